What follows belongs to an exercise in optimizing a design on an open flow for a short achievable clock period; a production flow would make more cautious choices.
RTL that was checked went through simulation tests only; none was proved equivalent to the original.
Order is by start time. A run may have started before the one above it ended, and the first run may already hold edits.
The series may have gaps, and a smaller design here may also do less where the tests do not look.
For runs 2 to 10 and 15, only the layout was checked, not whether the RTL still works.
The clock cells of runs 9 and 11 to 21 come from the design's own scripts or RTL, not from TritonCTS.
The clock input has no modelled driver; a real chip could not lean on it and would need a root buffer or a full tree.
Power figures rest on the tool's default switching activity, not on a simulated workload.

--- design.v ---
module pe
#(
    parameter DATA_BIT = 8
)(
    input clk, 
    input rst,
    input [DATA_BIT-1:0] input_north, 
    input [DATA_BIT-1:0] input_west,
    output reg [DATA_BIT-1:0] output_south, 
    output reg [DATA_BIT-1:0] output_east,
    output reg [2*DATA_BIT-1:0] result
);
    (* use_dsp = "yes" *) reg [DATA_BIT-1:0] north_reg;
    (* use_dsp = "yes" *) reg [DATA_BIT-1:0] west_reg;
    (* use_dsp = "yes" *) reg [2*DATA_BIT-1:0] mult_reg;
    always @(posedge clk or posedge rst) begin 
        if(rst) begin
            north_reg <= 0;
            west_reg <= 0;
            mult_reg <= 0;
            result <= 0;
            output_east <= 0;
            output_south <= 0;
        end
        else begin
            north_reg <= input_north;
            west_reg <= input_west;
            mult_reg <= north_reg * west_reg;
            result <= mult_reg + result;
            output_east <= input_west;
            output_south <= input_north;
        end
    end
endmodule
module systolic_array
#(
    parameter DATA_BIT = 8
)
(
    input [DATA_BIT-1:0] input_west0, 
    input [DATA_BIT-1:0] input_west4, 
    input [DATA_BIT-1:0] input_west8, 
    input [DATA_BIT-1:0] input_west12,
    input [DATA_BIT-1:0] input_north0, 
    input [DATA_BIT-1:0] input_north1, 
    input [DATA_BIT-1:0] input_north2, 
    input [DATA_BIT-1:0] input_north3,
    input clk, 
    input rst, 
    output reg done,
    output [2*DATA_BIT-1:0] result0, result1, result2, result3, 
                            result4, result5, result6, result7, 
                            result8, result9, result10, result11, 
                            result12, result13, result14, result15
);
    reg [3:0] count;
    wire [DATA_BIT-1:0] output_south0, output_south1, output_south2, output_south3, 
                         output_south4, output_south5, output_south6, output_south7, 
                         output_south8, output_south9, output_south10, output_south11, 
                         output_south12, output_south13, output_south14, output_south15;
    wire [DATA_BIT-1:0] output_east0, output_east1, output_east2, output_east3, 
                         output_east4, output_east5, output_east6, output_east7, 
                         output_east8, output_east9, output_east10, output_east11, 
                         output_east12, output_east13, output_east14, output_east15;
    pe #(.DATA_BIT(DATA_BIT)) P0 (clk, rst, input_north0, input_west0, output_south0, output_east0, result0);
    pe #(.DATA_BIT(DATA_BIT)) P1 (clk, rst, input_north1, output_east0, output_south1, output_east1, result1);
    pe #(.DATA_BIT(DATA_BIT)) P2 (clk, rst, input_north2, output_east1, output_south2, output_east2, result2);
    pe #(.DATA_BIT(DATA_BIT)) P3 (clk, rst, input_north3, output_east2, output_south3, output_east3, result3);
    pe #(.DATA_BIT(DATA_BIT)) P4 (clk, rst, output_south0, input_west4, output_south4, output_east4, result4);
    pe #(.DATA_BIT(DATA_BIT)) P8 (clk, rst, output_south4, input_west8, output_south8, output_east8, result8);
    pe #(.DATA_BIT(DATA_BIT)) P12 (clk, rst, output_south8, input_west12, output_south12, output_east12, result12);
    pe #(.DATA_BIT(DATA_BIT)) P5 (clk, rst, output_south1, output_east4, output_south5, output_east5, result5);
    pe #(.DATA_BIT(DATA_BIT)) P6 (clk, rst, output_south2, output_east5, output_south6, output_east6, result6);
    pe #(.DATA_BIT(DATA_BIT)) P7 (clk, rst, output_south3, output_east6, output_south7, output_east7, result7);
    pe #(.DATA_BIT(DATA_BIT)) P9 (clk, rst, output_south5, output_east8, output_south9, output_east9, result9);
    pe #(.DATA_BIT(DATA_BIT)) P10 (clk, rst, output_south6, output_east9, output_south10, output_east10, result10);
    pe #(.DATA_BIT(DATA_BIT)) P11 (clk, rst, output_south7, output_east10, output_south11, output_east11, result11);
    pe #(.DATA_BIT(DATA_BIT)) P13 (clk, rst, output_south9, output_east12, output_south13, output_east13, result13);
    pe #(.DATA_BIT(DATA_BIT)) P14 (clk, rst, output_south10, output_east13, output_south14, output_east14, result14);
    pe #(.DATA_BIT(DATA_BIT)) P15 (clk, rst, output_south11, output_east14, output_south15, output_east15, result15);
    always @(posedge clk or posedge rst) begin
        if(rst) begin
            done <= 0;
            count <= 0;
        end
        else begin
            if(count == 9) begin
                done <= 1;
                count <= 0;
            end
            else begin
                done <= 0;
                count <= count + 1;
            end
        end 
    end 
endmodule
--- run.sh ---
#!/bin/bash
# synth_recipe.tcl (not shown) runs the flow's synth.tcl, then flattens the netlist and writes it again
# the make line also repeats each setting of config.mk as NAME=value (left out here)
make -C /OpenROAD-flow-scripts/flow DESIGN_CONFIG=/design/flow/config.mk WORK_HOME=/design/flow/orfs CLKGATE_MAP_FILE= SYNTH_SCRIPT=/design/flow/synth_recipe.tcl finish
--- config.mk ---
export PLATFORM = sky130hd
export DESIGN_NAME = systolic_array
export DESIGN_NICKNAME = systolic_array
export VERILOG_FILES = /design/flow/design.v
export SDC_FILE = /design/flow/constraint.sdc
export NUM_CORES = 4
export LEC_CHECK = 0
export CAP_MARGIN = 20
export CORE_MARGIN = 2
export CORE_UTILIZATION = 40
export SLEW_MARGIN = 20
--- constraint.sdc ---
create_clock -name core_clock -period 5.0 [get_ports {clk}]
set_input_delay 1.0000 -clock core_clock [delete_from_list [all_inputs] [get_ports {clk}]]
set_output_delay 1.0000 -clock core_clock [all_outputs]
set_load 0.01 [all_outputs]
==> results of run 1 <==
[area by class of cell]
class	count	share of cell area
repair buffers	380	0.0517
clock buffers	125	0.0369
multi-input cells	4449	0.555
clock inverters	51	0.00918
inverters	951	0.0486
well taps	2072	0.0353
diodes	4	0.000136
flip-flops and latches	773	0.263
[power groups by stage]
| stage | Combinational, mW | Clock (mW) | Sequential [mW] |
|---|---|---|---|
| floorplan | 18.6 | 0 | 10.2 |
| global placement | 25.1 | 0 | 10.4 |
| detailed placement | 25.6 | 0 | 10.4 |
| CTS | 25.8 | 7.71 | 10.3 |
| global route | 29.1 | 7.96 | 10.5 |
| finish | 25.6 | 7.46 | 10.2 |
[logic make-up after synthesis]
| family | after synthesis | share of synthesized area |
|---|---|---|
| simple gates | 1777 | 0.152 |
| buf+inv | 972 | 0.0572 |
| compound gates | 920 | 0.0945 |
| fa+ha+maj | 1408 | 0.346 |
| xor+xnor | 340 | 0.0467 |
| mux | 4 | 0.000647 |
| flops | 773 | 0.303 |
[per-layer routing]
metal  share of wire  vias up  GRT usage
met4           0.027        6     0.0570
met3           0.040      192     0.0286
met1            0.43    22100      0.233
met2            0.51      646      0.330
li1                -    21200          -
met5         0.00029        -          0
[path summary, 6_finish.rpt]
path | end
setup / recovery | P1.mult_reg[15]$_DFF_PP0_
hold / removal | P2.west_reg[5]$_DFF_PP0_
setup reg to reg | P1.mult_reg[15]$_DFF_PP0_
hold reg to reg | P2.west_reg[5]$_DFF_PP0_
max in group asynchronous | P3.output_south[6]$_DFF_PP0_
min in group asynchronous | P10.west_reg[6]$_DFF_PP0_
[cells in the final DEF (no fill, tap or decap), drive strengths merged, types with 214 or more instances in the layout]
| cell | synthesis | routed |
|---|---|---|
| inv | 951 | 956 |
| fa | 592 | 592 |
| nand2 | 322 | 322 |
| clkdlybuf4s50 | 0 | 322 |
| dfrtp | 773 | 773 |
| ha | 816 | 816 |
| and2 | 845 | 845 |
| a21oi | 274 | 274 |
| xnor2 | 266 | 266 |
| nor2 | 214 | 214 |
[worst max-delay path, delay by kind of cell (launching register included)]
kind	cells	cell delay [ns]
buffers and inverters	2	0.10
AO/OA/AOI/OAI	6	1.30
adder cells (fa/ha/maj)	5	2.26
flip-flops	1	0.50
AND/OR/NAND/NOR	1	0.24
XOR/XNOR	1	0.15
[per-stage QoR]
| step | setup TNS (ns) | power [mW] | cell area, µm² |
|---|---|---|---|
| global placement | 0 | 35.5 | 70100 |
| detailed placement | 0 | 36.0 | 70100 |
| finish | 0 | 43.3 | 73500 |
| CTS | 0 | 43.8 | 73500 |
| floorplan | -5104.17 | 28.8 | 63800 |
| global route | 0 | 47.5 | 73500 |
==> impl_metrics.tcl, run 1 <==
set metrics [dict create \
    avgSynthCellArea_um2 10.3 \
    holdWs_ns 0.408 \
    pre_cts_slack_ns 0.279 \
    hold_viol 0 \
    syn_to_final_growth_pct 15.2 \
    core_um2 158000 \
    root_buffer "clkbuf_16" \
    fillCellCount 14800 \
    crit_top_cell "fa_1" \
    end_kind "flip-flop" \
    wl_per_cell_um 16.8 \
    grt_pass1_vias 46800 \
    min_from "P1.west_reg[5]$_DFF_PP0_" \
    reg2reg_from "P1.west_reg[2]$_DFF_PP0_" \
    grt_use_total 0.186 \
    r2r_setup_slack_ns 0.31 \
    cts_buffers 96 \
    synth_fp_nets 7668 \
    vias 44200 \
    clkSinkCount 773 \
    cts_tree "done" \
    first_pass_iters 5 \
    place_congestion 0.886 \
    cts-htree-levels 3 \
    fmax_mhz 213 \
    switching_share 0.413 \
    clk_pin_slew_ns 0.06 \
    drc 0 \
    post-cts-setup-buffers 0 \
    p_seq_frac 0.236 \
    synth_seq_cells 773 \
    grt_overflow_total 0 \
    cpPeakStageDelay_ns 0.50 \
    dp_cells 8625 \
    finalCritPeriodShare 0.938 \
    avgViaCountPerCell 5.01 \
    power.density_nw_per_um2 589 \
    tightest_slew_ns 0.825 \
    post_cts_resized 0 \
    layout-drive-gt1-share 0.0401 \
    synth_common_cells "inv_1, and2_1, ha_1" \
    synth_top_cell_by_area "dfrtp_1" \
    p_clk_frac 0.172 \
    p_comb_frac 0.592 \
    io_buffer_count 322 \
    nets 8125 \
    arrival_ns 5.30 \
    fin_util 0.464 \
    crit_chain "and2_1 -> fa_1 -> fa_1 -> inv_1 -> fa_1 -> fa_1 -> inv_1 -> ha_1 -> o21a_1 -> o31a_1 -> o211ai_1 -> a21oi_1 -> a2111oi_2 -> a21oi_1 -> xnor2_1" \
    cp.required_ns 5.61 \
    cp-startpoint "P1.west_reg[2]$_DFF_PP0_" \
    syn_area_um2 63800 \
    yosysWarnings 2 \
    grt_pass1_wl_um 245000 \
    synth_flop_cell "dfrtp_1" \
    ir_worst_vdd_mv 0.467 \
    rows 146 \
    io_pins 323 \
    p_int_mw 25.4 \
    drtAntennaViolNets 0 \
    synth_edf_count 0 \
    hpwl_um 119000 \
    fin_cells 8805 \
    cp_slowest_cell "dfrtp_1" \
    synth_cell_type_count 73 \
    rr_worst_depth 15 \
    grt_max_degree 111 \
    rsz0062_at_grt "false" \
    skew_ns 0.0275 \
    seq_area_um2 19300 \
    syn_inst 6194 \
    ctsHoldBuffers 0 \
    die_y_um 403 \
    drt-initial-drc-count 1811 \
    report.final.slew_viol_count 0 \
    hold_path_depth 0 \
    multiInputGateArea_um2 40800 \
    hold_path_class "flip-flop to flip-flop" \
    fin_ws_ns 0.309 \
    path_class "flip-flop to flip-flop" \
    yosysTopAreaCellShare 0.303 \
    yosysSeqAreaShare 0.303 \
    async_flop_share 1.00 \
    post-synth-top-count-cell "inv_1" \
    fin_crit_ns 4.69 \
    startpoint_type "flip-flop" \
    status "complete, no violations" \
    die_x_um 403 \
    cts_buffer_depth 3 \
    cp_max_fo 7 \
    setup_viol 0 \
    dieArea_um2 163000 \
    start_util 0.403 \
    antenna_found_initial 9 \
    clk_latency_ns 0.73 \
    netlist_top_cells_area "dfrtp_1, fa_1, ha_1, and2_1, inv_1" \
    p_leak_nw 35.9 \
    relSlewSlack 0.449 \
    p_switching_mw 17.9 \
    maxCapViolCount 0 \
    wl_um 148000 \
]
==> run 2, diff against run 1 <==
==> design.v (replaced) <==
module pe (
    input clk,
    input rst,
    input [7:0] a,
    input [7:0] b,
    output reg [15:0] result
);
    reg [48:0] s1;
    reg [28:0] s2;
    wire pp0_0 = a[0] & b[0];
    wire pp0_1 = a[0] & b[1];
    wire pp0_2 = a[0] & b[2];
    wire pp0_3 = a[0] & b[3];
    wire pp0_4 = a[0] & b[4];
    wire pp0_5 = a[0] & b[5];
    wire pp0_6 = a[0] & b[6];
    wire pp0_7 = a[0] & b[7];
    wire pp1_0 = a[1] & b[0];
    wire pp1_1 = a[1] & b[1];
    wire pp1_2 = a[1] & b[2];
    wire pp1_3 = a[1] & b[3];
    wire pp1_4 = a[1] & b[4];
    wire pp1_5 = a[1] & b[5];
    wire pp1_6 = a[1] & b[6];
    wire pp1_7 = a[1] & b[7];
    wire pp2_0 = a[2] & b[0];
    wire pp2_1 = a[2] & b[1];
    wire pp2_2 = a[2] & b[2];
    wire pp2_3 = a[2] & b[3];
    wire pp2_4 = a[2] & b[4];
    wire pp2_5 = a[2] & b[5];
    wire pp2_6 = a[2] & b[6];
    wire pp2_7 = a[2] & b[7];
    wire pp3_0 = a[3] & b[0];
    wire pp3_1 = a[3] & b[1];
    wire pp3_2 = a[3] & b[2];
    wire pp3_3 = a[3] & b[3];
    wire pp3_4 = a[3] & b[4];
    wire pp3_5 = a[3] & b[5];
    wire pp3_6 = a[3] & b[6];
    wire pp3_7 = a[3] & b[7];
    wire pp4_0 = a[4] & b[0];
    wire pp4_1 = a[4] & b[1];
    wire pp4_2 = a[4] & b[2];
    wire pp4_3 = a[4] & b[3];
    wire pp4_4 = a[4] & b[4];
    wire pp4_5 = a[4] & b[5];
    wire pp4_6 = a[4] & b[6];
    wire pp4_7 = a[4] & b[7];
    wire pp5_0 = a[5] & b[0];
    wire pp5_1 = a[5] & b[1];
    wire pp5_2 = a[5] & b[2];
    wire pp5_3 = a[5] & b[3];
    wire pp5_4 = a[5] & b[4];
    wire pp5_5 = a[5] & b[5];
    wire pp5_6 = a[5] & b[6];
    wire pp5_7 = a[5] & b[7];
    wire pp6_0 = a[6] & b[0];
    wire pp6_1 = a[6] & b[1];
    wire pp6_2 = a[6] & b[2];
    wire pp6_3 = a[6] & b[3];
    wire pp6_4 = a[6] & b[4];
    wire pp6_5 = a[6] & b[5];
    wire pp6_6 = a[6] & b[6];
    wire pp6_7 = a[6] & b[7];
    wire pp7_0 = a[7] & b[0];
    wire pp7_1 = a[7] & b[1];
    wire pp7_2 = a[7] & b[2];
    wire pp7_3 = a[7] & b[3];
    wire pp7_4 = a[7] & b[4];
    wire pp7_5 = a[7] & b[5];
    wire pp7_6 = a[7] & b[6];
    wire pp7_7 = a[7] & b[7];
    wire xs1;
    wire xc2;
    assign xs1 = pp0_6 ^ pp1_5;
    assign xc2 = pp0_6 & pp1_5;
    wire xs3;
    wire xc4;
    assign xs3 = pp0_7 ^ pp1_6 ^ pp2_5;
    assign xc4 = (pp0_7 & pp1_6) | (pp2_5 & (pp0_7 ^ pp1_6));
    wire xs5;
    wire xc6;
    assign xs5 = pp3_4 ^ pp4_3;
    assign xc6 = pp3_4 & pp4_3;
    wire xs7;
    wire xc8;
    assign xs7 = pp1_7 ^ pp2_6 ^ pp3_5;
    assign xc8 = (pp1_7 & pp2_6) | (pp3_5 & (pp1_7 ^ pp2_6));
    wire xs9;
    wire xc10;
    assign xs9 = pp4_4 ^ pp5_3;
    assign xc10 = pp4_4 & pp5_3;
    wire xs11;
    wire xc12;
    assign xs11 = pp2_7 ^ pp3_6 ^ pp4_5;
    assign xc12 = (pp2_7 & pp3_6) | (pp4_5 & (pp2_7 ^ pp3_6));
    wire xs13;
    wire xc14;
    assign xs13 = pp0_4 ^ pp1_3;
    assign xc14 = pp0_4 & pp1_3;
    wire xs15;
    wire xc16;
    assign xs15 = pp0_5 ^ pp1_4 ^ pp2_3;
    assign xc16 = (pp0_5 & pp1_4) | (pp2_3 & (pp0_5 ^ pp1_4));
    wire xs17;
    wire xc18;
    assign xs17 = pp3_2 ^ pp4_1;
    assign xc18 = pp3_2 & pp4_1;
    wire xs19;
    wire xc20;
    assign xs19 = pp2_4 ^ pp3_3 ^ pp4_2;
    assign xc20 = (pp2_4 & pp3_3) | (pp4_2 & (pp2_4 ^ pp3_3));
    wire xs21;
    wire xc22;
    assign xs21 = pp5_1 ^ pp6_0 ^ xs1;
    assign xc22 = (pp5_1 & pp6_0) | (xs1 & (pp5_1 ^ pp6_0));
    wire xs23;
    wire xc24;
    assign xs23 = pp5_2 ^ pp6_1 ^ pp7_0;
    assign xc24 = (pp5_2 & pp6_1) | (pp7_0 & (pp5_2 ^ pp6_1));
    wire xs25;
    wire xc26;
    assign xs25 = xs3 ^ xs5 ^ xc2;
    assign xc26 = (xs3 & xs5) | (xc2 & (xs3 ^ xs5));
    wire xs27;
    wire xc28;
    assign xs27 = pp6_2 ^ pp7_1 ^ xs7;
    assign xc28 = (pp6_2 & pp7_1) | (xs7 & (pp6_2 ^ pp7_1));
    wire xs29;
    wire xc30;
    assign xs29 = xs9 ^ xc4 ^ xc6;
    assign xc30 = (xs9 & xc4) | (xc6 & (xs9 ^ xc4));
    wire xs31;
    wire xc32;
    assign xs31 = pp5_4 ^ pp6_3 ^ pp7_2;
    assign xc32 = (pp5_4 & pp6_3) | (pp7_2 & (pp5_4 ^ pp6_3));
    wire xs33;
    wire xc34;
    assign xs33 = xs11 ^ xc8 ^ xc10;
    assign xc34 = (xs11 & xc8) | (xc10 & (xs11 ^ xc8));
    wire xs35;
    wire xc36;
    assign xs35 = pp3_7 ^ pp4_6 ^ pp5_5;
    assign xc36 = (pp3_7 & pp4_6) | (pp5_5 & (pp3_7 ^ pp4_6));
    wire xs37;
    wire xc38;
    assign xs37 = pp6_4 ^ pp7_3 ^ xc12;
    assign xc38 = (pp6_4 & pp7_3) | (xc12 & (pp6_4 ^ pp7_3));
    wire xs39;
    wire xc40;
    assign xs39 = pp4_7 ^ pp5_6 ^ pp6_5;
    assign xc40 = (pp4_7 & pp5_6) | (pp6_5 & (pp4_7 ^ pp5_6));
    wire xs41;
    wire xc42;
    assign xs41 = s1[6] ^ s1[7];
    assign xc42 = s1[6] & s1[7];
    wire xs43;
    wire xc44;
    assign xs43 = s1[10] ^ s1[11] ^ s1[12];
    assign xc44 = (s1[10] & s1[11]) | (s1[12] & (s1[10] ^ s1[11]));
    wire xs45;
    wire xc46;
    assign xs45 = s1[14] ^ s1[15] ^ s1[16];
    assign xc46 = (s1[14] & s1[15]) | (s1[16] & (s1[14] ^ s1[15]));
    wire xs47;
    wire xc48;
    assign xs47 = s1[18] ^ s1[19] ^ s1[20];
    assign xc48 = (s1[18] & s1[19]) | (s1[20] & (s1[18] ^ s1[19]));
    wire xs49;
    wire xc50;
    assign xs49 = s1[22] ^ s1[23] ^ s1[24];
    assign xc50 = (s1[22] & s1[23]) | (s1[24] & (s1[22] ^ s1[23]));
    wire xs51;
    wire xc52;
    assign xs51 = s1[26] ^ s1[27] ^ s1[28];
    assign xc52 = (s1[26] & s1[27]) | (s1[28] & (s1[26] ^ s1[27]));
    wire xs53;
    wire xc54;
    assign xs53 = s1[30] ^ s1[31] ^ s1[32];
    assign xc54 = (s1[30] & s1[31]) | (s1[32] & (s1[30] ^ s1[31]));
    wire xs55;
    wire xc56;
    assign xs55 = s1[34] ^ s1[35] ^ s1[36];
    assign xc56 = (s1[34] & s1[35]) | (s1[36] & (s1[34] ^ s1[35]));
    wire xs57;
    wire xc58;
    assign xs57 = s1[38] ^ s1[39] ^ s1[40];
    assign xc58 = (s1[38] & s1[39]) | (s1[40] & (s1[38] ^ s1[39]));
    wire xs59;
    wire xc60;
    assign xs59 = s1[42] ^ s1[43] ^ s1[44];
    assign xc60 = (s1[42] & s1[43]) | (s1[44] & (s1[42] ^ s1[43]));
    wire xs61;
    wire xc62;
    assign xs61 = s1[3] ^ s1[4];
    assign xc62 = s1[3] & s1[4];
    wire xs63;
    wire xc64;
    assign xs63 = s1[8] ^ s1[9] ^ xs41;
    assign xc64 = (s1[8] & s1[9]) | (xs41 & (s1[8] ^ s1[9]));
    wire xs65;
    wire xc66;
    assign xs65 = s1[13] ^ xs43 ^ xc42;
    assign xc66 = (s1[13] & xs43) | (xc42 & (s1[13] ^ xs43));
    wire xs67;
    wire xc68;
    assign xs67 = s1[17] ^ xs45 ^ xc44;
    assign xc68 = (s1[17] & xs45) | (xc44 & (s1[17] ^ xs45));
    wire xs69;
    wire xc70;
    assign xs69 = s1[21] ^ xs47 ^ xc46;
    assign xc70 = (s1[21] & xs47) | (xc46 & (s1[21] ^ xs47));
    wire xs71;
    wire xc72;
    assign xs71 = s1[25] ^ xs49 ^ xc48;
    assign xc72 = (s1[25] & xs49) | (xc48 & (s1[25] ^ xs49));
    wire xs73;
    wire xc74;
    assign xs73 = s1[29] ^ xs51 ^ xc50;
    assign xc74 = (s1[29] & xs51) | (xc50 & (s1[29] ^ xs51));
    wire xs75;
    wire xc76;
    assign xs75 = s1[33] ^ xs53 ^ xc52;
    assign xc76 = (s1[33] & xs53) | (xc52 & (s1[33] ^ xs53));
    wire xs77;
    wire xc78;
    assign xs77 = s1[37] ^ xs55 ^ xc54;
    assign xc78 = (s1[37] & xs55) | (xc54 & (s1[37] ^ xs55));
    wire xs79;
    wire xc80;
    assign xs79 = s1[41] ^ xs57 ^ xc56;
    assign xc80 = (s1[41] & xs57) | (xc56 & (s1[41] ^ xs57));
    wire xs81;
    wire xc82;
    assign xs81 = s1[45] ^ xs59 ^ xc58;
    assign xc82 = (s1[45] & xs59) | (xc58 & (s1[45] ^ xs59));
    wire xs83;
    wire xc84;
    assign xs83 = s1[46] ^ s1[47] ^ xc60;
    assign xc84 = (s1[46] & s1[47]) | (xc60 & (s1[46] ^ s1[47]));
    wire xs85;
    wire xc86;
    assign xs85 = result[1] ^ s2[1];
    assign xc86 = result[1] & s2[1];
    wire xs87;
    wire xc88;
    assign xs87 = result[2] ^ s2[3] ^ s2[4];
    assign xc88 = (result[2] & s2[3]) | (s2[4] & (result[2] ^ s2[3]));
    wire xs89;
    wire xc90;
    assign xs89 = result[3] ^ s2[5] ^ s2[6];
    assign xc90 = (result[3] & s2[5]) | (s2[6] & (result[3] ^ s2[5]));
    wire xs91;
    wire xc92;
    assign xs91 = result[4] ^ s2[7] ^ s2[8];
    assign xc92 = (result[4] & s2[7]) | (s2[8] & (result[4] ^ s2[7]));
    wire xs93;
    wire xc94;
    assign xs93 = result[5] ^ s2[9] ^ s2[10];
    assign xc94 = (result[5] & s2[9]) | (s2[10] & (result[5] ^ s2[9]));
    wire xs95;
    wire xc96;
    assign xs95 = result[6] ^ s2[11] ^ s2[12];
    assign xc96 = (result[6] & s2[11]) | (s2[12] & (result[6] ^ s2[11]));
    wire xs97;
    wire xc98;
    assign xs97 = result[7] ^ s2[13] ^ s2[14];
    assign xc98 = (result[7] & s2[13]) | (s2[14] & (result[7] ^ s2[13]));
    wire xs99;
    wire xc100;
    assign xs99 = result[8] ^ s2[15] ^ s2[16];
    assign xc100 = (result[8] & s2[15]) | (s2[16] & (result[8] ^ s2[15]));
    wire xs101;
    wire xc102;
    assign xs101 = result[9] ^ s2[17] ^ s2[18];
    assign xc102 = (result[9] & s2[17]) | (s2[18] & (result[9] ^ s2[17]));
    wire xs103;
    wire xc104;
    assign xs103 = result[10] ^ s2[19] ^ s2[20];
    assign xc104 = (result[10] & s2[19]) | (s2[20] & (result[10] ^ s2[19]));
    wire xs105;
    wire xc106;
    assign xs105 = result[11] ^ s2[21] ^ s2[22];
    assign xc106 = (result[11] & s2[21]) | (s2[22] & (result[11] ^ s2[21]));
    wire xs107;
    wire xc108;
    assign xs107 = result[12] ^ s2[23] ^ s2[24];
    assign xc108 = (result[12] & s2[23]) | (s2[24] & (result[12] ^ s2[23]));
    wire xs109;
    wire xc110;
    assign xs109 = result[13] ^ s2[25] ^ s2[26];
    assign xc110 = (result[13] & s2[25]) | (s2[26] & (result[13] ^ s2[25]));
    wire xs111;
    wire xc112;
    assign xs111 = result[14] ^ s2[27] ^ s2[28];
    assign xc112 = (result[14] & s2[27]) | (s2[28] & (result[14] ^ s2[27]));
    wire [48:0] s1_d;
    assign s1_d[0] = pp0_0;
    assign s1_d[1] = pp0_1;
    assign s1_d[2] = pp1_0;
    assign s1_d[3] = pp0_2;
    assign s1_d[4] = pp1_1;
    assign s1_d[5] = pp2_0;
    assign s1_d[6] = pp0_3;
    assign s1_d[7] = pp1_2;
    assign s1_d[8] = pp2_1;
    assign s1_d[9] = pp3_0;
    assign s1_d[10] = pp2_2;
    assign s1_d[11] = pp3_1;
    assign s1_d[12] = pp4_0;
    assign s1_d[13] = xs13;
    assign s1_d[14] = pp5_0;
    assign s1_d[15] = xs15;
    assign s1_d[16] = xs17;
    assign s1_d[17] = xc14;
    assign s1_d[18] = xs19;
    assign s1_d[19] = xs21;
    assign s1_d[20] = xc16;
    assign s1_d[21] = xc18;
    assign s1_d[22] = xs23;
    assign s1_d[23] = xs25;
    assign s1_d[24] = xc20;
    assign s1_d[25] = xc22;
    assign s1_d[26] = xs27;
    assign s1_d[27] = xs29;
    assign s1_d[28] = xc24;
    assign s1_d[29] = xc26;
    assign s1_d[30] = xs31;
    assign s1_d[31] = xs33;
    assign s1_d[32] = xc28;
    assign s1_d[33] = xc30;
    assign s1_d[34] = xs35;
    assign s1_d[35] = xs37;
    assign s1_d[36] = xc32;
    assign s1_d[37] = xc34;
    assign s1_d[38] = pp7_4;
    assign s1_d[39] = xs39;
    assign s1_d[40] = xc36;
    assign s1_d[41] = xc38;
    assign s1_d[42] = pp5_7;
    assign s1_d[43] = pp6_6;
    assign s1_d[44] = pp7_5;
    assign s1_d[45] = xc40;
    assign s1_d[46] = pp6_7;
    assign s1_d[47] = pp7_6;
    assign s1_d[48] = pp7_7;
    wire [28:0] s2_d;
    assign s2_d[0] = s1[0];
    assign s2_d[1] = s1[1];
    assign s2_d[2] = s1[2];
    assign s2_d[3] = s1[5];
    assign s2_d[4] = xs61;
    assign s2_d[5] = xs63;
    assign s2_d[6] = xc62;
    assign s2_d[7] = xs65;
    assign s2_d[8] = xc64;
    assign s2_d[9] = xs67;
    assign s2_d[10] = xc66;
    assign s2_d[11] = xs69;
    assign s2_d[12] = xc68;
    assign s2_d[13] = xs71;
    assign s2_d[14] = xc70;
    assign s2_d[15] = xs73;
    assign s2_d[16] = xc72;
    assign s2_d[17] = xs75;
    assign s2_d[18] = xc74;
    assign s2_d[19] = xs77;
    assign s2_d[20] = xc76;
    assign s2_d[21] = xs79;
    assign s2_d[22] = xc78;
    assign s2_d[23] = xs81;
    assign s2_d[24] = xc80;
    assign s2_d[25] = xs83;
    assign s2_d[26] = xc82;
    assign s2_d[27] = s1[48];
    assign s2_d[28] = xc84;
    wire [15:0] acc_x = {result[15], xs111, xs109, xs107, xs105, xs103, xs101, xs99, xs97, xs95, xs93, xs91, xs89, xs87, s2[2], result[0]};
    wire [15:0] acc_y = {xc112, xc110, xc108, xc106, xc104, xc102, xc100, xc98, xc96, xc94, xc92, xc90, xc88, xc86, xs85, s2[0]};
    always @(posedge clk or posedge rst) begin
        if (rst) begin
            s1 <= 0;
            s2 <= 0;
            result <= 0;
        end else begin
            s1 <= s1_d;
            s2 <= s2_d;
            result <= acc_x + acc_y;
        end
    end
endmodule
module systolic_array
#(
    parameter DATA_BIT = 8
)
(
    input [DATA_BIT-1:0] input_west0,
    input [DATA_BIT-1:0] input_west4,
    input [DATA_BIT-1:0] input_west8,
    input [DATA_BIT-1:0] input_west12,
    input [DATA_BIT-1:0] input_north0,
    input [DATA_BIT-1:0] input_north1,
    input [DATA_BIT-1:0] input_north2,
    input [DATA_BIT-1:0] input_north3,
    input clk,
    input rst,
    output reg done,
    output [2*DATA_BIT-1:0] result0, result1, result2, result3,
                            result4, result5, result6, result7,
                            result8, result9, result10, result11,
                            result12, result13, result14, result15
);
    reg [3:0] count;
    reg [7:0] wd0_0, wd0_1, wd0_2, wd1_0, wd1_1, wd1_2, wd2_0, wd2_1, wd2_2, wd3_0, wd3_1, wd3_2;
    reg [7:0] nd0_0, nd0_1, nd0_2, nd1_0, nd1_1, nd1_2, nd2_0, nd2_1, nd2_2, nd3_0, nd3_1, nd3_2;
    always @(posedge clk or posedge rst) begin
        if (rst) begin
            wd0_0 <= 0; wd0_1 <= 0; wd0_2 <= 0;
            wd1_0 <= 0; wd1_1 <= 0; wd1_2 <= 0;
            wd2_0 <= 0; wd2_1 <= 0; wd2_2 <= 0;
            wd3_0 <= 0; wd3_1 <= 0; wd3_2 <= 0;
            nd0_0 <= 0; nd0_1 <= 0; nd0_2 <= 0;
            nd1_0 <= 0; nd1_1 <= 0; nd1_2 <= 0;
            nd2_0 <= 0; nd2_1 <= 0; nd2_2 <= 0;
            nd3_0 <= 0; nd3_1 <= 0; nd3_2 <= 0;
        end else begin
            wd0_0 <= input_west0;  wd0_1 <= wd0_0; wd0_2 <= wd0_1;
            wd1_0 <= input_west4;  wd1_1 <= wd1_0; wd1_2 <= wd1_1;
            wd2_0 <= input_west8;  wd2_1 <= wd2_0; wd2_2 <= wd2_1;
            wd3_0 <= input_west12; wd3_1 <= wd3_0; wd3_2 <= wd3_1;
            nd0_0 <= input_north0; nd0_1 <= nd0_0; nd0_2 <= nd0_1;
            nd1_0 <= input_north1; nd1_1 <= nd1_0; nd1_2 <= nd1_1;
            nd2_0 <= input_north2; nd2_1 <= nd2_0; nd2_2 <= nd2_1;
            nd3_0 <= input_north3; nd3_1 <= nd3_0; nd3_2 <= nd3_1;
        end
    end
    pe P0 (.clk(clk), .rst(rst), .a(input_north0), .b(input_west0), .result(result0));
    pe P1 (.clk(clk), .rst(rst), .a(input_north1), .b(wd0_0), .result(result1));
    pe P2 (.clk(clk), .rst(rst), .a(input_north2), .b(wd0_1), .result(result2));
    pe P3 (.clk(clk), .rst(rst), .a(input_north3), .b(wd0_2), .result(result3));
    pe P4 (.clk(clk), .rst(rst), .a(nd0_0), .b(input_west4), .result(result4));
    pe P5 (.clk(clk), .rst(rst), .a(nd1_0), .b(wd1_0), .result(result5));
    pe P6 (.clk(clk), .rst(rst), .a(nd2_0), .b(wd1_1), .result(result6));
    pe P7 (.clk(clk), .rst(rst), .a(nd3_0), .b(wd1_2), .result(result7));
    pe P8 (.clk(clk), .rst(rst), .a(nd0_1), .b(input_west8), .result(result8));
    pe P9 (.clk(clk), .rst(rst), .a(nd1_1), .b(wd2_0), .result(result9));
    pe P10 (.clk(clk), .rst(rst), .a(nd2_1), .b(wd2_1), .result(result10));
    pe P11 (.clk(clk), .rst(rst), .a(nd3_1), .b(wd2_2), .result(result11));
    pe P12 (.clk(clk), .rst(rst), .a(nd0_2), .b(input_west12), .result(result12));
    pe P13 (.clk(clk), .rst(rst), .a(nd1_2), .b(wd3_0), .result(result13));
    pe P14 (.clk(clk), .rst(rst), .a(nd2_2), .b(wd3_1), .result(result14));
    pe P15 (.clk(clk), .rst(rst), .a(nd3_2), .b(wd3_2), .result(result15));
    always @(posedge clk or posedge rst) begin
        if (rst) begin
            done <= 0;
            count <= 0;
        end else begin
            if (count == 9) begin
                done <= 1;
                count <= 0;
            end else begin
                done <= 0;
                count <= count + 1;
            end
        end
    end
endmodule
--- a/config.mk
+++ b/config.mk
@@ -8,4 +8,5 @@
 export CAP_MARGIN = 20
 export CORE_MARGIN = 2
 export CORE_UTILIZATION = 40
+export SETUP_SLACK_MARGIN = 3.2
 export SLEW_MARGIN = 20
==> run 2 against run 1 <==
Against the previous run:
- die area increased by 24%
- register-to-register slack improved by 2.0 ns
- combinational power increased by 65%
- total power increased by 75%
- area after synthesis increased by 24%
- via count increased by 3.5%
- sequential share of layout area increased by 16 points
- first-iteration DRC count increased by 22%
- largest power group unchanged
- clock power increased by about 90%
==> impl_metrics.tcl, run 2 <==
set metrics [dict create \
    grt_use_total 0.184 \
    fin_crit_ns 2.68 \
    status "complete, no violations" \
    grt_max_degree 107 \
    fmax_mhz 373 \
    endpoint "P4.result[14]$_DFF_PP0_" \
    clk_pin_slew_ns 0.06 \
    grt_overflow_total 0 \
    fin_util 0.516 \
    cts_tree "done" \
    core_um2 197000 \
    fin_tns_setup_ns 0 \
    post-synth-top-count-cell "dfrtp_1" \
    tightest_slew_ns 0.688 \
    synth_fp_nets 6984 \
    synth_edf_count 0 \
    rr_worst_depth 8 \
    cts_buffer_depth 3 \
    yosysWarnings 2 \
    cts_buffers 183 \
    p_leak_nw 48.0 \
    dieArea_um2 202000 \
    synth_seq_cells 1701 \
    syn_to_final_growth_pct 28.1 \
    fin_cells 9592 \
    maxCapViolCount 0 \
    syn_area_um2 79400 \
    yosysSeqAreaShare 0.536 \
    cp-startpoint "P4.result[8]$_DFF_PP0_" \
    synth_top_cell_by_area "dfrtp_1" \
    ctsHoldBuffers 0 \
    synth_cell_type_count 69 \
    yosysTopAreaCellShare 0.536 \
    avgViaCountPerCell 4.76 \
    drt-initial-drc-count 2206 \
    rows 163 \
    final_cell_mix "dfrtp_1, and2_1, fa_1" \
    io_buffer_count 322 \
    startpoint_type "flip-flop" \
    cp.required_ns 5.74 \
    hold_viol 0 \
    skew_ns 0.0262 \
    syn_inst 5766 \
    hpwl_um 126000 \
    ir_worst_vdd_mv 0.515 \
    reg2reg_from "P4.result[8]$_DFF_PP0_" \
    hold_path_class "flip-flop to flip-flop" \
    report.final.slew_viol_count 0 \
    grt_pass1_wl_um 290000 \
    async_flop_share 1.00 \
    nets 8015 \
    wl_um 183000 \
    relSlewSlack 0.541 \
    clkSinkCount 1701 \
    clk_latency_ns 0.82 \
    path_class "flip-flop to flip-flop" \
    r2r_setup_slack_ns 2.32 \
    first_pass_iters 5 \
    cts-htree-levels 4 \
    place_area_um2 86200 \
    wl_per_cell_um 19.1 \
    die_y_um 449 \
    grt_pass1_vias 51300 \
    layout_commonest_cell "dfrtp_1" \
    rsz0062_at_grt "true" \
    finalCritPeriodShare 0.536 \
    end_kind "flip-flop" \
    root_buffer "clkbuf_16" \
    arrival_ns 3.42 \
    avgSynthCellArea_um2 13.8 \
    stdcell_area_um2 102000 \
    place_congestion 0.834 \
    vias 45700 \
    drc 0 \
    setup_viol 0 \
    start_util 0.402 \
    io_pins 323 \
    netlist_top_cells_area "dfrtp_1, fa_1, and2_1, ha_1, inv_1" \
    dp_cells 8726 \
    cp_max_fo 6 \
    synth_flop_cell "dfrtp_1" \
    antenna_found_initial 7 \
    r2r_end "P4.result[14]$_DFF_PP0_" \
    hold_path_depth 0 \
    power.density_nw_per_um2 743 \
    layout-drive-gt1-share 0.286 \
    holdWs_ns 0.343 \
    die_x_um 449 \
    synth_common_cells "dfrtp_1, and2_1, fa_1" \
    drtAntennaViolNets 0 \
]
-- run 2: cell types whose count changed in the layout (fill, tap and decap cells not counted), moves of 117 or more --
cell	before	now
a21oi_1	273	80
buf_4	47	389
buf_6	0	324
clkdlybuf4s50_1	322	15
dfrtp_1	772	1533
dfrtp_2	1	163
fa_1	592	754
ha_1	816	199
ha_4	0	143
inv_1	950	636
nor2_1	214	96
o21ai_0	161	44
xnor2_1	266	125
-- run 2: worst min-delay path by stage --
stage | startpoint | endpoint | slack [ns]
2_1_floorplan | P0.s1[0]$_DFF_PP0_ | P0.s2[0]$_DFF_PP0_ | 0.33
3_3_place_gp | P8.s1[0]$_DFF_PP0_ | P8.s2[0]$_DFF_PP0_ | 0.33
3_5_place_dp | P15.s1[1]$_DFF_PP0_ | P15.s2[1]$_DFF_PP0_ | 0.33
4_1_cts | input_north0[3] | nd0_0[3]$_DFF_PP0_ | 0.32
5_1_grt | input_west12[6] | wd3_0[6]$_DFF_PP0_ | 0.34
6_report | P8.s1[1]$_DFF_PP0_ | P8.s2[1]$_DFF_PP0_ | 0.34
-- run 2: cells by family after synthesis --
logic type / share of synthesized area
AO/OA/AOI/OAI: 0.0535
XOR/XNOR: 0.0235
adder cells (fa/ha/maj): 0.256
buffers and inverters: 0.0343
flip-flops: 0.536
multiplexers: 0.000252
AND/OR/NAND/NOR: 0.0964
-- run 2: timing repair --
action / 4_1_cts / 5_1_grt
setup buffers: 412 / 114
pin swaps: 502 / 296
resized for setup: 2183 / 440
setup endpoints to repair: 1522 / 540
-- run 2: report_power, final --
part / switching [mW] / internal (mW) / leakage [nW]
Sequential: 2.25 / 17.0 / 21.0
Combinational: 20.3 / 21.8 / 23.9
Clock: 5.75 / 8.45 / 3.12
-- run 2: stage by stage --
step,power (mW),setup slack (ns)
2_1_floorplan,39.0,-19.58
3_3_place_gp,46.7,1.85
3_5_place_dp,47.1,1.83
4_1_cts,71.2,2.27
5_1_grt,80.7,2.24
6_report,75.6,2.32
-- run 2: worst max-delay path, cell delays in order, from the launching register on --
cell and delay (ns):
dfrtp_1 0.41, fa_1 0.55, ha_2 0.31, and4_2 0.26, and2_1 0.19, nor4_2 0.21, a21oi_2 0.12, or4b_1 0.48
nand3_1 0.09
-- run 2: layout make-up --
class | instances | area [µm²]
inverters | 649 | 2440
fillers | 16500 | 95500
flip-flops and latches | 1701 | 42800
well taps | 2640 | 3300
clock inverters | 88 | 1190
diodes | 4 | 10.0
multi-input cells | 3372 | 38600
clock buffers | 248 | 5220
repair buffers | 890 | 8130
-- run 2: metal layers --
metal / global-route usage / part of all wire / vias up
li1: - / - / 20400
met1: 0.236 / 0.42 / 24300
met2: 0.317 / 0.52 / 723
met3: 0.0316 / 0.037 / 283
met4: 0.0588 / 0.032 / 2
met5: 0 / 0.000071 / -
==> run 3, diff against run 2 <==
--- a/config.mk
+++ b/config.mk
@@ -8,5 +8,4 @@
 export CAP_MARGIN = 20
 export CORE_MARGIN = 2
 export CORE_UTILIZATION = 40
-export SETUP_SLACK_MARGIN = 3.2
 export SLEW_MARGIN = 20
==> run 3 against run 2 <==
Against the previous run:
- register-to-register slack got worse by 0.24 ns
- final cell count fell by 5.5%
- sequential cell count did not move
- total power fell by 19%
- area after synthesis did not move
- sequential share of layout area rose by 3.9 points
- maximum frequency fell by 15%
- combinational power fell by 35%
- clock-buffer cell count did not move
- hold slack barely moved
- critical endpoint is now result13[12]
- die area did not move
- final area fell by 9.0%
- critical path type is now flip-flop to output pin
==> impl_metrics.tcl, run 3 <==
set metrics [dict create \
    status "complete, no violations" \
    place_congestion 0.834 \
    post-synth-top-count-cell "dfrtp_1" \
    first_pass_iters 5 \
    post-cts-setup-buffers 0 \
    io_buffer_count 322 \
    drtAntennaViolNets 0 \
    p_comb_frac 0.450 \
    rr_worst_depth 8 \
    switching_share 0.374 \
    start_util 0.402 \
    min_from "P8.s1[1]$_DFF_PP0_" \
    synth_top_cell_by_area "dfrtp_1" \
    syn_area_um2 79400 \
    setup_viol 0 \
    final_cell_mix "dfrtp_1, and2_1, fa_1" \
    cts-htree-levels 4 \
    fin_tns_setup_ns 0 \
    clk_pin_slew_ns 0.06 \
    p_clk_frac 0.233 \
    ctsHoldBuffers 0 \
    cp-startpoint "P13.result[12]$_DFF_PP0_" \
    grt_overflow_total 0 \
    report.final.slew_viol_count 0 \
    layout-drive-gt1-share 0.0600 \
    cts_tree "done" \
    startpoint_type "flip-flop" \
    yosysTopAreaCellShare 0.536 \
    end_kind "output pin" \
    avgSynthCellArea_um2 13.8 \
    r2r_setup_slack_ns 2.08 \
    cp_top_family "buffers and inverters" \
    fmax_mhz 317 \
    synth_cell_type_count 69 \
    wl_um 169000 \
    cp_max_fo 2 \
    endpoint "result13[12]" \
    synth_edf_count 0 \
    async_flop_share 1.00 \
    synth_fp_nets 6984 \
    fillCellCount 17400 \
    cts_buffers 183 \
    synth_common_cells "dfrtp_1, and2_1, fa_1" \
    die_x_um 449 \
    tightest_slew_ns 0.850 \
    clkSinkCount 1701 \
    nets 7489 \
    power.density_nw_per_um2 658 \
    clk_latency_ns 0.81 \
    avgViaCountPerCell 4.72 \
    path_buf_inv 1 \
    drt-initial-drc-count 1976 \
    syn_to_final_growth_pct 16.6 \
    fin_crit_ns 3.15 \
    netlist_top_cells_area "dfrtp_1, fa_1, and2_1, ha_1, inv_1" \
    cts_buffer_depth 3 \
    path_class "flip-flop to output pin" \
    p_switching_mw 22.8 \
    grt_pass1_wl_um 273000 \
    r2r_end "P3.result[11]$_DFF_PP0_" \
    cpPeakStageDelay_ns 0.78 \
    dieArea_um2 202000 \
    p_seq_frac 0.317 \
    hpwl_um 126000 \
    relSlewSlack 0.433 \
    grt_use_total 0.173 \
    cp_slowest_cell "clkdlybuf4s50_1" \
    rows 163 \
    reg2reg_from "P3.result[2]$_DFF_PP0_" \
    cp.depth 1 \
    ir_worst_vdd_mv 0.426 \
    holdWs_ns 0.343 \
    fin_util 0.469 \
    post_cts_resized 0 \
    layout_commonest_cell "dfrtp_1" \
    yosysSeqAreaShare 0.536 \
    cp.required_ns 4.00 \
    skew_ns 0.0265 \
    grt_pass1_vias 48000 \
    antenna_found_initial 10 \
    syn_inst 5766 \
    p_leak_nw 44.3 \
    wl_per_cell_um 18.6 \
    drc 0 \
    root_buffer "clkbuf_16" \
    die_y_um 449 \
    core_um2 197000 \
    finalCritPeriodShare 0.630 \
    io_pins 323 \
    dp_cells 8726 \
    fin_cells 9067 \
    hold_path_class "flip-flop to flip-flop" \
    synth_flop_cell "dfrtp_1" \
    maxCapViolCount 0 \
    hold_viol 0 \
    crit_chain "clkdlybuf4s50_1" \
    rsz0062_at_grt "false" \
    grt_max_degree 107 \
    synth_seq_cells 1701 \
    arrival_ns 2.15 \
    vias 42800 \
    yosysWarnings 2 \
    p_int_mw 38.2 \
]
run 3: cell counts after synthesis:
Identical to the previous run, type by type.
run 3: how the worst min path moves through the flow:
stage	to	slack (ns)	cells after the start
6_report	P8.s2[1]$_DFF_PP0_	0.34	0
5_1_grt	P4.s2[0]$_DFF_PP0_	0.35	0
4_1_cts	P11.s2[3]$_DFF_PP0_	0.34	0
3_5_place_dp	P15.s2[1]$_DFF_PP0_	0.33	0
3_3_place_gp	P8.s2[0]$_DFF_PP0_	0.33	0
2_1_floorplan	P0.s2[0]$_DFF_PP0_	0.33	0
run 3: area by class of cell:
cell class                      instances  area (µm²)  area share
Multi-Input combinational cell       3372       34100       0.368
Clock inverter                         88        1190      0.0128
Sequential cell                      1701       42600       0.460
Antenna cell                            5        12.5    0.000135
Clock buffer                          248        5220      0.0564
Tap cell                             2640        3300      0.0357
Inverter                              649        2440      0.0264
Timing Repair Buffer                  364        3780      0.0408
run 3: cells by family (layout without fill, tap and decap cells):
logic type	count (synthesis)	in the layout	share of synthesized area
compound gates	631	631	0.0535
xor+xnor	213	213	0.0235
fa+ha+maj	1152	1152	0.256
buf+inv	693	1349	0.0343
flops	1701	1701	0.536
mux	2	2	0.000252
other cells	0	5	0
simple gates	1374	1374	0.0964
run 3: power groups by stage:
stage	clock, mW	sequential [mW]	combinational (mW)
4_1_cts	14.6	19.5	27.7
5_1_grt	15.2	19.8	31.0
2_1_floorplan	0	19.3	19.8
3_3_place_gp	0	19.7	27.0
3_5_place_dp	0	19.7	27.4
6_report	14.2	19.3	27.4
run 3: metal layers:
metal	routed length [µm]	up-vias	part of all wire	global-route usage
met5	34	-	0.00020	0
met4	5970	4	0.035	0.0615
met3	6440	285	0.038	0.0309
met2	83600	695	0.50	0.289
met1	72800	22500	0.43	0.228
li1	-	19300	-	-
run 3: per-stage QoR:
step	worst slack, ns	instance area (µm²)	power [mW]
floorplan	-19.58	79400	39.0
global placement	1.85	86200	46.7
detailed placement	1.83	86200	47.1
CTS	1.65	92600	61.7
global route	1.75	92600	65.9
finish	1.85	92600	61.0
==> run 4, diff against run 3 <==
--- a/design.v
+++ b/design.v
@@ -239,62 +239,62 @@
     wire xc84;
     assign xs83 = s1[46] ^ s1[47] ^ xc60;
     assign xc84 = (s1[46] & s1[47]) | (xc60 & (s1[46] ^ s1[47]));
-    wire xs85;
-    wire xc86;
-    assign xs85 = result[1] ^ s2[1];
-    assign xc86 = result[1] & s2[1];
-    wire xs87;
-    wire xc88;
-    assign xs87 = result[2] ^ s2[3] ^ s2[4];
-    assign xc88 = (result[2] & s2[3]) | (s2[4] & (result[2] ^ s2[3]));
-    wire xs89;
-    wire xc90;
-    assign xs89 = result[3] ^ s2[5] ^ s2[6];
-    assign xc90 = (result[3] & s2[5]) | (s2[6] & (result[3] ^ s2[5]));
-    wire xs91;
-    wire xc92;
-    assign xs91 = result[4] ^ s2[7] ^ s2[8];
-    assign xc92 = (result[4] & s2[7]) | (s2[8] & (result[4] ^ s2[7]));
-    wire xs93;
-    wire xc94;
-    assign xs93 = result[5] ^ s2[9] ^ s2[10];
-    assign xc94 = (result[5] & s2[9]) | (s2[10] & (result[5] ^ s2[9]));
-    wire xs95;
-    wire xc96;
-    assign xs95 = result[6] ^ s2[11] ^ s2[12];
-    assign xc96 = (result[6] & s2[11]) | (s2[12] & (result[6] ^ s2[11]));
-    wire xs97;
-    wire xc98;
-    assign xs97 = result[7] ^ s2[13] ^ s2[14];
-    assign xc98 = (result[7] & s2[13]) | (s2[14] & (result[7] ^ s2[13]));
-    wire xs99;
-    wire xc100;
-    assign xs99 = result[8] ^ s2[15] ^ s2[16];
-    assign xc100 = (result[8] & s2[15]) | (s2[16] & (result[8] ^ s2[15]));
-    wire xs101;
-    wire xc102;
-    assign xs101 = result[9] ^ s2[17] ^ s2[18];
-    assign xc102 = (result[9] & s2[17]) | (s2[18] & (result[9] ^ s2[17]));
-    wire xs103;
-    wire xc104;
-    assign xs103 = result[10] ^ s2[19] ^ s2[20];
-    assign xc104 = (result[10] & s2[19]) | (s2[20] & (result[10] ^ s2[19]));
-    wire xs105;
-    wire xc106;
-    assign xs105 = result[11] ^ s2[21] ^ s2[22];
-    assign xc106 = (result[11] & s2[21]) | (s2[22] & (result[11] ^ s2[21]));
-    wire xs107;
-    wire xc108;
-    assign xs107 = result[12] ^ s2[23] ^ s2[24];
-    assign xc108 = (result[12] & s2[23]) | (s2[24] & (result[12] ^ s2[23]));
-    wire xs109;
-    wire xc110;
-    assign xs109 = result[13] ^ s2[25] ^ s2[26];
-    assign xc110 = (result[13] & s2[25]) | (s2[26] & (result[13] ^ s2[25]));
-    wire xs111;
-    wire xc112;
-    assign xs111 = result[14] ^ s2[27] ^ s2[28];
-    assign xc112 = (result[14] & s2[27]) | (s2[28] & (result[14] ^ s2[27]));
+    wire h85;
+    wire g86;
+    assign h85 = s1[1] ^ s1[2];
+    assign g86 = s1[1] & s1[2];
+    wire h87;
+    wire g88;
+    assign h87 = s1[5] ^ xs61;
+    assign g88 = s1[5] & xs61;
+    wire h89;
+    wire g90;
+    assign h89 = xs63 ^ xc62;
+    assign g90 = xs63 & xc62;
+    wire h91;
+    wire g92;
+    assign h91 = xs65 ^ xc64;
+    assign g92 = xs65 & xc64;
+    wire h93;
+    wire g94;
+    assign h93 = xs67 ^ xc66;
+    assign g94 = xs67 & xc66;
+    wire h95;
+    wire g96;
+    assign h95 = xs69 ^ xc68;
+    assign g96 = xs69 & xc68;
+    wire h97;
+    wire g98;
+    assign h97 = xs71 ^ xc70;
+    assign g98 = xs71 & xc70;
+    wire h99;
+    wire g100;
+    assign h99 = xs73 ^ xc72;
+    assign g100 = xs73 & xc72;
+    wire h101;
+    wire g102;
+    assign h101 = xs75 ^ xc74;
+    assign g102 = xs75 & xc74;
+    wire h103;
+    wire g104;
+    assign h103 = xs77 ^ xc76;
+    assign g104 = xs77 & xc76;
+    wire h105;
+    wire g106;
+    assign h105 = xs79 ^ xc78;
+    assign g106 = xs79 & xc78;
+    wire h107;
+    wire g108;
+    assign h107 = xs81 ^ xc80;
+    assign g108 = xs81 & xc80;
+    wire h109;
+    wire g110;
+    assign h109 = xs83 ^ xc82;
+    assign g110 = xs83 & xc82;
+    wire h111;
+    wire g112;
+    assign h111 = s1[48] ^ xc84;
+    assign g112 = s1[48] & xc84;
     wire [48:0] s1_d;
     assign s1_d[0] = pp0_0;
     assign s1_d[1] = pp0_1;
@@ -347,36 +347,290 @@
     assign s1_d[48] = pp7_7;
     wire [28:0] s2_d;
     assign s2_d[0] = s1[0];
-    assign s2_d[1] = s1[1];
-    assign s2_d[2] = s1[2];
-    assign s2_d[3] = s1[5];
-    assign s2_d[4] = xs61;
-    assign s2_d[5] = xs63;
-    assign s2_d[6] = xc62;
-    assign s2_d[7] = xs65;
-    assign s2_d[8] = xc64;
-    assign s2_d[9] = xs67;
-    assign s2_d[10] = xc66;
-    assign s2_d[11] = xs69;
-    assign s2_d[12] = xc68;
-    assign s2_d[13] = xs71;
-    assign s2_d[14] = xc70;
-    assign s2_d[15] = xs73;
-    assign s2_d[16] = xc72;
-    assign s2_d[17] = xs75;
-    assign s2_d[18] = xc74;
-    assign s2_d[19] = xs77;
-    assign s2_d[20] = xc76;
-    assign s2_d[21] = xs79;
-    assign s2_d[22] = xc78;
-    assign s2_d[23] = xs81;
-    assign s2_d[24] = xc80;
-    assign s2_d[25] = xs83;
-    assign s2_d[26] = xc82;
-    assign s2_d[27] = s1[48];
-    assign s2_d[28] = xc84;
-    wire [15:0] acc_x = {result[15], xs111, xs109, xs107, xs105, xs103, xs101, xs99, xs97, xs95, xs93, xs91, xs89, xs87, s2[2], result[0]};
-    wire [15:0] acc_y = {xc112, xc110, xc108, xc106, xc104, xc102, xc100, xc98, xc96, xc94, xc92, xc90, xc88, xc86, xs85, s2[0]};
+    assign s2_d[1] = h85;
+    assign s2_d[2] = g86;
+    assign s2_d[3] = h87;
+    assign s2_d[4] = g88;
+    assign s2_d[5] = h89;
+    assign s2_d[6] = g90;
+    assign s2_d[7] = h91;
+    assign s2_d[8] = g92;
+    assign s2_d[9] = h93;
+    assign s2_d[10] = g94;
+    assign s2_d[11] = h95;
+    assign s2_d[12] = g96;
+    assign s2_d[13] = h97;
+    assign s2_d[14] = g98;
+    assign s2_d[15] = h99;
+    assign s2_d[16] = g100;
+    assign s2_d[17] = h101;
+    assign s2_d[18] = g102;
+    assign s2_d[19] = h103;
+    assign s2_d[20] = g104;
+    assign s2_d[21] = h105;
+    assign s2_d[22] = g106;
+    assign s2_d[23] = h107;
+    assign s2_d[24] = g108;
+    assign s2_d[25] = h109;
+    assign s2_d[26] = g110;
+    assign s2_d[27] = h111;
+    assign s2_d[28] = g112;
+    wire pg113;
+    wire pp114;
+    wire px115;
+    assign pg113 = (result[0] ^ s2[0]) & 1'b0;
+    assign pp114 = (result[0] ^ s2[0]) | 1'b0;
+    assign px115 = (result[0] ^ s2[0]) ^ 1'b0;
+    wire pg116;
+    wire pp117;
+    wire px118;
+    assign pg116 = (result[1] ^ s2[1]) & (result[0] & s2[0]);
+    assign pp117 = (result[1] ^ s2[1]) | (result[0] & s2[0]);
+    assign px118 = (result[1] ^ s2[1]) ^ (result[0] & s2[0]);
+    wire pg119;
+    wire pp120;
+    wire px121;
+    assign pg119 = (result[2] ^ s2[3]) & ((result[1] & s2[1]) | s2[2]);
+    assign pp120 = (result[2] ^ s2[3]) | ((result[1] & s2[1]) | s2[2]);
+    assign px121 = (result[2] ^ s2[3]) ^ ((result[1] & s2[1]) | s2[2]);
+    wire pg122;
+    wire pp123;
+    wire px124;
+    assign pg122 = (result[3] ^ s2[5]) & ((result[2] & s2[3]) | s2[4]);
+    assign pp123 = (result[3] ^ s2[5]) | ((result[2] & s2[3]) | s2[4]);
+    assign px124 = (result[3] ^ s2[5]) ^ ((result[2] & s2[3]) | s2[4]);
+    wire pg125;
+    wire pp126;
+    wire px127;
+    assign pg125 = (result[4] ^ s2[7]) & ((result[3] & s2[5]) | s2[6]);
+    assign pp126 = (result[4] ^ s2[7]) | ((result[3] & s2[5]) | s2[6]);
+    assign px127 = (result[4] ^ s2[7]) ^ ((result[3] & s2[5]) | s2[6]);
+    wire pg128;
+    wire pp129;
+    wire px130;
+    assign pg128 = (result[5] ^ s2[9]) & ((result[4] & s2[7]) | s2[8]);
+    assign pp129 = (result[5] ^ s2[9]) | ((result[4] & s2[7]) | s2[8]);
+    assign px130 = (result[5] ^ s2[9]) ^ ((result[4] & s2[7]) | s2[8]);
+    wire pg131;
+    wire pp132;
+    wire px133;
+    assign pg131 = (result[6] ^ s2[11]) & ((result[5] & s2[9]) | s2[10]);
+    assign pp132 = (result[6] ^ s2[11]) | ((result[5] & s2[9]) | s2[10]);
+    assign px133 = (result[6] ^ s2[11]) ^ ((result[5] & s2[9]) | s2[10]);
+    wire pg134;
+    wire pp135;
+    wire px136;
+    assign pg134 = (result[7] ^ s2[13]) & ((result[6] & s2[11]) | s2[12]);
+    assign pp135 = (result[7] ^ s2[13]) | ((result[6] & s2[11]) | s2[12]);
+    assign px136 = (result[7] ^ s2[13]) ^ ((result[6] & s2[11]) | s2[12]);
+    wire pg137;
+    wire pp138;
+    wire px139;
+    assign pg137 = (result[8] ^ s2[15]) & ((result[7] & s2[13]) | s2[14]);
+    assign pp138 = (result[8] ^ s2[15]) | ((result[7] & s2[13]) | s2[14]);
+    assign px139 = (result[8] ^ s2[15]) ^ ((result[7] & s2[13]) | s2[14]);
+    wire pg140;
+    wire pp141;
+    wire px142;
+    assign pg140 = (result[9] ^ s2[17]) & ((result[8] & s2[15]) | s2[16]);
+    assign pp141 = (result[9] ^ s2[17]) | ((result[8] & s2[15]) | s2[16]);
+    assign px142 = (result[9] ^ s2[17]) ^ ((result[8] & s2[15]) | s2[16]);
+    wire pg143;
+    wire pp144;
+    wire px145;
+    assign pg143 = (result[10] ^ s2[19]) & ((result[9] & s2[17]) | s2[18]);
+    assign pp144 = (result[10] ^ s2[19]) | ((result[9] & s2[17]) | s2[18]);
+    assign px145 = (result[10] ^ s2[19]) ^ ((result[9] & s2[17]) | s2[18]);
+    wire pg146;
+    wire pp147;
+    wire px148;
+    assign pg146 = (result[11] ^ s2[21]) & ((result[10] & s2[19]) | s2[20]);
+    assign pp147 = (result[11] ^ s2[21]) | ((result[10] & s2[19]) | s2[20]);
+    assign px148 = (result[11] ^ s2[21]) ^ ((result[10] & s2[19]) | s2[20]);
+    wire pg149;
+    wire pp150;
+    wire px151;
+    assign pg149 = (result[12] ^ s2[23]) & ((result[11] & s2[21]) | s2[22]);
+    assign pp150 = (result[12] ^ s2[23]) | ((result[11] & s2[21]) | s2[22]);
+    assign px151 = (result[12] ^ s2[23]) ^ ((result[11] & s2[21]) | s2[22]);
+    wire pg152;
+    wire pp153;
+    wire px154;
+    assign pg152 = (result[13] ^ s2[25]) & ((result[12] & s2[23]) | s2[24]);
+    assign pp153 = (result[13] ^ s2[25]) | ((result[12] & s2[23]) | s2[24]);
+    assign px154 = (result[13] ^ s2[25]) ^ ((result[12] & s2[23]) | s2[24]);
+    wire pg155;
+    wire pp156;
+    wire px157;
+    assign pg155 = (result[14] ^ s2[27]) & ((result[13] & s2[25]) | s2[26]);
+    assign pp156 = (result[14] ^ s2[27]) | ((result[13] & s2[25]) | s2[26]);
+    assign px157 = (result[14] ^ s2[27]) ^ ((result[13] & s2[25]) | s2[26]);
+    wire pg158;
+    wire pp159;
+    wire px160;
+    assign pg158 = result[15] & ((result[14] & s2[27]) | s2[28]);
+    assign pp159 = result[15] | ((result[14] & s2[27]) | s2[28]);
+    assign px160 = result[15] ^ ((result[14] & s2[27]) | s2[28]);
+    wire pG161;
+    wire pP162;
+    assign pG161 = pg116 | (pp117 & pg113);
+    assign pP162 = pp117 & pp114;
+    wire pG163;
+    wire pP164;
+    assign pG163 = pg122 | (pp123 & pg119);
+    assign pP164 = pp123 & pp120;
+    wire pG165;
+    wire pP166;
+    assign pG165 = pg128 | (pp129 & pg125);
+    assign pP166 = pp129 & pp126;
+    wire pG167;
+    wire pP168;
+    assign pG167 = pg134 | (pp135 & pg131);
+    assign pP168 = pp135 & pp132;
+    wire pG169;
+    wire pP170;
+    assign pG169 = pg140 | (pp141 & pg137);
+    assign pP170 = pp141 & pp138;
+    wire pG171;
+    wire pP172;
+    assign pG171 = pg146 | (pp147 & pg143);
+    assign pP172 = pp147 & pp144;
+    wire pG173;
+    wire pP174;
+    assign pG173 = pg152 | (pp153 & pg149);
+    assign pP174 = pp153 & pp150;
+    wire pG175;
+    wire pP176;
+    assign pG175 = pg158 | (pp159 & pg155);
+    assign pP176 = pp159 & pp156;
+    wire pG177;
+    wire pP178;
+    assign pG177 = pg119 | (pp120 & pG161);
+    assign pP178 = pp120 & pP162;
+    wire pG179;
+    wire pP180;
+    assign pG179 = pG163 | (pP164 & pG161);
+    assign pP180 = pP164 & pP162;
+    wire pG181;
+    wire pP182;
+    assign pG181 = pg131 | (pp132 & pG165);
+    assign pP182 = pp132 & pP166;
+    wire pG183;
+    wire pP184;
+    assign pG183 = pG167 | (pP168 & pG165);
+    assign pP184 = pP168 & pP166;
+    wire pG185;
+    wire pP186;
+    assign pG185 = pg143 | (pp144 & pG169);
+    assign pP186 = pp144 & pP170;
+    wire pG187;
+    wire pP188;
+    assign pG187 = pG171 | (pP172 & pG169);
+    assign pP188 = pP172 & pP170;
+    wire pG189;
+    wire pP190;
+    assign pG189 = pg155 | (pp156 & pG173);
+    assign pP190 = pp156 & pP174;
+    wire pG191;
+    wire pP192;
+    assign pG191 = pG175 | (pP176 & pG173);
+    assign pP192 = pP176 & pP174;
+    wire pG193;
+    wire pP194;
+    assign pG193 = pg125 | (pp126 & pG179);
+    assign pP194 = pp126 & pP180;
+    wire pG195;
+    wire pP196;
+    assign pG195 = pG165 | (pP166 & pG179);
+    assign pP196 = pP166 & pP180;
+    wire pG197;
+    wire pP198;
+    assign pG197 = pG181 | (pP182 & pG179);
+    assign pP198 = pP182 & pP180;
+    wire pG199;
+    wire pP200;
+    assign pG199 = pG183 | (pP184 & pG179);
+    assign pP200 = pP184 & pP180;
+    wire pG201;
+    wire pP202;
+    assign pG201 = pg149 | (pp150 & pG187);
+    assign pP202 = pp150 & pP188;
+    wire pG203;
+    wire pP204;
+    assign pG203 = pG173 | (pP174 & pG187);
+    assign pP204 = pP174 & pP188;
+    wire pG205;
+    wire pP206;
+    assign pG205 = pG189 | (pP190 & pG187);
+    assign pP206 = pP190 & pP188;
+    wire pG207;
+    wire pP208;
+    assign pG207 = pG191 | (pP192 & pG187);
+    assign pP208 = pP192 & pP188;
+    wire pG209;
+    wire pP210;
+    assign pG209 = pg137 | (pp138 & pG199);
+    assign pP210 = pp138 & pP200;
+    wire pG211;
+    wire pP212;
+    assign pG211 = pG169 | (pP170 & pG199);
+    assign pP212 = pP170 & pP200;
+    wire pG213;
+    wire pP214;
+    assign pG213 = pG185 | (pP186 & pG199);
+    assign pP214 = pP186 & pP200;
+    wire pG215;
+    wire pP216;
+    assign pG215 = pG187 | (pP188 & pG199);
+    assign pP216 = pP188 & pP200;
+    wire pG217;
+    wire pP218;
+    assign pG217 = pG201 | (pP202 & pG199);
+    assign pP218 = pP202 & pP200;
+    wire pG219;
+    wire pP220;
+    assign pG219 = pG203 | (pP204 & pG199);
+    assign pP220 = pP204 & pP200;
+    wire pG221;
+    wire pP222;
+    assign pG221 = pG205 | (pP206 & pG199);
+    assign pP222 = pP206 & pP200;
+    wire pG223;
+    wire pP224;
+    assign pG223 = pG207 | (pP208 & pG199);
+    assign pP224 = pP208 & pP200;
+    wire ps225;
+    assign ps225 = px118 ^ pg113;
+    wire ps226;
+    assign ps226 = px121 ^ pG161;
+    wire ps227;
+    assign ps227 = px124 ^ pG177;
+    wire ps228;
+    assign ps228 = px127 ^ pG179;
+    wire ps229;
+    assign ps229 = px130 ^ pG193;
+    wire ps230;
+    assign ps230 = px133 ^ pG195;
+    wire ps231;
+    assign ps231 = px136 ^ pG197;
+    wire ps232;
+    assign ps232 = px139 ^ pG199;
+    wire ps233;
+    assign ps233 = px142 ^ pG209;
+    wire ps234;
+    assign ps234 = px145 ^ pG211;
+    wire ps235;
+    assign ps235 = px148 ^ pG213;
+    wire ps236;
+    assign ps236 = px151 ^ pG215;
+    wire ps237;
+    assign ps237 = px154 ^ pG217;
+    wire ps238;
+    assign ps238 = px157 ^ pG219;
+    wire ps239;
+    assign ps239 = px160 ^ pG221;
+    wire [15:0] acc_x = {ps239, ps238, ps237, ps236, ps235, ps234, ps233, ps232, ps231, ps230, ps229, ps228, ps227, ps226, ps225, px115};
+    wire [15:0] acc_y = {1'b0, 1'b0, 1'b0, 1'b0, 1'b0, 1'b0, 1'b0, 1'b0, 1'b0, 1'b0, 1'b0, 1'b0, 1'b0, 1'b0, 1'b0, 1'b0};
     always @(posedge clk or posedge rst) begin
         if (rst) begin
             s1 <= 0;
@@ -385,7 +639,7 @@
         end else begin
             s1 <= s1_d;
             s2 <= s2_d;
-            result <= acc_x + acc_y;
+            result <= acc_x;
         end
     end
 endmodule
--- a/config.mk
+++ b/config.mk
@@ -8,4 +8,5 @@
 export CAP_MARGIN = 20
 export CORE_MARGIN = 2
 export CORE_UTILIZATION = 40
+export SETUP_SLACK_MARGIN = 3.2
 export SLEW_MARGIN = 20
==> run 4 against run 3 <==
Against the previous run:
- still clean on timing, DRC and antenna
- critical path depth grew 1
- critical path type unchanged
- combinational power grew 24%
- via count grew 10%
- wire length grew 8.3%
- die area grew 5.4%
- sequential cell count is the same
- non-clock buffer count grew 527
- final area grew 16%
- clock power is essentially flat
==> impl_metrics.tcl, run 4 <==
set metrics [dict create \
    power.density_nw_per_um2 630 \
    synth_common_cells "dfrtp_1, ha_1, inv_1" \
    netlist_top_cells_area "dfrtp_1, ha_1, fa_1, and2_1, inv_1" \
    cp_max_fo 2 \
    report.final.slew_viol_count 0 \
    async_flop_share 1.00 \
    yosysTopAreaCellShare 0.509 \
    wl_um 183000 \
    tightest_slew_ns 0.606 \
    synth_seq_cells 1701 \
    path_class "flip-flop to output pin" \
    drtAntennaViolNets 0 \
    cts_buffers 190 \
    fin_tns_setup_ns 0 \
    clk_latency_ns 0.84 \
    place_area_um2 90900 \
    switching_share 0.363 \
    fmax_mhz 404 \
    cp.required_ns 4.00 \
    cts-htree-levels 4 \
    die_x_um 461 \
    nets 9093 \
    min_from "P14.s1[0]$_DFF_PP0_" \
    drc 0 \
    clk_pin_slew_ns 0.06 \
    p_int_mw 43.0 \
    p_seq_frac 0.282 \
    startpoint_type "flip-flop" \
    rsz0062_at_grt "true" \
    total_power_mw 67.6 \
    vias 47200 \
    synth_edf_count 0 \
    yosysWarnings 2 \
    drt-initial-drc-count 1820 \
    multiInputGateArea_um2 42900 \
    avgViaCountPerCell 4.56 \
    skew_ns 0.0354 \
    layout-drive-gt1-share 0.313 \
    first_pass_iters 7 \
    post-synth-top-count-cell "dfrtp_1" \
    fin_crit_ns 2.48 \
    synth_fp_nets 8010 \
    hold_path_class "flip-flop to flip-flop" \
    p_switching_mw 24.6 \
    hpwl_um 126000 \
    die_y_um 461 \
    stdcell_area_um2 107000 \
    syn_to_final_growth_pct 28.3 \
    status "complete, no violations" \
    start_util 0.403 \
    arrival_ns 1.48 \
    syn_area_um2 83700 \
    core_um2 207000 \
    reg2reg_from "P1.result[5]$_DFF_PP0_" \
    final_cell_mix "dfrtp_1, inv_1, and2_1" \
    io_buffer_count 322 \
    grt_max_degree 169 \
    dieArea_um2 213000 \
    dp_cells 9473 \
    seq_area_um2 42800 \
    grt_pass1_wl_um 294000 \
    wl_per_cell_um 17.7 \
    finalCritPeriodShare 0.496 \
    fin_cells 10400 \
    end_kind "output pin" \
    cp-startpoint "P0.result[3]$_DFF_PP0_" \
    ir_worst_vdd_mv 0.497 \
    synth_cell_type_count 44 \
    io_pins 323 \
    avgSynthCellArea_um2 13.2 \
    antenna_found_initial 10 \
    synth_top_cell_by_area "dfrtp_1" \
    p_comb_frac 0.504 \
    p_clk_frac 0.214 \
    grt_overflow_total 0 \
    hold_viol 0 \
    maxCapViolCount 0 \
    clkSinkCount 1701 \
    cts_buffer_depth 3 \
    setup_viol 0 \
    syn_inst 6328 \
    ctsHoldBuffers 0 \
    rows 167 \
    grt_use_total 0.176 \
    synth_flop_cell "dfrtp_1" \
    place_congestion 0.803 \
    fillCellCount 17300 \
    p_leak_nw 52.5 \
    grt_pass1_vias 53200 \
    layout_commonest_cell "dfrtp_1" \
    relSlewSlack 0.596 \
    cts_tree "done" \
    yosysSeqAreaShare 0.509 \
    root_buffer "clkbuf_16" \
]
-- run 4: per-stage QoR --
stage | utilization | hold WS, ns | setup WS, ns
4_1_cts | 0.503 | 0.349 | 2.45
3_3_place_gp | 0.438 | 0.333 | 1.85
6_report | 0.517 | 0.347 | 2.52
2_1_floorplan | - | 0.331 | -19.58
5_1_grt | 0.517 | 0.320 | 2.44
3_5_place_dp | 0.438 | 0.336 | 1.80
-- run 4: cell type report --
class	count	share of cell area
Inverter	982	0.0347
Timing Repair Buffer	891	0.0737
Antenna cell	5	0.000117
Clock inverter	79	0.00988
Sequential cell	1701	0.398
Multi-Input combinational cell	3645	0.400
Tap cell	2788	0.0325
Clock buffer	267	0.0513
-- run 4: cells by family after synthesis --
logic type	count (synthesis)	synth area share
DFF	1701	0.509
buffers and inverters	982	0.0440
AOI/OAI and AO/OA	240	0.0235
muxes	1	0.000120
xor gates and xnor gates	179	0.0187
adders and majority gates	1616	0.296
and+or+nand+nor	1609	0.109
-- run 4: path summary, 6_finish.rpt --
path / end / slack (ns) / cells past startpoint
max: result0[3] / 2.52 / 2
min: P14.s2[0]$_DFF_PP0_ / 0.35 / 0
max reg2reg: P1.result[9]$_DFF_PP0_ / 2.52 / 9
min reg2reg: P14.s2[0]$_DFF_PP0_ / 0.35 / 0
max in group asynchronous: P0.result[7]$_DFF_PP0_ / 3.19 / 4
min in group asynchronous: P14.s1[36]$_DFF_PP0_ / 0.96 / 3
-- run 4: worst max-delay path, stage by stage (launching register included) --
cell and delay, ns:
dfrtp_1 0.40, buf_6 0.12, buf_6 0.12
-- run 4: power by group through the flow --
stage,clock network [mW],registers [mW],logic (mW)
final,14.5,19.1,34.1
after global routing,15.5,19.4,38.1
after CTS,14.9,19.0,30.9
after detailed placement,0,19.2,24.3
after global placement,0,19.2,23.5
after floorplan,0,19.0,16.9
-- run 4: layer usage --
layer  GRT usage  wire length, µm  vias up
met5           0               50        -
met4      0.0484             4200        8
met3      0.0310             6500      270
met2       0.302            92200      615
met1       0.230            80000    24600
li1            -                -    21800
-- run 4: timing repair --
item	CTS	global route
gates cloned	2	3
setup buffers	402	127
endpoints found under the setup margin	1016	1183
resized for setup	2418	465
pin swaps	685	464
==> run 5, diff against run 4 <==
--- a/config.mk
+++ b/config.mk
@@ -8,5 +8,7 @@
 export CAP_MARGIN = 20
 export CORE_MARGIN = 2
 export CORE_UTILIZATION = 40
+export CTS_CLUSTER_DIAMETER = 80
+export CTS_CLUSTER_SIZE = 30
 export SETUP_SLACK_MARGIN = 3.2
 export SLEW_MARGIN = 20
==> run 5 against run 4 <==
Against the previous run:
- combinational power is 1% higher
- largest cell class unchanged
- largest power group unchanged
- global-route usage is 0.19 points lower
- final area is 1.7% lower
- still clean
==> impl_metrics.tcl, run 5 <==
set metrics [dict create \
    grt_overflow_total 0 \
    netlist_top_cells_area "dfrtp_1, ha_1, fa_1, and2_1, inv_1" \
    fin_ws_ns 2.53 \
    layout_commonest_cell "dfrtp_1" \
    grt_max_degree 169 \
    skew_ns 0.0396 \
    hold_viol 0 \
    maxCapViolCount 0 \
    stdcell_area_um2 105000 \
    pre_cts_slack_ns 1.80 \
    cp-startpoint "P9.result[4]$_DFF_PP0_" \
    grt_pass1_wl_um 291000 \
    cts_buffers 109 \
    cts_tree "done" \
    drc 0 \
    met2_length_um 91200 \
    status "complete, no violations" \
    yosysSeqAreaShare 0.509 \
    async_flop_share 1.00 \
    fillCellCount 17500 \
    avgViaCountPerCell 4.56 \
    cts-htree-levels 3 \
    cp.required_ns 4.00 \
    clk_latency_ns 0.80 \
    reg2reg_from "P9.result[4]$_DFF_PP0_" \
    die_x_um 461 \
    nets 9029 \
    tightest_slew_ns 0.616 \
    core_um2 207000 \
    io_pins 323 \
    synth_flop_cell "dfrtp_1" \
    synth_top_cell_by_area "dfrtp_1" \
    dieArea_um2 213000 \
    synth_cell_type_count 44 \
    io_buffer_count 322 \
    rows 167 \
    startpoint_type "flip-flop" \
    hpwl_um 126000 \
    drtAntennaViolNets 0 \
    yosysWarnings 2 \
    fin_tns_setup_ns 0 \
    synth_common_cells "dfrtp_1, ha_1, inv_1" \
    synth_fp_nets 8010 \
    rsz0062_at_grt "true" \
    fin_cells 10200 \
    clk_pin_slew_ns 0.09 \
    wl_um 181000 \
    final_cell_mix "dfrtp_1, inv_1, and2_1" \
    setup_viol 0 \
    start_util 0.403 \
    clkSinkCount 1701 \
    cts_buffer_depth 3 \
    syn_area_um2 83700 \
    p_leak_nw 51.4 \
    end_kind "output pin" \
    root_buffer "clkbuf_16" \
    place_congestion 0.803 \
    grt_use_total 0.174 \
    grt_pass1_vias 52700 \
    drt-initial-drc-count 1821 \
    route.met3.wl_um 6540 \
    cp_max_fo 2 \
    place_area_um2 90900 \
    dp_cells 9473 \
    report.final.slew_viol_count 0 \
    synth_edf_count 0 \
    top_layer "met5" \
    first_pass_iters 5 \
    antenna_found_initial 11 \
    arrival_ns 1.47 \
    syn_inst 6328 \
    ir_worst_vdd_mv 0.479 \
    post-synth-top-count-cell "dfrtp_1" \
    met1Wirelength_um 79200 \
    power.density_nw_per_um2 608 \
    fmax_mhz 406 \
    fin_crit_ns 2.47 \
    layout-drive-gt1-share 0.311 \
    wl_per_cell_um 17.7 \
    min_from "P15.s1[0]$_DFF_PP0_" \
    relSlewSlack 0.589 \
    avgSynthCellArea_um2 13.2 \
    synth_seq_cells 1701 \
    yosysTopAreaCellShare 0.509 \
    vias 46700 \
    path_class "flip-flop to output pin" \
    die_y_um 461 \
    syn_to_final_growth_pct 26.0 \
    hold_path_class "flip-flop to flip-flop" \
    finalCritPeriodShare 0.493 \
]
[run 5: cell counts after synthesis]
Identical to the previous run, type by type.
[run 5: worst max-delay path, cell delays in order, from the launching register on]
cell and delay [ns]:
dfrtp_2 0.44, buf_12 0.13, buf_6 0.11
[run 5: path summary, 6_finish.rpt]
path | end | slack, ns | cells past startpoint
setup / recovery | result9[4] | 2.53 | 2
hold / removal | P15.s2[0]$_DFF_PP0_ | 0.35 | 0
setup reg to reg | P9.result[12]$_DFF_PP0_ | 2.55 | 11
hold reg to reg | P15.s2[0]$_DFF_PP0_ | 0.35 | 0
max in group asynchronous | P0.result[7]$_DFF_PP0_ | 3.36 | 5
min in group asynchronous | P14.s1[38]$_DFF_PP0_ | 0.80 | 4
[run 5: per-layer routing]
metal	vias to the layer above	global-route usage
li1	21600	-
met1	24400	0.229
met2	508	0.302
met3	228	0.0270
met4	8	0.0415
met5	-	0
[run 5: kinds of logic after synthesis]
logic type / Yosys count / synth area share
buffers and inverters: 982 / 0.0440
xor gates and xnor gates: 179 / 0.0187
AOI/OAI and AO/OA: 240 / 0.0235
and+or+nand+nor: 1609 / 0.109
DFF: 1701 / 0.509
muxes: 1 / 0.000120
adders and majority gates: 1616 / 0.296
[run 5: layout make-up]
class                      count  area (µm²)  area share
multi-input combinational   3645       43200       0.410
sequential                  1701       42800       0.405
timing repair buffer         908        8100      0.0768
inverter                     982        3720      0.0353
tap                         2788        3490      0.0331
clock buffer                 118        2870      0.0272
clock inverter                87        1300      0.0123
antenna                        6        15.0    0.000142
[run 5: timing repair]
| item | CTS | global route |
|---|---|---|
| resized for setup | 2517 | 497 |
| setup endpoints to repair | 1153 | 1142 |
| setup buffers | 416 | 130 |
| gates cloned | 3 | 2 |
| pin swaps | 741 | 454 |
| hold buffers | 0 | 0 |
[run 5: power breakdown]
group	internal (mW)	switching [mW]	leakage [nW]	total [mW]
Combinational	17.7	16.8	28.3	34.5
Sequential	17.0	2.08	21.1	19.0
Clock	4.86	5.76	2.01	10.6
Total	39.5	24.6	51.4	64.1
[run 5: metrics by stage]
| step | hold slack [ns] | utilization | total power [mW] |
|---|---|---|---|
| 6_report | 0.350 | 0.508 | 64.1 |
| 5_1_grt | 0.355 | 0.508 | 69.5 |
| 4_1_cts | 0.354 | 0.495 | 61.4 |
| 3_5_place_dp | 0.336 | 0.438 | 43.5 |
| 3_3_place_gp | 0.333 | 0.438 | 42.6 |
| 2_1_floorplan | 0.331 | - | 35.8 |
==> run 6, diff against run 5 <==
--- a/design.v
+++ b/design.v
@@ -1,6 +1,7 @@
 module pe (
     input clk,
     input rst,
+    input ok,
     input [7:0] a,
     input [7:0] b,
     output reg [15:0] result
@@ -631,14 +632,13 @@
     assign ps239 = px160 ^ pG221;
     wire [15:0] acc_x = {ps239, ps238, ps237, ps236, ps235, ps234, ps233, ps232, ps231, ps230, ps229, ps228, ps227, ps226, ps225, px115};
     wire [15:0] acc_y = {1'b0, 1'b0, 1'b0, 1'b0, 1'b0, 1'b0, 1'b0, 1'b0, 1'b0, 1'b0, 1'b0, 1'b0, 1'b0, 1'b0, 1'b0, 1'b0};
+    always @(posedge clk) s1 <= s1_d;
     always @(posedge clk or posedge rst) begin
         if (rst) begin
-            s1 <= 0;
             s2 <= 0;
             result <= 0;
         end else begin
-            s1 <= s1_d;
-            s2 <= s2_d;
+            s2 <= ok ? s2_d : 0;
             result <= acc_x;
         end
     end
@@ -667,17 +667,7 @@
     reg [3:0] count;
     reg [7:0] wd0_0, wd0_1, wd0_2, wd1_0, wd1_1, wd1_2, wd2_0, wd2_1, wd2_2, wd3_0, wd3_1, wd3_2;
     reg [7:0] nd0_0, nd0_1, nd0_2, nd1_0, nd1_1, nd1_2, nd2_0, nd2_1, nd2_2, nd3_0, nd3_1, nd3_2;
-    always @(posedge clk or posedge rst) begin
-        if (rst) begin
-            wd0_0 <= 0; wd0_1 <= 0; wd0_2 <= 0;
-            wd1_0 <= 0; wd1_1 <= 0; wd1_2 <= 0;
-            wd2_0 <= 0; wd2_1 <= 0; wd2_2 <= 0;
-            wd3_0 <= 0; wd3_1 <= 0; wd3_2 <= 0;
-            nd0_0 <= 0; nd0_1 <= 0; nd0_2 <= 0;
-            nd1_0 <= 0; nd1_1 <= 0; nd1_2 <= 0;
-            nd2_0 <= 0; nd2_1 <= 0; nd2_2 <= 0;
-            nd3_0 <= 0; nd3_1 <= 0; nd3_2 <= 0;
-        end else begin
+    always @(posedge clk) begin
             wd0_0 <= input_west0;  wd0_1 <= wd0_0; wd0_2 <= wd0_1;
             wd1_0 <= input_west4;  wd1_1 <= wd1_0; wd1_2 <= wd1_1;
             wd2_0 <= input_west8;  wd2_1 <= wd2_0; wd2_2 <= wd2_1;
@@ -686,24 +676,28 @@
             nd1_0 <= input_north1; nd1_1 <= nd1_0; nd1_2 <= nd1_1;
             nd2_0 <= input_north2; nd2_1 <= nd2_0; nd2_2 <= nd2_1;
             nd3_0 <= input_north3; nd3_1 <= nd3_0; nd3_2 <= nd3_1;
-        end
     end
-    pe P0 (.clk(clk), .rst(rst), .a(input_north0), .b(input_west0), .result(result0));
-    pe P1 (.clk(clk), .rst(rst), .a(input_north1), .b(wd0_0), .result(result1));
-    pe P2 (.clk(clk), .rst(rst), .a(input_north2), .b(wd0_1), .result(result2));
-    pe P3 (.clk(clk), .rst(rst), .a(input_north3), .b(wd0_2), .result(result3));
-    pe P4 (.clk(clk), .rst(rst), .a(nd0_0), .b(input_west4), .result(result4));
-    pe P5 (.clk(clk), .rst(rst), .a(nd1_0), .b(wd1_0), .result(result5));
-    pe P6 (.clk(clk), .rst(rst), .a(nd2_0), .b(wd1_1), .result(result6));
-    pe P7 (.clk(clk), .rst(rst), .a(nd3_0), .b(wd1_2), .result(result7));
-    pe P8 (.clk(clk), .rst(rst), .a(nd0_1), .b(input_west8), .result(result8));
-    pe P9 (.clk(clk), .rst(rst), .a(nd1_1), .b(wd2_0), .result(result9));
-    pe P10 (.clk(clk), .rst(rst), .a(nd2_1), .b(wd2_1), .result(result10));
-    pe P11 (.clk(clk), .rst(rst), .a(nd3_1), .b(wd2_2), .result(result11));
-    pe P12 (.clk(clk), .rst(rst), .a(nd0_2), .b(input_west12), .result(result12));
-    pe P13 (.clk(clk), .rst(rst), .a(nd1_2), .b(wd3_0), .result(result13));
-    pe P14 (.clk(clk), .rst(rst), .a(nd2_2), .b(wd3_1), .result(result14));
-    pe P15 (.clk(clk), .rst(rst), .a(nd3_2), .b(wd3_2), .result(result15));
+    reg [3:0] vld;
+    always @(posedge clk or posedge rst) begin
+        if (rst) vld <= 4'b0;
+        else vld <= {vld[2:0], 1'b1};
+    end
+    pe P0 (.clk(clk), .rst(rst), .ok(vld[0]), .a(input_north0), .b(input_west0), .result(result0));
+    pe P1 (.clk(clk), .rst(rst), .ok(vld[1]), .a(input_north1), .b(wd0_0), .result(result1));
+    pe P2 (.clk(clk), .rst(rst), .ok(vld[2]), .a(input_north2), .b(wd0_1), .result(result2));
+    pe P3 (.clk(clk), .rst(rst), .ok(vld[3]), .a(input_north3), .b(wd0_2), .result(result3));
+    pe P4 (.clk(clk), .rst(rst), .ok(vld[1]), .a(nd0_0), .b(input_west4), .result(result4));
+    pe P5 (.clk(clk), .rst(rst), .ok(vld[1]), .a(nd1_0), .b(wd1_0), .result(result5));
+    pe P6 (.clk(clk), .rst(rst), .ok(vld[2]), .a(nd2_0), .b(wd1_1), .result(result6));
+    pe P7 (.clk(clk), .rst(rst), .ok(vld[3]), .a(nd3_0), .b(wd1_2), .result(result7));
+    pe P8 (.clk(clk), .rst(rst), .ok(vld[2]), .a(nd0_1), .b(input_west8), .result(result8));
+    pe P9 (.clk(clk), .rst(rst), .ok(vld[2]), .a(nd1_1), .b(wd2_0), .result(result9));
+    pe P10 (.clk(clk), .rst(rst), .ok(vld[2]), .a(nd2_1), .b(wd2_1), .result(result10));
+    pe P11 (.clk(clk), .rst(rst), .ok(vld[3]), .a(nd3_1), .b(wd2_2), .result(result11));
+    pe P12 (.clk(clk), .rst(rst), .ok(vld[3]), .a(nd0_2), .b(input_west12), .result(result12));
+    pe P13 (.clk(clk), .rst(rst), .ok(vld[3]), .a(nd1_2), .b(wd3_0), .result(result13));
+    pe P14 (.clk(clk), .rst(rst), .ok(vld[3]), .a(nd2_2), .b(wd3_1), .result(result14));
+    pe P15 (.clk(clk), .rst(rst), .ok(vld[3]), .a(nd3_2), .b(wd3_2), .result(result15));
     always @(posedge clk or posedge rst) begin
         if (rst) begin
             done <= 0;
--- a/config.mk
+++ b/config.mk
@@ -8,7 +8,5 @@
 export CAP_MARGIN = 20
 export CORE_MARGIN = 2
 export CORE_UTILIZATION = 40
-export CTS_CLUSTER_DIAMETER = 80
-export CTS_CLUSTER_SIZE = 30
 export SETUP_SLACK_MARGIN = 3.2
 export SLEW_MARGIN = 20
==> run 6 against run 5 <==
Against the previous run:
- maximum frequency decreased by 4.0%
- clock power grew about 40%
- register-to-register slack worse by 0.12 ns
- global-route usage down 0.61 points
- critical endpoint is now P6.result[14]$_DFF_PP0_
- clock-buffer cell count up 174
- still clean on timing, DRC and antenna
==> impl_metrics.tcl, run 6 <==
set metrics [dict create \
    ir_worst_vdd_mv 0.349 \
    skew_ns 0.0326 \
    ctsHoldBuffers 0 \
    syn_area_um2 84000 \
    fmax_mhz 389 \
    clkSinkCount 1705 \
    clk_latency_ns 0.83 \
    report.final.slew_viol_count 0 \
    wl_um 179000 \
    grt_use_total 0.168 \
    met1Wirelength_um 77600 \
    synth_fp_nets 9119 \
    syn_to_final_growth_pct 26.1 \
    nets 9949 \
    worst_hold_path.endpoint "wd0_0[7]$_DFF_P_" \
    core_um2 209000 \
    relSlewSlack 0.405 \
    cts_tree "done" \
    cp_max_fo 4 \
    grt_pass1_wl_um 286000 \
    hold_path_depth 1 \
    dieArea_um2 214000 \
    grt_overflow_total 0 \
    grt_pass1_vias 53300 \
    final_cell_mix "inv_1, and2_1, dfrtp_1" \
    route.met3.wl_um 7980 \
    layout_commonest_cell "inv_1" \
    yosysTopAreaCellShare 0.233 \
    cp.required_ns 5.70 \
    p_leak_nw 51.5 \
    p_seq_frac 0.317 \
    syn_inst 7437 \
    synth_edf_count 0 \
    fin_crit_ns 2.57 \
    synth_flop_cell "dfxtp_1" \
    die_x_um 462 \
    startpoint_type "flip-flop" \
    rr_worst_depth 11 \
    tightest_slew_ns 0.893 \
    cp_top_family "compound AO/OA/AOI/OAI gates" \
    path_buf_inv 1 \
    p_comb_frac 0.426 \
    total_power_mw 57.5 \
    setup_viol 0 \
    rsz0062_at_grt "true" \
    p_clk_frac 0.257 \
    io_pins 323 \
    hold_path_class "input pin to flip-flop" \
    cts_buffer_depth 3 \
    cts_buffers 189 \
    avgSynthCellArea_um2 11.3 \
    wl_per_cell_um 15.9 \
    avgViaCountPerCell 4.34 \
    hpwl_um 128000 \
    vias 48800 \
    synth_cell_type_count 39 \
    drc 0 \
    status "complete, no violations" \
    first_pass_iters 5 \
    yosysWarnings 2 \
    end_kind "flip-flop" \
    async_flop_share 0.428 \
    drt-initial-drc-count 1475 \
    post-synth-top-count-cell "inv_1" \
    crit_chain "ha_4 -> nor2_4 -> inv_2 -> ha_1 -> nor2b_1 -> nor3_4 -> o21ai_4 -> o31a_4 -> a211oi_4 -> o21bai_1 -> xor2_1" \
    r2r_end "P6.result[14]$_DFF_PP0_" \
    switching_share 0.341 \
    rows 168 \
    reg2reg_from "P6.result[3]$_DFF_PP0_" \
    power.density_nw_per_um2 542 \
    antenna_found_initial 19 \
    arrival_ns 3.27 \
    layout-drive-gt1-share 0.336 \
    met2_length_um 87800 \
    path_class "flip-flop to flip-flop" \
    hold_viol 0 \
    cts-htree-levels 4 \
    synth_seq_cells 1705 \
    die_y_um 462 \
    synth_top_cell_by_area "dfxtp_1" \
    yosysSeqAreaShare 0.450 \
    min_from "input_west0[7]" \
    io_buffer_count 322 \
    r2r_setup_slack_ns 2.43 \
    fin_util 0.507 \
    clk_pin_slew_ns 0.06 \
    place_congestion 0.805 \
    netlist_top_cells_area "dfxtp_1, dfrtp_1, ha_1, fa_1, and2_1" \
    fin_tns_setup_ns 0 \
    cpPeakStageDelay_ns 0.43 \
    finalCritPeriodShare 0.514 \
    synth_common_cells "inv_1, and2_1, ha_1" \
    start_util 0.402 \
    top_layer "met5" \
    p_int_mw 37.9 \
    p_switching_mw 19.6 \
    drtAntennaViolNets 0 \
    grt_max_degree 116 \
    root_buffer "clkbuf_16" \
    maxCapViolCount 0 \
    fillCellCount 18200 \
    cp_slowest_cell "dfrtp_1" \
]
-- run 6: cell types whose count changed after synthesis, moves of 33 or more --
cell,previous run,this run
dfxtp_1,0,976
dfrtp_1,1701,729
inv_1,982,1727
and2_1,833,1296
nor2_1,177,85
clkbuf_1,0,50
nand2b_1,56,19
o21bai_1,16,49
-- run 6: metrics by stage --
step                hold WS, ns  cell area [µm²]  setup slack (ns)  std cells
floorplan                 0.352            84600             -5.99       7437
global placement          0.428            91500              1.88      10500
detailed placement        0.430            91500              1.89      10500
CTS                       0.328           103000              2.43      11100
global route              0.319           106000              2.36      11200
finish                    0.376           106000              2.43      11200
-- run 6: power by group through the flow --
stage	combinational (mW)	clock, mW	sequential [mW]
floorplan	13.2	0	18.1
detailed placement	19.4	0	18.3
finish	24.5	14.8	18.2
global placement	18.7	0	18.3
global route	27.8	15.7	18.5
CTS	22.4	15.2	18.2
-- run 6: worst max path at each step --
stage / cells after the start / startpoint / end
after floorplan: 1 / rst / P0.result[0]$_DFF_PP0_
after global placement: 6 / input_west8[7] / P8.s1[26]$_DFF_P_
after detailed placement: 5 / input_west8[7] / P8.s1[23]$_DFF_P_
after CTS: 11 / P10.result[2]$_DFF_PP0_ / P10.result[12]$_DFF_PP0_
after global routing: 11 / P0.result[4]$_DFF_PP0_ / P0.result[14]$_DFF_PP0_
final: 11 / P6.result[3]$_DFF_PP0_ / P6.result[14]$_DFF_PP0_
-- run 6: layout make-up --
| class | instances | area (µm²) | area share |
|---|---|---|---|
| Tap cell | 2805 | 3510 | 0.0331 |
| Timing Repair Buffer | 689 | 5920 | 0.0559 |
| Inverter | 1743 | 6560 | 0.0619 |
| Clock inverter | 66 | 787 | 0.00743 |
| Clock buffer | 292 | 5960 | 0.0563 |
| Sequential cell | 1705 | 38400 | 0.363 |
| Antenna cell | 6 | 15.0 | 0.000142 |
| Multi-Input combinational cell | 3939 | 44800 | 0.423 |
-- run 6: timing repair --
item                                    CTS  global route
gates cloned                              0             0
setup buffers                           235           104
gates resized for setup                2372           957
endpoints found under the hold margin     0             0
setup endpoints to repair              1143           829
pin swaps                               629           321
-- run 6: layer usage --
| metal | track usage | up-vias |
|---|---|---|
| li1 | - | 23700 |
| met1 | 0.210 | 24200 |
| met2 | 0.291 | 618 |
| met3 | 0.0354 | 290 |
| met4 | 0.0507 | 16 |
| met5 | 0 | - |
-- run 6: cell families (layout without fill, tap and decap cells) --
logic type | after synthesis | in the layout | synth area share
other cells | 1 | 7 | 0.0000446
buf+inv | 1793 | 2790 | 0.0801
fa+ha+maj | 1616 | 1616 | 0.295
xor+xnor | 193 | 193 | 0.0201
flops | 1705 | 1705 | 0.450
simple gates | 1858 | 1858 | 0.131
compound gates | 271 | 271 | 0.0244
==> run 7, diff against run 6 <==
--- a/design.v
+++ b/design.v
@@ -391,87 +391,87 @@
     wire pg119;
     wire pp120;
     wire px121;
-    assign pg119 = (result[2] ^ s2[3]) & ((result[1] & s2[1]) | s2[2]);
-    assign pp120 = (result[2] ^ s2[3]) | ((result[1] & s2[1]) | s2[2]);
-    assign px121 = (result[2] ^ s2[3]) ^ ((result[1] & s2[1]) | s2[2]);
+    assign pg119 = (result[2] ^ s2[3]) & (result[1] ? (s2[1] | s2[2]) : s2[2]);
+    assign pp120 = (result[2] ^ s2[3]) | (result[1] ? (s2[1] | s2[2]) : s2[2]);
+    assign px121 = (result[2] ^ s2[3]) ^ (result[1] ? (s2[1] | s2[2]) : s2[2]);
     wire pg122;
     wire pp123;
     wire px124;
-    assign pg122 = (result[3] ^ s2[5]) & ((result[2] & s2[3]) | s2[4]);
-    assign pp123 = (result[3] ^ s2[5]) | ((result[2] & s2[3]) | s2[4]);
-    assign px124 = (result[3] ^ s2[5]) ^ ((result[2] & s2[3]) | s2[4]);
+    assign pg122 = (result[3] ^ s2[5]) & (result[2] ? (s2[3] | s2[4]) : s2[4]);
+    assign pp123 = (result[3] ^ s2[5]) | (result[2] ? (s2[3] | s2[4]) : s2[4]);
+    assign px124 = (result[3] ^ s2[5]) ^ (result[2] ? (s2[3] | s2[4]) : s2[4]);
     wire pg125;
     wire pp126;
     wire px127;
-    assign pg125 = (result[4] ^ s2[7]) & ((result[3] & s2[5]) | s2[6]);
-    assign pp126 = (result[4] ^ s2[7]) | ((result[3] & s2[5]) | s2[6]);
-    assign px127 = (result[4] ^ s2[7]) ^ ((result[3] & s2[5]) | s2[6]);
+    assign pg125 = (result[4] ^ s2[7]) & (result[3] ? (s2[5] | s2[6]) : s2[6]);
+    assign pp126 = (result[4] ^ s2[7]) | (result[3] ? (s2[5] | s2[6]) : s2[6]);
+    assign px127 = (result[4] ^ s2[7]) ^ (result[3] ? (s2[5] | s2[6]) : s2[6]);
     wire pg128;
     wire pp129;
     wire px130;
-    assign pg128 = (result[5] ^ s2[9]) & ((result[4] & s2[7]) | s2[8]);
-    assign pp129 = (result[5] ^ s2[9]) | ((result[4] & s2[7]) | s2[8]);
-    assign px130 = (result[5] ^ s2[9]) ^ ((result[4] & s2[7]) | s2[8]);
+    assign pg128 = (result[5] ^ s2[9]) & (result[4] ? (s2[7] | s2[8]) : s2[8]);
+    assign pp129 = (result[5] ^ s2[9]) | (result[4] ? (s2[7] | s2[8]) : s2[8]);
+    assign px130 = (result[5] ^ s2[9]) ^ (result[4] ? (s2[7] | s2[8]) : s2[8]);
     wire pg131;
     wire pp132;
     wire px133;
-    assign pg131 = (result[6] ^ s2[11]) & ((result[5] & s2[9]) | s2[10]);
-    assign pp132 = (result[6] ^ s2[11]) | ((result[5] & s2[9]) | s2[10]);
-    assign px133 = (result[6] ^ s2[11]) ^ ((result[5] & s2[9]) | s2[10]);
+    assign pg131 = (result[6] ^ s2[11]) & (result[5] ? (s2[9] | s2[10]) : s2[10]);
+    assign pp132 = (result[6] ^ s2[11]) | (result[5] ? (s2[9] | s2[10]) : s2[10]);
+    assign px133 = (result[6] ^ s2[11]) ^ (result[5] ? (s2[9] | s2[10]) : s2[10]);
     wire pg134;
     wire pp135;
     wire px136;
-    assign pg134 = (result[7] ^ s2[13]) & ((result[6] & s2[11]) | s2[12]);
-    assign pp135 = (result[7] ^ s2[13]) | ((result[6] & s2[11]) | s2[12]);
-    assign px136 = (result[7] ^ s2[13]) ^ ((result[6] & s2[11]) | s2[12]);
+    assign pg134 = (result[7] ^ s2[13]) & (result[6] ? (s2[11] | s2[12]) : s2[12]);
+    assign pp135 = (result[7] ^ s2[13]) | (result[6] ? (s2[11] | s2[12]) : s2[12]);
+    assign px136 = (result[7] ^ s2[13]) ^ (result[6] ? (s2[11] | s2[12]) : s2[12]);
     wire pg137;
     wire pp138;
     wire px139;
-    assign pg137 = (result[8] ^ s2[15]) & ((result[7] & s2[13]) | s2[14]);
-    assign pp138 = (result[8] ^ s2[15]) | ((result[7] & s2[13]) | s2[14]);
-    assign px139 = (result[8] ^ s2[15]) ^ ((result[7] & s2[13]) | s2[14]);
+    assign pg137 = (result[8] ^ s2[15]) & (result[7] ? (s2[13] | s2[14]) : s2[14]);
+    assign pp138 = (result[8] ^ s2[15]) | (result[7] ? (s2[13] | s2[14]) : s2[14]);
+    assign px139 = (result[8] ^ s2[15]) ^ (result[7] ? (s2[13] | s2[14]) : s2[14]);
     wire pg140;
     wire pp141;
     wire px142;
-    assign pg140 = (result[9] ^ s2[17]) & ((result[8] & s2[15]) | s2[16]);
-    assign pp141 = (result[9] ^ s2[17]) | ((result[8] & s2[15]) | s2[16]);
-    assign px142 = (result[9] ^ s2[17]) ^ ((result[8] & s2[15]) | s2[16]);
+    assign pg140 = (result[9] ^ s2[17]) & (result[8] ? (s2[15] | s2[16]) : s2[16]);
+    assign pp141 = (result[9] ^ s2[17]) | (result[8] ? (s2[15] | s2[16]) : s2[16]);
+    assign px142 = (result[9] ^ s2[17]) ^ (result[8] ? (s2[15] | s2[16]) : s2[16]);
     wire pg143;
     wire pp144;
     wire px145;
-    assign pg143 = (result[10] ^ s2[19]) & ((result[9] & s2[17]) | s2[18]);
-    assign pp144 = (result[10] ^ s2[19]) | ((result[9] & s2[17]) | s2[18]);
-    assign px145 = (result[10] ^ s2[19]) ^ ((result[9] & s2[17]) | s2[18]);
+    assign pg143 = (result[10] ^ s2[19]) & (result[9] ? (s2[17] | s2[18]) : s2[18]);
+    assign pp144 = (result[10] ^ s2[19]) | (result[9] ? (s2[17] | s2[18]) : s2[18]);
+    assign px145 = (result[10] ^ s2[19]) ^ (result[9] ? (s2[17] | s2[18]) : s2[18]);
     wire pg146;
     wire pp147;
     wire px148;
-    assign pg146 = (result[11] ^ s2[21]) & ((result[10] & s2[19]) | s2[20]);
-    assign pp147 = (result[11] ^ s2[21]) | ((result[10] & s2[19]) | s2[20]);
-    assign px148 = (result[11] ^ s2[21]) ^ ((result[10] & s2[19]) | s2[20]);
+    assign pg146 = (result[11] ^ s2[21]) & (result[10] ? (s2[19] | s2[20]) : s2[20]);
+    assign pp147 = (result[11] ^ s2[21]) | (result[10] ? (s2[19] | s2[20]) : s2[20]);
+    assign px148 = (result[11] ^ s2[21]) ^ (result[10] ? (s2[19] | s2[20]) : s2[20]);
     wire pg149;
     wire pp150;
     wire px151;
-    assign pg149 = (result[12] ^ s2[23]) & ((result[11] & s2[21]) | s2[22]);
-    assign pp150 = (result[12] ^ s2[23]) | ((result[11] & s2[21]) | s2[22]);
-    assign px151 = (result[12] ^ s2[23]) ^ ((result[11] & s2[21]) | s2[22]);
+    assign pg149 = (result[12] ^ s2[23]) & (result[11] ? (s2[21] | s2[22]) : s2[22]);
+    assign pp150 = (result[12] ^ s2[23]) | (result[11] ? (s2[21] | s2[22]) : s2[22]);
+    assign px151 = (result[12] ^ s2[23]) ^ (result[11] ? (s2[21] | s2[22]) : s2[22]);
     wire pg152;
     wire pp153;
     wire px154;
-    assign pg152 = (result[13] ^ s2[25]) & ((result[12] & s2[23]) | s2[24]);
-    assign pp153 = (result[13] ^ s2[25]) | ((result[12] & s2[23]) | s2[24]);
-    assign px154 = (result[13] ^ s2[25]) ^ ((result[12] & s2[23]) | s2[24]);
+    assign pg152 = (result[13] ^ s2[25]) & (result[12] ? (s2[23] | s2[24]) : s2[24]);
+    assign pp153 = (result[13] ^ s2[25]) | (result[12] ? (s2[23] | s2[24]) : s2[24]);
+    assign px154 = (result[13] ^ s2[25]) ^ (result[12] ? (s2[23] | s2[24]) : s2[24]);
     wire pg155;
     wire pp156;
     wire px157;
-    assign pg155 = (result[14] ^ s2[27]) & ((result[13] & s2[25]) | s2[26]);
-    assign pp156 = (result[14] ^ s2[27]) | ((result[13] & s2[25]) | s2[26]);
-    assign px157 = (result[14] ^ s2[27]) ^ ((result[13] & s2[25]) | s2[26]);
+    assign pg155 = (result[14] ^ s2[27]) & (result[13] ? (s2[25] | s2[26]) : s2[26]);
+    assign pp156 = (result[14] ^ s2[27]) | (result[13] ? (s2[25] | s2[26]) : s2[26]);
+    assign px157 = (result[14] ^ s2[27]) ^ (result[13] ? (s2[25] | s2[26]) : s2[26]);
     wire pg158;
     wire pp159;
     wire px160;
-    assign pg158 = result[15] & ((result[14] & s2[27]) | s2[28]);
-    assign pp159 = result[15] | ((result[14] & s2[27]) | s2[28]);
-    assign px160 = result[15] ^ ((result[14] & s2[27]) | s2[28]);
+    assign pg158 = result[15] & (result[14] ? (s2[27] | s2[28]) : s2[28]);
+    assign pp159 = result[15] | (result[14] ? (s2[27] | s2[28]) : s2[28]);
+    assign px160 = result[15] ^ (result[14] ? (s2[27] | s2[28]) : s2[28]);
     wire pG161;
     wire pP162;
     assign pG161 = pg116 | (pp117 & pg113);
--- a/config.mk
+++ b/config.mk
@@ -7,6 +7,9 @@
 export LEC_CHECK = 0
 export CAP_MARGIN = 20
 export CORE_MARGIN = 2
-export CORE_UTILIZATION = 40
+export CORE_UTILIZATION = 65
+export CTS_CLUSTER_DIAMETER = 60
+export CTS_CLUSTER_SIZE = 30
+export PLACE_DENSITY = 0.75
 export SETUP_SLACK_MARGIN = 3.2
 export SLEW_MARGIN = 20
==> run 7 against run 6 <==
Against the previous run:
- final area decreased by 3.4%
- maximum frequency increased by 1.3%
- global-route usage increased by 9.7 points
- worst setup slack improved by 0.032 ns
- clock power decreased by 22%
- total power decreased by 2.8%
- core utilization increased by 30 points
- clock-buffer cell count decreased by 130
- area after synthesis decreased by 0.67%
- still clean
- first-iteration DRC count increased by 46%
==> impl_metrics.tcl, run 7 <==
set metrics [dict create \
    cts-htree-levels 4 \
    report.final.slew_viol_count 0 \
    cp_max_fo 4 \
    fin_util 0.803 \
    p_seq_frac 0.329 \
    syn_inst 7437 \
    synth_flop_cell "dfxtp_1" \
    worst_hold_path.endpoint "wd3_1[5]$_DFF_P_" \
    synth_common_cells "inv_1, and2_1, dfxtp_1" \
    avgViaCountPerCell 4.99 \
    post-synth-top-count-cell "inv_1" \
    synth_cell_type_count 39 \
    startpoint_type "flip-flop" \
    fin_tns_setup_ns 0 \
    wl_um 179000 \
    io_buffer_count 322 \
    relSlewSlack 0.405 \
    clkSinkCount 1705 \
    hold_path_class "flip-flop to flip-flop" \
    antenna_found_initial 11 \
    grt_overflow_total 0 \
    finalCritPeriodShare 0.507 \
    p_leak_nw 50.8 \
    p_int_mw 35.5 \
    synth_edf_count 0 \
    ir_worst_vdd_mv 0.490 \
    cp_slowest_cell "dfrtp_1" \
    clk_pin_slew_ns 0.11 \
    setup_viol 0 \
    root_buffer "clkbuf_16" \
    core_um2 128000 \
    yosysTopAreaCellShare 0.234 \
    dieArea_um2 131000 \
    skew_ns 0.0396 \
    first_pass_iters 5 \
    r2r_setup_slack_ns 2.46 \
    drc 0 \
    switching_share 0.365 \
    p_clk_frac 0.208 \
    drt-initial-drc-count 2147 \
    path_class "flip-flop to flip-flop" \
    rsz0062_at_grt "true" \
    syn_to_final_growth_pct 22.6 \
    nets 9762 \
    cts_buffers 135 \
    power.density_nw_per_um2 546 \
    hpwl_um 118000 \
    rows 131 \
    fin_crit_ns 2.54 \
    status "complete, no violations" \
    syn_area_um2 83500 \
    grt_pass1_wl_um 277000 \
    grt_max_degree 123 \
    avgSynthCellArea_um2 11.2 \
    layout-drive-gt1-share 0.323 \
    fillCellCount 7418 \
    drtAntennaViolNets 0 \
    ctsHoldBuffers 0 \
    synth_fp_nets 8895 \
    seq_area_um2 38400 \
    start_util 0.655 \
    rr_worst_depth 12 \
    tightest_slew_ns 0.893 \
    crit_chain "buf_6 -> a21o_1 -> inv_1 -> ha_2 -> nor3b_4 -> nor3_2 -> o21ai_4 -> o31a_4 -> a211oi_4 -> buf_4 -> o31ai_2 -> xnor2_1" \
    grt_pass1_vias 54100 \
    grt_use_total 0.266 \
    r2r_end "P4.result[15]$_DFF_PP0_" \
    p_comb_frac 0.464 \
    final_cell_mix "inv_1, and2_1, dfrtp_1" \
    synth_seq_cells 1705 \
    place_area_um2 89100 \
    p_switching_mw 20.4 \
    io_pins 323 \
    netlist_top_cells_area "dfxtp_1, dfrtp_1, fa_1, ha_1, and2_1" \
    wl_per_cell_um 17.8 \
    reg2reg_from "P4.result[4]$_DFF_PP0_" \
    arrival_ns 3.21 \
    cpPeakStageDelay_ns 0.42 \
    die_y_um 362 \
    cp.required_ns 5.68 \
    stdcell_area_um2 102000 \
    clk_latency_ns 0.79 \
    hold_path_depth 0 \
    hold_viol 0 \
    maxCapViolCount 0 \
    layout_commonest_cell "inv_1" \
    cts_tree "done" \
    place_congestion 0.840 \
    fmax_mhz 394 \
    die_x_um 362 \
    min_from "wd3_0[5]$_DFF_P_" \
    yosysSeqAreaShare 0.453 \
    async_flop_share 0.428 \
    multiInputGateArea_um2 44000 \
    yosysWarnings 2 \
    vias 50300 \
    synth_top_cell_by_area "dfxtp_1" \
    cts_buffer_depth 3 \
    end_kind "flip-flop" \
]
[run 7: changes by cell type after synthesis, moves of 64 or more]
cell,before,now
xnor2_1,66,210
xor2_1,127,207
or2_2,160,0
a21o_1,1,161
nor2_1,85,21
a21oi_1,94,158
ha_1,1008,784
[run 7: cell families after synthesis]
group                      count (synthesis)  share of synthesized area
AOI/OAI and AO/OA                        495                     0.0428
xor gates and xnor gates                 417                     0.0438
adders and majority gates               1392                      0.263
buffers and inverters                   1793                     0.0806
DFF                                     1705                      0.453
other                                      1                  0.0000449
and+or+nand+nor                         1634                      0.117
[run 7: critical path: cells and delay by family, from the launching register on]
kind                     cells  cell delay [ns]
AO/OA/AOI/OAI                5             0.93
XOR/XNOR                     1             0.13
adder cells (fa/ha/maj)      1             0.24
buffers and inverters        3             0.38
flip-flops                   1             0.42
AND/OR/NAND/NOR              2             0.30
[run 7: layer usage]
| layer | vias to the layer above | global-route usage | wire length (µm) |
|---|---|---|---|
| met5 | - | 0 | 47 |
| met2 | 853 | 0.464 | 91600 |
| met4 | 8 | 0.0832 | 5390 |
| met1 | 25400 | 0.338 | 74300 |
| met3 | 324 | 0.0448 | 7670 |
| li1 | 23700 | - | - |
[run 7: through the flow]
stage | total power [mW] | hold WS (ns) | worst slack [ns] | cells
5_1_grt | 59.7 | 0.375 | 2.38 | 10100
3_5_place_dp | 37.8 | 0.427 | 1.77 | 9391
4_1_cts | 52.6 | 0.377 | 2.50 | 9945
3_3_place_gp | 36.9 | 0.424 | 1.77 | 9391
2_1_floorplan | 31.5 | 0.352 | -5.99 | 7437
6_report | 55.9 | 0.409 | 2.46 | 10100
[run 7: final cells by class]
type / count / share of cell area
antenna: 6 / 0.000147
timing repair buffer: 780 / 0.0635
multi-input combinational: 3939 / 0.430
clock buffer: 162 / 0.0369
clock inverter: 84 / 0.0101
inverter: 1743 / 0.0640
sequential: 1705 / 0.375
tap: 1662 / 0.0203
[run 7: worst max path at each step]
stage / start / to
after floorplan: rst / P0.result[0]$_DFF_PP0_
after global placement: input_west0[5] / P0.s1[26]$_DFF_P_
after detailed placement: input_west0[5] / P0.s1[26]$_DFF_P_
after CTS: P9.result[3]$_DFF_PP0_ / P9.result[14]$_DFF_PP0_
after global routing: P9.result[5]$_DFF_PP0_ / P9.result[12]$_DFF_PP0_
final: P4.result[4]$_DFF_PP0_ / P4.result[15]$_DFF_PP0_
[run 7: power by group through the flow]
stage | clock network, mW | logic [mW] | registers (mW)
3_3_place_gp | 0 | 18.2 | 18.7
3_5_place_dp | 0 | 19.1 | 18.7
2_1_floorplan | 0 | 13.0 | 18.5
6_report | 11.6 | 25.9 | 18.4
4_1_cts | 11.8 | 22.6 | 18.2
5_1_grt | 12.4 | 28.7 | 18.6
[run 7: timing repair]
action / 4_1_cts / 5_1_grt
setup endpoints to repair: 974 / 985
setup buffers: 308 / 130
pin swaps: 610 / 341
gates resized for setup: 2320 / 1056
==> run 8, diff against run 7 <==
--- a/config.mk
+++ b/config.mk
@@ -7,9 +7,6 @@
 export LEC_CHECK = 0
 export CAP_MARGIN = 20
 export CORE_MARGIN = 2
-export CORE_UTILIZATION = 65
-export CTS_CLUSTER_DIAMETER = 60
-export CTS_CLUSTER_SIZE = 30
-export PLACE_DENSITY = 0.75
+export CORE_UTILIZATION = 40
 export SETUP_SLACK_MARGIN = 3.2
 export SLEW_MARGIN = 20
==> run 8 against run 7 <==
Against the previous run:
- die area rose by 62%
- register-to-register slack barely moved
- final cell count rose by 12%
- hold slack got worse by 0.017 ns
- final area rose by 3.4%
- total power rose by 4.6%
- sequential power barely moved
- clock skew fell by 0.0091 ns
- sequential cell count did not move
- highest routed layer unchanged
==> impl_metrics.tcl, run 8 <==
set metrics [dict create \
    hpwl_um 131000 \
    drtAntennaViolNets 0 \
    cp_top_family "compound AO/OA/AOI/OAI gates" \
    syn_to_final_growth_pct 26.8 \
    fillCellCount 18100 \
    ctsHoldBuffers 0 \
    layout-drive-gt1-share 0.325 \
    async_flop_share 0.428 \
    netlist_top_cells_area "dfxtp_1, dfrtp_1, fa_1, ha_1, and2_1" \
    clkSinkCount 1705 \
    min_from "input_west4[7]" \
    setup_viol 0 \
    place_congestion 0.806 \
    cts_buffers 186 \
    arrival_ns 3.26 \
    rows 167 \
    grt_max_degree 130 \
    syn_area_um2 83500 \
    final_cell_mix "inv_1, and2_1, dfrtp_1" \
    cts_buffer_depth 3 \
    multiInputGateArea_um2 44000 \
    skew_ns 0.0305 \
    drc 0 \
    avgViaCountPerCell 4.38 \
    io_buffer_count 322 \
    cp.required_ns 5.73 \
    r2r_setup_slack_ns 2.47 \
    hold_viol 0 \
    cp_slowest_cell "dfrtp_1" \
    synth_common_cells "inv_1, and2_1, dfxtp_1" \
    synth_top_cell_by_area "dfxtp_1" \
    ir_worst_vdd_mv 0.379 \
    fmax_mhz 394 \
    finalCritPeriodShare 0.507 \
    p_leak_nw 51.8 \
    die_y_um 461 \
    synth_flop_cell "dfxtp_1" \
    maxCapViolCount 0 \
    die_x_um 461 \
    grt_use_total 0.174 \
    hold_path_depth 1 \
    drt-initial-drc-count 1671 \
    io_pins 323 \
    synth_edf_count 0 \
    wl_per_cell_um 16.2 \
    nets 9818 \
    vias 49500 \
    stdcell_area_um2 106000 \
    reg2reg_from "P13.result[3]$_DFF_PP0_" \
    fin_tns_setup_ns 0 \
    crit_chain "buf_6 -> xnor2_2 -> inv_1 -> ha_2 -> nor3b_4 -> nor3_4 -> o21ai_4 -> o31a_4 -> a211o_1 -> a21oi_2 -> xnor2_1" \
    cp-startpoint "P13.result[3]$_DFF_PP0_" \
    synth_seq_cells 1705 \
    yosysTopAreaCellShare 0.234 \
    place_area_um2 90500 \
    clk_latency_ns 0.83 \
    seq_area_um2 38400 \
    end_kind "flip-flop" \
    grt_pass1_vias 54300 \
    avgSynthCellArea_um2 11.2 \
    syn_inst 7437 \
    worst_hold_path.endpoint "wd1_0[7]$_DFF_P_" \
    startpoint_type "flip-flop" \
    rsz0062_at_grt "true" \
    first_pass_iters 5 \
    status "complete, no violations" \
    grt_pass1_wl_um 291000 \
    synth_cell_type_count 39 \
    path_class "flip-flop to flip-flop" \
    root_buffer "clkbuf_16" \
    post-synth-top-count-cell "inv_1" \
    rr_worst_depth 11 \
    power.density_nw_per_um2 552 \
    yosysSeqAreaShare 0.453 \
    grt_overflow_total 0 \
    report.final.slew_viol_count 0 \
    r2r_end "P13.result[12]$_DFF_PP0_" \
    core_um2 207000 \
    layout_commonest_cell "inv_1" \
    synth_fp_nets 8895 \
    cp_max_fo 4 \
    fin_util 0.511 \
    clk_pin_slew_ns 0.06 \
    tightest_slew_ns 0.881 \
    relSlewSlack 0.412 \
    cpPeakStageDelay_ns 0.39 \
    cts_tree "done" \
    path_buf_inv 2 \
    yosysWarnings 2 \
    antenna_found_initial 17 \
    cts-htree-levels 4 \
    fin_crit_ns 2.54 \
    start_util 0.403 \
    dieArea_um2 212000 \
    wl_um 183000 \
    hold_path_class "input pin to flip-flop" \
]
## run 8: cell types whose count changed in the layout (fill, tap and decap cells not counted), sizes merged
cell and delta:
clkbuf +116, inv -35, clkinv +14, bufinv +11, dlygate4sd2 +5, buf -3, clkdlybuf4s50 +3, clkdlybuf4s15 +2
clkinvlp +2, dlymetal6s2s -2
## run 8: metrics by stage
step                      setup WS [ns]  hold slack [ns]  instances  power, mW
after global routing               2.35            0.343      11300       62.9
after floorplan                   -5.99            0.352       7437       31.5
after CTS                          2.48            0.345      11200       56.2
after global placement             1.74            0.423      10500       37.4
final                              2.47            0.392      11300       58.5
after detailed placement           1.72            0.427      10500       38.1
## run 8: worst max-delay path by stage
stage | endpoint | cells past startpoint
final | P13.result[12]$_DFF_PP0_ | 11
after global routing | P13.result[12]$_DFF_PP0_ | 11
after global placement | P0.s1[26]$_DFF_P_ | 6
after floorplan | P0.result[0]$_DFF_PP0_ | 1
after CTS | result10[1] | 1
after detailed placement | P0.s1[26]$_DFF_P_ | 6
## run 8: final cells by class
| class | instances | area share |
|---|---|---|
| flip-flops and latches | 1705 | 0.363 |
| clock inverters | 76 | 0.00935 |
| well taps | 2788 | 0.0329 |
| clock buffers | 278 | 0.0526 |
| diodes | 6 | 0.000142 |
| multi-input cells | 3939 | 0.415 |
| repair buffers | 785 | 0.0648 |
| inverters | 1743 | 0.0619 |
## run 8: cells by family (layout without fill, tap and decap cells)
| group | Yosys count | after routing | synth area share |
|---|---|---|---|
| AO/OA/AOI/OAI | 495 | 495 | 0.0428 |
| XOR/XNOR | 417 | 417 | 0.0438 |
| adder cells (fa/ha/maj) | 1392 | 1392 | 0.263 |
| buffers and inverters | 1793 | 2882 | 0.0806 |
| flip-flops | 1705 | 1705 | 0.453 |
| other | 1 | 7 | 0.0000449 |
| AND/OR/NAND/NOR | 1634 | 1634 | 0.117 |
## run 8: per-layer routing
layer / up-vias / share of wire / GRT usage
met5: - / 0.00040 / 0
met4: 10 / 0.024 / 0.0479
met3: 274 / 0.039 / 0.0332
met2: 608 / 0.50 / 0.300
met1: 24800 / 0.44 / 0.222
li1: 23800 / - / -
## run 8: repair_timing
action | in CTS | in global routing
pin swaps | 601 | 330
gates resized for setup | 2366 | 1014
cloned | 0 | 1
buffers inserted | 305 | 136
endpoints found under the setup margin | 932 | 996
## run 8: where the power goes
part | internal [mW] | switching, mW
clock | 8.63 | 5.84
combinational | 13.2 | 12.3
sequential | 16.4 | 2.07
## run 8: worst register-to-register path: stages, from the launching register on
cell and delay (ns):
dfrtp_1 0.39, buf_6 0.14, xnor2_2 0.18, inv_1 0.08, ha_2 0.19, nor3b_4 0.17, nor3_4 0.23, o21ai_4 0.10
o31a_4 0.37, a211o_1 0.34, a21oi_2 0.14, xnor2_1 0.13
==> run 9, diff against run 8 <==
==> flow/run.sh (new file) <==
#!/bin/bash
# The standard ORFS flow (standard.sh), except that the clock tree is a
# two-level tree built by flow/manual_cts.tcl (sourced as the PRE_CTS_TCL hook).
set -euo pipefail
here=$(pwd)
bash standard.sh synth > synth.log 2>&1
bash standard.sh floorplan > floorplan.log 2>&1
bash standard.sh place > place.log 2>&1
PRE_CTS_TCL=$here/flow/manual_cts.tcl bash standard.sh cts > cts.log 2>&1
grep -q "manual_cts: clock tree built" orfs/logs/sky130hd/systolic_array/base/4_1_cts.log
bash standard.sh finish > finish.log 2>&1
==> flow/manual_cts.tcl (new file) <==
# Manual two-level clock tree: the clock port drives NROOT root buffers, each
# root drives the leaf buffers of one region, and each leaf buffer drives a
# cluster of about LEAF_SIZE neighbouring flip-flops.
set leaf_size [expr {[info exists ::env(MCTS_LEAF_SIZE)] ? $::env(MCTS_LEAF_SIZE) : 28}]
set nroot [expr {[info exists ::env(MCTS_NROOT)] ? $::env(MCTS_NROOT) : 4}]
set bufcell [expr {[info exists ::env(MCTS_BUF)] ? $::env(MCTS_BUF) : "sky130_fd_sc_hd__clkbuf_16"}]
set rootcell [expr {[info exists ::env(MCTS_ROOTBUF)] ? $::env(MCTS_ROOTBUF) : "sky130_fd_sc_hd__clkbuf_16"}]

set block [ord::get_db_block]
set dbu [$block getDbUnitsPerMicron]
set clk_port_name [get_full_name [lindex [get_property [lindex [all_clocks] 0] sources] 0]]
set clknet [$block findNet $clk_port_name]

# sinks: every instance pin on the clock net, with its location in um
set sinks {}
foreach it [$clknet getITerms] {
  set inst [$it getInst]
  set bb [$inst getBBox]
  set x [expr {([$bb xMin] + [$bb xMax]) / 2.0 / $dbu}]
  set y [expr {([$bb yMin] + [$bb yMax]) / 2.0 / $dbu}]
  lappend sinks [list [$inst getName]/[[$it getMTerm] getName] $x $y]
}
set n [llength $sinks]
puts "manual_cts: $n sinks on $clk_port_name"

# split a list of {name x y} into groups of near-equal size on a grid
proc grid_split {items ngroups} {
  set xs [lsort -real [lmap i $items {lindex $i 1}]]
  set ys [lsort -real [lmap i $items {lindex $i 2}]]
  set w [expr {max(1.0, [lindex $xs end] - [lindex $xs 0])}]
  set h [expr {max(1.0, [lindex $ys end] - [lindex $ys 0])}]
  set nx [expr {max(1, int(round(sqrt($ngroups * $w / $h))))}]
  if {$nx > $ngroups} { set nx $ngroups }
  set ny [expr {int(ceil(double($ngroups) / $nx))}]
  set byx [lsort -real -index 1 $items]
  set m [llength $byx]
  set groups {}
  for {set i 0} {$i < $nx} {incr i} {
    set a [expr {$i * $m / $nx}]
    set b [expr {($i + 1) * $m / $nx - 1}]
    set col [lsort -real -index 2 [lrange $byx $a $b]]
    set mc [llength $col]
    # snake order so neighbouring groups stay close
    for {set j 0} {$j < $ny} {incr j} {
      set c [expr {$j * $mc / $ny}]
      set d [expr {($j + 1) * $mc / $ny - 1}]
      if {$d >= $c} { lappend groups [lrange $col $c $d] }
    }
  }
  return $groups
}

proc centroid {g} {
  set sx 0; set sy 0
  foreach i $g { set sx [expr {$sx + [lindex $i 1]}]; set sy [expr {$sy + [lindex $i 2]}] }
  return [list [expr {$sx / [llength $g]}] [expr {$sy / [llength $g]}]]
}

set nleaf [expr {int(ceil(double($n) / $leaf_size))}]
set leaves {}
set k 0
foreach g [grid_split $sinks $nleaf] {
  lassign [centroid $g] cx cy
  set pins [lmap i $g {get_pins [lindex $i 0]}]
  set name clkleaf_$k
  insert_buffer -buffer_cell $bufcell -net $clk_port_name -load_pins $pins -location [list $cx $cy] -buffer_name $name -net_name clknet_leaf_$k
  set drv [[[$block findITerm [lindex $g 0 0]] getNet] getFirstOutput]
  lappend leaves [list [[$drv getInst] getName]/A $cx $cy]
  incr k
}
puts "manual_cts: $k leaf buffers"
set k 0
foreach g [grid_split $leaves $nroot] {
  lassign [centroid $g] cx cy
  set pins [lmap i $g {get_pins [lindex $i 0]}]
  insert_buffer -buffer_cell $rootcell -net $clk_port_name -load_pins $pins -location [list $cx $cy] -buffer_name clkroot_$k -net_name clknet_root_$k
  incr k
}
puts "manual_cts: $k root buffers"
foreach net [$block getNets] {
  if {[string match clknet_* [$net getName]] || [$net getName] eq $clk_port_name} { $net setSigType CLOCK }
}
set_propagated_clock [all_clocks]

# The tree is complete: TritonCTS, which cts.tcl calls next, has nothing left to do.
rename clock_tree_synthesis triton_clock_tree_synthesis
proc clock_tree_synthesis {args} { puts "manual_cts: clock tree built by manual_cts.tcl" }
==> standard.sh (new file) <==
#!/bin/bash
# synth_recipe.tcl (not shown) runs the flow's synth.tcl, then flattens the netlist and writes it again
# the make line also repeats each setting of config.mk as NAME=value (left out here)
make -C /OpenROAD-flow-scripts/flow DESIGN_CONFIG=/design/flow/config.mk WORK_HOME=/design/flow/orfs CLKGATE_MAP_FILE= SYNTH_SCRIPT=/design/flow/synth_recipe.tcl "${@:-finish}"
--- a/config.mk
+++ b/config.mk
@@ -7,6 +7,7 @@
 export LEC_CHECK = 0
 export CAP_MARGIN = 20
 export CORE_MARGIN = 2
-export CORE_UTILIZATION = 40
+export CORE_UTILIZATION = 65
+export PLACE_DENSITY = 0.75
 export SETUP_SLACK_MARGIN = 3.2
 export SLEW_MARGIN = 20
removed: run.sh
==> run 9 against run 8 <==
Against the previous run:
- largest power group unchanged
- combinational power about the same
- critical endpoint is now P14.result[12]$_DFF_PP0_
- die area decreased by 38%
- clock skew decreased by 0.0023 ns
- synthesized cell count unchanged
- critical path type unchanged
- final area decreased by 5.9%
- critical path depth unchanged
- hold slack improved by 0.029 ns
- final cell count decreased by 13%
- sequential share of layout area increased by 2.3 points
- maximum frequency decreased by 0.32%
==> impl_metrics.tcl, run 9 <==
set metrics [dict create \
    synth_seq_cells 1705 \
    seq_area_um2 38400 \
    multiInputGateArea_um2 44000 \
    layout-drive-gt1-share 0.314 \
    cp.required_ns 5.43 \
    total_power_mw 50.7 \
    synth_cell_type_count 39 \
    synth_edf_count 0 \
    grt_overflow_total 0 \
    drtAntennaViolNets 0 \
    io_pins 323 \
    die_x_um 362 \
    stdcell_area_um2 99600 \
    report.final.slew_viol_count 0 \
    arrival_ns 2.97 \
    hpwl_um 118000 \
    yosysTopAreaCellShare 0.234 \
    synth_fp_nets 8895 \
    dieArea_um2 131000 \
    die_y_um 362 \
    syn_area_um2 83500 \
    first_pass_iters 5 \
    path_class "flip-flop to flip-flop" \
    core_um2 128000 \
    hold_viol 0 \
    yosysSeqAreaShare 0.453 \
    clk_latency_ns 0.53 \
    cpPeakStageDelay_ns 0.40 \
    io_buffer_count 322 \
    startpoint_type "flip-flop" \
    wl_um 174000 \
    rows 131 \
    skew_ns 0.0282 \
    hold_path_class "flip-flop to flip-flop" \
    crit_chain "buf_6 -> xnor2_4 -> inv_2 -> ha_4 -> nor3b_4 -> nor3_2 -> o21ai_4 -> o31a_4 -> a211o_1 -> a21oi_2 -> xnor2_1" \
    syn_to_final_growth_pct 19.3 \
    rsz0062_at_grt "true" \
    drc 0 \
    final_cell_mix "inv_1, and2_1, dfrtp_1" \
    grt_pass1_vias 52900 \
    finalCritPeriodShare 0.509 \
    place_area_um2 89100 \
    power.density_nw_per_um2 509 \
    vias 49300 \
    syn_inst 7437 \
    cp_max_fo 4 \
    p_leak_nw 49.4 \
    end_kind "flip-flop" \
    synth_common_cells "inv_1, and2_1, dfxtp_1" \
    grt_use_total 0.254 \
    nets 9684 \
    ctsHoldBuffers 0 \
    avgViaCountPerCell 4.98 \
    maxCapViolCount 0 \
    avgSynthCellArea_um2 11.2 \
    tightest_slew_ns 0.895 \
    clk_pin_slew_ns 0.10 \
    grt_max_degree 123 \
    path_buf_inv 2 \
    start_util 0.655 \
    relSlewSlack 0.403 \
    cp_top_family "compound AO/OA/AOI/OAI gates" \
    layout_commonest_cell "inv_1" \
    place_congestion 0.840 \
    wl_per_cell_um 17.6 \
    async_flop_share 0.428 \
    grt_pass1_wl_um 269000 \
    yosysWarnings 2 \
    status "complete, no violations" \
    post-synth-top-count-cell "inv_1" \
    antenna_found_initial 7 \
    drt-initial-drc-count 2199 \
    cp_slowest_cell "dfrtp_1" \
    setup_viol 0 \
    fin_crit_ns 2.54 \
    fillCellCount 7863 \
    ir_worst_vdd_mv 0.413 \
    netlist_top_cells_area "dfxtp_1, dfrtp_1, fa_1, ha_1, and2_1" \
    fmax_mhz 393 \
    synth_flop_cell "dfxtp_1" \
    synth_top_cell_by_area "dfxtp_1" \
]
-- run 9: cell types whose count changed in the layout (fill, tap and decap cells not counted), moves of 17 or more --
cell and delta:
clkdlybuf4s50_1 -17, clkbuf_1 -44, buf_4 -38, fa_1 -29, bufinv_16 -17, clkinv_2 -31, clkbuf_8 -40, clkbuf_16 -123
buf_2 +32, fa_2 +29
-- run 9: worst register-to-register path, stage by stage, from the launching register on --
cell and delay, ns:
dfrtp_1 0.40, buf_6 0.14, xnor2_4 0.18, inv_2 0.08
ha_4 0.16, nor3b_4 0.15, nor3_2 0.27, o21ai_4 0.11
o31a_4 0.34, a211o_1 0.32, a21oi_2 0.17, xnor2_1 0.15
-- run 9: routing by layer --
layer,global-route usage,wire [µm],up-vias
li1,-,-,23400
met1,0.333,73700,25000
met2,0.451,88700,691
met3,0.0295,6660,257
met4,0.0589,4980,0
met5,0,0,-
-- run 9: kinds of logic after synthesis --
family	after synthesis	share of synthesized area
flip-flops	1705	0.453
adder cells (fa/ha/maj)	1392	0.263
XOR/XNOR	417	0.0438
AND/OR/NAND/NOR	1634	0.117
other	1	0.0000449
AO/OA/AOI/OAI	495	0.0428
buffers and inverters	1793	0.0806
-- run 9: what timing repair did --
action,4_1_cts,5_1_grt
gates cloned,1,4
pin swaps,606,360
setup buffers,296,126
endpoints found under the setup margin,1518,1208
gates resized for setup,2460,1121
-- run 9: path summary, 6_finish.rpt --
kind	end	start	slack (ns)	cells after the start
min	wd3_2[7]$_DFF_P_	wd3_1[7]$_DFF_P_	0.42	0
max reg2reg	P14.result[12]$_DFF_PP0_	P14.result[3]$_DFF_PP0_	2.46	11
min in group asynchronous	P0.result[14]$_DFF_PP0_	rst	1.12	4
max	P14.result[12]$_DFF_PP0_	P14.result[3]$_DFF_PP0_	2.46	11
max in group asynchronous	P3.result[11]$_DFF_PP0_	rst	3.19	5
min reg2reg	wd3_2[7]$_DFF_P_	wd3_1[7]$_DFF_P_	0.42	0
-- run 9: area by class of cell, without the clock buffers --
class	instances	area share
antenna	7	0.000176
inverter	1743	0.0657
multi-input combinational	3939	0.442
sequential	1705	0.386
tap	1662	0.0209
timing repair buffer	769	0.0687
-- run 9: per-stage QoR --
step                instances   util   TNS, ns  hold slack (ns)  setup WS, ns
CTS                      9756  0.746         0            0.435          2.54
detailed placement       9391  0.699         0            0.427          1.77
finish                   9893  0.781         0            0.421          2.46
global route             9888  0.781         0            0.429          2.40
global placement         9391  0.699         0            0.424          1.77
floorplan                7437      -  -4364.97            0.352         -5.99
-- run 9: report_power, final --
part | switching, mW | leakage (nW) | internal, mW | total, mW
logic | 12.7 | 31.1 | 13.1 | 25.8
clock network | 4.01 | 0.838 | 2.43 | 6.44
registers | 2.03 | 17.5 | 16.4 | 18.4
total | 18.7 | 49.4 | 31.9 | 50.7
==> run 10, diff against run 9 <==
==> run.sh (new file) <==
#!/bin/bash
# synth_recipe.tcl (not shown) runs the flow's synth.tcl, then flattens the netlist and writes it again
# the make line also repeats each setting of config.mk as NAME=value (left out here)
make -C /OpenROAD-flow-scripts/flow DESIGN_CONFIG=/design/flow/config.mk WORK_HOME=/design/flow/orfs CLKGATE_MAP_FILE= SYNTH_SCRIPT=/design/flow/synth_recipe.tcl finish
--- a/config.mk
+++ b/config.mk
@@ -5,9 +5,9 @@
 export SDC_FILE = /design/flow/constraint.sdc
 export NUM_CORES = 4
 export LEC_CHECK = 0
+export ABC_AREA = 1
 export CAP_MARGIN = 20
 export CORE_MARGIN = 2
-export CORE_UTILIZATION = 65
-export PLACE_DENSITY = 0.75
+export CORE_UTILIZATION = 40
 export SETUP_SLACK_MARGIN = 3.2
 export SLEW_MARGIN = 20
removed: flow/run.sh
removed: flow/manual_cts.tcl
removed: standard.sh
==> run 10 against run 9 <==
Against the previous run:
- register-to-register slack better by 0.27 ns
- clock power grew 130%
- critical endpoint is now result2[15]
- largest cell class unchanged
- final cell count increased by 39%
- clock skew increased by 0.017 ns
- first-iteration DRC count is 24% higher
- still clean on timing, DRC and antenna
==> impl_metrics.tcl, run 10 <==
set metrics [dict create \
    status "complete, no violations" \
    synth_edf_count 0 \
    arrival_ns 1.48 \
    yosys.area_share.adder 0.250 \
    p_leak_nw 65.0 \
    nets 12100 \
    synth_common_cells "inv_1, nand2_1, dfxtp_1" \
    synth_fp_nets 11400 \
    grt_overflow_total 0 \
    cpPeakStageDelay_ns 0.49 \
    yosysWarnings 2 \
    hold_viol 0 \
    wl_per_cell_um 15.8 \
    synth_cell_type_count 20 \
    gr-max-usage-layer "met2" \
    post-synth-top-count-cell "inv_1" \
    synth_top_family_by_area "adder cells" \
    gr-usage-met3 0.0373 \
    avgViaCountPerCell 4.33 \
    maxCapViolCount 0 \
    p_clk_frac 0.238 \
    synth_seq_cells 1705 \
    syn_inst 9963 \
    io_pins 323 \
    synth_top_cell_by_area "dfxtp_1" \
    seq_area_um2 38400 \
    syn_area_um2 88100 \
    cp_slowest_cell "dfrtp_2" \
    grt_use_total 0.191 \
    clk_latency_ns 0.84 \
    root_buffer "clkbuf_16" \
    drc 0 \
    report.final.slew_viol_count 0 \
    startpoint_type "flip-flop" \
    p_seq_frac 0.303 \
    die_y_um 473 \
    ctsHoldBuffers 0 \
    vias 59400 \
    p_int_mw 38.0 \
    synthSimpleGateAreaFrac 0.112 \
    fmax_mhz 403 \
    avgSynthCellArea_um2 8.84 \
    cts_tree "done" \
    p_comb_frac 0.459 \
    layout_commonest_cell "inv_1" \
    first_pass_iters 5 \
    yosysTopAreaCellShare 0.222 \
    async_flop_share 0.428 \
    end_kind "output pin" \
    fin_tns_setup_ns 0 \
    cts-htree-levels 4 \
    io_buffer_count 322 \
    start_util 0.402 \
    fillCellCount 19700 \
    synth_compound_area_frac 0.0201 \
    finalCritPeriodShare 0.496 \
    final_cell_mix "inv_1, nand2_1, dfxtp_1" \
    power.density_nw_per_um2 554 \
    rows 172 \
    cts_buffers 190 \
    switching_share 0.383 \
    yosysSeqAreaShare 0.429 \
    tightest_slew_ns 1.18 \
    grt_pass1_wl_um 335000 \
    skew_ns 0.0456 \
    cp_top_family "flip-flops" \
    drtAntennaViolNets 0 \
    wl_um 216000 \
    path_class "flip-flop to output pin" \
    relSlewSlack 0.214 \
    grt_max_degree 117 \
    antenna_found_initial 25 \
    setup_viol 0 \
    multiInputGateArea_um2 42300 \
    dieArea_um2 224000 \
    holdWs_ns 0.387 \
    cts_buffer_depth 3 \
    cp_max_fo 2 \
    clkSinkCount 1705 \
    clk_pin_slew_ns 0.06 \
    ir_worst_vdd_mv 0.372 \
    syn_to_final_growth_pct 26.1 \
    grt_util_met2 0.332 \
    netlist_top_cells_area "dfxtp_1, dfrtp_1, inv_1, fa_1, ha_1" \
    die_x_um 473 \
    place_congestion 0.868 \
    cp.required_ns 4.00 \
    p_switching_mw 23.6 \
    synthMuxAreaShare 0 \
    path_buf_inv 1 \
    grt_pass1_vias 62300 \
    fin_crit_ns 2.48 \
    synth_xor_area_frac 0.0320 \
    crit_chain "buf_6" \
    core_um2 219000 \
    synth_flop_cell "dfxtp_1" \
    grt_util_met1 0.242 \
    hold_path_class "input pin to flip-flop" \
    hpwl_um 157000 \
    drt-initial-drc-count 2724 \
    rsz0062_at_grt "true" \
    layout-drive-gt1-share 0.287 \
]
[run 10: worst register-to-register path: stages (launching register included)]
cell,delay [ns]
dfrtp_2,0.44
buf_6,0.13
buf_6,0.10
buf_6,0.10
buf_6,0.12
xor2_4,0.19
inv_1,0.07
ha_2,0.18
inv_2,0.06
nand2_4,0.05
nor2_4,0.08
nand3_2,0.09
nand2_4,0.10
fa_2,0.43
[run 10: cell families after synthesis]
kind of cell / after synthesis
buffers and inverters: 3672
DFF: 1705
xor gates and xnor gates: 322
and+or+nand+nor: 2533
AOI/OAI and AO/OA: 338
adders and majority gates: 1392
other: 1
[run 10: repair_timing]
item,4_1_cts,5_1_grt
gates cloned,1,0
resized for setup,2693,1073
pin swaps,533,297
setup buffers,318,155
endpoints found under the setup margin,1190,779
[run 10: power by group through the flow]
stage                     Sequential [mW]  Clock (mW)  Combinational [mW]
after floorplan                      18.4           0                14.1
after global placement               19.0           0                20.1
after detailed placement             19.0           0                20.9
after CTS                            18.6        15.0                25.1
after global routing                 18.9        15.6                31.9
final                                18.6        14.7                28.3
[run 10: worst paths after layout]
check,start,end,slack [ns],cells after the start
min reg2reg,P2.s1[0]$_DFF_P_,P2.s2[0]$_DFF_PP0_,0.41,2
max reg2reg,P8.result[4]$_DFF_PP0_,P8.result[8]$_DFF_PP0_,2.73,13
max in group asynchronous,rst,P5.result[13]$_DFF_PP0_,3.43,5
min in group asynchronous,rst,P1.s2[1]$_DFF_PP0_,0.75,2
min,input_north1[1],nd1_0[1]$_DFF_P_,0.39,1
max,P2.result[15]$_DFF_PP0_,result2[15],2.52,1
[run 10: routing by layer]
metal  up-vias  part of all wire  routed length (µm)
met4        14             0.026                5580
li1      28900                 -                   -
met3       327             0.048               10400
met2       998              0.49              107000
met1     29100              0.43               93600
met5         -           0.00044                  95
[run 10: per-stage QoR]
| stage | utilization | std cells | setup slack [ns] | instance area [µm²] | total power, mW |
|---|---|---|---|---|---|
| floorplan | - | 9963 | -5.99 | 89100 | 32.5 |
| global placement | 0.431 | 12900 | 1.75 | 94500 | 39.1 |
| detailed placement | 0.431 | 12900 | 1.76 | 94500 | 39.9 |
| CTS | 0.488 | 13600 | 2.44 | 107000 | 58.8 |
| global route | 0.507 | 13700 | 2.46 | 111000 | 66.3 |
| finish | 0.507 | 13700 | 2.52 | 111000 | 61.6 |
[run 10: layout make-up]
class                           instances  area share
Tap cell                             2871      0.0323
Clock inverter                         71     0.00881
Multi-Input combinational cell       4586       0.381
Sequential cell                      1705       0.346
Timing Repair inverter                  1   0.0000451
Timing Repair Buffer                  831      0.0670
Clock buffer                          289      0.0512
Antenna cell                            6    0.000135
Inverter                             3364       0.114
==> run 11, diff against run 10 <==
--- a/design.v
+++ b/design.v
@@ -379,267 +379,339 @@
     wire pg113;
     wire pp114;
     wire px115;
-    assign pg113 = (result[0] ^ s2[0]) & 1'b0;
-    assign pp114 = (result[0] ^ s2[0]) | 1'b0;
-    assign px115 = (result[0] ^ s2[0]) ^ 1'b0;
+    assign pg113 = (racc[0] ^ s2[0]) & 1'b0;
+    assign pp114 = (racc[0] ^ s2[0]) ^ 1'b0;
+    assign px115 = (racc[0] ^ s2[0]) ^ 1'b0;
     wire pg116;
     wire pp117;
     wire px118;
-    assign pg116 = (result[1] ^ s2[1]) & (result[0] & s2[0]);
-    assign pp117 = (result[1] ^ s2[1]) | (result[0] & s2[0]);
-    assign px118 = (result[1] ^ s2[1]) ^ (result[0] & s2[0]);
+    assign pg116 = (racc[1] ^ s2[1]) & (racc[0] & s2[0]);
+    assign pp117 = (racc[1] ^ s2[1]) ^ (racc[0] & s2[0]);
+    assign px118 = (racc[1] ^ s2[1]) ^ (racc[0] & s2[0]);
     wire pg119;
     wire pp120;
     wire px121;
-    assign pg119 = (result[2] ^ s2[3]) & (result[1] ? (s2[1] | s2[2]) : s2[2]);
-    assign pp120 = (result[2] ^ s2[3]) | (result[1] ? (s2[1] | s2[2]) : s2[2]);
-    assign px121 = (result[2] ^ s2[3]) ^ (result[1] ? (s2[1] | s2[2]) : s2[2]);
+    assign pg119 = (racc[2] ^ s2[3]) & (racc[1] ? (s2[1] | s2[2]) : s2[2]);
+    assign pp120 = (racc[2] ^ s2[3]) ^ (racc[1] ? (s2[1] | s2[2]) : s2[2]);
+    assign px121 = (racc[2] ^ s2[3]) ^ (racc[1] ? (s2[1] | s2[2]) : s2[2]);
     wire pg122;
     wire pp123;
     wire px124;
-    assign pg122 = (result[3] ^ s2[5]) & (result[2] ? (s2[3] | s2[4]) : s2[4]);
-    assign pp123 = (result[3] ^ s2[5]) | (result[2] ? (s2[3] | s2[4]) : s2[4]);
-    assign px124 = (result[3] ^ s2[5]) ^ (result[2] ? (s2[3] | s2[4]) : s2[4]);
+    assign pg122 = (racc[3] ^ s2[5]) & (racc[2] ? (s2[3] | s2[4]) : s2[4]);
+    assign pp123 = (racc[3] ^ s2[5]) ^ (racc[2] ? (s2[3] | s2[4]) : s2[4]);
+    assign px124 = (racc[3] ^ s2[5]) ^ (racc[2] ? (s2[3] | s2[4]) : s2[4]);
     wire pg125;
     wire pp126;
     wire px127;
-    assign pg125 = (result[4] ^ s2[7]) & (result[3] ? (s2[5] | s2[6]) : s2[6]);
-    assign pp126 = (result[4] ^ s2[7]) | (result[3] ? (s2[5] | s2[6]) : s2[6]);
-    assign px127 = (result[4] ^ s2[7]) ^ (result[3] ? (s2[5] | s2[6]) : s2[6]);
+    assign pg125 = (racc[4] ^ s2[7]) & (racc[3] ? (s2[5] | s2[6]) : s2[6]);
+    assign pp126 = (racc[4] ^ s2[7]) ^ (racc[3] ? (s2[5] | s2[6]) : s2[6]);
+    assign px127 = (racc[4] ^ s2[7]) ^ (racc[3] ? (s2[5] | s2[6]) : s2[6]);
     wire pg128;
     wire pp129;
     wire px130;
-    assign pg128 = (result[5] ^ s2[9]) & (result[4] ? (s2[7] | s2[8]) : s2[8]);
-    assign pp129 = (result[5] ^ s2[9]) | (result[4] ? (s2[7] | s2[8]) : s2[8]);
-    assign px130 = (result[5] ^ s2[9]) ^ (result[4] ? (s2[7] | s2[8]) : s2[8]);
+    assign pg128 = (racc[5] ^ s2[9]) & (racc[4] ? (s2[7] | s2[8]) : s2[8]);
+    assign pp129 = (racc[5] ^ s2[9]) ^ (racc[4] ? (s2[7] | s2[8]) : s2[8]);
+    assign px130 = (racc[5] ^ s2[9]) ^ (racc[4] ? (s2[7] | s2[8]) : s2[8]);
     wire pg131;
     wire pp132;
     wire px133;
-    assign pg131 = (result[6] ^ s2[11]) & (result[5] ? (s2[9] | s2[10]) : s2[10]);
-    assign pp132 = (result[6] ^ s2[11]) | (result[5] ? (s2[9] | s2[10]) : s2[10]);
-    assign px133 = (result[6] ^ s2[11]) ^ (result[5] ? (s2[9] | s2[10]) : s2[10]);
+    assign pg131 = (racc[6] ^ s2[11]) & (racc[5] ? (s2[9] | s2[10]) : s2[10]);
+    assign pp132 = (racc[6] ^ s2[11]) ^ (racc[5] ? (s2[9] | s2[10]) : s2[10]);
+    assign px133 = (racc[6] ^ s2[11]) ^ (racc[5] ? (s2[9] | s2[10]) : s2[10]);
     wire pg134;
     wire pp135;
     wire px136;
-    assign pg134 = (result[7] ^ s2[13]) & (result[6] ? (s2[11] | s2[12]) : s2[12]);
-    assign pp135 = (result[7] ^ s2[13]) | (result[6] ? (s2[11] | s2[12]) : s2[12]);
-    assign px136 = (result[7] ^ s2[13]) ^ (result[6] ? (s2[11] | s2[12]) : s2[12]);
+    assign pg134 = (racc[7] ^ s2[13]) & (racc[6] ? (s2[11] | s2[12]) : s2[12]);
+    assign pp135 = (racc[7] ^ s2[13]) ^ (racc[6] ? (s2[11] | s2[12]) : s2[12]);
+    assign px136 = (racc[7] ^ s2[13]) ^ (racc[6] ? (s2[11] | s2[12]) : s2[12]);
     wire pg137;
     wire pp138;
     wire px139;
-    assign pg137 = (result[8] ^ s2[15]) & (result[7] ? (s2[13] | s2[14]) : s2[14]);
-    assign pp138 = (result[8] ^ s2[15]) | (result[7] ? (s2[13] | s2[14]) : s2[14]);
-    assign px139 = (result[8] ^ s2[15]) ^ (result[7] ? (s2[13] | s2[14]) : s2[14]);
+    assign pg137 = (racc[8] ^ s2[15]) & (racc[7] ? (s2[13] | s2[14]) : s2[14]);
+    assign pp138 = (racc[8] ^ s2[15]) ^ (racc[7] ? (s2[13] | s2[14]) : s2[14]);
+    assign px139 = (racc[8] ^ s2[15]) ^ (racc[7] ? (s2[13] | s2[14]) : s2[14]);
     wire pg140;
     wire pp141;
     wire px142;
-    assign pg140 = (result[9] ^ s2[17]) & (result[8] ? (s2[15] | s2[16]) : s2[16]);
-    assign pp141 = (result[9] ^ s2[17]) | (result[8] ? (s2[15] | s2[16]) : s2[16]);
-    assign px142 = (result[9] ^ s2[17]) ^ (result[8] ? (s2[15] | s2[16]) : s2[16]);
+    assign pg140 = (racc[9] ^ s2[17]) & (racc[8] ? (s2[15] | s2[16]) : s2[16]);
+    assign pp141 = (racc[9] ^ s2[17]) ^ (racc[8] ? (s2[15] | s2[16]) : s2[16]);
+    assign px142 = (racc[9] ^ s2[17]) ^ (racc[8] ? (s2[15] | s2[16]) : s2[16]);
     wire pg143;
     wire pp144;
     wire px145;
-    assign pg143 = (result[10] ^ s2[19]) & (result[9] ? (s2[17] | s2[18]) : s2[18]);
-    assign pp144 = (result[10] ^ s2[19]) | (result[9] ? (s2[17] | s2[18]) : s2[18]);
-    assign px145 = (result[10] ^ s2[19]) ^ (result[9] ? (s2[17] | s2[18]) : s2[18]);
+    assign pg143 = (racc[10] ^ s2[19]) & (racc[9] ? (s2[17] | s2[18]) : s2[18]);
+    assign pp144 = (racc[10] ^ s2[19]) ^ (racc[9] ? (s2[17] | s2[18]) : s2[18]);
+    assign px145 = (racc[10] ^ s2[19]) ^ (racc[9] ? (s2[17] | s2[18]) : s2[18]);
     wire pg146;
     wire pp147;
     wire px148;
-    assign pg146 = (result[11] ^ s2[21]) & (result[10] ? (s2[19] | s2[20]) : s2[20]);
-    assign pp147 = (result[11] ^ s2[21]) | (result[10] ? (s2[19] | s2[20]) : s2[20]);
-    assign px148 = (result[11] ^ s2[21]) ^ (result[10] ? (s2[19] | s2[20]) : s2[20]);
+    assign pg146 = (racc[11] ^ s2[21]) & (racc[10] ? (s2[19] | s2[20]) : s2[20]);
+    assign pp147 = (racc[11] ^ s2[21]) ^ (racc[10] ? (s2[19] | s2[20]) : s2[20]);
+    assign px148 = (racc[11] ^ s2[21]) ^ (racc[10] ? (s2[19] | s2[20]) : s2[20]);
     wire pg149;
     wire pp150;
     wire px151;
-    assign pg149 = (result[12] ^ s2[23]) & (result[11] ? (s2[21] | s2[22]) : s2[22]);
-    assign pp150 = (result[12] ^ s2[23]) | (result[11] ? (s2[21] | s2[22]) : s2[22]);
-    assign px151 = (result[12] ^ s2[23]) ^ (result[11] ? (s2[21] | s2[22]) : s2[22]);
+    assign pg149 = (racc[12] ^ s2[23]) & (racc[11] ? (s2[21] | s2[22]) : s2[22]);
+    assign pp150 = (racc[12] ^ s2[23]) ^ (racc[11] ? (s2[21] | s2[22]) : s2[22]);
+    assign px151 = (racc[12] ^ s2[23]) ^ (racc[11] ? (s2[21] | s2[22]) : s2[22]);
     wire pg152;
     wire pp153;
     wire px154;
-    assign pg152 = (result[13] ^ s2[25]) & (result[12] ? (s2[23] | s2[24]) : s2[24]);
-    assign pp153 = (result[13] ^ s2[25]) | (result[12] ? (s2[23] | s2[24]) : s2[24]);
-    assign px154 = (result[13] ^ s2[25]) ^ (result[12] ? (s2[23] | s2[24]) : s2[24]);
+    assign pg152 = (racc[13] ^ s2[25]) & (racc[12] ? (s2[23] | s2[24]) : s2[24]);
+    assign pp153 = (racc[13] ^ s2[25]) ^ (racc[12] ? (s2[23] | s2[24]) : s2[24]);
+    assign px154 = (racc[13] ^ s2[25]) ^ (racc[12] ? (s2[23] | s2[24]) : s2[24]);
     wire pg155;
     wire pp156;
     wire px157;
-    assign pg155 = (result[14] ^ s2[27]) & (result[13] ? (s2[25] | s2[26]) : s2[26]);
-    assign pp156 = (result[14] ^ s2[27]) | (result[13] ? (s2[25] | s2[26]) : s2[26]);
-    assign px157 = (result[14] ^ s2[27]) ^ (result[13] ? (s2[25] | s2[26]) : s2[26]);
+    assign pg155 = (racc[14] ^ s2[27]) & (racc[13] ? (s2[25] | s2[26]) : s2[26]);
+    assign pp156 = (racc[14] ^ s2[27]) ^ (racc[13] ? (s2[25] | s2[26]) : s2[26]);
+    assign px157 = (racc[14] ^ s2[27]) ^ (racc[13] ? (s2[25] | s2[26]) : s2[26]);
     wire pg158;
     wire pp159;
     wire px160;
-    assign pg158 = result[15] & (result[14] ? (s2[27] | s2[28]) : s2[28]);
-    assign pp159 = result[15] | (result[14] ? (s2[27] | s2[28]) : s2[28]);
-    assign px160 = result[15] ^ (result[14] ? (s2[27] | s2[28]) : s2[28]);
+    assign pg158 = racc[15] & (racc[14] ? (s2[27] | s2[28]) : s2[28]);
+    assign pp159 = racc[15] ^ (racc[14] ? (s2[27] | s2[28]) : s2[28]);
+    assign px160 = racc[15] ^ (racc[14] ? (s2[27] | s2[28]) : s2[28]);
     wire pG161;
     wire pP162;
     assign pG161 = pg116 | (pp117 & pg113);
     assign pP162 = pp117 & pp114;
     wire pG163;
     wire pP164;
-    assign pG163 = pg122 | (pp123 & pg119);
-    assign pP164 = pp123 & pp120;
+    assign pG163 = pg119 | (pp120 & pg116);
+    assign pP164 = pp120 & pp117;
     wire pG165;
     wire pP166;
-    assign pG165 = pg128 | (pp129 & pg125);
-    assign pP166 = pp129 & pp126;
+    assign pG165 = pg122 | (pp123 & pg119);
+    assign pP166 = pp123 & pp120;
     wire pG167;
     wire pP168;
-    assign pG167 = pg134 | (pp135 & pg131);
-    assign pP168 = pp135 & pp132;
+    assign pG167 = pg125 | (pp126 & pg122);
+    assign pP168 = pp126 & pp123;
     wire pG169;
     wire pP170;
-    assign pG169 = pg140 | (pp141 & pg137);
-    assign pP170 = pp141 & pp138;
+    assign pG169 = pg128 | (pp129 & pg125);
+    assign pP170 = pp129 & pp126;
     wire pG171;
     wire pP172;
-    assign pG171 = pg146 | (pp147 & pg143);
-    assign pP172 = pp147 & pp144;
+    assign pG171 = pg131 | (pp132 & pg128);
+    assign pP172 = pp132 & pp129;
     wire pG173;
     wire pP174;
-    assign pG173 = pg152 | (pp153 & pg149);
-    assign pP174 = pp153 & pp150;
+    assign pG173 = pg134 | (pp135 & pg131);
+    assign pP174 = pp135 & pp132;
     wire pG175;
     wire pP176;
-    assign pG175 = pg158 | (pp159 & pg155);
-    assign pP176 = pp159 & pp156;
+    assign pG175 = pg137 | (pp138 & pg134);
+    assign pP176 = pp138 & pp135;
     wire pG177;
     wire pP178;
-    assign pG177 = pg119 | (pp120 & pG161);
-    assign pP178 = pp120 & pP162;
+    assign pG177 = pg140 | (pp141 & pg137);
+    assign pP178 = pp141 & pp138;
     wire pG179;
     wire pP180;
-    assign pG179 = pG163 | (pP164 & pG161);
-    assign pP180 = pP164 & pP162;
+    assign pG179 = pg143 | (pp144 & pg140);
+    assign pP180 = pp144 & pp141;
     wire pG181;
     wire pP182;
-    assign pG181 = pg131 | (pp132 & pG165);
-    assign pP182 = pp132 & pP166;
+    assign pG181 = pg146 | (pp147 & pg143);
+    assign pP182 = pp147 & pp144;
     wire pG183;
     wire pP184;
-    assign pG183 = pG167 | (pP168 & pG165);
-    assign pP184 = pP168 & pP166;
+    assign pG183 = pg149 | (pp150 & pg146);
+    assign pP184 = pp150 & pp147;
     wire pG185;
     wire pP186;
-    assign pG185 = pg143 | (pp144 & pG169);
-    assign pP186 = pp144 & pP170;
+    assign pG185 = pg152 | (pp153 & pg149);
+    assign pP186 = pp153 & pp150;
     wire pG187;
     wire pP188;
-    assign pG187 = pG171 | (pP172 & pG169);
-    assign pP188 = pP172 & pP170;
+    assign pG187 = pg155 | (pp156 & pg152);
+    assign pP188 = pp156 & pp153;
     wire pG189;
     wire pP190;
-    assign pG189 = pg155 | (pp156 & pG173);
-    assign pP190 = pp156 & pP174;
+    assign pG189 = pg158 | (pp159 & pg155);
+    assign pP190 = pp159 & pp156;
     wire pG191;
     wire pP192;
-    assign pG191 = pG175 | (pP176 & pG173);
-    assign pP192 = pP176 & pP174;
+    assign pG191 = pG163 | (pP164 & pg113);
+    assign pP192 = pP164 & pp114;
     wire pG193;
     wire pP194;
-    assign pG193 = pg125 | (pp126 & pG179);
-    assign pP194 = pp126 & pP180;
+    assign pG193 = pG165 | (pP166 & pG161);
+    assign pP194 = pP166 & pP162;
     wire pG195;
     wire pP196;
-    assign pG195 = pG165 | (pP166 & pG179);
-    assign pP196 = pP166 & pP180;
+    assign pG195 = pG167 | (pP168 & pG163);
+    assign pP196 = pP168 & pP164;
     wire pG197;
     wire pP198;
-    assign pG197 = pG181 | (pP182 & pG179);
-    assign pP198 = pP182 & pP180;
+    assign pG197 = pG169 | (pP170 & pG165);
+    assign pP198 = pP170 & pP166;
     wire pG199;
     wire pP200;
-    assign pG199 = pG183 | (pP184 & pG179);
-    assign pP200 = pP184 & pP180;
+    assign pG199 = pG171 | (pP172 & pG167);
+    assign pP200 = pP172 & pP168;
     wire pG201;
     wire pP202;
-    assign pG201 = pg149 | (pp150 & pG187);
-    assign pP202 = pp150 & pP188;
+    assign pG201 = pG173 | (pP174 & pG169);
+    assign pP202 = pP174 & pP170;
     wire pG203;
     wire pP204;
-    assign pG203 = pG173 | (pP174 & pG187);
-    assign pP204 = pP174 & pP188;
+    assign pG203 = pG175 | (pP176 & pG171);
+    assign pP204 = pP176 & pP172;
     wire pG205;
     wire pP206;
-    assign pG205 = pG189 | (pP190 & pG187);
-    assign pP206 = pP190 & pP188;
+    assign pG205 = pG177 | (pP178 & pG173);
+    assign pP206 = pP178 & pP174;
     wire pG207;
     wire pP208;
-    assign pG207 = pG191 | (pP192 & pG187);
-    assign pP208 = pP192 & pP188;
+    assign pG207 = pG179 | (pP180 & pG175);
+    assign pP208 = pP180 & pP176;
     wire pG209;
     wire pP210;
-    assign pG209 = pg137 | (pp138 & pG199);
-    assign pP210 = pp138 & pP200;
+    assign pG209 = pG181 | (pP182 & pG177);
+    assign pP210 = pP182 & pP178;
     wire pG211;
     wire pP212;
-    assign pG211 = pG169 | (pP170 & pG199);
-    assign pP212 = pP170 & pP200;
+    assign pG211 = pG183 | (pP184 & pG179);
+    assign pP212 = pP184 & pP180;
     wire pG213;
     wire pP214;
-    assign pG213 = pG185 | (pP186 & pG199);
-    assign pP214 = pP186 & pP200;
+    assign pG213 = pG185 | (pP186 & pG181);
+    assign pP214 = pP186 & pP182;
     wire pG215;
     wire pP216;
-    assign pG215 = pG187 | (pP188 & pG199);
-    assign pP216 = pP188 & pP200;
+    assign pG215 = pG187 | (pP188 & pG183);
+    assign pP216 = pP188 & pP184;
     wire pG217;
     wire pP218;
-    assign pG217 = pG201 | (pP202 & pG199);
-    assign pP218 = pP202 & pP200;
+    assign pG217 = pG189 | (pP190 & pG185);
+    assign pP218 = pP190 & pP186;
     wire pG219;
     wire pP220;
-    assign pG219 = pG203 | (pP204 & pG199);
-    assign pP220 = pP204 & pP200;
+    assign pG219 = pG195 | (pP196 & pg113);
+    assign pP220 = pP196 & pp114;
     wire pG221;
     wire pP222;
-    assign pG221 = pG205 | (pP206 & pG199);
-    assign pP222 = pP206 & pP200;
+    assign pG221 = pG197 | (pP198 & pG161);
+    assign pP222 = pP198 & pP162;
     wire pG223;
     wire pP224;
-    assign pG223 = pG207 | (pP208 & pG199);
-    assign pP224 = pP208 & pP200;
-    wire ps225;
-    assign ps225 = px118 ^ pg113;
-    wire ps226;
-    assign ps226 = px121 ^ pG161;
-    wire ps227;
-    assign ps227 = px124 ^ pG177;
-    wire ps228;
-    assign ps228 = px127 ^ pG179;
-    wire ps229;
-    assign ps229 = px130 ^ pG193;
-    wire ps230;
-    assign ps230 = px133 ^ pG195;
-    wire ps231;
-    assign ps231 = px136 ^ pG197;
-    wire ps232;
-    assign ps232 = px139 ^ pG199;
-    wire ps233;
-    assign ps233 = px142 ^ pG209;
-    wire ps234;
-    assign ps234 = px145 ^ pG211;
-    wire ps235;
-    assign ps235 = px148 ^ pG213;
-    wire ps236;
-    assign ps236 = px151 ^ pG215;
-    wire ps237;
-    assign ps237 = px154 ^ pG217;
-    wire ps238;
-    assign ps238 = px157 ^ pG219;
-    wire ps239;
-    assign ps239 = px160 ^ pG221;
-    wire [15:0] acc_x = {ps239, ps238, ps237, ps236, ps235, ps234, ps233, ps232, ps231, ps230, ps229, ps228, ps227, ps226, ps225, px115};
+    assign pG223 = pG199 | (pP200 & pG191);
+    assign pP224 = pP200 & pP192;
+    wire pG225;
+    wire pP226;
+    assign pG225 = pG201 | (pP202 & pG193);
+    assign pP226 = pP202 & pP194;
+    wire pG227;
+    wire pP228;
+    assign pG227 = pG203 | (pP204 & pG195);
+    assign pP228 = pP204 & pP196;
+    wire pG229;
+    wire pP230;
+    assign pG229 = pG205 | (pP206 & pG197);
+    assign pP230 = pP206 & pP198;
+    wire pG231;
+    wire pP232;
+    assign pG231 = pG207 | (pP208 & pG199);
+    assign pP232 = pP208 & pP200;
+    wire pG233;
+    wire pP234;
+    assign pG233 = pG209 | (pP210 & pG201);
+    assign pP234 = pP210 & pP202;
+    wire pG235;
+    wire pP236;
+    assign pG235 = pG211 | (pP212 & pG203);
+    assign pP236 = pP212 & pP204;
+    wire pG237;
+    wire pP238;
+    assign pG237 = pG213 | (pP214 & pG205);
+    assign pP238 = pP214 & pP206;
+    wire pG239;
+    wire pP240;
+    assign pG239 = pG215 | (pP216 & pG207);
+    assign pP240 = pP216 & pP208;
+    wire pG241;
+    wire pP242;
+    assign pG241 = pG217 | (pP218 & pG209);
+    assign pP242 = pP218 & pP210;
+    wire pG243;
+    wire pP244;
+    assign pG243 = pG227 | (pP228 & pg113);
+    assign pP244 = pP228 & pp114;
+    wire pG245;
+    wire pP246;
+    assign pG245 = pG229 | (pP230 & pG161);
+    assign pP246 = pP230 & pP162;
+    wire pG247;
+    wire pP248;
+    assign pG247 = pG231 | (pP232 & pG191);
+    assign pP248 = pP232 & pP192;
+    wire pG249;
+    wire pP250;
+    assign pG249 = pG233 | (pP234 & pG193);
+    assign pP250 = pP234 & pP194;
+    wire pG251;
+    wire pP252;
+    assign pG251 = pG235 | (pP236 & pG219);
+    assign pP252 = pP236 & pP220;
+    wire pG253;
+    wire pP254;
+    assign pG253 = pG237 | (pP238 & pG221);
+    assign pP254 = pP238 & pP222;
+    wire pG255;
+    wire pP256;
+    assign pG255 = pG239 | (pP240 & pG223);
+    assign pP256 = pP240 & pP224;
+    wire pG257;
+    wire pP258;
+    assign pG257 = pG241 | (pP242 & pG225);
+    assign pP258 = pP242 & pP226;
+    wire ps259;
+    assign ps259 = px118 ^ pg113;
+    wire ps260;
+    assign ps260 = px121 ^ pG161;
+    wire ps261;
+    assign ps261 = px124 ^ pG191;
+    wire ps262;
+    assign ps262 = px127 ^ pG193;
+    wire ps263;
+    assign ps263 = px130 ^ pG219;
+    wire ps264;
+    assign ps264 = px133 ^ pG221;
+    wire ps265;
+    assign ps265 = px136 ^ pG223;
+    wire ps266;
+    assign ps266 = px139 ^ pG225;
+    wire ps267;
+    assign ps267 = px142 ^ pG243;
+    wire ps268;
+    assign ps268 = px145 ^ pG245;
+    wire ps269;
+    assign ps269 = px148 ^ pG247;
+    wire ps270;
+    assign ps270 = px151 ^ pG249;
+    wire ps271;
+    assign ps271 = px154 ^ pG251;
+    wire ps272;
+    assign ps272 = px157 ^ pG253;
+    wire ps273;
+    assign ps273 = px160 ^ pG255;
+    wire [15:0] acc_x = {ps273, ps272, ps271, ps270, ps269, ps268, ps267, ps266, ps265, ps264, ps263, ps262, ps261, ps260, ps259, px115};
     wire [15:0] acc_y = {1'b0, 1'b0, 1'b0, 1'b0, 1'b0, 1'b0, 1'b0, 1'b0, 1'b0, 1'b0, 1'b0, 1'b0, 1'b0, 1'b0, 1'b0, 1'b0};
+    reg [15:0] racc_n;
+    wire [15:0] racc = ~racc_n;
     always @(posedge clk) s1 <= s1_d;
     always @(posedge clk or posedge rst) begin
         if (rst) begin
             s2 <= 0;
             result <= 0;
+            racc_n <= 16'hffff;
         end else begin
             s2 <= ok ? s2_d : 0;
             result <= acc_x;
+            racc_n <= ~acc_x;
         end
     end
 endmodule
==> flow/run.sh (new file) <==
#!/bin/bash
# The standard ORFS flow (standard.sh), except that the clock tree is a
# two-level tree built by flow/manual_cts.tcl (sourced as the PRE_CTS_TCL hook).
set -euo pipefail
here=$(pwd)
bash standard.sh synth > synth.log 2>&1
bash standard.sh floorplan > floorplan.log 2>&1
bash standard.sh place > place.log 2>&1
PRE_CTS_TCL=$here/flow/manual_cts.tcl bash standard.sh cts > cts.log 2>&1
grep -q "manual_cts: clock tree built" orfs/logs/sky130hd/systolic_array/base/4_1_cts.log
bash standard.sh finish > finish.log 2>&1
==> flow/manual_cts.tcl: back to that of run 9 <==
==> standard.sh (new file) <==
#!/bin/bash
# synth_recipe.tcl (not shown) runs the flow's synth.tcl, then flattens the netlist and writes it again
# the make line also repeats each setting of config.mk as NAME=value (left out here)
make -C /OpenROAD-flow-scripts/flow DESIGN_CONFIG=/design/flow/config.mk WORK_HOME=/design/flow/orfs CLKGATE_MAP_FILE= SYNTH_SCRIPT=/design/flow/synth_recipe.tcl "${@:-finish}"
--- a/config.mk
+++ b/config.mk
@@ -8,6 +8,7 @@
 export ABC_AREA = 1
 export CAP_MARGIN = 20
 export CORE_MARGIN = 2
-export CORE_UTILIZATION = 40
+export CORE_UTILIZATION = 65
+export PLACE_DENSITY = 0.75
 export SETUP_SLACK_MARGIN = 3.2
 export SLEW_MARGIN = 20
removed: run.sh
==> run 11 against run 10 <==
Against the previous run:
- total power up 19%
- global-route usage up 8.5 points
- final cell count down 2.5%
==> impl_metrics.tcl, run 11 <==
set metrics [dict create \
    reg2reg_from "P3.racc_n[0]$_DFF_PP1_" \
    yosysWarnings 2 \
    power.density_nw_per_um2 629 \
    crit_chain "buf_6" \
    path_class "flip-flop to output pin" \
    io_buffer_count 322 \
    drtAntennaViolNets 0 \
    startpoint_type "flip-flop" \
    synth_seq_cells 1961 \
    cp_slowest_cell "dfrtp_2" \
    rsz0062_at_grt "true" \
    stdcell_area_um2 116000 \
    skew_ns 0.0414 \
    fin_ws_ns 2.79 \
    core_um2 148000 \
    netlist_top_cells_area "dfxtp_1, dfrtp_1, inv_1, fa_1, nand2_1" \
    vias 66500 \
    nets 12700 \
    finalCritPeriodShare 0.443 \
    drc 0 \
    min_from "P14.s1[0]$_DFF_P_" \
    wl_um 224000 \
    rows 141 \
    antenna_found_initial 17 \
    clk_pin_slew_ns 0.11 \
    clk_latency_ns 0.57 \
    place_congestion 0.883 \
    worst_hold_path.endpoint "P14.s2[0]$_DFF_PP0_" \
    post-synth-top-count-cell "inv_1" \
    hold_path_depth 2 \
    io_pins 323 \
    synth_common_cells "inv_1, nand2_1, dfxtp_1" \
    end_kind "output pin" \
    syn_inst 11000 \
    r2r_setup_slack_ns 2.89 \
    pre_cts_slack_ns 1.85 \
    synth_cell_type_count 25 \
    synth_fp_nets 12200 \
    layout-drive-gt1-share 0.314 \
    dp_cells 13000 \
    dieArea_um2 152000 \
    arrival_ns 1.21 \
    grt_pass1_wl_um 339000 \
    syn_area_um2 96800 \
    ctsHoldBuffers 0 \
    ir_worst_vdd_mv 0.517 \
    report.final.slew_viol_count 0 \
    synth_top_cell_by_area "dfxtp_1" \
    cp_max_fo 1 \
    cpPeakStageDelay_ns 0.50 \
    grt_use_total 0.277 \
    tightest_slew_ns 1.29 \
    fin_cells 13400 \
    die_x_um 390 \
    grt_pass1_vias 67600 \
    hpwl_um 153000 \
    syn_to_final_growth_pct 20.0 \
    r2r_end "P3.result[15]$_DFF_PP0_" \
    hold_viol 0 \
    path_buf_inv 1 \
    fillCellCount 9404 \
    synth_flop_cell "dfxtp_1" \
    rr_worst_depth 12 \
    drt-initial-drc-count 3496 \
    place_area_um2 102000 \
    holdWs_ns 0.399 \
    grt_max_degree 91 \
    p_leak_nw 66.1 \
    cp_top_family "flip-flops" \
    yosysSeqAreaShare 0.460 \
    maxCapViolCount 0 \
    die_y_um 390 \
    grt_overflow_total 0 \
    wl_per_cell_um 16.8 \
    first_pass_iters 8 \
    hold_path_class "flip-flop to flip-flop" \
    fin_util 0.786 \
    cp.required_ns 4.00 \
    fmax_mhz 452 \
    avgViaCountPerCell 4.97 \
    async_flop_share 0.502 \
    relSlewSlack 0.140 \
    fin_crit_ns 2.21 \
    setup_viol 0 \
    status "complete, no violations" \
    yosysTopAreaCellShare 0.202 \
    start_util 0.655 \
    synth_edf_count 0 \
    avgSynthCellArea_um2 8.80 \
    layout_commonest_cell "inv_1" \
    final_cell_mix "inv_1, nand2_1, dfrtp_1" \
]
-- run 11: how the worst max path moves through the flow --
stage / startpoint / endpoint / slack, ns / depth (start not counted)
floorplan: rst / P0.result[0]$_DFF_PP0_ / -9.36 / 1
global placement: input_west0[5] / P0.s1[26]$_DFF_P_ / 1.84 / 7
detailed placement: input_west0[5] / P0.s1[26]$_DFF_P_ / 1.85 / 7
CTS: P8.result[1]$_DFF_PP0_ / result8[1] / 2.75 / 1
global route: P8.result[2]$_DFF_PP0_ / result8[2] / 2.77 / 1
finish: P3.result[4]$_DFF_PP0_ / result3[4] / 2.79 / 1
-- run 11: stage by stage --
stage	TNS [ns]	power [mW]
after CTS	0	61.9
after global routing	0	78.0
final	0	73.1
after detailed placement	0	51.1
after global placement	0	50.5
after floorplan	-8239.15	42.3
-- run 11: cells by family after synthesis --
| family | count (synthesis) | share of synthesized area |
|---|---|---|
| compound gates | 322 | 0.0224 |
| xor+xnor | 370 | 0.0353 |
| fa+ha+maj | 1152 | 0.194 |
| buf+inv | 3737 | 0.145 |
| flops | 1961 | 0.460 |
| other cells | 1 | 0.0000387 |
| simple gates | 3462 | 0.144 |
-- run 11: metal layers --
layer	wire (µm)	track usage
met5	97	0
met4	8460	0.0774
met3	9930	0.0257
met2	115000	0.493
met1	90800	0.362
-- run 11: area by class of cell, without the clock buffers --
class / count / area [µm²] / area share
Multi-Input combinational cell: 5307 / 48000 / 0.414
Timing Repair Buffer: 677 / 5800 / 0.0499
Inverter: 3429 / 12900 / 0.111
Tap cell: 1930 / 2410 / 0.0208
Antenna cell: 2 / 5.00 / 0.0000431
Sequential cell: 1961 / 45100 / 0.388
-- run 11: what timing repair did --
action | in CTS | in global routing
setup endpoints to repair | 2013 | 1199
cloned | 6 | 2
hold endpoints to repair | 0 | 0
gates resized for setup | 2636 | 1933
setup buffers | 124 | 195
pin swaps | 740 | 840
-- run 11: power breakdown --
group,leakage (nW),switching [mW],internal (mW),total (mW)
Clock,0.937,4.63,2.70,7.33
Combinational,45.0,24.5,18.0,42.6
Sequential,20.2,2.64,20.5,23.2
==> run 12, diff against run 11 <==
--- a/design.v
+++ b/design.v
@@ -376,329 +376,329 @@
     assign s2_d[26] = g110;
     assign s2_d[27] = h111;
     assign s2_d[28] = g112;
-    wire pg113;
-    wire pp114;
-    wire px115;
-    assign pg113 = (racc[0] ^ s2[0]) & 1'b0;
-    assign pp114 = (racc[0] ^ s2[0]) ^ 1'b0;
-    assign px115 = (racc[0] ^ s2[0]) ^ 1'b0;
-    wire pg116;
-    wire pp117;
-    wire px118;
-    assign pg116 = (racc[1] ^ s2[1]) & (racc[0] & s2[0]);
-    assign pp117 = (racc[1] ^ s2[1]) ^ (racc[0] & s2[0]);
-    assign px118 = (racc[1] ^ s2[1]) ^ (racc[0] & s2[0]);
-    wire pg119;
-    wire pp120;
-    wire px121;
-    assign pg119 = (racc[2] ^ s2[3]) & (racc[1] ? (s2[1] | s2[2]) : s2[2]);
-    assign pp120 = (racc[2] ^ s2[3]) ^ (racc[1] ? (s2[1] | s2[2]) : s2[2]);
-    assign px121 = (racc[2] ^ s2[3]) ^ (racc[1] ? (s2[1] | s2[2]) : s2[2]);
-    wire pg122;
-    wire pp123;
-    wire px124;
-    assign pg122 = (racc[3] ^ s2[5]) & (racc[2] ? (s2[3] | s2[4]) : s2[4]);
-    assign pp123 = (racc[3] ^ s2[5]) ^ (racc[2] ? (s2[3] | s2[4]) : s2[4]);
-    assign px124 = (racc[3] ^ s2[5]) ^ (racc[2] ? (s2[3] | s2[4]) : s2[4]);
-    wire pg125;
-    wire pp126;
-    wire px127;
-    assign pg125 = (racc[4] ^ s2[7]) & (racc[3] ? (s2[5] | s2[6]) : s2[6]);
-    assign pp126 = (racc[4] ^ s2[7]) ^ (racc[3] ? (s2[5] | s2[6]) : s2[6]);
-    assign px127 = (racc[4] ^ s2[7]) ^ (racc[3] ? (s2[5] | s2[6]) : s2[6]);
-    wire pg128;
-    wire pp129;
-    wire px130;
-    assign pg128 = (racc[5] ^ s2[9]) & (racc[4] ? (s2[7] | s2[8]) : s2[8]);
-    assign pp129 = (racc[5] ^ s2[9]) ^ (racc[4] ? (s2[7] | s2[8]) : s2[8]);
-    assign px130 = (racc[5] ^ s2[9]) ^ (racc[4] ? (s2[7] | s2[8]) : s2[8]);
-    wire pg131;
-    wire pp132;
-    wire px133;
-    assign pg131 = (racc[6] ^ s2[11]) & (racc[5] ? (s2[9] | s2[10]) : s2[10]);
-    assign pp132 = (racc[6] ^ s2[11]) ^ (racc[5] ? (s2[9] | s2[10]) : s2[10]);
-    assign px133 = (racc[6] ^ s2[11]) ^ (racc[5] ? (s2[9] | s2[10]) : s2[10]);
-    wire pg134;
-    wire pp135;
-    wire px136;
-    assign pg134 = (racc[7] ^ s2[13]) & (racc[6] ? (s2[11] | s2[12]) : s2[12]);
-    assign pp135 = (racc[7] ^ s2[13]) ^ (racc[6] ? (s2[11] | s2[12]) : s2[12]);
-    assign px136 = (racc[7] ^ s2[13]) ^ (racc[6] ? (s2[11] | s2[12]) : s2[12]);
-    wire pg137;
-    wire pp138;
-    wire px139;
-    assign pg137 = (racc[8] ^ s2[15]) & (racc[7] ? (s2[13] | s2[14]) : s2[14]);
-    assign pp138 = (racc[8] ^ s2[15]) ^ (racc[7] ? (s2[13] | s2[14]) : s2[14]);
-    assign px139 = (racc[8] ^ s2[15]) ^ (racc[7] ? (s2[13] | s2[14]) : s2[14]);
-    wire pg140;
-    wire pp141;
-    wire px142;
-    assign pg140 = (racc[9] ^ s2[17]) & (racc[8] ? (s2[15] | s2[16]) : s2[16]);
-    assign pp141 = (racc[9] ^ s2[17]) ^ (racc[8] ? (s2[15] | s2[16]) : s2[16]);
-    assign px142 = (racc[9] ^ s2[17]) ^ (racc[8] ? (s2[15] | s2[16]) : s2[16]);
-    wire pg143;
-    wire pp144;
-    wire px145;
-    assign pg143 = (racc[10] ^ s2[19]) & (racc[9] ? (s2[17] | s2[18]) : s2[18]);
-    assign pp144 = (racc[10] ^ s2[19]) ^ (racc[9] ? (s2[17] | s2[18]) : s2[18]);
-    assign px145 = (racc[10] ^ s2[19]) ^ (racc[9] ? (s2[17] | s2[18]) : s2[18]);
-    wire pg146;
-    wire pp147;
-    wire px148;
-    assign pg146 = (racc[11] ^ s2[21]) & (racc[10] ? (s2[19] | s2[20]) : s2[20]);
-    assign pp147 = (racc[11] ^ s2[21]) ^ (racc[10] ? (s2[19] | s2[20]) : s2[20]);
-    assign px148 = (racc[11] ^ s2[21]) ^ (racc[10] ? (s2[19] | s2[20]) : s2[20]);
-    wire pg149;
-    wire pp150;
-    wire px151;
-    assign pg149 = (racc[12] ^ s2[23]) & (racc[11] ? (s2[21] | s2[22]) : s2[22]);
-    assign pp150 = (racc[12] ^ s2[23]) ^ (racc[11] ? (s2[21] | s2[22]) : s2[22]);
-    assign px151 = (racc[12] ^ s2[23]) ^ (racc[11] ? (s2[21] | s2[22]) : s2[22]);
-    wire pg152;
-    wire pp153;
-    wire px154;
-    assign pg152 = (racc[13] ^ s2[25]) & (racc[12] ? (s2[23] | s2[24]) : s2[24]);
-    assign pp153 = (racc[13] ^ s2[25]) ^ (racc[12] ? (s2[23] | s2[24]) : s2[24]);
-    assign px154 = (racc[13] ^ s2[25]) ^ (racc[12] ? (s2[23] | s2[24]) : s2[24]);
-    wire pg155;
-    wire pp156;
-    wire px157;
-    assign pg155 = (racc[14] ^ s2[27]) & (racc[13] ? (s2[25] | s2[26]) : s2[26]);
-    assign pp156 = (racc[14] ^ s2[27]) ^ (racc[13] ? (s2[25] | s2[26]) : s2[26]);
-    assign px157 = (racc[14] ^ s2[27]) ^ (racc[13] ? (s2[25] | s2[26]) : s2[26]);
-    wire pg158;
-    wire pp159;
-    wire px160;
-    assign pg158 = racc[15] & (racc[14] ? (s2[27] | s2[28]) : s2[28]);
-    assign pp159 = racc[15] ^ (racc[14] ? (s2[27] | s2[28]) : s2[28]);
-    assign px160 = racc[15] ^ (racc[14] ? (s2[27] | s2[28]) : s2[28]);
-    wire pG161;
-    wire pP162;
-    assign pG161 = pg116 | (pp117 & pg113);
-    assign pP162 = pp117 & pp114;
-    wire pG163;
-    wire pP164;
-    assign pG163 = pg119 | (pp120 & pg116);
-    assign pP164 = pp120 & pp117;
-    wire pG165;
-    wire pP166;
-    assign pG165 = pg122 | (pp123 & pg119);
-    assign pP166 = pp123 & pp120;
-    wire pG167;
-    wire pP168;
-    assign pG167 = pg125 | (pp126 & pg122);
-    assign pP168 = pp126 & pp123;
-    wire pG169;
-    wire pP170;
-    assign pG169 = pg128 | (pp129 & pg125);
-    assign pP170 = pp129 & pp126;
-    wire pG171;
-    wire pP172;
-    assign pG171 = pg131 | (pp132 & pg128);
-    assign pP172 = pp132 & pp129;
-    wire pG173;
-    wire pP174;
-    assign pG173 = pg134 | (pp135 & pg131);
-    assign pP174 = pp135 & pp132;
-    wire pG175;
-    wire pP176;
-    assign pG175 = pg137 | (pp138 & pg134);
-    assign pP176 = pp138 & pp135;
-    wire pG177;
-    wire pP178;
-    assign pG177 = pg140 | (pp141 & pg137);
-    assign pP178 = pp141 & pp138;
-    wire pG179;
-    wire pP180;
-    assign pG179 = pg143 | (pp144 & pg140);
-    assign pP180 = pp144 & pp141;
-    wire pG181;
-    wire pP182;
-    assign pG181 = pg146 | (pp147 & pg143);
-    assign pP182 = pp147 & pp144;
-    wire pG183;
-    wire pP184;
-    assign pG183 = pg149 | (pp150 & pg146);
-    assign pP184 = pp150 & pp147;
-    wire pG185;
-    wire pP186;
-    assign pG185 = pg152 | (pp153 & pg149);
-    assign pP186 = pp153 & pp150;
-    wire pG187;
-    wire pP188;
-    assign pG187 = pg155 | (pp156 & pg152);
-    assign pP188 = pp156 & pp153;
-    wire pG189;
-    wire pP190;
-    assign pG189 = pg158 | (pp159 & pg155);
-    assign pP190 = pp159 & pp156;
-    wire pG191;
-    wire pP192;
-    assign pG191 = pG163 | (pP164 & pg113);
-    assign pP192 = pP164 & pp114;
-    wire pG193;
-    wire pP194;
-    assign pG193 = pG165 | (pP166 & pG161);
-    assign pP194 = pP166 & pP162;
-    wire pG195;
-    wire pP196;
-    assign pG195 = pG167 | (pP168 & pG163);
-    assign pP196 = pP168 & pP164;
-    wire pG197;
-    wire pP198;
-    assign pG197 = pG169 | (pP170 & pG165);
-    assign pP198 = pP170 & pP166;
-    wire pG199;
-    wire pP200;
-    assign pG199 = pG171 | (pP172 & pG167);
-    assign pP200 = pP172 & pP168;
-    wire pG201;
-    wire pP202;
-    assign pG201 = pG173 | (pP174 & pG169);
-    assign pP202 = pP174 & pP170;
-    wire pG203;
-    wire pP204;
-    assign pG203 = pG175 | (pP176 & pG171);
-    assign pP204 = pP176 & pP172;
-    wire pG205;
-    wire pP206;
-    assign pG205 = pG177 | (pP178 & pG173);
-    assign pP206 = pP178 & pP174;
-    wire pG207;
-    wire pP208;
-    assign pG207 = pG179 | (pP180 & pG175);
-    assign pP208 = pP180 & pP176;
-    wire pG209;
-    wire pP210;
-    assign pG209 = pG181 | (pP182 & pG177);
-    assign pP210 = pP182 & pP178;
-    wire pG211;
-    wire pP212;
-    assign pG211 = pG183 | (pP184 & pG179);
-    assign pP212 = pP184 & pP180;
-    wire pG213;
-    wire pP214;
-    assign pG213 = pG185 | (pP186 & pG181);
-    assign pP214 = pP186 & pP182;
-    wire pG215;
-    wire pP216;
-    assign pG215 = pG187 | (pP188 & pG183);
-    assign pP216 = pP188 & pP184;
-    wire pG217;
-    wire pP218;
-    assign pG217 = pG189 | (pP190 & pG185);
-    assign pP218 = pP190 & pP186;
-    wire pG219;
-    wire pP220;
-    assign pG219 = pG195 | (pP196 & pg113);
-    assign pP220 = pP196 & pp114;
-    wire pG221;
-    wire pP222;
-    assign pG221 = pG197 | (pP198 & pG161);
-    assign pP222 = pP198 & pP162;
-    wire pG223;
-    wire pP224;
-    assign pG223 = pG199 | (pP200 & pG191);
-    assign pP224 = pP200 & pP192;
-    wire pG225;
-    wire pP226;
-    assign pG225 = pG201 | (pP202 & pG193);
-    assign pP226 = pP202 & pP194;
-    wire pG227;
-    wire pP228;
-    assign pG227 = pG203 | (pP204 & pG195);
-    assign pP228 = pP204 & pP196;
-    wire pG229;
-    wire pP230;
-    assign pG229 = pG205 | (pP206 & pG197);
-    assign pP230 = pP206 & pP198;
-    wire pG231;
-    wire pP232;
-    assign pG231 = pG207 | (pP208 & pG199);
-    assign pP232 = pP208 & pP200;
-    wire pG233;
-    wire pP234;
-    assign pG233 = pG209 | (pP210 & pG201);
-    assign pP234 = pP210 & pP202;
-    wire pG235;
-    wire pP236;
-    assign pG235 = pG211 | (pP212 & pG203);
-    assign pP236 = pP212 & pP204;
-    wire pG237;
-    wire pP238;
-    assign pG237 = pG213 | (pP214 & pG205);
-    assign pP238 = pP214 & pP206;
-    wire pG239;
-    wire pP240;
-    assign pG239 = pG215 | (pP216 & pG207);
-    assign pP240 = pP216 & pP208;
-    wire pG241;
-    wire pP242;
-    assign pG241 = pG217 | (pP218 & pG209);
-    assign pP242 = pP218 & pP210;
-    wire pG243;
-    wire pP244;
-    assign pG243 = pG227 | (pP228 & pg113);
-    assign pP244 = pP228 & pp114;
-    wire pG245;
-    wire pP246;
-    assign pG245 = pG229 | (pP230 & pG161);
-    assign pP246 = pP230 & pP162;
-    wire pG247;
-    wire pP248;
-    assign pG247 = pG231 | (pP232 & pG191);
-    assign pP248 = pP232 & pP192;
-    wire pG249;
-    wire pP250;
-    assign pG249 = pG233 | (pP234 & pG193);
-    assign pP250 = pP234 & pP194;
-    wire pG251;
-    wire pP252;
-    assign pG251 = pG235 | (pP236 & pG219);
-    assign pP252 = pP236 & pP220;
-    wire pG253;
-    wire pP254;
-    assign pG253 = pG237 | (pP238 & pG221);
-    assign pP254 = pP238 & pP222;
-    wire pG255;
-    wire pP256;
-    assign pG255 = pG239 | (pP240 & pG223);
-    assign pP256 = pP240 & pP224;
-    wire pG257;
-    wire pP258;
-    assign pG257 = pG241 | (pP242 & pG225);
-    assign pP258 = pP242 & pP226;
-    wire ps259;
-    assign ps259 = px118 ^ pg113;
-    wire ps260;
-    assign ps260 = px121 ^ pG161;
-    wire ps261;
-    assign ps261 = px124 ^ pG191;
-    wire ps262;
-    assign ps262 = px127 ^ pG193;
-    wire ps263;
-    assign ps263 = px130 ^ pG219;
-    wire ps264;
-    assign ps264 = px133 ^ pG221;
-    wire ps265;
-    assign ps265 = px136 ^ pG223;
-    wire ps266;
-    assign ps266 = px139 ^ pG225;
-    wire ps267;
-    assign ps267 = px142 ^ pG243;
-    wire ps268;
-    assign ps268 = px145 ^ pG245;
-    wire ps269;
-    assign ps269 = px148 ^ pG247;
-    wire ps270;
-    assign ps270 = px151 ^ pG249;
-    wire ps271;
-    assign ps271 = px154 ^ pG251;
-    wire ps272;
-    assign ps272 = px157 ^ pG253;
-    wire ps273;
-    assign ps273 = px160 ^ pG255;
-    wire [15:0] acc_x = {ps273, ps272, ps271, ps270, ps269, ps268, ps267, ps266, ps265, ps264, ps263, ps262, ps261, ps260, ps259, px115};
+    wire lg113;
+    wire lt114;
+    wire lp115;
+    assign lg113 = (racc[0] ^ s2[0]) & 1'b0;
+    assign lt114 = (racc[0] ^ s2[0]) | 1'b0;
+    assign lp115 = (racc[0] ^ s2[0]) ^ 1'b0;
+    wire lg116;
+    wire lt117;
+    wire lp118;
+    assign lg116 = (racc[1] ^ s2[1]) & (racc[0] & s2[0]);
+    assign lt117 = (racc[1] ^ s2[1]) | (racc[0] & s2[0]);
+    assign lp118 = (racc[1] ^ s2[1]) ^ (racc[0] & s2[0]);
+    wire lg119;
+    wire lt120;
+    wire lp121;
+    assign lg119 = (racc[2] ^ s2[3]) & (racc[1] ? (s2[1] | s2[2]) : s2[2]);
+    assign lt120 = (racc[2] ^ s2[3]) | (racc[1] ? (s2[1] | s2[2]) : s2[2]);
+    assign lp121 = (racc[2] ^ s2[3]) ^ (racc[1] ? (s2[1] | s2[2]) : s2[2]);
+    wire lg122;
+    wire lt123;
+    wire lp124;
+    assign lg122 = (racc[3] ^ s2[5]) & (racc[2] ? (s2[3] | s2[4]) : s2[4]);
+    assign lt123 = (racc[3] ^ s2[5]) | (racc[2] ? (s2[3] | s2[4]) : s2[4]);
+    assign lp124 = (racc[3] ^ s2[5]) ^ (racc[2] ? (s2[3] | s2[4]) : s2[4]);
+    wire lg125;
+    wire lt126;
+    wire lp127;
+    assign lg125 = (racc[4] ^ s2[7]) & (racc[3] ? (s2[5] | s2[6]) : s2[6]);
+    assign lt126 = (racc[4] ^ s2[7]) | (racc[3] ? (s2[5] | s2[6]) : s2[6]);
+    assign lp127 = (racc[4] ^ s2[7]) ^ (racc[3] ? (s2[5] | s2[6]) : s2[6]);
+    wire lg128;
+    wire lt129;
+    wire lp130;
+    assign lg128 = (racc[5] ^ s2[9]) & (racc[4] ? (s2[7] | s2[8]) : s2[8]);
+    assign lt129 = (racc[5] ^ s2[9]) | (racc[4] ? (s2[7] | s2[8]) : s2[8]);
+    assign lp130 = (racc[5] ^ s2[9]) ^ (racc[4] ? (s2[7] | s2[8]) : s2[8]);
+    wire lg131;
+    wire lt132;
+    wire lp133;
+    assign lg131 = (racc[6] ^ s2[11]) & (racc[5] ? (s2[9] | s2[10]) : s2[10]);
+    assign lt132 = (racc[6] ^ s2[11]) | (racc[5] ? (s2[9] | s2[10]) : s2[10]);
+    assign lp133 = (racc[6] ^ s2[11]) ^ (racc[5] ? (s2[9] | s2[10]) : s2[10]);
+    wire lg134;
+    wire lt135;
+    wire lp136;
+    assign lg134 = (racc[7] ^ s2[13]) & (racc[6] ? (s2[11] | s2[12]) : s2[12]);
+    assign lt135 = (racc[7] ^ s2[13]) | (racc[6] ? (s2[11] | s2[12]) : s2[12]);
+    assign lp136 = (racc[7] ^ s2[13]) ^ (racc[6] ? (s2[11] | s2[12]) : s2[12]);
+    wire lg137;
+    wire lt138;
+    wire lp139;
+    assign lg137 = (racc[8] ^ s2[15]) & (racc[7] ? (s2[13] | s2[14]) : s2[14]);
+    assign lt138 = (racc[8] ^ s2[15]) | (racc[7] ? (s2[13] | s2[14]) : s2[14]);
+    assign lp139 = (racc[8] ^ s2[15]) ^ (racc[7] ? (s2[13] | s2[14]) : s2[14]);
+    wire lg140;
+    wire lt141;
+    wire lp142;
+    assign lg140 = (racc[9] ^ s2[17]) & (racc[8] ? (s2[15] | s2[16]) : s2[16]);
+    assign lt141 = (racc[9] ^ s2[17]) | (racc[8] ? (s2[15] | s2[16]) : s2[16]);
+    assign lp142 = (racc[9] ^ s2[17]) ^ (racc[8] ? (s2[15] | s2[16]) : s2[16]);
+    wire lg143;
+    wire lt144;
+    wire lp145;
+    assign lg143 = (racc[10] ^ s2[19]) & (racc[9] ? (s2[17] | s2[18]) : s2[18]);
+    assign lt144 = (racc[10] ^ s2[19]) | (racc[9] ? (s2[17] | s2[18]) : s2[18]);
+    assign lp145 = (racc[10] ^ s2[19]) ^ (racc[9] ? (s2[17] | s2[18]) : s2[18]);
+    wire lg146;
+    wire lt147;
+    wire lp148;
+    assign lg146 = (racc[11] ^ s2[21]) & (racc[10] ? (s2[19] | s2[20]) : s2[20]);
+    assign lt147 = (racc[11] ^ s2[21]) | (racc[10] ? (s2[19] | s2[20]) : s2[20]);
+    assign lp148 = (racc[11] ^ s2[21]) ^ (racc[10] ? (s2[19] | s2[20]) : s2[20]);
+    wire lg149;
+    wire lt150;
+    wire lp151;
+    assign lg149 = (racc[12] ^ s2[23]) & (racc[11] ? (s2[21] | s2[22]) : s2[22]);
+    assign lt150 = (racc[12] ^ s2[23]) | (racc[11] ? (s2[21] | s2[22]) : s2[22]);
+    assign lp151 = (racc[12] ^ s2[23]) ^ (racc[11] ? (s2[21] | s2[22]) : s2[22]);
+    wire lg152;
+    wire lt153;
+    wire lp154;
+    assign lg152 = (racc[13] ^ s2[25]) & (racc[12] ? (s2[23] | s2[24]) : s2[24]);
+    assign lt153 = (racc[13] ^ s2[25]) | (racc[12] ? (s2[23] | s2[24]) : s2[24]);
+    assign lp154 = (racc[13] ^ s2[25]) ^ (racc[12] ? (s2[23] | s2[24]) : s2[24]);
+    wire lg155;
+    wire lt156;
+    wire lp157;
+    assign lg155 = (racc[14] ^ s2[27]) & (racc[13] ? (s2[25] | s2[26]) : s2[26]);
+    assign lt156 = (racc[14] ^ s2[27]) | (racc[13] ? (s2[25] | s2[26]) : s2[26]);
+    assign lp157 = (racc[14] ^ s2[27]) ^ (racc[13] ? (s2[25] | s2[26]) : s2[26]);
+    wire lg158;
+    wire lt159;
+    wire lp160;
+    assign lg158 = racc[15] & (racc[14] ? (s2[27] | s2[28]) : s2[28]);
+    assign lt159 = racc[15] | (racc[14] ? (s2[27] | s2[28]) : s2[28]);
+    assign lp160 = racc[15] ^ (racc[14] ? (s2[27] | s2[28]) : s2[28]);
+    wire lH161;
+    wire lT162;
+    assign lH161 = lg116 | (lt114 & lg113);
+    assign lT162 = lt114 & 1'b0;
+    wire lH163;
+    wire lT164;
+    assign lH163 = lg119 | (lt117 & lg116);
+    assign lT164 = lt117 & lt114;
+    wire lH165;
+    wire lT166;
+    assign lH165 = lg122 | (lt120 & lg119);
+    assign lT166 = lt120 & lt117;
+    wire lH167;
+    wire lT168;
+    assign lH167 = lg125 | (lt123 & lg122);
+    assign lT168 = lt123 & lt120;
+    wire lH169;
+    wire lT170;
+    assign lH169 = lg128 | (lt126 & lg125);
+    assign lT170 = lt126 & lt123;
+    wire lH171;
+    wire lT172;
+    assign lH171 = lg131 | (lt129 & lg128);
+    assign lT172 = lt129 & lt126;
+    wire lH173;
+    wire lT174;
+    assign lH173 = lg134 | (lt132 & lg131);
+    assign lT174 = lt132 & lt129;
+    wire lH175;
+    wire lT176;
+    assign lH175 = lg137 | (lt135 & lg134);
+    assign lT176 = lt135 & lt132;
+    wire lH177;
+    wire lT178;
+    assign lH177 = lg140 | (lt138 & lg137);
+    assign lT178 = lt138 & lt135;
+    wire lH179;
+    wire lT180;
+    assign lH179 = lg143 | (lt141 & lg140);
+    assign lT180 = lt141 & lt138;
+    wire lH181;
+    wire lT182;
+    assign lH181 = lg146 | (lt144 & lg143);
+    assign lT182 = lt144 & lt141;
+    wire lH183;
+    wire lT184;
+    assign lH183 = lg149 | (lt147 & lg146);
+    assign lT184 = lt147 & lt144;
+    wire lH185;
+    wire lT186;
+    assign lH185 = lg152 | (lt150 & lg149);
+    assign lT186 = lt150 & lt147;
+    wire lH187;
+    wire lT188;
+    assign lH187 = lg155 | (lt153 & lg152);
+    assign lT188 = lt153 & lt150;
+    wire lH189;
+    wire lT190;
+    assign lH189 = lg158 | (lt156 & lg155);
+    assign lT190 = lt156 & lt153;
+    wire lH191;
+    wire lT192;
+    assign lH191 = lH163 | (lT164 & lg113);
+    assign lT192 = lT164 & 1'b0;
+    wire lH193;
+    wire lT194;
+    assign lH193 = lH165 | (lT166 & lH161);
+    assign lT194 = lT166 & lT162;
+    wire lH195;
+    wire lT196;
+    assign lH195 = lH167 | (lT168 & lH163);
+    assign lT196 = lT168 & lT164;
+    wire lH197;
+    wire lT198;
+    assign lH197 = lH169 | (lT170 & lH165);
+    assign lT198 = lT170 & lT166;
+    wire lH199;
+    wire lT200;
+    assign lH199 = lH171 | (lT172 & lH167);
+    assign lT200 = lT172 & lT168;
+    wire lH201;
+    wire lT202;
+    assign lH201 = lH173 | (lT174 & lH169);
+    assign lT202 = lT174 & lT170;
+    wire lH203;
+    wire lT204;
+    assign lH203 = lH175 | (lT176 & lH171);
+    assign lT204 = lT176 & lT172;
+    wire lH205;
+    wire lT206;
+    assign lH205 = lH177 | (lT178 & lH173);
+    assign lT206 = lT178 & lT174;
+    wire lH207;
+    wire lT208;
+    assign lH207 = lH179 | (lT180 & lH175);
+    assign lT208 = lT180 & lT176;
+    wire lH209;
+    wire lT210;
+    assign lH209 = lH181 | (lT182 & lH177);
+    assign lT210 = lT182 & lT178;
+    wire lH211;
+    wire lT212;
+    assign lH211 = lH183 | (lT184 & lH179);
+    assign lT212 = lT184 & lT180;
+    wire lH213;
+    wire lT214;
+    assign lH213 = lH185 | (lT186 & lH181);
+    assign lT214 = lT186 & lT182;
+    wire lH215;
+    wire lT216;
+    assign lH215 = lH187 | (lT188 & lH183);
+    assign lT216 = lT188 & lT184;
+    wire lH217;
+    wire lT218;
+    assign lH217 = lH189 | (lT190 & lH185);
+    assign lT218 = lT190 & lT186;
+    wire lH219;
+    wire lT220;
+    assign lH219 = lH195 | (lT196 & lg113);
+    assign lT220 = lT196 & 1'b0;
+    wire lH221;
+    wire lT222;
+    assign lH221 = lH197 | (lT198 & lH161);
+    assign lT222 = lT198 & lT162;
+    wire lH223;
+    wire lT224;
+    assign lH223 = lH199 | (lT200 & lH191);
+    assign lT224 = lT200 & lT192;
+    wire lH225;
+    wire lT226;
+    assign lH225 = lH201 | (lT202 & lH193);
+    assign lT226 = lT202 & lT194;
+    wire lH227;
+    wire lT228;
+    assign lH227 = lH203 | (lT204 & lH195);
+    assign lT228 = lT204 & lT196;
+    wire lH229;
+    wire lT230;
+    assign lH229 = lH205 | (lT206 & lH197);
+    assign lT230 = lT206 & lT198;
+    wire lH231;
+    wire lT232;
+    assign lH231 = lH207 | (lT208 & lH199);
+    assign lT232 = lT208 & lT200;
+    wire lH233;
+    wire lT234;
+    assign lH233 = lH209 | (lT210 & lH201);
+    assign lT234 = lT210 & lT202;
+    wire lH235;
+    wire lT236;
+    assign lH235 = lH211 | (lT212 & lH203);
+    assign lT236 = lT212 & lT204;
+    wire lH237;
+    wire lT238;
+    assign lH237 = lH213 | (lT214 & lH205);
+    assign lT238 = lT214 & lT206;
+    wire lH239;
+    wire lT240;
+    assign lH239 = lH215 | (lT216 & lH207);
+    assign lT240 = lT216 & lT208;
+    wire lH241;
+    wire lT242;
+    assign lH241 = lH217 | (lT218 & lH209);
+    assign lT242 = lT218 & lT210;
+    wire lH243;
+    wire lT244;
+    assign lH243 = lH227 | (lT228 & lg113);
+    assign lT244 = lT228 & 1'b0;
+    wire lH245;
+    wire lT246;
+    assign lH245 = lH229 | (lT230 & lH161);
+    assign lT246 = lT230 & lT162;
+    wire lH247;
+    wire lT248;
+    assign lH247 = lH231 | (lT232 & lH191);
+    assign lT248 = lT232 & lT192;
+    wire lH249;
+    wire lT250;
+    assign lH249 = lH233 | (lT234 & lH193);
+    assign lT250 = lT234 & lT194;
+    wire lH251;
+    wire lT252;
+    assign lH251 = lH235 | (lT236 & lH219);
+    assign lT252 = lT236 & lT220;
+    wire lH253;
+    wire lT254;
+    assign lH253 = lH237 | (lT238 & lH221);
+    assign lT254 = lT238 & lT222;
+    wire lH255;
+    wire lT256;
+    assign lH255 = lH239 | (lT240 & lH223);
+    assign lT256 = lT240 & lT224;
+    wire lH257;
+    wire lT258;
+    assign lH257 = lH241 | (lT242 & lH225);
+    assign lT258 = lT242 & lT226;
+    wire ls259;
+    assign ls259 = lp118 ^ (lt114 & lg113);
+    wire ls260;
+    assign ls260 = lp121 ^ (lt117 & lH161);
+    wire ls261;
+    assign ls261 = lp124 ^ (lt120 & lH191);
+    wire ls262;
+    assign ls262 = lp127 ^ (lt123 & lH193);
+    wire ls263;
+    assign ls263 = lp130 ^ (lt126 & lH219);
+    wire ls264;
+    assign ls264 = lp133 ^ (lt129 & lH221);
+    wire ls265;
+    assign ls265 = lp136 ^ (lt132 & lH223);
+    wire ls266;
+    assign ls266 = lp139 ^ (lt135 & lH225);
+    wire ls267;
+    assign ls267 = lp142 ^ (lt138 & lH243);
+    wire ls268;
+    assign ls268 = lp145 ^ (lt141 & lH245);
+    wire ls269;
+    assign ls269 = lp148 ^ (lt144 & lH247);
+    wire ls270;
+    assign ls270 = lp151 ^ (lt147 & lH249);
+    wire ls271;
+    assign ls271 = lp154 ^ (lt150 & lH251);
+    wire ls272;
+    assign ls272 = lp157 ^ (lt153 & lH253);
+    wire ls273;
+    assign ls273 = lp160 ^ (lt156 & lH255);
+    wire [15:0] acc_x = {ls273, ls272, ls271, ls270, ls269, ls268, ls267, ls266, ls265, ls264, ls263, ls262, ls261, ls260, ls259, lp115};
     wire [15:0] acc_y = {1'b0, 1'b0, 1'b0, 1'b0, 1'b0, 1'b0, 1'b0, 1'b0, 1'b0, 1'b0, 1'b0, 1'b0, 1'b0, 1'b0, 1'b0, 1'b0};
     reg [15:0] racc_n;
     wire [15:0] racc = ~racc_n;
--- a/flow/manual_cts.tcl
+++ b/flow/manual_cts.tcl
@@ -5,6 +5,32 @@
 set nroot [expr {[info exists ::env(MCTS_NROOT)] ? $::env(MCTS_NROOT) : 4}]
 set bufcell [expr {[info exists ::env(MCTS_BUF)] ? $::env(MCTS_BUF) : "sky130_fd_sc_hd__clkbuf_16"}]
 set rootcell [expr {[info exists ::env(MCTS_ROOTBUF)] ? $::env(MCTS_ROOTBUF) : "sky130_fd_sc_hd__clkbuf_16"}]
+
+# Output buffers: move each port's buffer next to the cell that drives it, so the
+# buffer (not the flip-flop) drives the long wire to the pin.
+if {![info exists ::env(MCTS_MOVE_OUTBUF)] || $::env(MCTS_MOVE_OUTBUF)} {
+  set nmoved 0
+  set blk [ord::get_db_block]
+  foreach bt [$blk getBTerms] {
+    if {[$bt getIoType] ne "OUTPUT"} continue
+    set onet [$bt getNet]
+    if {$onet eq "NULL"} continue
+    set drv [$onet getFirstOutput]
+    if {$drv eq "NULL"} continue
+    set buf [$drv getInst]
+    if {![string match *buf* [[$buf getMaster] getName]]} continue
+    set ain [$buf findITerm A]
+    if {$ain eq "NULL"} continue
+    set inet [$ain getNet]
+    if {$inet eq "NULL"} continue
+    set src [$inet getFirstOutput]
+    if {$src eq "NULL"} continue
+    lassign [[$src getInst] getLocation] sx sy
+    $buf setLocation $sx $sy
+    incr nmoved
+  }
+  puts "manual_cts: moved $nmoved output buffers next to their drivers"
+}
 
 set block [ord::get_db_block]
 set dbu [$block getDbUnitsPerMicron]
==> run 12 against run 11 <==
Against the previous run:
- global-route usage rose by 1.0 points
- critical endpoint is now P14.result[14]$_DFF_PP0_
- via count rose by 7.4%
- still clean on timing, DRC and antenna
- combinational power rose by 6.1%
==> impl_metrics.tcl, run 12 <==
set metrics [dict create \
    setup_viol 0 \
    yosysTopAreaCellShare 0.193 \
    clk_pin_slew_ns 0.10 \
    die_y_um 399 \
    grt_max_degree 114 \
    fin_crit_ns 2.13 \
    fin_tns_setup_ns 0 \
    place_area_um2 107000 \
    report.final.slew_viol_count 0 \
    dieArea_um2 159000 \
    wl_um 248000 \
    drt-initial-drc-count 3908 \
    avgSynthCellArea_um2 8.64 \
    synth_fp_nets 13200 \
    first_pass_iters 6 \
    maxCapViolCount 0 \
    wl_per_cell_um 17.3 \
    post-synth-top-count-cell "inv_1" \
    cp_max_fo 3 \
    tightest_slew_ns 1.09 \
    reg2reg_from "P14.racc_n[2]$_DFF_PP1_" \
    synth_common_cells "inv_1, nand2_1, dfxtp_1" \
    r2r_setup_slack_ns 2.87 \
    synth_cell_type_count 32 \
    cp.required_ns 5.45 \
    synth_flop_cell "dfxtp_1" \
    netlist_top_cells_area "dfxtp_1, dfrtp_1, inv_1, fa_1, ha_1" \
    vias 71400 \
    avgViaCountPerCell 4.98 \
    syn_inst 11700 \
    synth_top_cell_by_area "dfxtp_1" \
    ir_worst_vdd_mv 0.567 \
    die_x_um 399 \
    stdcell_area_um2 124000 \
    clk_latency_ns 0.57 \
    synth_seq_cells 1961 \
    path_class "flip-flop to flip-flop" \
    relSlewSlack 0.276 \
    skew_ns 0.0206 \
    status "complete, no violations" \
    fmax_mhz 469 \
    power.density_nw_per_um2 614 \
    drc 0 \
    async_flop_share 0.502 \
    yosysSeqAreaShare 0.439 \
    final_cell_mix "inv_1, nand2_1, dfrtp_1" \
    startpoint_type "flip-flop" \
    layout-drive-gt1-share 0.339 \
    syn_to_final_growth_pct 21.9 \
    start_util 0.652 \
    layout_commonest_cell "inv_1" \
    yosysWarnings 2 \
    place_congestion 0.923 \
    holdWs_ns 0.407 \
    syn_area_um2 101000 \
    core_um2 156000 \
    grt_use_total 0.287 \
    nets 13800 \
    io_buffer_count 322 \
    end_kind "flip-flop" \
    hold_path_class "flip-flop to flip-flop" \
    hold_viol 0 \
    grt_pass1_wl_um 369000 \
    finalCritPeriodShare 0.427 \
    endpoint "P14.result[14]$_DFF_PP0_" \
    cp-startpoint "P14.racc_n[2]$_DFF_PP1_" \
    grt_pass1_vias 73300 \
    grt_overflow_total 0 \
    synth_edf_count 0 \
    antenna_found_initial 25 \
    rows 145 \
    r2r_end "P14.result[14]$_DFF_PP0_" \
    p_leak_nw 71.1 \
    hpwl_um 160000 \
    rr_worst_depth 13 \
    arrival_ns 2.58 \
    rsz0062_at_grt "true" \
    drtAntennaViolNets 0 \
    io_pins 323 \
]
-- run 12: kinds of logic (layout without fill, tap and decap cells) --
group,after synthesis,count (layout),synth area share
fa+ha+maj,1440,1440,0.220
simple gates,3592,3592,0.141
other cells,1,13,0.0000369
xor+xnor,352,352,0.0316
buf+inv,4056,4571,0.150
compound gates,339,339,0.0185
flops,1961,1961,0.439
-- run 12: worst min path at each step --
stage	start	end	slack (ns)	depth (start not counted)
2_1_floorplan	nd0_0[0]$_DFF_P_	nd0_1[0]$_DFF_P_	0.33	0
3_3_place_gp	P7.s1[0]$_DFF_P_	P7.s2[0]$_DFF_PP0_	0.40	2
3_5_place_dp	P6.s1[0]$_DFF_P_	P6.s2[0]$_DFF_PP0_	0.40	2
4_1_cts	P14.s1[0]$_DFF_P_	P14.s2[0]$_DFF_PP0_	0.41	2
5_1_grt	nd3_1[1]$_DFF_P_	nd3_2[1]$_DFF_P_	0.43	0
6_report	P14.s1[0]$_DFF_P_	P14.s2[0]$_DFF_PP0_	0.41	2
-- run 12: routing by layer --
metal | up-vias | GRT usage | part of all wire
li1 | 33700 | - | -
met3 | 632 | 0.0410 | 0.055
met2 | 1953 | 0.501 | 0.51
met5 | - | 0 | 0.00043
met4 | 16 | 0.0928 | 0.046
met1 | 35100 | 0.368 | 0.39
-- run 12: layout make-up, without the clock buffers --
cell class / count / area (µm²)
multi-input combinational: 5724 / 52800
sequential: 1961 / 45100
fill: 9440 / 31900
inverter: 3748 / 14100
timing repair buffer: 747 / 7230
tap: 2058 / 2570
antenna: 12 / 30.0
-- run 12: timing repair --
action,CTS,global route
gates cloned,3,2
setup endpoints to repair,1873,1279
pin swaps,925,823
setup buffers,219,171
resized for setup,3417,1984
hold buffers,0,0
-- run 12: power breakdown --
group | internal [mW] | switching (mW) | total (mW)
combinational | 18.9 | 26.3 | 45.2
sequential | 20.5 | 2.90 | 23.4
clock | 2.70 | 4.66 | 7.36
total | 42.1 | 33.9 | 75.9
-- run 12: stage by stage --
stage               instances  worst slack [ns]  power, mW   util
finish                  14300              2.87       75.9  0.795
global route            14300              2.78       81.1  0.795
CTS                     14100              2.86       66.2  0.742
detailed placement      13800              1.84       52.2  0.685
global placement        13800              1.88       51.2  0.685
floorplan               11700             -9.36       43.4      -
-- run 12: worst max-delay path, cell delays in order (launching register included) --
cell and delay, ns:
dfstp_2 0.60, xnor2_4 0.15, inv_2 0.08, ha_4 0.18
nor2_2 0.13, nand4_1 0.12, nand2_2 0.13, nand2_4 0.09
nand2_4 0.09, nand2_4 0.06, nand3b_1 0.15, nand2_1 0.09
nand2_1 0.08, nand2_1 0.07
==> run 13, diff against run 12 <==
--- a/design.v
+++ b/design.v
@@ -379,99 +379,99 @@
     wire lg113;
     wire lt114;
     wire lp115;
-    assign lg113 = (racc[0] ^ s2[0]) & 1'b0;
-    assign lt114 = (racc[0] ^ s2[0]) | 1'b0;
-    assign lp115 = (racc[0] ^ s2[0]) ^ 1'b0;
+    assign lg113 = (result[0] ^ s2[0]) & 1'b0;
+    assign lt114 = (result[0] ^ s2[0]) | 1'b0;
+    assign lp115 = (result[0] ^ s2[0]) ^ 1'b0;
     wire lg116;
     wire lt117;
     wire lp118;
-    assign lg116 = (racc[1] ^ s2[1]) & (racc[0] & s2[0]);
-    assign lt117 = (racc[1] ^ s2[1]) | (racc[0] & s2[0]);
-    assign lp118 = (racc[1] ^ s2[1]) ^ (racc[0] & s2[0]);
+    assign lg116 = (result[1] ^ s2[1]) & (result[0] & s2[0]);
+    assign lt117 = (result[1] ^ s2[1]) | (result[0] & s2[0]);
+    assign lp118 = (result[1] ^ s2[1]) ^ (result[0] & s2[0]);
     wire lg119;
     wire lt120;
     wire lp121;
-    assign lg119 = (racc[2] ^ s2[3]) & (racc[1] ? (s2[1] | s2[2]) : s2[2]);
-    assign lt120 = (racc[2] ^ s2[3]) | (racc[1] ? (s2[1] | s2[2]) : s2[2]);
-    assign lp121 = (racc[2] ^ s2[3]) ^ (racc[1] ? (s2[1] | s2[2]) : s2[2]);
+    assign lg119 = (result[2] ^ s2[3]) & (result[1] ? (s2[1] | s2[2]) : s2[2]);
+    assign lt120 = (result[2] ^ s2[3]) | (result[1] ? (s2[1] | s2[2]) : s2[2]);
+    assign lp121 = (result[2] ^ s2[3]) ^ (result[1] ? (s2[1] | s2[2]) : s2[2]);
     wire lg122;
     wire lt123;
     wire lp124;
-    assign lg122 = (racc[3] ^ s2[5]) & (racc[2] ? (s2[3] | s2[4]) : s2[4]);
-    assign lt123 = (racc[3] ^ s2[5]) | (racc[2] ? (s2[3] | s2[4]) : s2[4]);
-    assign lp124 = (racc[3] ^ s2[5]) ^ (racc[2] ? (s2[3] | s2[4]) : s2[4]);
+    assign lg122 = (result[3] ^ s2[5]) & (result[2] ? (s2[3] | s2[4]) : s2[4]);
+    assign lt123 = (result[3] ^ s2[5]) | (result[2] ? (s2[3] | s2[4]) : s2[4]);
+    assign lp124 = (result[3] ^ s2[5]) ^ (result[2] ? (s2[3] | s2[4]) : s2[4]);
     wire lg125;
     wire lt126;
     wire lp127;
-    assign lg125 = (racc[4] ^ s2[7]) & (racc[3] ? (s2[5] | s2[6]) : s2[6]);
-    assign lt126 = (racc[4] ^ s2[7]) | (racc[3] ? (s2[5] | s2[6]) : s2[6]);
-    assign lp127 = (racc[4] ^ s2[7]) ^ (racc[3] ? (s2[5] | s2[6]) : s2[6]);
+    assign lg125 = (result[4] ^ s2[7]) & (result[3] ? (s2[5] | s2[6]) : s2[6]);
+    assign lt126 = (result[4] ^ s2[7]) | (result[3] ? (s2[5] | s2[6]) : s2[6]);
+    assign lp127 = (result[4] ^ s2[7]) ^ (result[3] ? (s2[5] | s2[6]) : s2[6]);
     wire lg128;
     wire lt129;
     wire lp130;
-    assign lg128 = (racc[5] ^ s2[9]) & (racc[4] ? (s2[7] | s2[8]) : s2[8]);
-    assign lt129 = (racc[5] ^ s2[9]) | (racc[4] ? (s2[7] | s2[8]) : s2[8]);
-    assign lp130 = (racc[5] ^ s2[9]) ^ (racc[4] ? (s2[7] | s2[8]) : s2[8]);
+    assign lg128 = (result[5] ^ s2[9]) & (result[4] ? (s2[7] | s2[8]) : s2[8]);
+    assign lt129 = (result[5] ^ s2[9]) | (result[4] ? (s2[7] | s2[8]) : s2[8]);
+    assign lp130 = (result[5] ^ s2[9]) ^ (result[4] ? (s2[7] | s2[8]) : s2[8]);
     wire lg131;
     wire lt132;
     wire lp133;
-    assign lg131 = (racc[6] ^ s2[11]) & (racc[5] ? (s2[9] | s2[10]) : s2[10]);
-    assign lt132 = (racc[6] ^ s2[11]) | (racc[5] ? (s2[9] | s2[10]) : s2[10]);
-    assign lp133 = (racc[6] ^ s2[11]) ^ (racc[5] ? (s2[9] | s2[10]) : s2[10]);
+    assign lg131 = (result[6] ^ s2[11]) & (result[5] ? (s2[9] | s2[10]) : s2[10]);
+    assign lt132 = (result[6] ^ s2[11]) | (result[5] ? (s2[9] | s2[10]) : s2[10]);
+    assign lp133 = (result[6] ^ s2[11]) ^ (result[5] ? (s2[9] | s2[10]) : s2[10]);
     wire lg134;
     wire lt135;
     wire lp136;
-    assign lg134 = (racc[7] ^ s2[13]) & (racc[6] ? (s2[11] | s2[12]) : s2[12]);
-    assign lt135 = (racc[7] ^ s2[13]) | (racc[6] ? (s2[11] | s2[12]) : s2[12]);
-    assign lp136 = (racc[7] ^ s2[13]) ^ (racc[6] ? (s2[11] | s2[12]) : s2[12]);
+    assign lg134 = (result[7] ^ s2[13]) & (result[6] ? (s2[11] | s2[12]) : s2[12]);
+    assign lt135 = (result[7] ^ s2[13]) | (result[6] ? (s2[11] | s2[12]) : s2[12]);
+    assign lp136 = (result[7] ^ s2[13]) ^ (result[6] ? (s2[11] | s2[12]) : s2[12]);
     wire lg137;
     wire lt138;
     wire lp139;
-    assign lg137 = (racc[8] ^ s2[15]) & (racc[7] ? (s2[13] | s2[14]) : s2[14]);
-    assign lt138 = (racc[8] ^ s2[15]) | (racc[7] ? (s2[13] | s2[14]) : s2[14]);
-    assign lp139 = (racc[8] ^ s2[15]) ^ (racc[7] ? (s2[13] | s2[14]) : s2[14]);
+    assign lg137 = (result[8] ^ s2[15]) & (result[7] ? (s2[13] | s2[14]) : s2[14]);
+    assign lt138 = (result[8] ^ s2[15]) | (result[7] ? (s2[13] | s2[14]) : s2[14]);
+    assign lp139 = (result[8] ^ s2[15]) ^ (result[7] ? (s2[13] | s2[14]) : s2[14]);
     wire lg140;
     wire lt141;
     wire lp142;
-    assign lg140 = (racc[9] ^ s2[17]) & (racc[8] ? (s2[15] | s2[16]) : s2[16]);
-    assign lt141 = (racc[9] ^ s2[17]) | (racc[8] ? (s2[15] | s2[16]) : s2[16]);
-    assign lp142 = (racc[9] ^ s2[17]) ^ (racc[8] ? (s2[15] | s2[16]) : s2[16]);
+    assign lg140 = (result[9] ^ s2[17]) & (result[8] ? (s2[15] | s2[16]) : s2[16]);
+    assign lt141 = (result[9] ^ s2[17]) | (result[8] ? (s2[15] | s2[16]) : s2[16]);
+    assign lp142 = (result[9] ^ s2[17]) ^ (result[8] ? (s2[15] | s2[16]) : s2[16]);
     wire lg143;
     wire lt144;
     wire lp145;
-    assign lg143 = (racc[10] ^ s2[19]) & (racc[9] ? (s2[17] | s2[18]) : s2[18]);
-    assign lt144 = (racc[10] ^ s2[19]) | (racc[9] ? (s2[17] | s2[18]) : s2[18]);
-    assign lp145 = (racc[10] ^ s2[19]) ^ (racc[9] ? (s2[17] | s2[18]) : s2[18]);
+    assign lg143 = (result[10] ^ s2[19]) & (result[9] ? (s2[17] | s2[18]) : s2[18]);
+    assign lt144 = (result[10] ^ s2[19]) | (result[9] ? (s2[17] | s2[18]) : s2[18]);
+    assign lp145 = (result[10] ^ s2[19]) ^ (result[9] ? (s2[17] | s2[18]) : s2[18]);
     wire lg146;
     wire lt147;
     wire lp148;
-    assign lg146 = (racc[11] ^ s2[21]) & (racc[10] ? (s2[19] | s2[20]) : s2[20]);
-    assign lt147 = (racc[11] ^ s2[21]) | (racc[10] ? (s2[19] | s2[20]) : s2[20]);
-    assign lp148 = (racc[11] ^ s2[21]) ^ (racc[10] ? (s2[19] | s2[20]) : s2[20]);
+    assign lg146 = (result[11] ^ s2[21]) & (result[10] ? (s2[19] | s2[20]) : s2[20]);
+    assign lt147 = (result[11] ^ s2[21]) | (result[10] ? (s2[19] | s2[20]) : s2[20]);
+    assign lp148 = (result[11] ^ s2[21]) ^ (result[10] ? (s2[19] | s2[20]) : s2[20]);
     wire lg149;
     wire lt150;
     wire lp151;
-    assign lg149 = (racc[12] ^ s2[23]) & (racc[11] ? (s2[21] | s2[22]) : s2[22]);
-    assign lt150 = (racc[12] ^ s2[23]) | (racc[11] ? (s2[21] | s2[22]) : s2[22]);
-    assign lp151 = (racc[12] ^ s2[23]) ^ (racc[11] ? (s2[21] | s2[22]) : s2[22]);
+    assign lg149 = (result[12] ^ s2[23]) & (result[11] ? (s2[21] | s2[22]) : s2[22]);
+    assign lt150 = (result[12] ^ s2[23]) | (result[11] ? (s2[21] | s2[22]) : s2[22]);
+    assign lp151 = (result[12] ^ s2[23]) ^ (result[11] ? (s2[21] | s2[22]) : s2[22]);
     wire lg152;
     wire lt153;
     wire lp154;
-    assign lg152 = (racc[13] ^ s2[25]) & (racc[12] ? (s2[23] | s2[24]) : s2[24]);
-    assign lt153 = (racc[13] ^ s2[25]) | (racc[12] ? (s2[23] | s2[24]) : s2[24]);
-    assign lp154 = (racc[13] ^ s2[25]) ^ (racc[12] ? (s2[23] | s2[24]) : s2[24]);
+    assign lg152 = (result[13] ^ s2[25]) & (result[12] ? (s2[23] | s2[24]) : s2[24]);
+    assign lt153 = (result[13] ^ s2[25]) | (result[12] ? (s2[23] | s2[24]) : s2[24]);
+    assign lp154 = (result[13] ^ s2[25]) ^ (result[12] ? (s2[23] | s2[24]) : s2[24]);
     wire lg155;
     wire lt156;
     wire lp157;
-    assign lg155 = (racc[14] ^ s2[27]) & (racc[13] ? (s2[25] | s2[26]) : s2[26]);
-    assign lt156 = (racc[14] ^ s2[27]) | (racc[13] ? (s2[25] | s2[26]) : s2[26]);
-    assign lp157 = (racc[14] ^ s2[27]) ^ (racc[13] ? (s2[25] | s2[26]) : s2[26]);
+    assign lg155 = (result[14] ^ s2[27]) & (result[13] ? (s2[25] | s2[26]) : s2[26]);
+    assign lt156 = (result[14] ^ s2[27]) | (result[13] ? (s2[25] | s2[26]) : s2[26]);
+    assign lp157 = (result[14] ^ s2[27]) ^ (result[13] ? (s2[25] | s2[26]) : s2[26]);
     wire lg158;
     wire lt159;
     wire lp160;
-    assign lg158 = racc[15] & (racc[14] ? (s2[27] | s2[28]) : s2[28]);
-    assign lt159 = racc[15] | (racc[14] ? (s2[27] | s2[28]) : s2[28]);
-    assign lp160 = racc[15] ^ (racc[14] ? (s2[27] | s2[28]) : s2[28]);
+    assign lg158 = result[15] & (result[14] ? (s2[27] | s2[28]) : s2[28]);
+    assign lt159 = result[15] | (result[14] ? (s2[27] | s2[28]) : s2[28]);
+    assign lp160 = result[15] ^ (result[14] ? (s2[27] | s2[28]) : s2[28]);
     wire lH161;
     wire lT162;
     assign lH161 = lg116 | (lt114 & lg113);
@@ -700,18 +700,14 @@
     assign ls273 = lp160 ^ (lt156 & lH255);
     wire [15:0] acc_x = {ls273, ls272, ls271, ls270, ls269, ls268, ls267, ls266, ls265, ls264, ls263, ls262, ls261, ls260, ls259, lp115};
     wire [15:0] acc_y = {1'b0, 1'b0, 1'b0, 1'b0, 1'b0, 1'b0, 1'b0, 1'b0, 1'b0, 1'b0, 1'b0, 1'b0, 1'b0, 1'b0, 1'b0, 1'b0};
-    reg [15:0] racc_n;
-    wire [15:0] racc = ~racc_n;
     always @(posedge clk) s1 <= s1_d;
     always @(posedge clk or posedge rst) begin
         if (rst) begin
             s2 <= 0;
             result <= 0;
-            racc_n <= 16'hffff;
         end else begin
             s2 <= ok ? s2_d : 0;
             result <= acc_x;
-            racc_n <= ~acc_x;
         end
     end
 endmodule
==> run 13 against run 12 <==
Against the previous run:
- still clean on timing, DRC and antenna
- critical path depth shrank 12
- wire length shrank 3.8%
- sequential share of layout area shrank 2.3 points
- die area shrank 10%
- clock power shrank about 10%
- worst setup slack lost 0.030 ns
- final cell count shrank 6.7%
- synthesized cell count shrank 7.5%
- combinational power shrank 15%
- critical path type is now flip-flop to output pin
- critical endpoint is now result1[7]
- highest routed layer unchanged
==> impl_metrics.tcl, run 13 <==
set metrics [dict create \
    status "complete, no violations" \
    clk_latency_ns 0.55 \
    p_switching_mw 28.1 \
    first_pass_iters 6 \
    startpoint_type "flip-flop" \
    setup_viol 0 \
    drc 0 \
    synth_seq_cells 1705 \
    synth_fp_nets 12200 \
    synth_flop_cell "dfxtp_1" \
    netlist_top_cells_area "dfxtp_1, dfrtp_1, inv_1, fa_1, nand2_1" \
    start_util 0.654 \
    nets 12900 \
    rsz0062_at_grt "true" \
    hpwl_um 160000 \
    path_buf_inv 1 \
    place_congestion 0.922 \
    relSlewSlack 0.163 \
    grt_pass1_vias 67100 \
    cpPeakStageDelay_ns 0.46 \
    syn_to_final_growth_pct 23.6 \
    grt_pass1_wl_um 349000 \
    r2r_setup_slack_ns 2.86 \
    io_pins 323 \
    post-synth-top-count-cell "inv_1" \
    fin_cells 13400 \
    fin_crit_ns 2.16 \
    syn_area_um2 91000 \
    tightest_slew_ns 1.26 \
    dp_cells 12800 \
    layout_commonest_cell "inv_1" \
    die_y_um 378 \
    layout-drive-gt1-share 0.329 \
    synth_top_cell_by_area "dfxtp_1" \
    yosysWarnings 2 \
    antenna_found_initial 13 \
    ir_worst_vdd_mv 0.566 \
    drt-initial-drc-count 4203 \
    cp.required_ns 4.00 \
    hold_path_depth 2 \
    path_class "flip-flop to output pin" \
    wl_um 238000 \
    arrival_ns 1.16 \
    grt_use_total 0.307 \
    drtAntennaViolNets 0 \
    p_int_mw 35.4 \
    cp.depth 1 \
    vias 66600 \
    cp_slowest_cell "dfrtp_1" \
    synth_cell_type_count 30 \
    report.final.slew_viol_count 0 \
    p_seq_frac 0.293 \
    holdWs_ns 0.419 \
    p_comb_frac 0.604 \
    cp_top_family "flip-flops" \
    syn_inst 10900 \
    finalCritPeriodShare 0.433 \
    grt_overflow_total 0 \
    skew_ns 0.0344 \
    io_buffer_count 322 \
    die_x_um 378 \
    cp_max_fo 2 \
    grt_max_degree 144 \
    hold_path_class "flip-flop to flip-flop" \
    wl_per_cell_um 17.8 \
    rows 137 \
    rr_worst_depth 13 \
    avgSynthCellArea_um2 8.37 \
    clk_pin_slew_ns 0.12 \
    p_clk_frac 0.104 \
    fmax_mhz 462 \
    dieArea_um2 143000 \
    hold_viol 0 \
    maxCapViolCount 0 \
    avgViaCountPerCell 4.98 \
    final_cell_mix "inv_1, nand2_1, dfrtp_1" \
    end_kind "output pin" \
    core_um2 139000 \
    synth_edf_count 0 \
    yosysTopAreaCellShare 0.215 \
    crit_chain "buf_6" \
    synth_common_cells "inv_1, nand2_1, dfxtp_1" \
    power.density_nw_per_um2 565 \
    p_leak_nw 64.4 \
    yosysSeqAreaShare 0.415 \
    switching_share 0.443 \
    async_flop_share 0.428 \
]
==> run 13: changes by cell type after synthesis, moves of 48 or more <==
cell | before | now
nand2_1 | 2819 | 2606
nand3_1 | 289 | 104
ha_1 | 864 | 752
inv_1 | 3667 | 3429
xnor2_1 | 208 | 49
nand3b_1 | 16 | 64
nor2_1 | 277 | 423
xor2_1 | 128 | 257
dfstp_2 | 256 | 0
inv_2 | 81 | 28
==> run 13: per-layer routing <==
metal	vias to the layer above	wire length [µm]	global-route usage
li1	31300	-	-
met3	570	13800	0.0426
met5	-	29	0
met1	32800	93500	0.393
met4	4	11400	0.101
met2	1942	120000	0.537
==> run 13: worst register-to-register path, cell delays in order, from the launching register on <==
cell and delay, ns:
dfrtp_1 0.43, buf_4 0.16, xor2_2 0.20, inv_1 0.09, ha_2 0.23, nor2_1 0.17, inv_1 0.12, nor2_1 0.18
and2_1 0.16, nand2_2 0.05, nand2_2 0.09, nand2_1 0.06, nand2_1 0.05, nand2_1 0.06
==> run 13: cells by family (layout without fill, tap and decap cells) <==
kind of cell,Yosys count,after routing,share of synthesized area
buffers and inverters,3777,4391,0.156
and+or+nand+nor,3392,3392,0.150
DFF,1705,1705,0.415
adders and majority gates,1312,1312,0.227
AOI/OAI and AO/OA,370,370,0.0223
xor gates and xnor gates,306,306,0.0295
other,1,7,0.0000412
==> run 13: layout make-up, without the clock buffers <==
class / instances / area [µm²]
diodes: 6 / 15.0
fillers: 8446 / 26700
well taps: 1876 / 2350
inverters: 3469 / 13100
flip-flops and latches: 1705 / 38400
multi-input cells: 5381 / 48700
repair buffers: 854 / 8200
==> run 13: timing repair <==
action | 4_1_cts | 5_1_grt
cloned | 2 | 3
hold buffers | 0 | 0
setup buffers | 331 | 175
pin swaps | 610 | 596
hold endpoints to repair | 0 | 0
endpoints found under the setup margin | 1400 | 859
gates resized for setup | 3078 | 2063
==> run 13: stage by stage <==
stage                     worst slack [ns]  total power [mW]   TNS, ns  utilization  instance area (µm²)
after global routing                  2.77              67.7         0        0.808               112000
after floorplan                      -5.99              34.8  -4364.97            -                92000
after CTS                             2.86              54.1         0        0.748               104000
after global placement                1.78              42.0         0        0.690                96000
after detailed placement              1.74              42.7         0        0.690                96000
final                                 2.84              63.5         0        0.808               112000
==> run 13: worst paths after layout <==
| path | from | to |
|---|---|---|
| worst max register to register | P2.result[7]$_DFF_PP0_ | P2.result[14]$_DFF_PP0_ |
| worst min register to register | P9.s1[0]$_DFF_P_ | P9.s2[0]$_DFF_PP0_ |
| worst min-delay path | P9.s1[0]$_DFF_P_ | P9.s2[0]$_DFF_PP0_ |
| min in group asynchronous | rst | P6.s2[2]$_DFF_PP0_ |
| worst max-delay path | P1.result[7]$_DFF_PP0_ | result1[7] |
| max in group asynchronous | rst | P15.result[0]$_DFF_PP0_ |
==> run 13: power by group through the flow <==
stage | sequential, mW | clock, mW | combinational, mW
CTS | 18.2 | 6.60 | 29.3
finish | 18.6 | 6.59 | 38.3
global route | 18.8 | 7.08 | 41.8
global placement | 18.8 | 0 | 23.1
floorplan | 18.4 | 0 | 16.4
detailed placement | 18.9 | 0 | 23.8
==> run 14, diff against run 13 <==
==> design.v: back to that of run 12 <==
--- a/config.mk
+++ b/config.mk
@@ -12,3 +12,4 @@
 export PLACE_DENSITY = 0.75
 export SETUP_SLACK_MARGIN = 3.2
 export SLEW_MARGIN = 20
+export TNS_END_PERCENT = 5
==> run 14 against run 13 <==
Against the previous run:
- still clean
- combinational power shrank 7.8%
- sequential cell count grew 256
- clock power grew 11%
- largest power group unchanged
==> impl_metrics.tcl, run 14 <==
set metrics [dict create \
    status "complete, no violations" \
    relSlewSlack 0.302 \
    drt-initial-drc-count 3542 \
    maxCapViolCount 0 \
    ctsHoldBuffers 0 \
    report.final.slew_viol_count 0 \
    wl_um 219000 \
    synth_seq_cells 1961 \
    hold_viol 0 \
    setup_viol 0 \
    rows 145 \
    core_um2 156000 \
    drc 0 \
    path_class "flip-flop to flip-flop" \
    yosysWarnings 2 \
    cp_top_family "simple AND/OR/NAND/NOR gates" \
    synth_common_cells "inv_1, nand2_1, dfxtp_1" \
    io_buffer_count 322 \
    syn_to_final_growth_pct 11.7 \
    vias 68200 \
    fmax_mhz 470 \
    syn_area_um2 101000 \
    grt_pass1_vias 70300 \
    crit_chain "inv_1 -> a21oi_2 -> inv_1 -> ha_1 -> nor2_4 -> nor3_2 -> nor3_1 -> o21ai_1 -> inv_1 -> nand2_2 -> nand3_1 -> nand2_1" \
    clk_latency_ns 0.56 \
    arrival_ns 2.56 \
    die_x_um 399 \
    tightest_slew_ns 1.05 \
    fin_ws_ns 2.87 \
    cp_max_fo 3 \
    cp.required_ns 5.43 \
    skew_ns 0.0189 \
    syn_inst 11700 \
    cp_slowest_cell "dfstp_2" \
    hpwl_um 160000 \
    synth_top_cell_by_area "dfxtp_1" \
    netlist_top_cells_area "dfxtp_1, dfrtp_1, inv_1, fa_1, ha_1" \
    avgViaCountPerCell 4.85 \
    cpPeakStageDelay_ns 0.57 \
    rsz0062_at_grt "true" \
    final_cell_mix "inv_1, nand2_1, dfxtp_1" \
    io_pins 323 \
    end_kind "flip-flop" \
    dieArea_um2 159000 \
    startpoint_type "flip-flop" \
    path_buf_inv 3 \
    fin_crit_ns 2.13 \
    p_leak_nw 67.8 \
    avgSynthCellArea_um2 8.64 \
    grt_overflow_total 0 \
    first_pass_iters 8 \
    synth_flop_cell "dfxtp_1" \
    layout_commonest_cell "inv_1" \
    nets 13500 \
    place_congestion 0.893 \
    antenna_found_initial 14 \
    yosysSeqAreaShare 0.439 \
    ir_worst_vdd_mv 0.465 \
    grt_use_total 0.267 \
    wl_per_cell_um 15.6 \
    crit_top_cell "inv_1" \
    layout-drive-gt1-share 0.169 \
    synth_fp_nets 13200 \
    async_flop_share 0.502 \
    grt_max_degree 146 \
    power.density_nw_per_um2 580 \
    die_y_um 399 \
    yosysTopAreaCellShare 0.193 \
    synth_edf_count 0 \
    finalCritPeriodShare 0.426 \
    holdWs_ns 0.410 \
    synth_cell_type_count 32 \
    clk_pin_slew_ns 0.11 \
    hold_path_class "flip-flop to flip-flop" \
    start_util 0.652 \
    grt_pass1_wl_um 344000 \
    drtAntennaViolNets 0 \
    post-synth-top-count-cell "inv_1" \
    pre_cts_slack_ns 1.89 \
]
## run 14: timing repair
item | CTS | global route
endpoints found under the setup margin | 2077 | 1857
pin swaps | 5 | 374
hold endpoints to repair | 0 | 0
cloned | 1 | 0
setup buffers | 6 | 122
resized for setup | 1362 | 1218
## run 14: worst paths after layout
path	cells past startpoint	start	slack (ns)	to
worst min-delay path	2	P15.s1[0]$_DFF_P_	0.41	P15.s2[0]$_DFF_PP0_
min in group asynchronous	3	rst	0.91	P12.result[14]$_DFF_PP0_
worst max-delay path	12	P1.racc_n[10]$_DFF_PP1_	2.87	P1.result[15]$_DFF_PP0_
worst max register to register	12	P1.racc_n[10]$_DFF_PP1_	2.87	P1.result[15]$_DFF_PP0_
max in group asynchronous	5	rst	3.08	P10.racc_n[11]$_DFF_PP1_
worst min register to register	2	P15.s1[0]$_DFF_P_	0.41	P15.s2[0]$_DFF_PP0_
## run 14: report_power, final
group / internal [mW] / total (mW) / switching (mW)
Sequential: 20.4 / 23.1 / 2.63
Clock: 2.70 / 7.33 / 4.63
Combinational: 13.8 / 35.3 / 21.5
## run 14: worst reg2reg max path, delay by kind of cell, from the launching register on
family	cells	cell delay [ns]
AND/OR/NAND/NOR	6	0.70
flip-flops	1	0.57
AO/OA/AOI/OAI	2	0.26
buffers and inverters	3	0.24
adder cells (fa/ha/maj)	1	0.22
## run 14: cell type report, without the clock buffers
| cell class | count | area, µm² |
|---|---|---|
| inverters | 3748 | 14100 |
| multi-input cells | 5724 | 46300 |
| flip-flops and latches | 1961 | 44500 |
| fillers | 11400 | 42300 |
| diodes | 4 | 10.0 |
| repair buffers | 480 | 3940 |
| repair inverters | 1 | 5.00 |
| well taps | 2058 | 2570 |
## run 14: kinds of logic (layout without fill, tap and decap cells)
logic type                 count (synthesis)  count (layout)  share of synthesized area
AOI/OAI and AO/OA                        339             339                     0.0185
buffers and inverters                   4056            4305                      0.150
xor gates and xnor gates                 352             352                     0.0316
DFF                                     1961            1961                      0.439
and+or+nand+nor                         3592            3592                      0.141
adders and majority gates               1440            1440                      0.220
other                                      1               5                  0.0000369
## run 14: per-layer routing
layer | global-route usage | up-vias | share of wire | routed length (µm)
met5 | 0 | - | 0.00025 | 55
met4 | 0.0757 | 10 | 0.036 | 7870
met3 | 0.0250 | 377 | 0.042 | 9290
met2 | 0.483 | 1360 | 0.51 | 111000
met1 | 0.341 | 33300 | 0.41 | 90200
li1 | - | 33100 | - | -
## run 14: metrics by stage
step                      utilization  power [mW]  setup TNS, ns  instance area (µm²)  instances
after floorplan                     -        43.3       -8239.15               101000      11700
after global placement          0.684        51.6              0               106000      13800
after detailed placement        0.684        52.7              0               106000      13800
after CTS                       0.694        60.1              0               108000      13900
after global routing            0.728        71.0              0               113000      14100
final                           0.728        65.7              0               113000      14100
==> run 15, diff against run 14 <==
--- a/design.v
+++ b/design.v
@@ -376,342 +376,664 @@
     assign s2_d[26] = g110;
     assign s2_d[27] = h111;
     assign s2_d[28] = g112;
-    wire lg113;
-    wire lt114;
-    wire lp115;
-    assign lg113 = (racc[0] ^ s2[0]) & 1'b0;
-    assign lt114 = (racc[0] ^ s2[0]) | 1'b0;
-    assign lp115 = (racc[0] ^ s2[0]) ^ 1'b0;
-    wire lg116;
-    wire lt117;
-    wire lp118;
-    assign lg116 = (racc[1] ^ s2[1]) & (racc[0] & s2[0]);
-    assign lt117 = (racc[1] ^ s2[1]) | (racc[0] & s2[0]);
-    assign lp118 = (racc[1] ^ s2[1]) ^ (racc[0] & s2[0]);
-    wire lg119;
-    wire lt120;
-    wire lp121;
-    assign lg119 = (racc[2] ^ s2[3]) & (racc[1] ? (s2[1] | s2[2]) : s2[2]);
-    assign lt120 = (racc[2] ^ s2[3]) | (racc[1] ? (s2[1] | s2[2]) : s2[2]);
-    assign lp121 = (racc[2] ^ s2[3]) ^ (racc[1] ? (s2[1] | s2[2]) : s2[2]);
-    wire lg122;
-    wire lt123;
-    wire lp124;
-    assign lg122 = (racc[3] ^ s2[5]) & (racc[2] ? (s2[3] | s2[4]) : s2[4]);
-    assign lt123 = (racc[3] ^ s2[5]) | (racc[2] ? (s2[3] | s2[4]) : s2[4]);
-    assign lp124 = (racc[3] ^ s2[5]) ^ (racc[2] ? (s2[3] | s2[4]) : s2[4]);
-    wire lg125;
-    wire lt126;
-    wire lp127;
-    assign lg125 = (racc[4] ^ s2[7]) & (racc[3] ? (s2[5] | s2[6]) : s2[6]);
-    assign lt126 = (racc[4] ^ s2[7]) | (racc[3] ? (s2[5] | s2[6]) : s2[6]);
-    assign lp127 = (racc[4] ^ s2[7]) ^ (racc[3] ? (s2[5] | s2[6]) : s2[6]);
-    wire lg128;
-    wire lt129;
-    wire lp130;
-    assign lg128 = (racc[5] ^ s2[9]) & (racc[4] ? (s2[7] | s2[8]) : s2[8]);
-    assign lt129 = (racc[5] ^ s2[9]) | (racc[4] ? (s2[7] | s2[8]) : s2[8]);
-    assign lp130 = (racc[5] ^ s2[9]) ^ (racc[4] ? (s2[7] | s2[8]) : s2[8]);
-    wire lg131;
-    wire lt132;
-    wire lp133;
-    assign lg131 = (racc[6] ^ s2[11]) & (racc[5] ? (s2[9] | s2[10]) : s2[10]);
-    assign lt132 = (racc[6] ^ s2[11]) | (racc[5] ? (s2[9] | s2[10]) : s2[10]);
-    assign lp133 = (racc[6] ^ s2[11]) ^ (racc[5] ? (s2[9] | s2[10]) : s2[10]);
-    wire lg134;
-    wire lt135;
-    wire lp136;
-    assign lg134 = (racc[7] ^ s2[13]) & (racc[6] ? (s2[11] | s2[12]) : s2[12]);
-    assign lt135 = (racc[7] ^ s2[13]) | (racc[6] ? (s2[11] | s2[12]) : s2[12]);
-    assign lp136 = (racc[7] ^ s2[13]) ^ (racc[6] ? (s2[11] | s2[12]) : s2[12]);
-    wire lg137;
-    wire lt138;
-    wire lp139;
-    assign lg137 = (racc[8] ^ s2[15]) & (racc[7] ? (s2[13] | s2[14]) : s2[14]);
-    assign lt138 = (racc[8] ^ s2[15]) | (racc[7] ? (s2[13] | s2[14]) : s2[14]);
-    assign lp139 = (racc[8] ^ s2[15]) ^ (racc[7] ? (s2[13] | s2[14]) : s2[14]);
-    wire lg140;
-    wire lt141;
-    wire lp142;
-    assign lg140 = (racc[9] ^ s2[17]) & (racc[8] ? (s2[15] | s2[16]) : s2[16]);
-    assign lt141 = (racc[9] ^ s2[17]) | (racc[8] ? (s2[15] | s2[16]) : s2[16]);
-    assign lp142 = (racc[9] ^ s2[17]) ^ (racc[8] ? (s2[15] | s2[16]) : s2[16]);
-    wire lg143;
-    wire lt144;
-    wire lp145;
-    assign lg143 = (racc[10] ^ s2[19]) & (racc[9] ? (s2[17] | s2[18]) : s2[18]);
-    assign lt144 = (racc[10] ^ s2[19]) | (racc[9] ? (s2[17] | s2[18]) : s2[18]);
-    assign lp145 = (racc[10] ^ s2[19]) ^ (racc[9] ? (s2[17] | s2[18]) : s2[18]);
-    wire lg146;
-    wire lt147;
-    wire lp148;
-    assign lg146 = (racc[11] ^ s2[21]) & (racc[10] ? (s2[19] | s2[20]) : s2[20]);
-    assign lt147 = (racc[11] ^ s2[21]) | (racc[10] ? (s2[19] | s2[20]) : s2[20]);
-    assign lp148 = (racc[11] ^ s2[21]) ^ (racc[10] ? (s2[19] | s2[20]) : s2[20]);
-    wire lg149;
-    wire lt150;
-    wire lp151;
-    assign lg149 = (racc[12] ^ s2[23]) & (racc[11] ? (s2[21] | s2[22]) : s2[22]);
-    assign lt150 = (racc[12] ^ s2[23]) | (racc[11] ? (s2[21] | s2[22]) : s2[22]);
-    assign lp151 = (racc[12] ^ s2[23]) ^ (racc[11] ? (s2[21] | s2[22]) : s2[22]);
-    wire lg152;
-    wire lt153;
-    wire lp154;
-    assign lg152 = (racc[13] ^ s2[25]) & (racc[12] ? (s2[23] | s2[24]) : s2[24]);
-    assign lt153 = (racc[13] ^ s2[25]) | (racc[12] ? (s2[23] | s2[24]) : s2[24]);
-    assign lp154 = (racc[13] ^ s2[25]) ^ (racc[12] ? (s2[23] | s2[24]) : s2[24]);
-    wire lg155;
-    wire lt156;
-    wire lp157;
-    assign lg155 = (racc[14] ^ s2[27]) & (racc[13] ? (s2[25] | s2[26]) : s2[26]);
-    assign lt156 = (racc[14] ^ s2[27]) | (racc[13] ? (s2[25] | s2[26]) : s2[26]);
-    assign lp157 = (racc[14] ^ s2[27]) ^ (racc[13] ? (s2[25] | s2[26]) : s2[26]);
-    wire lg158;
-    wire lt159;
-    wire lp160;
-    assign lg158 = racc[15] & (racc[14] ? (s2[27] | s2[28]) : s2[28]);
-    assign lt159 = racc[15] | (racc[14] ? (s2[27] | s2[28]) : s2[28]);
-    assign lp160 = racc[15] ^ (racc[14] ? (s2[27] | s2[28]) : s2[28]);
-    wire lH161;
-    wire lT162;
-    assign lH161 = lg116 | (lt114 & lg113);
-    assign lT162 = lt114 & 1'b0;
-    wire lH163;
-    wire lT164;
-    assign lH163 = lg119 | (lt117 & lg116);
-    assign lT164 = lt117 & lt114;
-    wire lH165;
-    wire lT166;
-    assign lH165 = lg122 | (lt120 & lg119);
-    assign lT166 = lt120 & lt117;
-    wire lH167;
-    wire lT168;
-    assign lH167 = lg125 | (lt123 & lg122);
-    assign lT168 = lt123 & lt120;
-    wire lH169;
-    wire lT170;
-    assign lH169 = lg128 | (lt126 & lg125);
-    assign lT170 = lt126 & lt123;
-    wire lH171;
-    wire lT172;
-    assign lH171 = lg131 | (lt129 & lg128);
-    assign lT172 = lt129 & lt126;
-    wire lH173;
-    wire lT174;
-    assign lH173 = lg134 | (lt132 & lg131);
-    assign lT174 = lt132 & lt129;
-    wire lH175;
-    wire lT176;
-    assign lH175 = lg137 | (lt135 & lg134);
-    assign lT176 = lt135 & lt132;
-    wire lH177;
-    wire lT178;
-    assign lH177 = lg140 | (lt138 & lg137);
-    assign lT178 = lt138 & lt135;
-    wire lH179;
-    wire lT180;
-    assign lH179 = lg143 | (lt141 & lg140);
-    assign lT180 = lt141 & lt138;
-    wire lH181;
-    wire lT182;
-    assign lH181 = lg146 | (lt144 & lg143);
-    assign lT182 = lt144 & lt141;
-    wire lH183;
-    wire lT184;
-    assign lH183 = lg149 | (lt147 & lg146);
-    assign lT184 = lt147 & lt144;
-    wire lH185;
-    wire lT186;
-    assign lH185 = lg152 | (lt150 & lg149);
-    assign lT186 = lt150 & lt147;
-    wire lH187;
-    wire lT188;
-    assign lH187 = lg155 | (lt153 & lg152);
-    assign lT188 = lt153 & lt150;
-    wire lH189;
-    wire lT190;
-    assign lH189 = lg158 | (lt156 & lg155);
-    assign lT190 = lt156 & lt153;
-    wire lH191;
-    wire lT192;
-    assign lH191 = lH163 | (lT164 & lg113);
-    assign lT192 = lT164 & 1'b0;
-    wire lH193;
-    wire lT194;
-    assign lH193 = lH165 | (lT166 & lH161);
-    assign lT194 = lT166 & lT162;
-    wire lH195;
-    wire lT196;
-    assign lH195 = lH167 | (lT168 & lH163);
-    assign lT196 = lT168 & lT164;
-    wire lH197;
-    wire lT198;
-    assign lH197 = lH169 | (lT170 & lH165);
-    assign lT198 = lT170 & lT166;
-    wire lH199;
-    wire lT200;
-    assign lH199 = lH171 | (lT172 & lH167);
-    assign lT200 = lT172 & lT168;
-    wire lH201;
-    wire lT202;
-    assign lH201 = lH173 | (lT174 & lH169);
-    assign lT202 = lT174 & lT170;
-    wire lH203;
-    wire lT204;
-    assign lH203 = lH175 | (lT176 & lH171);
-    assign lT204 = lT176 & lT172;
-    wire lH205;
-    wire lT206;
-    assign lH205 = lH177 | (lT178 & lH173);
-    assign lT206 = lT178 & lT174;
-    wire lH207;
-    wire lT208;
-    assign lH207 = lH179 | (lT180 & lH175);
-    assign lT208 = lT180 & lT176;
-    wire lH209;
-    wire lT210;
-    assign lH209 = lH181 | (lT182 & lH177);
-    assign lT210 = lT182 & lT178;
-    wire lH211;
-    wire lT212;
-    assign lH211 = lH183 | (lT184 & lH179);
-    assign lT212 = lT184 & lT180;
-    wire lH213;
-    wire lT214;
-    assign lH213 = lH185 | (lT186 & lH181);
-    assign lT214 = lT186 & lT182;
-    wire lH215;
-    wire lT216;
-    assign lH215 = lH187 | (lT188 & lH183);
-    assign lT216 = lT188 & lT184;
-    wire lH217;
-    wire lT218;
-    assign lH217 = lH189 | (lT190 & lH185);
-    assign lT218 = lT190 & lT186;
-    wire lH219;
-    wire lT220;
-    assign lH219 = lH195 | (lT196 & lg113);
-    assign lT220 = lT196 & 1'b0;
-    wire lH221;
-    wire lT222;
-    assign lH221 = lH197 | (lT198 & lH161);
-    assign lT222 = lT198 & lT162;
-    wire lH223;
-    wire lT224;
-    assign lH223 = lH199 | (lT200 & lH191);
-    assign lT224 = lT200 & lT192;
-    wire lH225;
-    wire lT226;
-    assign lH225 = lH201 | (lT202 & lH193);
-    assign lT226 = lT202 & lT194;
-    wire lH227;
-    wire lT228;
-    assign lH227 = lH203 | (lT204 & lH195);
-    assign lT228 = lT204 & lT196;
-    wire lH229;
-    wire lT230;
-    assign lH229 = lH205 | (lT206 & lH197);
-    assign lT230 = lT206 & lT198;
-    wire lH231;
-    wire lT232;
-    assign lH231 = lH207 | (lT208 & lH199);
-    assign lT232 = lT208 & lT200;
-    wire lH233;
-    wire lT234;
-    assign lH233 = lH209 | (lT210 & lH201);
-    assign lT234 = lT210 & lT202;
-    wire lH235;
-    wire lT236;
-    assign lH235 = lH211 | (lT212 & lH203);
-    assign lT236 = lT212 & lT204;
-    wire lH237;
-    wire lT238;
-    assign lH237 = lH213 | (lT214 & lH205);
-    assign lT238 = lT214 & lT206;
-    wire lH239;
-    wire lT240;
-    assign lH239 = lH215 | (lT216 & lH207);
-    assign lT240 = lT216 & lT208;
-    wire lH241;
-    wire lT242;
-    assign lH241 = lH217 | (lT218 & lH209);
-    assign lT242 = lT218 & lT210;
-    wire lH243;
-    wire lT244;
-    assign lH243 = lH227 | (lT228 & lg113);
-    assign lT244 = lT228 & 1'b0;
-    wire lH245;
-    wire lT246;
-    assign lH245 = lH229 | (lT230 & lH161);
-    assign lT246 = lT230 & lT162;
-    wire lH247;
-    wire lT248;
-    assign lH247 = lH231 | (lT232 & lH191);
-    assign lT248 = lT232 & lT192;
-    wire lH249;
-    wire lT250;
-    assign lH249 = lH233 | (lT234 & lH193);
-    assign lT250 = lT234 & lT194;
-    wire lH251;
-    wire lT252;
-    assign lH251 = lH235 | (lT236 & lH219);
-    assign lT252 = lT236 & lT220;
-    wire lH253;
-    wire lT254;
-    assign lH253 = lH237 | (lT238 & lH221);
-    assign lT254 = lT238 & lT222;
-    wire lH255;
-    wire lT256;
-    assign lH255 = lH239 | (lT240 & lH223);
-    assign lT256 = lT240 & lT224;
-    wire lH257;
-    wire lT258;
-    assign lH257 = lH241 | (lT242 & lH225);
-    assign lT258 = lT242 & lT226;
-    wire ls259;
-    assign ls259 = lp118 ^ (lt114 & lg113);
-    wire ls260;
-    assign ls260 = lp121 ^ (lt117 & lH161);
-    wire ls261;
-    assign ls261 = lp124 ^ (lt120 & lH191);
-    wire ls262;
-    assign ls262 = lp127 ^ (lt123 & lH193);
-    wire ls263;
-    assign ls263 = lp130 ^ (lt126 & lH219);
-    wire ls264;
-    assign ls264 = lp133 ^ (lt129 & lH221);
-    wire ls265;
-    assign ls265 = lp136 ^ (lt132 & lH223);
-    wire ls266;
-    assign ls266 = lp139 ^ (lt135 & lH225);
-    wire ls267;
-    assign ls267 = lp142 ^ (lt138 & lH243);
-    wire ls268;
-    assign ls268 = lp145 ^ (lt141 & lH245);
-    wire ls269;
-    assign ls269 = lp148 ^ (lt144 & lH247);
-    wire ls270;
-    assign ls270 = lp151 ^ (lt147 & lH249);
-    wire ls271;
-    assign ls271 = lp154 ^ (lt150 & lH251);
-    wire ls272;
-    assign ls272 = lp157 ^ (lt153 & lH253);
-    wire ls273;
-    assign ls273 = lp160 ^ (lt156 & lH255);
-    wire [15:0] acc_x = {ls273, ls272, ls271, ls270, ls269, ls268, ls267, ls266, ls265, ls264, ls263, ls262, ls261, ls260, ls259, lp115};
+    wire pg113;
+    wire pp114;
+    wire px115;
+    assign pg113 = (racc[0] ^ s2[0]) & 1'b0;
+    assign pp114 = (racc[0] ^ s2[0]) | 1'b0;
+    assign px115 = (racc[0] ^ s2[0]) ^ 1'b0;
+    wire pg116;
+    wire pp117;
+    wire px118;
+    assign pg116 = (racc[1] ^ s2[1]) & (racc[0] & s2[0]);
+    assign pp117 = (racc[1] ^ s2[1]) | (racc[0] & s2[0]);
+    assign px118 = (racc[1] ^ s2[1]) ^ (racc[0] & s2[0]);
+    wire pg119;
+    wire pp120;
+    wire px121;
+    assign pg119 = (racc[2] ^ s2[3]) & (racc[1] ? (s2[1] | s2[2]) : s2[2]);
+    assign pp120 = (racc[2] ^ s2[3]) | (racc[1] ? (s2[1] | s2[2]) : s2[2]);
+    assign px121 = (racc[2] ^ s2[3]) ^ (racc[1] ? (s2[1] | s2[2]) : s2[2]);
+    wire pg122;
+    wire pp123;
+    wire px124;
+    assign pg122 = (racc[3] ^ s2[5]) & (racc[2] ? (s2[3] | s2[4]) : s2[4]);
+    assign pp123 = (racc[3] ^ s2[5]) | (racc[2] ? (s2[3] | s2[4]) : s2[4]);
+    assign px124 = (racc[3] ^ s2[5]) ^ (racc[2] ? (s2[3] | s2[4]) : s2[4]);
+    wire pg125;
+    wire pp126;
+    wire px127;
+    assign pg125 = (racc[4] ^ s2[7]) & (racc[3] ? (s2[5] | s2[6]) : s2[6]);
+    assign pp126 = (racc[4] ^ s2[7]) | (racc[3] ? (s2[5] | s2[6]) : s2[6]);
+    assign px127 = (racc[4] ^ s2[7]) ^ (racc[3] ? (s2[5] | s2[6]) : s2[6]);
+    wire pg128;
+    wire pp129;
+    wire px130;
+    assign pg128 = (racc[5] ^ s2[9]) & (racc[4] ? (s2[7] | s2[8]) : s2[8]);
+    assign pp129 = (racc[5] ^ s2[9]) | (racc[4] ? (s2[7] | s2[8]) : s2[8]);
+    assign px130 = (racc[5] ^ s2[9]) ^ (racc[4] ? (s2[7] | s2[8]) : s2[8]);
+    wire pg131;
+    wire pp132;
+    wire px133;
+    assign pg131 = (racc[6] ^ s2[11]) & (racc[5] ? (s2[9] | s2[10]) : s2[10]);
+    assign pp132 = (racc[6] ^ s2[11]) | (racc[5] ? (s2[9] | s2[10]) : s2[10]);
+    assign px133 = (racc[6] ^ s2[11]) ^ (racc[5] ? (s2[9] | s2[10]) : s2[10]);
+    wire pg134;
+    wire pp135;
+    wire px136;
+    assign pg134 = (racc[7] ^ s2[13]) & (racc[6] ? (s2[11] | s2[12]) : s2[12]);
+    assign pp135 = (racc[7] ^ s2[13]) | (racc[6] ? (s2[11] | s2[12]) : s2[12]);
+    assign px136 = (racc[7] ^ s2[13]) ^ (racc[6] ? (s2[11] | s2[12]) : s2[12]);
+    wire pg137;
+    wire pp138;
+    wire px139;
+    assign pg137 = (racc[8] ^ s2[15]) & (racc[7] ? (s2[13] | s2[14]) : s2[14]);
+    assign pp138 = (racc[8] ^ s2[15]) | (racc[7] ? (s2[13] | s2[14]) : s2[14]);
+    assign px139 = (racc[8] ^ s2[15]) ^ (racc[7] ? (s2[13] | s2[14]) : s2[14]);
+    wire pg140;
+    wire pp141;
+    wire px142;
+    assign pg140 = (racc[9] ^ s2[17]) & (racc[8] ? (s2[15] | s2[16]) : s2[16]);
+    assign pp141 = (racc[9] ^ s2[17]) | (racc[8] ? (s2[15] | s2[16]) : s2[16]);
+    assign px142 = (racc[9] ^ s2[17]) ^ (racc[8] ? (s2[15] | s2[16]) : s2[16]);
+    wire pg143;
+    wire pp144;
+    wire px145;
+    assign pg143 = (racc[10] ^ s2[19]) & (racc[9] ? (s2[17] | s2[18]) : s2[18]);
+    assign pp144 = (racc[10] ^ s2[19]) | (racc[9] ? (s2[17] | s2[18]) : s2[18]);
+    assign px145 = (racc[10] ^ s2[19]) ^ (racc[9] ? (s2[17] | s2[18]) : s2[18]);
+    wire pg146;
+    wire pp147;
+    wire px148;
+    assign pg146 = (racc[11] ^ s2[21]) & (racc[10] ? (s2[19] | s2[20]) : s2[20]);
+    assign pp147 = (racc[11] ^ s2[21]) | (racc[10] ? (s2[19] | s2[20]) : s2[20]);
+    assign px148 = (racc[11] ^ s2[21]) ^ (racc[10] ? (s2[19] | s2[20]) : s2[20]);
+    wire pg149;
+    wire pp150;
+    wire px151;
+    assign pg149 = (racc[12] ^ s2[23]) & (racc[11] ? (s2[21] | s2[22]) : s2[22]);
+    assign pp150 = (racc[12] ^ s2[23]) | (racc[11] ? (s2[21] | s2[22]) : s2[22]);
+    assign px151 = (racc[12] ^ s2[23]) ^ (racc[11] ? (s2[21] | s2[22]) : s2[22]);
+    wire pg152;
+    wire pp153;
+    wire px154;
+    assign pg152 = (racc[13] ^ s2[25]) & (racc[12] ? (s2[23] | s2[24]) : s2[24]);
+    assign pp153 = (racc[13] ^ s2[25]) | (racc[12] ? (s2[23] | s2[24]) : s2[24]);
+    assign px154 = (racc[13] ^ s2[25]) ^ (racc[12] ? (s2[23] | s2[24]) : s2[24]);
+    wire pg155;
+    wire pp156;
+    wire px157;
+    assign pg155 = (racc[14] ^ s2[27]) & (racc[13] ? (s2[25] | s2[26]) : s2[26]);
+    assign pp156 = (racc[14] ^ s2[27]) | (racc[13] ? (s2[25] | s2[26]) : s2[26]);
+    assign px157 = (racc[14] ^ s2[27]) ^ (racc[13] ? (s2[25] | s2[26]) : s2[26]);
+    wire pg158;
+    wire pp159;
+    wire px160;
+    assign pg158 = racc[15] & (racc[14] ? (s2[27] | s2[28]) : s2[28]);
+    assign pp159 = racc[15] | (racc[14] ? (s2[27] | s2[28]) : s2[28]);
+    assign px160 = racc[15] ^ (racc[14] ? (s2[27] | s2[28]) : s2[28]);
+    wire pG161;
+    wire pP162;
+    assign pG161 = pg116 | (pp117 & pg113);
+    assign pP162 = pp117 & pp114;
+    wire pG163;
+    wire pP164;
+    assign pG163 = pg119 | (pp120 & pg116);
+    assign pP164 = pp120 & pp117;
+    wire pG165;
+    wire pP166;
+    assign pG165 = pg122 | (pp123 & pg119);
+    assign pP166 = pp123 & pp120;
+    wire pG167;
+    wire pP168;
+    assign pG167 = pg125 | (pp126 & pg122);
+    assign pP168 = pp126 & pp123;
+    wire pG169;
+    wire pP170;
+    assign pG169 = pg128 | (pp129 & pg125);
+    assign pP170 = pp129 & pp126;
+    wire pG171;
+    wire pP172;
+    assign pG171 = pg131 | (pp132 & pg128);
+    assign pP172 = pp132 & pp129;
+    wire pG173;
+    wire pP174;
+    assign pG173 = pg134 | (pp135 & pg131);
+    assign pP174 = pp135 & pp132;
+    wire pG175;
+    wire pP176;
+    assign pG175 = pg137 | (pp138 & pg134);
+    assign pP176 = pp138 & pp135;
+    wire pG177;
+    wire pP178;
+    assign pG177 = pg140 | (pp141 & pg137);
+    assign pP178 = pp141 & pp138;
+    wire pG179;
+    wire pP180;
+    assign pG179 = pg143 | (pp144 & pg140);
+    assign pP180 = pp144 & pp141;
+    wire pG181;
+    wire pP182;
+    assign pG181 = pg146 | (pp147 & pg143);
+    assign pP182 = pp147 & pp144;
+    wire pG183;
+    wire pP184;
+    assign pG183 = pg149 | (pp150 & pg146);
+    assign pP184 = pp150 & pp147;
+    wire pG185;
+    wire pP186;
+    assign pG185 = pg152 | (pp153 & pg149);
+    assign pP186 = pp153 & pp150;
+    wire pG187;
+    wire pP188;
+    assign pG187 = pg155 | (pp156 & pg152);
+    assign pP188 = pp156 & pp153;
+    wire pG189;
+    wire pP190;
+    assign pG189 = pg158 | (pp159 & pg155);
+    assign pP190 = pp159 & pp156;
+    wire pG191;
+    wire pP192;
+    assign pG191 = pG163 | (pP164 & pg113);
+    assign pP192 = pP164 & pp114;
+    wire pG193;
+    wire pP194;
+    assign pG193 = pG165 | (pP166 & pG161);
+    assign pP194 = pP166 & pP162;
+    wire pG195;
+    wire pP196;
+    assign pG195 = pG167 | (pP168 & pG163);
+    assign pP196 = pP168 & pP164;
+    wire pG197;
+    wire pP198;
+    assign pG197 = pG169 | (pP170 & pG165);
+    assign pP198 = pP170 & pP166;
+    wire pG199;
+    wire pP200;
+    assign pG199 = pG171 | (pP172 & pG167);
+    assign pP200 = pP172 & pP168;
+    wire pG201;
+    wire pP202;
+    assign pG201 = pG173 | (pP174 & pG169);
+    assign pP202 = pP174 & pP170;
+    wire pG203;
+    wire pP204;
+    assign pG203 = pG175 | (pP176 & pG171);
+    assign pP204 = pP176 & pP172;
+    wire pG205;
+    wire pP206;
+    assign pG205 = pG177 | (pP178 & pG173);
+    assign pP206 = pP178 & pP174;
+    wire pG207;
+    wire pP208;
+    assign pG207 = pG179 | (pP180 & pG175);
+    assign pP208 = pP180 & pP176;
+    wire pG209;
+    wire pP210;
+    assign pG209 = pG181 | (pP182 & pG177);
+    assign pP210 = pP182 & pP178;
+    wire pG211;
+    wire pP212;
+    assign pG211 = pG183 | (pP184 & pG179);
+    assign pP212 = pP184 & pP180;
+    wire pG213;
+    wire pP214;
+    assign pG213 = pG185 | (pP186 & pG181);
+    assign pP214 = pP186 & pP182;
+    wire pG215;
+    wire pP216;
+    assign pG215 = pG187 | (pP188 & pG183);
+    assign pP216 = pP188 & pP184;
+    wire pG217;
+    wire pP218;
+    assign pG217 = pG189 | (pP190 & pG185);
+    assign pP218 = pP190 & pP186;
+    wire pG219;
+    wire pP220;
+    assign pG219 = pG195 | (pP196 & pg113);
+    assign pP220 = pP196 & pp114;
+    wire pG221;
+    wire pP222;
+    assign pG221 = pG197 | (pP198 & pG161);
+    assign pP222 = pP198 & pP162;
+    wire pG223;
+    wire pP224;
+    assign pG223 = pG199 | (pP200 & pG191);
+    assign pP224 = pP200 & pP192;
+    wire pG225;
+    wire pP226;
+    assign pG225 = pG201 | (pP202 & pG193);
+    assign pP226 = pP202 & pP194;
+    wire pG227;
+    wire pP228;
+    assign pG227 = pG203 | (pP204 & pG195);
+    assign pP228 = pP204 & pP196;
+    wire pG229;
+    wire pP230;
+    assign pG229 = pG205 | (pP206 & pG197);
+    assign pP230 = pP206 & pP198;
+    wire pG231;
+    wire pP232;
+    assign pG231 = pG207 | (pP208 & pG199);
+    assign pP232 = pP208 & pP200;
+    wire pG233;
+    wire pP234;
+    assign pG233 = pG209 | (pP210 & pG201);
+    assign pP234 = pP210 & pP202;
+    wire pG235;
+    wire pP236;
+    assign pG235 = pG211 | (pP212 & pG203);
+    assign pP236 = pP212 & pP204;
+    wire pG237;
+    wire pP238;
+    assign pG237 = pG213 | (pP214 & pG205);
+    assign pP238 = pP214 & pP206;
+    wire pG239;
+    wire pP240;
+    assign pG239 = pG215 | (pP216 & pG207);
+    assign pP240 = pP216 & pP208;
+    wire pG241;
+    wire pP242;
+    assign pG241 = pG217 | (pP218 & pG209);
+    assign pP242 = pP218 & pP210;
+    wire pG243;
+    wire pP244;
+    assign pG243 = pG227 | (pP228 & pg113);
+    assign pP244 = pP228 & pp114;
+    wire pG245;
+    wire pP246;
+    assign pG245 = pG229 | (pP230 & pG161);
+    assign pP246 = pP230 & pP162;
+    wire pG247;
+    wire pP248;
+    assign pG247 = pG231 | (pP232 & pG191);
+    assign pP248 = pP232 & pP192;
+    wire pG249;
+    wire pP250;
+    assign pG249 = pG233 | (pP234 & pG193);
+    assign pP250 = pP234 & pP194;
+    wire pG251;
+    wire pP252;
+    assign pG251 = pG235 | (pP236 & pG219);
+    assign pP252 = pP236 & pP220;
+    wire pG253;
+    wire pP254;
+    assign pG253 = pG237 | (pP238 & pG221);
+    assign pP254 = pP238 & pP222;
+    wire pG255;
+    wire pP256;
+    assign pG255 = pG239 | (pP240 & pG223);
+    assign pP256 = pP240 & pP224;
+    wire pG257;
+    wire pP258;
+    assign pG257 = pG241 | (pP242 & pG225);
+    assign pP258 = pP242 & pP226;
+    wire ps259;
+    assign ps259 = px118 ^ pg113;
+    wire ps260;
+    assign ps260 = px121 ^ pG161;
+    wire ps261;
+    assign ps261 = px124 ^ pG191;
+    wire ps262;
+    assign ps262 = px127 ^ pG193;
+    wire ps263;
+    assign ps263 = px130 ^ pG219;
+    wire ps264;
+    assign ps264 = px133 ^ pG221;
+    wire ps265;
+    assign ps265 = px136 ^ pG223;
+    wire ps266;
+    assign ps266 = px139 ^ pG225;
+    wire ps267;
+    assign ps267 = px142 ^ pG243;
+    wire ps268;
+    assign ps268 = px145 ^ pG245;
+    wire ps269;
+    assign ps269 = px148 ^ pG247;
+    wire ps270;
+    assign ps270 = px151 ^ pG249;
+    wire ps271;
+    assign ps271 = px154 ^ pG251;
+    wire ps272;
+    assign ps272 = px157 ^ pG253;
+    wire ps273;
+    assign ps273 = px160 ^ pG255;
+    wire [15:0] oz = {ps273, ps272, ps271, ps270, ps269, ps268, ps267, ps266, ps265, ps264, ps263, ps262, ps261, ps260, ps259, px115};
+    wire lg274;
+    wire lt275;
+    wire lp276;
+    assign lg274 = (racc[0] ^ s2[0]) & 1'b0;
+    assign lt275 = (racc[0] ^ s2[0]) | 1'b0;
+    assign lp276 = (racc[0] ^ s2[0]) ^ 1'b0;
+    wire lg277;
+    wire lt278;
+    wire lp279;
+    assign lg277 = (racc[1] ^ s2[1]) & (racc[0] & s2[0]);
+    assign lt278 = (racc[1] ^ s2[1]) | (racc[0] & s2[0]);
+    assign lp279 = (racc[1] ^ s2[1]) ^ (racc[0] & s2[0]);
+    wire lg280;
+    wire lt281;
+    wire lp282;
+    assign lg280 = (racc[2] ^ s2[3]) & (racc[1] ? (s2[1] | s2[2]) : s2[2]);
+    assign lt281 = (racc[2] ^ s2[3]) | (racc[1] ? (s2[1] | s2[2]) : s2[2]);
+    assign lp282 = (racc[2] ^ s2[3]) ^ (racc[1] ? (s2[1] | s2[2]) : s2[2]);
+    wire lg283;
+    wire lt284;
+    wire lp285;
+    assign lg283 = (racc[3] ^ s2[5]) & (racc[2] ? (s2[3] | s2[4]) : s2[4]);
+    assign lt284 = (racc[3] ^ s2[5]) | (racc[2] ? (s2[3] | s2[4]) : s2[4]);
+    assign lp285 = (racc[3] ^ s2[5]) ^ (racc[2] ? (s2[3] | s2[4]) : s2[4]);
+    wire lg286;
+    wire lt287;
+    wire lp288;
+    assign lg286 = (racc[4] ^ s2[7]) & (racc[3] ? (s2[5] | s2[6]) : s2[6]);
+    assign lt287 = (racc[4] ^ s2[7]) | (racc[3] ? (s2[5] | s2[6]) : s2[6]);
+    assign lp288 = (racc[4] ^ s2[7]) ^ (racc[3] ? (s2[5] | s2[6]) : s2[6]);
+    wire lg289;
+    wire lt290;
+    wire lp291;
+    assign lg289 = (racc[5] ^ s2[9]) & (racc[4] ? (s2[7] | s2[8]) : s2[8]);
+    assign lt290 = (racc[5] ^ s2[9]) | (racc[4] ? (s2[7] | s2[8]) : s2[8]);
+    assign lp291 = (racc[5] ^ s2[9]) ^ (racc[4] ? (s2[7] | s2[8]) : s2[8]);
+    wire lg292;
+    wire lt293;
+    wire lp294;
+    assign lg292 = (racc[6] ^ s2[11]) & (racc[5] ? (s2[9] | s2[10]) : s2[10]);
+    assign lt293 = (racc[6] ^ s2[11]) | (racc[5] ? (s2[9] | s2[10]) : s2[10]);
+    assign lp294 = (racc[6] ^ s2[11]) ^ (racc[5] ? (s2[9] | s2[10]) : s2[10]);
+    wire lg295;
+    wire lt296;
+    wire lp297;
+    assign lg295 = (racc[7] ^ s2[13]) & (racc[6] ? (s2[11] | s2[12]) : s2[12]);
+    assign lt296 = (racc[7] ^ s2[13]) | (racc[6] ? (s2[11] | s2[12]) : s2[12]);
+    assign lp297 = (racc[7] ^ s2[13]) ^ (racc[6] ? (s2[11] | s2[12]) : s2[12]);
+    wire lg298;
+    wire lt299;
+    wire lp300;
+    assign lg298 = (racc[8] ^ s2[15]) & (racc[7] ? (s2[13] | s2[14]) : s2[14]);
+    assign lt299 = (racc[8] ^ s2[15]) | (racc[7] ? (s2[13] | s2[14]) : s2[14]);
+    assign lp300 = (racc[8] ^ s2[15]) ^ (racc[7] ? (s2[13] | s2[14]) : s2[14]);
+    wire lg301;
+    wire lt302;
+    wire lp303;
+    assign lg301 = (racc[9] ^ s2[17]) & (racc[8] ? (s2[15] | s2[16]) : s2[16]);
+    assign lt302 = (racc[9] ^ s2[17]) | (racc[8] ? (s2[15] | s2[16]) : s2[16]);
+    assign lp303 = (racc[9] ^ s2[17]) ^ (racc[8] ? (s2[15] | s2[16]) : s2[16]);
+    wire lg304;
+    wire lt305;
+    wire lp306;
+    assign lg304 = (racc[10] ^ s2[19]) & (racc[9] ? (s2[17] | s2[18]) : s2[18]);
+    assign lt305 = (racc[10] ^ s2[19]) | (racc[9] ? (s2[17] | s2[18]) : s2[18]);
+    assign lp306 = (racc[10] ^ s2[19]) ^ (racc[9] ? (s2[17] | s2[18]) : s2[18]);
+    wire lg307;
+    wire lt308;
+    wire lp309;
+    assign lg307 = (racc[11] ^ s2[21]) & (racc[10] ? (s2[19] | s2[20]) : s2[20]);
+    assign lt308 = (racc[11] ^ s2[21]) | (racc[10] ? (s2[19] | s2[20]) : s2[20]);
+    assign lp309 = (racc[11] ^ s2[21]) ^ (racc[10] ? (s2[19] | s2[20]) : s2[20]);
+    wire lg310;
+    wire lt311;
+    wire lp312;
+    assign lg310 = (racc[12] ^ s2[23]) & (racc[11] ? (s2[21] | s2[22]) : s2[22]);
+    assign lt311 = (racc[12] ^ s2[23]) | (racc[11] ? (s2[21] | s2[22]) : s2[22]);
+    assign lp312 = (racc[12] ^ s2[23]) ^ (racc[11] ? (s2[21] | s2[22]) : s2[22]);
+    wire lg313;
+    wire lt314;
+    wire lp315;
+    assign lg313 = (racc[13] ^ s2[25]) & (racc[12] ? (s2[23] | s2[24]) : s2[24]);
+    assign lt314 = (racc[13] ^ s2[25]) | (racc[12] ? (s2[23] | s2[24]) : s2[24]);
+    assign lp315 = (racc[13] ^ s2[25]) ^ (racc[12] ? (s2[23] | s2[24]) : s2[24]);
+    wire lg316;
+    wire lt317;
+    wire lp318;
+    assign lg316 = (racc[14] ^ s2[27]) & (racc[13] ? (s2[25] | s2[26]) : s2[26]);
+    assign lt317 = (racc[14] ^ s2[27]) | (racc[13] ? (s2[25] | s2[26]) : s2[26]);
+    assign lp318 = (racc[14] ^ s2[27]) ^ (racc[13] ? (s2[25] | s2[26]) : s2[26]);
+    wire lg319;
+    wire lt320;
+    wire lp321;
+    assign lg319 = racc[15] & (racc[14] ? (s2[27] | s2[28]) : s2[28]);
+    assign lt320 = racc[15] | (racc[14] ? (s2[27] | s2[28]) : s2[28]);
+    assign lp321 = racc[15] ^ (racc[14] ? (s2[27] | s2[28]) : s2[28]);
+    wire lH322;
+    wire lT323;
+    assign lH322 = lg277 | (lt275 & lg274);
+    assign lT323 = lt275 & 1'b0;
+    wire lH324;
+    wire lT325;
+    assign lH324 = lg280 | (lt278 & lg277);
+    assign lT325 = lt278 & lt275;
+    wire lH326;
+    wire lT327;
+    assign lH326 = lg283 | (lt281 & lg280);
+    assign lT327 = lt281 & lt278;
+    wire lH328;
+    wire lT329;
+    assign lH328 = lg286 | (lt284 & lg283);
+    assign lT329 = lt284 & lt281;
+    wire lH330;
+    wire lT331;
+    assign lH330 = lg289 | (lt287 & lg286);
+    assign lT331 = lt287 & lt284;
+    wire lH332;
+    wire lT333;
+    assign lH332 = lg292 | (lt290 & lg289);
+    assign lT333 = lt290 & lt287;
+    wire lH334;
+    wire lT335;
+    assign lH334 = lg295 | (lt293 & lg292);
+    assign lT335 = lt293 & lt290;
+    wire lH336;
+    wire lT337;
+    assign lH336 = lg298 | (lt296 & lg295);
+    assign lT337 = lt296 & lt293;
+    wire lH338;
+    wire lT339;
+    assign lH338 = lg301 | (lt299 & lg298);
+    assign lT339 = lt299 & lt296;
+    wire lH340;
+    wire lT341;
+    assign lH340 = lg304 | (lt302 & lg301);
+    assign lT341 = lt302 & lt299;
+    wire lH342;
+    wire lT343;
+    assign lH342 = lg307 | (lt305 & lg304);
+    assign lT343 = lt305 & lt302;
+    wire lH344;
+    wire lT345;
+    assign lH344 = lg310 | (lt308 & lg307);
+    assign lT345 = lt308 & lt305;
+    wire lH346;
+    wire lT347;
+    assign lH346 = lg313 | (lt311 & lg310);
+    assign lT347 = lt311 & lt308;
+    wire lH348;
+    wire lT349;
+    assign lH348 = lg316 | (lt314 & lg313);
+    assign lT349 = lt314 & lt311;
+    wire lH350;
+    wire lT351;
+    assign lH350 = lg319 | (lt317 & lg316);
+    assign lT351 = lt317 & lt314;
+    wire lH352;
+    wire lT353;
+    assign lH352 = lH324 | (lT325 & lg274);
+    assign lT353 = lT325 & 1'b0;
+    wire lH354;
+    wire lT355;
+    assign lH354 = lH326 | (lT327 & lH322);
+    assign lT355 = lT327 & lT323;
+    wire lH356;
+    wire lT357;
+    assign lH356 = lH328 | (lT329 & lH324);
+    assign lT357 = lT329 & lT325;
+    wire lH358;
+    wire lT359;
+    assign lH358 = lH330 | (lT331 & lH326);
+    assign lT359 = lT331 & lT327;
+    wire lH360;
+    wire lT361;
+    assign lH360 = lH332 | (lT333 & lH328);
+    assign lT361 = lT333 & lT329;
+    wire lH362;
+    wire lT363;
+    assign lH362 = lH334 | (lT335 & lH330);
+    assign lT363 = lT335 & lT331;
+    wire lH364;
+    wire lT365;
+    assign lH364 = lH336 | (lT337 & lH332);
+    assign lT365 = lT337 & lT333;
+    wire lH366;
+    wire lT367;
+    assign lH366 = lH338 | (lT339 & lH334);
+    assign lT367 = lT339 & lT335;
+    wire lH368;
+    wire lT369;
+    assign lH368 = lH340 | (lT341 & lH336);
+    assign lT369 = lT341 & lT337;
+    wire lH370;
+    wire lT371;
+    assign lH370 = lH342 | (lT343 & lH338);
+    assign lT371 = lT343 & lT339;
+    wire lH372;
+    wire lT373;
+    assign lH372 = lH344 | (lT345 & lH340);
+    assign lT373 = lT345 & lT341;
+    wire lH374;
+    wire lT375;
+    assign lH374 = lH346 | (lT347 & lH342);
+    assign lT375 = lT347 & lT343;
+    wire lH376;
+    wire lT377;
+    assign lH376 = lH348 | (lT349 & lH344);
+    assign lT377 = lT349 & lT345;
+    wire lH378;
+    wire lT379;
+    assign lH378 = lH350 | (lT351 & lH346);
+    assign lT379 = lT351 & lT347;
+    wire lH380;
+    wire lT381;
+    assign lH380 = lH356 | (lT357 & lg274);
+    assign lT381 = lT357 & 1'b0;
+    wire lH382;
+    wire lT383;
+    assign lH382 = lH358 | (lT359 & lH322);
+    assign lT383 = lT359 & lT323;
+    wire lH384;
+    wire lT385;
+    assign lH384 = lH360 | (lT361 & lH352);
+    assign lT385 = lT361 & lT353;
+    wire lH386;
+    wire lT387;
+    assign lH386 = lH362 | (lT363 & lH354);
+    assign lT387 = lT363 & lT355;
+    wire lH388;
+    wire lT389;
+    assign lH388 = lH364 | (lT365 & lH356);
+    assign lT389 = lT365 & lT357;
+    wire lH390;
+    wire lT391;
+    assign lH390 = lH366 | (lT367 & lH358);
+    assign lT391 = lT367 & lT359;
+    wire lH392;
+    wire lT393;
+    assign lH392 = lH368 | (lT369 & lH360);
+    assign lT393 = lT369 & lT361;
+    wire lH394;
+    wire lT395;
+    assign lH394 = lH370 | (lT371 & lH362);
+    assign lT395 = lT371 & lT363;
+    wire lH396;
+    wire lT397;
+    assign lH396 = lH372 | (lT373 & lH364);
+    assign lT397 = lT373 & lT365;
+    wire lH398;
+    wire lT399;
+    assign lH398 = lH374 | (lT375 & lH366);
+    assign lT399 = lT375 & lT367;
+    wire lH400;
+    wire lT401;
+    assign lH400 = lH376 | (lT377 & lH368);
+    assign lT401 = lT377 & lT369;
+    wire lH402;
+    wire lT403;
+    assign lH402 = lH378 | (lT379 & lH370);
+    assign lT403 = lT379 & lT371;
+    wire lH404;
+    wire lT405;
+    assign lH404 = lH388 | (lT389 & lg274);
+    assign lT405 = lT389 & 1'b0;
+    wire lH406;
+    wire lT407;
+    assign lH406 = lH390 | (lT391 & lH322);
+    assign lT407 = lT391 & lT323;
+    wire lH408;
+    wire lT409;
+    assign lH408 = lH392 | (lT393 & lH352);
+    assign lT409 = lT393 & lT353;
+    wire lH410;
+    wire lT411;
+    assign lH410 = lH394 | (lT395 & lH354);
+    assign lT411 = lT395 & lT355;
+    wire lH412;
+    wire lT413;
+    assign lH412 = lH396 | (lT397 & lH380);
+    assign lT413 = lT397 & lT381;
+    wire lH414;
+    wire lT415;
+    assign lH414 = lH398 | (lT399 & lH382);
+    assign lT415 = lT399 & lT383;
+    wire lH416;
+    wire lT417;
+    assign lH416 = lH400 | (lT401 & lH384);
+    assign lT417 = lT401 & lT385;
+    wire lH418;
+    wire lT419;
+    assign lH418 = lH402 | (lT403 & lH386);
+    assign lT419 = lT403 & lT387;
+    wire ls420;
+    assign ls420 = lp279 ^ (lt275 & lg274);
+    wire ls421;
+    assign ls421 = lp282 ^ (lt278 & lH322);
+    wire ls422;
+    assign ls422 = lp285 ^ (lt281 & lH352);
+    wire ls423;
+    assign ls423 = lp288 ^ (lt284 & lH354);
+    wire ls424;
+    assign ls424 = lp291 ^ (lt287 & lH380);
+    wire ls425;
+    assign ls425 = lp294 ^ (lt290 & lH382);
+    wire ls426;
+    assign ls426 = lp297 ^ (lt293 & lH384);
+    wire ls427;
+    assign ls427 = lp300 ^ (lt296 & lH386);
+    wire ls428;
+    assign ls428 = lp303 ^ (lt299 & lH404);
+    wire ls429;
+    assign ls429 = lp306 ^ (lt302 & lH406);
+    wire ls430;
+    assign ls430 = lp309 ^ (lt305 & lH408);
+    wire ls431;
+    assign ls431 = lp312 ^ (lt308 & lH410);
+    wire ls432;
+    assign ls432 = lp315 ^ (lt311 & lH412);
+    wire ls433;
+    assign ls433 = lp318 ^ (lt314 & lH414);
+    wire ls434;
+    assign ls434 = lp321 ^ (lt317 & lH416);
+    wire [15:0] acc_x = {ls434, ls433, ls432, ls431, ls430, ls429, ls428, ls427, ls426, ls425, ls424, ls423, ls422, ls421, ls420, lp276};
     wire [15:0] acc_y = {1'b0, 1'b0, 1'b0, 1'b0, 1'b0, 1'b0, 1'b0, 1'b0, 1'b0, 1'b0, 1'b0, 1'b0, 1'b0, 1'b0, 1'b0, 1'b0};
-    reg [15:0] racc_n;
-    wire [15:0] racc = ~racc_n;
+    reg [15:0] racc;
     always @(posedge clk) s1 <= s1_d;
     always @(posedge clk or posedge rst) begin
         if (rst) begin
             s2 <= 0;
             result <= 0;
-            racc_n <= 16'hffff;
+            racc <= 0;
         end else begin
             s2 <= ok ? s2_d : 0;
-            result <= acc_x;
-            racc_n <= ~acc_x;
+            result <= oz;
+            racc <= acc_x;
         end
     end
 endmodule
--- a/config.mk
+++ b/config.mk
@@ -12,4 +12,3 @@
 export PLACE_DENSITY = 0.75
 export SETUP_SLACK_MARGIN = 3.2
 export SLEW_MARGIN = 20
-export TNS_END_PERCENT = 5
==> run 15 against run 14 <==
Against the previous run:
- clock power increased by 2%
- synthesized cell count grew 9.1%
- worst setup slack got worse by 0.11 ns
- area after synthesis up 4.3%
- highest routed layer unchanged
==> impl_metrics.tcl, run 15 <==
set metrics [dict create \
    rows 148 \
    fillCellCount 9087 \
    grt_max_degree 127 \
    p_leak_nw 74.4 \
    synth_cell_type_count 52 \
    synth_flop_cell "dfxtp_1" \
    grt_pass1_wl_um 434000 \
    startpoint_type "flip-flop" \
    antenna_found_initial 32 \
    yosysTopAreaCellShare 0.221 \
    cp_slowest_cell "dfrtp_1" \
    clk_latency_ns 0.58 \
    skew_ns 0.0305 \
    wl_um 312000 \
    grt_overflow_total 0 \
    crit_chain "buf_6 -> buf_6 -> buf_6 -> a21oi_4 -> inv_2 -> ha_4 -> nor2_2 -> inv_1 -> a21oi_1 -> nand2_1 -> nand2_1 -> nand2_1 -> nand3_1 -> nand2_1" \
    final_cell_mix "inv_1, nand2_1, dfrtp_1" \
    io_buffer_count 322 \
    ctsHoldBuffers 0 \
    synth_fp_nets 14300 \
    synth_edf_count 0 \
    avgViaCountPerCell 5.27 \
    syn_to_final_growth_pct 27.4 \
    relSlewSlack 0.364 \
    grt_pass1_vias 82900 \
    crit_top_cell "nand2_1" \
    tightest_slew_ns 0.954 \
    grt_use_total 0.324 \
    synth_seq_cells 1913 \
    vias 83200 \
    cp.required_ns 5.46 \
    first_pass_iters 6 \
    die_y_um 408 \
    multiInputGateArea_um2 62800 \
    setup_viol 0 \
    end_kind "flip-flop" \
    cpPeakStageDelay_ns 0.43 \
    met2_length_um 157000 \
    async_flop_share 0.490 \
    cp_top_family "simple AND/OR/NAND/NOR gates" \
    hold_viol 0 \
    synth_common_cells "inv_1, nand2_1, dfxtp_1" \
    rsz0062_at_grt "true" \
    io_pins 323 \
    avgSynthCellArea_um2 8.27 \
    hpwl_um 200000 \
    route.met3.wl_um 17900 \
    netlist_top_cells_area "dfrtp_1, dfxtp_1, inv_1, nand2_1, fa_1" \
    path_buf_inv 5 \
    place_congestion 0.971 \
    cp_max_fo 3 \
    yosysSeqAreaShare 0.406 \
    hold_path_class "flip-flop to flip-flop" \
    top_layer "met5" \
    fmax_mhz 447 \
    syn_area_um2 106000 \
    nets 15000 \
    ir_worst_vdd_mv 0.528 \
    post-synth-top-count-cell "inv_1" \
    syn_inst 12800 \
    synth_top_cell_by_area "dfrtp_1" \
    drc 0 \
    clk_pin_slew_ns 0.11 \
    place_area_um2 111000 \
    maxCapViolCount 0 \
    dieArea_um2 166000 \
    layout_commonest_cell "inv_1" \
    seq_area_um2 43700 \
    path_class "flip-flop to flip-flop" \
    status "complete, no violations" \
    stdcell_area_um2 135000 \
    layout-drive-gt1-share 0.369 \
    wl_per_cell_um 19.8 \
    power.density_nw_per_um2 656 \
    start_util 0.653 \
    report.final.slew_viol_count 0 \
    fin_tns_setup_ns 0 \
    finalCritPeriodShare 0.447 \
    drtAntennaViolNets 0 \
    die_x_um 408 \
    drt-initial-drc-count 6123 \
    arrival_ns 2.70 \
    core_um2 162000 \
    fin_crit_ns 2.24 \
    met1Wirelength_um 116000 \
    yosysWarnings 2 \
]
-- run 15: changes by cell type in the layout (fill, tap and decap cells not counted), sizes merged, moves of 30 or more --
cell and change:
xor2 +126, nor3 +61, a21oi +165, dfstp -256, nand3 +136, inv -30
nor2 +179, dfrtp +208, buf +599, nand2 +294, o21ai +126, xnor2 -57
-- run 15: cells by family (layout without fill, tap and decap cells) --
group / Yosys count / count (layout) / synth area share
other cells: 1 / 23 / 0.0000354
buf+inv: 4078 / 4840 / 0.147
simple gates: 4255 / 4255 / 0.165
compound gates: 730 / 730 / 0.0414
xor+xnor: 421 / 421 / 0.0348
fa+ha+maj: 1408 / 1408 / 0.206
flops: 1913 / 1913 / 0.406
-- run 15: path summary, 6_finish.rpt --
kind	startpoint	to	slack, ns	depth (start not counted)
max in group asynchronous	rst	P4.s2[21]$_DFF_PP0_	3.29	5
setup reg to reg	P13.racc[2]$_DFF_PP0_	P13.racc[15]$_DFF_PP0_	2.76	14
hold / removal	P7.s1[0]$_DFF_P_	P7.s2[0]$_DFF_PP0_	0.42	2
setup / recovery	P13.racc[2]$_DFF_PP0_	P13.racc[15]$_DFF_PP0_	2.76	14
hold reg to reg	P7.s1[0]$_DFF_P_	P7.s2[0]$_DFF_PP0_	0.42	2
min in group asynchronous	rst	P3.racc[9]$_DFF_PP0_	1.11	4
-- run 15: final cells by class, without the clock buffers --
type	count	area share
multi-input combinational	6815	0.466
sequential	1913	0.324
inverter	3722	0.106
timing repair buffer	1042	0.0700
tap	2175	0.0202
antenna	22	0.000408
-- run 15: what timing repair did --
item | 4_1_cts | 5_1_grt
hold endpoints to repair | 0 | 0
setup buffers | 329 | 364
gates resized for setup | 3758 | 2909
pin swaps | 949 | 1255
setup endpoints to repair | 1929 | 1246
gates cloned | 5 | 1
-- run 15: routing by layer --
metal  track usage  up-vias
met5             0        -
met4         0.134       10
met3        0.0285     1026
met2         0.571     3177
met1         0.412    40900
li1              -    38000
-- run 15: worst min-delay path, stage by stage (launching register included) --
cell and delay, ns:
dfxtp_1 0.31, nand2_1 0.05, inv_1 0.03
-- run 15: report_power, final --
group	internal (mW)	leakage [nW]	total [mW]	switching, mW
combinational	24.6	53.5	59.1	34.5
sequential	19.0	20.0	21.9	2.87
clock	2.71	0.937	7.45	4.75
-- run 15: per-stage QoR --
| stage | instances | util | hold WS (ns) | setup slack, ns | total power [mW] |
|---|---|---|---|---|---|
| 2_1_floorplan | 12800 | - | 0.329 | -8.90 | 45.9 |
| 4_1_cts | 15400 | 0.749 | 0.418 | 2.84 | 72.9 |
| 5_1_grt | 15800 | 0.831 | 0.418 | 2.75 | 93.5 |
| 3_3_place_gp | 15000 | 0.682 | 0.399 | 1.87 | 56.5 |
| 3_5_place_dp | 15000 | 0.682 | 0.403 | 1.85 | 57.1 |
| 6_report | 15800 | 0.832 | 0.415 | 2.76 | 88.5 |
==> run 16, diff against run 15 <==
==> design.v: back to that of run 12 <==
--- a/config.mk
+++ b/config.mk
@@ -10,5 +10,5 @@
 export CORE_MARGIN = 2
 export CORE_UTILIZATION = 65
 export PLACE_DENSITY = 0.75
-export SETUP_SLACK_MARGIN = 3.2
+export SETUP_SLACK_MARGIN = 2.95
 export SLEW_MARGIN = 20
==> run 16 against run 15 <==
Against the previous run:
- maximum frequency increased by 6.3%
- final area decreased by 16%
- global-route usage decreased by 5.6 points
- first-iteration DRC count decreased by 44%
- critical path type is now flip-flop to output pin
==> impl_metrics.tcl, run 16 <==
set metrics [dict create \
    grt_pass1_vias 69500 \
    cp_slowest_cell "dfrtp_1" \
    vias 67500 \
    maxCapViolCount 0 \
    total_power_mw 64.1 \
    async_flop_share 0.502 \
    post-synth-top-count-cell "inv_1" \
    report.final.slew_viol_count 0 \
    r2r_setup_slack_ns 2.95 \
    pre_cts_slack_ns 1.84 \
    tightest_slew_ns 1.04 \
    path_buf_inv 1 \
    grt_overflow_total 0 \
    cpPeakStageDelay_ns 0.40 \
    drtAntennaViolNets 0 \
    synth_top_cell_by_area "dfxtp_1" \
    nets 13500 \
    rsz0062_at_grt "true" \
    yosysTopAreaCellShare 0.193 \
    seq_area_um2 44600 \
    cp.depth 1 \
    synth_edf_count 0 \
    fmax_mhz 475 \
    ir_worst_vdd_mv 0.424 \
    die_x_um 399 \
    fin_ws_ns 2.90 \
    cp_top_family "flip-flops" \
    synth_common_cells "inv_1, nand2_1, dfxtp_1" \
    syn_inst 11700 \
    rr_worst_depth 14 \
    syn_area_um2 101000 \
    place_area_um2 107000 \
    grt_max_degree 126 \
    finalCritPeriodShare 0.421 \
    hpwl_um 160000 \
    clk_pin_slew_ns 0.10 \
    arrival_ns 1.10 \
    skew_ns 0.0180 \
    crit_chain "buf_6" \
    fin_util 0.725 \
    netlist_top_cells_area "dfxtp_1, dfrtp_1, inv_1, fa_1, ha_1" \
    layout-drive-gt1-share 0.158 \
    r2r_end "P10.result[14]$_DFF_PP0_" \
    cp.required_ns 4.00 \
    syn_to_final_growth_pct 11.3 \
    first_pass_iters 6 \
    rows 145 \
    layout_commonest_cell "inv_1" \
    grt_use_total 0.268 \
    place_congestion 0.923 \
    stdcell_area_um2 113000 \
    yosysWarnings 2 \
    gr-usage-met3 0.0378 \
    grt_util_met2 0.464 \
    drt-initial-drc-count 3447 \
    synth_seq_cells 1961 \
    io_buffer_count 322 \
    start_util 0.652 \
    clk_latency_ns 0.57 \
    yosysSeqAreaShare 0.439 \
    path_class "flip-flop to output pin" \
    endpoint "result3[6]" \
    ctsHoldBuffers 0 \
    relSlewSlack 0.304 \
    startpoint_type "flip-flop" \
    wl_um 215000 \
    end_kind "output pin" \
    p_leak_nw 68.0 \
    synth_cell_type_count 32 \
    hold_viol 0 \
    gr-max-usage-layer "met2" \
    cp_max_fo 1 \
    power.density_nw_per_um2 568 \
    drc 0 \
    antenna_found_initial 31 \
    cp-startpoint "P3.result[6]$_DFF_PP0_" \
    status "complete, no violations" \
    core_um2 156000 \
    synth_fp_nets 13200 \
    grt_pass1_wl_um 346000 \
    fillCellCount 11500 \
    dieArea_um2 159000 \
    avgSynthCellArea_um2 8.64 \
    reg2reg_from "P10.racc_n[2]$_DFF_PP1_" \
    hold_path_class "flip-flop to flip-flop" \
    setup_viol 0 \
    wl_per_cell_um 15.3 \
    final_cell_mix "inv_1, nand2_1, dfxtp_1" \
    fin_crit_ns 2.10 \
    die_y_um 399 \
    grt_util_met1 0.354 \
    synth_flop_cell "dfxtp_1" \
    holdWs_ns 0.407 \
    io_pins 323 \
    avgViaCountPerCell 4.81 \
    multiInputGateArea_um2 45500 \
]
run 16: cell types whose count changed in the layout (fill, tap and decap cells not counted), sizes merged, moves of 136 or more:
cell	previous run	this run
buf	1017	415
dfrtp	937	729
nand3	425	289
a21oi	375	210
nor2	489	310
nand2	3174	2880
dfstp	0	256
run 16: what timing repair did:
item                       4_1_cts  5_1_grt
resized for setup             1560      976
setup endpoints to repair      645      722
pin swaps                       50      368
setup buffers                   17       87
run 16: worst min-delay path by stage:
stage / from / to / slack (ns) / depth (start not counted)
CTS: P14.s1[0]$_DFF_P_ / P14.s2[0]$_DFF_PP0_ / 0.41 / 2
floorplan: nd0_0[0]$_DFF_P_ / nd0_1[0]$_DFF_P_ / 0.33 / 0
global route: P14.s1[0]$_DFF_P_ / P14.s2[0]$_DFF_PP0_ / 0.44 / 2
detailed placement: P6.s1[0]$_DFF_P_ / P6.s2[0]$_DFF_PP0_ / 0.40 / 2
global placement: P7.s1[0]$_DFF_P_ / P7.s2[0]$_DFF_PP0_ / 0.40 / 2
finish: P14.s1[0]$_DFF_P_ / P14.s2[0]$_DFF_PP0_ / 0.41 / 2
run 16: area by class of cell, without the clock buffers:
type	instances	area share
Inverter	3748	0.125
Multi-Input combinational cell	5724	0.403
Sequential cell	1961	0.395
Timing Repair Buffer	456	0.0373
Antenna cell	13	0.000288
Tap cell	2058	0.0228
run 16: per-layer routing:
layer	share of wire	vias to the layer above
li1	-	33100
met1	0.43	32800
met2	0.49	1292
met3	0.051	338
met4	0.033	26
met5	0.00076	-
run 16: kinds of logic after synthesis:
group                      synth area share
and+or+nand+nor                       0.141
adders and majority gates             0.220
buffers and inverters                 0.150
DFF                                   0.439
xor gates and xnor gates             0.0316
other                             0.0000369
AOI/OAI and AO/OA                    0.0185
run 16: where the power goes:
group / switching, mW / internal [mW] / total [mW] / leakage, nW
registers: 2.65 / 20.4 / 23.1 / 20.2
logic: 20.2 / 13.5 / 33.7 / 46.9
clock network: 4.59 / 2.70 / 7.29 / 0.937
run 16: through the flow:
| step | setup TNS, ns | std cells |
|---|---|---|
| 2_1_floorplan | -8239.15 | 11700 |
| 3_3_place_gp | 0 | 13800 |
| 3_5_place_dp | 0 | 13800 |
| 4_1_cts | 0 | 13900 |
| 5_1_grt | 0 | 14000 |
| 6_report | 0 | 14000 |
==> run 17, diff against run 16 <==
--- a/flow/manual_cts.tcl
+++ b/flow/manual_cts.tcl
@@ -5,6 +5,24 @@
 set nroot [expr {[info exists ::env(MCTS_NROOT)] ? $::env(MCTS_NROOT) : 4}]
 set bufcell [expr {[info exists ::env(MCTS_BUF)] ? $::env(MCTS_BUF) : "sky130_fd_sc_hd__clkbuf_16"}]
 set rootcell [expr {[info exists ::env(MCTS_ROOTBUF)] ? $::env(MCTS_ROOTBUF) : "sky130_fd_sc_hd__clkbuf_16"}]
+
+# Port buffers that an earlier step left as delay cells become plain buffers.
+if {![info exists ::env(MCTS_FIX_IOBUF)] || $::env(MCTS_FIX_IOBUF)} {
+  set nfix 0
+  foreach bt [[ord::get_db_block] getBTerms] {
+    set n [$bt getNet]
+    if {$n eq "NULL"} continue
+    foreach it [$n getITerms] {
+      set inst [$it getInst]
+      set mname [[$inst getMaster] getName]
+      if {[string match *clkdlybuf* $mname] || [string match *dlygate* $mname] || [string match *dlymetal* $mname]} {
+        replace_cell [$inst getName] sky130_fd_sc_hd__buf_6
+        incr nfix
+      }
+    }
+  }
+  puts "manual_cts: $nfix port buffers made plain buffers"
+}
 
 # Output buffers: move each port's buffer next to the cell that drives it, so the
 # buffer (not the flip-flop) drives the long wire to the pin.
@@ -57,16 +75,19 @@
   set h [expr {max(1.0, [lindex $ys end] - [lindex $ys 0])}]
   set nx [expr {max(1, int(round(sqrt($ngroups * $w / $h))))}]
   if {$nx > $ngroups} { set nx $ngroups }
-  set ny [expr {int(ceil(double($ngroups) / $nx))}]
   set byx [lsort -real -index 1 $items]
   set m [llength $byx]
   set groups {}
+  set start 0
   for {set i 0} {$i < $nx} {incr i} {
-    set a [expr {$i * $m / $nx}]
-    set b [expr {($i + 1) * $m / $nx - 1}]
-    set col [lsort -real -index 2 [lrange $byx $a $b]]
+    # column i gets ny groups and a matching share of the items
+    set g0 [expr {$i * $ngroups / $nx}]
+    set g1 [expr {($i + 1) * $ngroups / $nx}]
+    set ny [expr {$g1 - $g0}]
+    set end [expr {$g1 * $m / $ngroups}]
+    set col [lsort -real -index 2 [lrange $byx $start [expr {$end - 1}]]]
+    set start $end
     set mc [llength $col]
-    # snake order so neighbouring groups stay close
     for {set j 0} {$j < $ny} {incr j} {
       set c [expr {$j * $mc / $ny}]
       set d [expr {($j + 1) * $mc / $ny - 1}]
--- a/config.mk
+++ b/config.mk
@@ -8,7 +8,7 @@
 export ABC_AREA = 1
 export CAP_MARGIN = 20
 export CORE_MARGIN = 2
-export CORE_UTILIZATION = 65
-export PLACE_DENSITY = 0.75
+export CORE_UTILIZATION = 72
+export PLACE_DENSITY = 0.82
 export SETUP_SLACK_MARGIN = 2.95
 export SLEW_MARGIN = 20
==> run 17 against run 16 <==
Against the previous run:
- combinational power grew 4%
- final cell count is 1.3% lower
- final area is 0.51% higher
- clock skew is 0.0040 ns higher
- die area decreased by 9.6%
- worst setup slack got worse by 0.011 ns
- sequential power about the same
- largest power group unchanged
- critical endpoint is now result11[0]
- sequential share of layout area is 0.17 points lower
- highest routed layer unchanged
- clock power about the same
- global-route usage is 3.8 points higher
- synthesized cell count unchanged
==> impl_metrics.tcl, run 17 <==
set metrics [dict create \
    cp_max_fo 1 \
    avgSynthCellArea_um2 8.64 \
    syn_area_um2 101000 \
    wl_per_cell_um 16.4 \
    grt_overflow_total 0 \
    status "complete, no violations" \
    hold_path_class "flip-flop to flip-flop" \
    arrival_ns 1.11 \
    drc 0 \
    end_kind "output pin" \
    synth_seq_cells 1961 \
    synth_common_cells "inv_1, nand2_1, dfxtp_1" \
    yosysSeqAreaShare 0.439 \
    start_util 0.727 \
    power.density_nw_per_um2 578 \
    drtAntennaViolNets 0 \
    skew_ns 0.0220 \
    grt_max_degree 118 \
    grt_pass1_vias 72000 \
    r2r_end "P8.racc_n[15]$_DFF_PP1_" \
    clk_latency_ns 0.56 \
    fmax_mhz 473 \
    cp_slowest_cell "dfrtp_1" \
    ir_worst_vdd_mv 0.475 \
    netlist_top_cells_area "dfxtp_1, dfrtp_1, inv_1, fa_1, ha_1" \
    cpPeakStageDelay_ns 0.43 \
    layout-drive-gt1-share 0.171 \
    layout_commonest_cell "inv_1" \
    worst_hold_path.endpoint "vld[2]$_DFF_PP0_" \
    finalCritPeriodShare 0.423 \
    crit_chain "buf_6" \
    avgViaCountPerCell 5.01 \
    fillCellCount 8599 \
    grt_pass1_wl_um 354000 \
    holdWs_ns 0.396 \
    die_x_um 379 \
    place_congestion 0.934 \
    io_pins 323 \
    post-synth-top-count-cell "inv_1" \
    grt_use_total 0.307 \
    dp_cells 13700 \
    yosysTopAreaCellShare 0.193 \
    drt-initial-drc-count 4220 \
    synth_edf_count 0 \
    relSlewSlack 0.334 \
    place_area_um2 106000 \
    hold_path_depth 0 \
    fin_tns_setup_ns 0 \
    first_pass_iters 6 \
    clk_pin_slew_ns 0.11 \
    cp-startpoint "P11.result[0]$_DFF_PP0_" \
    vias 69400 \
    io_buffer_count 322 \
    startpoint_type "flip-flop" \
    maxCapViolCount 0 \
    wl_um 227000 \
    setup_viol 0 \
    reg2reg_from "P8.racc_n[11]$_DFF_PP1_" \
    rr_worst_depth 12 \
    tightest_slew_ns 0.998 \
    synth_flop_cell "dfxtp_1" \
    path_buf_inv 1 \
    report.final.slew_viol_count 0 \
    core_um2 140000 \
    stdcell_area_um2 113000 \
    cp_top_family "flip-flops" \
    r2r_setup_slack_ns 2.90 \
    cp.required_ns 4.00 \
    yosysWarnings 2 \
    fin_crit_ns 2.11 \
    antenna_found_initial 18 \
    p_leak_nw 68.1 \
    hold_viol 0 \
    final_cell_mix "inv_1, nand2_1, dfxtp_1" \
    syn_inst 11700 \
    synth_cell_type_count 32 \
    path_class "flip-flop to output pin" \
    nets 13500 \
    rsz0062_at_grt "true" \
    dieArea_um2 144000 \
    die_y_um 379 \
    hpwl_um 163000 \
    synth_fp_nets 13200 \
    fin_cells 13900 \
    synth_top_cell_by_area "dfxtp_1" \
    rows 137 \
    async_flop_share 0.502 \
    syn_to_final_growth_pct 11.8 \
    min_from "vld[1]$_DFF_PP0_" \
]
[run 17: cell types whose count changed in the layout (fill, tap and decap cells not counted), sizes merged]
cell and delta:
dlymetal6s2s -7, dlygate4sd2 -11, diode -11, buf +58, clkbuf -6, clkdlybuf4s50 -13, clkdlybuf4s15 -5
[run 17: logic make-up (layout without fill, tap and decap cells)]
| group | after synthesis | after routing | synth area share |
|---|---|---|---|
| flip-flops | 1961 | 1961 | 0.439 |
| AO/OA/AOI/OAI | 339 | 339 | 0.0185 |
| buffers and inverters | 4056 | 4296 | 0.150 |
| other | 1 | 3 | 0.0000369 |
| adder cells (fa/ha/maj) | 1440 | 1440 | 0.220 |
| AND/OR/NAND/NOR | 3592 | 3592 | 0.141 |
| XOR/XNOR | 352 | 352 | 0.0316 |
[run 17: worst max path at each step]
stage                     slack [ns]  depth (start not counted)                      end
after floorplan                -9.36                          1   P0.result[0]$_DFF_PP0_
after global placement          1.84                          7        P0.s1[26]$_DFF_P_
after detailed placement        1.80                          7        P0.s1[26]$_DFF_P_
after CTS                       2.86                          1               result9[4]
after global routing            2.75                         12  P8.result[15]$_DFF_PP0_
final                           2.89                          1              result11[0]
[run 17: report_power, final]
part	internal, mW	switching (mW)	total (mW)
clock	2.67	4.61	7.29
combinational	14.0	21.1	35.1
sequential	20.4	2.78	23.2
total	37.1	28.5	65.6
[run 17: cell type report, without the clock buffers]
class,instances,area [µm²],share of cell area
Antenna cell,2,5.00,0.0000441
Inverter,3748,14100,0.124
Multi-Input combinational cell,5724,45700,0.402
Sequential cell,1961,44600,0.393
Tap cell,1876,2350,0.0207
Timing Repair Buffer,473,4900,0.0432
[run 17: repair_timing]
action / in CTS / in global routing
hold buffers: 0 / 0
setup endpoints to repair: 391 / 657
pin swaps: 52 / 417
resized for setup: 152 / 977
buffers inserted: 17 / 98
[run 17: per-stage QoR]
step / utilization / setup WS, ns / total power [mW]
3_5_place_dp: 0.762 / 1.80 / 52.5
4_1_cts: 0.784 / 2.86 / 61.3
3_3_place_gp: 0.762 / 1.84 / 51.2
6_report: 0.812 / 2.89 / 65.6
2_1_floorplan: - / -9.36 / 43.4
5_1_grt: 0.812 / 2.75 / 70.7
[run 17: layer usage]
metal,up-vias,GRT usage,wire [µm]
met1,33900,0.385,89400
li1,33100,-,-
met2,1852,0.542,114000
met3,526,0.0429,13400
met5,-,0,158
met4,26,0.110,9800
==> run 18, diff against run 17 <==
--- a/config.mk
+++ b/config.mk
@@ -8,7 +8,7 @@
 export ABC_AREA = 1
 export CAP_MARGIN = 20
 export CORE_MARGIN = 2
-export CORE_UTILIZATION = 72
-export PLACE_DENSITY = 0.82
-export SETUP_SLACK_MARGIN = 2.95
+export CORE_UTILIZATION = 65
+export PLACE_DENSITY = 0.75
+export SETUP_SLACK_MARGIN = 2.8
 export SLEW_MARGIN = 20
==> run 18 against run 17 <==
Against the previous run:
- still clean on timing, DRC and antenna
- first-iteration DRC count down 23%
- combinational power decreased by 11%
- synthesized cell count unchanged
- highest routed layer unchanged
==> impl_metrics.tcl, run 18 <==
set metrics [dict create \
    status "complete, no violations" \
    clk_pin_slew_ns 0.11 \
    antenna_found_initial 11 \
    syn_inst 11700 \
    syn_area_um2 101000 \
    grt_use_total 0.267 \
    vias 66600 \
    rows 145 \
    cp_max_fo 3 \
    fin_ws_ns 2.86 \
    drt-initial-drc-count 3241 \
    yosysSeqAreaShare 0.439 \
    yosysTopAreaCellShare 0.193 \
    fin_crit_ns 2.14 \
    grt_pass1_vias 68600 \
    syn_to_final_growth_pct 8.47 \
    clk_latency_ns 0.57 \
    seq_area_um2 44500 \
    nets 13400 \
    io_pins 323 \
    synth_fp_nets 13200 \
    arrival_ns 2.64 \
    report.final.slew_viol_count 0 \
    pre_cts_slack_ns 1.78 \
    synth_cell_type_count 32 \
    startpoint_type "flip-flop" \
    maxCapViolCount 0 \
    avgSynthCellArea_um2 8.64 \
    grt_max_degree 152 \
    drtAntennaViolNets 0 \
    post-synth-top-count-cell "inv_1" \
    fillCellCount 12000 \
    synth_flop_cell "dfxtp_1" \
    start_util 0.652 \
    netlist_top_cells_area "dfxtp_1, dfrtp_1, inv_1, fa_1, ha_1" \
    ctsHoldBuffers 0 \
    rsz0062_at_grt "true" \
    core_um2 156000 \
    cp.required_ns 5.50 \
    skew_ns 0.0335 \
    stdcell_area_um2 110000 \
    synth_common_cells "inv_1, nand2_1, dfxtp_1" \
    dieArea_um2 159000 \
    tightest_slew_ns 0.952 \
    ir_worst_vdd_mv 0.462 \
    setup_viol 0 \
    first_pass_iters 6 \
    async_flop_share 0.502 \
    io_buffer_count 322 \
    grt_pass1_wl_um 345000 \
    total_power_mw 61.2 \
    place_area_um2 107000 \
    wl_per_cell_um 15.0 \
    end_kind "flip-flop" \
    fin_tns_setup_ns 0 \
    die_y_um 399 \
    hold_viol 0 \
    fmax_mhz 467 \
    drc 0 \
    final_cell_mix "inv_1, nand2_1, dfxtp_1" \
    p_leak_nw 67.3 \
    die_x_um 399 \
    avgViaCountPerCell 4.78 \
    relSlewSlack 0.365 \
    layout_commonest_cell "inv_1" \
    synth_seq_cells 1961 \
    multiInputGateArea_um2 43000 \
    grt_overflow_total 0 \
    power.density_nw_per_um2 556 \
    synth_top_cell_by_area "dfxtp_1" \
    finalCritPeriodShare 0.429 \
    yosysWarnings 2 \
    path_class "flip-flop to flip-flop" \
    place_congestion 0.901 \
    hold_path_class "flip-flop to flip-flop" \
    wl_um 209000 \
    layout-drive-gt1-share 0.0985 \
    fin_util 0.707 \
    synth_edf_count 0 \
    hpwl_um 159000 \
]
## run 18: cell counts after synthesis
No cell type changed its count.
## run 18: worst max-delay path, stage by stage (launching register included)
cell and delay [ns]:
dfstp_2 0.60, inv_1 0.06, a21oi_1 0.22, inv_1 0.10, ha_1 0.20, nor2_1 0.09
nand2_1 0.08, nand2_2 0.09, nand2_2 0.07, nand2_1 0.10, nand3b_1 0.18, buf_4 0.19
nand3_1 0.06, nand2_1 0.05
## run 18: worst paths after layout
check                                       start                      end  cells after the start  slack, ns
max                        P8.racc_n[2]$_DFF_PP1_  P8.racc_n[14]$_DFF_PP1_                     13       2.86
min                              P2.s1[0]$_DFF_P_       P2.s2[0]$_DFF_PP0_                      2       0.40
max reg2reg                P8.racc_n[2]$_DFF_PP1_  P8.racc_n[14]$_DFF_PP1_                     13       2.86
min reg2reg                      P2.s1[0]$_DFF_P_       P2.s2[0]$_DFF_PP0_                      2       0.40
max in group asynchronous                     rst   P5.racc_n[7]$_DFF_PP1_                      4       3.16
min in group asynchronous                     rst  P13.result[5]$_DFF_PP0_                      3       0.91
## run 18: kinds of logic after synthesis
kind of cell    count (synthesis)  share of synthesized area
fa+ha+maj                    1440                      0.220
xor+xnor                      352                     0.0316
flops                        1961                      0.439
compound gates                339                     0.0185
buf+inv                      4056                      0.150
simple gates                 3592                      0.141
other cells                     1                  0.0000369
## run 18: repair_timing
item                                    in CTS  in global routing
pin swaps                                    0                 40
buffers inserted                             0                 15
endpoints found under the setup margin       8                196
resized for setup                            8                239
## run 18: metal layers
layer / vias to the layer above / track usage / routed length (µm)
met1: 32200 / 0.361 / 91000
met3: 280 / 0.0292 / 9890
li1: 32900 / - / -
met5: - / 0 / 58
met4: 10 / 0.0710 / 6610
met2: 1227 / 0.462 / 101000
## run 18: report_power, final
part	switching [mW]	internal [mW]	leakage (nW)
Sequential	2.46	20.4	20.2
Clock	4.57	2.67	0.924
Combinational	18.9	12.1	46.2
## run 18: stage by stage
step	cells	hold WS [ns]
after floorplan	11700	0.329
after global placement	13800	0.400
after detailed placement	13800	0.403
after CTS	13900	0.398
after global routing	13900	0.431
final	13900	0.400
## run 18: final cells by class, without the clock buffers
cell class	instances	share of cell area
diodes	4	0.0000909
inverters	3748	0.128
multi-input cells	5724	0.390
flip-flops and latches	1961	0.404
well taps	2058	0.0234
repair buffers	366	0.0371
==> run 19, diff against run 18 <==
--- a/config.mk
+++ b/config.mk
@@ -10,5 +10,5 @@
 export CORE_MARGIN = 2
 export CORE_UTILIZATION = 65
 export PLACE_DENSITY = 0.75
-export SETUP_SLACK_MARGIN = 2.8
+export SETUP_SLACK_MARGIN = 2.95
 export SLEW_MARGIN = 20
==> run 19 against run 18 <==
Against the previous run:
- critical path depth fell by 12
- final cell count rose by 0.59%
- global-route usage rose by 0.099 points
- final area rose by 2.8%
- clock skew fell by 0.0096 ns
- clock power barely moved
- combinational power rose by 8.7%
- critical path type is now flip-flop to output pin
- wire length rose by 2.9%
- sequential power barely moved
- sequential share of layout area fell by 1.1 points
- die area did not move
- highest routed layer unchanged
==> impl_metrics.tcl, run 19 <==
set metrics [dict create \
    io_buffer_count 322 \
    hold_viol 0 \
    final_cell_mix "inv_1, nand2_1, dfxtp_1" \
    fin_crit_ns 2.10 \
    relSlewSlack 0.312 \
    vias 67400 \
    netlist_top_cells_area "dfxtp_1, dfrtp_1, inv_1, fa_1, ha_1" \
    grt_max_degree 126 \
    async_flop_share 0.502 \
    stdcell_area_um2 113000 \
    end_kind "output pin" \
    nets 13500 \
    clk_latency_ns 0.56 \
    first_pass_iters 6 \
    cpPeakStageDelay_ns 0.39 \
    yosysSeqAreaShare 0.439 \
    synth_common_cells "inv_1, nand2_1, dfxtp_1" \
    synth_cell_type_count 32 \
    antenna_found_initial 16 \
    hpwl_um 160000 \
    hold_path_class "flip-flop to flip-flop" \
    setup_viol 0 \
    finalCritPeriodShare 0.419 \
    syn_to_final_growth_pct 11.5 \
    cp-startpoint "P9.result[4]$_DFF_PP0_" \
    synth_flop_cell "dfxtp_1" \
    rsz0062_at_grt "true" \
    grt_pass1_vias 69400 \
    wl_per_cell_um 15.3 \
    maxCapViolCount 0 \
    crit_chain "buf_6" \
    ir_worst_vdd_mv 0.455 \
    fin_util 0.727 \
    rows 145 \
    startpoint_type "flip-flop" \
    synth_fp_nets 13200 \
    grt_pass1_wl_um 347000 \
    layout-drive-gt1-share 0.156 \
    core_um2 156000 \
    cp.required_ns 4.00 \
    arrival_ns 1.10 \
    cp_top_family "flip-flops" \
    path_class "flip-flop to output pin" \
    syn_inst 11700 \
    grt_use_total 0.268 \
    synth_edf_count 0 \
    place_area_um2 107000 \
    wl_um 215000 \
    skew_ns 0.0239 \
    clk_pin_slew_ns 0.10 \
    dieArea_um2 159000 \
    path_buf_inv 1 \
    tightest_slew_ns 1.03 \
    grt_overflow_total 0 \
    cp_slowest_cell "dfrtp_1" \
    synth_seq_cells 1961 \
    place_congestion 0.923 \
    drc 0 \
    avgViaCountPerCell 4.81 \
    layout_commonest_cell "inv_1" \
    start_util 0.652 \
    p_leak_nw 68.0 \
    synth_top_cell_by_area "dfxtp_1" \
    post-synth-top-count-cell "inv_1" \
    io_pins 323 \
    drt-initial-drc-count 3353 \
    cp_max_fo 1 \
    yosysTopAreaCellShare 0.193 \
    drtAntennaViolNets 0 \
    yosysWarnings 2 \
    die_x_um 399 \
    syn_area_um2 101000 \
    status "complete, no violations" \
    fmax_mhz 477 \
    min_from "P14.s1[0]$_DFF_P_" \
    report.final.slew_viol_count 0 \
    power.density_nw_per_um2 567 \
    fin_tns_setup_ns 0 \
    reg2reg_from "P1.racc_n[12]$_DFF_PP1_" \
    die_y_um 399 \
    avgSynthCellArea_um2 8.64 \
]
## run 19: cell counts after synthesis
Identical to the previous run, type by type.
## run 19: worst paths after layout
path | to | slack, ns | cells past startpoint
min in group asynchronous | P12.result[11]$_DFF_PP0_ | 0.46 | 2
setup / recovery | result9[4] | 2.90 | 1
hold / removal | P14.s2[0]$_DFF_PP0_ | 0.41 | 2
setup reg to reg | P1.result[15]$_DFF_PP0_ | 2.93 | 11
max in group asynchronous | P8.racc_n[5]$_DFF_PP1_ | 3.30 | 4
hold reg to reg | P14.s2[0]$_DFF_PP0_ | 0.41 | 2
## run 19: logic make-up after synthesis
kind of cell             synth area share
flip-flops                          0.439
adder cells (fa/ha/maj)             0.220
AND/OR/NAND/NOR                     0.141
AO/OA/AOI/OAI                      0.0185
XOR/XNOR                           0.0316
buffers and inverters               0.150
other                           0.0000369
## run 19: power by group
part	internal (mW)	leakage, nW	switching (mW)
Combinational	13.7	47.0	20.2
Sequential	20.4	20.2	2.69
Clock	2.67	0.924	4.58
## run 19: what timing repair did
item | 4_1_cts | 5_1_grt
resized for setup | 148 | 833
setup buffers | 15 | 80
setup endpoints to repair | 400 | 719
pin swaps | 37 | 348
hold buffers | 0 | 0
cloned | 0 | 0
## run 19: through the flow
| stage | cells | worst slack [ns] | total power, mW | hold slack, ns |
|---|---|---|---|---|
| final | 14000 | 2.90 | 64.2 | 0.408 |
| after global routing | 14000 | 2.78 | 69.7 | 0.418 |
| after CTS | 13900 | 2.86 | 60.9 | 0.393 |
| after detailed placement | 13800 | 1.84 | 52.2 | 0.402 |
| after global placement | 13800 | 1.88 | 51.2 | 0.401 |
| after floorplan | 11700 | -9.36 | 43.4 | 0.329 |
## run 19: area by class of cell, without the clock buffers
class,count,area [µm²]
Inverter,3748,14100
Timing Repair Buffer,447,4740
Fill cell,11500,42500
Sequential cell,1961,44600
Antenna cell,5,12.5
Multi-Input combinational cell,5724,45300
Tap cell,2058,2570
## run 19: routing by layer
layer | share of wire | vias to the layer above | global-route usage
met2 | 0.49 | 1210 | 0.464
met5 | 0.00067 | - | 0
met3 | 0.051 | 329 | 0.0378
met4 | 0.034 | 24 | 0.0739
li1 | - | 33100 | -
met1 | 0.43 | 32800 | 0.354
==> run 20, diff against run 19 <==
==> flow/run.sh (replaced) <==
#!/bin/bash
# The standard ORFS flow (standard.sh), except that the clock tree is a
# two-level tree built by flow/manual_cts.tcl (sourced as the PRE_CTS_TCL hook),
# followed by a second worst-path setup repair (flow/post_cts.tcl, the POST_CTS_TCL hook).
set -euo pipefail
here=$(pwd)
bash standard.sh synth > synth.log 2>&1
bash standard.sh floorplan > floorplan.log 2>&1
bash standard.sh place > place.log 2>&1
PRE_CTS_TCL=$here/flow/manual_cts.tcl POST_CTS_TCL=$here/flow/post_cts.tcl bash standard.sh cts > cts.log 2>&1
grep -q "manual_cts: clock tree built" orfs/logs/sky130hd/systolic_array/base/4_1_cts.log
bash standard.sh finish > finish.log 2>&1
==> flow/post_cts.tcl (new file) <==
# A second setup repair after the standard one, aimed at the worst path only.
log_cmd estimate_parasitics -placement
log_cmd repair_timing -setup -setup_margin $::env(SETUP_SLACK_MARGIN) -repair_tns 0 -verbose
log_cmd detailed_placement
check_placement -verbose
==> run 20 against run 19 <==
Against the previous run:
- hold slack is the same
- worst setup slack unchanged
- final cell count stayed put
- clock power about the same
- sequential cell count unchanged
- core utilization stayed put
- sequential power hardly changed
- combinational power about the same
- wire length stayed put
- sequential share of layout area is the same
- final area unchanged
==> impl_metrics.tcl, run 20 <==
set metrics [dict create \
    drtAntennaViolNets 0 \
    io_pins 323 \
    async_flop_share 0.502 \
    path_buf_inv 1 \
    r2r_setup_slack_ns 2.93 \
    path_class "flip-flop to output pin" \
    stdcell_area_um2 113000 \
    synth_fp_nets 13200 \
    synth_common_cells "inv_1, nand2_1, dfxtp_1" \
    rows 145 \
    avgViaCountPerCell 4.81 \
    grt_use_total 0.268 \
    worst_hold_path.endpoint "P14.s2[0]$_DFF_PP0_" \
    die_x_um 399 \
    layout-drive-gt1-share 0.156 \
    dieArea_um2 159000 \
    synth_seq_cells 1961 \
    drt-initial-drc-count 3353 \
    status "complete, no violations" \
    place_area_um2 107000 \
    hpwl_um 160000 \
    yosysTopAreaCellShare 0.193 \
    p_leak_nw 68.0 \
    netlist_top_cells_area "dfxtp_1, dfrtp_1, inv_1, fa_1, ha_1" \
    hold_viol 0 \
    drc 0 \
    power.density_nw_per_um2 567 \
    final_cell_mix "inv_1, nand2_1, dfxtp_1" \
    yosysSeqAreaShare 0.439 \
    yosysWarnings 2 \
    fmax_mhz 477 \
    startpoint_type "flip-flop" \
    syn_to_final_growth_pct 11.5 \
    fin_util 0.727 \
    clk_latency_ns 0.56 \
    rsz0062_at_grt "true" \
    antenna_found_initial 16 \
    reg2reg_from "P1.racc_n[12]$_DFF_PP1_" \
    avgSynthCellArea_um2 8.64 \
    syn_inst 11700 \
    start_util 0.652 \
    post-synth-top-count-cell "inv_1" \
    core_um2 156000 \
    rr_worst_depth 11 \
    vias 67400 \
    synth_cell_type_count 32 \
    hold_path_depth 2 \
    grt_pass1_vias 69400 \
    nets 13500 \
    min_from "P14.s1[0]$_DFF_P_" \
    skew_ns 0.0239 \
    tightest_slew_ns 1.03 \
    ir_worst_vdd_mv 0.455 \
    hold_path_class "flip-flop to flip-flop" \
    end_kind "output pin" \
    setup_viol 0 \
    synth_edf_count 0 \
    maxCapViolCount 0 \
    cp_top_family "flip-flops" \
    wl_um 215000 \
    grt_overflow_total 0 \
    arrival_ns 1.10 \
    fin_crit_ns 2.10 \
    grt_max_degree 126 \
    place_congestion 0.923 \
    layout_commonest_cell "inv_1" \
    io_buffer_count 322 \
    first_pass_iters 6 \
    fillCellCount 11500 \
    synth_flop_cell "dfxtp_1" \
    cp.required_ns 4.00 \
    wl_per_cell_um 15.3 \
    report.final.slew_viol_count 0 \
    die_y_um 399 \
    cp_max_fo 1 \
    syn_area_um2 101000 \
    synth_top_cell_by_area "dfxtp_1" \
    cpPeakStageDelay_ns 0.39 \
    cp-startpoint "P9.result[4]$_DFF_PP0_" \
    r2r_end "P1.result[15]$_DFF_PP0_" \
    crit_chain "buf_6" \
    clk_pin_slew_ns 0.10 \
    grt_pass1_wl_um 347000 \
    relSlewSlack 0.312 \
    finalCritPeriodShare 0.419 \
    cp_slowest_cell "dfrtp_1" \
]
[run 20: cell counts after synthesis]
Identical to the previous run, type by type.
[run 20: how the worst max path moves through the flow]
stage                     depth (start not counted)  slack, ns                      end
final                                             1       2.90               result9[4]
after global routing                             11       2.78  P1.result[15]$_DFF_PP0_
after detailed placement                          7       1.84        P0.s1[26]$_DFF_P_
after global placement                            7       1.88        P0.s1[26]$_DFF_P_
after floorplan                                   1      -9.36   P0.result[0]$_DFF_PP0_
[run 20: metal layers]
metal,vias up,global-route usage,part of all wire
li1,33100,-,-
met1,32800,0.354,0.43
met2,1210,0.464,0.49
met3,329,0.0378,0.051
met4,24,0.0739,0.034
met5,-,0,0.00067
[run 20: power breakdown]
part / switching [mW] / total (mW) / internal [mW] / leakage, nW
Combinational: 20.2 / 33.8 / 13.7 / 47.0
Sequential: 2.69 / 23.1 / 20.4 / 20.2
Clock: 4.58 / 7.25 / 2.67 / 0.924
[run 20: logic make-up (layout without fill, tap and decap cells)]
| kind of cell | count (synthesis) | in the layout | share of synthesized area |
|---|---|---|---|
| other | 1 | 6 | 0.0000369 |
| AO/OA/AOI/OAI | 339 | 339 | 0.0185 |
| adder cells (fa/ha/maj) | 1440 | 1440 | 0.220 |
| flip-flops | 1961 | 1961 | 0.439 |
| buffers and inverters | 4056 | 4270 | 0.150 |
| AND/OR/NAND/NOR | 3592 | 3592 | 0.141 |
| XOR/XNOR | 352 | 352 | 0.0316 |
[run 20: worst reg2reg max path: cells and delay by family (launching register included)]
kind / cells / cell delay [ns]
AND/OR/NAND/NOR: 6 / 0.71
flip-flops: 1 / 0.55
adder cells (fa/ha/maj): 1 / 0.26
XOR/XNOR: 1 / 0.18
buffers and inverters: 2 / 0.15
AO/OA/AOI/OAI: 1 / 0.09
[run 20: layout make-up, without the clock buffers]
class                           instances  area [µm²]  share of cell area
Antenna cell                            5        12.5            0.000111
Inverter                             3748       14100               0.124
Multi-Input combinational cell       5724       45300               0.401
Sequential cell                      1961       44600               0.394
Tap cell                             2058        2570              0.0227
Timing Repair Buffer                  447        4740              0.0418
[run 20: metrics by stage]
step                hold WS, ns   TNS, ns  worst slack (ns)  power (mW)  std cells
floorplan                 0.329  -8239.15             -9.36        43.4      11700
global placement          0.401         0              1.88        51.2      13800
detailed placement        0.402         0              1.84        52.2      13800
global route              0.418         0              2.78        69.7      14000
finish                    0.408         0              2.90        64.2      14000
==> run 21, diff against run 20 <==
==> design.v: back to that of run 13 <==
==> flow/run.sh (replaced) <==
#!/bin/bash
# The standard ORFS flow (standard.sh), except that the clock tree is a
# two-level tree built by flow/manual_cts.tcl (sourced as the PRE_CTS_TCL hook).
set -euo pipefail
here=$(pwd)
bash standard.sh synth > synth.log 2>&1
bash standard.sh floorplan > floorplan.log 2>&1
bash standard.sh place > place.log 2>&1
PRE_CTS_TCL=$here/flow/manual_cts.tcl bash standard.sh cts > cts.log 2>&1
grep -q "manual_cts: clock tree built" orfs/logs/sky130hd/systolic_array/base/4_1_cts.log
bash standard.sh finish > finish.log 2>&1
removed: flow/post_cts.tcl
==> run 21 against run 20 <==
Against the previous run:
- critical path depth did not move
- largest cell class unchanged
- critical endpoint is now result10[4]
- final cell count is 6.4% lower
- clock power decreased by 12%
- area after synthesis shrank 10%
- hold slack gained 0.0092 ns
- core utilization grew 0.47 points
- still clean on timing, DRC and antenna
- wire length down 3.6%
==> impl_metrics.tcl, run 21 <==
set metrics [dict create \
    status "complete, no violations" \
    rows 137 \
    setup_viol 0 \
    synth_cell_type_count 30 \
    die_x_um 378 \
    yosysWarnings 2 \
    synth_fp_nets 12200 \
    grt_max_degree 156 \
    hpwl_um 156000 \
    startpoint_type "flip-flop" \
    synth_edf_count 0 \
    vias 62800 \
    drt-initial-drc-count 3671 \
    wl_per_cell_um 15.8 \
    grt_use_total 0.289 \
    crit_chain "buf_6" \
    finalCritPeriodShare 0.421 \
    post-synth-top-count-cell "inv_1" \
    cp_max_fo 2 \
    met1Wirelength_um 87100 \
    clk_latency_ns 0.54 \
    syn_to_final_growth_pct 12.0 \
    grt_pass1_vias 64500 \
    tightest_slew_ns 0.926 \
    relSlewSlack 0.383 \
    layout-drive-gt1-share 0.122 \
    cp_slowest_cell "dfrtp_2" \
    ir_worst_vdd_mv 0.386 \
    first_pass_iters 9 \
    place_congestion 0.916 \
    die_y_um 378 \
    fillCellCount 10500 \
    cpPeakStageDelay_ns 0.43 \
    avgViaCountPerCell 4.79 \
    syn_area_um2 91000 \
    drtAntennaViolNets 0 \
    top_layer "met5" \
    dieArea_um2 143000 \
    synth_seq_cells 1705 \
    wl_um 207000 \
    fin_ws_ns 2.90 \
    total_power_mw 53.1 \
    fmax_mhz 475 \
    synth_top_cell_by_area "dfxtp_1" \
    io_buffer_count 322 \
    syn_inst 10900 \
    grt_pass1_wl_um 330000 \
    route.met3.wl_um 9470 \
    synth_common_cells "inv_1, nand2_1, dfxtp_1" \
    end_kind "output pin" \
    core_um2 139000 \
    final_cell_mix "inv_1, nand2_1, dfxtp_1" \
    report.final.slew_viol_count 0 \
    rsz0062_at_grt "true" \
    async_flop_share 0.428 \
    fin_util 0.732 \
    io_pins 323 \
    synth_flop_cell "dfxtp_1" \
    met2_length_um 104000 \
    nets 12600 \
    hold_viol 0 \
    pre_cts_slack_ns 1.83 \
    start_util 0.654 \
    p_leak_nw 62.7 \
    yosysTopAreaCellShare 0.215 \
    holdWs_ns 0.417 \
    cp.required_ns 4.00 \
    power.density_nw_per_um2 521 \
    r2r_setup_slack_ns 2.96 \
    path_class "flip-flop to output pin" \
    cp_top_family "flip-flops" \
    skew_ns 0.0330 \
    path_buf_inv 1 \
    hold_path_class "flip-flop to flip-flop" \
    grt_overflow_total 0 \
    netlist_top_cells_area "dfxtp_1, dfrtp_1, inv_1, fa_1, nand2_1" \
    layout_commonest_cell "inv_1" \
    maxCapViolCount 0 \
    arrival_ns 1.10 \
    drc 0 \
    clk_pin_slew_ns 0.12 \
    avgSynthCellArea_um2 8.37 \
    antenna_found_initial 3 \
    fin_crit_ns 2.10 \
    yosysSeqAreaShare 0.415 \
]
==> run 21: worst paths after layout <==
check | cells after the start | end | startpoint
hold reg to reg | 2 | P4.s2[0]$_DFF_PP0_ | P4.s1[0]$_DFF_P_
setup / recovery | 1 | result10[4] | P10.result[4]$_DFF_PP0_
max in group asynchronous | 4 | vld[2]$_DFF_PP0_ | rst
setup reg to reg | 7 | P12.s2[7]$_DFF_PP0_ | P12.s1[10]$_DFF_P_
min in group asynchronous | 2 | P3.s2[24]$_DFF_PP0_ | rst
hold / removal | 2 | P4.s2[0]$_DFF_PP0_ | P4.s1[0]$_DFF_P_
==> run 21: kinds of logic (layout without fill, tap and decap cells) <==
kind of cell	after synthesis	in the layout	synth area share
flip-flops	1705	1705	0.415
adder cells (fa/ha/maj)	1312	1312	0.227
AO/OA/AOI/OAI	370	370	0.0223
buffers and inverters	3777	4162	0.156
XOR/XNOR	306	306	0.0295
AND/OR/NAND/NOR	3392	3392	0.150
other	1	2	0.0000412
==> run 21: final cells by class, without the clock buffers <==
type / count / area (µm²) / area share
multi-input cells: 5381 / 40900 / 0.402
flip-flops and latches: 1705 / 37900 / 0.372
inverters: 3469 / 13000 / 0.128
repair buffers: 628 / 6030 / 0.0592
well taps: 1876 / 2350 / 0.0230
diodes: 1 / 2.50 / 0.0000246
==> run 21: stage by stage <==
stage          std cells  setup TNS (ns)  instance area [µm²]
2_1_floorplan      10900        -4364.97                91900
6_report           13100               0               102000
4_1_cts            13100               0                99700
5_1_grt            13100               0               102000
3_5_place_dp       12800               0                95800
3_3_place_gp       12800               0                95800
==> run 21: what timing repair did <==
item	in CTS	in global routing
hold buffers	0	0
gates resized for setup	34	450
setup endpoints to repair	342	523
buffers inserted	240	47
pin swaps	29	196
==> run 21: power by group <==
part	switching (mW)	total (mW)	internal, mW
clock	4.06	6.39	2.33
sequential	1.96	18.2	16.2
combinational	16.5	28.5	12.0
==> run 21: per-layer routing <==
layer | track usage | vias to the layer above
met5 | 0 | -
met4 | 0.0698 | 4
met3 | 0.0308 | 291
met2 | 0.519 | 1214
met1 | 0.374 | 30500
li1 | - | 30800

## what the ideal ports hide
No port has a modelled driver above. Below, the same layouts with a new extraction and two added sets of constraints. Step 1, drivers: a clkbuf_16 drives clk and a buf_2 each remaining input, both assumed. Step 2, shift: input delay + t, output delay - t, t = (earliest + latest rising clock arrival at the registers) / 2. This alone moves slack from input paths to output paths. Slacks: no drivers / after step 1 / after step 2; pairs: no drivers / after step 1.
run | t (ns) | slack for setup (ns) | worst setup path after step 2 | latest minus earliest clock arrival (ns) | pins driven straight from the clock port
run 1 | 0.794 | 0.309 / 0.309 / 0.309 | register to register | 0.034 / 0.034 | 1
run 2 | 0.883 | 2.319 / 2.319 / 2.260 | input to register | 0.031 / 0.030 | 1
run 3 | 0.879 | 1.849 / 1.770 / 1.807 | input to register | 0.029 / 0.029 | 1
run 4 | 0.904 | 2.522 / 2.438 / 2.274 | input to register | 0.038 / 0.038 | 1
run 5 | 0.861 | 2.534 / 2.450 / 2.288 | input to register | 0.052 / 0.053 | 1
run 6 | 0.891 | 2.431 / 2.392 / 2.334 | input to register | 0.035 / 0.035 | 1
run 7 | 0.847 | 2.463 / 2.393 / 2.388 | input to register | 0.044 / 0.043 | 1
run 8 | 0.897 | 2.465 / 2.443 / 2.309 | input to register | 0.031 / 0.031 | 1
run 9 | 0.678 | 2.457 / 2.407 / 2.443 | input to register | 0.030 / 0.030 | 4
run 10 | 0.911 | 2.521 / 2.434 / 2.271 | input to register | 0.054 / 0.054 | 1
run 11 | 0.737 | 2.787 / 2.603 / 2.471 | input to register | 0.042 / 0.042 | 4
run 12 | 0.726 | 2.867 / 2.704 / 2.478 | input to register | 0.030 / 0.030 | 4
run 13 | 0.706 | 2.837 / 2.664 / 2.451 | input to register | 0.044 / 0.043 | 4
run 14 | 0.728 | 2.871 / 2.706 / 2.266 | input to register | 0.027 / 0.027 | 4
run 15 | 0.754 | 2.763 / 2.624 / 2.485 | input to register | 0.038 / 0.038 | 4
run 16 | 0.724 | 2.896 / 2.724 / 2.316 | input to register | 0.029 / 0.030 | 4
run 17 | 0.720 | 2.885 / 2.716 / 2.494 | input to register | 0.029 / 0.029 | 4
run 18 | 0.716 | 2.857 / 2.732 / 2.443 | input to register | 0.036 / 0.035 | 4
run 19 | 0.722 | 2.903 / 2.726 / 2.446 | input to register | 0.028 / 0.028 | 4
run 20 | 0.722 | 2.903 / 2.726 / 2.446 | input to register | 0.028 / 0.028 | 4
run 21 | 0.694 | 2.897 / 2.724 / 2.432 | input to register | 0.036 / 0.036 | 4
After both steps setup and hold are still met in every run listed. The setup slack of run 14, which loses most, moves by -0.165 ns with the drivers and by -0.605 ns with both steps.
